Background: an optimization exercise with open tools, aiming at small area. Do not read the settings as production practice.
Function was checked by simulation only, so behaviour that the tests miss may differ from the original.
Order is by start time. A run may have started before the one above it ended, and the first run may already hold edits.
Not every run is shown, and edits may drop behaviour that the tests do not exercise.
Power is estimated from default activity; no workload was simulated.

## flow/design.v

```verilog
module player(
	output reg beep,
	input Clk,enable,rst
);
	parameter KDIV = 25000;
	parameter TSHIFT = 0;
	wire khz_rise, khz_fall;
	reg [16:0] count,tone;  
	reg clk_khz; 				   
	reg [14:0]kcnt;            
	reg beep_enable;           
	reg [8:0] now;           
	reg [12:0] lengh,beeplengh;   
	parameter 
		all = 9'd339,  
		NOTE_B0  = 17'hc4e33,
		NOTE_C1  = 17'hb8f47,
		NOTE_CS1 = 17'hae62d,
		NOTE_D1  = 17'ha4f5b,
		NOTE_DS1 = 17'h9c801,
		NOTE_E1  = 17'h94ddc,
		NOTE_F1  = 17'h8ab75,
		NOTE_FS1 = 17'h84af6,
		NOTE_G1  = 17'h7c8fc,
		NOTE_GS1 = 17'h75601,
		NOTE_A1  = 17'h6ef91,
		NOTE_AS1 = 17'h693ba,
		NOTE_B1  = 17'h62719,
		NOTE_C2  = 17'h5de67,
		NOTE_CS2 = 17'h5874e,
		NOTE_D2  = 17'h539c1,
		NOTE_DS2 = 17'h4e400,
		NOTE_E2  = 17'h4a6ee,
		NOTE_F2  = 17'h4627c,
		NOTE_FS2 = 17'h41a11,
		NOTE_G2  = 17'h3e47e,
		NOTE_GS2 = 17'h3ab00,
		NOTE_A2  = 17'h377c8,
		NOTE_AS2 = 17'h342ab,
		NOTE_B2  = 17'h319f4,
		NOTE_C3  = 17'h2e977,
		NOTE_CS3 = 17'h2be90,
		NOTE_D3  = 17'h29854,
		NOTE_DS3 = 17'h27200,
		NOTE_E3  = 17'h24fdb,
		NOTE_F3  = 17'h22e09,
		NOTE_FS3 = 17'h20fdf,
		NOTE_G3  = 17'h1f23f,
		NOTE_GS3 = 17'h1d580,
		NOTE_A3  = 17'h1bbe4,
		NOTE_AS3 = 17'h1a320,
		NOTE_B3  = 17'h18b5e,
		NOTE_C4  = 17'h174bb,
		NOTE_CS4 = 17'h1608c,
		NOTE_D4  = 17'h14c2a,
		NOTE_DS4 = 17'h13a01,
		NOTE_E4  = 17'h127ed,
		NOTE_F4  = 17'h117d1,
		NOTE_FS4 = 17'h107ef,
		NOTE_G4  = 17'hf91f,
		NOTE_GS4 = 17'heb50,
		NOTE_A4  = 17'hddf2,
		NOTE_AS4 = 17'hd190,
		NOTE_B4  = 17'hc5af,
		NOTE_C5  = 17'hbab9,
		NOTE_CS5 = 17'hb046,
		NOTE_D5  = 17'ha65d,
		NOTE_DS5 = 17'h9d00,
		NOTE_E5  = 17'h9430,
		NOTE_F5  = 17'h8be8,
		NOTE_FS5 = 17'h83f7,
		NOTE_G5  = 17'h7c8f,
		NOTE_GS5 = 17'h7584,
		NOTE_A5  = 17'h6ef9,
		NOTE_AS5 = 17'h68c8,
		NOTE_B5  = 17'h62d7,
		NOTE_C6  = 17'h5d45,
		NOTE_CS6 = 17'h580e,
		NOTE_D6  = 17'h531c,
		NOTE_DS6 = 17'h4e70,
		NOTE_E6  = 17'h4a09,
		NOTE_F6  = 17'h45e7,
		NOTE_FS6 = 17'h41fb,
		NOTE_G6  = 17'h3e47,
		NOTE_GS6 = 17'h3acb,
		NOTE_A6  = 17'h377c,
		NOTE_AS6 = 17'h345c,
		NOTE_B6  = 17'h316b,
		NOTE_C7  = 17'h2ea8,
		NOTE_CS7 = 17'h2c0c,
		NOTE_D7  = 17'h2992,
		NOTE_DS7 = 17'h273c,
		NOTE_E7  = 17'h2508,
		NOTE_F7  = 17'h22f3,
		NOTE_FS7 = 17'h20fd,
		NOTE_G7  = 17'h1f23,
		NOTE_GS7 = 17'h1d65,
		NOTE_A7  = 17'h1bbe,
		NOTE_AS7 = 17'h1a30,
		NOTE_B7  = 17'h18b7,
		NOTE_C8  = 17'h1754,
		NOTE_CS8 = 17'h1604,
		NOTE_D8  = 17'h14c8,
		NOTE_DS8 = 17'h139e,
		REST     = 17'h0,
		l2  = 13'd960,
		l4  = 13'd480,
		l4d = 13'd720,
		l8  = 13'd240,
		l8d = 13'd360,
		l16 = 13'd120,
		l16d= 13'd180;
	always@(posedge Clk)
		if(rst)begin tone <= NOTE_D5; beeplengh <= l16; end
		else if(khz_fall)
		case(now)
			9'd0:  begin tone <= NOTE_D5  ; beeplengh<= l4d ; end
			9'd1:  begin tone <=  NOTE_E5  ; beeplengh<= l4d ; end 
			9'd2:  begin tone <=  NOTE_A4  ; beeplengh<= l4 ; end  
			9'd3:  begin tone <= NOTE_E5  ; beeplengh<= l4d ; end  
			9'd4:  begin tone <=  NOTE_FS5  ; beeplengh<= l4d ; end
			9'd5:  begin tone <=  NOTE_A5  ; beeplengh<= l16 ; end 
			9'd6:  begin tone <=  NOTE_G5  ; beeplengh<= l16 ; end 
			9'd7:  begin tone <=  NOTE_FS5  ; beeplengh<= l8 ; end
			9'd8:  begin tone <= NOTE_D5  ; beeplengh<= l4d ; end
			9'd9:  begin tone <=  NOTE_E5  ; beeplengh<= l4d ; end
			9'd10:  begin tone <=  NOTE_A4  ; beeplengh<= l2 ; end
			9'd11:  begin tone <= NOTE_A4  ; beeplengh<= l16 ; end
			9'd12:  begin tone <=  NOTE_A4  ; beeplengh<= l16 ; end
			9'd13:  begin tone <=  NOTE_B4  ; beeplengh<= l16 ; end
			9'd14:  begin tone <=  NOTE_D5  ; beeplengh<= l8 ; end
			9'd15:  begin tone <=  NOTE_D5  ; beeplengh<= l16 ; end
			9'd16:  begin tone <= NOTE_D5  ; beeplengh<= l4d ; end
			9'd17:  begin tone <=  NOTE_E5  ; beeplengh<= l4d ; end
			9'd18:  begin tone <=  NOTE_A4  ; beeplengh<= l4 ; end
			9'd19:  begin tone <= NOTE_E5  ; beeplengh<= l4d ; end
			9'd20:  begin tone <=  NOTE_FS5  ; beeplengh<= l4d ; end
			9'd21:  begin tone <=  NOTE_A5  ; beeplengh<= l16 ; end
			9'd22:  begin tone <=  NOTE_G5  ; beeplengh<= l16 ; end
			9'd23:  begin tone <=  NOTE_FS5  ; beeplengh<= l8 ; end
			9'd24:  begin tone <= NOTE_D5  ; beeplengh<= l4d ; end
			9'd25:  begin tone <=  NOTE_E5  ; beeplengh<= l4d ; end
			9'd26:  begin tone <=  NOTE_A4  ; beeplengh<= l2 ; end
			9'd27:  begin tone <= NOTE_A4  ; beeplengh<= l16 ; end
			9'd28:  begin tone <=  NOTE_A4  ; beeplengh<= l16 ; end
			9'd29:  begin tone <=  NOTE_B4  ; beeplengh<= l16 ; end
			9'd30:  begin tone <=  NOTE_D5  ; beeplengh<= l8 ; end
			9'd31:  begin tone <=  NOTE_D5  ; beeplengh<= l16 ; end
			9'd32:  begin tone <= REST  ; beeplengh<= l4 ; end
			9'd33:  begin tone <=  NOTE_B4  ; beeplengh<= l8 ; end
			9'd34:  begin tone <=  NOTE_CS5  ; beeplengh<= l8 ; end
			9'd35:  begin tone <=  NOTE_D5  ; beeplengh<= l8 ; end
			9'd36:  begin tone <=  NOTE_D5  ; beeplengh<= l8 ; end
			9'd37:  begin tone <=  NOTE_E5  ; beeplengh<= l8 ; end
			9'd38:  begin tone <=  NOTE_CS5  ; beeplengh<= l8d ; end
			9'd39:  begin tone <= NOTE_B4  ; beeplengh<= l16 ; end
			9'd40:  begin tone <=  NOTE_A4  ; beeplengh<= l2 ; end
			9'd41:  begin tone <=  REST  ; beeplengh<= l4 ; end
			9'd42:  begin tone <= REST  ; beeplengh<= l8 ; end
			9'd43:  begin tone <=  NOTE_B4  ; beeplengh<= l8 ; end
			9'd44:  begin tone <=  NOTE_B4  ; beeplengh<= l8 ; end
			9'd45:  begin tone <=  NOTE_CS5  ; beeplengh<= l8 ; end
			9'd46:  begin tone <=  NOTE_D5  ; beeplengh<= l8 ; end
			9'd47:  begin tone <=  NOTE_B4  ; beeplengh<= l4 ; end
			9'd48:  begin tone <=  NOTE_A4  ; beeplengh<= l8 ; end
			9'd49:  begin tone <= NOTE_A5  ; beeplengh<= l8 ; end
			9'd50:  begin tone <=  REST  ; beeplengh<= l8 ; end
			9'd51:  begin tone <=  NOTE_A5  ; beeplengh<= l8 ; end
			9'd52:  begin tone <=  NOTE_E5  ; beeplengh<= l4d ; end
			9'd53:  begin tone <=  REST  ; beeplengh<= l4 ; end
			9'd54:  begin tone <= NOTE_B4  ; beeplengh<= l8 ; end
			9'd55:  begin tone <=  NOTE_B4  ; beeplengh<= l8 ; end
			9'd56:  begin tone <=  NOTE_CS5  ; beeplengh<= l8 ; end
			9'd57:  begin tone <=  NOTE_D5  ; beeplengh<= l8 ; end
			9'd58:  begin tone <=  NOTE_B4  ; beeplengh<= l8 ; end
			9'd59:  begin tone <=  NOTE_D5  ; beeplengh<= l8 ; end
			9'd60:  begin tone <=  NOTE_E5  ; beeplengh<= l8 ; end
			9'd61:  begin tone <=  REST  ; beeplengh<= l8 ; end
			9'd62:  begin tone <= REST  ; beeplengh<= l8 ; end
			9'd63:  begin tone <=  NOTE_CS5  ; beeplengh<= l8 ; end
			9'd64:  begin tone <=  NOTE_B4  ; beeplengh<= l8 ; end
			9'd65:  begin tone <=  NOTE_A4  ; beeplengh<= l4d ; end
			9'd66:  begin tone <=  REST  ; beeplengh<= l4 ; end
			9'd67:  begin tone <= REST  ; beeplengh<= l8 ; end
			9'd68:  begin tone <=  NOTE_B4  ; beeplengh<= l8 ; end
			9'd69:  begin tone <=  NOTE_B4  ; beeplengh<= l8 ; end
			9'd70:  begin tone <=  NOTE_CS5  ; beeplengh<= l8 ; end
			9'd71:  begin tone <=  NOTE_D5  ; beeplengh<= l8 ; end
			9'd72:  begin tone <=  NOTE_B4  ; beeplengh<= l8 ; end
			9'd73:  begin tone <=  NOTE_A4  ; beeplengh<= l4 ; end
			9'd74:  begin tone <= NOTE_E5  ; beeplengh<= l8 ; end
			9'd75:  begin tone <=  NOTE_E5  ; beeplengh<= l8 ; end
			9'd76:  begin tone <=  NOTE_E5  ; beeplengh<= l8 ; end
			9'd77:  begin tone <=  NOTE_FS5  ; beeplengh<= l8 ; end
			9'd78:  begin tone <=  NOTE_E5  ; beeplengh<= l4 ; end
			9'd79:  begin tone <=  REST  ; beeplengh<= l4 ; end
			9'd80:  begin tone <= NOTE_D5  ; beeplengh<= l2 ; end
			9'd81:  begin tone <=  NOTE_E5  ; beeplengh<= l8 ; end
			9'd82:  begin tone <=  NOTE_FS5  ; beeplengh<= l8 ; end
			9'd83:  begin tone <=  NOTE_D5  ; beeplengh<= l8 ; end
			9'd84:  begin tone <= NOTE_E5  ; beeplengh<= l8 ; end
			9'd85:  begin tone <=  NOTE_E5  ; beeplengh<= l8 ; end
			9'd86:  begin tone <=  NOTE_E5  ; beeplengh<= l8 ; end
			9'd87:  begin tone <=  NOTE_FS5  ; beeplengh<= l8 ; end
			9'd88:  begin tone <=  NOTE_E5  ; beeplengh<= l4 ; end
			9'd89:  begin tone <=  NOTE_A4  ; beeplengh<= l4 ; end
			9'd90:  begin tone <= REST  ; beeplengh<= l2 ; end
			9'd91:  begin tone <=  NOTE_B4  ; beeplengh<= l8 ; end
			9'd92:  begin tone <=  NOTE_CS5  ; beeplengh<= l8 ; end
			9'd93:  begin tone <=  NOTE_D5  ; beeplengh<= l8 ; end
			9'd94:  begin tone <=  NOTE_B4  ; beeplengh<= l8 ; end
			9'd95:  begin tone <= REST  ; beeplengh<= l8 ; end
			9'd96:  begin tone <=  NOTE_E5  ; beeplengh<= l8 ; end
			9'd97:  begin tone <=  NOTE_FS5  ; beeplengh<= l8 ; end
			9'd98:  begin tone <=  NOTE_E5  ; beeplengh<= l4d ; end
			9'd99:  begin tone <=  NOTE_A4  ; beeplengh<= l16 ; end
			9'd100:  begin tone <=  NOTE_B4  ; beeplengh<= l16 ; end
			9'd101:  begin tone <=  NOTE_D5  ; beeplengh<= l16 ; end
			9'd102:  begin tone <=  NOTE_B4  ; beeplengh<= l16 ; end
			9'd103:  begin tone <= NOTE_FS5  ; beeplengh<= l8d ; end
			9'd104:  begin tone <=  NOTE_FS5  ; beeplengh<= l8d ; end
			9'd105:  begin tone <=  NOTE_E5  ; beeplengh<= l4d ; end
			9'd106:  begin tone <=  NOTE_A4  ; beeplengh<= l16 ; end
			9'd107:  begin tone <=  NOTE_B4  ; beeplengh<= l16 ; end
			9'd108:  begin tone <=  NOTE_D5  ; beeplengh<= l16 ; end
			9'd109:  begin tone <=  NOTE_B4  ; beeplengh<= l16 ; end
			9'd110:  begin tone <= NOTE_E5  ; beeplengh<= l8d ; end
			9'd111:  begin tone <=  NOTE_E5  ; beeplengh<= l8d ; end
			9'd112:  begin tone <=  NOTE_D5  ; beeplengh<= l8d ; end
			9'd113:  begin tone <=  NOTE_CS5  ; beeplengh<= l16 ; end
			9'd114:  begin tone <=  NOTE_B4  ; beeplengh<= l8d ; end
			9'd115:  begin tone <=  NOTE_A4  ; beeplengh<= l16 ; end
			9'd116:  begin tone <=  NOTE_B4  ; beeplengh<= l16 ; end
			9'd117:  begin tone <=  NOTE_D5  ; beeplengh<= l16 ; end
			9'd118:  begin tone <=  NOTE_B4  ; beeplengh<= l16 ; end
			9'd119:  begin tone <= NOTE_D5  ; beeplengh<= l4 ; end
			9'd120:  begin tone <=  NOTE_E5  ; beeplengh<= l8 ; end
			9'd121:  begin tone <=  NOTE_CS5  ; beeplengh<= l8d ; end
			9'd122:  begin tone <=  NOTE_B4  ; beeplengh<= l16 ; end
			9'd123:  begin tone <=  NOTE_A4  ; beeplengh<= l8 ; end
			9'd124:  begin tone <=  NOTE_A4  ; beeplengh<= l8 ; end
			9'd125:  begin tone <=  NOTE_A4  ; beeplengh<= l8 ; end
			9'd126:  begin tone <= NOTE_E5  ; beeplengh<= l4 ; end
			9'd127:  begin tone <=  NOTE_D5  ; beeplengh<= l2 ; end
			9'd128:  begin tone <=  NOTE_A4  ; beeplengh<= l16 ; end
			9'd129:  begin tone <=  NOTE_B4  ; beeplengh<= l16 ; end
			9'd130:  begin tone <=  NOTE_D5  ; beeplengh<= l16 ; end
			9'd131:  begin tone <=  NOTE_B4  ; beeplengh<= l16 ; end
			9'd132:  begin tone <= NOTE_FS5  ; beeplengh<= l8d ; end
			9'd133:  begin tone <=  NOTE_FS5  ; beeplengh<= l8d ; end
			9'd134:  begin tone <=  NOTE_E5  ; beeplengh<= l4d ; end
			9'd135:  begin tone <=  NOTE_A4  ; beeplengh<= l16 ; end
			9'd136:  begin tone <=  NOTE_B4  ; beeplengh<= l16 ; end
			9'd137:  begin tone <=  NOTE_D5  ; beeplengh<= l16 ; end
			9'd138:  begin tone <=  NOTE_B4  ; beeplengh<= l16 ; end
			9'd139:  begin tone <= NOTE_A5  ; beeplengh<= l4 ; end
			9'd140:  begin tone <=  NOTE_CS5  ; beeplengh<= l8 ; end
			9'd141:  begin tone <=  NOTE_D5  ; beeplengh<= l8d ; end
			9'd142:  begin tone <=  NOTE_CS5  ; beeplengh<= l16 ; end
			9'd143:  begin tone <=  NOTE_B4  ; beeplengh<= l8 ; end
			9'd144:  begin tone <=  NOTE_A4  ; beeplengh<= l16 ; end
			9'd145:  begin tone <=  NOTE_B4  ; beeplengh<= l16 ; end
			9'd146:  begin tone <=  NOTE_D5  ; beeplengh<= l16 ; end
			9'd147:  begin tone <=  NOTE_B4  ; beeplengh<= l16 ; end
			9'd148:  begin tone <= NOTE_D5  ; beeplengh<= l4 ; end
			9'd149:  begin tone <=  NOTE_E5  ; beeplengh<= l8 ; end
			9'd150:  begin tone <=  NOTE_CS5  ; beeplengh<= l8d ; end
			9'd151:  begin tone <=  NOTE_B4  ; beeplengh<= l16 ; end
			9'd152:  begin tone <=  NOTE_A4  ; beeplengh<= l4 ; end
			9'd153:  begin tone <=  NOTE_A4  ; beeplengh<= l8 ; end
			9'd154:  begin tone <= NOTE_E5  ; beeplengh<= l4 ; end
			9'd155:  begin tone <=  NOTE_D5  ; beeplengh<= l2 ; end
			9'd156:  begin tone <=  REST  ; beeplengh<= l4 ; end
			9'd157:  begin tone <= REST  ; beeplengh<= l8 ; end
			9'd158:  begin tone <=  NOTE_B4  ; beeplengh<= l8 ; end
			9'd159:  begin tone <=  NOTE_D5  ; beeplengh<= l8 ; end
			9'd160:  begin tone <=  NOTE_B4  ; beeplengh<= l8 ; end
			9'd161:  begin tone <=  NOTE_D5  ; beeplengh<= l8 ; end
			9'd162:  begin tone <=  NOTE_E5  ; beeplengh<= l4 ; end
			9'd163:  begin tone <=  REST  ; beeplengh<= l8 ; end
			9'd164:  begin tone <= REST  ; beeplengh<= l8 ; end
			9'd165:  begin tone <=  NOTE_CS5  ; beeplengh<= l8 ; end
			9'd166:  begin tone <=  NOTE_B4  ; beeplengh<= l8 ; end
			9'd167:  begin tone <=  NOTE_A4  ; beeplengh<= l4d ; end
			9'd168:  begin tone <=  REST  ; beeplengh<= l4 ; end
			9'd169:  begin tone <= REST  ; beeplengh<= l8 ; end
			9'd170:  begin tone <=  NOTE_B4  ; beeplengh<= l8 ; end
			9'd171:  begin tone <=  NOTE_B4  ; beeplengh<= l8 ; end
			9'd172:  begin tone <=  NOTE_CS5  ; beeplengh<= l8 ; end
			9'd173:  begin tone <=  NOTE_D5  ; beeplengh<= l8 ; end
			9'd174:  begin tone <=  NOTE_B4  ; beeplengh<= l8 ; end
			9'd175:  begin tone <=  NOTE_A4  ; beeplengh<= l4 ; end
			9'd176:  begin tone <= REST  ; beeplengh<= l8 ; end
			9'd177:  begin tone <=  NOTE_A5  ; beeplengh<= l8 ; end
			9'd178:  begin tone <=  NOTE_A5  ; beeplengh<= l8 ; end
			9'd179:  begin tone <=  NOTE_E5  ; beeplengh<= l8 ; end
			9'd180:  begin tone <=  NOTE_FS5  ; beeplengh<= l8 ; end
			9'd181:  begin tone <=  NOTE_E5  ; beeplengh<= l8 ; end
			9'd182:  begin tone <=  NOTE_D5  ; beeplengh<= l8 ; end
			9'd183:  begin tone <= REST  ; beeplengh<= l8 ; end
			9'd184:  begin tone <=  NOTE_A4  ; beeplengh<= l8 ; end
			9'd185:  begin tone <=  NOTE_B4  ; beeplengh<= l8 ; end
			9'd186:  begin tone <=  NOTE_CS5  ; beeplengh<= l8 ; end
			9'd187:  begin tone <=  NOTE_D5  ; beeplengh<= l8 ; end
			9'd188:  begin tone <=  NOTE_B4  ; beeplengh<= l8 ; end
			9'd189:  begin tone <= REST  ; beeplengh<= l8 ; end
			9'd190:  begin tone <=  NOTE_CS5  ; beeplengh<= l8 ; end
			9'd191:  begin tone <=  NOTE_B4  ; beeplengh<= l8 ; end
			9'd192:  begin tone <=  NOTE_A4  ; beeplengh<= l4d ; end
			9'd193:  begin tone <=  REST  ; beeplengh<= l4 ; end
			9'd194:  begin tone <= NOTE_B4  ; beeplengh<= l8 ; end
			9'd195:  begin tone <=  NOTE_B4  ; beeplengh<= l8 ; end
			9'd196:  begin tone <=  NOTE_CS5  ; beeplengh<= l8 ; end
			9'd197:  begin tone <=  NOTE_D5  ; beeplengh<= l8 ; end
			9'd198:  begin tone <=  NOTE_B4  ; beeplengh<= l8 ; end
			9'd199:  begin tone <=  NOTE_A4  ; beeplengh<= l4 ; end
			9'd200:  begin tone <=  REST  ; beeplengh<= l8 ; end
			9'd201:  begin tone <= REST  ; beeplengh<= l8 ; end
			9'd202:  begin tone <=  NOTE_E5  ; beeplengh<= l8 ; end
			9'd203:  begin tone <=  NOTE_E5  ; beeplengh<= l8 ; end
			9'd204:  begin tone <=  NOTE_FS5  ; beeplengh<= l4 ; end
			9'd205:  begin tone <=  NOTE_E5  ; beeplengh<= l4d ; end
			9'd206:  begin tone <= NOTE_D5  ; beeplengh<= l2 ; end
			9'd207:  begin tone <=  NOTE_D5  ; beeplengh<= l8 ; end
			9'd208:  begin tone <=  NOTE_E5  ; beeplengh<= l8 ; end
			9'd209:  begin tone <=  NOTE_FS5  ; beeplengh<= l8 ; end
			9'd210:  begin tone <=  NOTE_E5  ; beeplengh<= l4 ; end
			9'd211:  begin tone <= NOTE_E5  ; beeplengh<= l8 ; end
			9'd212:  begin tone <=  NOTE_E5  ; beeplengh<= l8 ; end
			9'd213:  begin tone <=  NOTE_FS5  ; beeplengh<= l8 ; end
			9'd214:  begin tone <=  NOTE_E5  ; beeplengh<= l8 ; end
			9'd215:  begin tone <=  NOTE_A4  ; beeplengh<= l8 ; end
			9'd216:  begin tone <=  NOTE_A4  ; beeplengh<= l4 ; end
			9'd217:  begin tone <= REST  ; beeplengh<= l4d ; end
			9'd218:  begin tone <=  NOTE_A4  ; beeplengh<= l8 ; end
			9'd219:  begin tone <=  NOTE_B4  ; beeplengh<= l8 ; end
			9'd220:  begin tone <=  NOTE_CS5  ; beeplengh<= l8 ; end
			9'd221:  begin tone <=  NOTE_D5  ; beeplengh<= l8 ; end
			9'd222:  begin tone <=  NOTE_B4  ; beeplengh<= l8 ; end
			9'd223:  begin tone <= REST  ; beeplengh<= l8 ; end
			9'd224:  begin tone <=  NOTE_E5  ; beeplengh<= l8 ; end
			9'd225:  begin tone <=  NOTE_FS5  ; beeplengh<= l8 ; end
			9'd226:  begin tone <=  NOTE_E5  ; beeplengh<= l4d ; end
			9'd227:  begin tone <=  NOTE_A4  ; beeplengh<= l16 ; end
			9'd228:  begin tone <=  NOTE_B4  ; beeplengh<= l16 ; end
			9'd229:  begin tone <=  NOTE_D5  ; beeplengh<= l16 ; end
			9'd230:  begin tone <=  NOTE_B4  ; beeplengh<= l16 ; end
			9'd231:  begin tone <= NOTE_FS5  ; beeplengh<= l8d ; end
			9'd232:  begin tone <=  NOTE_FS5  ; beeplengh<= l8d ; end
			9'd233:  begin tone <=  NOTE_E5  ; beeplengh<= l4d ; end
			9'd234:  begin tone <=  NOTE_A4  ; beeplengh<= l16 ; end
			9'd235:  begin tone <=  NOTE_B4  ; beeplengh<= l16 ; end
			9'd236:  begin tone <=  NOTE_D5  ; beeplengh<= l16 ; end
			9'd237:  begin tone <=  NOTE_B4  ; beeplengh<= l16 ; end
			9'd238:  begin tone <= NOTE_E5  ; beeplengh<= l8d ; end
			9'd239:  begin tone <=  NOTE_E5  ; beeplengh<= l8d ; end
			9'd240:  begin tone <=  NOTE_D5  ; beeplengh<= l8d ; end
			9'd241:  begin tone <=  NOTE_CS5  ; beeplengh<= l16 ; end
			9'd242:  begin tone <=  NOTE_B4  ; beeplengh<= l8 ; end
			9'd243:  begin tone <=  NOTE_A4  ; beeplengh<= l16 ; end
			9'd244:  begin tone <=  NOTE_B4  ; beeplengh<= l16 ; end
			9'd245:  begin tone <=  NOTE_D5  ; beeplengh<= l16 ; end
			9'd246:  begin tone <=  NOTE_B4  ; beeplengh<= l16 ; end
			9'd247:  begin tone <= NOTE_D5  ; beeplengh<= l4 ; end
			9'd248:  begin tone <=  NOTE_E5  ; beeplengh<= l8 ; end
			9'd249:  begin tone <=  NOTE_CS5  ; beeplengh<= l8d ; end
			9'd250:  begin tone <=  NOTE_B4  ; beeplengh<= l16 ; end
			9'd251:  begin tone <=  NOTE_A4  ; beeplengh<= l4 ; end
			9'd252:  begin tone <=  NOTE_A4  ; beeplengh<= l8 ; end
			9'd253:  begin tone <= NOTE_E5  ; beeplengh<= l4 ; end
			9'd254:  begin tone <=  NOTE_D5  ; beeplengh<= l2 ; end
			9'd255:  begin tone <=  NOTE_A4  ; beeplengh<= l16 ; end
			9'd256:  begin tone <=  NOTE_B4  ; beeplengh<= l16 ; end
			9'd257:  begin tone <=  NOTE_D5  ; beeplengh<= l16 ; end
			9'd258:  begin tone <=  NOTE_B4  ; beeplengh<= l16 ; end
			9'd259:  begin tone <= NOTE_FS5  ; beeplengh<= l8d ; end
			9'd260:  begin tone <=  NOTE_FS5  ; beeplengh<= l8d ; end
			9'd261:  begin tone <=  NOTE_E5  ; beeplengh<= l4d ; end
			9'd262:  begin tone <=  NOTE_A4  ; beeplengh<= l16 ; end
			9'd263:  begin tone <=  NOTE_B4  ; beeplengh<= l16 ; end
			9'd264:  begin tone <=  NOTE_D5  ; beeplengh<= l16 ; end
			9'd265:  begin tone <=  NOTE_B4  ; beeplengh<= l16 ; end
			9'd266:  begin tone <= NOTE_A5  ; beeplengh<= l4 ; end
			9'd267:  begin tone <=  NOTE_CS5  ; beeplengh<= l8 ; end
			9'd268:  begin tone <=  NOTE_D5  ; beeplengh<= l8d ; end
			9'd269:  begin tone <=  NOTE_CS5  ; beeplengh<= l16 ; end
			9'd270:  begin tone <=  NOTE_B4  ; beeplengh<= l8 ; end
			9'd271:  begin tone <=  NOTE_A4  ; beeplengh<= l16 ; end
			9'd272:  begin tone <=  NOTE_B4  ; beeplengh<= l16 ; end
			9'd273:  begin tone <=  NOTE_D5  ; beeplengh<= l16 ; end
			9'd274:  begin tone <=  NOTE_B4  ; beeplengh<= l16 ; end
			9'd275:  begin tone <= NOTE_D5  ; beeplengh<= l4 ; end
			9'd276:  begin tone <=  NOTE_E5  ; beeplengh<= l8 ; end
			9'd277:  begin tone <=  NOTE_CS5  ; beeplengh<= l8d ; end
			9'd278:  begin tone <=  NOTE_B4  ; beeplengh<= l16 ; end
			9'd279:  begin tone <=  NOTE_A4  ; beeplengh<= l4 ; end
			9'd280:  begin tone <=  NOTE_A4  ; beeplengh<= l8 ; end
			9'd281:  begin tone <= NOTE_E5  ; beeplengh<= l4 ; end
			9'd282:  begin tone <=  NOTE_D5  ; beeplengh<= l2 ; end
			9'd283:  begin tone <=  NOTE_A4  ; beeplengh<= l16 ; end
			9'd284:  begin tone <=  NOTE_B4  ; beeplengh<= l16 ; end
			9'd285:  begin tone <=  NOTE_D5  ; beeplengh<= l16 ; end
			9'd286:  begin tone <=  NOTE_B4  ; beeplengh<= l16 ; end
			9'd287:  begin tone <= NOTE_FS5  ; beeplengh<= l8d ; end
			9'd288:  begin tone <=  NOTE_FS5  ; beeplengh<= l8d ; end
			9'd289:  begin tone <=  NOTE_E5  ; beeplengh<= l4d ; end
			9'd290:  begin tone <=  NOTE_A4  ; beeplengh<= l16 ; end
			9'd291:  begin tone <=  NOTE_B4  ; beeplengh<= l16 ; end
			9'd292:  begin tone <=  NOTE_D5  ; beeplengh<= l16 ; end
			9'd293:  begin tone <=  NOTE_B4  ; beeplengh<= l16 ; end
			9'd294:  begin tone <= NOTE_A5  ; beeplengh<= l4 ; end
			9'd295:  begin tone <=  NOTE_CS5  ; beeplengh<= l8 ; end
			9'd296:  begin tone <=  NOTE_D5  ; beeplengh<= l8d ; end
			9'd297:  begin tone <=  NOTE_CS5  ; beeplengh<= l16 ; end
			9'd298:  begin tone <=  NOTE_B4  ; beeplengh<= l8 ; end
			9'd299:  begin tone <=  NOTE_A4  ; beeplengh<= l16 ; end
			9'd300:  begin tone <=  NOTE_B4  ; beeplengh<= l16 ; end
			9'd301:  begin tone <=  NOTE_D5  ; beeplengh<= l16 ; end
			9'd302:  begin tone <=  NOTE_B4  ; beeplengh<= l16 ; end
			9'd303:  begin tone <= NOTE_D5  ; beeplengh<= l4 ; end
			9'd304:  begin tone <=  NOTE_E5  ; beeplengh<= l8 ; end
			9'd305:  begin tone <=  NOTE_CS5  ; beeplengh<= l8d ; end
			9'd306:  begin tone <=  NOTE_B4  ; beeplengh<= l16 ; end
			9'd307:  begin tone <=  NOTE_A4  ; beeplengh<= l4 ; end
			9'd308:  begin tone <=  NOTE_A4  ; beeplengh<= l8 ; end
			9'd309:  begin tone <= NOTE_E5  ; beeplengh<= l4 ; end
			9'd310:  begin tone <=  NOTE_D5  ; beeplengh<= l2 ; end
			9'd311:  begin tone <=  NOTE_A4  ; beeplengh<= l16 ; end
			9'd312:  begin tone <=  NOTE_B4  ; beeplengh<= l16 ; end
			9'd313:  begin tone <=  NOTE_D5  ; beeplengh<= l16 ; end
			9'd314:  begin tone <=  NOTE_B4  ; beeplengh<= l16 ; end
			9'd315:  begin tone <= NOTE_FS5  ; beeplengh<= l8d ; end
			9'd316:  begin tone <=  NOTE_FS5  ; beeplengh<= l8d ; end
			9'd317:  begin tone <=  NOTE_E5  ; beeplengh<= l4d ; end
			9'd318:  begin tone <=  NOTE_A4  ; beeplengh<= l16 ; end
			9'd319:  begin tone <=  NOTE_B4  ; beeplengh<= l16 ; end
			9'd320:  begin tone <=  NOTE_D5  ; beeplengh<= l16 ; end
			9'd321:  begin tone <=  NOTE_B4  ; beeplengh<= l16 ; end
			9'd322:  begin tone <= NOTE_A5  ; beeplengh<= l4 ; end
			9'd323:  begin tone <=  NOTE_CS5  ; beeplengh<= l8 ; end
			9'd324:  begin tone <=  NOTE_D5  ; beeplengh<= l8d ; end
			9'd325:  begin tone <=  NOTE_CS5  ; beeplengh<= l16 ; end
			9'd326:  begin tone <=  NOTE_B4  ; beeplengh<= l8 ; end
			9'd327:  begin tone <=  NOTE_A4  ; beeplengh<= l16 ; end
			9'd328:  begin tone <=  NOTE_B4  ; beeplengh<= l16 ; end
			9'd329:  begin tone <=  NOTE_D5  ; beeplengh<= l16 ; end
			9'd330:  begin tone <=  NOTE_B4  ; beeplengh<= l16 ; end
			9'd331:  begin tone <= NOTE_D5  ; beeplengh<= l4 ; end
			9'd332:  begin tone <=  NOTE_E5  ; beeplengh<= l8 ; end
			9'd333:  begin tone <=  NOTE_CS5  ; beeplengh<= l8d ; end
			9'd334:  begin tone <=  NOTE_B4  ; beeplengh<= l16 ; end
			9'd335:  begin tone <=  NOTE_A4  ; beeplengh<= l4 ; end
			9'd336:  begin tone <=  NOTE_A4  ; beeplengh<= l8 ; end
			9'd337:  begin tone <= NOTE_E5  ; beeplengh<= l4 ; end
			9'd338:  begin tone <=  NOTE_D5  ; beeplengh<= l2 ; end
			9'd339:  begin tone <=  REST  ; beeplengh<= l4 ; end
		endcase
	always@(posedge Clk)begin
		if(rst || ~enable)begin
			beep_enable <= enable;
			now <= 0;
			lengh <= 0;
			end
		else if(khz_rise)begin
			beep_enable <= 1;
			if(lengh > beeplengh)begin
				lengh <= 0;
				if(now < all)now <= now +1;
				end
			else lengh <= lengh+1;
			end
		end
	always@(posedge Clk)  
			if(rst)begin kcnt <= 0; clk_khz <= 0; end
			else if(kcnt>KDIV)begin
				kcnt <= 0;
				clk_khz <= ~clk_khz;
				end
			else
				kcnt <= kcnt +1;
	always @(posedge Clk)  
		begin
			if(rst)begin count <= 0; beep <= 0; end
			else if(tone == 0)beep <= 0;
			else
				if (beep_enable)
					if(count > (tone >> TSHIFT))begin
						count<=0;
						beep<=~beep;
					end
					else
						count <= count+1;
				else
					beep <= 0;
		end
	assign khz_rise = (kcnt>KDIV) && ~clk_khz;
	assign khz_fall = (kcnt>KDIV) && clk_khz;
endmodule
module player_wrong(
	output reg beep,
	input Clk,enable,rst
);
	parameter KDIV = 25000;
	parameter TSHIFT = 0;
	wire khz_rise, khz_fall;
	reg [16:0] count,tone;  
	reg clk_khz; 				   
	reg [14:0]kcnt;            
	reg beep_enable;           
	reg [1:0] now;           
	reg [12:0] lengh,beeplengh;   
	parameter 
		all = 2'd2,  
		NOTE_B0  = 17'hc4e33,
		NOTE_C1  = 17'hb8f47,
		NOTE_CS1 = 17'hae62d,
		NOTE_D1  = 17'ha4f5b,
		NOTE_DS1 = 17'h9c801,
		NOTE_E1  = 17'h94ddc,
		NOTE_F1  = 17'h8ab75,
		NOTE_FS1 = 17'h84af6,
		NOTE_G1  = 17'h7c8fc,
		NOTE_GS1 = 17'h75601,
		NOTE_A1  = 17'h6ef91,
		NOTE_AS1 = 17'h693ba,
		NOTE_B1  = 17'h62719,
		NOTE_C2  = 17'h5de67,
		NOTE_CS2 = 17'h5874e,
		NOTE_D2  = 17'h539c1,
		NOTE_DS2 = 17'h4e400,
		NOTE_E2  = 17'h4a6ee,
		NOTE_F2  = 17'h4627c,
		NOTE_FS2 = 17'h41a11,
		NOTE_G2  = 17'h3e47e,
		NOTE_GS2 = 17'h3ab00,
		NOTE_A2  = 17'h377c8,
		NOTE_AS2 = 17'h342ab,
		NOTE_B2  = 17'h319f4,
		NOTE_C3  = 17'h2e977,
		NOTE_CS3 = 17'h2be90,
		NOTE_D3  = 17'h29854,
		NOTE_DS3 = 17'h27200,
		NOTE_E3  = 17'h24fdb,
		NOTE_F3  = 17'h22e09,
		NOTE_FS3 = 17'h20fdf,
		NOTE_G3  = 17'h1f23f,
		NOTE_GS3 = 17'h1d580,
		NOTE_A3  = 17'h1bbe4,
		NOTE_AS3 = 17'h1a320,
		NOTE_B3  = 17'h18b5e,
		NOTE_C4  = 17'h174bb,
		NOTE_CS4 = 17'h1608c,
		NOTE_D4  = 17'h14c2a,
		NOTE_DS4 = 17'h13a01,
		NOTE_E4  = 17'h127ed,
		NOTE_F4  = 17'h117d1,
		NOTE_FS4 = 17'h107ef,
		NOTE_G4  = 17'hf91f,
		NOTE_GS4 = 17'heb50,
		NOTE_A4  = 17'hddf2,
		NOTE_AS4 = 17'hd190,
		NOTE_B4  = 17'hc5af,
		NOTE_C5  = 17'hbab9,
		NOTE_CS5 = 17'hb046,
		NOTE_D5  = 17'ha65d,
		NOTE_DS5 = 17'h9d00,
		NOTE_E5  = 17'h9430,
		NOTE_F5  = 17'h8be8,
		NOTE_FS5 = 17'h83f7,
		NOTE_G5  = 17'h7c8f,
		NOTE_GS5 = 17'h7584,
		NOTE_A5  = 17'h6ef9,
		NOTE_AS5 = 17'h68c8,
		NOTE_B5  = 17'h62d7,
		NOTE_C6  = 17'h5d45,
		NOTE_CS6 = 17'h580e,
		NOTE_D6  = 17'h531c,
		NOTE_DS6 = 17'h4e70,
		NOTE_E6  = 17'h4a09,
		NOTE_F6  = 17'h45e7,
		NOTE_FS6 = 17'h41fb,
		NOTE_G6  = 17'h3e47,
		NOTE_GS6 = 17'h3acb,
		NOTE_A6  = 17'h377c,
		NOTE_AS6 = 17'h345c,
		NOTE_B6  = 17'h316b,
		NOTE_C7  = 17'h2ea8,
		NOTE_CS7 = 17'h2c0c,
		NOTE_D7  = 17'h2992,
		NOTE_DS7 = 17'h273c,
		NOTE_E7  = 17'h2508,
		NOTE_F7  = 17'h22f3,
		NOTE_FS7 = 17'h20fd,
		NOTE_G7  = 17'h1f23,
		NOTE_GS7 = 17'h1d65,
		NOTE_A7  = 17'h1bbe,
		NOTE_AS7 = 17'h1a30,
		NOTE_B7  = 17'h18b7,
		NOTE_C8  = 17'h1754,
		NOTE_CS8 = 17'h1604,
		NOTE_D8  = 17'h14c8,
		NOTE_DS8 = 17'h139e,
		REST     = 17'h0,
		l2  = 13'd960,
		l4  = 13'd480,
		l4d = 13'd720,
		l8  = 13'd240,
		l8d = 13'd360,
		l16 = 13'd120,
		l16d= 13'd180;
	always@(posedge Clk)
		if(rst)begin tone <= NOTE_D5; beeplengh <= l16; end
		else if(khz_fall)
		case(now)
			2'd0:  begin tone <= NOTE_E5  ; beeplengh<= l16 ; end
			2'd1:  begin tone <=  NOTE_D5  ; beeplengh<= l16 ; end 
			2'd2:  begin tone <=  REST  ; beeplengh<= l4 ; end  
		endcase
	always@(posedge Clk)begin
		if(rst || ~enable)begin
			beep_enable <= enable;
			now <= 0;
			lengh <= 0;
			end
		else if(khz_rise)begin
			beep_enable <= 1;
			if(lengh > beeplengh)begin
				lengh <= 0;
				if(now < all)now <= now +1;
				end
			else lengh <= lengh+1;
			end
		end
	always@(posedge Clk)  
			if(rst)begin kcnt <= 0; clk_khz <= 0; end
			else if(kcnt>KDIV)begin
				kcnt <= 0;
				clk_khz <= ~clk_khz;
				end
			else
				kcnt <= kcnt +1;
	always @(posedge Clk)  
		begin
			if(rst)begin count <= 0; beep <= 0; end
			else if(tone == 0)beep <= 0;
			else
				if (beep_enable)
					if(count > (tone >> TSHIFT))begin
						count<=0;
						beep<=~beep;
					end
					else
						count <= count+1;
				else
					beep <= 0;
		end
	assign khz_rise = (kcnt>KDIV) && ~clk_khz;
	assign khz_fall = (kcnt>KDIV) && clk_khz;
endmodule
module player_correct(
	output reg beep,
	input Clk,enable,rst
);
	parameter KDIV = 25000;
	parameter TSHIFT = 0;
	wire khz_rise, khz_fall;
	reg [16:0] count,tone;  
	reg clk_khz; 				   
	reg [14:0]kcnt;            
	reg beep_enable;           
	reg [2:0] now;           
	reg [12:0] lengh,beeplengh;   
	parameter 
		all = 3'd7,  
		NOTE_B0  = 17'hc4e33,
		NOTE_C1  = 17'hb8f47,
		NOTE_CS1 = 17'hae62d,
		NOTE_D1  = 17'ha4f5b,
		NOTE_DS1 = 17'h9c801,
		NOTE_E1  = 17'h94ddc,
		NOTE_F1  = 17'h8ab75,
		NOTE_FS1 = 17'h84af6,
		NOTE_G1  = 17'h7c8fc,
		NOTE_GS1 = 17'h75601,
		NOTE_A1  = 17'h6ef91,
		NOTE_AS1 = 17'h693ba,
		NOTE_B1  = 17'h62719,
		NOTE_C2  = 17'h5de67,
		NOTE_CS2 = 17'h5874e,
		NOTE_D2  = 17'h539c1,
		NOTE_DS2 = 17'h4e400,
		NOTE_E2  = 17'h4a6ee,
		NOTE_F2  = 17'h4627c,
		NOTE_FS2 = 17'h41a11,
		NOTE_G2  = 17'h3e47e,
		NOTE_GS2 = 17'h3ab00,
		NOTE_A2  = 17'h377c8,
		NOTE_AS2 = 17'h342ab,
		NOTE_B2  = 17'h319f4,
		NOTE_C3  = 17'h2e977,
		NOTE_CS3 = 17'h2be90,
		NOTE_D3  = 17'h29854,
		NOTE_DS3 = 17'h27200,
		NOTE_E3  = 17'h24fdb,
		NOTE_F3  = 17'h22e09,
		NOTE_FS3 = 17'h20fdf,
		NOTE_G3  = 17'h1f23f,
		NOTE_GS3 = 17'h1d580,
		NOTE_A3  = 17'h1bbe4,
		NOTE_AS3 = 17'h1a320,
		NOTE_B3  = 17'h18b5e,
		NOTE_C4  = 17'h174bb,
		NOTE_CS4 = 17'h1608c,
		NOTE_D4  = 17'h14c2a,
		NOTE_DS4 = 17'h13a01,
		NOTE_E4  = 17'h127ed,
		NOTE_F4  = 17'h117d1,
		NOTE_FS4 = 17'h107ef,
		NOTE_G4  = 17'hf91f,
		NOTE_GS4 = 17'heb50,
		NOTE_A4  = 17'hddf2,
		NOTE_AS4 = 17'hd190,
		NOTE_B4  = 17'hc5af,
		NOTE_C5  = 17'hbab9,
		NOTE_CS5 = 17'hb046,
		NOTE_D5  = 17'ha65d,
		NOTE_DS5 = 17'h9d00,
		NOTE_E5  = 17'h9430,
		NOTE_F5  = 17'h8be8,
		NOTE_FS5 = 17'h83f7,
		NOTE_G5  = 17'h7c8f,
		NOTE_GS5 = 17'h7584,
		NOTE_A5  = 17'h6ef9,
		NOTE_AS5 = 17'h68c8,
		NOTE_B5  = 17'h62d7,
		NOTE_C6  = 17'h5d45,
		NOTE_CS6 = 17'h580e,
		NOTE_D6  = 17'h531c,
		NOTE_DS6 = 17'h4e70,
		NOTE_E6  = 17'h4a09,
		NOTE_F6  = 17'h45e7,
		NOTE_FS6 = 17'h41fb,
		NOTE_G6  = 17'h3e47,
		NOTE_GS6 = 17'h3acb,
		NOTE_A6  = 17'h377c,
		NOTE_AS6 = 17'h345c,
		NOTE_B6  = 17'h316b,
		NOTE_C7  = 17'h2ea8,
		NOTE_CS7 = 17'h2c0c,
		NOTE_D7  = 17'h2992,
		NOTE_DS7 = 17'h273c,
		NOTE_E7  = 17'h2508,
		NOTE_F7  = 17'h22f3,
		NOTE_FS7 = 17'h20fd,
		NOTE_G7  = 17'h1f23,
		NOTE_GS7 = 17'h1d65,
		NOTE_A7  = 17'h1bbe,
		NOTE_AS7 = 17'h1a30,
		NOTE_B7  = 17'h18b7,
		NOTE_C8  = 17'h1754,
		NOTE_CS8 = 17'h1604,
		NOTE_D8  = 17'h14c8,
		NOTE_DS8 = 17'h139e,
		REST     = 17'h0,
		l2  = 13'd960,
		l4  = 13'd480,
		l4d = 13'd720,
		l8  = 13'd240,
		l8d = 13'd360,
		l16 = 13'd120,
		l16d= 13'd180;
	always@(posedge Clk)
		if(rst)begin tone <= NOTE_D5; beeplengh <= l16; end
		else if(khz_fall)
		case(now)
			3'd0:  begin tone <=  NOTE_D4  ; beeplengh<= l16 ; end
			3'd1:  begin tone <=  NOTE_F4  ; beeplengh<= l16 ; end 
			3'd2:  begin tone <=  NOTE_C5  ; beeplengh<= l16 ; end 
			3'd3:  begin tone <=  NOTE_A5  ; beeplengh<= l16 ; end 
			3'd4:  begin tone <=  REST     ; beeplengh<= l8 ; end  
			3'd5:  begin tone <=  NOTE_F5  ; beeplengh<= l16 ; end 
			3'd6:  begin tone <=  NOTE_A5  ; beeplengh<= l4 ; end 
			3'd7:  begin tone <=  REST     ; beeplengh<= l16 ; end 
		endcase
	always@(posedge Clk)begin
		if(rst || ~enable)begin
			beep_enable <= enable;
			now <= 0;
			lengh <= 0;
			end
		else if(khz_rise)begin
			beep_enable <= 1;
			if(lengh > beeplengh)begin
				lengh <= 0;
				if(now < all)now <= now +1;
				end
			else lengh <= lengh+1;
			end
		end
	always@(posedge Clk)  
			if(rst)begin kcnt <= 0; clk_khz <= 0; end
			else if(kcnt>KDIV)begin
				kcnt <= 0;
				clk_khz <= ~clk_khz;
				end
			else
				kcnt <= kcnt +1;
	always @(posedge Clk)  
		begin
			if(rst)begin count <= 0; beep <= 0; end
			else if(tone == 0)beep <= 0;
			else
				if (beep_enable)
					if(count > (tone >> TSHIFT))begin
						count<=0;
						beep<=~beep;
					end
					else
						count <= count+1;
				else
					beep <= 0;
		end
	assign khz_rise = (kcnt>KDIV) && ~clk_khz;
	assign khz_fall = (kcnt>KDIV) && clk_khz;
endmodule
module player_cong(
	output reg beep,
	input Clk,enable,rst
);
	parameter KDIV = 25000;
	parameter TSHIFT = 0;
	wire khz_rise, khz_fall;
	reg [16:0] count,tone;  
	reg clk_khz; 				   
	reg [14:0]kcnt;            
	reg beep_enable;           
	reg [9:0] now;           
	reg [12:0] lengh,beeplengh;   
	parameter 
		all = 10'd387,  
		NOTE_B0  = 17'hc4e33,
		NOTE_C1  = 17'hb8f47,
		NOTE_CS1 = 17'hae62d,
		NOTE_D1  = 17'ha4f5b,
		NOTE_DS1 = 17'h9c801,
		NOTE_E1  = 17'h94ddc,
		NOTE_F1  = 17'h8ab75,
		NOTE_FS1 = 17'h84af6,
		NOTE_G1  = 17'h7c8fc,
		NOTE_GS1 = 17'h75601,
		NOTE_A1  = 17'h6ef91,
		NOTE_AS1 = 17'h693ba,
		NOTE_B1  = 17'h62719,
		NOTE_C2  = 17'h5de67,
		NOTE_CS2 = 17'h5874e,
		NOTE_D2  = 17'h539c1,
		NOTE_DS2 = 17'h4e400,
		NOTE_E2  = 17'h4a6ee,
		NOTE_F2  = 17'h4627c,
		NOTE_FS2 = 17'h41a11,
		NOTE_G2  = 17'h3e47e,
		NOTE_GS2 = 17'h3ab00,
		NOTE_A2  = 17'h377c8,
		NOTE_AS2 = 17'h342ab,
		NOTE_B2  = 17'h319f4,
		NOTE_C3  = 17'h2e977,
		NOTE_CS3 = 17'h2be90,
		NOTE_D3  = 17'h29854,
		NOTE_DS3 = 17'h27200,
		NOTE_E3  = 17'h24fdb,
		NOTE_F3  = 17'h22e09,
		NOTE_FS3 = 17'h20fdf,
		NOTE_G3  = 17'h1f23f,
		NOTE_GS3 = 17'h1d580,
		NOTE_A3  = 17'h1bbe4,
		NOTE_AS3 = 17'h1a320,
		NOTE_B3  = 17'h18b5e,
		NOTE_C4  = 17'h174bb,
		NOTE_CS4 = 17'h1608c,
		NOTE_D4  = 17'h14c2a,
		NOTE_DS4 = 17'h13a01,
		NOTE_E4  = 17'h127ed,
		NOTE_F4  = 17'h117d1,
		NOTE_FS4 = 17'h107ef,
		NOTE_G4  = 17'hf91f,
		NOTE_GS4 = 17'heb50,
		NOTE_A4  = 17'hddf2,
		NOTE_AS4 = 17'hd190,
		NOTE_B4  = 17'hc5af,
		NOTE_C5  = 17'hbab9,
		NOTE_CS5 = 17'hb046,
		NOTE_D5  = 17'ha65d,
		NOTE_DS5 = 17'h9d00,
		NOTE_E5  = 17'h9430,
		NOTE_F5  = 17'h8be8,
		NOTE_FS5 = 17'h83f7,
		NOTE_G5  = 17'h7c8f,
		NOTE_GS5 = 17'h7584,
		NOTE_A5  = 17'h6ef9,
		NOTE_AS5 = 17'h68c8,
		NOTE_B5  = 17'h62d7,
		NOTE_C6  = 17'h5d45,
		NOTE_CS6 = 17'h580e,
		NOTE_D6  = 17'h531c,
		NOTE_DS6 = 17'h4e70,
		NOTE_E6  = 17'h4a09,
		NOTE_F6  = 17'h45e7,
		NOTE_FS6 = 17'h41fb,
		NOTE_G6  = 17'h3e47,
		NOTE_GS6 = 17'h3acb,
		NOTE_A6  = 17'h377c,
		NOTE_AS6 = 17'h345c,
		NOTE_B6  = 17'h316b,
		NOTE_C7  = 17'h2ea8,
		NOTE_CS7 = 17'h2c0c,
		NOTE_D7  = 17'h2992,
		NOTE_DS7 = 17'h273c,
		NOTE_E7  = 17'h2508,
		NOTE_F7  = 17'h22f3,
		NOTE_FS7 = 17'h20fd,
		NOTE_G7  = 17'h1f23,
		NOTE_GS7 = 17'h1d65,
		NOTE_A7  = 17'h1bbe,
		NOTE_AS7 = 17'h1a30,
		NOTE_B7  = 17'h18b7,
		NOTE_C8  = 17'h1754,
		NOTE_CS8 = 17'h1604,
		NOTE_D8  = 17'h14c8,
		NOTE_DS8 = 17'h139e,
		REST     = 17'h0,
		l2  = 13'd960,
		l4  = 13'd480,
		l4d = 13'd720,
		l8  = 13'd240,
		l8d = 13'd360,
		l16 = 13'd120,
		l16d= 13'd180;
	always@(posedge Clk)
		if(rst)begin tone <= NOTE_D5; beeplengh <= l16; end
		else if(khz_fall)
		case(now)
			10'd0:  begin tone <=  NOTE_G3  ; beeplengh<= l16 ; end
			10'd1:  begin tone <=  NOTE_A3  ; beeplengh<= l16 ; end 
			10'd2:  begin tone <=  NOTE_B3  ; beeplengh<= l16 ; end 
			10'd3:  begin tone <=  NOTE_D4  ; beeplengh<= l16 ; end 
			10'd4:  begin tone <=  REST     ; beeplengh<= l8 ; end  
			10'd5:  begin tone <=  NOTE_C4  ; beeplengh<= l16 ; end 
			10'd6:  begin tone <=  NOTE_D4  ; beeplengh<= l4 ; end 
			10'd7:  begin tone <=  REST     ; beeplengh<= l4 ; end 
			10'd8:  begin tone <=  NOTE_B3  ; beeplengh<= l16 ; end
			10'd9:  begin tone <=  NOTE_C4  ; beeplengh<= l16 ; end 
			10'd10:  begin tone <=  NOTE_D4  ; beeplengh<= l16 ; end 
			10'd11:  begin tone <=  NOTE_F4  ; beeplengh<= l16 ; end 
			10'd12:  begin tone <=  REST     ; beeplengh<= l8 ; end  
			10'd13:  begin tone <=  NOTE_E4  ; beeplengh<= l16 ; end 
			10'd14:  begin tone <=  NOTE_F4  ; beeplengh<= l4 ; end 
			10'd15:  begin tone <=  REST     ; beeplengh<= l4 ; end 
			10'd16:  begin tone <=  NOTE_D4  ; beeplengh<= l16 ; end
			10'd17:  begin tone <=  NOTE_E4  ; beeplengh<= l16 ; end 
			10'd18:  begin tone <=  NOTE_F4  ; beeplengh<= l16 ; end 
			10'd19:  begin tone <=  NOTE_A4  ; beeplengh<= l16 ; end 
			10'd20:  begin tone <=  REST     ; beeplengh<= l8 ; end  
			10'd21:  begin tone <=  NOTE_G4  ; beeplengh<= l16 ; end 
			10'd22:  begin tone <=  NOTE_A4  ; beeplengh<= l4 ; end 
			10'd23:  begin tone <=  REST     ; beeplengh<= l4 ; end 
			10'd24:  begin tone <=  NOTE_B5  ; beeplengh<= l16 ; end 
			10'd25:  begin tone <=  REST     ; beeplengh<= 20 ; end 
			10'd26:  begin tone <=  NOTE_B5  ; beeplengh<= l16 ; end 
			10'd27:  begin tone <=  REST     ; beeplengh<= 20 ; end 
			10'd28:  begin tone <=  NOTE_B5  ; beeplengh<= l16 ; end 
			10'd29:  begin tone <=  REST     ; beeplengh<= 20 ; end 
			10'd30:  begin tone <=  NOTE_E6  ; beeplengh<= 2000 ; end 
			10'd31:  begin tone <=  REST     ; beeplengh<= 50 ; end 
			10'd32:		begin tone <=  NOTE_E6  ; beeplengh<= l16 ; end 
			10'd33:		begin tone <=  REST     ; beeplengh<= 20 ; end 
			10'd34:		begin tone <=  NOTE_E6  ; beeplengh<= l16 ; end 
			10'd35:		begin tone <=  REST     ; beeplengh<= l8 ; end 
			10'd36:		begin tone <=  NOTE_E6  ; beeplengh<= l16 ; end 
			10'd37:		begin tone <=  REST     ; beeplengh<= 20 ; end 
			10'd38:		begin tone <=  NOTE_E6  ; beeplengh<= l16 ; end 
			10'd39:		begin tone <=  REST     ; beeplengh<= 20 ; end 
			10'd40:		begin tone <=  NOTE_E6  ; beeplengh<= l16 ; end 
			10'd41:		begin tone <=  REST     ; beeplengh<= 20 ; end 
			10'd42:		begin tone <=  NOTE_E6  ; beeplengh<= l16 ; end 
			10'd43:		begin tone <=  REST     ; beeplengh<= 20 ; end 
			10'd44:		begin tone <=  NOTE_E6  ; beeplengh<= l16 ; end 
			10'd45:		begin tone <=  REST     ; beeplengh<= 20 ; end 
			10'd46:		begin tone <=  NOTE_E6  ; beeplengh<= l16 ; end 
			10'd47:		begin tone <=  REST     ; beeplengh<= 20 ; end 
			10'd48:	   begin tone <= NOTE_D5  ; beeplengh<= l4d ; end
			10'd49:	   begin tone <=  NOTE_E5  ; beeplengh<= l4d ; end 
			10'd50:	   begin tone <=  NOTE_A4  ; beeplengh<= l4 ; end  
			10'd51:	   begin tone <= NOTE_E5  ; beeplengh<= l4d ; end  
			10'd52:	   begin tone <=  NOTE_FS5  ; beeplengh<= l4d ; end
			10'd53:	   begin tone <=  NOTE_A5  ; beeplengh<= l16 ; end 
			10'd54:	   begin tone <=  NOTE_G5  ; beeplengh<= l16 ; end 
			10'd55:	   begin tone <=  NOTE_FS5  ; beeplengh<= l8 ; end
			10'd56:	   begin tone <= NOTE_D5  ; beeplengh<= l4d ; end
			10'd57:	   begin tone <=  NOTE_E5  ; beeplengh<= l4d ; end
			10'd58:		begin tone <=  NOTE_A4  ; beeplengh<= l2 ; end
			10'd59:		begin tone <= NOTE_A4  ; beeplengh<= l16 ; end
			10'd60:		begin tone <=  NOTE_A4  ; beeplengh<= l16 ; end
			10'd61:		begin tone <=  NOTE_B4  ; beeplengh<= l16 ; end
			10'd62:		begin tone <=  NOTE_D5  ; beeplengh<= l8 ; end
			10'd63:		begin tone <=  NOTE_D5  ; beeplengh<= l16 ; end
			10'd64:		begin tone <= NOTE_D5  ; beeplengh<= l4d ; end
			10'd65:		begin tone <=  NOTE_E5  ; beeplengh<= l4d ; end
			10'd66:		begin tone <=  NOTE_A4  ; beeplengh<= l4 ; end
			10'd67:		begin tone <= NOTE_E5  ; beeplengh<= l4d ; end
			10'd68:		begin tone <=  NOTE_FS5  ; beeplengh<= l4d ; end
			10'd69:		begin tone <=  NOTE_A5  ; beeplengh<= l16 ; end
			10'd70:		begin tone <=  NOTE_G5  ; beeplengh<= l16 ; end
			10'd71:		begin tone <=  NOTE_FS5  ; beeplengh<= l8 ; end
			10'd72:		begin tone <= NOTE_D5  ; beeplengh<= l4d ; end
			10'd73:		begin tone <=  NOTE_E5  ; beeplengh<= l4d ; end
			10'd74:		begin tone <=  NOTE_A4  ; beeplengh<= l2 ; end
			10'd75:		begin tone <= NOTE_A4  ; beeplengh<= l16 ; end
			10'd76:		begin tone <=  NOTE_A4  ; beeplengh<= l16 ; end
			10'd77:		begin tone <=  NOTE_B4  ; beeplengh<= l16 ; end
			10'd78:		begin tone <=  NOTE_D5  ; beeplengh<= l8 ; end
			10'd79:		begin tone <=  NOTE_D5  ; beeplengh<= l16 ; end
			10'd80:		begin tone <= REST  ; beeplengh<= l4 ; end
			10'd81:		begin tone <=  NOTE_B4  ; beeplengh<= l8 ; end
			10'd82:		begin tone <=  NOTE_CS5  ; beeplengh<= l8 ; end
			10'd83:		begin tone <=  NOTE_D5  ; beeplengh<= l8 ; end
			10'd84:		begin tone <=  NOTE_D5  ; beeplengh<= l8 ; end
			10'd85:		begin tone <=  NOTE_E5  ; beeplengh<= l8 ; end
			10'd86:		begin tone <=  NOTE_CS5  ; beeplengh<= l8d ; end
			10'd87:		begin tone <= NOTE_B4  ; beeplengh<= l16 ; end
			10'd88:		begin tone <=  NOTE_A4  ; beeplengh<= l2 ; end
			10'd89:		begin tone <=  REST  ; beeplengh<= l4 ; end
			10'd90:		begin tone <= REST  ; beeplengh<= l8 ; end
			10'd91:		begin tone <=  NOTE_B4  ; beeplengh<= l8 ; end
			10'd92:		begin tone <=  NOTE_B4  ; beeplengh<= l8 ; end
			10'd93:		begin tone <=  NOTE_CS5  ; beeplengh<= l8 ; end
			10'd94:		begin tone <=  NOTE_D5  ; beeplengh<= l8 ; end
			10'd95:		begin tone <=  NOTE_B4  ; beeplengh<= l4 ; end
			10'd96:		begin tone <=  NOTE_A4  ; beeplengh<= l8 ; end
			10'd97:		begin tone <= NOTE_A5  ; beeplengh<= l8 ; end
			10'd98:		begin tone <=  REST  ; beeplengh<= l8 ; end
			10'd99:		begin tone <=  NOTE_A5  ; beeplengh<= l8 ; end
			10'd100:		begin tone <=  NOTE_E5  ; beeplengh<= l4d ; end
			10'd101:		begin tone <=  REST  ; beeplengh<= l4 ; end
			10'd102:		begin tone <= NOTE_B4  ; beeplengh<= l8 ; end
			10'd103:		begin tone <=  NOTE_B4  ; beeplengh<= l8 ; end
			10'd104:		begin tone <=  NOTE_CS5  ; beeplengh<= l8 ; end
			10'd105:		begin tone <=  NOTE_D5  ; beeplengh<= l8 ; end
			10'd106:		begin tone <=  NOTE_B4  ; beeplengh<= l8 ; end
			10'd107:		begin tone <=  NOTE_D5  ; beeplengh<= l8 ; end
			10'd108:		begin tone <=  NOTE_E5  ; beeplengh<= l8 ; end
			10'd109:		begin tone <=  REST  ; beeplengh<= l8 ; end
			10'd110:		begin tone <= REST  ; beeplengh<= l8 ; end
			10'd111:		begin tone <=  NOTE_CS5  ; beeplengh<= l8 ; end
			10'd112:		begin tone <=  NOTE_B4  ; beeplengh<= l8 ; end
			10'd113:		begin tone <=  NOTE_A4  ; beeplengh<= l4d ; end
			10'd114:		begin tone <=  REST  ; beeplengh<= l4 ; end
			10'd115:		begin tone <= REST  ; beeplengh<= l8 ; end
			10'd116:		begin tone <=  NOTE_B4  ; beeplengh<= l8 ; end
			10'd117:		begin tone <=  NOTE_B4  ; beeplengh<= l8 ; end
			10'd118:		begin tone <=  NOTE_CS5  ; beeplengh<= l8 ; end
			10'd119:		begin tone <=  NOTE_D5  ; beeplengh<= l8 ; end
			10'd120:		begin tone <=  NOTE_B4  ; beeplengh<= l8 ; end
			10'd121:		begin tone <=  NOTE_A4  ; beeplengh<= l4 ; end
			10'd122:		begin tone <= NOTE_E5  ; beeplengh<= l8 ; end
			10'd123:		begin tone <=  NOTE_E5  ; beeplengh<= l8 ; end
			10'd124:		begin tone <=  NOTE_E5  ; beeplengh<= l8 ; end
			10'd125:		begin tone <=  NOTE_FS5  ; beeplengh<= l8 ; end
			10'd126:		begin tone <=  NOTE_E5  ; beeplengh<= l4 ; end
			10'd127:		begin tone <=  REST  ; beeplengh<= l4 ; end
			10'd128:		begin tone <= NOTE_D5  ; beeplengh<= l2 ; end
			10'd129:		begin tone <=  NOTE_E5  ; beeplengh<= l8 ; end
			10'd130:		begin tone <=  NOTE_FS5  ; beeplengh<= l8 ; end
			10'd131:		begin tone <=  NOTE_D5  ; beeplengh<= l8 ; end
			10'd132:		begin tone <= NOTE_E5  ; beeplengh<= l8 ; end
			10'd133:		begin tone <=  NOTE_E5  ; beeplengh<= l8 ; end
			10'd134:		begin tone <=  NOTE_E5  ; beeplengh<= l8 ; end
			10'd135:		begin tone <=  NOTE_FS5  ; beeplengh<= l8 ; end
			10'd136:		begin tone <=  NOTE_E5  ; beeplengh<= l4 ; end
			10'd137:		begin tone <=  NOTE_A4  ; beeplengh<= l4 ; end
			10'd138:		begin tone <= REST  ; beeplengh<= l2 ; end
			10'd139:		begin tone <=  NOTE_B4  ; beeplengh<= l8 ; end
			10'd140:		begin tone <=  NOTE_CS5  ; beeplengh<= l8 ; end
			10'd141:		begin tone <=  NOTE_D5  ; beeplengh<= l8 ; end
			10'd142:		begin tone <=  NOTE_B4  ; beeplengh<= l8 ; end
			10'd143:		begin tone <= REST  ; beeplengh<= l8 ; end
			10'd144:		begin tone <=  NOTE_E5  ; beeplengh<= l8 ; end
			10'd145:		begin tone <=  NOTE_FS5  ; beeplengh<= l8 ; end
			10'd146:		begin tone <=  NOTE_E5  ; beeplengh<= l4d ; end
			10'd147:		begin tone <=  NOTE_A4  ; beeplengh<= l16 ; end
			10'd148:        begin tone <=  NOTE_B4  ; beeplengh<= l16 ; end
			10'd149:        begin tone <=  NOTE_D5  ; beeplengh<= l16 ; end
			10'd150:        begin tone <=  NOTE_B4  ; beeplengh<= l16 ; end
			10'd151:        begin tone <= NOTE_FS5  ; beeplengh<= l8d ; end
			10'd152:        begin tone <=  NOTE_FS5  ; beeplengh<= l8d ; end
			10'd153:        begin tone <=  NOTE_E5  ; beeplengh<= l4d ; end
			10'd154:        begin tone <=  NOTE_A4  ; beeplengh<= l16 ; end
			10'd155:        begin tone <=  NOTE_B4  ; beeplengh<= l16 ; end
			10'd156:        begin tone <=  NOTE_D5  ; beeplengh<= l16 ; end
			10'd157:        begin tone <=  NOTE_B4  ; beeplengh<= l16 ; end
			10'd158:        begin tone <= NOTE_E5  ; beeplengh<= l8d ; end
			10'd159:        begin tone <=  NOTE_E5  ; beeplengh<= l8d ; end
			10'd160:        begin tone <=  NOTE_D5  ; beeplengh<= l8d ; end
			10'd161:        begin tone <=  NOTE_CS5  ; beeplengh<= l16 ; end
			10'd162:        begin tone <=  NOTE_B4  ; beeplengh<= l8d ; end
			10'd163:        begin tone <=  NOTE_A4  ; beeplengh<= l16 ; end
			10'd164:        begin tone <=  NOTE_B4  ; beeplengh<= l16 ; end
			10'd165:        begin tone <=  NOTE_D5  ; beeplengh<= l16 ; end
			10'd166:        begin tone <=  NOTE_B4  ; beeplengh<= l16 ; end
			10'd167:        begin tone <= NOTE_D5  ; beeplengh<= l4 ; end
			10'd168:        begin tone <=  NOTE_E5  ; beeplengh<= l8 ; end
			10'd169:        begin tone <=  NOTE_CS5  ; beeplengh<= l8d ; end
			10'd170:        begin tone <=  NOTE_B4  ; beeplengh<= l16 ; end
			10'd171:        begin tone <=  NOTE_A4  ; beeplengh<= l8 ; end
			10'd172:        begin tone <=  NOTE_A4  ; beeplengh<= l8 ; end
			10'd173:        begin tone <=  NOTE_A4  ; beeplengh<= l8 ; end
			10'd174:        begin tone <= NOTE_E5  ; beeplengh<= l4 ; end
			10'd175:        begin tone <=  NOTE_D5  ; beeplengh<= l2 ; end
			10'd176:        begin tone <=  NOTE_A4  ; beeplengh<= l16 ; end
			10'd177:        begin tone <=  NOTE_B4  ; beeplengh<= l16 ; end
			10'd178:        begin tone <=  NOTE_D5  ; beeplengh<= l16 ; end
			10'd179:        begin tone <=  NOTE_B4  ; beeplengh<= l16 ; end
			10'd180:        begin tone <= NOTE_FS5  ; beeplengh<= l8d ; end
			10'd181:        begin tone <=  NOTE_FS5  ; beeplengh<= l8d ; end
			10'd182:        begin tone <=  NOTE_E5  ; beeplengh<= l4d ; end
			10'd183:        begin tone <=  NOTE_A4  ; beeplengh<= l16 ; end
			10'd184:        begin tone <=  NOTE_B4  ; beeplengh<= l16 ; end
			10'd185:        begin tone <=  NOTE_D5  ; beeplengh<= l16 ; end
			10'd186:        begin tone <=  NOTE_B4  ; beeplengh<= l16 ; end
			10'd187:        begin tone <= NOTE_A5  ; beeplengh<= l4 ; end
			10'd188:        begin tone <=  NOTE_CS5  ; beeplengh<= l8 ; end
			10'd189:        begin tone <=  NOTE_D5  ; beeplengh<= l8d ; end
			10'd190:        begin tone <=  NOTE_CS5  ; beeplengh<= l16 ; end
			10'd191:        begin tone <=  NOTE_B4  ; beeplengh<= l8 ; end
			10'd192:        begin tone <=  NOTE_A4  ; beeplengh<= l16 ; end
			10'd193:        begin tone <=  NOTE_B4  ; beeplengh<= l16 ; end
			10'd194:        begin tone <=  NOTE_D5  ; beeplengh<= l16 ; end
			10'd195:        begin tone <=  NOTE_B4  ; beeplengh<= l16 ; end
			10'd196:        begin tone <= NOTE_D5  ; beeplengh<= l4 ; end
			10'd197:        begin tone <=  NOTE_E5  ; beeplengh<= l8 ; end
			10'd198:        begin tone <=  NOTE_CS5  ; beeplengh<= l8d ; end
			10'd199:        begin tone <=  NOTE_B4  ; beeplengh<= l16 ; end
			10'd200:        begin tone <=  NOTE_A4  ; beeplengh<= l4 ; end
			10'd201:        begin tone <=  NOTE_A4  ; beeplengh<= l8 ; end
			10'd202:        begin tone <= NOTE_E5  ; beeplengh<= l4 ; end
			10'd203:        begin tone <=  NOTE_D5  ; beeplengh<= l2 ; end
			10'd204:        begin tone <=  REST  ; beeplengh<= l4 ; end
			10'd205:        begin tone <= REST  ; beeplengh<= l8 ; end
			10'd206:        begin tone <=  NOTE_B4  ; beeplengh<= l8 ; end
			10'd207:        begin tone <=  NOTE_D5  ; beeplengh<= l8 ; end
			10'd208:        begin tone <=  NOTE_B4  ; beeplengh<= l8 ; end
			10'd209:        begin tone <=  NOTE_D5  ; beeplengh<= l8 ; end
			10'd210:        begin tone <=  NOTE_E5  ; beeplengh<= l4 ; end
			10'd211:        begin tone <=  REST  ; beeplengh<= l8 ; end
			10'd212:        begin tone <= REST  ; beeplengh<= l8 ; end
			10'd213:        begin tone <=  NOTE_CS5  ; beeplengh<= l8 ; end
			10'd214:        begin tone <=  NOTE_B4  ; beeplengh<= l8 ; end
			10'd215:        begin tone <=  NOTE_A4  ; beeplengh<= l4d ; end
			10'd216:        begin tone <=  REST  ; beeplengh<= l4 ; end
			10'd217:        begin tone <= REST  ; beeplengh<= l8 ; end
			10'd218:        begin tone <=  NOTE_B4  ; beeplengh<= l8 ; end
			10'd219:        begin tone <=  NOTE_B4  ; beeplengh<= l8 ; end
			10'd220:        begin tone <=  NOTE_CS5  ; beeplengh<= l8 ; end
			10'd221:        begin tone <=  NOTE_D5  ; beeplengh<= l8 ; end
			10'd222:        begin tone <=  NOTE_B4  ; beeplengh<= l8 ; end
			10'd223:        begin tone <=  NOTE_A4  ; beeplengh<= l4 ; end
			10'd224:        begin tone <= REST  ; beeplengh<= l8 ; end
			10'd225:        begin tone <=  NOTE_A5  ; beeplengh<= l8 ; end
			10'd226:        begin tone <=  NOTE_A5  ; beeplengh<= l8 ; end
			10'd227:        begin tone <=  NOTE_E5  ; beeplengh<= l8 ; end
			10'd228:        begin tone <=  NOTE_FS5  ; beeplengh<= l8 ; end
			10'd229:        begin tone <=  NOTE_E5  ; beeplengh<= l8 ; end
			10'd230:        begin tone <=  NOTE_D5  ; beeplengh<= l8 ; end
			10'd231:        begin tone <= REST  ; beeplengh<= l8 ; end
			10'd232:        begin tone <=  NOTE_A4  ; beeplengh<= l8 ; end
			10'd233:        begin tone <=  NOTE_B4  ; beeplengh<= l8 ; end
			10'd234:        begin tone <=  NOTE_CS5  ; beeplengh<= l8 ; end
			10'd235:        begin tone <=  NOTE_D5  ; beeplengh<= l8 ; end
			10'd236:        begin tone <=  NOTE_B4  ; beeplengh<= l8 ; end
			10'd237:        begin tone <= REST  ; beeplengh<= l8 ; end
			10'd238:        begin tone <=  NOTE_CS5  ; beeplengh<= l8 ; end
			10'd239:        begin tone <=  NOTE_B4  ; beeplengh<= l8 ; end
			10'd240:        begin tone <=  NOTE_A4  ; beeplengh<= l4d ; end
			10'd241:        begin tone <=  REST  ; beeplengh<= l4 ; end
			10'd242:        begin tone <= NOTE_B4  ; beeplengh<= l8 ; end
			10'd243:        begin tone <=  NOTE_B4  ; beeplengh<= l8 ; end
			10'd244:        begin tone <=  NOTE_CS5  ; beeplengh<= l8 ; end
			10'd245:        begin tone <=  NOTE_D5  ; beeplengh<= l8 ; end
			10'd246:        begin tone <=  NOTE_B4  ; beeplengh<= l8 ; end
			10'd247:        begin tone <=  NOTE_A4  ; beeplengh<= l4 ; end
			10'd248:        begin tone <=  REST  ; beeplengh<= l8 ; end
			10'd249:        begin tone <= REST  ; beeplengh<= l8 ; end
			10'd250:        begin tone <=  NOTE_E5  ; beeplengh<= l8 ; end
			10'd251:        begin tone <=  NOTE_E5  ; beeplengh<= l8 ; end
			10'd252:        begin tone <=  NOTE_FS5  ; beeplengh<= l4 ; end
			10'd253:        begin tone <=  NOTE_E5  ; beeplengh<= l4d ; end
			10'd254:        begin tone <= NOTE_D5  ; beeplengh<= l2 ; end
			10'd255:        begin tone <=  NOTE_D5  ; beeplengh<= l8 ; end
			10'd256:        begin tone <=  NOTE_E5  ; beeplengh<= l8 ; end
			10'd257:        begin tone <=  NOTE_FS5  ; beeplengh<= l8 ; end
			10'd258:        begin tone <=  NOTE_E5  ; beeplengh<= l4 ; end
			10'd259:        begin tone <= NOTE_E5  ; beeplengh<= l8 ; end
			10'd260:        begin tone <=  NOTE_E5  ; beeplengh<= l8 ; end
			10'd261:        begin tone <=  NOTE_FS5  ; beeplengh<= l8 ; end
			10'd262:        begin tone <=  NOTE_E5  ; beeplengh<= l8 ; end
			10'd263:        begin tone <=  NOTE_A4  ; beeplengh<= l8 ; end
			10'd264:        begin tone <=  NOTE_A4  ; beeplengh<= l4 ; end
			10'd265:        begin tone <= REST  ; beeplengh<= l4d ; end
			10'd266:        begin tone <=  NOTE_A4  ; beeplengh<= l8 ; end
			10'd267:        begin tone <=  NOTE_B4  ; beeplengh<= l8 ; end
			10'd268:        begin tone <=  NOTE_CS5  ; beeplengh<= l8 ; end
			10'd269:        begin tone <=  NOTE_D5  ; beeplengh<= l8 ; end
			10'd270:        begin tone <=  NOTE_B4  ; beeplengh<= l8 ; end
			10'd271:        begin tone <= REST  ; beeplengh<= l8 ; end
			10'd272:        begin tone <=  NOTE_E5  ; beeplengh<= l8 ; end
			10'd273:        begin tone <=  NOTE_FS5  ; beeplengh<= l8 ; end
			10'd274:        begin tone <=  NOTE_E5  ; beeplengh<= l4d ; end
			10'd275:        begin tone <=  NOTE_A4  ; beeplengh<= l16 ; end
			10'd276:        begin tone <=  NOTE_B4  ; beeplengh<= l16 ; end
			10'd277:        begin tone <=  NOTE_D5  ; beeplengh<= l16 ; end
			10'd278:        begin tone <=  NOTE_B4  ; beeplengh<= l16 ; end
			10'd279:        begin tone <= NOTE_FS5  ; beeplengh<= l8d ; end
			10'd280:        begin tone <=  NOTE_FS5  ; beeplengh<= l8d ; end
			10'd281:        begin tone <=  NOTE_E5  ; beeplengh<= l4d ; end
			10'd282:        begin tone <=  NOTE_A4  ; beeplengh<= l16 ; end
			10'd283:        begin tone <=  NOTE_B4  ; beeplengh<= l16 ; end
			10'd284:        begin tone <=  NOTE_D5  ; beeplengh<= l16 ; end
			10'd285:        begin tone <=  NOTE_B4  ; beeplengh<= l16 ; end
			10'd286:        begin tone <= NOTE_E5  ; beeplengh<= l8d ; end
			10'd287:        begin tone <=  NOTE_E5  ; beeplengh<= l8d ; end
			10'd288:        begin tone <=  NOTE_D5  ; beeplengh<= l8d ; end
			10'd289:        begin tone <=  NOTE_CS5  ; beeplengh<= l16 ; end
			10'd290:        begin tone <=  NOTE_B4  ; beeplengh<= l8 ; end
			10'd291:        begin tone <=  NOTE_A4  ; beeplengh<= l16 ; end
			10'd292:        begin tone <=  NOTE_B4  ; beeplengh<= l16 ; end
			10'd293:        begin tone <=  NOTE_D5  ; beeplengh<= l16 ; end
			10'd294:        begin tone <=  NOTE_B4  ; beeplengh<= l16 ; end
			10'd295:        begin tone <= NOTE_D5  ; beeplengh<= l4 ; end
			10'd296:        begin tone <=  NOTE_E5  ; beeplengh<= l8 ; end
			10'd297:        begin tone <=  NOTE_CS5  ; beeplengh<= l8d ; end
			10'd298:        begin tone <=  NOTE_B4  ; beeplengh<= l16 ; end
			10'd299:        begin tone <=  NOTE_A4  ; beeplengh<= l4 ; end
			10'd300:        begin tone <=  NOTE_A4  ; beeplengh<= l8 ; end
			10'd301:        begin tone <= NOTE_E5  ; beeplengh<= l4 ; end
			10'd302:        begin tone <=  NOTE_D5  ; beeplengh<= l2 ; end
			10'd303:        begin tone <=  NOTE_A4  ; beeplengh<= l16 ; end
			10'd304:        begin tone <=  NOTE_B4  ; beeplengh<= l16 ; end
			10'd305:        begin tone <=  NOTE_D5  ; beeplengh<= l16 ; end
			10'd306:        begin tone <=  NOTE_B4  ; beeplengh<= l16 ; end
			10'd307:        begin tone <= NOTE_FS5  ; beeplengh<= l8d ; end
			10'd308:        begin tone <=  NOTE_FS5  ; beeplengh<= l8d ; end
			10'd309:        begin tone <=  NOTE_E5  ; beeplengh<= l4d ; end
			10'd310:        begin tone <=  NOTE_A4  ; beeplengh<= l16 ; end
			10'd311:        begin tone <=  NOTE_B4  ; beeplengh<= l16 ; end
			10'd312:        begin tone <=  NOTE_D5  ; beeplengh<= l16 ; end
			10'd313:        begin tone <=  NOTE_B4  ; beeplengh<= l16 ; end
			10'd314:        begin tone <= NOTE_A5  ; beeplengh<= l4 ; end
			10'd315:        begin tone <=  NOTE_CS5  ; beeplengh<= l8 ; end
			10'd316:        begin tone <=  NOTE_D5  ; beeplengh<= l8d ; end
			10'd317:        begin tone <=  NOTE_CS5  ; beeplengh<= l16 ; end
			10'd318:        begin tone <=  NOTE_B4  ; beeplengh<= l8 ; end
			10'd319:        begin tone <=  NOTE_A4  ; beeplengh<= l16 ; end
			10'd320:        begin tone <=  NOTE_B4  ; beeplengh<= l16 ; end
			10'd321:        begin tone <=  NOTE_D5  ; beeplengh<= l16 ; end
			10'd322:        begin tone <=  NOTE_B4  ; beeplengh<= l16 ; end
			10'd323:        begin tone <= NOTE_D5  ; beeplengh<= l4 ; end
			10'd324:        begin tone <=  NOTE_E5  ; beeplengh<= l8 ; end
			10'd325:        begin tone <=  NOTE_CS5  ; beeplengh<= l8d ; end
			10'd326:        begin tone <=  NOTE_B4  ; beeplengh<= l16 ; end
			10'd327:        begin tone <=  NOTE_A4  ; beeplengh<= l4 ; end
			10'd328:        begin tone <=  NOTE_A4  ; beeplengh<= l8 ; end
			10'd329:        begin tone <= NOTE_E5  ; beeplengh<= l4 ; end
			10'd330:        begin tone <=  NOTE_D5  ; beeplengh<= l2 ; end
			10'd331:        begin tone <=  NOTE_A4  ; beeplengh<= l16 ; end
			10'd332:        begin tone <=  NOTE_B4  ; beeplengh<= l16 ; end
			10'd333:        begin tone <=  NOTE_D5  ; beeplengh<= l16 ; end
			10'd334:        begin tone <=  NOTE_B4  ; beeplengh<= l16 ; end
			10'd335:        begin tone <= NOTE_FS5  ; beeplengh<= l8d ; end
			10'd336:        begin tone <=  NOTE_FS5  ; beeplengh<= l8d ; end
			10'd337:        begin tone <=  NOTE_E5  ; beeplengh<= l4d ; end
			10'd338:        begin tone <=  NOTE_A4  ; beeplengh<= l16 ; end
			10'd339:        begin tone <=  NOTE_B4  ; beeplengh<= l16 ; end
			10'd340:        begin tone <=  NOTE_D5  ; beeplengh<= l16 ; end
			10'd341:        begin tone <=  NOTE_B4  ; beeplengh<= l16 ; end
			10'd342:        begin tone <= NOTE_A5  ; beeplengh<= l4 ; end
			10'd343:        begin tone <=  NOTE_CS5  ; beeplengh<= l8 ; end
			10'd344:        begin tone <=  NOTE_D5  ; beeplengh<= l8d ; end
			10'd345:        begin tone <=  NOTE_CS5  ; beeplengh<= l16 ; end
			10'd346:        begin tone <=  NOTE_B4  ; beeplengh<= l8 ; end
			10'd347:        begin tone <=  NOTE_A4  ; beeplengh<= l16 ; end
			10'd348:        begin tone <=  NOTE_B4  ; beeplengh<= l16 ; end
			10'd349:        begin tone <=  NOTE_D5  ; beeplengh<= l16 ; end
			10'd350:        begin tone <=  NOTE_B4  ; beeplengh<= l16 ; end
			10'd351:        begin tone <= NOTE_D5  ; beeplengh<= l4 ; end
			10'd352:        begin tone <=  NOTE_E5  ; beeplengh<= l8 ; end
			10'd353:        begin tone <=  NOTE_CS5  ; beeplengh<= l8d ; end
			10'd354:        begin tone <=  NOTE_B4  ; beeplengh<= l16 ; end
			10'd355:        begin tone <=  NOTE_A4  ; beeplengh<= l4 ; end
			10'd356:        begin tone <=  NOTE_A4  ; beeplengh<= l8 ; end
			10'd357:        begin tone <= NOTE_E5  ; beeplengh<= l4 ; end
			10'd358:        begin tone <=  NOTE_D5  ; beeplengh<= l2 ; end
			10'd359:        begin tone <=  NOTE_A4  ; beeplengh<= l16 ; end
			10'd360:        begin tone <=  NOTE_B4  ; beeplengh<= l16 ; end
			10'd361:        begin tone <=  NOTE_D5  ; beeplengh<= l16 ; end
			10'd362:        begin tone <=  NOTE_B4  ; beeplengh<= l16 ; end
			10'd363:        begin tone <= NOTE_FS5  ; beeplengh<= l8d ; end
			10'd364:        begin tone <=  NOTE_FS5  ; beeplengh<= l8d ; end
			10'd365:        begin tone <=  NOTE_E5  ; beeplengh<= l4d ; end
			10'd366:        begin tone <=  NOTE_A4  ; beeplengh<= l16 ; end
			10'd367:        begin tone <=  NOTE_B4  ; beeplengh<= l16 ; end
			10'd368:        begin tone <=  NOTE_D5  ; beeplengh<= l16 ; end
			10'd369:        begin tone <=  NOTE_B4  ; beeplengh<= l16 ; end
			10'd370:        begin tone <= NOTE_A5  ; beeplengh<= l4 ; end
			10'd371:        begin tone <=  NOTE_CS5  ; beeplengh<= l8 ; end
			10'd372:        begin tone <=  NOTE_D5  ; beeplengh<= l8d ; end
			10'd373:        begin tone <=  NOTE_CS5  ; beeplengh<= l16 ; end
			10'd374:        begin tone <=  NOTE_B4  ; beeplengh<= l8 ; end
			10'd375:        begin tone <=  NOTE_A4  ; beeplengh<= l16 ; end
			10'd376:        begin tone <=  NOTE_B4  ; beeplengh<= l16 ; end
			10'd377:        begin tone <=  NOTE_D5  ; beeplengh<= l16 ; end
			10'd378:        begin tone <=  NOTE_B4  ; beeplengh<= l16 ; end
			10'd379:        begin tone <= NOTE_D5  ; beeplengh<= l4 ; end
			10'd380:        begin tone <=  NOTE_E5  ; beeplengh<= l8 ; end
			10'd381:        begin tone <=  NOTE_CS5  ; beeplengh<= l8d ; end
			10'd382:        begin tone <=  NOTE_B4  ; beeplengh<= l16 ; end
			10'd383:        begin tone <=  NOTE_A4  ; beeplengh<= l4 ; end
			10'd384:        begin tone <=  NOTE_A4  ; beeplengh<= l8 ; end
			10'd385:        begin tone <= NOTE_E5  ; beeplengh<= l4 ; end
			10'd386:        begin tone <=  NOTE_D5  ; beeplengh<= l2 ; end
			10'd387:        begin tone <=  REST  ; beeplengh<= l4 ; end
			endcase
	always@(posedge Clk)begin
		if(rst || ~enable)begin
			beep_enable <= enable;
			now <= 0;
			lengh <= 0;
			end
		else if(khz_rise)begin
			beep_enable <= 1;
			if(lengh > beeplengh)begin
				lengh <= 0;
				if(now < all)now <= now +1;
				end
			else lengh <= lengh+1;
			end
		end
	always@(posedge Clk)  
			if(rst)begin kcnt <= 0; clk_khz <= 0; end
			else if(kcnt>KDIV)begin
				kcnt <= 0;
				clk_khz <= ~clk_khz;
				end
			else
				kcnt <= kcnt +1;
	always @(posedge Clk)  
		begin
			if(rst)begin count <= 0; beep <= 0; end
			else if(tone == 0)beep <= 0;
			else
				if (beep_enable)
					if(count > (tone >> TSHIFT))begin
						count<=0;
						beep<=~beep;
					end
					else
						count <= count+1;
				else
					beep <= 0;
		end
	assign khz_rise = (kcnt>KDIV) && ~clk_khz;
	assign khz_fall = (kcnt>KDIV) && clk_khz;
endmodule
module keep_talk_beeper(
	input  clk,
	input  rst,
	input  en_rick,
	input  en_wrong,
	input  en_correct,
	input  en_cong,
	output beep_rick,
	output beep_wrong,
	output beep_correct,
	output beep_cong
);
	localparam KDIV = 22;
	localparam TSHIFT = 10;
	player         #(.KDIV(KDIV), .TSHIFT(TSHIFT)) C2(beep_rick,    clk, en_rick,    rst);
	player_wrong   #(.KDIV(KDIV), .TSHIFT(TSHIFT)) CB(beep_wrong,   clk, en_wrong,   rst);
	player_correct #(.KDIV(KDIV), .TSHIFT(TSHIFT)) CC(beep_correct, clk, en_correct, rst);
	player_cong    #(.KDIV(KDIV), .TSHIFT(TSHIFT)) CD(beep_cong,    clk, en_cong,    rst);
endmodule
```

## flow/run.sh

```bash
#!/bin/bash
# synth_recipe.tcl (not shown) runs the flow's synth.tcl, then flattens the netlist and writes it again
# the make line also repeats each setting of config.mk as NAME=value (left out here)
make -C /OpenROAD-flow-scripts/flow DESIGN_CONFIG=/design/flow/config.mk WORK_HOME=/design/flow/orfs CLKGATE_MAP_FILE= SYNTH_SCRIPT=/design/flow/synth_recipe.tcl finish
```

## flow/constraint.sdc

```tcl
create_clock -name core_clock -period 10.0 [get_ports {clk}]
set_input_delay 2.0000 -clock core_clock [delete_from_list [all_inputs] [get_ports {clk}]]
set_output_delay 2.0000 -clock core_clock [all_outputs]
set_load 0.01 [all_outputs]
```

## flow/config.mk

```make
export PLATFORM = sky130hd
export DESIGN_NAME = keep_talk_beeper
export DESIGN_NICKNAME = keep_talk_beeper
export VERILOG_FILES = /design/flow/design.v
export SDC_FILE = /design/flow/constraint.sdc
export NUM_CORES = 4
export LEC_CHECK = 0
export CAP_MARGIN = 20
export CORE_MARGIN = 2
export CORE_UTILIZATION = 40
export SLEW_MARGIN = 20
```

==> results.cfg, run 1 <==
[logic_synthesis]
postSynthCellCount = 2535
number_of_enable_type_register_cells_in_the_synthesized_netlist = 4
synth_top_cell_by_area = dfxtp_1
synthesis.area_mm2 = 0.0194
async_flop_share_pct = 0
commonest_register_cell_after_synthesis = dfxtp_1
netlist_top_cells_area = dfxtp_1, nor2_1, ha_1
ys_seq_elements = 289
syn_avg_cell_area_um2 = 7.65
netlist.area_leader.share_pct = 29.4
synth_sequential_area_ratio_pct = 30.0
number_of_distinct_library_cells_after_synthesis = 89
synth_warnings = 132

[sta]
max_slew_margin_pct = 19.4
tns_ns = 0
fin_crit_ns = 4.83
rsz_0062_raised_after_global_routing = false
timing.final.max_slew_violations = 0
finalHoldViolations = 0
skew_ns = 0.0184
min_period_over_period_pct = 48.3
timing.fmax_mhz = 207
worst_slew_pin_slew_ns = 1.21
setup_violation_total_in_the_final_timing_report = 0

[power]
power_density_mw_per_mm2 = 115
vdd_ir_drop_max_uv = 132
p_leak_nw = 7.52

[setup_path]
critical_path_required_ns = 10.41
cp_top_family = simple AND/OR/NAND/NOR gates
worst_ep_arrival_time_ns = 5.24
worst_path_max_delay_cell = buf_4
critical_path.endpoint_type = flop
timing.critical_path.slowest_cell_delay_ns = 0.62
cells_traversed_along_the_worst_timing_path = buf_4, nand3b_1, nor3_1, a311o_1, or3_1, or4b_1, or3_4, nor3_1, a41o_1, buf_4, mux2i_1, nor2_1
crit_path_max_fanout = 74
worstPathBufferInverterCount = 2
crit_path_start_kind = flop
critPathKind = flop to flop

[clock_network]
postCtsResizedCells = 0
cts_max_path_buffers = 3
cts.root.buffer_cell = clkbuf_16
hold_buffers = 0
post-cts-setup-buffer-count = 0
tritoncts_clock_tree = built
ctsHtreeMaxLevel = 1
clk-insertion-delay-late_ns = 0.56
cts_sinks = 289
clock_transition_time_at_the_flip_flop_clock_pins_of_the_worst_setup_and_hold_paths_ns = 0.06
cts_made_buffers = 28

[global_route]
groute.usage.overall_pct = 29.1
number_of_global_route_vias_before_repair = 19100
globalRoute.totalOverflow = 0
antenna_found_initial = 1
grt_max_degree = 75
grt_pass1_wl_mm = 115

[hold_path]
worst_min_delay_path_category = flop to flop

[detailed_routing]
postRouteWirelength_mm = 75.0
drt_pre_antenna_iters = 8
ant_nets = 0
routedWlPerCell_um = 24.1
post_drt_via_cell_ratio = 6.53
initialDrtViolationCount = 3217
drcViolationCount = 0
route.vias.total = 20300

[die]
die_w_um = 224
dieArea_mm2 = 0.0503
design.core.area_mm2 = 0.0478
boundaryPins = 10
fp-row-count = 80
die_height_um = 224
initial_utilization_pct = 40.5

[placement]
routabilityCongestion = 1.06
port_buffers = 9
dp_hpwl_mm = 51.3

[run]
max_cap_viol_count = 0

[cells_and_area]
syn_to_final_growth_pct = 7.77
layout-drive-gt1-share_pct = 6.17
num-nets-final = 2566
num_antenna_cells = 0
final_util_pct = 43.7

[status]
outcome = no timing/DRC/antenna violations
==> cells in the final DEF (no fill, tap or decap), types with 20 or more instances in the layout <==
cell | synthesis | layout
xor2_1 | 53 | 53
a21oi_1 | 113 | 113
inv_1 | 101 | 101
nor2_1 | 347 | 347
o21ai_0 | 68 | 68
o22ai_1 | 40 | 40
nand2b_1 | 48 | 48
nand3b_1 | 27 | 27
a211oi_1 | 37 | 37
ha_1 | 86 | 86
and3_1 | 38 | 38
nand2_1 | 185 | 185
a31oi_1 | 47 | 47
nor4_1 | 54 | 53
nor3_1 | 115 | 115
o32ai_1 | 28 | 28
buf_4 | 11 | 42
mux2i_1 | 24 | 24
conb_1 | 1 | 40
nand3_1 | 97 | 97
and2_1 | 20 | 20
nand4_1 | 51 | 51
dfxtp_1 | 285 | 282
xnor2_1 | 50 | 50
nor2b_1 | 41 | 40
clkbuf_16 | 0 | 29
==> layout make-up <==
| cell class | count | area, µm² |
|---|---|---|
| fill | 4942 | 26900 |
| multi-input combinational | 1998 | 12500 |
| sequential | 289 | 5830 |
| clock buffer | 44 | 852 |
| tap | 615 | 769 |
| timing repair buffer | 52 | 405 |
| inverter | 105 | 394 |
| clock inverter | 8 | 110 |
==> worst reg2reg max path, stage by stage (launching register included) <==
cell and delay (ns):
dfxtp_2 0.34, buf_4 0.62, nand3b_1 0.63, nor3_1 0.09
a311o_1 0.35, or3_1 0.44, or4b_1 0.56, or3_4 0.44
nor3_1 0.33, a41o_1 0.23, buf_4 0.36, mux2i_1 0.26
nor2_1 0.05
==> registers in the layout, summed over array words and instances, names as in the netlist, 4 cells and up <==
signal	flops
CC.kcnt	15
C2.kcnt	15
C2.tone	16
CD.tone	17
CD.now	10
CB.count	17
CD.beeplengh	10
CC.beeplengh	4
C2.beeplengh	6
CB.lengh	13
CC.tone	15
C2.lengh	13
C2.count	17
CD.count	17
CC.lengh	13
CC.count	17
CB.kcnt	15
C2.now	9
CD.kcnt	15
CD.lengh	13
==> power by group <==
group | total [mW] | switching [mW] | internal (mW)
clock network | 1.10 | 0.456 | 0.640
registers | 1.20 | 0.0190 | 1.18
logic | 0.108 | 0.0675 | 0.0406
total | 2.41 | 0.543 | 1.86
==> logic make-up after synthesis <==
logic type / count (synthesis) / share of synthesized area (%)
mux: 24 / 1.24
other cells: 1 / 0.0193
xor+xnor: 103 / 4.65
fa+ha+maj: 86 / 5.55
flops: 289 / 30.0
simple gates: 1191 / 32.3
compound gates: 554 / 19.9
buf+inv: 287 / 6.27
==> cells in the mapped netlist (14+ instances only) <==
library cell	number
nor4_1	54
o32ai_1	28
or4_1	19
or3b_2	14
nand4_1	51
nand3_1	97
nand2b_1	48
a211oi_1	37
nand2_1	185
xor2_1	53
buf_2	59
dfxtp_1	285
o211ai_1	19
mux2i_1	24
a2111oi_0	19
or2_2	17
or3_1	18
o21a_1	19
and2_1	20
a31oi_1	47
nand3b_1	27
xnor2_1	50
clkbuf_1	100
o21ai_0	68
nand4b_1	17
inv_1	101
o22ai_1	40
and3_1	38
nor3_1	115
ha_1	86
a21oi_1	113
nor2b_1	41
nor2_1	347
==> stage by stage <==
stage	hold WS, ns	power (mW)	std cells	setup slack, ns	instance area (µm²)
after CTS	0.457	2.43	3110	5.31	20900
after global placement	0.438	1.33	3057	5.28	19900
final	0.454	2.41	3111	5.17	20900
after floorplan	0.423	1.31	2574	6.19	19500
after global routing	0.485	2.50	3111	4.89	20900
after detailed placement	0.446	1.34	3058	5.33	19900
==> path summary, 6_finish.rpt <==
kind              start         endpoint  slack, ns  cells past startpoint
max reg2reg   CD.now[2]  CD.beeplengh[2]       5.17                     12
min reg2reg  CC.tone[2]       CC.tone[2]       0.45                      2
max           CD.now[2]  CD.beeplengh[2]       5.17                     12
min          CC.tone[2]       CC.tone[2]       0.45                      2
==> per-layer routing <==
metal	routed length, µm	GRT usage, %	vias to the layer above
met5	0	0	-
met4	4630	15.0	0
met3	7400	5.98	347
met2	31900	44.5	1328
met1	31000	38.7	9524
li1	-	-	9122
==> inputs of run 2 (changes only) <==
==> flow/design.v (replaced) <==
module player(
	output reg beep,
	input clk, rst, enable, rise, fall
);
	reg [8:0] now;
	reg [9:0] lengh;
	reg [3:0] tcode;
	reg [5:0] count;
	reg beep_enable;
	reg [3:0] rom_t;
	reg [2:0] rom_l;
	reg [9:0] lim;
	reg [5:0] tval;
	localparam [2379:0] SCORE = 2380'h454d2044255982424889422149350e84911284e3366248894254d2044255982424889422149350e84911284e3366248894254d2044255982424889422149350e84911284e3366248894254d20442559824248894221493366c4911284e336624889427181800208281080222406181830698182054e3230600004420828102012410a000820a04200040c3030e1c00442082810200024821400006880820200022a6902212acc1212444a110a49a8742488942719b312444a12a6902040255982424889422d493366c4911284e33662488942718180020828101511a6060c1820c0c150469818306110820a0408000920850000182020828102011c7001c201441408100012512acc1020a040222404a14294e146105cb43888e1422404a14294e146105cb43888e14;
	localparam [79:0] LIMS = 80'hf02d05a1e01e0f0;
	localparam [95:0] TVALS = 96'h1f6e0b37969c40;
	always @(*) begin
		{rom_t, rom_l} = SCORE[now*7 +: 7];
		lim = LIMS[rom_l*10 +: 10];
		tval = TVALS[tcode*6 +: 6];
	end
	always @(posedge clk)
		if (rst) tcode <= 4'd2;
		else if (fall) tcode <= rom_t;
	always @(posedge clk)
		if (rst || ~enable) begin
			beep_enable <= enable;
			now <= 0;
			lengh <= 0;
		end else if (rise) begin
			beep_enable <= 1'b1;
			if (lengh > lim) begin
				lengh <= 0;
				if (now != 9'd339) now <= now + 1'b1;
			end else
				lengh <= lengh + 1'b1;
		end
	always @(posedge clk)
		if (rst) begin count <= 0; beep <= 1'b0; end
		else if (tcode == 0) beep <= 1'b0;
		else if (beep_enable) begin
			if (count > tval) begin
				count <= 0;
				beep <= ~beep;
			end else
				count <= count + 1'b1;
		end else
			beep <= 1'b0;
endmodule
module player_wrong(
	output reg beep,
	input clk, rst, enable, rise, fall
);
	reg [1:0] now;
	reg [8:0] lengh;
	reg [1:0] tcode;
	reg [5:0] count;
	reg beep_enable;
	reg [1:0] rom_t;
	reg [0:0] rom_l;
	reg [8:0] lim;
	reg [5:0] tval;
	localparam [8:0] SCORE = 9'h62;
	localparam [17:0] LIMS = 18'h3c078;
	localparam [23:0] TVALS = 24'h29940;
	always @(*) begin
		{rom_t, rom_l} = SCORE[now*3 +: 3];
		lim = LIMS[rom_l*9 +: 9];
		tval = TVALS[tcode*6 +: 6];
	end
	always @(posedge clk)
		if (rst) tcode <= 2'd2;
		else if (fall) tcode <= rom_t;
	always @(posedge clk)
		if (rst || ~enable) begin
			beep_enable <= enable;
			now <= 0;
			lengh <= 0;
		end else if (rise) begin
			beep_enable <= 1'b1;
			if (lengh > lim) begin
				lengh <= 0;
				if (now != 2'd2) now <= now + 1'b1;
			end else
				lengh <= lengh + 1'b1;
		end
	always @(posedge clk)
		if (rst) begin count <= 0; beep <= 1'b0; end
		else if (tcode == 0) beep <= 1'b0;
		else if (beep_enable) begin
			if (count > tval) begin
				count <= 0;
				beep <= ~beep;
			end else
				count <= count + 1'b1;
		end else
			beep <= 1'b0;
endmodule
module player_correct(
	output reg beep,
	input clk, rst, enable, rise, fall
);
	reg [2:0] now;
	reg [8:0] lengh;
	reg [2:0] tcode;
	reg [6:0] count;
	reg beep_enable;
	reg [2:0] rom_t;
	reg [1:0] rom_l;
	reg [8:0] lim;
	reg [6:0] tval;
	localparam [39:0] SCORE = 40'h190123214;
	localparam [35:0] LIMS = 36'h781e078;
	localparam [55:0] TVALS = 56'ha69c55c88d80;
	always @(*) begin
		{rom_t, rom_l} = SCORE[now*5 +: 5];
		lim = LIMS[rom_l*9 +: 9];
		tval = TVALS[tcode*7 +: 7];
	end
	always @(posedge clk)
		if (rst) tcode <= 3'd6;
		else if (fall) tcode <= rom_t;
	always @(posedge clk)
		if (rst || ~enable) begin
			beep_enable <= enable;
			now <= 0;
			lengh <= 0;
		end else if (rise) begin
			beep_enable <= 1'b1;
			if (lengh > lim) begin
				lengh <= 0;
				if (now != 3'd7) now <= now + 1'b1;
			end else
				lengh <= lengh + 1'b1;
		end
	always @(posedge clk)
		if (rst) begin count <= 0; beep <= 1'b0; end
		else if (tcode == 0) beep <= 1'b0;
		else if (beep_enable) begin
			if (count > tval) begin
				count <= 0;
				beep <= ~beep;
			end else
				count <= count + 1'b1;
		end else
			beep <= 1'b0;
endmodule
module player_cong(
	output reg beep,
	input clk, rst, enable, rise, fall
);
	reg [8:0] now;
	reg [10:0] lengh;
	reg [4:0] tcode;
	reg [6:0] count;
	reg beep_enable;
	reg [4:0] rom_t;
	reg [3:0] rom_l;
	reg [10:0] lim;
	reg [6:0] tval;
	localparam [3491:0] SCORE = 3492'h1094644021044a63011044421120840a223281c8222108904686331844421120894644021044a63011044421120840a223281c8222108904686331844421120894644021044a63011044421120840a223281c8222108904686331844421120894644021044a63011044421120840a223198cc2221089046863318444211208d0c030000404050081000842200c0c030180c8c030100946862180c00000210404050080400444081400010101402040000806060181c0e00021040405008040000222040a000000c84010100400002128c880420894c6022088842241081444650390444211208d0c663088842241128c8804020044a6301104442112084ca223198cc2221089046863318444211208d0c030000404050080148432300c06030101806025010c8c030180c0841010140201000008881028000003010040405008040043438000e04009080a0100800004450894c602010140200210880224120914682430304e2641a108682410880224120914682430304e2641a1086824032040c81032040c81032040c81002040c8103a200ca1032840ca10110a020020ac5a291012c9a20058a45c2f101249c20048bc62321;
	localparam [175:0] LIMS = 176'h7d0064051e02d02d07803c0f0;
	localparam [223:0] TVALS = 224'h1f373ec57649f8a6299236816374aa5880;
	always @(*) begin
		{rom_t, rom_l} = SCORE[now*9 +: 9];
		lim = LIMS[rom_l*11 +: 11];
		tval = TVALS[tcode*7 +: 7];
	end
	always @(posedge clk)
		if (rst) tcode <= 5'd2;
		else if (fall) tcode <= rom_t;
	always @(posedge clk)
		if (rst || ~enable) begin
			beep_enable <= enable;
			now <= 0;
			lengh <= 0;
		end else if (rise) begin
			beep_enable <= 1'b1;
			if (lengh > lim) begin
				lengh <= 0;
				if (now != 9'd387) now <= now + 1'b1;
			end else
				lengh <= lengh + 1'b1;
		end
	always @(posedge clk)
		if (rst) begin count <= 0; beep <= 1'b0; end
		else if (tcode == 0) beep <= 1'b0;
		else if (beep_enable) begin
			if (count > tval) begin
				count <= 0;
				beep <= ~beep;
			end else
				count <= count + 1'b1;
		end else
			beep <= 1'b0;
endmodule
module keep_talk_beeper(
	input  clk,
	input  rst,
	input  en_rick,
	input  en_wrong,
	input  en_correct,
	input  en_cong,
	output beep_rick,
	output beep_wrong,
	output beep_correct,
	output beep_cong
);
	reg [4:0] kcnt;
	reg clk_khz;
	wire kwrap = (kcnt == 5'd23);
	wire rise = kwrap & ~clk_khz;
	wire fall = kwrap & clk_khz;
	always @(posedge clk)
		if (rst) begin kcnt <= 5'd0; clk_khz <= 1'b0; end
		else if (kwrap) begin kcnt <= 5'd0; clk_khz <= ~clk_khz; end
		else kcnt <= kcnt + 1'b1;
	player         C2(.beep(beep_rick),    .clk(clk), .rst(rst), .enable(en_rick),    .rise(rise), .fall(fall));
	player_wrong   CB(.beep(beep_wrong),   .clk(clk), .rst(rst), .enable(en_wrong),   .rise(rise), .fall(fall));
	player_correct CC(.beep(beep_correct), .clk(clk), .rst(rst), .enable(en_correct), .rise(rise), .fall(fall));
	player_cong    CD(.beep(beep_cong),    .clk(clk), .rst(rst), .enable(en_cong),    .rise(rise), .fall(fall));
endmodule
--- a/flow/config.mk
+++ b/flow/config.mk
@@ -6,4 +6,5 @@
 export NUM_CORES = 4
 export LEC_CHECK = 0
+export ABC_AREA = 1
 export CAP_MARGIN = 20
 export CORE_MARGIN = 2
==> run 2 against run 1 <==
Net effect: core utilization down 0.16 points; cell count is 23% lower; critical endpoint is now CD.now[0]; non-clock buffer count is 31 lower; critical path type unchanged; largest cell class unchanged.
==> results.cfg, run 2 <==
[status]
outcome = no timing/DRC/antenna violations

[logic_synthesis]
synth_top_cell_by_area = dfxtp_1
synth_warnings = 5
commonest_register_cell_after_synthesis = dfxtp_1
postSynthCellCount = 2035
netlist.area_leader.share_pct = 18.1
syn_avg_cell_area_um2 = 6.09
synthesis.area_mm2 = 0.0124
netlist_top_cells_area = dfxtp_1, nand2_1, ha_1
number_of_distinct_library_cells_after_synthesis = 62
async_flop_share_pct = 0
leading_post_synthesis_cells_by_instance_count = nand2_1, nor2_1, inv_1
number_of_enable_type_register_cells_in_the_synthesized_netlist = 4
ys_seq_elements = 116
synth.most_common_cell = nand2_1
synth_sequential_area_ratio_pct = 19.1

[detailed_routing]
postRouteWirelength_mm = 44.8
detail_route.wirelength.met1_mm = 18.7
route.vias.total = 14100
drt_pre_antenna_iters = 6
ant_nets = 0
routedWlPerCell_um = 18.6
post_drt_via_cell_ratio = 5.88
wl_met3_mm = 4.45
initialDrtViolationCount = 1672
routed.top_layer = met4
drcViolationCount = 0
detailroute.wirelength.met2_mm = 19.1

[die]
fp-row-count = 64
die_w_um = 180
boundaryPins = 10
initial_utilization_pct = 40.6
dieArea_mm2 = 0.0324
die_height_um = 180
design.core.area_mm2 = 0.0305

[setup_path]
r2r-end = CD.now[0]
worst_ep_arrival_time_ns = 5.19
crit_top_cell = nand2_1
worst_path_max_delay_cell = inv_2
critPathKind = flop to flop
timing.critical_path.slowest_cell_delay_ns = 0.59
critical_path.endpoint_type = flop
reg2reg_slack_ns = 5.12
crit_path_start_kind = flop
cells_traversed_along_the_worst_timing_path = buf_4, inv_2, nand2_2, inv_2, nand2_1, nand3_1, nand2_1, o21ai_1, inv_1, a21oi_4, nand3_2, nor2_1, nand2_1, ha_1, nand2_1, nand2_1, nor2_1, o21a_1, o21a_1, o21ai_2, nand3_1, nor2_1, nor2_1
crit_path_max_fanout = 39
worstReg2RegStart = CD.now[3]
critical_path_required_ns = 10.31
ff2ff_path_depth = 23

[clock_network]
clock_transition_time_at_the_flip_flop_clock_pins_of_the_worst_setup_and_hold_paths_ns = 0.06
post-cts-setup-buffer-count = 0
postCtsResizedCells = 0
clk-insertion-delay-late_ns = 0.42
cts_made_buffers = 17
cts_max_path_buffers = 2
cts.root.buffer_cell = clkbuf_16
hold_buffers = 0
ctsHtreeMaxLevel = 4
tritoncts_clock_tree = built
cts_sinks = 116

[cells_and_area]
syn_to_final_growth_pct = 7.21
commonest_cells_after_routing_fill_and_taps_aside = nand2_1, nor2_1, inv_1, nand3_1, a21oi_1
largest_reg_flops = 11
fillCellCount = 3215
layout-drive-gt1-share_pct = 5.38
top_regs = CD.lengh x11, C2.lengh x10
largest-register = CD.lengh
num_antenna_cells = 0
num-nets-final = 2130
final_common_cell = nand2_1

[sta]
skew_ns = 0.00511
min_period_over_period_pct = 48.8
finalHoldViolations = 0
max_slew_margin_pct = 20.0
setup_violation_total_in_the_final_timing_report = 0
timing.final.max_slew_violations = 0
fin_crit_ns = 4.88
tns_ns = 0
rsz_0062_raised_after_global_routing = false
worst_slew_pin_slew_ns = 1.20
timing.fmax_mhz = 205

[global_route]
grt_max_degree = 63
groute.usage.overall_pct = 27.0
globalRoute.totalOverflow = 0
grt_pass1_wl_mm = 71.0
antenna_found_initial = 0
number_of_global_route_vias_before_repair = 13200

[hold_path]
min_from = kcnt[0]
min_to = kcnt[0]
min_path_cells = 1
worst_min_delay_path_category = flop to flop

[placement]
routabilityCongestion = 1.04
dp_hpwl_mm = 33.0
port_buffers = 9

[run]
max_cap_viol_count = 0
## run 2: through the flow
stage               util (%)  setup slack [ns]  hold slack (ns)  cells  cell area [µm²]
floorplan                  -              6.46            0.418   2035            12400
global placement        41.4              5.24            0.429   2373            12600
detailed placement      41.4              5.29            0.451   2373            12600
CTS                     43.5              5.26            0.456   2405            13300
global route            43.5              4.64            0.483   2405            13300
finish                  43.5              5.12            0.452   2405            13300
## run 2: final cells by class
type	instances	area, µm²	area share, %
Tap cell	396	495	3.73
Sequential cell	116	2360	17.8
Inverter	205	776	5.84
Clock buffer	19	443	3.34
Timing Repair Buffer	21	180	1.36
Clock inverter	13	205	1.55
Multi-Input combinational cell	1635	8810	66.4
## run 2: worst max path at each step
stage / from / slack, ns / to
4_1_cts: CD.now[3] / 5.26 / CD.now[1]
2_1_floorplan: CD.now[1] / 6.46 / CD.lengh[0]
3_5_place_dp: CD.now[3] / 5.29 / CD.now[0]
5_1_grt: CD.now[3] / 4.64 / CD.now[1]
6_report: CD.now[3] / 5.12 / CD.now[0]
3_3_place_gp: CD.now[3] / 5.24 / CD.now[0]
## run 2: cells by family after synthesis
kind of cell               after synthesis  synth area share, %
AOI/OAI and AO/OA                      392                 18.0
buffers and inverters                  284                 9.76
xor gates and xnor gates                40                 2.83
adders and majority gates              128                 12.9
DFF                                    116                 19.1
and+or+nand+nor                       1075                 37.4
## run 2: critical path, delay by kind of cell, from the launching register on
kind                     cells  cell delay [ns]
AO/OA/AOI/OAI                5             0.96
adder cells (fa/ha/maj)      1             0.29
buffers and inverters        4             1.30
flip-flops                   1             0.52
AND/OR/NAND/NOR             13             1.67
## run 2: routing by layer
layer,vias up,GRT usage (%)
li1,6705,-
met1,6364,35.2
met2,858,41.9
met3,213,5.94
met4,0,14.0
met5,-,0
Power of run 2 is not shown: the default activity estimate is doubtful for this run.
==> inputs of run 3 (changes only) <==
==> flow/design.v (replaced) <==
module score_rom(
	input [8:0] addr,
	output [4:0] t,
	output [3:0] l
);
	localparam [3491:0] SCORE = 3492'h1094644021044a63011044421120840a223281c8222108904686331844421120894644021044a63011044421120840a223281c8222108904686331844421120894644021044a63011044421120840a223281c8222108904686331844421120894644021044a63011044421120840a223198cc2221089046863318444211208d0c030000404050081000842200c0c030180c8c030100946862180c00000210404050080400444081400010101402040000806060181c0e00021040405008040000222040a000000c84010100400002128c880420894c6022088842241081444650390444211208d0c663088842241128c8804020044a6301104442112084ca223198cc2221089046863318444211208d0c030000404050080148432300c06030101806025010c8c030180c0841010140201000008881028000003010040405008040043438000e04009080a0100800004450894c602010140200210880224120914682430204e2641a108682410880224120914682430204e2641a1086824032440c91032440c91032440c91002440c910425c0cc1033040cc10110a420020ac5c2a1012c9c20058a85e2d101289e20050b460311;
	assign {t, l} = SCORE[addr*9 +: 9];
endmodule
module player_cong(
	output reg beep,
	input clk, rst, enable, rise, fall,
	output reg [8:0] now,
	input [4:0] rom_t,
	input [3:0] rom_l
);
	localparam [175:0] LIMS = 176'h32fa0051e02d02d07803c0f0;
	localparam [223:0] TVALS = 224'hfbe6ebb271188b4c91f36816374aa5880;
	reg [10:0] lengh;
	reg [4:0] tcode;
	reg [6:0] count;
	reg beep_enable;
	wire [4:0] cur_t = rom_t;
	wire [3:0] cur_l = rom_l;
	wire [10:0] lim = LIMS[cur_l*11 +: 11];
	wire [6:0] tval = TVALS[tcode*7 +: 7];
	always @(posedge clk)
		if (rst) tcode <= 5'd2;
		else if (fall) tcode <= cur_t;
	always @(posedge clk)
		if (rst || ~enable) begin
			beep_enable <= enable;
			now <= 9'd0;
			lengh <= 0;
		end else if (rise) begin
			beep_enable <= 1'b1;
			if (lengh > lim) begin
				lengh <= 0;
				if (now != 9'd387) now <= now + 1'b1;
			end else
				lengh <= lengh + 1'b1;
		end
	always @(posedge clk)
		if (rst) begin count <= 0; beep <= 1'b0; end
		else if (tcode == 0) beep <= 1'b0;
		else if (beep_enable) begin
			if (count > tval) begin
				count <= 0;
				beep <= ~beep;
			end else
				count <= count + 1'b1;
		end else
			beep <= 1'b0;
endmodule
module player(
	output reg beep,
	input clk, rst, enable, rise, fall,
	output reg [8:0] now,
	input [4:0] rom_t,
	input [3:0] rom_l
);
	localparam [79:0] LIMS = 80'hf02d05a1e01e0f0;
	localparam [95:0] TVALS = 96'h1f6e0b37969c40;
	reg [9:0] lengh;
	reg [3:0] tcode;
	reg [5:0] count;
	reg beep_enable;
	reg [3:0] stage_t;
	reg [2:0] stage_l;
	always @(posedge clk)
		if (rst || ~enable) begin
			stage_t <= 4'd2;
			stage_l <= 3'd4;
		end else if (~(rise | fall)) begin
			stage_t <= rom_t[3:0];
			stage_l <= rom_l[2:0];
		end
	wire [3:0] cur_t = stage_t;
	wire [2:0] cur_l = stage_l;
	wire [9:0] lim = LIMS[cur_l*10 +: 10];
	wire [5:0] tval = TVALS[tcode*6 +: 6];
	always @(posedge clk)
		if (rst) tcode <= 4'd2;
		else if (fall) tcode <= cur_t;
	always @(posedge clk)
		if (rst || ~enable) begin
			beep_enable <= enable;
			now <= 9'd48;
			lengh <= 0;
		end else if (rise) begin
			beep_enable <= 1'b1;
			if (lengh > lim) begin
				lengh <= 0;
				if (now != 9'd387) now <= now + 1'b1;
			end else
				lengh <= lengh + 1'b1;
		end
	always @(posedge clk)
		if (rst) begin count <= 0; beep <= 1'b0; end
		else if (tcode == 0) beep <= 1'b0;
		else if (beep_enable) begin
			if (count > tval) begin
				count <= 0;
				beep <= ~beep;
			end else
				count <= count + 1'b1;
		end else
			beep <= 1'b0;
endmodule
module player_wrong(
	output reg beep,
	input clk, rst, enable, rise, fall
);
	localparam [8:0] SCORE = 9'h62;
	localparam [17:0] LIMS = 18'h3c078;
	localparam [23:0] TVALS = 24'h29940;
	reg [1:0] now;
	reg [8:0] lengh;
	reg [1:0] tcode;
	reg [5:0] count;
	reg beep_enable;
	wire [1:0] rom_t;
	wire [0:0] rom_l;
	assign {rom_t, rom_l} = SCORE[now*3 +: 3];
	wire [8:0] lim = LIMS[rom_l*9 +: 9];
	wire [5:0] tval = TVALS[tcode*6 +: 6];
	always @(posedge clk)
		if (rst) tcode <= 2'd2;
		else if (fall) tcode <= rom_t;
	always @(posedge clk)
		if (rst || ~enable) begin
			beep_enable <= enable;
			now <= 0;
			lengh <= 0;
		end else if (rise) begin
			beep_enable <= 1'b1;
			if (lengh > lim) begin
				lengh <= 0;
				if (now != 2'd2) now <= now + 1'b1;
			end else
				lengh <= lengh + 1'b1;
		end
	always @(posedge clk)
		if (rst) begin count <= 0; beep <= 1'b0; end
		else if (tcode == 0) beep <= 1'b0;
		else if (beep_enable) begin
			if (count > tval) begin
				count <= 0;
				beep <= ~beep;
			end else
				count <= count + 1'b1;
		end else
			beep <= 1'b0;
endmodule
module player_correct(
	output reg beep,
	input clk, rst, enable, rise, fall
);
	localparam [39:0] SCORE = 40'h190124298;
	localparam [35:0] LIMS = 36'h781e078;
	localparam [55:0] TVALS = 56'h14e2ae5288d80;
	reg [2:0] now;
	reg [8:0] lengh;
	reg [2:0] tcode;
	reg [6:0] count;
	reg beep_enable;
	wire [2:0] rom_t;
	wire [1:0] rom_l;
	assign {rom_t, rom_l} = SCORE[now*5 +: 5];
	wire [8:0] lim = LIMS[rom_l*9 +: 9];
	wire [6:0] tval = TVALS[tcode*7 +: 7];
	always @(posedge clk)
		if (rst) tcode <= 3'd3;
		else if (fall) tcode <= rom_t;
	always @(posedge clk)
		if (rst || ~enable) begin
			beep_enable <= enable;
			now <= 0;
			lengh <= 0;
		end else if (rise) begin
			beep_enable <= 1'b1;
			if (lengh > lim) begin
				lengh <= 0;
				if (now != 3'd7) now <= now + 1'b1;
			end else
				lengh <= lengh + 1'b1;
		end
	always @(posedge clk)
		if (rst) begin count <= 0; beep <= 1'b0; end
		else if (tcode == 0) beep <= 1'b0;
		else if (beep_enable) begin
			if (count > tval) begin
				count <= 0;
				beep <= ~beep;
			end else
				count <= count + 1'b1;
		end else
			beep <= 1'b0;
endmodule
module keep_talk_beeper(
	input  clk,
	input  rst,
	input  en_rick,
	input  en_wrong,
	input  en_correct,
	input  en_cong,
	output beep_rick,
	output beep_wrong,
	output beep_correct,
	output beep_cong
);
	reg [4:0] kcnt;
	reg clk_khz;
	wire kwrap = (kcnt == 5'd23);
	wire rise = kwrap & ~clk_khz;
	wire fall = kwrap & clk_khz;
	always @(posedge clk)
		if (rst) begin kcnt <= 5'd0; clk_khz <= 1'b0; end
		else if (kwrap) begin kcnt <= 5'd0; clk_khz <= ~clk_khz; end
		else kcnt <= kcnt + 1'b1;
	wire [8:0] now_rick, now_cong;
	wire [4:0] rom_t;
	wire [3:0] rom_l;
	score_rom      SR(.addr(kwrap ? now_cong : now_rick), .t(rom_t), .l(rom_l));
	player         C2(.beep(beep_rick),    .clk(clk), .rst(rst), .enable(en_rick),    .rise(rise), .fall(fall),
	                  .now(now_rick), .rom_t(rom_t), .rom_l(rom_l));
	player_wrong   CB(.beep(beep_wrong),   .clk(clk), .rst(rst), .enable(en_wrong),   .rise(rise), .fall(fall));
	player_correct CC(.beep(beep_correct), .clk(clk), .rst(rst), .enable(en_correct), .rise(rise), .fall(fall));
	player_cong    CD(.beep(beep_cong),    .clk(clk), .rst(rst), .enable(en_cong),    .rise(rise), .fall(fall),
	                  .now(now_cong), .rom_t(rom_t), .rom_l(rom_l));
endmodule
==> run 3 against run 2 <==
Net effect: hold slack improved by 0.0030 ns; sequential cell count increased by 7; fmax decreased by 15%; non-clock buffer count fell by 3; clock-buffer cell count up 2; cell count fell by 20%; core utilization grew 0.60 points; cell area down 17%.
==> results.cfg, run 3 <==
[sta]
min_period_over_period_pct = 57.7
tns_ns = 0
finalHoldViolations = 0
skew_ns = 0.0185
worst_slew_pin_slew_ns = 0.781
timing.final.max_slew_violations = 0
timing.fmax_mhz = 173
max_slew_margin_pct = 47.8
rsz_0062_raised_after_global_routing = false
setup_violation_total_in_the_final_timing_report = 0
fin_crit_ns = 5.77

[hold_path]
min_path_cells = 1
worst_min_delay_path_category = flop to flop

[clock_network]
hold_buffers = 0
cts_made_buffers = 17
post-cts-setup-buffer-count = 0
tritoncts_clock_tree = built
cts_sinks = 123
cts_max_path_buffers = 2
cts.root.buffer_cell = clkbuf_16
postCtsResizedCells = 0
clk-insertion-delay-late_ns = 0.42
clock_transition_time_at_the_flip_flop_clock_pins_of_the_worst_setup_and_hold_paths_ns = 0.06
ctsHtreeMaxLevel = 4

[setup_path]
critPathKind = flop to flop
crit_cells = 30
crit_path_max_fanout = 37
crit_path_start_kind = flop
worstPathBufferInverterCount = 4
critical_path_required_ns = 10.30
ff2ff_path_depth = 30
cp_top_family = simple AND/OR/NAND/NOR gates
worst_path_max_delay_cell = nor3_1
crit_top_cell = nand2_1
timing.critical_path.slowest_cell_delay_ns = 0.42
worst_ep_arrival_time_ns = 6.07
critical_path.endpoint_type = flop

[run]
max_cap_viol_count = 0

[power]
vdd_ir_drop_max_uv = 78.4
power_density_mw_per_mm2 = 101
p_leak_nw = 5.13
total_power_mw = 1.12

[detailed_routing]
postRouteWirelength_mm = 32.3
routedWlPerCell_um = 16.8
ant_nets = 0
detailroute.wirelength.met2_mm = 13.2
drcViolationCount = 0
drt_pre_antenna_iters = 6
detail_route.wirelength.met1_mm = 14.9
route.vias.total = 10700
post_drt_via_cell_ratio = 5.53
wl_met3_mm = 2.97
initialDrtViolationCount = 1138
routed.top_layer = met4

[die]
initial_utilization_pct = 40.6
fp-row-count = 58
boundaryPins = 10
dieArea_mm2 = 0.0268
design.core.area_mm2 = 0.0251
die_height_um = 164
die_w_um = 164

[placement]
dp_hpwl_mm = 23.8
port_buffers = 9
place_inst = 1893
routabilityCongestion = 1.02

[cells_and_area]
syn_to_final_growth_pct = 8.66
layout-drive-gt1-share_pct = 5.33
num_antenna_cells = 0
stdcell_count = 1925
fillCellCount = 2696
final_util_pct = 44.1
top_regs = CD.lengh x11, C2.lengh x10
commonest_cells_after_routing_fill_and_taps_aside = nand2_1, inv_1, nand3_1, nor2_1, a21oi_1
largest_reg_flops = 11
final_common_cell = nand2_1
num-nets-final = 1694
largest-register = CD.lengh

[logic_synthesis]
leading_post_synthesis_cells_by_instance_count = nand2_1, inv_1, nand3_1
number_of_distinct_library_cells_after_synthesis = 53
synthesis.area_mm2 = 0.0102
ys_seq_elements = 123
commonest_register_cell_after_synthesis = dfxtp_1
postSynthCellCount = 1590
number_of_enable_type_register_cells_in_the_synthesized_netlist = 4
synth_warnings = 5
async_flop_share_pct = 0
netlist_top_cells_area = dfxtp_1, nand2_1, ha_1
syn_avg_cell_area_um2 = 6.41
synth_sequential_area_ratio_pct = 24.5
synth.most_common_cell = nand2_1
netlist.area_leader.share_pct = 23.4
synth_top_cell_by_area = dfxtp_1

[global_route]
grt_max_degree = 53
groute.usage.overall_pct = 24.7
antenna_found_initial = 0
number_of_global_route_vias_before_repair = 9968
globalRoute.totalOverflow = 0
grt_pass1_wl_mm = 52.4

[status]
outcome = no timing/DRC/antenna violations
run 3: worst paths after layout:
path | start | endpoint | slack [ns]
worst max-delay path | kcnt[0] | CD.now[7] | 4.23
worst min-delay path | kcnt[0] | kcnt[0] | 0.45
worst max register to register | kcnt[0] | CD.now[7] | 4.23
worst min register to register | kcnt[0] | kcnt[0] | 0.45
run 3: cell type report:
class / instances / area (µm²) / area share, %
clock buffer: 21 / 480 / 4.34
clock inverter: 11 / 85.1 / 0.768
inverter: 179 / 672 / 6.07
multi-input combinational: 1243 / 6770 / 61.1
sequential: 123 / 2500 / 22.6
tap: 330 / 413 / 3.73
timing repair buffer: 18 / 158 / 1.42
run 3: kinds of logic after synthesis:
group / after synthesis / synth area share, %
and+or+nand+nor: 812 / 34.9
AOI/OAI and AO/OA: 296 / 16.0
buffers and inverters: 224 / 9.07
DFF: 123 / 24.5
adders and majority gates: 106 / 13.0
xor gates and xnor gates: 28 / 2.41
muxes: 1 / 0.0982
run 3: per-stage QoR:
| step | setup slack [ns] | hold WS [ns] | instance area [µm²] |
|---|---|---|---|
| 2_1_floorplan | 5.77 | 0.418 | 10200 |
| 4_1_cts | 4.40 | 0.454 | 11100 |
| 5_1_grt | 3.60 | 0.469 | 11100 |
| 3_3_place_gp | 4.51 | 0.429 | 10500 |
| 6_report | 4.23 | 0.455 | 11100 |
| 3_5_place_dp | 4.44 | 0.442 | 10500 |
run 3: where the power goes:
part / switching (mW) / leakage [nW] / internal (mW)
Clock: 0.242 / 0.272 / 0.345
Sequential: 0.00449 / 1.00 / 0.498
Combinational: 0.0229 / 3.86 / 0.0114
Total: 0.270 / 5.13 / 0.854
run 3: layer usage:
layer | up-vias | GRT usage, %
met5 | - | 0
met4 | 0 | 10.4
met3 | 104 | 5.89
met2 | 493 | 36.4
met1 | 4785 | 34.3
li1 | 5272 | -
run 3: worst reg2reg max path, delay by kind of cell, from the launching register on:
kind,cells,cell delay [ns]
adders and majority gates,3,0.77
and+or+nand+nor,20,3.38
buffers and inverters,4,0.81
AOI/OAI and AO/OA,3,0.34
DFF,1,0.35
==> inputs of run 4 (changes only) <==
==> flow/design.v (replaced) <==
module keep_talk_beeper(clk, rst, en_rick, en_wrong, en_correct, en_cong, beep_rick, beep_wrong, beep_correct, beep_cong);
  input clk;
  wire clk;
  input rst;
  wire rst;
  input en_rick;
  wire en_rick;
  input en_wrong;
  wire en_wrong;
  input en_correct;
  wire en_correct;
  input en_cong;
  wire en_cong;
  output beep_rick;
  reg beep_rick;
  output beep_wrong;
  reg beep_wrong;
  output beep_correct;
  reg beep_correct;
  output beep_cong;
  reg beep_cong;
  reg \C2.beep_enable ;
  reg [5:0] \C2.count ;
  reg [2:0] \C2.cur_l ;
  reg [3:0] \C2.cur_t ;
  wire \C2.fall ;
  reg [9:0] \C2.lengh ;
  reg [8:0] \C2.now ;
  wire \C2.rise ;
  wire [3:0] \C2.rom_l ;
  wire [4:0] \C2.rom_t ;
  reg [3:0] \C2.tcode ;
  reg \CB.beep_enable ;
  reg [5:0] \CB.count ;
  wire [1:0] \CB.cur_t ;
  reg [8:0] \CB.lengh ;
  reg [1:0] \CB.now ;
  reg [1:0] \CB.tcode ;
  reg \CC.beep_enable ;
  reg [6:0] \CC.count ;
  wire [2:0] \CC.cur_t ;
  reg [8:0] \CC.lengh ;
  reg [2:0] \CC.now ;
  reg [2:0] \CC.tcode ;
  reg \CD.beep_enable ;
  reg [6:0] \CD.count ;
  reg [10:0] \CD.lengh ;
  reg [8:0] \CD.now ;
  reg [4:0] \CD.tcode ;
  wire [8:0] \SR.addr ;
  reg clk_khz;
  reg [4:0] kcnt;
  wire n0;
  wire n1;
  wire n10;
  wire n100;
  wire n1000;
  wire n1001;
  wire n1002;
  wire n1003;
  wire n1004;
  wire n1005;
  wire n1006;
  wire n1007;
  wire n1008;
  wire n1009;
  wire n101;
  wire n1010;
  wire n1011;
  wire n1012;
  wire n1013;
  wire n1014;
  wire n1015;
  wire n1016;
  wire n1017;
  wire n1018;
  wire n1019;
  wire n102;
  wire n1020;
  wire n1021;
  wire n1022;
  wire n1023;
  wire n1024;
  wire n1025;
  wire n1026;
  wire n1027;
  wire n1028;
  wire n1029;
  wire n103;
  wire n1030;
  wire n1031;
  wire n1032;
  wire n1033;
  wire n1034;
  wire n1035;
  wire n1036;
  wire n1037;
  wire n1038;
  wire n1039;
  wire n104;
  wire n1040;
  wire n1041;
  wire n1042;
  wire n1043;
  wire n1044;
  wire n1045;
  wire n1046;
  wire n1047;
  wire n1048;
  wire n1049;
  wire n105;
  wire n1050;
  wire n1051;
  wire n1052;
  wire n1053;
  wire n1054;
  wire n1055;
  wire n1056;
  wire n1057;
  wire n1058;
  wire n1059;
  wire n106;
  wire n1060;
  wire n1061;
  wire n1062;
  wire n1063;
  wire n1064;
  wire n1065;
  wire n1066;
  wire n1067;
  wire n1068;
  wire n1069;
  wire n107;
  wire n1070;
  wire n1071;
  wire n1072;
  wire n1073;
  wire n1074;
  wire n1075;
  wire n1076;
  wire n1077;
  wire n1078;
  wire n1079;
  wire n108;
  wire n1080;
  wire n1081;
  wire n1082;
  wire n1083;
  wire n1084;
  wire n1085;
  wire n1086;
  wire n1087;
  wire n1088;
  wire n1089;
  wire n109;
  wire n1090;
  wire n1091;
  wire n1092;
  wire n1093;
  wire n1094;
  wire n1095;
  wire n1096;
  wire n1097;
  wire n1098;
  wire n1099;
  wire n11;
  wire n110;
  wire n1100;
  wire n1101;
  wire n1102;
  wire n1103;
  wire n1104;
  wire n1105;
  wire n1106;
  wire n1107;
  wire n1108;
  wire n1109;
  wire n111;
  wire n1110;
  wire n1111;
  wire n1112;
  wire n1113;
  wire n1114;
  wire n1115;
  wire n1116;
  wire n1117;
  wire n1118;
  wire n1119;
  wire n112;
  wire n1120;
  wire n1121;
  wire n1122;
  wire n1123;
  wire [4:0] n1124;
  wire n1125;
  wire n1126;
  wire n1127;
  wire [4:0] n1128;
  wire n1129;
  wire n113;
  wire n1130;
  wire n1131;
  wire n1132;
  wire n1133;
  wire n1134;
  wire n1135;
  wire n1136;
  wire n114;
  wire n115;
  wire n116;
  wire n117;
  wire n118;
  wire n119;
  wire n12;
  wire n120;
  wire n121;
  wire [1:0] n122;
  wire n123;
  wire n124;
  wire n125;
  wire n126;
  wire n127;
  wire n128;
  wire n129;
  wire n13;
  wire [1:0] n130;
  wire n131;
  wire n132;
  wire n133;
  wire n134;
  wire n135;
  wire n136;
  wire n137;
  wire n138;
  wire n139;
  wire n14;
  wire n140;
  wire n141;
  wire n142;
  wire n143;
  wire n144;
  wire n145;
  wire n146;
  wire n147;
  wire n148;
  wire n149;
  wire [2:0] n15;
  wire n150;
  wire n151;
  wire n152;
  wire n153;
  wire n154;
  wire n155;
  wire n156;
  wire n157;
  wire n158;
  wire n159;
  wire n16;
  wire n160;
  wire n161;
  wire n162;
  wire n163;
  wire n164;
  wire n165;
  wire n166;
  wire n167;
  wire n168;
  wire n169;
  wire n17;
  wire n170;
  wire n171;
  wire n172;
  wire n173;
  wire n174;
  wire n175;
  wire n176;
  wire n177;
  wire n178;
  wire n179;
  wire n18;
  wire n180;
  wire n181;
  wire n182;
  wire n183;
  wire n184;
  wire n185;
  wire n186;
  wire n187;
  wire n188;
  wire n189;
  wire n19;
  wire n190;
  wire n191;
  wire n192;
  wire n193;
  wire n194;
  wire n195;
  wire n196;
  wire n197;
  wire n198;
  wire n199;
  wire n2;
  wire n20;
  wire n200;
  wire [8:0] n201;
  wire n202;
  wire n203;
  wire n204;
  wire n205;
  wire n206;
  wire n207;
  wire n208;
  wire [8:0] n209;
  wire n21;
  wire n210;
  wire n211;
  wire n212;
  wire n213;
  wire n214;
  wire n215;
  wire n216;
  wire n217;
  wire n218;
  wire n219;
  wire n22;
  wire n220;
  wire n221;
  wire n222;
  wire n223;
  wire n224;
  wire n225;
  wire n226;
  wire n227;
  wire n228;
  wire n229;
  wire n23;
  wire n230;
  wire n231;
  wire n232;
  wire n233;
  wire n234;
  wire n235;
  wire n236;
  wire n237;
  wire n238;
  wire n239;
  wire n24;
  wire n240;
  wire n241;
  wire n242;
  wire n243;
  wire n244;
  wire n245;
  wire n246;
  wire n247;
  wire n248;
  wire n249;
  wire n25;
  wire n250;
  wire n251;
  wire n252;
  wire n253;
  wire n254;
  wire n255;
  wire n256;
  wire n257;
  wire n258;
  wire n259;
  wire n26;
  wire n260;
  wire n261;
  wire n262;
  wire n263;
  wire n264;
  wire n265;
  wire n266;
  wire n267;
  wire n268;
  wire n269;
  wire n27;
  wire n270;
  wire n271;
  wire n272;
  wire n273;
  wire n274;
  wire n275;
  wire n276;
  wire n277;
  wire n278;
  wire n279;
  wire n28;
  wire n280;
  wire n281;
  wire n282;
  wire n283;
  wire n284;
  wire n285;
  wire n286;
  wire n287;
  wire n288;
  wire n289;
  wire n29;
  wire n290;
  wire n291;
  wire n292;
  wire n293;
  wire n294;
  wire n295;
  wire n296;
  wire n297;
  wire n298;
  wire n299;
  wire n3;
  wire n30;
  wire n300;
  wire n301;
  wire n302;
  wire n303;
  wire n304;
  wire n305;
  wire n306;
  wire n307;
  wire n308;
  wire n309;
  wire n31;
  wire n310;
  wire n311;
  wire n312;
  wire n313;
  wire n314;
  wire n315;
  wire n316;
  wire n317;
  wire n318;
  wire n319;
  wire n32;
  wire n320;
  wire n321;
  wire n322;
  wire n323;
  wire n324;
  wire n325;
  wire n326;
  wire n327;
  wire n328;
  wire n329;
  wire n33;
  wire n330;
  wire n331;
  wire n332;
  wire n333;
  wire n334;
  wire n335;
  wire n336;
  wire n337;
  wire n338;
  wire n339;
  wire n34;
  wire n340;
  wire n341;
  wire n342;
  wire n343;
  wire n344;
  wire n345;
  wire n346;
  wire n347;
  wire n348;
  wire n349;
  wire n35;
  wire n350;
  wire n351;
  wire n352;
  wire n353;
  wire n354;
  wire n355;
  wire n356;
  wire n357;
  wire n358;
  wire n359;
  wire n36;
  wire n360;
  wire n361;
  wire n362;
  wire n363;
  wire n364;
  wire n365;
  wire n366;
  wire n367;
  wire n368;
  wire n369;
  wire n37;
  wire n370;
  wire n371;
  wire n372;
  wire n373;
  wire n374;
  wire n375;
  wire n376;
  wire n377;
  wire n378;
  wire n379;
  wire n38;
  wire n380;
  wire n381;
  wire n382;
  wire n383;
  wire n384;
  wire n385;
  wire n386;
  wire n387;
  wire n388;
  wire n389;
  wire n39;
  wire n390;
  wire n391;
  wire n392;
  wire n393;
  wire n394;
  wire n395;
  wire n396;
  wire n397;
  wire n398;
  wire n399;
  wire n4;
  wire n40;
  wire n400;
  wire n401;
  wire n402;
  wire n403;
  wire n404;
  wire n405;
  wire n406;
  wire n407;
  wire n408;
  wire n409;
  wire n41;
  wire n410;
  wire n411;
  wire n412;
  wire n413;
  wire n414;
  wire n415;
  wire n416;
  wire n417;
  wire n418;
  wire n419;
  wire n42;
  wire n420;
  wire n421;
  wire n422;
  wire n423;
  wire n424;
  wire n425;
  wire n426;
  wire n427;
  wire n428;
  wire n429;
  wire n43;
  wire n430;
  wire n431;
  wire n432;
  wire n433;
  wire n434;
  wire n435;
  wire n436;
  wire n437;
  wire n438;
  wire n439;
  wire n44;
  wire n440;
  wire n441;
  wire n442;
  wire n443;
  wire n444;
  wire n445;
  wire n446;
  wire n447;
  wire n448;
  wire n449;
  wire n45;
  wire n450;
  wire n451;
  wire n452;
  wire n453;
  wire n454;
  wire n455;
  wire n456;
  wire n457;
  wire n458;
  wire n459;
  wire n46;
  wire n460;
  wire n461;
  wire n462;
  wire n463;
  wire n464;
  wire n465;
  wire n466;
  wire n467;
  wire n468;
  wire n469;
  wire n47;
  wire n470;
  wire n471;
  wire n472;
  wire n473;
  wire n474;
  wire n475;
  wire n476;
  wire n477;
  wire n478;
  wire n479;
  wire n48;
  wire n480;
  wire n481;
  wire n482;
  wire n483;
  wire n484;
  wire n485;
  wire n486;
  wire n487;
  wire n488;
  wire n489;
  wire n49;
  wire n490;
  wire n491;
  wire n492;
  wire n493;
  wire n494;
  wire n495;
  wire n496;
  wire n497;
  wire n498;
  wire n499;
  wire n5;
  wire n50;
  wire n500;
  wire n501;
  wire n502;
  wire n503;
  wire n504;
  wire n505;
  wire n506;
  wire n507;
  wire n508;
  wire n509;
  wire n51;
  wire n510;
  wire n511;
  wire n512;
  wire n513;
  wire n514;
  wire n515;
  wire n516;
  wire n517;
  wire n518;
  wire n519;
  wire n52;
  wire n520;
  wire n521;
  wire n522;
  wire n523;
  wire n524;
  wire n525;
  wire n526;
  wire n527;
  wire n528;
  wire n529;
  wire n53;
  wire n530;
  wire n531;
  wire n532;
  wire n533;
  wire n534;
  wire n535;
  wire n536;
  wire n537;
  wire n538;
  wire n539;
  wire n54;
  wire n540;
  wire n541;
  wire n542;
  wire n543;
  wire n544;
  wire n545;
  wire n546;
  wire n547;
  wire n548;
  wire n549;
  wire n55;
  wire n550;
  wire n551;
  wire n552;
  wire n553;
  wire n554;
  wire n555;
  wire n556;
  wire n557;
  wire n558;
  wire n559;
  wire n56;
  wire n560;
  wire n561;
  wire n562;
  wire n563;
  wire n564;
  wire n565;
  wire n566;
  wire n567;
  wire n568;
  wire n569;
  wire n57;
  wire n570;
  wire n571;
  wire n572;
  wire n573;
  wire n574;
  wire n575;
  wire n576;
  wire n577;
  wire n578;
  wire n579;
  wire n58;
  wire n580;
  wire n581;
  wire n582;
  wire n583;
  wire n584;
  wire n585;
  wire n586;
  wire n587;
  wire n588;
  wire n589;
  wire n59;
  wire n590;
  wire n591;
  wire n592;
  wire n593;
  wire n594;
  wire n595;
  wire n596;
  wire n597;
  wire n598;
  wire n599;
  wire n6;
  wire n60;
  wire n600;
  wire n601;
  wire n602;
  wire n603;
  wire n604;
  wire n605;
  wire n606;
  wire n607;
  wire n608;
  wire n609;
  wire n61;
  wire n610;
  wire n611;
  wire n612;
  wire n613;
  wire n614;
  wire n615;
  wire n616;
  wire n617;
  wire n618;
  wire n619;
  wire n62;
  wire n620;
  wire n621;
  wire n622;
  wire n623;
  wire n624;
  wire n625;
  wire n626;
  wire n627;
  wire n628;
  wire n629;
  wire n63;
  wire n630;
  wire n631;
  wire n632;
  wire n633;
  wire n634;
  wire n635;
  wire n636;
  wire n637;
  wire n638;
  wire n639;
  wire n64;
  wire n640;
  wire n641;
  wire n642;
  wire n643;
  wire n644;
  wire n645;
  wire n646;
  wire n647;
  wire n648;
  wire n649;
  wire n65;
  wire n650;
  wire n651;
  wire n652;
  wire n653;
  wire n654;
  wire n655;
  wire n656;
  wire n657;
  wire n658;
  wire n659;
  wire n66;
  wire n660;
  wire n661;
  wire n662;
  wire n663;
  wire n664;
  wire n665;
  wire n666;
  wire n667;
  wire n668;
  wire n669;
  wire n67;
  wire n670;
  wire n671;
  wire n672;
  wire n673;
  wire n674;
  wire n675;
  wire n676;
  wire n677;
  wire n678;
  wire n679;
  wire n68;
  wire n680;
  wire n681;
  wire n682;
  wire n683;
  wire n684;
  wire n685;
  wire n686;
  wire n687;
  wire n688;
  wire n689;
  wire n69;
  wire n690;
  wire n691;
  wire n692;
  wire n693;
  wire n694;
  wire n695;
  wire n696;
  wire n697;
  wire n698;
  wire n699;
  wire [2:0] n7;
  wire n70;
  wire n700;
  wire n701;
  wire n702;
  wire n703;
  wire n704;
  wire n705;
  wire n706;
  wire n707;
  wire n708;
  wire n709;
  wire n71;
  wire n710;
  wire n711;
  wire n712;
  wire n713;
  wire n714;
  wire n715;
  wire n716;
  wire n717;
  wire n718;
  wire n719;
  wire n72;
  wire n720;
  wire n721;
  wire n722;
  wire n723;
  wire n724;
  wire n725;
  wire n726;
  wire n727;
  wire n728;
  wire n729;
  wire n73;
  wire n730;
  wire n731;
  wire n732;
  wire n733;
  wire n734;
  wire n735;
  wire n736;
  wire n737;
  wire n738;
  wire n739;
  wire n74;
  wire n740;
  wire n741;
  wire n742;
  wire n743;
  wire n744;
  wire n745;
  wire n746;
  wire n747;
  wire n748;
  wire n749;
  wire n75;
  wire n750;
  wire n751;
  wire n752;
  wire n753;
  wire n754;
  wire n755;
  wire n756;
  wire n757;
  wire n758;
  wire n759;
  wire n76;
  wire n760;
  wire n761;
  wire n762;
  wire n763;
  wire n764;
  wire n765;
  wire n766;
  wire n767;
  wire n768;
  wire n769;
  wire n77;
  wire n770;
  wire n771;
  wire n772;
  wire n773;
  wire n774;
  wire n775;
  wire n776;
  wire n777;
  wire n778;
  wire n779;
  wire n78;
  wire n780;
  wire n781;
  wire n782;
  wire n783;
  wire n784;
  wire n785;
  wire n786;
  wire n787;
  wire n788;
  wire n789;
  wire n79;
  wire n790;
  wire n791;
  wire n792;
  wire n793;
  wire n794;
  wire n795;
  wire n796;
  wire n797;
  wire n798;
  wire n799;
  wire n8;
  wire n80;
  wire n800;
  wire n801;
  wire n802;
  wire n803;
  wire n804;
  wire n805;
  wire n806;
  wire n807;
  wire n808;
  wire n809;
  wire n81;
  wire n810;
  wire n811;
  wire n812;
  wire n813;
  wire n814;
  wire n815;
  wire n816;
  wire n817;
  wire n818;
  wire n819;
  wire n82;
  wire n820;
  wire n821;
  wire n822;
  wire n823;
  wire n824;
  wire n825;
  wire n826;
  wire n827;
  wire n828;
  wire n829;
  wire n83;
  wire n830;
  wire n831;
  wire n832;
  wire n833;
  wire n834;
  wire n835;
  wire n836;
  wire n837;
  wire n838;
  wire n839;
  wire n84;
  wire n840;
  wire n841;
  wire n842;
  wire n843;
  wire n844;
  wire n845;
  wire n846;
  wire n847;
  wire n848;
  wire n849;
  wire n85;
  wire n850;
  wire n851;
  wire n852;
  wire n853;
  wire n854;
  wire n855;
  wire n856;
  wire n857;
  wire n858;
  wire n859;
  wire n86;
  wire n860;
  wire n861;
  wire n862;
  wire n863;
  wire n864;
  wire n865;
  wire n866;
  wire n867;
  wire n868;
  wire n869;
  wire n87;
  wire n870;
  wire n871;
  wire n872;
  wire n873;
  wire n874;
  wire n875;
  wire n876;
  wire n877;
  wire n878;
  wire n879;
  wire n88;
  wire n880;
  wire n881;
  wire n882;
  wire n883;
  wire n884;
  wire n885;
  wire n886;
  wire n887;
  wire n888;
  wire n889;
  wire n89;
  wire n890;
  wire n891;
  wire n892;
  wire n893;
  wire n894;
  wire n895;
  wire n896;
  wire n897;
  wire n898;
  wire n899;
  wire n9;
  wire n90;
  wire n900;
  wire n901;
  wire n902;
  wire n903;
  wire n904;
  wire n905;
  wire n906;
  wire n907;
  wire n908;
  wire n909;
  wire n91;
  wire n910;
  wire n911;
  wire n912;
  wire n913;
  wire n914;
  wire n915;
  wire n916;
  wire n917;
  wire n918;
  wire n919;
  wire n92;
  wire n920;
  wire n921;
  wire n922;
  wire n923;
  wire n924;
  wire n925;
  wire n926;
  wire n927;
  wire n928;
  wire n929;
  wire n93;
  wire n930;
  wire n931;
  wire n932;
  wire n933;
  wire n934;
  wire n935;
  wire n936;
  wire n937;
  wire n938;
  wire n939;
  wire n94;
  wire n940;
  wire n941;
  wire n942;
  wire n943;
  wire n944;
  wire n945;
  wire n946;
  wire n947;
  wire n948;
  wire n949;
  wire n95;
  wire n950;
  wire n951;
  wire n952;
  wire n953;
  wire n954;
  wire [8:0] n955;
  wire n956;
  wire n957;
  wire n958;
  wire n959;
  wire n96;
  wire n960;
  wire n961;
  wire n962;
  wire [8:0] n963;
  wire n964;
  wire n965;
  wire n966;
  wire n967;
  wire n968;
  wire n969;
  wire n97;
  wire n970;
  wire n971;
  wire n972;
  wire n973;
  wire n974;
  wire n975;
  wire n976;
  wire n977;
  wire n978;
  wire n979;
  wire n98;
  wire n980;
  wire n981;
  wire n982;
  wire n983;
  wire n984;
  wire n985;
  wire n986;
  wire n987;
  wire n988;
  wire n989;
  wire n99;
  wire n990;
  wire n991;
  wire n992;
  wire n993;
  wire n994;
  wire n995;
  wire n996;
  wire n997;
  wire n998;
  wire n999;
  always @(posedge clk)
    if (rst) \CC.count [3] <= 1'h0;
    else if (n24) \CC.count [3] <= n16;
  always @(posedge clk)
    if (rst) \CC.count [4] <= 1'h0;
    else if (n24) \CC.count [4] <= n14;
  always @(posedge clk)
    if (n21) \CC.now [2] <= 1'h0;
    else if (n25) \CC.now [2] <= n15[2];
  always @(posedge clk)
    if (rst) \CC.count [5] <= 1'h0;
    else if (n24) \CC.count [5] <= n13;
  always @(posedge clk)
    if (rst) \CC.tcode [2] <= 1'h0;
    else if (\C2.fall ) \CC.tcode [2] <= \CC.cur_t [2];
  always @(posedge clk)
    if (n21) \CC.lengh [7] <= 1'h0;
    else if (\C2.rise ) \CC.lengh [7] <= n3;
  always @(posedge clk)
    if (rst) \CC.tcode [0] <= 1'h1;
    else if (\C2.fall ) \CC.tcode [0] <= \CC.cur_t [0];
  always @(posedge clk)
    if (rst) \CC.tcode [1] <= 1'h1;
    else if (\C2.fall ) \CC.tcode [1] <= \CC.cur_t [1];
  always @(posedge clk)
    if (n21) \CC.lengh [0] <= 1'h0;
    else if (\C2.rise ) \CC.lengh [0] <= n11;
  always @(posedge clk)
    if (n21) \CC.lengh [1] <= 1'h0;
    else if (\C2.rise ) \CC.lengh [1] <= n10;
  always @(posedge clk)
    if (n21) \CC.lengh [2] <= 1'h0;
    else if (\C2.rise ) \CC.lengh [2] <= n9;
  always @(posedge clk)
    if (n21) \CC.lengh [3] <= 1'h0;
    else if (\C2.rise ) \CC.lengh [3] <= n8;
  always @(posedge clk)
    if (n21) \CC.lengh [4] <= 1'h0;
    else if (\C2.rise ) \CC.lengh [4] <= n6;
  always @(posedge clk)
    if (n21) \CC.lengh [5] <= 1'h0;
    else if (\C2.rise ) \CC.lengh [5] <= n5;
  always @(posedge clk)
    if (n21) \CC.lengh [6] <= 1'h0;
    else if (\C2.rise ) \CC.lengh [6] <= n4;
  always @(posedge clk)
    if (n21) \CC.now [0] <= 1'h0;
    else if (n25) \CC.now [0] <= n7[0];
  always @(posedge clk)
    if (n21) \CC.now [1] <= 1'h0;
    else if (n25) \CC.now [1] <= n15[1];
  always @(posedge clk)
    if (rst) \CC.count [0] <= 1'h0;
    else if (n24) \CC.count [0] <= n19;
  always @(posedge clk)
    if (rst) \CC.count [1] <= 1'h0;
    else if (n24) \CC.count [1] <= n18;
  assign n28 = \CC.lengh [7] & ~(n1127);
  assign n27 = ~beep_correct;
  assign n26 = n12 & ~(n161);
  assign n161 = n160 & ~(\CC.count [6]);
  assign n160 = ~(n1132 & \CC.count [5]);
  assign n25 = n1127 & ~(n159);
  assign n159 = n56 | ~(\C2.rise );
  assign n23 = rst | ~(n24);
  assign n24 = \CC.beep_enable  & ~(n85);
  assign n85 = n46 & ~(n45);
  assign n22 = n21 | \C2.rise ;
  assign n21 = rst | ~(en_correct);
  assign \CC.cur_t [1] = n72 & ~(n84);
  assign n84 = n53 | \CC.now [1];
  assign n19 = n12 & ~(\CC.count [0]);
  assign n18 = n12 & ~(n83);
  assign n83 = ~(n913 & n916);
  assign n17 = n12 & ~(n82);
  assign n82 = n915 | ~(n48);
  assign n16 = n12 & ~(n81);
  assign n81 = n48 ^ \CC.count [3];
  assign n14 = n12 & ~(n80);
  assign n80 = n47 ^ \CC.count [4];
  assign n13 = n12 & ~(n1131);
  assign n1131 = n1132 ^ n1123;
  assign n1132 = \CC.count [4] & ~(n47);
  assign n12 = n1133 | n1134;
  assign n1133 = n0 & ~(\CC.count [6]);
  assign n1134 = n2 & ~(n1135);
  assign n1135 = n1136 | n1;
  assign n1136 = \CC.count [6] & ~(n0);
  assign n0 = n912 & ~(n46);
  assign n1 = \CC.count [5] & ~(n31);
  assign n2 = n20 | n29;
  assign n20 = n917 & ~(n36);
  assign n29 = n1123 & ~(n30);
  assign n30 = n33 & ~(n31);
  assign n31 = n46 ? \CC.tcode [1] : n32;
  assign n32 = ~n45;
  assign n33 = n34 | n35;
  assign n34 = ~(\CC.tcode [2] ^ \CC.tcode [0]);
  assign n35 = n36 & ~(n917);
  assign n36 = n51 & ~(n37);
  assign n37 = n38 | n43;
  assign n38 = n40 & ~(n39);
  assign n39 = \CC.tcode [2] | ~(\CC.tcode [0]);
  assign n40 = n41 | n50;
  assign n41 = n49 & ~(n42);
  assign n42 = \CC.count [1] & \CC.tcode [1];
  assign n43 = n47 & ~(n44);
  assign n44 = n45 | n46;
  assign n45 = \CC.tcode [0] | \CC.tcode [1];
  assign n46 = ~\CC.tcode [2];
  assign n47 = n48 | n50;
  assign n48 = n916 | n49;
  assign n49 = ~\CC.count [2];
  assign n50 = ~\CC.count [3];
  assign n51 = n162 | ~(n914);
  assign n162 = n302 | n911;
  assign n302 = n303 | \CC.count [3];
  assign n303 = \CC.count [2] & ~(n910);
  assign n910 = ~(\CC.count [1] | \CC.tcode [1]);
  assign n911 = n913 & ~(n912);
  assign n912 = \CC.tcode [0] ^ \CC.tcode [1];
  assign n913 = \CC.count [0] | \CC.count [1];
  assign n914 = n915 | \CC.tcode [2];
  assign n915 = n916 & ~(\CC.count [2]);
  assign n916 = ~(\CC.count [0] & \CC.count [1]);
  assign n917 = ~\CC.count [4];
  assign n1123 = ~\CC.count [5];
  assign n11 = ~(n1125 | n1127);
  assign n1125 = n63 & ~(n76);
  assign n10 = \CC.lengh [0] & ~(n1127);
  assign n9 = \CC.lengh [1] & ~(n1127);
  assign n8 = \CC.lengh [2] & ~(n1127);
  assign n6 = \CC.lengh [3] & ~(n75);
  assign n5 = \CC.lengh [4] & ~(n1127);
  assign n4 = \CC.lengh [5] & ~(n1127);
  assign n3 = \CC.lengh [6] & ~(n1127);
  assign n1127 = n75 & ~(n79);
  assign n79 = n78 & ~(\CC.lengh [3]);
  assign n78 = n77 | ~(n76);
  assign n77 = \CC.lengh [6] | ~(n54);
  assign n76 = \CC.lengh [8] & \CC.lengh [4];
  assign n75 = n74 | n71;
  assign n74 = n61 & ~(n73);
  assign n73 = ~(n64 & n72);
  assign n72 = ~n54;
  assign n71 = n70 & ~(\CC.lengh [2]);
  assign n70 = n69 | ~(n62);
  assign n69 = n64 & ~(n68);
  assign n68 = ~(n67 & n55);
  assign n67 = ~(n66 | n65);
  assign n66 = \CC.lengh [7] | \CC.lengh [5];
  assign n65 = \CC.lengh [1] | ~(\CC.lengh [0]);
  assign n64 = \CC.lengh [6] & ~(n63);
  assign n63 = \CC.lengh [8] | \CC.lengh [4];
  assign n62 = \CC.now [1] | ~(n61);
  assign n61 = ~(n60 | n57);
  assign n60 = n59 | n58;
  assign n59 = ~(\CC.lengh [7] & \CC.lengh [5]);
  assign n58 = \CC.lengh [0] | ~(\CC.lengh [1]);
  assign n57 = \CC.lengh [3] & ~(\CC.lengh [2]);
  assign n15[1] = \CC.now [0] ^ \CC.now [1];
  assign n15[2] = ~(n56 | \CC.cur_t [2]);
  assign n56 = n52 & \CC.now [2];
  assign n7[0] = ~\CC.now [0];
  assign \CC.cur_t [0] = n55 | n53;
  assign n55 = n54 & \CC.now [1];
  assign n54 = \CC.now [2] & ~(\CC.now [0]);
  assign n53 = \CC.now [0] & ~(\CC.now [2]);
  assign \CC.cur_t [2] = ~(n52 | \CC.now [2]);
  assign n52 = \CC.now [0] & \CC.now [1];
  always @(posedge clk)
    if (rst) \CC.count [2] <= 1'h0;
    else if (n24) \CC.count [2] <= n17;
  always @(posedge clk)
    if (n129) \CB.lengh [8] <= 1'h0;
    else if (\C2.rise ) \CB.lengh [8] <= n138;
  always @(posedge clk)
    if (n129) \CB.lengh [4] <= 1'h0;
    else if (\C2.rise ) \CB.lengh [4] <= n116;
  always @(posedge clk)
    if (rst) \CB.count [5] <= 1'h0;
    else if (n133) \CB.count [5] <= n135;
  always @(posedge clk)
    if (n131)
      if (!n129) \CB.beep_enable  <= 1'h1;
      else \CB.beep_enable  <= en_wrong;
  always @(posedge clk)
    if (n129) \CB.lengh [5] <= 1'h0;
    else if (\C2.rise ) \CB.lengh [5] <= \CB.lengh [4];
  always @(posedge clk)
    if (n129) \CB.lengh [6] <= 1'h0;
    else if (\C2.rise ) \CB.lengh [6] <= n114;
  always @(posedge clk)
    if (n129) \CB.now [0] <= 1'h0;
    else if (n134) \CB.now [0] <= n122[0];
  always @(posedge clk)
    if (rst) \CB.count [0] <= 1'h0;
    else if (n133) \CB.count [0] <= n127;
  always @(posedge clk)
    if (rst) \CB.tcode [1] <= 1'h1;
    else if (\C2.fall ) \CB.tcode [1] <= \CB.cur_t [1];
  always @(posedge clk)
    if (rst) \CB.count [1] <= 1'h0;
    else if (n133) \CB.count [1] <= n126;
  always @(posedge clk)
    if (n129) \CB.now [1] <= 1'h0;
    else if (n134) \CB.now [1] <= n130[1];
  always @(posedge clk)
    if (rst) \CB.count [2] <= 1'h0;
    else if (n133) \CB.count [2] <= n125;
  always @(posedge clk)
    if (rst) \CB.count [3] <= 1'h0;
    else if (n133) \CB.count [3] <= n124;
  always @(posedge clk)
    if (rst) \CB.count [4] <= 1'h0;
    else if (n133) \CB.count [4] <= n123;
  always @(posedge clk)
    if (n129) \CB.lengh [7] <= 1'h0;
    else if (\C2.rise ) \CB.lengh [7] <= n113;
  always @(posedge clk)
    if (rst) \CB.tcode [0] <= 1'h0;
    else if (\C2.fall ) \CB.tcode [0] <= \CB.cur_t [0];
  always @(posedge clk)
    if (n129) \CB.lengh [0] <= 1'h0;
    else if (\C2.rise ) \CB.lengh [0] <= n120;
  always @(posedge clk)
    if (n129) \CB.lengh [1] <= 1'h0;
    else if (\C2.rise ) \CB.lengh [1] <= n119;
  always @(posedge clk)
    if (n129) \CB.lengh [2] <= 1'h0;
    else if (\C2.rise ) \CB.lengh [2] <= n118;
  always @(posedge clk)
    if (n129) \CB.lengh [3] <= 1'h0;
    else if (\C2.rise ) \CB.lengh [3] <= n117;
  assign n138 = \CB.lengh [7] & ~(n149);
  assign \CB.cur_t [0] = ~(\CB.now [1] | \CB.now [0]);
  assign n136 = ~beep_wrong;
  assign n135 = n121 & ~(n92);
  assign n92 = n147 & ~(n93);
  assign n93 = n105 & ~(n146);
  assign n134 = n95 & ~(n94);
  assign n94 = ~(n86 & \C2.rise );
  assign n95 = n98 & ~(n96);
  assign n96 = n97 | n89;
  assign n97 = n152 & n86;
  assign n98 = n99 | n86;
  assign n99 = ~(n158 | n91);
  assign n132 = rst | ~(n133);
  assign n133 = \CB.beep_enable  & ~(n100);
  assign n100 = ~(\CB.tcode [0] | \CB.tcode [1]);
  assign n131 = n129 | \C2.rise ;
  assign n129 = rst | ~(en_wrong);
  assign n122[0] = ~\CB.now [0];
  assign n127 = n121 & ~(\CB.count [0]);
  assign n126 = n121 & ~(n101);
  assign n101 = n115 | ~(n107);
  assign n125 = n121 & ~(n102);
  assign n102 = n107 ^ \CB.count [2];
  assign n124 = n121 & ~(n103);
  assign n103 = n106 ^ \CB.count [3];
  assign n123 = n121 & ~(n104);
  assign n104 = n105 ^ n146;
  assign n105 = \CB.count [3] & ~(n106);
  assign n106 = n107 | ~(\CB.count [2]);
  assign n107 = ~(\CB.count [1] & \CB.count [0]);
  assign n121 = n137 & ~(n108);
  assign n108 = n128 & ~(n109);
  assign n109 = n115 & ~(n110);
  assign n110 = n111 | n112;
  assign n111 = \CB.count [2] | \CB.count [3];
  assign n112 = \CB.count [4] | \CB.count [5];
  assign n115 = ~(\CB.count [1] | \CB.count [0]);
  assign n128 = ~(\CB.tcode [0] ^ \CB.tcode [1]);
  assign n137 = n139 | n147;
  assign n139 = n146 & ~(n140);
  assign n140 = n143 & ~(n141);
  assign n141 = n142 & ~(\CB.count [3]);
  assign n142 = \CB.tcode [1] | ~(\CB.count [2]);
  assign n143 = n144 | \CB.count [1];
  assign n144 = \CB.count [3] & ~(n145);
  assign n145 = \CB.tcode [1] & ~(\CB.count [2]);
  assign n146 = ~\CB.count [4];
  assign n147 = ~\CB.count [5];
  assign n120 = ~(n148 | n149);
  assign n148 = \CB.lengh [8] ^ \CB.lengh [4];
  assign n119 = \CB.lengh [0] & ~(n149);
  assign n118 = \CB.lengh [1] & ~(n149);
  assign n117 = \CB.lengh [2] & ~(n149);
  assign n116 = \CB.lengh [3] & ~(n149);
  assign n114 = \CB.lengh [5] & ~(n149);
  assign n113 = \CB.lengh [6] & ~(n149);
  assign n149 = ~(n150 | n89);
  assign n150 = n156 & ~(n151);
  assign n151 = n86 & ~(n152);
  assign n152 = n153 | ~(n154);
  assign n153 = \CB.lengh [0] | ~(\CB.lengh [1]);
  assign n154 = \CB.lengh [7] & ~(n155);
  assign n155 = ~(\CB.lengh [5] & \CB.lengh [2]);
  assign n156 = n157 | n91;
  assign n157 = n158 | n86;
  assign n158 = \CB.lengh [1] | ~(\CB.lengh [0]);
  assign n91 = n90 | \CB.lengh [7];
  assign n90 = \CB.lengh [5] | \CB.lengh [2];
  assign n89 = n88 | n87;
  assign n88 = ~(\CB.lengh [6] & \CB.lengh [3]);
  assign n87 = \CB.lengh [8] | \CB.lengh [4];
  assign n130[1] = \CB.cur_t [1] | ~(n86);
  assign n86 = \CB.now [0] | ~(\CB.now [1]);
  assign \CB.cur_t [1] = \CB.now [0] & ~(\CB.now [1]);
  always @(posedge clk)
    if (n21) \CC.lengh [8] <= 1'h0;
    else if (\C2.rise ) \CC.lengh [8] <= n28;
  always @(posedge clk)
    if (n213) \C2.lengh [9] <= 1'h0;
    else if (\C2.rise ) \C2.lengh [9] <= n229;
  always @(posedge clk)
    if (rst) \C2.count [1] <= 1'h0;
    else if (n210) \C2.count [1] <= n227;
  always @(posedge clk)
    if (rst) \C2.tcode [3] <= 1'h0;
    else if (\C2.fall ) \C2.tcode [3] <= \C2.cur_t [3];
  always @(posedge clk)
    if (n211) beep_rick <= 1'h0;
    else if (!n223) beep_rick <= n206;
  always @(posedge clk)
    if (n213) \C2.cur_t [3] <= 1'h0;
    else if (!n205) \C2.cur_t [3] <= \C2.rom_t [3];
  always @(posedge clk)
    if (rst) \C2.count [2] <= 1'h0;
    else if (n210) \C2.count [2] <= n226;
  always @(posedge clk)
    if (rst) \C2.count [3] <= 1'h0;
    else if (n210) \C2.count [3] <= n225;
  always @(posedge clk)
    if (rst) \C2.count [4] <= 1'h0;
    else if (n210) \C2.count [4] <= n224;
  always @(posedge clk)
    if (rst) \C2.count [5] <= 1'h0;
    else if (n210) \C2.count [5] <= n207;
  always @(posedge clk)
    if (n213) \C2.cur_l [2] <= 1'h1;
    else if (!n205) \C2.cur_l [2] <= \C2.rom_l [2];
  always @(posedge clk)
    if (n213) \C2.lengh [8] <= 1'h0;
    else if (\C2.rise ) \C2.lengh [8] <= n214;
  always @(posedge clk)
    if (n213) \C2.cur_l [0] <= 1'h0;
    else if (!n205) \C2.cur_l [0] <= \C2.rom_l [0];
  always @(posedge clk)
    if (n213) \C2.cur_l [1] <= 1'h0;
    else if (!n205) \C2.cur_l [1] <= \C2.rom_l [1];
  always @(posedge clk)
    if (n213) \C2.cur_t [0] <= 1'h0;
    else if (!n205) \C2.cur_t [0] <= \C2.rom_t [0];
  always @(posedge clk)
    if (n213) \C2.cur_t [1] <= 1'h1;
    else if (!n205) \C2.cur_t [1] <= \C2.rom_t [1];
  always @(posedge clk)
    if (n213) \C2.cur_t [2] <= 1'h0;
    else if (!n205) \C2.cur_t [2] <= \C2.rom_t [2];
  always @(posedge clk)
    if (rst) \C2.tcode [0] <= 1'h0;
    else if (\C2.fall ) \C2.tcode [0] <= \C2.cur_t [0];
  always @(posedge clk)
    if (rst) \C2.tcode [1] <= 1'h1;
    else if (\C2.fall ) \C2.tcode [1] <= \C2.cur_t [1];
  always @(posedge clk)
    if (rst) \C2.tcode [2] <= 1'h0;
    else if (\C2.fall ) \C2.tcode [2] <= \C2.cur_t [2];
  always @(posedge clk)
    if (n213) \C2.lengh [0] <= 1'h0;
    else if (\C2.rise ) \C2.lengh [0] <= n222;
  always @(posedge clk)
    if (n213) \C2.lengh [1] <= 1'h0;
    else if (\C2.rise ) \C2.lengh [1] <= n221;
  always @(posedge clk)
    if (n213) \C2.lengh [2] <= 1'h0;
    else if (\C2.rise ) \C2.lengh [2] <= n220;
  always @(posedge clk)
    if (n213) \C2.lengh [3] <= 1'h0;
    else if (\C2.rise ) \C2.lengh [3] <= n219;
  always @(posedge clk)
    if (n213) \C2.lengh [4] <= 1'h0;
    else if (\C2.rise ) \C2.lengh [4] <= n218;
  always @(posedge clk)
    if (n213) \C2.lengh [5] <= 1'h0;
    else if (\C2.rise ) \C2.lengh [5] <= n217;
  always @(posedge clk)
    if (n213) \C2.lengh [6] <= 1'h0;
    else if (\C2.rise ) \C2.lengh [6] <= n216;
  always @(posedge clk)
    if (n213) \C2.lengh [7] <= 1'h0;
    else if (\C2.rise ) \C2.lengh [7] <= n215;
  always @(posedge clk)
    if (n213) \C2.now [8] <= 1'h0;
    else if (n208) \C2.now [8] <= n209[8];
  always @(posedge clk)
    if (n213) \C2.now [0] <= 1'h0;
    else if (n208) \C2.now [0] <= n201[0];
  always @(posedge clk)
    if (n213) \C2.now [1] <= 1'h0;
    else if (n208) \C2.now [1] <= n209[1];
  always @(posedge clk)
    if (n213) \C2.now [2] <= 1'h0;
    else if (n208) \C2.now [2] <= n209[2];
  always @(posedge clk)
    if (n213) \C2.now [3] <= 1'h0;
    else if (n208) \C2.now [3] <= n209[3];
  always @(posedge clk)
    if (n213) \C2.now [4] <= 1'h1;
    else if (n208) \C2.now [4] <= n209[4];
  always @(posedge clk)
    if (n213) \C2.now [5] <= 1'h1;
    else if (n208) \C2.now [5] <= n209[5];
  always @(posedge clk)
    if (n213) \C2.now [6] <= 1'h0;
    else if (n208) \C2.now [6] <= n209[6];
  always @(posedge clk)
    if (n213) \C2.now [7] <= 1'h0;
    else if (n208) \C2.now [7] <= n209[7];
  always @(posedge clk)
    if (rst) \C2.count [0] <= 1'h0;
    else if (n210) \C2.count [0] <= n228;
  assign n205 = \C2.fall  | \C2.rise ;
  assign n206 = ~beep_rick;
  assign n207 = n223 & ~(n173);
  assign n173 = n174 ^ n254;
  assign n174 = \C2.count [4] & ~(n188);
  assign n208 = n256 & ~(n175);
  assign n175 = ~(n176 & \C2.rise );
  assign n176 = n177 | ~(n181);
  assign n177 = n178 | n260;
  assign n178 = n179 | n180;
  assign n179 = \C2.now [5] | \C2.now [4];
  assign n180 = \C2.now [6] | ~(\C2.now [7]);
  assign n181 = \C2.now [8] & ~(n182);
  assign n182 = \C2.now [3] | \C2.now [2];
  assign n211 = rst | ~(n210);
  assign n210 = \C2.beep_enable  & ~(n183);
  assign n183 = n236 & ~(\C2.tcode [3]);
  assign n212 = n213 | \C2.rise ;
  assign n213 = rst | ~(en_rick);
  assign n229 = \C2.lengh [8] & ~(n256);
  assign n228 = n223 & ~(\C2.count [0]);
  assign n227 = n223 & ~(n184);
  assign n184 = ~(n190 & n249);
  assign n226 = n223 & ~(n185);
  assign n185 = n190 ^ \C2.count [2];
  assign n225 = n223 & ~(n186);
  assign n186 = n189 ^ \C2.count [3];
  assign n224 = n223 & ~(n187);
  assign n187 = n188 ^ \C2.count [4];
  assign n188 = n189 | ~(\C2.count [3]);
  assign n189 = n190 | ~(\C2.count [2]);
  assign n190 = ~(\C2.count [0] & \C2.count [1]);
  assign n223 = n238 & ~(n191);
  assign n191 = n234 & ~(n192);
  assign n192 = n204 & ~(n193);
  assign n193 = n200 & ~(n194);
  assign n194 = n198 & ~(n195);
  assign n195 = n197 & ~(n196);
  assign n196 = n252 | n253;
  assign n197 = \C2.count [3] | \C2.tcode [2];
  assign n198 = ~(n199 & \C2.count [4]);
  assign n199 = \C2.count [3] | ~(\C2.tcode [2]);
  assign n200 = n202 | \C2.count [2];
  assign n202 = n243 & ~(n203);
  assign n203 = ~(\C2.count [1] | \C2.count [3]);
  assign n204 = ~(n230 & n233);
  assign n230 = n231 | ~(n242);
  assign n231 = n232 | n249;
  assign n232 = \C2.count [2] | \C2.count [5];
  assign n233 = n236 | \C2.tcode [3];
  assign n234 = n235 | n237;
  assign n235 = n236 ^ \C2.tcode [3];
  assign n236 = n253 & ~(n244);
  assign n237 = n251 | \C2.count [5];
  assign n238 = n239 | n254;
  assign n239 = n240 & ~(n251);
  assign n240 = n241 | ~(n245);
  assign n241 = n243 ? n253 : n242;
  assign n242 = ~(\C2.count [3] | \C2.count [4]);
  assign n243 = n244 & ~(n252);
  assign n244 = \C2.tcode [0] | \C2.tcode [2];
  assign n245 = n246 | \C2.count [4];
  assign n246 = n250 & ~(n247);
  assign n247 = ~(n248 & n249);
  assign n248 = \C2.count [1] | \C2.tcode [2];
  assign n249 = \C2.count [0] | \C2.count [1];
  assign n250 = \C2.count [2] | ~(\C2.tcode [0]);
  assign n251 = n252 & ~(n253);
  assign n252 = \C2.tcode [0] & \C2.tcode [2];
  assign n253 = ~\C2.tcode [1];
  assign n254 = ~\C2.count [5];
  assign n222 = ~(n255 | n256);
  assign n255 = \C2.lengh [9] ^ \C2.lengh [6];
  assign n221 = \C2.lengh [0] & ~(n172);
  assign n220 = \C2.lengh [1] & ~(n256);
  assign n219 = \C2.lengh [2] & ~(n256);
  assign n218 = \C2.lengh [3] & ~(n256);
  assign n217 = \C2.lengh [4] & ~(n256);
  assign n216 = \C2.lengh [5] & ~(n256);
  assign n215 = \C2.lengh [6] & ~(n256);
  assign n214 = \C2.lengh [7] & ~(n256);
  assign n256 = n172 & ~(n257);
  assign n257 = n258 & ~(\C2.lengh [0]);
  assign n258 = \C2.cur_l [2] ? \C2.lengh [4] : n259;
  assign n259 = ~\C2.lengh [6];
  assign n172 = n285 & ~(n171);
  assign n171 = n170 | n290;
  assign n170 = n169 | n300;
  assign n169 = n168 | n164;
  assign n168 = n166 & ~(n167);
  assign n167 = \C2.lengh [2] | ~(\C2.lengh [1]);
  assign n166 = n165 | n279;
  assign n165 = ~(\C2.lengh [9] | \C2.cur_l [0]);
  assign n164 = \C2.lengh [2] & ~(n163);
  assign n163 = \C2.lengh [3] & ~(n301);
  assign n301 = \C2.lengh [1] & ~(\C2.cur_l [2]);
  assign n300 = n299 | n297;
  assign n299 = n298 & ~(\C2.lengh [5]);
  assign n298 = ~(\C2.lengh [4] | \C2.cur_l [1]);
  assign n297 = n296 | n293;
  assign n296 = n295 | n294;
  assign n295 = \C2.lengh [9] & \C2.lengh [5];
  assign n294 = \C2.lengh [4] & ~(\C2.lengh [1]);
  assign n293 = n291 & ~(n292);
  assign n292 = \C2.lengh [8] & \C2.lengh [1];
  assign n291 = \C2.lengh [9] | \C2.lengh [5];
  assign n290 = \C2.lengh [3] & ~(n289);
  assign n289 = n287 & ~(n288);
  assign n288 = \C2.cur_l [1] & ~(\C2.lengh [8]);
  assign n287 = ~(n286 & \C2.lengh [6]);
  assign n286 = \C2.lengh [7] | ~(\C2.cur_l [0]);
  assign n285 = n284 | n278;
  assign n284 = n281 & ~(n283);
  assign n283 = n282 | n269;
  assign n282 = \C2.cur_l [0] | \C2.cur_l [1];
  assign n281 = n280 | n279;
  assign n280 = \C2.lengh [6] & ~(\C2.lengh [0]);
  assign n279 = ~\C2.lengh [7];
  assign n278 = n268 & ~(n277);
  assign n277 = n270 & ~(n276);
  assign n276 = n272 & ~(n275);
  assign n275 = n274 | \C2.cur_l [2];
  assign n274 = \C2.lengh [0] & ~(n273);
  assign n273 = \C2.lengh [1] & ~(\C2.lengh [4]);
  assign n272 = n271 | \C2.lengh [2];
  assign n271 = ~(\C2.cur_l [0] & \C2.cur_l [1]);
  assign n270 = n269 | \C2.lengh [8];
  assign n269 = \C2.lengh [0] & ~(\C2.lengh [6]);
  assign n268 = n267 | \C2.lengh [3];
  assign n267 = ~(\C2.lengh [7] | \C2.lengh [6]);
  assign n209[1] = \C2.now [1] ^ \C2.now [0];
  assign n209[2] = ~(n260 ^ \C2.now [2]);
  assign n209[3] = ~(n261 ^ \C2.now [3]);
  assign n209[4] = ~(n262 ^ \C2.now [4]);
  assign n209[5] = ~(n263 ^ \C2.now [5]);
  assign n209[6] = n264 ^ \C2.now [6];
  assign n209[7] = n265 ^ \C2.now [7];
  assign n209[8] = n266 ^ \C2.now [8];
  assign n266 = n265 & \C2.now [7];
  assign n265 = n264 & \C2.now [6];
  assign n264 = \C2.now [5] & ~(n263);
  assign n263 = n262 | ~(\C2.now [4]);
  assign n262 = n261 | ~(\C2.now [3]);
  assign n261 = n260 | ~(\C2.now [2]);
  assign n260 = ~(\C2.now [1] & \C2.now [0]);
  assign n201[0] = ~\C2.now [0];
  always @(posedge clk)
    if (rst) \CC.count [6] <= 1'h0;
    else if (n24) \CC.count [6] <= n26;
  assign n751 = n752 | n780;
  assign n752 = n769 & ~(n753);
  assign n753 = n754 | n323;
  assign n754 = n767 & ~(n755);
  assign n755 = n756 | n760;
  assign n756 = n757 | n404;
  assign n757 = n648 & ~(n758);
  assign n758 = n335 & ~(n759);
  assign n759 = n360 | n407;
  assign n760 = n765 & ~(n761);
  assign n761 = n762 | n498;
  assign n762 = n691 & ~(n763);
  assign n763 = n764 | n393;
  assign n764 = n434 & ~(n845);
  assign n765 = n766 | n859;
  assign n766 = n647 | \SR.addr [4];
  assign n767 = n768 | n381;
  assign n768 = n702 | n437;
  assign n769 = n770 | \SR.addr [6];
  assign n770 = n829 & ~(n771);
  assign n771 = n772 | n778;
  assign n772 = n773 | n777;
  assign n773 = n341 & ~(n774);
  assign n774 = n776 & ~(n775);
  assign n775 = n860 | n367;
  assign n776 = n333 | n407;
  assign n777 = n324 & ~(n480);
  assign n778 = n486 & ~(n779);
  assign n779 = n475 & ~(n314);
  assign n780 = n788 & ~(n781);
  assign n781 = n782 | n597;
  assign n782 = n404 & ~(n783);
  assign n783 = n787 & ~(n784);
  assign n784 = n785 | n786;
  assign n785 = ~(n379 | n437);
  assign n786 = n341 & ~(n795);
  assign n787 = n852 | ~(n405);
  assign n788 = n789 | n404;
  assign n789 = n791 & ~(n790);
  assign n790 = n833 & ~(n364);
  assign n791 = n792 | n796;
  assign n792 = n793 | n794;
  assign n793 = n359 & ~(n627);
  assign n794 = n795 & ~(\SR.addr [4]);
  assign n795 = n346 ? n350 : n374;
  assign n796 = \SR.addr [5] & ~(n797);
  assign n797 = \SR.addr [4] & ~(n798);
  assign n798 = n799 & ~(n611);
  assign n799 = n337 & ~(n426);
  assign n800 = n801 | n803;
  assign n801 = n802 | n463;
  assign n802 = n381 & ~(n466);
  assign n803 = n821 & ~(n804);
  assign n804 = n805 | \SR.addr [7];
  assign n805 = n813 & ~(n806);
  assign n806 = n807 | n810;
  assign n807 = n808 | n404;
  assign n808 = n695 & ~(n809);
  assign n809 = n747 | n342;
  assign n810 = n679 & ~(n811);
  assign n811 = n812 | n593;
  assign n812 = n493 ? n346 : n350;
  assign n813 = n818 & ~(n814);
  assign n814 = n817 & ~(n815);
  assign n815 = n816 | n424;
  assign n816 = ~(n359 & n430);
  assign n817 = n493 | n346;
  assign n818 = n819 | n421;
  assign n819 = n820 | n907;
  assign n820 = n543 | n364;
  assign n821 = n822 | n831;
  assign n822 = ~(n823 & n829);
  assign n823 = ~(n824 | n828);
  assign n824 = n825 | \SR.addr [6];
  assign n825 = n827 & ~(n826);
  assign n826 = n396 | n593;
  assign n827 = n499 | n346;
  assign n828 = n341 & ~(n305);
  assign n829 = n830 | n437;
  assign n830 = n380 & ~(n704);
  assign n831 = n834 & ~(n832);
  assign n832 = n833 | n364;
  assign n833 = n345 & ~(n350);
  assign n834 = n354 | n407;
  assign \C2.rom_l [1] = n867 & ~(n835);
  assign n835 = n711 & ~(n836);
  assign n836 = n855 & ~(n837);
  assign n837 = n838 | \SR.addr [7];
  assign n838 = n853 & ~(n839);
  assign n839 = n840 | n849;
  assign n840 = n841 | n846;
  assign n841 = n842 | n404;
  assign n842 = n844 & ~(n843);
  assign n843 = n848 | n342;
  assign n844 = n845 | n374;
  assign n845 = \SR.addr [1] & \SR.addr [3];
  assign n846 = n366 & ~(n847);
  assign n847 = n407 & ~(n848);
  assign n848 = n333 & n329;
  assign n849 = n850 & ~(n852);
  assign n850 = \SR.addr [0] & ~(n851);
  assign n851 = \SR.addr [3] & ~(n610);
  assign n852 = n586 | n593;
  assign n853 = n854 | n437;
  assign n854 = n400 & ~(n488);
  assign n855 = n856 | n865;
  assign n856 = n857 | n861;
  assign n857 = n486 & ~(n858);
  assign n858 = ~(n859 | n860);
  assign n859 = n353 & ~(n356);
  assign n860 = n609 & ~(n373);
  assign n861 = n862 | n905;
  assign n862 = n863 | \SR.addr [6];
  assign n863 = n324 & ~(n864);
  assign n864 = ~(n520 | n334);
  assign n865 = n446 & ~(n866);
  assign n866 = n610 | n609;
  assign n867 = n868 | n887;
  assign n868 = n323 & ~(n869);
  assign n869 = n877 & ~(n870);
  assign n870 = n871 | n874;
  assign n871 = n872 | n532;
  assign n872 = n873 | \SR.addr [8];
  assign n873 = n512 & ~(n563);
  assign n874 = n876 & ~(n875);
  assign n875 = n615 | n658;
  assign n876 = n375 | n393;
  assign n877 = n878 | n498;
  assign n878 = n882 & ~(n879);
  assign n879 = n880 | n881;
  assign n880 = n404 & ~(n536);
  assign n881 = n334 & ~(n393);
  assign n882 = n883 | n404;
  assign n883 = n886 & ~(n884);
  assign n884 = n610 & ~(n885);
  assign n885 = ~(n511 & n376);
  assign n886 = n535 | n904;
  assign n887 = \SR.addr [7] & ~(n888);
  assign n888 = n897 & ~(n889);
  assign n889 = n890 | n892;
  assign n890 = n580 & ~(n891);
  assign n891 = n514 & ~(n327);
  assign n892 = n895 & ~(n893);
  assign n893 = n894 | n658;
  assign n894 = ~(n712 | n450);
  assign n895 = n896 | n488;
  assign n896 = n334 | n393;
  assign n897 = n898 | \SR.addr [6];
  assign n898 = n908 & ~(n899);
  assign n899 = n900 | n905;
  assign n900 = n901 | n902;
  assign n901 = n382 & ~(n593);
  assign n902 = n341 & ~(n903);
  assign n903 = n904 & ~(n611);
  assign n904 = n325 | \SR.addr [3];
  assign n905 = n359 & ~(n906);
  assign n906 = n337 & ~(n907);
  assign n907 = n471 & ~(n374);
  assign n908 = ~(n909 & n305);
  assign n909 = ~(n304 | n703);
  assign n304 = n455 | n364;
  assign n305 = n436 & ~(n450);
  assign \C2.rom_t [0] = n306 | n738;
  assign n306 = n320 & ~(n307);
  assign n307 = n308 | n558;
  assign n308 = n317 & ~(n309);
  assign n309 = n310 | n315;
  assign n310 = n311 | \SR.addr [6];
  assign n311 = n312 & ~(n314);
  assign n312 = ~(n313 | n447);
  assign n313 = n377 | n364;
  assign n314 = n493 & ~(n418);
  assign n315 = n487 & ~(n316);
  assign n316 = ~(n494 & n341);
  assign n317 = n318 | n678;
  assign n318 = n416 & ~(n319);
  assign n319 = n536 & ~(n542);
  assign n320 = n321 | n740;
  assign n321 = n750 | n743;
  assign n750 = n749 | n746;
  assign n749 = n486 & ~(n748);
  assign n748 = n379 & ~(n747);
  assign n747 = \SR.addr [3] & ~(n345);
  assign n746 = n324 & ~(n745);
  assign n745 = n368 & ~(n744);
  assign n744 = ~(n387 & n330);
  assign n743 = n742 | n404;
  assign n742 = n406 & ~(n741);
  assign n741 = n479 | n342;
  assign n740 = n359 & ~(n739);
  assign n739 = n331 & ~(n624);
  assign n738 = n709 & ~(n737);
  assign n737 = n736 | n711;
  assign n736 = n726 & ~(n735);
  assign n735 = n734 | n731;
  assign n734 = n733 | \SR.addr [7];
  assign n733 = n663 & ~(n732);
  assign n732 = \SR.addr [4] & ~(n720);
  assign n731 = n530 & ~(n730);
  assign n730 = n728 & ~(n729);
  assign n729 = n552 | n334;
  assign n728 = n727 | n713;
  assign n727 = n438 & ~(n655);
  assign n726 = n725 | n404;
  assign n725 = n719 & ~(n724);
  assign n724 = n723 | n721;
  assign n723 = n633 & ~(n722);
  assign n722 = n386 | n437;
  assign n721 = n720 & ~(n593);
  assign n720 = n435 | n347;
  assign n719 = n718 | n715;
  assign n718 = n364 & ~(n717);
  assign n717 = n699 & ~(n716);
  assign n716 = n431 | n498;
  assign n715 = n714 & ~(n713);
  assign n714 = n529 | n346;
  assign n713 = n712 | n417;
  assign n712 = n388 | \SR.addr [4];
  assign n711 = \SR.addr [8] & ~(n710);
  assign n710 = n435 & ~(n466);
  assign n709 = ~(n708 & \SR.addr [7]);
  assign n708 = n707 | ~(n689);
  assign n707 = n698 & ~(n706);
  assign n706 = n705 | n701;
  assign n705 = n341 & ~(n704);
  assign n704 = n430 & ~(n703);
  assign n703 = n702 | n388;
  assign n702 = n356 & ~(n329);
  assign n701 = n630 & ~(n700);
  assign n700 = ~(n699 & n359);
  assign n699 = n632 | n367;
  assign n698 = n693 & ~(n697);
  assign n697 = n696 | n404;
  assign n696 = n324 & ~(n695);
  assign n695 = n623 | n694;
  assign n694 = ~n376;
  assign n693 = ~(n692 & n691);
  assign n692 = n486 & ~(n611);
  assign n691 = n690 | n577;
  assign n690 = n347 | n332;
  assign n689 = n688 | n684;
  assign n688 = n687 | n391;
  assign n687 = n686 | \SR.addr [6];
  assign n686 = n341 & ~(n685);
  assign n685 = n348 & ~(n495);
  assign n684 = n683 & ~(n678);
  assign n683 = n682 | ~(n679);
  assign n682 = n681 | n680;
  assign n681 = n360 | \SR.addr [4];
  assign n680 = n407 & ~(n335);
  assign n679 = n613 | n347;
  assign n678 = n677 | \SR.addr [5];
  assign n677 = \SR.addr [4] & ~(n451);
  assign \C2.rom_t [4] = n395 & ~(n676);
  assign n676 = n675 | n603;
  assign n675 = n393 & ~(n674);
  assign n674 = n346 & ~(n328);
  assign \C2.rom_l [0] = n673 | n641;
  assign n673 = n672 | n654;
  assign n672 = n671 | n561;
  assign n671 = n470 & ~(n670);
  assign n670 = n661 & ~(n669);
  assign n669 = n668 | n664;
  assign n668 = n666 & ~(n667);
  assign n667 = n602 | n563;
  assign n666 = n665 | n511;
  assign n665 = n347 | n434;
  assign n664 = n663 & ~(n662);
  assign n663 = n533 & ~(n534);
  assign n662 = \SR.addr [4] & ~(n656);
  assign n661 = n660 | n657;
  assign n660 = n659 | n658;
  assign n659 = ~(n513 | n520);
  assign n658 = ~n541;
  assign n657 = n393 & ~(n656);
  assign n656 = n419 & ~(n655);
  assign n655 = n384 ? n434 : n360;
  assign n654 = n646 & ~(n653);
  assign n653 = n652 | n323;
  assign n652 = n649 & ~(n651);
  assign n651 = n650 | n404;
  assign n650 = n552 & ~(n342);
  assign n649 = n647 | ~(n648);
  assign n648 = n324 & ~(n367);
  assign n647 = \SR.addr [3] & ~(n568);
  assign n646 = n645 | n606;
  assign n645 = n644 | n642;
  assign n644 = n614 & ~(n643);
  assign n643 = n578 | n364;
  assign n642 = n621 | n564;
  assign n641 = n619 & ~(n640);
  assign n640 = n639 | n558;
  assign n639 = n622 & ~(n638);
  assign n638 = n637 | n629;
  assign n637 = n636 | n631;
  assign n636 = n635 | n404;
  assign n635 = n633 & ~(n634);
  assign n634 = n499 | n364;
  assign n633 = ~(n632 & n351);
  assign n632 = n332 | n383;
  assign n631 = n630 & ~(n593);
  assign n630 = ~(n420 | n382);
  assign n629 = n359 & ~(n628);
  assign n628 = n625 & ~(n627);
  assign n627 = n626 | n552;
  assign n626 = n351 & ~(n610);
  assign n625 = n624 | n373;
  assign n624 = n376 & ~(n623);
  assign n623 = n357 & ~(n360);
  assign n622 = n431 | ~(n621);
  assign n621 = n341 & ~(n620);
  assign n620 = n358 & ~(n525);
  assign n619 = n618 | n606;
  assign n618 = \SR.addr [5] & ~(n617);
  assign n617 = n608 & ~(n616);
  assign n616 = n615 & n614;
  assign n615 = n393 & ~(n334);
  assign n614 = n613 & n337;
  assign n613 = ~(n612 | n611);
  assign n612 = \SR.addr [3] & ~(n376);
  assign n611 = n609 & ~(n610);
  assign n610 = n373 | ~(n328);
  assign n609 = \SR.addr [0] & \SR.addr [3];
  assign n608 = n607 | n395;
  assign n607 = n343 & ~(n384);
  assign n606 = n605 | \SR.addr [6];
  assign n605 = n330 & ~(n587);
  assign \C2.rom_l [3] = n602 & ~(n604);
  assign n604 = n603 | n336;
  assign n603 = ~(n470 & n530);
  assign n602 = \SR.addr [4] & ~(n329);
  assign \C2.rom_t [3] = n592 & ~(n601);
  assign n601 = n600 | n596;
  assign n600 = n599 | n597;
  assign n599 = n598 & ~(n594);
  assign n598 = n516 & ~(n498);
  assign n597 = ~n470;
  assign n596 = \SR.addr [6] & ~(n595);
  assign n595 = n594 & ~(n593);
  assign n594 = n373 & ~(n333);
  assign n593 = ~n324;
  assign n592 = n591 | \SR.addr [5];
  assign n591 = n588 & ~(n590);
  assign n590 = n589 & ~(n399);
  assign n589 = ~(n405 & n328);
  assign n588 = n587 | n326;
  assign n587 = n586 | n437;
  assign n586 = n434 & ~(n379);
  assign \C2.rom_l [2] = n585 | n540;
  assign n585 = n584 | n562;
  assign n584 = n322 & ~(n583);
  assign n583 = n567 & ~(n582);
  assign n582 = n581 | n576;
  assign n581 = n580 & ~(n579);
  assign n580 = n341 & ~(n404);
  assign n579 = ~(n578 | n464);
  assign n578 = n454 & n577;
  assign n577 = \SR.addr [2] & \SR.addr [3];
  assign n576 = n575 | n572;
  assign n575 = n512 & ~(n574);
  assign n574 = ~(n573 & n533);
  assign n573 = \SR.addr [0] ? \SR.addr [3] : \SR.addr [4];
  assign n572 = n541 & ~(n571);
  assign n571 = n569 & ~(n570);
  assign n570 = \SR.addr [4] & ~(n337);
  assign n569 = ~(n568 & n542);
  assign n568 = \SR.addr [0] & ~(n430);
  assign n567 = n566 | n563;
  assign n566 = n565 & ~(n564);
  assign n565 = n549 | n393;
  assign n564 = n344 & ~(n501);
  assign n563 = ~n530;
  assign n562 = n561 | n559;
  assign n561 = ~(n560 | n466);
  assign n560 = ~(n334 & \SR.addr [8]);
  assign n559 = n557 & ~(n558);
  assign n558 = \SR.addr [7] | ~(\SR.addr [8]);
  assign n557 = n556 | n546;
  assign n556 = n555 | n548;
  assign n555 = n554 | n551;
  assign n554 = n553 & n533;
  assign n553 = \SR.addr [4] ? n394 : n552;
  assign n552 = n360 & ~(n384);
  assign n551 = n550 & ~(n549);
  assign n550 = n516 & n530;
  assign n549 = n330 & ~(n334);
  assign n548 = n481 & ~(n547);
  assign n547 = n365 | n404;
  assign n546 = n541 & ~(n545);
  assign n545 = n515 & ~(n544);
  assign n544 = n543 & n542;
  assign n543 = n383 & ~(n430);
  assign n542 = \SR.addr [3] & ~(\SR.addr [4]);
  assign n541 = \SR.addr [6] & ~(\SR.addr [5]);
  assign n540 = n470 & ~(n539);
  assign n539 = n527 & ~(n538);
  assign n538 = n537 | n532;
  assign n537 = n533 & ~(n536);
  assign n536 = n535 | n431;
  assign n535 = ~n534;
  assign n534 = \SR.addr [0] & ~(\SR.addr [4]);
  assign n533 = \SR.addr [5] & ~(\SR.addr [6]);
  assign n532 = n529 & ~(n531);
  assign n531 = ~(n511 & n530);
  assign n530 = ~(\SR.addr [5] | \SR.addr [6]);
  assign n529 = ~(n528 | n396);
  assign n528 = n383 & ~(n373);
  assign n527 = n526 | n524;
  assign n526 = n500 | ~(n525);
  assign n525 = n336 & ~(n349);
  assign n524 = n510 & ~(n523);
  assign n523 = n519 & ~(n522);
  assign n522 = n521 | n404;
  assign n521 = n359 & ~(n520);
  assign n520 = n326 & ~(n328);
  assign n519 = ~(n518 & n515);
  assign n518 = \SR.addr [5] & ~(n517);
  assign n517 = n367 & ~(n516);
  assign n516 = \SR.addr [0] | \SR.addr [4];
  assign n515 = n514 | n513;
  assign n514 = n374 | n335;
  assign n513 = n512 | n393;
  assign n512 = n373 & ~(n511);
  assign n511 = \SR.addr [3] & \SR.addr [4];
  assign n510 = ~(n341 & n404);
  assign \C2.rom_t [2] = n415 & ~(n509);
  assign n509 = n508 | n469;
  assign n508 = n470 & ~(n507);
  assign n507 = n492 & ~(n506);
  assign n506 = n503 & ~(n505);
  assign n505 = n504 | \SR.addr [6];
  assign n504 = n341 & ~(n477);
  assign n503 = n502 | n497;
  assign n502 = ~(n501 & n498);
  assign n501 = n500 | n399;
  assign n500 = n499 | n334;
  assign n499 = \SR.addr [0] & ~(n325);
  assign n498 = ~\SR.addr [5];
  assign n497 = n496 & ~(n495);
  assign n496 = \SR.addr [4] & ~(n450);
  assign n495 = n325 & ~(n494);
  assign n494 = n493 | \SR.addr [3];
  assign n493 = n344 | ~(n343);
  assign n492 = n491 | n485;
  assign n491 = n490 | n404;
  assign n490 = n486 & ~(n489);
  assign n489 = ~(n488 | n474);
  assign n488 = n325 & ~(n487);
  assign n487 = n405 | n346;
  assign n486 = ~n364;
  assign n485 = n484 | n478;
  assign n484 = n483 | n482;
  assign n483 = n341 & ~(n473);
  assign n482 = n481 & ~(n437);
  assign n481 = n418 & ~(n480);
  assign n480 = n479 | n426;
  assign n479 = n325 & ~(n329);
  assign n478 = n324 & ~(n477);
  assign n477 = ~(n476 & n473);
  assign n476 = n475 & ~(n474);
  assign n475 = n374 | n348;
  assign n474 = n434 & ~(n418);
  assign n473 = n472 | n353;
  assign n472 = n471 | n332;
  assign n471 = \SR.addr [3] & ~(n347);
  assign n470 = ~(\SR.addr [8] | \SR.addr [7]);
  assign n469 = n462 & ~(n468);
  assign n468 = n467 | n463;
  assign n467 = n464 & ~(n466);
  assign n466 = n465 | ~(n324);
  assign n465 = \SR.addr [6] | ~(\SR.addr [7]);
  assign n464 = n425 & ~(n333);
  assign n463 = ~\SR.addr [8];
  assign n462 = n461 | n444;
  assign n461 = n460 | \SR.addr [7];
  assign n460 = n449 & ~(n459);
  assign n459 = n458 | n453;
  assign n458 = n457 | n363;
  assign n457 = n456 & ~(n365);
  assign n456 = n455 | n434;
  assign n455 = \SR.addr [3] & ~(n454);
  assign n454 = n376 & ~(n377);
  assign n453 = n452 & ~(n451);
  assign n452 = n324 & ~(n431);
  assign n451 = n335 & ~(n450);
  assign n450 = n326 & ~(n373);
  assign n449 = ~(n448 & n446);
  assign n448 = ~(n447 | n382);
  assign n447 = \SR.addr [3] & ~(n387);
  assign n446 = n380 & ~(n445);
  assign n445 = n424 | n342;
  assign n444 = n423 & ~(n443);
  assign n443 = n442 | n429;
  assign n442 = n441 | n433;
  assign n441 = n440 | n404;
  assign n440 = n436 & ~(n439);
  assign n439 = n438 | n437;
  assign n438 = \SR.addr [3] & ~(n352);
  assign n437 = ~n359;
  assign n436 = ~(n435 | n367);
  assign n435 = n434 & ~(n335);
  assign n434 = ~\SR.addr [2];
  assign n433 = n341 & ~(n432);
  assign n432 = n343 & ~(n431);
  assign n431 = n346 & ~(n430);
  assign n430 = \SR.addr [2] | ~(\SR.addr [1]);
  assign n429 = n324 & ~(n428);
  assign n428 = n427 & ~(n424);
  assign n427 = n426 | n348;
  assign n426 = n326 & ~(n425);
  assign n425 = ~(\SR.addr [1] | \SR.addr [2]);
  assign n424 = \SR.addr [2] & ~(n335);
  assign n423 = n422 | n364;
  assign n422 = n416 & ~(n421);
  assign n421 = n420 | n417;
  assign n420 = ~(n419 | n344);
  assign n419 = n418 | n347;
  assign n418 = n350 | \SR.addr [3];
  assign n417 = n325 & ~(n335);
  assign n416 = ~n349;
  assign n415 = n414 | n323;
  assign n414 = n372 & ~(n413);
  assign n413 = n392 & ~(n412);
  assign n412 = n411 | n403;
  assign n411 = n410 | n404;
  assign n410 = n341 & ~(n409);
  assign n409 = n406 & ~(n408);
  assign n408 = n407 & ~(n387);
  assign n407 = ~\SR.addr [1];
  assign n406 = n405 | \SR.addr [3];
  assign n405 = n383 ? \SR.addr [1] : n336;
  assign n404 = ~\SR.addr [6];
  assign n403 = n398 & ~(n402);
  assign n402 = n401 | \SR.addr [5];
  assign n401 = n400 & ~(n399);
  assign n400 = n374 | n333;
  assign n399 = n382 | \SR.addr [4];
  assign n398 = n397 | n395;
  assign n397 = n396 | n327;
  assign n396 = \SR.addr [1] & ~(n343);
  assign n395 = n394 | n393;
  assign n394 = n356 & ~(n335);
  assign n393 = ~\SR.addr [4];
  assign n392 = n375 | ~(n391);
  assign n391 = ~(n390 | n364);
  assign n390 = n389 & ~(n381);
  assign n389 = ~(n388 | n386);
  assign n388 = n346 & ~(n387);
  assign n387 = \SR.addr [0] | ~(\SR.addr [2]);
  assign n386 = n385 | n382;
  assign n385 = n383 & ~(n384);
  assign n384 = ~(\SR.addr [1] & \SR.addr [3]);
  assign n383 = ~\SR.addr [0];
  assign n382 = \SR.addr [3] & ~(n328);
  assign n381 = n376 & ~(n380);
  assign n380 = n379 | \SR.addr [2];
  assign n379 = n378 | n377;
  assign n378 = n360 | \SR.addr [3];
  assign n377 = \SR.addr [0] & \SR.addr [1];
  assign n376 = \SR.addr [0] | \SR.addr [1];
  assign n375 = n357 & ~(n374);
  assign n374 = n328 & ~(n373);
  assign n373 = \SR.addr [1] & \SR.addr [2];
  assign n372 = n371 | n340;
  assign n371 = n370 | n355;
  assign n370 = n369 | n363;
  assign n369 = n368 & n366;
  assign n368 = n333 & ~(n367);
  assign n367 = n346 & ~(n325);
  assign n366 = n336 & ~(n365);
  assign n365 = n364 | n344;
  assign n364 = \SR.addr [4] | ~(\SR.addr [5]);
  assign n363 = n362 | \SR.addr [6];
  assign n362 = n361 & ~(n358);
  assign n361 = n359 & ~(n360);
  assign n360 = \SR.addr [2] & ~(\SR.addr [0]);
  assign n359 = \SR.addr [4] & ~(\SR.addr [5]);
  assign n358 = n357 | n356;
  assign n357 = ~(n333 & n329);
  assign n356 = \SR.addr [2] & ~(\SR.addr [1]);
  assign n355 = n354 & ~(n342);
  assign n354 = n353 | n349;
  assign n353 = n351 & ~(n352);
  assign n352 = \SR.addr [0] & ~(\SR.addr [2]);
  assign n351 = n346 & ~(n350);
  assign n350 = \SR.addr [1] & ~(\SR.addr [0]);
  assign n349 = n345 & ~(n348);
  assign n348 = n347 | n346;
  assign n347 = \SR.addr [0] & ~(\SR.addr [1]);
  assign n346 = ~\SR.addr [3];
  assign n345 = n343 & ~(n344);
  assign n344 = ~(\SR.addr [0] | \SR.addr [2]);
  assign n343 = ~(\SR.addr [0] & \SR.addr [2]);
  assign n342 = ~n341;
  assign n341 = \SR.addr [4] & \SR.addr [5];
  assign n340 = n324 & ~(n339);
  assign n339 = n331 & ~(n338);
  assign n338 = n334 | ~(n337);
  assign n337 = n336 | n335;
  assign n336 = ~(\SR.addr [1] & \SR.addr [2]);
  assign n335 = \SR.addr [3] | ~(\SR.addr [0]);
  assign n334 = n332 & ~(n333);
  assign n333 = \SR.addr [0] | \SR.addr [3];
  assign n332 = \SR.addr [1] & ~(\SR.addr [2]);
  assign n331 = n330 & ~(n327);
  assign n330 = n329 | n328;
  assign n329 = ~(\SR.addr [0] & \SR.addr [3]);
  assign n328 = \SR.addr [1] | \SR.addr [2];
  assign n327 = n326 & ~(n325);
  assign n326 = \SR.addr [3] & ~(\SR.addr [0]);
  assign n325 = \SR.addr [1] | ~(\SR.addr [2]);
  assign n324 = ~(\SR.addr [4] | \SR.addr [5]);
  assign n323 = ~n322;
  assign n322 = \SR.addr [7] & ~(\SR.addr [8]);
  always @(posedge clk)
    if (n22)
      if (!n21) \CC.beep_enable  <= 1'h1;
      else \CC.beep_enable  <= en_correct;
  always @(posedge clk)
    if (n971)
      if (!n935) \CD.beep_enable  <= 1'h1;
      else \CD.beep_enable  <= en_cong;
  always @(posedge clk)
    if (n935) \CD.lengh [5] <= 1'h0;
    else if (\C2.rise ) \CD.lengh [5] <= n976;
  always @(posedge clk)
    if (n935) \CD.lengh [6] <= 1'h0;
    else if (\C2.rise ) \CD.lengh [6] <= n975;
  always @(posedge clk)
    if (n935) \CD.lengh [7] <= 1'h0;
    else if (\C2.rise ) \CD.lengh [7] <= n974;
  always @(posedge clk)
    if (rst) \CD.count [6] <= 1'h0;
    else if (n969) \CD.count [6] <= n967;
  always @(posedge clk)
    if (rst) \CD.tcode [4] <= 1'h0;
    else if (\C2.fall ) \CD.tcode [4] <= \C2.rom_t [4];
  always @(posedge clk)
    if (n935) \CD.lengh [8] <= 1'h0;
    else if (\C2.rise ) \CD.lengh [8] <= n973;
  always @(posedge clk)
    if (n935) \CD.lengh [9] <= 1'h0;
    else if (\C2.rise ) \CD.lengh [9] <= n972;
  always @(posedge clk)
    if (rst) \CD.tcode [2] <= 1'h0;
    else if (\C2.fall ) \CD.tcode [2] <= \C2.rom_t [2];
  always @(posedge clk)
    if (n935) \CD.now [0] <= 1'h0;
    else if (n968) \CD.now [0] <= n955[0];
  always @(posedge clk)
    if (n935) \CD.now [1] <= 1'h0;
    else if (n968) \CD.now [1] <= n963[1];
  always @(posedge clk)
    if (n935) \CD.now [2] <= 1'h0;
    else if (n968) \CD.now [2] <= n963[2];
  always @(posedge clk)
    if (n935) \CD.now [3] <= 1'h0;
    else if (n968) \CD.now [3] <= n963[3];
  always @(posedge clk)
    if (n935) \CD.now [4] <= 1'h0;
    else if (n968) \CD.now [4] <= n963[4];
  always @(posedge clk)
    if (n935) \CD.now [5] <= 1'h0;
    else if (n968) \CD.now [5] <= n963[5];
  always @(posedge clk)
    if (n935) \CD.now [6] <= 1'h0;
    else if (n968) \CD.now [6] <= n963[6];
  always @(posedge clk)
    if (n935) \CD.now [7] <= 1'h0;
    else if (n968) \CD.now [7] <= n963[7];
  always @(posedge clk)
    if (rst) \CD.count [0] <= 1'h0;
    else if (n969) \CD.count [0] <= n988;
  always @(posedge clk)
    if (rst) \CD.count [1] <= 1'h0;
    else if (n969) \CD.count [1] <= n987;
  always @(posedge clk)
    if (rst) \CD.count [2] <= 1'h0;
    else if (n969) \CD.count [2] <= n986;
  always @(posedge clk)
    if (rst) \CD.count [3] <= 1'h0;
    else if (n969) \CD.count [3] <= n985;
  always @(posedge clk)
    if (rst) \CD.count [4] <= 1'h0;
    else if (n969) \CD.count [4] <= n984;
  always @(posedge clk)
    if (rst) \CD.count [5] <= 1'h0;
    else if (n969) \CD.count [5] <= n983;
  always @(posedge clk)
    if (n935) \CD.lengh [10] <= 1'h0;
    else if (\C2.rise ) \CD.lengh [10] <= n1075;
  always @(posedge clk)
    if (rst) \CD.tcode [3] <= 1'h0;
    else if (\C2.fall ) \CD.tcode [3] <= \C2.rom_t [3];
  always @(posedge clk)
    if (rst) \CD.tcode [0] <= 1'h0;
    else if (\C2.fall ) \CD.tcode [0] <= \C2.rom_t [0];
  always @(posedge clk)
    if (rst) \CD.tcode [1] <= 1'h1;
    else if (\C2.fall ) \CD.tcode [1] <= \C2.rom_t [1];
  always @(posedge clk)
    if (n935) \CD.now [8] <= 1'h0;
    else if (n968) \CD.now [8] <= n963[8];
  always @(posedge clk)
    if (n935) \CD.lengh [0] <= 1'h0;
    else if (\C2.rise ) \CD.lengh [0] <= n981;
  always @(posedge clk)
    if (n935) \CD.lengh [1] <= 1'h0;
    else if (\C2.rise ) \CD.lengh [1] <= n980;
  always @(posedge clk)
    if (n935) \CD.lengh [2] <= 1'h0;
    else if (\C2.rise ) \CD.lengh [2] <= n979;
  always @(posedge clk)
    if (n935) \CD.lengh [3] <= 1'h0;
    else if (\C2.rise ) \CD.lengh [3] <= n978;
  always @(posedge clk)
    if (n935) \CD.lengh [4] <= 1'h0;
    else if (\C2.rise ) \CD.lengh [4] <= n977;
  assign n966 = ~beep_cong;
  assign n967 = n982 & ~(n921);
  assign n921 = n922 ^ \CD.count [6];
  assign n922 = ~(n938 & \CD.count [5]);
  assign n968 = n1093 & ~(n923);
  assign n923 = ~(n924 & \C2.rise );
  assign n924 = n925 | ~(n929);
  assign n925 = ~(n926 & n1019);
  assign n926 = ~(n927 | n928);
  assign n927 = \CD.now [3] | \CD.now [2];
  assign n928 = \CD.now [5] | \CD.now [4];
  assign n929 = \CD.now [7] & ~(n930);
  assign n930 = \CD.now [6] | ~(\CD.now [8]);
  assign n970 = rst | ~(n969);
  assign n969 = \CD.beep_enable  & ~(n931);
  assign n931 = n1106 & ~(n1110);
  assign n971 = n935 | \C2.rise ;
  assign n935 = rst | ~(en_cong);
  assign n1075 = \CD.lengh [9] & ~(n1093);
  assign n988 = n982 & ~(\CD.count [0]);
  assign n987 = n982 & ~(n932);
  assign n932 = n954 | n994;
  assign n986 = n982 & ~(n933);
  assign n933 = n954 ^ n1003;
  assign n985 = n982 & ~(n934);
  assign n934 = n940 ^ n965;
  assign n984 = n982 & ~(n936);
  assign n936 = n939 ^ n941;
  assign n983 = n982 & ~(n937);
  assign n937 = ~(n938 ^ \CD.count [5]);
  assign n938 = n939 & ~(n941);
  assign n939 = n940 & ~(n965);
  assign n940 = n954 & ~(n1003);
  assign n941 = ~\CD.count [4];
  assign n982 = n1104 & ~(n942);
  assign n942 = n1105 & ~(n943);
  assign n943 = n1116 & ~(n944);
  assign n944 = n1117 & ~(n945);
  assign n945 = n1007 & ~(n946);
  assign n946 = n1004 & ~(n947);
  assign n947 = n948 | n949;
  assign n948 = n965 & ~(n957);
  assign n949 = n989 & ~(n950);
  assign n950 = n951 | n956;
  assign n951 = n991 & ~(n952);
  assign n952 = n953 | n1003;
  assign n953 = n1017 & ~(n954);
  assign n954 = \CD.count [0] & \CD.count [1];
  assign n956 = n957 & ~(n965);
  assign n957 = n1101 & ~(n958);
  assign n958 = n959 | n964;
  assign n959 = n961 & ~(n960);
  assign n960 = n919 | ~(\CD.tcode [2]);
  assign n961 = n962 | \CD.tcode [3];
  assign n962 = \CD.tcode [0] & ~(\CD.count [2]);
  assign n964 = n1012 & ~(n998);
  assign n965 = ~\CD.count [3];
  assign n989 = n990 | n1015;
  assign n990 = n1003 & ~(n991);
  assign n991 = n1000 & ~(n992);
  assign n992 = n993 | n995;
  assign n993 = n994 | n918;
  assign n994 = ~(\CD.count [0] | \CD.count [1]);
  assign n995 = n999 & ~(n996);
  assign n996 = ~(n997 & n998);
  assign n997 = ~(\CD.count [1] | \CD.tcode [4]);
  assign n998 = \CD.tcode [0] | \CD.tcode [1];
  assign n999 = \CD.tcode [3] | ~(\CD.tcode [2]);
  assign n1000 = n1001 | n1002;
  assign n1001 = n1102 | \CD.tcode [1];
  assign n1002 = \CD.count [0] | ~(\CD.tcode [0]);
  assign n1003 = ~\CD.count [2];
  assign n1004 = n1005 | n1008;
  assign n1005 = \CD.count [4] & ~(n1006);
  assign n1006 = \CD.tcode [2] & ~(\CD.count [3]);
  assign n1007 = ~(n1008 & \CD.count [4]);
  assign n1008 = n1013 & ~(n1009);
  assign n1009 = n1118 ? n1012 : n1010;
  assign n1010 = n1096 & ~(n1011);
  assign n1011 = \CD.tcode [4] & ~(n1108);
  assign n1012 = \CD.tcode [3] & ~(\CD.tcode [4]);
  assign n1013 = n1014 | ~(n1015);
  assign n1014 = n1098 | n1097;
  assign n1015 = n1018 & ~(n1016);
  assign n1016 = n1017 & ~(n919);
  assign n1017 = ~\CD.tcode [0];
  assign n1018 = n920 | n1107;
  assign n920 = n918 | ~(n919);
  assign n919 = \CD.tcode [4] | ~(\CD.tcode [1]);
  assign n918 = n1118 & ~(n1102);
  assign n1118 = ~(\CD.tcode [0] | \CD.tcode [2]);
  assign n1117 = n1115 | \CD.count [5];
  assign n1116 = ~(n1115 & \CD.count [5]);
  assign n1115 = n1114 | ~(n1110);
  assign n1114 = n1113 | n1112;
  assign n1113 = \CD.tcode [3] & ~(\CD.tcode [0]);
  assign n1112 = n1100 & ~(n1111);
  assign n1111 = n1095 & ~(\CD.tcode [4]);
  assign n1110 = n1109 | n1107;
  assign n1109 = n1108 | \CD.tcode [2];
  assign n1108 = \CD.tcode [0] & ~(\CD.tcode [3]);
  assign n1107 = n1106 & ~(n1100);
  assign n1106 = ~\CD.tcode [3];
  assign n1105 = n1103 | \CD.count [6];
  assign n1104 = ~(n1103 & \CD.count [6]);
  assign n1103 = n1096 ? n1101 : n1102;
  assign n1102 = \CD.tcode [4] | ~(\CD.tcode [3]);
  assign n1101 = n1100 | \CD.tcode [3];
  assign n1100 = n1097 ? n1098 : n1099;
  assign n1099 = \CD.tcode [0] | \CD.tcode [2];
  assign n1098 = \CD.tcode [4] ? \CD.tcode [2] : n1095;
  assign n1097 = ~\CD.tcode [1];
  assign n1096 = n1095 & ~(\CD.tcode [1]);
  assign n1095 = ~(\CD.tcode [0] & \CD.tcode [2]);
  assign n981 = ~(n1094 | n1093);
  assign n1094 = \CD.lengh [10] ^ \CD.lengh [8];
  assign n980 = \CD.lengh [0] & ~(n1093);
  assign n979 = \CD.lengh [1] & ~(n1093);
  assign n978 = \CD.lengh [2] & ~(n1093);
  assign n977 = \CD.lengh [3] & ~(n1093);
  assign n976 = \CD.lengh [4] & ~(n1093);
  assign n975 = \CD.lengh [5] & ~(n1093);
  assign n974 = \CD.lengh [6] & ~(n1093);
  assign n973 = \CD.lengh [7] & ~(n1087);
  assign n972 = \CD.lengh [8] & ~(n1093);
  assign n1093 = n1087 & ~(n1092);
  assign n1092 = n1073 & ~(n1091);
  assign n1091 = n1072 & ~(n1090);
  assign n1090 = n1089 | n1088;
  assign n1089 = \CD.lengh [5] & \CD.lengh [4];
  assign n1088 = \CD.lengh [8] & ~(n1065);
  assign n1087 = n1044 & ~(n1086);
  assign n1086 = ~(n1085 & n1051);
  assign n1085 = ~(n1084 | n1068);
  assign n1084 = n1083 | n1079;
  assign n1083 = n1080 & ~(n1082);
  assign n1082 = \CD.lengh [2] & ~(n1081);
  assign n1081 = \CD.lengh [10] & ~(\CD.lengh [8]);
  assign n1080 = n1047 | \CD.lengh [10];
  assign n1079 = n1072 & ~(n1078);
  assign n1078 = n1073 & ~(n1077);
  assign n1077 = n1074 & ~(n1076);
  assign n1076 = ~(\CD.lengh [6] | \C2.rom_l [3]);
  assign n1074 = \CD.lengh [5] | \CD.lengh [4];
  assign n1073 = ~\CD.lengh [7];
  assign n1072 = n1071 | n1070;
  assign n1071 = \C2.rom_l [0] | \C2.rom_l [3];
  assign n1070 = n1069 & ~(\C2.rom_l [1]);
  assign n1069 = \CD.lengh [3] | ~(\C2.rom_l [2]);
  assign n1068 = n1067 | n1060;
  assign n1067 = n1066 | n1063;
  assign n1066 = n1065 & ~(n1064);
  assign n1065 = \C2.rom_l [1] & ~(\C2.rom_l [3]);
  assign n1064 = \CD.lengh [8] & \CD.lengh [6];
  assign n1063 = n1062 & ~(n1035);
  assign n1062 = \CD.lengh [0] & ~(n1061);
  assign n1061 = \CD.lengh [10] & ~(\C2.rom_l [2]);
  assign n1060 = n1059 | n1056;
  assign n1059 = n1057 & ~(n1058);
  assign n1058 = n1041 | ~(\CD.lengh [9]);
  assign n1057 = \C2.rom_l [3] | ~(\CD.lengh [1]);
  assign n1056 = n1052 & ~(n1055);
  assign n1055 = n1054 | n1053;
  assign n1054 = \C2.rom_l [0] | ~(\CD.lengh [2]);
  assign n1053 = \CD.lengh [10] & ~(\CD.lengh [3]);
  assign n1052 = ~(\CD.lengh [6] & \C2.rom_l [3]);
  assign n1051 = n1050 | \CD.lengh [0];
  assign n1050 = n1048 & ~(n1049);
  assign n1049 = \CD.lengh [1] & ~(\CD.lengh [10]);
  assign n1048 = ~(n1047 & n1039);
  assign n1047 = ~(n1046 | n1045);
  assign n1046 = \CD.lengh [9] & \CD.lengh [4];
  assign n1045 = ~(\CD.lengh [6] | \CD.lengh [3]);
  assign n1044 = n1043 | n1028;
  assign n1043 = n1037 & ~(n1042);
  assign n1042 = n1041 | n1040;
  assign n1041 = \CD.lengh [5] & ~(\C2.rom_l [0]);
  assign n1040 = \CD.lengh [2] & ~(n1039);
  assign n1039 = \CD.lengh [1] ? n1038 : \CD.lengh [10];
  assign n1038 = ~\C2.rom_l [0];
  assign n1037 = n1036 | n1033;
  assign n1036 = \C2.rom_l [3] & ~(n1035);
  assign n1035 = n1029 & ~(n1034);
  assign n1034 = \C2.rom_l [1] | \C2.rom_l [0];
  assign n1033 = n1032 & ~(\CD.lengh [4]);
  assign n1032 = n1031 | \CD.lengh [9];
  assign n1031 = n1029 & ~(n1030);
  assign n1030 = ~(\CD.lengh [5] | \CD.lengh [3]);
  assign n1029 = ~\C2.rom_l [2];
  assign n1028 = n1026 & ~(n1027);
  assign n1027 = ~(\CD.lengh [3] & \C2.rom_l [2]);
  assign n1026 = \CD.lengh [9] | \CD.lengh [4];
  assign n955[0] = ~\CD.now [0];
  assign n963[1] = \CD.now [0] ^ \CD.now [1];
  assign n963[2] = n1019 ^ \CD.now [2];
  assign n963[3] = n1020 ^ \CD.now [3];
  assign n963[4] = n1021 ^ \CD.now [4];
  assign n963[5] = n1022 ^ \CD.now [5];
  assign n963[6] = n1023 ^ \CD.now [6];
  assign n963[7] = n1024 ^ \CD.now [7];
  assign n963[8] = n1025 ^ \CD.now [8];
  assign n1025 = n1024 & \CD.now [7];
  assign n1024 = n1023 & \CD.now [6];
  assign n1023 = n1022 & \CD.now [5];
  assign n1022 = n1021 & \CD.now [4];
  assign n1021 = n1020 & \CD.now [3];
  assign n1020 = n1019 & \CD.now [2];
  assign n1019 = \CD.now [0] & \CD.now [1];
  assign n1119 = kcnt[1] & kcnt[0];
  assign n1120 = ~(n1119 & kcnt[2]);
  assign n1121 = kcnt[3] & ~(n1120);
  assign n1122 = n1121 | ~(kcnt[4]);
  assign n1126 = n1122 | n1120;
  assign \SR.addr [7] = n1126 ? \C2.now [7] : \CD.now [7];
  assign \SR.addr [6] = n1126 ? \C2.now [6] : \CD.now [6];
  assign \SR.addr [5] = n1126 ? \C2.now [5] : \CD.now [5];
  assign \SR.addr [4] = n1126 ? \C2.now [4] : \CD.now [4];
  assign \SR.addr [3] = n1126 ? \C2.now [3] : \CD.now [3];
  assign \SR.addr [2] = n1126 ? \C2.now [2] : \CD.now [2];
  assign \SR.addr [1] = n1126 ? \C2.now [1] : \CD.now [1];
  assign \SR.addr [0] = n1126 ? \C2.now [0] : \CD.now [0];
  assign n1124[0] = ~kcnt[0];
  assign n1128[2] = n1119 ^ kcnt[2];
  assign n1128[4] = n1121 ^ kcnt[4];
  assign n1128[3] = ~(n1120 ^ kcnt[3]);
  assign n1128[1] = kcnt[1] ^ kcnt[0];
  assign n1129 = rst | ~(n1126);
  assign \SR.addr [8] = n1126 ? \C2.now [8] : \CD.now [8];
  assign n1130 = ~clk_khz;
  assign \C2.fall  = clk_khz & ~(n1126);
  assign \C2.rise  = n1130 & ~(n1126);
  always @(posedge clk)
    if (n23) beep_correct <= 1'h0;
    else if (!n12) beep_correct <= n27;
  always @(posedge clk)
    if (n132) beep_wrong <= 1'h0;
    else if (!n121) beep_wrong <= n136;
  always @(posedge clk)
    if (n212)
      if (!n213) \C2.beep_enable  <= 1'h1;
      else \C2.beep_enable  <= en_rick;
  always @(posedge clk)
    if (n1129) kcnt[0] <= 1'h0;
    else kcnt[0] <= n1124[0];
  assign \C2.rom_t [1] = n800 & ~(n751);
  always @(posedge clk)
    if (n1129) kcnt[3] <= 1'h0;
    else kcnt[3] <= n1128[3];
  always @(posedge clk)
    if (n1129) kcnt[2] <= 1'h0;
    else kcnt[2] <= n1128[2];
  always @(posedge clk)
    if (n1129) kcnt[4] <= 1'h0;
    else kcnt[4] <= n1128[4];
  always @(posedge clk)
    if (n1129) kcnt[1] <= 1'h0;
    else kcnt[1] <= n1128[1];
  always @(posedge clk)
    if (rst) clk_khz <= 1'h0;
    else if (!n1126) clk_khz <= n1130;
  always @(posedge clk)
    if (n970) beep_cong <= 1'h0;
    else if (!n982) beep_cong <= n966;
  assign n7[2:1] = \CC.now [2:1];
  assign n15[0] = n7[0];
  assign n122[1] = \CB.now [1];
  assign n130[0] = n122[0];
  assign n201[8:1] = \C2.now [8:1];
  assign n209[0] = n201[0];
  assign n955[8:1] = \CD.now [8:1];
  assign n963[0] = n955[0];
  assign n1124[4:1] = kcnt[4:1];
  assign n1128[0] = n1124[0];
endmodule
--- a/flow/config.mk
+++ b/flow/config.mk
@@ -9,4 +9,6 @@
 export CAP_MARGIN = 20
 export CORE_MARGIN = 2
-export CORE_UTILIZATION = 40
+export CORE_UTILIZATION = 60
+export CTS_BUF_LIST = sky130_fd_sc_hd__clkbuf_8
+export CTS_CLUSTER_SIZE = 30
 export SLEW_MARGIN = 20
==> run 4 against run 3 <==
Net effect: still clean; first-iteration DRC count grew 14%; global-route usage is 10 points higher; hold slack worse by 0.028 ns; clock-buffer cell count decreased by 3; critical path depth fell by 1; via count is 8.7% lower; clock power shrank 9.4%; core utilization rose by 22 points; combinational power increased by 18%; critical path type unchanged.
==> results.cfg, run 4 <==
[logic_synthesis]
synth_sequential_area_ratio_pct = 27.9
syn_avg_cell_area_um2 = 6.64
netlist_top_cells_area = dfxtp_1, nand2_1, ha_1
netlist.area_leader.share_pct = 26.5
synth_warnings = 1
synth.most_common_cell = nand2_1
async_flop_share_pct = 0
number_of_distinct_library_cells_after_synthesis = 56
synth_top_cell_by_area = dfxtp_1
ys_seq_elements = 123
synthesis.area_mm2 = 0.00897
leading_post_synthesis_cells_by_instance_count = nand2_1, inv_1, nor2_1
postSynthCellCount = 1352
commonest_register_cell_after_synthesis = dfxtp_1
number_of_enable_type_register_cells_in_the_synthesized_netlist = 4

[die]
boundaryPins = 10
dieArea_mm2 = 0.0160
initial_utilization_pct = 61.5
die_w_um = 126
die_height_um = 126
design.core.area_mm2 = 0.0146
fp-row-count = 44

[setup_path]
worst_ep_arrival_time_ns = 5.92
critPathKind = flop to flop
worst_path_max_delay_cell = nand2_1
critical_path.endpoint_type = flop
crit_path_start_kind = flop
timing.critical_path.slowest_cell_delay_ns = 0.45
crit_path_max_fanout = 31
crit_top_cell = nand2_1
critical_path_required_ns = 10.38

[placement]
place_inst = 1517
routabilityCongestion = 1.12
port_buffers = 9
detailed_place.area_mm2 = 0.00912
pre_cts_slack_ns = 4.68
dp_hpwl_mm = 20.6

[clock_network]
ctsHtreeMaxLevel = 4
cts_max_path_buffers = 2
post-cts-setup-buffer-count = 0
tritoncts_clock_tree = built
cts_made_buffers = 17
clk-insertion-delay-late_ns = 0.45
postCtsResizedCells = 0
cts_sinks = 123
cts.root.buffer_cell = clkbuf_8
hold_buffers = 0
clock_transition_time_at_the_flip_flop_clock_pins_of_the_worst_setup_and_hold_paths_ns = 0.08

[cells_and_area]
layout.cell_area.non_filler_mm2 = 0.00960
layout-drive-gt1-share_pct = 5.64
num-nets-final = 1433
final_common_cell = nand2_1
commonest_cells_after_routing_fill_and_taps_aside = nand2_1, inv_1, nor2_1, dfxtp_1, nand3_1
syn_to_final_growth_pct = 6.94
fillCellCount = 1314
stdcell_count = 1549
num_antenna_cells = 0
largest-register = CD.lengh
final_util_pct = 65.8
top_regs = CD.lengh x11, C2.lengh x10
largest_reg_flops = 11

[sta]
skew_ns = 0.0153
min_period_over_period_pct = 55.4
rsz_0062_raised_after_global_routing = false
tns_ns = 0
timing.final.max_slew_violations = 0
timing.fmax_mhz = 181
worst_slew_pin_slew_ns = 1.14
setup_ws_ns = 4.46
holdWs_ns = 0.426
setup_violation_total_in_the_final_timing_report = 0
max_slew_margin_pct = 23.4
fin_crit_ns = 5.54
finalHoldViolations = 0

[power]
total_power_mw = 1.08
vdd_ir_drop_max_uv = 121
p_leak_nw = 4.50
power_density_mw_per_mm2 = 112

[global_route]
number_of_global_route_vias_before_repair = 8959
globalRoute.totalOverflow = 0
antenna_found_initial = 0
groute.usage.overall_pct = 35.2
grt_max_degree = 32
grt_pass1_wl_mm = 45.4

[detailed_routing]
routedWlPerCell_um = 18.3
drcViolationCount = 0
initialDrtViolationCount = 1303
route.vias.total = 9731
post_drt_via_cell_ratio = 6.28
ant_nets = 0
drt_pre_antenna_iters = 6
postRouteWirelength_mm = 28.3

[status]
outcome = no timing/DRC/antenna violations

[hold_path]
worst_min_delay_path_category = flop to flop

[run]
max_cap_viol_count = 0
[run 4: cell types whose count changed after synthesis, moves of 8 or more]
| cell | before | now |
|---|---|---|
| nand3_1 | 143 | 115 |
| nor3b_1 | 11 | 1 |
| o32ai_1 | 0 | 25 |
| nor2_1 | 132 | 121 |
| o21ai_1 | 12 | 4 |
| ha_1 | 106 | 75 |
| o21ai_0 | 98 | 90 |
| nand2_1 | 429 | 302 |
| xor2_1 | 20 | 4 |
| a21oi_1 | 131 | 89 |
| inv_1 | 168 | 199 |
[run 4: final timing paths]
path / startpoint / endpoint / slack [ns] / cells after the start
worst max-delay path: kcnt[0] / CD.now[7] / 4.46 / 29
worst min-delay path: kcnt[0] / kcnt[0] / 0.43 / 1
worst max register to register: kcnt[0] / CD.now[7] / 4.46 / 29
worst min register to register: kcnt[0] / kcnt[0] / 0.43 / 1
[run 4: worst max-delay path, delay by kind of cell (launching register included)]
kind	cells	cell delay (ns)
AND/OR/NAND/NOR	20	2.97
buffers and inverters	4	0.72
flip-flops	1	0.34
adder cells (fa/ha/maj)	5	1.44
[run 4: logic make-up after synthesis]
family          Yosys count  synth area share (%)
compound gates          288                  19.7
xor+xnor                  5                 0.488
fa+ha+maj                76                  10.6
buf+inv                 243                  11.1
flops                   123                  27.9
simple gates            617                  30.2
[run 4: per-layer routing]
metal | share of wire (%) | GRT usage [%] | up-vias
met5 | 0 | 0 | -
met4 | 5.1 | 17.1 | 0
met3 | 11 | 10.2 | 157
met2 | 42 | 52.8 | 672
met1 | 41 | 46.5 | 4355
li1 | - | - | 4547
[run 4: cell type report]
cell class,instances,area [µm²],share of cell area [%]
clock buffer,18,248,2.58
clock inverter,14,230,2.40
inverter,211,792,8.25
multi-input combinational,986,5470,57.0
sequential,123,2500,26.1
tap,184,230,2.40
timing repair buffer,13,120,1.25
[run 4: power breakdown]
part / internal (mW) / total (mW) / switching [mW]
sequential: 0.498 / 0.504 / 0.00506
combinational: 0.0137 / 0.0404 / 0.0266
clock: 0.310 / 0.533 / 0.223
==> inputs of run 5 (changes only) <==
--- a/flow/config.mk
+++ b/flow/config.mk
@@ -10,5 +10,4 @@
 export CORE_MARGIN = 2
 export CORE_UTILIZATION = 60
-export CTS_BUF_LIST = sky130_fd_sc_hd__clkbuf_8
-export CTS_CLUSTER_SIZE = 30
+export CTS_BUF_LIST = sky130_fd_sc_hd__clkbuf_2 sky130_fd_sc_hd__clkbuf_4 sky130_fd_sc_hd__clkbuf_8
 export SLEW_MARGIN = 20
==> run 5 against run 4 <==
Net effect: clock skew stayed put; via count is the same; critical path type unchanged; clock-buffer cell count unchanged; synthesized cell count did not move; sequential power hardly changed.
==> results.cfg, run 5 <==
[clock_network]
cts_sinks = 123
postCtsResizedCells = 0
post-cts-setup-buffer-count = 0
tritoncts_clock_tree = built
cts_made_buffers = 17
clock_transition_time_at_the_flip_flop_clock_pins_of_the_worst_setup_and_hold_paths_ns = 0.08
cts.root.buffer_cell = clkbuf_8
ctsHtreeMaxLevel = 4
hold_buffers = 0
clk-insertion-delay-late_ns = 0.45
cts_max_path_buffers = 2

[sta]
skew_ns = 0.0153
min_period_over_period_pct = 55.4
finalHoldViolations = 0
fin_crit_ns = 5.54
tns_ns = 0
rsz_0062_raised_after_global_routing = false
timing.fmax_mhz = 181
setup_violation_total_in_the_final_timing_report = 0
timing.final.max_slew_violations = 0
worst_slew_pin_slew_ns = 1.14
max_slew_margin_pct = 23.4

[cells_and_area]
layout.cell_area.non_filler_mm2 = 0.00960
num_antenna_cells = 0
largest-register = CD.lengh
top_regs = CD.lengh x11, C2.lengh x10
commonest_cells_after_routing_fill_and_taps_aside = nand2_1, inv_1, nor2_1, dfxtp_1, nand3_1
layout-drive-gt1-share_pct = 5.64
largest_reg_flops = 11
final_common_cell = nand2_1
fillCellCount = 1314
final_util_pct = 65.8
num-nets-final = 1433
syn_to_final_growth_pct = 6.94

[detailed_routing]
route.vias.total = 9731
drcViolationCount = 0
routedWlPerCell_um = 18.3
post_drt_via_cell_ratio = 6.28
postRouteWirelength_mm = 28.3
ant_nets = 0
initialDrtViolationCount = 1303
drt_pre_antenna_iters = 6

[die]
dieArea_mm2 = 0.0160
fp-row-count = 44
die_w_um = 126
initial_utilization_pct = 61.5
design.core.area_mm2 = 0.0146
die_height_um = 126
boundaryPins = 10

[logic_synthesis]
synthesis.area_mm2 = 0.00897
ys_seq_elements = 123
postSynthCellCount = 1352
commonest_register_cell_after_synthesis = dfxtp_1
netlist_top_cells_area = dfxtp_1, nand2_1, ha_1
number_of_enable_type_register_cells_in_the_synthesized_netlist = 4
syn_avg_cell_area_um2 = 6.64
synth.most_common_cell = nand2_1
number_of_distinct_library_cells_after_synthesis = 56
synth_sequential_area_ratio_pct = 27.9
synth_warnings = 1
leading_post_synthesis_cells_by_instance_count = nand2_1, inv_1, nor2_1
async_flop_share_pct = 0
netlist.area_leader.share_pct = 26.5
synth_top_cell_by_area = dfxtp_1

[power]
p_leak_nw = 4.50
vdd_ir_drop_max_uv = 121
total_power_mw = 1.08
power_density_mw_per_mm2 = 112

[placement]
port_buffers = 9
routabilityCongestion = 1.12
dp_hpwl_mm = 20.6
detailed_place.area_mm2 = 0.00912

[status]
outcome = no timing/DRC/antenna violations

[global_route]
grt_pass1_wl_mm = 45.4
grt_max_degree = 32
groute.usage.overall_pct = 35.2
globalRoute.totalOverflow = 0
antenna_found_initial = 0
number_of_global_route_vias_before_repair = 8959

[hold_path]
worst_min_delay_path_category = flop to flop

[setup_path]
crit_path_max_fanout = 31
critical_path_required_ns = 10.38
critical_path.endpoint_type = flop
worst_path_max_delay_cell = nand2_1
worst_ep_arrival_time_ns = 5.92
timing.critical_path.slowest_cell_delay_ns = 0.45
crit_path_start_kind = flop
critPathKind = flop to flop
crit_top_cell = nand2_1

[run]
max_cap_viol_count = 0
==> run 5: cell counts after synthesis <==
Identical to the previous run, type by type.
==> run 5: area by class of cell <==
class	count	area [µm²]	share of cell area, %
clock buffers	18	248	2.58
inverters	211	792	8.25
flip-flops and latches	123	2500	26.1
well taps	184	230	2.40
clock inverters	14	230	2.40
multi-input cells	986	5470	57.0
repair buffers	13	120	1.25
==> run 5: stage by stage <==
| step | instances | setup slack, ns | hold slack [ns] |
|---|---|---|---|
| 3_3_place_gp | 1517 | 4.86 | 0.408 |
| 5_1_grt | 1549 | 4.06 | 0.445 |
| 6_report | 1549 | 4.46 | 0.426 |
| 2_1_floorplan | 1352 | 6.12 | 0.399 |
| 3_5_place_dp | 1517 | 4.68 | 0.421 |
| 4_1_cts | 1549 | 4.66 | 0.432 |
==> run 5: worst max-delay path: cells and delay by family (launching register included) <==
kind	cells	cell delay, ns
AND/OR/NAND/NOR	20	2.97
adder cells (fa/ha/maj)	5	1.44
flip-flops	1	0.34
buffers and inverters	4	0.72
==> run 5: logic make-up after synthesis <==
group | after synthesis | synth area share, %
DFF | 123 | 27.9
xor gates and xnor gates | 5 | 0.488
buffers and inverters | 243 | 11.1
and+or+nand+nor | 617 | 30.2
adders and majority gates | 76 | 10.6
AOI/OAI and AO/OA | 288 | 19.7
==> run 5: worst paths after layout <==
path	start	to	slack, ns	cells past startpoint
setup reg to reg	kcnt[0]	CD.now[7]	4.46	29
setup / recovery	kcnt[0]	CD.now[7]	4.46	29
hold reg to reg	kcnt[0]	kcnt[0]	0.43	1
hold / removal	kcnt[0]	kcnt[0]	0.43	1
==> run 5: routing by layer <==
metal	track usage, %	wire, µm	vias up
li1	-	-	4547
met1	46.5	11700	4355
met2	52.8	11900	672
met3	10.2	3250	157
met4	17.1	1450	0
met5	0	0	-
==> run 5: where the power goes <==
group	switching [mW]	total, mW	internal [mW]
sequential	0.00506	0.504	0.498
combinational	0.0266	0.0404	0.0137
clock	0.223	0.533	0.310
==> inputs of run 6 (changes only) <==
--- a/flow/config.mk
+++ b/flow/config.mk
@@ -10,4 +10,6 @@
 export CORE_MARGIN = 2
 export CORE_UTILIZATION = 60
-export CTS_BUF_LIST = sky130_fd_sc_hd__clkbuf_2 sky130_fd_sc_hd__clkbuf_4 sky130_fd_sc_hd__clkbuf_8
+export CTS_BUF_LIST = sky130_fd_sc_hd__clkbuf_8
+export CTS_CLUSTER_SIZE = 30
+export GPL_TIMING_DRIVEN = 0
 export SLEW_MARGIN = 20
==> run 6 against run 5 <==
Net effect: non-clock buffer count grew 28; hold slack better by 0.016 ns; sequential share of layout area down 0.26 points; largest cell class unchanged; largest power group is now sequential cells; highest routed layer unchanged.
==> results.cfg, run 6 <==
[cells_and_area]
final_common_cell = nand2_1
num_antenna_cells = 0
top_regs = CD.lengh x11, C2.lengh x10
largest_reg_flops = 11
commonest_cells_after_routing_fill_and_taps_aside = nand2_1, inv_1, nor2_1, dfxtp_1, nand3_1
syn_to_final_growth_pct = 8.00
largest-register = CD.lengh
layout-drive-gt1-share_pct = 6.68
num-nets-final = 1461
fillCellCount = 1216

[die]
boundaryPins = 10
fp-row-count = 44
dieArea_mm2 = 0.0160
design.core.area_mm2 = 0.0146
die_w_um = 126
initial_utilization_pct = 61.5
die_height_um = 126

[placement]
dp_hpwl_mm = 22.5
pre_cts_slack_ns = 5.01
port_buffers = 9
routabilityCongestion = 1.08

[setup_path]
critical_path_required_ns = 10.35
crit_path_start_kind = flop
worst_ep_arrival_time_ns = 5.62
crit_path_max_fanout = 15
timing.critical_path.slowest_cell_delay_ns = 0.35
r2r-end = CD.now[7]
critPathKind = flop to flop
worst_path_max_delay_cell = dfxtp_1
critical_path.endpoint_type = flop
crit_top_cell = nand2_1
worstReg2RegStart = kcnt[0]
reg2reg_slack_ns = 4.73
ff2ff_path_depth = 34
timing.critical_path.from = kcnt[0]

[sta]
timing.final.max_slew_violations = 0
rsz_0062_raised_after_global_routing = false
min_period_over_period_pct = 52.7
setup_ws_ns = 4.73
tns_ns = 0
setup_violation_total_in_the_final_timing_report = 0
worst_slew_pin_slew_ns = 0.831
skew_ns = 0.0133
timing.fmax_mhz = 190
finalHoldViolations = 0
fin_crit_ns = 5.27
max_slew_margin_pct = 44.4

[logic_synthesis]
syn_avg_cell_area_um2 = 6.64
synth-adder-area-share_pct = 10.6
netlist.area_leader.share_pct = 26.5
synth_compound_gate_area_share_pct = 19.7
postSynthCellCount = 1352
synth_top_cell_by_area = dfxtp_1
netlist_top_cells_area = dfxtp_1, nand2_1, ha_1
synth_simple_gate_area_share_pct = 30.2
commonest_register_cell_after_synthesis = dfxtp_1
synth_top_family_by_area = simple AND/OR/NAND/NOR gates
synth_sequential_area_ratio_pct = 27.9
async_flop_share_pct = 0
synth.most_common_cell = nand2_1
synth_warnings = 1
number_of_distinct_library_cells_after_synthesis = 56
synthXorXnorAreaFrac_pct = 0.488
synthMuxAreaShare_pct = 0
synthesis.area_mm2 = 0.00897
number_of_enable_type_register_cells_in_the_synthesized_netlist = 4
ys_seq_elements = 123
leading_post_synthesis_cells_by_instance_count = nand2_1, inv_1, nor2_1

[global_route]
antenna_found_initial = 0
number_of_global_route_vias_before_repair = 9386
grt_max_degree = 17
groute.usage.overall_pct = 38.9
grt_pass1_wl_mm = 49.1
globalRoute.totalOverflow = 0

[clock_network]
clock_transition_time_at_the_flip_flop_clock_pins_of_the_worst_setup_and_hold_paths_ns = 0.08
clk-insertion-delay-late_ns = 0.46
cts_sinks = 123
hold_buffers = 0
postCtsResizedCells = 0
tritoncts_clock_tree = built
cts_made_buffers = 17
ctsHtreeMaxLevel = 4
cts.root.buffer_cell = clkbuf_8
post-cts-setup-buffer-count = 0
cts_max_path_buffers = 2

[hold_path]
worst_min_delay_path_category = flop to flop
min_to = kcnt[0]
min_path_cells = 1
min_from = kcnt[0]

[detailed_routing]
ant_nets = 0
post_drt_via_cell_ratio = 6.32
initialDrtViolationCount = 1350
drt_pre_antenna_iters = 7
postRouteWirelength_mm = 31.3
routedWlPerCell_um = 19.8
drcViolationCount = 0
route.vias.total = 9963

[run]
max_cap_viol_count = 0

[status]
outcome = no timing/DRC/antenna violations

[power]
vdd_ir_drop_max_uv = 123
power_density_mw_per_mm2 = 103
p_leak_nw = 4.56
[run 6: cell counts after synthesis]
Identical to the previous run, type by type.
[run 6: final cells by class]
class | instances | area (µm²) | share of cell area (%)
clock inverters | 15 | 164 | 1.69
repair buffers | 9 | 90.1 | 0.930
flip-flops and latches | 123 | 2500 | 25.8
multi-input cells | 986 | 5470 | 56.5
plain buffers | 32 | 205 | 2.12
clock buffers | 17 | 234 | 2.41
inverters | 211 | 792 | 8.17
well taps | 184 | 230 | 2.38
[run 6: worst max-delay path by stage]
stage,end
final,CD.now[7]
after floorplan,CD.now[2]
after global placement,CD.now[2]
after global routing,CD.now[3]
after CTS,CD.now[7]
after detailed placement,CD.now[0]
[run 6: critical path, delay by kind of cell (launching register included)]
kind	cells	cell delay, ns
adder cells (fa/ha/maj)	5	0.97
AND/OR/NAND/NOR	20	2.28
flip-flops	1	0.35
buffers and inverters	9	1.56
[run 6: power by group]
group | switching (mW) | internal (mW)
registers | 0.00461 | 0.498
logic | 0.0292 | 0.0141
clock network | 0.229 | 0.226
[run 6: through the flow]
step                std cells  area [µm²]  utilization (%)  total power, mW  hold slack (ns)
floorplan                1352        8970                -            0.542            0.399
global placement         1545        9290             63.7            0.554            0.409
detailed placement       1545        9290             63.7            0.555            0.435
CTS                      1577        9690             66.4             1.00            0.446
global route             1577        9690             66.4             1.03            0.475
finish                   1577        9690             66.4             1.00            0.442
[run 6: routing by layer]
layer	vias up	track usage, %	routed length [µm]
met5	-	0	0
met4	0	18.2	1550
met3	147	9.19	3330
met2	630	60.9	13700
met1	4567	50.9	12700
li1	4619	-	-
[run 6: logic make-up (layout without fill, tap and decap cells)]
| kind of cell | Yosys count | count (layout) |
|---|---|---|
| fa+ha+maj | 76 | 76 |
| flops | 123 | 123 |
| compound gates | 288 | 288 |
| simple gates | 617 | 617 |
| xor+xnor | 5 | 5 |
| buf+inv | 243 | 284 |
==> inputs of run 7 (changes only) <==
==> flow/design.v (replaced) <==
module keep_talk_beeper(clk, rst, en_rick, en_wrong, en_correct, en_cong, beep_rick, beep_wrong, beep_correct, beep_cong);
  input clk;
  wire clk;
  input rst;
  wire rst;
  input en_rick;
  wire en_rick;
  input en_wrong;
  wire en_wrong;
  input en_correct;
  wire en_correct;
  input en_cong;
  wire en_cong;
  output beep_rick;
  reg beep_rick;
  output beep_wrong;
  reg beep_wrong;
  output beep_correct;
  reg beep_correct;
  output beep_cong;
  reg beep_cong;
  reg \C2.beep_enable ;
  reg [5:0] \C2.count ;
  reg [2:0] \C2.cur_l ;
  reg [3:0] \C2.cur_t ;
  wire \C2.fall ;
  reg [9:0] \C2.lengh ;
  reg [1:0] \C2.lr ;
  reg [8:0] \C2.now ;
  wire \C2.rise ;
  wire [3:0] \C2.rom_l ;
  wire [4:0] \C2.rom_t ;
  reg [3:0] \C2.tcode ;
  reg \CB.beep_enable ;
  reg [5:0] \CB.count ;
  wire [1:0] \CB.cur_t ;
  reg [8:0] \CB.lengh ;
  reg [1:0] \CB.now ;
  reg [1:0] \CB.tcode ;
  reg \CC.beep_enable ;
  reg [6:0] \CC.count ;
  wire [2:0] \CC.cur_t ;
  reg [8:0] \CC.lengh ;
  reg [2:0] \CC.now ;
  reg [2:0] \CC.tcode ;
  reg \CD.beep_enable ;
  reg [6:0] \CD.count ;
  reg [10:0] \CD.lengh ;
  reg [1:0] \CD.lr ;
  reg [8:0] \CD.now ;
  reg [4:0] \CD.tcode ;
  wire [8:0] \SR.addr ;
  reg clk_khz;
  reg [4:0] kcnt;
  wire n0;
  wire n1;
  wire n10;
  wire n100;
  wire n1000;
  wire n1001;
  wire n1002;
  wire n1003;
  wire n1004;
  wire n1005;
  wire n1006;
  wire n1007;
  wire n1008;
  wire n1009;
  wire n101;
  wire n1010;
  wire n1011;
  wire n1012;
  wire n1013;
  wire n1014;
  wire n1015;
  wire n1016;
  wire n1017;
  wire n1018;
  wire n1019;
  wire n102;
  wire n1020;
  wire n1021;
  wire n1022;
  wire n1023;
  wire n1024;
  wire n1025;
  wire n1026;
  wire n1027;
  wire n1028;
  wire n1029;
  wire n103;
  wire n1030;
  wire n1031;
  wire n1032;
  wire n1033;
  wire n1034;
  wire n1035;
  wire n1036;
  wire n1037;
  wire n1038;
  wire n1039;
  wire n104;
  wire n1040;
  wire n1041;
  wire n1042;
  wire n1043;
  wire n1044;
  wire n1045;
  wire n1046;
  wire n1047;
  wire n1048;
  wire n1049;
  wire n105;
  wire n1050;
  wire n1051;
  wire n1052;
  wire n1053;
  wire n1054;
  wire n1055;
  wire n1056;
  wire n1057;
  wire [4:0] n1058;
  wire n1059;
  wire n106;
  wire n1060;
  wire n1061;
  wire [4:0] n1062;
  wire n1063;
  wire n1064;
  wire n1065;
  wire n1066;
  wire n1067;
  wire n1068;
  wire n1069;
  wire n107;
  wire n1070;
  wire n108;
  wire n109;
  wire n11;
  wire n110;
  wire n111;
  wire n112;
  wire n113;
  wire n114;
  wire n115;
  wire n116;
  wire n117;
  wire n118;
  wire n119;
  wire n12;
  wire n120;
  wire n121;
  wire [1:0] n122;
  wire n123;
  wire n124;
  wire n125;
  wire n126;
  wire n127;
  wire n128;
  wire n129;
  wire n13;
  wire [1:0] n130;
  wire n131;
  wire n132;
  wire n133;
  wire n134;
  wire n135;
  wire n136;
  wire n137;
  wire n138;
  wire n139;
  wire n14;
  wire n140;
  wire n141;
  wire n142;
  wire n143;
  wire n144;
  wire n145;
  wire n146;
  wire n147;
  wire n148;
  wire n149;
  wire [2:0] n15;
  wire n150;
  wire n151;
  wire n152;
  wire n153;
  wire n154;
  wire n155;
  wire n156;
  wire n157;
  wire n158;
  wire n159;
  wire n16;
  wire n160;
  wire n161;
  wire n162;
  wire n163;
  wire n164;
  wire n165;
  wire n166;
  wire n167;
  wire n168;
  wire n169;
  wire n17;
  wire n170;
  wire n171;
  wire n172;
  wire n173;
  wire n174;
  wire n175;
  wire n176;
  wire n177;
  wire n178;
  wire n179;
  wire n18;
  wire n180;
  wire n181;
  wire n182;
  wire n183;
  wire n184;
  wire n185;
  wire n186;
  wire n187;
  wire n188;
  wire n189;
  wire n19;
  wire n190;
  wire n191;
  wire n192;
  wire n193;
  wire n194;
  wire n195;
  wire n196;
  wire n197;
  wire n198;
  wire n199;
  wire n2;
  wire n20;
  wire n200;
  wire n201;
  wire n202;
  wire n203;
  wire n204;
  wire n205;
  wire n206;
  wire n207;
  wire n208;
  wire n209;
  wire n21;
  wire n210;
  wire n211;
  wire n212;
  wire n213;
  wire n214;
  wire n215;
  wire n216;
  wire n217;
  wire n218;
  wire n219;
  wire n22;
  wire n220;
  wire n221;
  wire n222;
  wire n223;
  wire n224;
  wire n225;
  wire n226;
  wire n227;
  wire n228;
  wire n229;
  wire n23;
  wire n230;
  wire n231;
  wire n232;
  wire n233;
  wire n234;
  wire n235;
  wire n236;
  wire n237;
  wire n238;
  wire n239;
  wire n24;
  wire n240;
  wire n241;
  wire n242;
  wire n243;
  wire n244;
  wire n245;
  wire n246;
  wire n247;
  wire n248;
  wire n249;
  wire n25;
  wire n250;
  wire n251;
  wire n252;
  wire n253;
  wire n254;
  wire n255;
  wire n256;
  wire n257;
  wire n258;
  wire n259;
  wire n26;
  wire n260;
  wire n261;
  wire n262;
  wire n263;
  wire n264;
  wire n265;
  wire n266;
  wire n267;
  wire n268;
  wire n269;
  wire n27;
  wire n270;
  wire n271;
  wire n272;
  wire n273;
  wire n274;
  wire n275;
  wire n276;
  wire n277;
  wire n278;
  wire n279;
  wire n28;
  wire n280;
  wire n281;
  wire n282;
  wire n283;
  wire n284;
  wire n285;
  wire n286;
  wire n287;
  wire n288;
  wire n289;
  wire n29;
  wire n290;
  wire n291;
  wire n292;
  wire n293;
  wire n294;
  wire n295;
  wire n296;
  wire n297;
  wire n298;
  wire n299;
  wire n3;
  wire n30;
  wire n300;
  wire n301;
  wire n302;
  wire n303;
  wire n304;
  wire n305;
  wire n306;
  wire n307;
  wire n308;
  wire n309;
  wire n31;
  wire n310;
  wire n311;
  wire n312;
  wire n313;
  wire n314;
  wire n315;
  wire n316;
  wire n317;
  wire n318;
  wire n319;
  wire n32;
  wire n320;
  wire n321;
  wire n322;
  wire n323;
  wire n324;
  wire n325;
  wire n326;
  wire n327;
  wire n328;
  wire n329;
  wire n33;
  wire n330;
  wire n331;
  wire n332;
  wire n333;
  wire n334;
  wire n335;
  wire n336;
  wire n337;
  wire n338;
  wire n339;
  wire n34;
  wire n340;
  wire n341;
  wire n342;
  wire n343;
  wire n344;
  wire n345;
  wire n346;
  wire n347;
  wire n348;
  wire n349;
  wire n35;
  wire n350;
  wire n351;
  wire n352;
  wire n353;
  wire n354;
  wire n355;
  wire n356;
  wire n357;
  wire n358;
  wire n359;
  wire n36;
  wire n360;
  wire n361;
  wire n362;
  wire n363;
  wire n364;
  wire n365;
  wire n366;
  wire n367;
  wire n368;
  wire n369;
  wire n37;
  wire n370;
  wire n371;
  wire n372;
  wire n373;
  wire n374;
  wire n375;
  wire n376;
  wire n377;
  wire n378;
  wire n379;
  wire n38;
  wire n380;
  wire n381;
  wire n382;
  wire n383;
  wire n384;
  wire n385;
  wire n386;
  wire n387;
  wire n388;
  wire n389;
  wire n39;
  wire n390;
  wire n391;
  wire n392;
  wire n393;
  wire n394;
  wire n395;
  wire n396;
  wire n397;
  wire n398;
  wire n399;
  wire n4;
  wire n40;
  wire n400;
  wire n401;
  wire n402;
  wire n403;
  wire n404;
  wire n405;
  wire n406;
  wire n407;
  wire n408;
  wire n409;
  wire n41;
  wire n410;
  wire n411;
  wire n412;
  wire n413;
  wire n414;
  wire n415;
  wire n416;
  wire n417;
  wire n418;
  wire n419;
  wire n42;
  wire n420;
  wire n421;
  wire n422;
  wire n423;
  wire n424;
  wire n425;
  wire n426;
  wire n427;
  wire n428;
  wire n429;
  wire n43;
  wire n430;
  wire n431;
  wire n432;
  wire n433;
  wire n434;
  wire n435;
  wire n436;
  wire n437;
  wire n438;
  wire n439;
  wire n44;
  wire n440;
  wire n441;
  wire n442;
  wire n443;
  wire n444;
  wire n445;
  wire n446;
  wire n447;
  wire n448;
  wire n449;
  wire n45;
  wire n450;
  wire n451;
  wire n452;
  wire n453;
  wire n454;
  wire n455;
  wire n456;
  wire n457;
  wire n458;
  wire n459;
  wire n46;
  wire n460;
  wire n461;
  wire n462;
  wire n463;
  wire n464;
  wire n465;
  wire n466;
  wire n467;
  wire n468;
  wire n469;
  wire n47;
  wire n470;
  wire n471;
  wire n472;
  wire n473;
  wire n474;
  wire n475;
  wire n476;
  wire n477;
  wire n478;
  wire n479;
  wire n48;
  wire n480;
  wire n481;
  wire n482;
  wire n483;
  wire n484;
  wire n485;
  wire n486;
  wire n487;
  wire n488;
  wire n489;
  wire n49;
  wire n490;
  wire n491;
  wire n492;
  wire n493;
  wire n494;
  wire n495;
  wire n496;
  wire n497;
  wire n498;
  wire n499;
  wire n5;
  wire n50;
  wire n500;
  wire n501;
  wire n502;
  wire n503;
  wire n504;
  wire n505;
  wire n506;
  wire n507;
  wire n508;
  wire n509;
  wire n51;
  wire n510;
  wire n511;
  wire n512;
  wire n513;
  wire n514;
  wire n515;
  wire n516;
  wire n517;
  wire n518;
  wire n519;
  wire n52;
  wire n520;
  wire n521;
  wire n522;
  wire n523;
  wire n524;
  wire n525;
  wire n526;
  wire n527;
  wire n528;
  wire n529;
  wire n53;
  wire n530;
  wire n531;
  wire n532;
  wire n533;
  wire n534;
  wire n535;
  wire n536;
  wire n537;
  wire n538;
  wire n539;
  wire n54;
  wire n540;
  wire n541;
  wire n542;
  wire n543;
  wire n544;
  wire n545;
  wire n546;
  wire n547;
  wire n548;
  wire n549;
  wire n55;
  wire n550;
  wire n551;
  wire n552;
  wire n553;
  wire n554;
  wire n555;
  wire n556;
  wire n557;
  wire n558;
  wire n559;
  wire n56;
  wire n560;
  wire n561;
  wire n562;
  wire n563;
  wire n564;
  wire n565;
  wire n566;
  wire n567;
  wire n568;
  wire n569;
  wire n57;
  wire n570;
  wire n571;
  wire n572;
  wire n573;
  wire n574;
  wire n575;
  wire n576;
  wire n577;
  wire n578;
  wire n579;
  wire n58;
  wire n580;
  wire n581;
  wire n582;
  wire n583;
  wire n584;
  wire n585;
  wire n586;
  wire n587;
  wire n588;
  wire n589;
  wire n59;
  wire n590;
  wire n591;
  wire n592;
  wire n593;
  wire n594;
  wire n595;
  wire n596;
  wire n597;
  wire n598;
  wire n599;
  wire n6;
  wire n60;
  wire n600;
  wire n601;
  wire n602;
  wire n603;
  wire n604;
  wire n605;
  wire n606;
  wire n607;
  wire n608;
  wire n609;
  wire n61;
  wire n610;
  wire n611;
  wire n612;
  wire n613;
  wire n614;
  wire n615;
  wire n616;
  wire n617;
  wire n618;
  wire n619;
  wire n62;
  wire n620;
  wire n621;
  wire n622;
  wire n623;
  wire n624;
  wire n625;
  wire n626;
  wire n627;
  wire n628;
  wire n629;
  wire n63;
  wire n630;
  wire n631;
  wire n632;
  wire n633;
  wire n634;
  wire n635;
  wire n636;
  wire n637;
  wire n638;
  wire n639;
  wire n64;
  wire n640;
  wire n641;
  wire n642;
  wire n643;
  wire n644;
  wire n645;
  wire n646;
  wire n647;
  wire n648;
  wire n649;
  wire n65;
  wire n650;
  wire n651;
  wire n652;
  wire n653;
  wire n654;
  wire n655;
  wire n656;
  wire n657;
  wire n658;
  wire n659;
  wire n66;
  wire n660;
  wire n661;
  wire n662;
  wire n663;
  wire n664;
  wire n665;
  wire n666;
  wire n667;
  wire n668;
  wire n669;
  wire n67;
  wire n670;
  wire n671;
  wire n672;
  wire n673;
  wire n674;
  wire n675;
  wire n676;
  wire n677;
  wire n678;
  wire n679;
  wire n68;
  wire n680;
  wire n681;
  wire n682;
  wire n683;
  wire n684;
  wire n685;
  wire n686;
  wire n687;
  wire n688;
  wire n689;
  wire n69;
  wire n690;
  wire n691;
  wire n692;
  wire n693;
  wire n694;
  wire n695;
  wire n696;
  wire n697;
  wire n698;
  wire n699;
  wire [2:0] n7;
  wire n70;
  wire n700;
  wire n701;
  wire n702;
  wire n703;
  wire n704;
  wire n705;
  wire n706;
  wire n707;
  wire n708;
  wire n709;
  wire n71;
  wire n710;
  wire n711;
  wire n712;
  wire n713;
  wire n714;
  wire n715;
  wire n716;
  wire n717;
  wire n718;
  wire n719;
  wire n72;
  wire n720;
  wire n721;
  wire n722;
  wire n723;
  wire n724;
  wire n725;
  wire n726;
  wire n727;
  wire n728;
  wire n729;
  wire n73;
  wire n730;
  wire n731;
  wire n732;
  wire n733;
  wire n734;
  wire n735;
  wire n736;
  wire n737;
  wire n738;
  wire n739;
  wire n74;
  wire n740;
  wire n741;
  wire n742;
  wire n743;
  wire n744;
  wire n745;
  wire n746;
  wire n747;
  wire n748;
  wire n749;
  wire n75;
  wire n750;
  wire n751;
  wire n752;
  wire n753;
  wire n754;
  wire n755;
  wire n756;
  wire n757;
  wire n758;
  wire n759;
  wire n76;
  wire n760;
  wire n761;
  wire n762;
  wire n763;
  wire n764;
  wire n765;
  wire n766;
  wire n767;
  wire n768;
  wire n769;
  wire n77;
  wire n770;
  wire n771;
  wire n772;
  wire n773;
  wire n774;
  wire n775;
  wire n776;
  wire n777;
  wire n778;
  wire n779;
  wire n78;
  wire n780;
  wire n781;
  wire n782;
  wire n783;
  wire n784;
  wire n785;
  wire n786;
  wire n787;
  wire n788;
  wire n789;
  wire n79;
  wire n790;
  wire n791;
  wire n792;
  wire n793;
  wire n794;
  wire n795;
  wire n796;
  wire n797;
  wire n798;
  wire n799;
  wire n8;
  wire n80;
  wire n800;
  wire n801;
  wire n802;
  wire n803;
  wire n804;
  wire n805;
  wire n806;
  wire n807;
  wire n808;
  wire n809;
  wire n81;
  wire n810;
  wire n811;
  wire n812;
  wire n813;
  wire n814;
  wire n815;
  wire n816;
  wire n817;
  wire n818;
  wire n819;
  wire n82;
  wire n820;
  wire n821;
  wire n822;
  wire n823;
  wire n824;
  wire n825;
  wire n826;
  wire n827;
  wire n828;
  wire n829;
  wire n83;
  wire n830;
  wire n831;
  wire n832;
  wire n833;
  wire n834;
  wire n835;
  wire n836;
  wire n837;
  wire n838;
  wire n839;
  wire n84;
  wire n840;
  wire n841;
  wire n842;
  wire n843;
  wire n844;
  wire n845;
  wire n846;
  wire n847;
  wire n848;
  wire n849;
  wire n85;
  wire n850;
  wire n851;
  wire n852;
  wire n853;
  wire n854;
  wire n855;
  wire n856;
  wire n857;
  wire n858;
  wire n859;
  wire n86;
  wire n860;
  wire n861;
  wire n862;
  wire n863;
  wire n864;
  wire n865;
  wire n866;
  wire n867;
  wire n868;
  wire n869;
  wire n87;
  wire n870;
  wire n871;
  wire n872;
  wire n873;
  wire n874;
  wire n875;
  wire n876;
  wire n877;
  wire n878;
  wire n879;
  wire n88;
  wire n880;
  wire n881;
  wire n882;
  wire n883;
  wire n884;
  wire n885;
  wire n886;
  wire n887;
  wire n888;
  wire n889;
  wire n89;
  wire n890;
  wire n891;
  wire n892;
  wire n893;
  wire n894;
  wire n895;
  wire n896;
  wire n897;
  wire n898;
  wire n899;
  wire n9;
  wire n90;
  wire n900;
  wire n901;
  wire n902;
  wire n903;
  wire n904;
  wire n905;
  wire n906;
  wire n907;
  wire n908;
  wire n909;
  wire n91;
  wire n910;
  wire n911;
  wire n912;
  wire n913;
  wire n914;
  wire n915;
  wire n916;
  wire n917;
  wire n918;
  wire n919;
  wire n92;
  wire n920;
  wire n921;
  wire n922;
  wire n923;
  wire n924;
  wire n925;
  wire n926;
  wire n927;
  wire n928;
  wire n929;
  wire n93;
  wire n930;
  wire n931;
  wire n932;
  wire n933;
  wire n934;
  wire n935;
  wire n936;
  wire n937;
  wire n938;
  wire n939;
  wire n94;
  wire n940;
  wire n941;
  wire n942;
  wire n943;
  wire n944;
  wire n945;
  wire n946;
  wire n947;
  wire n948;
  wire n949;
  wire n95;
  wire n950;
  wire n951;
  wire n952;
  wire n953;
  wire n954;
  wire n955;
  wire n956;
  wire n957;
  wire n958;
  wire n959;
  wire n96;
  wire n960;
  wire n961;
  wire n962;
  wire n963;
  wire n964;
  wire n965;
  wire n966;
  wire n967;
  wire n968;
  wire n969;
  wire n97;
  wire n970;
  wire n971;
  wire n972;
  wire n973;
  wire n974;
  wire n975;
  wire n976;
  wire n977;
  wire n978;
  wire n979;
  wire n98;
  wire n980;
  wire n981;
  wire n982;
  wire n983;
  wire n984;
  wire n985;
  wire n986;
  wire n987;
  wire n988;
  wire n989;
  wire n99;
  wire n990;
  wire n991;
  wire n992;
  wire n993;
  wire n994;
  wire n995;
  wire n996;
  wire n997;
  wire n998;
  wire n999;
  always @(posedge clk)
    if (rst) \CC.count [3] <= 1'h0;
    else if (n24) \CC.count [3] <= n16;
  always @(posedge clk)
    if (rst) \CC.count [4] <= 1'h0;
    else if (n24) \CC.count [4] <= n14;
  always @(posedge clk)
    if (n21) \CC.now [2] <= 1'h0;
    else if (n25) \CC.now [2] <= n15[2];
  always @(posedge clk)
    if (rst) \CC.count [5] <= 1'h0;
    else if (n24) \CC.count [5] <= n13;
  always @(posedge clk)
    if (rst) \CC.tcode [2] <= 1'h0;
    else if (\C2.fall ) \CC.tcode [2] <= \CC.cur_t [2];
  always @(posedge clk)
    if (n21) \CC.lengh [7] <= 1'h0;
    else if (\C2.rise ) \CC.lengh [7] <= n3;
  always @(posedge clk)
    if (rst) \CC.tcode [0] <= 1'h1;
    else if (\C2.fall ) \CC.tcode [0] <= \CC.cur_t [0];
  always @(posedge clk)
    if (rst) \CC.tcode [1] <= 1'h1;
    else if (\C2.fall ) \CC.tcode [1] <= \CC.cur_t [1];
  always @(posedge clk)
    if (n21) \CC.lengh [0] <= 1'h0;
    else if (\C2.rise ) \CC.lengh [0] <= n11;
  always @(posedge clk)
    if (n21) \CC.lengh [1] <= 1'h0;
    else if (\C2.rise ) \CC.lengh [1] <= n10;
  always @(posedge clk)
    if (n21) \CC.lengh [2] <= 1'h0;
    else if (\C2.rise ) \CC.lengh [2] <= n9;
  always @(posedge clk)
    if (n21) \CC.lengh [3] <= 1'h0;
    else if (\C2.rise ) \CC.lengh [3] <= n8;
  always @(posedge clk)
    if (n21) \CC.lengh [4] <= 1'h0;
    else if (\C2.rise ) \CC.lengh [4] <= n6;
  always @(posedge clk)
    if (n21) \CC.lengh [5] <= 1'h0;
    else if (\C2.rise ) \CC.lengh [5] <= n5;
  always @(posedge clk)
    if (n21) \CC.lengh [6] <= 1'h0;
    else if (\C2.rise ) \CC.lengh [6] <= n4;
  always @(posedge clk)
    if (n21) \CC.now [0] <= 1'h0;
    else if (n25) \CC.now [0] <= n7[0];
  always @(posedge clk)
    if (n21) \CC.now [1] <= 1'h0;
    else if (n25) \CC.now [1] <= n15[1];
  always @(posedge clk)
    if (rst) \CC.count [0] <= 1'h0;
    else if (n24) \CC.count [0] <= n19;
  always @(posedge clk)
    if (rst) \CC.count [1] <= 1'h0;
    else if (n24) \CC.count [1] <= n18;
  assign n28 = \CC.lengh [7] & ~(n1061);
  assign n27 = ~beep_correct;
  assign n26 = n12 & ~(n161);
  assign n161 = n160 & ~(\CC.count [6]);
  assign n160 = ~(n1066 & \CC.count [5]);
  assign n25 = n1061 & ~(n159);
  assign n159 = n56 | ~(\C2.rise );
  assign n23 = rst | ~(n24);
  assign n24 = \CC.beep_enable  & ~(n85);
  assign n85 = n46 & ~(n45);
  assign n22 = n21 | \C2.rise ;
  assign n21 = rst | ~(en_correct);
  assign \CC.cur_t [1] = n72 & ~(n84);
  assign n84 = n53 | \CC.now [1];
  assign n19 = n12 & ~(\CC.count [0]);
  assign n18 = n12 & ~(n83);
  assign n83 = ~(n815 & n818);
  assign n17 = n12 & ~(n82);
  assign n82 = n817 | ~(n48);
  assign n16 = n12 & ~(n81);
  assign n81 = n48 ^ \CC.count [3];
  assign n14 = n12 & ~(n80);
  assign n80 = n47 ^ \CC.count [4];
  assign n13 = n12 & ~(n1065);
  assign n1065 = n1066 ^ n1057;
  assign n1066 = \CC.count [4] & ~(n47);
  assign n12 = n1067 | n1068;
  assign n1067 = n0 & ~(\CC.count [6]);
  assign n1068 = n2 & ~(n1069);
  assign n1069 = n1070 | n1;
  assign n1070 = \CC.count [6] & ~(n0);
  assign n0 = n814 & ~(n46);
  assign n1 = \CC.count [5] & ~(n31);
  assign n2 = n20 | n29;
  assign n20 = n819 & ~(n36);
  assign n29 = n1057 & ~(n30);
  assign n30 = n33 & ~(n31);
  assign n31 = n46 ? \CC.tcode [1] : n32;
  assign n32 = ~n45;
  assign n33 = n34 | n35;
  assign n34 = ~(\CC.tcode [2] ^ \CC.tcode [0]);
  assign n35 = n36 & ~(n819);
  assign n36 = n51 & ~(n37);
  assign n37 = n38 | n43;
  assign n38 = n40 & ~(n39);
  assign n39 = \CC.tcode [2] | ~(\CC.tcode [0]);
  assign n40 = n41 | n50;
  assign n41 = n49 & ~(n42);
  assign n42 = \CC.count [1] & \CC.tcode [1];
  assign n43 = n47 & ~(n44);
  assign n44 = n45 | n46;
  assign n45 = \CC.tcode [0] | \CC.tcode [1];
  assign n46 = ~\CC.tcode [2];
  assign n47 = n48 | n50;
  assign n48 = n818 | n49;
  assign n49 = ~\CC.count [2];
  assign n50 = ~\CC.count [3];
  assign n51 = n162 | ~(n816);
  assign n162 = n338 | n813;
  assign n338 = n339 | \CC.count [3];
  assign n339 = \CC.count [2] & ~(n812);
  assign n812 = ~(\CC.count [1] | \CC.tcode [1]);
  assign n813 = n815 & ~(n814);
  assign n814 = \CC.tcode [0] ^ \CC.tcode [1];
  assign n815 = \CC.count [0] | \CC.count [1];
  assign n816 = n817 | \CC.tcode [2];
  assign n817 = n818 & ~(\CC.count [2]);
  assign n818 = ~(\CC.count [0] & \CC.count [1]);
  assign n819 = ~\CC.count [4];
  assign n1057 = ~\CC.count [5];
  assign n11 = ~(n1059 | n1061);
  assign n1059 = n63 & ~(n76);
  assign n10 = \CC.lengh [0] & ~(n1061);
  assign n9 = \CC.lengh [1] & ~(n1061);
  assign n8 = \CC.lengh [2] & ~(n1061);
  assign n6 = \CC.lengh [3] & ~(n75);
  assign n5 = \CC.lengh [4] & ~(n1061);
  assign n4 = \CC.lengh [5] & ~(n1061);
  assign n3 = \CC.lengh [6] & ~(n1061);
  assign n1061 = n75 & ~(n79);
  assign n79 = n78 & ~(\CC.lengh [3]);
  assign n78 = n77 | ~(n76);
  assign n77 = \CC.lengh [6] | ~(n54);
  assign n76 = \CC.lengh [8] & \CC.lengh [4];
  assign n75 = n74 | n71;
  assign n74 = n61 & ~(n73);
  assign n73 = ~(n64 & n72);
  assign n72 = ~n54;
  assign n71 = n70 & ~(\CC.lengh [2]);
  assign n70 = n69 | ~(n62);
  assign n69 = n64 & ~(n68);
  assign n68 = ~(n67 & n55);
  assign n67 = ~(n66 | n65);
  assign n66 = \CC.lengh [7] | \CC.lengh [5];
  assign n65 = \CC.lengh [1] | ~(\CC.lengh [0]);
  assign n64 = \CC.lengh [6] & ~(n63);
  assign n63 = \CC.lengh [8] | \CC.lengh [4];
  assign n62 = \CC.now [1] | ~(n61);
  assign n61 = ~(n60 | n57);
  assign n60 = n59 | n58;
  assign n59 = ~(\CC.lengh [7] & \CC.lengh [5]);
  assign n58 = \CC.lengh [0] | ~(\CC.lengh [1]);
  assign n57 = \CC.lengh [3] & ~(\CC.lengh [2]);
  assign n15[1] = \CC.now [0] ^ \CC.now [1];
  assign n15[2] = ~(n56 | \CC.cur_t [2]);
  assign n56 = n52 & \CC.now [2];
  assign n7[0] = ~\CC.now [0];
  assign \CC.cur_t [0] = n55 | n53;
  assign n55 = n54 & \CC.now [1];
  assign n54 = \CC.now [2] & ~(\CC.now [0]);
  assign n53 = \CC.now [0] & ~(\CC.now [2]);
  assign \CC.cur_t [2] = ~(n52 | \CC.now [2]);
  assign n52 = \CC.now [0] & \CC.now [1];
  always @(posedge clk)
    if (rst) \CC.count [2] <= 1'h0;
    else if (n24) \CC.count [2] <= n17;
  always @(posedge clk)
    if (n129) \CB.lengh [8] <= 1'h0;
    else if (\C2.rise ) \CB.lengh [8] <= n138;
  always @(posedge clk)
    if (n129) \CB.lengh [4] <= 1'h0;
    else if (\C2.rise ) \CB.lengh [4] <= n116;
  always @(posedge clk)
    if (rst) \CB.count [5] <= 1'h0;
    else if (n133) \CB.count [5] <= n135;
  always @(posedge clk)
    if (n131)
      if (!n129) \CB.beep_enable  <= 1'h1;
      else \CB.beep_enable  <= en_wrong;
  always @(posedge clk)
    if (n129) \CB.lengh [5] <= 1'h0;
    else if (\C2.rise ) \CB.lengh [5] <= \CB.lengh [4];
  always @(posedge clk)
    if (n129) \CB.lengh [6] <= 1'h0;
    else if (\C2.rise ) \CB.lengh [6] <= n114;
  always @(posedge clk)
    if (n129) \CB.now [0] <= 1'h0;
    else if (n134) \CB.now [0] <= n122[0];
  always @(posedge clk)
    if (rst) \CB.count [0] <= 1'h0;
    else if (n133) \CB.count [0] <= n127;
  always @(posedge clk)
    if (rst) \CB.tcode [1] <= 1'h1;
    else if (\C2.fall ) \CB.tcode [1] <= \CB.cur_t [1];
  always @(posedge clk)
    if (rst) \CB.count [1] <= 1'h0;
    else if (n133) \CB.count [1] <= n126;
  always @(posedge clk)
    if (n129) \CB.now [1] <= 1'h0;
    else if (n134) \CB.now [1] <= n130[1];
  always @(posedge clk)
    if (rst) \CB.count [2] <= 1'h0;
    else if (n133) \CB.count [2] <= n125;
  always @(posedge clk)
    if (rst) \CB.count [3] <= 1'h0;
    else if (n133) \CB.count [3] <= n124;
  always @(posedge clk)
    if (rst) \CB.count [4] <= 1'h0;
    else if (n133) \CB.count [4] <= n123;
  always @(posedge clk)
    if (n129) \CB.lengh [7] <= 1'h0;
    else if (\C2.rise ) \CB.lengh [7] <= n113;
  always @(posedge clk)
    if (rst) \CB.tcode [0] <= 1'h0;
    else if (\C2.fall ) \CB.tcode [0] <= \CB.cur_t [0];
  always @(posedge clk)
    if (n129) \CB.lengh [0] <= 1'h0;
    else if (\C2.rise ) \CB.lengh [0] <= n120;
  always @(posedge clk)
    if (n129) \CB.lengh [1] <= 1'h0;
    else if (\C2.rise ) \CB.lengh [1] <= n119;
  always @(posedge clk)
    if (n129) \CB.lengh [2] <= 1'h0;
    else if (\C2.rise ) \CB.lengh [2] <= n118;
  always @(posedge clk)
    if (n129) \CB.lengh [3] <= 1'h0;
    else if (\C2.rise ) \CB.lengh [3] <= n117;
  assign n138 = \CB.lengh [7] & ~(n149);
  assign \CB.cur_t [0] = ~(\CB.now [1] | \CB.now [0]);
  assign n136 = ~beep_wrong;
  assign n135 = n121 & ~(n92);
  assign n92 = n147 & ~(n93);
  assign n93 = n105 & ~(n146);
  assign n134 = n95 & ~(n94);
  assign n94 = ~(n86 & \C2.rise );
  assign n95 = n98 & ~(n96);
  assign n96 = n97 | n89;
  assign n97 = n152 & n86;
  assign n98 = n99 | n86;
  assign n99 = ~(n158 | n91);
  assign n132 = rst | ~(n133);
  assign n133 = \CB.beep_enable  & ~(n100);
  assign n100 = ~(\CB.tcode [0] | \CB.tcode [1]);
  assign n131 = n129 | \C2.rise ;
  assign n129 = rst | ~(en_wrong);
  assign n122[0] = ~\CB.now [0];
  assign n127 = n121 & ~(\CB.count [0]);
  assign n126 = n121 & ~(n101);
  assign n101 = n115 | ~(n107);
  assign n125 = n121 & ~(n102);
  assign n102 = n107 ^ \CB.count [2];
  assign n124 = n121 & ~(n103);
  assign n103 = n106 ^ \CB.count [3];
  assign n123 = n121 & ~(n104);
  assign n104 = n105 ^ n146;
  assign n105 = \CB.count [3] & ~(n106);
  assign n106 = n107 | ~(\CB.count [2]);
  assign n107 = ~(\CB.count [1] & \CB.count [0]);
  assign n121 = n137 & ~(n108);
  assign n108 = n128 & ~(n109);
  assign n109 = n115 & ~(n110);
  assign n110 = n111 | n112;
  assign n111 = \CB.count [2] | \CB.count [3];
  assign n112 = \CB.count [4] | \CB.count [5];
  assign n115 = ~(\CB.count [1] | \CB.count [0]);
  assign n128 = ~(\CB.tcode [0] ^ \CB.tcode [1]);
  assign n137 = n139 | n147;
  assign n139 = n146 & ~(n140);
  assign n140 = n143 & ~(n141);
  assign n141 = n142 & ~(\CB.count [3]);
  assign n142 = \CB.tcode [1] | ~(\CB.count [2]);
  assign n143 = n144 | \CB.count [1];
  assign n144 = \CB.count [3] & ~(n145);
  assign n145 = \CB.tcode [1] & ~(\CB.count [2]);
  assign n146 = ~\CB.count [4];
  assign n147 = ~\CB.count [5];
  assign n120 = ~(n148 | n149);
  assign n148 = \CB.lengh [8] ^ \CB.lengh [4];
  assign n119 = \CB.lengh [0] & ~(n149);
  assign n118 = \CB.lengh [1] & ~(n149);
  assign n117 = \CB.lengh [2] & ~(n149);
  assign n116 = \CB.lengh [3] & ~(n149);
  assign n114 = \CB.lengh [5] & ~(n149);
  assign n113 = \CB.lengh [6] & ~(n149);
  assign n149 = ~(n150 | n89);
  assign n150 = n156 & ~(n151);
  assign n151 = n86 & ~(n152);
  assign n152 = n153 | ~(n154);
  assign n153 = \CB.lengh [0] | ~(\CB.lengh [1]);
  assign n154 = \CB.lengh [7] & ~(n155);
  assign n155 = ~(\CB.lengh [5] & \CB.lengh [2]);
  assign n156 = n157 | n91;
  assign n157 = n158 | n86;
  assign n158 = \CB.lengh [1] | ~(\CB.lengh [0]);
  assign n91 = n90 | \CB.lengh [7];
  assign n90 = \CB.lengh [5] | \CB.lengh [2];
  assign n89 = n88 | n87;
  assign n88 = ~(\CB.lengh [6] & \CB.lengh [3]);
  assign n87 = \CB.lengh [8] | \CB.lengh [4];
  assign n130[1] = \CB.cur_t [1] | ~(n86);
  assign n86 = \CB.now [0] | ~(\CB.now [1]);
  assign \CB.cur_t [1] = \CB.now [0] & ~(\CB.now [1]);
  always @(posedge clk)
    if (n21) \CC.lengh [8] <= 1'h0;
    else if (\C2.rise ) \CC.lengh [8] <= n28;
  always @(posedge clk)
    if (rst) \C2.count [5] <= 1'h0;
    else if (n232) \C2.count [5] <= n237;
  always @(posedge clk)
    if (rst) \C2.count [2] <= 1'h0;
    else if (n232) \C2.count [2] <= n226;
  always @(posedge clk)
    if (rst) \C2.tcode [3] <= 1'h0;
    else if (\C2.fall ) \C2.tcode [3] <= \C2.cur_t [3];
  always @(posedge clk)
    if (rst) \C2.count [3] <= 1'h0;
    else if (n232) \C2.count [3] <= n225;
  always @(posedge clk)
    if (n233) \C2.cur_t [3] <= 1'h0;
    else if (!n240) \C2.cur_t [3] <= \C2.rom_t [3];
  always @(posedge clk)
    if (rst) \C2.count [4] <= 1'h0;
    else if (n232) \C2.count [4] <= n224;
  always @(posedge clk)
    if (n233) \C2.now [7] <= 1'h0;
    else if (n230) \C2.now [7] <= n205;
  always @(posedge clk)
    if (n236) beep_rick <= 1'h0;
    else if (!n223) beep_rick <= n238;
  always @(posedge clk)
    if (n233) \C2.now [0] <= 1'h0;
    else if (n230) \C2.now [0] <= n212;
  always @(posedge clk)
    if (n233) \C2.cur_l [2] <= 1'h1;
    else if (!n240) \C2.cur_l [2] <= \C2.rom_l [2];
  always @(posedge clk)
    if (n233) \C2.now [1] <= 1'h0;
    else if (n230) \C2.now [1] <= n211;
  always @(posedge clk)
    if (n233) \C2.now [2] <= 1'h0;
    else if (n230) \C2.now [2] <= n210;
  always @(posedge clk)
    if (n233) \C2.now [3] <= 1'h0;
    else if (n230) \C2.now [3] <= n209;
  always @(posedge clk)
    if (n233) \C2.now [4] <= 1'h1;
    else if (n230) \C2.now [4] <= n208;
  always @(posedge clk)
    if (n233) \C2.now [5] <= 1'h1;
    else if (n230) \C2.now [5] <= n207;
  always @(posedge clk)
    if (n233) \C2.lengh [9] <= 1'h0;
    else if (\C2.rise ) \C2.lengh [9] <= n229;
  always @(posedge clk)
    if (n234)
      if (!n233) \C2.beep_enable  <= 1'h1;
      else \C2.beep_enable  <= en_rick;
  always @(posedge clk)
    if (n233) \C2.now [6] <= 1'h0;
    else if (n230) \C2.now [6] <= n206;
  always @(posedge clk)
    if (n233) \C2.lr [0] <= 1'h0;
    else if (n235) \C2.lr [0] <= n222;
  always @(posedge clk)
    if (n233) \C2.lengh [0] <= 1'h0;
    else if (\C2.rise ) \C2.lengh [0] <= n221;
  always @(posedge clk)
    if (n233) \C2.lr [1] <= 1'h0;
    else if (n235) \C2.lr [1] <= n231;
  always @(posedge clk)
    if (n233) \C2.lengh [1] <= 1'h0;
    else if (\C2.rise ) \C2.lengh [1] <= n220;
  always @(posedge clk)
    if (n233) \C2.lengh [2] <= 1'h0;
    else if (\C2.rise ) \C2.lengh [2] <= n219;
  always @(posedge clk)
    if (n233) \C2.lengh [3] <= 1'h0;
    else if (\C2.rise ) \C2.lengh [3] <= n218;
  always @(posedge clk)
    if (n233) \C2.lengh [4] <= 1'h0;
    else if (\C2.rise ) \C2.lengh [4] <= n217;
  always @(posedge clk)
    if (n233) \C2.lengh [5] <= 1'h0;
    else if (\C2.rise ) \C2.lengh [5] <= n216;
  always @(posedge clk)
    if (n233) \C2.lengh [6] <= 1'h0;
    else if (\C2.rise ) \C2.lengh [6] <= n215;
  always @(posedge clk)
    if (n233) \C2.lengh [7] <= 1'h0;
    else if (\C2.rise ) \C2.lengh [7] <= n214;
  always @(posedge clk)
    if (n233) \C2.lengh [8] <= 1'h0;
    else if (\C2.rise ) \C2.lengh [8] <= n213;
  always @(posedge clk)
    if (n233) \C2.cur_l [0] <= 1'h0;
    else if (!n240) \C2.cur_l [0] <= \C2.rom_l [0];
  always @(posedge clk)
    if (n233) \C2.cur_l [1] <= 1'h0;
    else if (!n240) \C2.cur_l [1] <= \C2.rom_l [1];
  always @(posedge clk)
    if (n233) \C2.cur_t [0] <= 1'h1;
    else if (!n240) \C2.cur_t [0] <= \C2.rom_t [0];
  always @(posedge clk)
    if (n233) \C2.cur_t [1] <= 1'h1;
    else if (!n240) \C2.cur_t [1] <= \C2.rom_t [1];
  always @(posedge clk)
    if (n233) \C2.cur_t [2] <= 1'h0;
    else if (!n240) \C2.cur_t [2] <= \C2.rom_t [2];
  always @(posedge clk)
    if (rst) \C2.tcode [0] <= 1'h1;
    else if (\C2.fall ) \C2.tcode [0] <= \C2.cur_t [0];
  always @(posedge clk)
    if (rst) \C2.tcode [1] <= 1'h1;
    else if (\C2.fall ) \C2.tcode [1] <= \C2.cur_t [1];
  always @(posedge clk)
    if (rst) \C2.tcode [2] <= 1'h0;
    else if (\C2.fall ) \C2.tcode [2] <= \C2.cur_t [2];
  always @(posedge clk)
    if (rst) \C2.count [0] <= 1'h0;
    else if (n232) \C2.count [0] <= n228;
  always @(posedge clk)
    if (rst) \C2.count [1] <= 1'h0;
    else if (n232) \C2.count [1] <= n227;
  assign n240 = \C2.fall  | \C2.rise ;
  assign n239 = n204 ^ \C2.now [8];
  assign n204 = n281 & \C2.now [7];
  assign n238 = ~beep_rick;
  assign n237 = n223 & ~(n241);
  assign n241 = n181 & ~(n242);
  assign n242 = n252 & ~(n262);
  assign n236 = rst | ~(n232);
  assign n235 = n246 & ~(n243);
  assign n243 = n292 & ~(n284);
  assign n234 = n233 | \C2.rise ;
  assign n233 = rst | ~(en_rick);
  assign n232 = \C2.beep_enable  & ~(n244);
  assign n244 = n271 & ~(\C2.tcode [3]);
  assign n231 = n284 ? n293 : n285;
  assign n230 = n246 & ~(n245);
  assign n245 = ~(n290 | n275);
  assign n246 = n178 & \C2.rise ;
  assign n229 = \C2.lengh [8] & ~(n175);
  assign n228 = n223 & ~(\C2.count [0]);
  assign n227 = n223 & ~(n247);
  assign n247 = n249 | n189;
  assign n226 = n223 & ~(n248);
  assign n248 = n249 ^ n182;
  assign n249 = \C2.count [0] & \C2.count [1];
  assign n225 = n223 & ~(n250);
  assign n250 = n253 ^ n188;
  assign n224 = n223 & ~(n251);
  assign n251 = n252 ^ n262;
  assign n252 = n253 & ~(n188);
  assign n253 = \C2.count [0] & ~(n195);
  assign n223 = n254 | n263;
  assign n254 = n259 & ~(n255);
  assign n255 = n256 | n257;
  assign n256 = \C2.tcode [3] | ~(n272);
  assign n257 = \C2.count [5] & ~(n258);
  assign n258 = n183 & ~(\C2.tcode [1]);
  assign n259 = n260 | n262;
  assign n260 = n200 & ~(n261);
  assign n261 = \C2.count [3] & \C2.count [5];
  assign n262 = ~\C2.count [4];
  assign n263 = n274 & ~(n264);
  assign n264 = n269 & ~(n265);
  assign n265 = n189 & ~(n266);
  assign n266 = n267 | n268;
  assign n267 = \C2.count [2] | \C2.count [3];
  assign n268 = \C2.count [4] | \C2.count [5];
  assign n269 = n270 | n273;
  assign n270 = n271 ^ \C2.tcode [3];
  assign n271 = ~(n272 | \C2.tcode [1]);
  assign n272 = \C2.tcode [0] | \C2.tcode [2];
  assign n273 = \C2.tcode [1] & ~(n183);
  assign n274 = n203 | n181;
  assign n203 = n200 & ~(n202);
  assign n202 = n201 | \C2.count [4];
  assign n201 = n194 & ~(n193);
  assign n200 = n199 | n187;
  assign n199 = n198 | n192;
  assign n198 = n193 & ~(n197);
  assign n197 = n194 & ~(n196);
  assign n196 = n195 & ~(\C2.tcode [2]);
  assign n195 = ~(\C2.count [1] & \C2.count [2]);
  assign n194 = ~\C2.tcode [0];
  assign n193 = \C2.tcode [1] & ~(\C2.count [3]);
  assign n192 = n190 & ~(n191);
  assign n191 = \C2.tcode [1] | ~(\C2.tcode [2]);
  assign n190 = n189 | n188;
  assign n189 = ~(\C2.count [0] | \C2.count [1]);
  assign n188 = ~\C2.count [3];
  assign n187 = n182 & ~(n186);
  assign n186 = n183 & ~(n185);
  assign n185 = n184 & ~(\C2.count [1]);
  assign n184 = \C2.tcode [0] | ~(\C2.count [0]);
  assign n183 = ~(\C2.tcode [0] & \C2.tcode [2]);
  assign n182 = ~\C2.count [2];
  assign n181 = ~\C2.count [5];
  assign n222 = n180 & ~(\C2.lr [0]);
  assign n180 = n284 | ~(\C2.lr [1]);
  assign n221 = ~(n179 | n178);
  assign n179 = \C2.lengh [9] ^ \C2.lengh [6];
  assign n220 = \C2.lengh [0] & ~(n178);
  assign n219 = \C2.lengh [1] & ~(n178);
  assign n218 = \C2.lengh [2] & ~(n178);
  assign n217 = \C2.lengh [3] & ~(n178);
  assign n216 = \C2.lengh [4] & ~(n178);
  assign n215 = \C2.lengh [5] & ~(n178);
  assign n214 = \C2.lengh [6] & ~(n178);
  assign n213 = \C2.lengh [7] & ~(n178);
  assign n178 = n175 & ~(n177);
  assign n177 = n176 & ~(\C2.lengh [8]);
  assign n176 = n335 | ~(\C2.cur_l [2]);
  assign n175 = n318 & ~(n174);
  assign n174 = n173 | n328;
  assign n173 = n172 | n331;
  assign n172 = n171 | n165;
  assign n171 = n170 | n167;
  assign n170 = n169 | n168;
  assign n169 = \C2.lengh [5] & ~(n302);
  assign n168 = \C2.lengh [7] & \C2.cur_l [2];
  assign n167 = \C2.lengh [8] & ~(n166);
  assign n166 = \C2.lengh [6] | \C2.lengh [1];
  assign n165 = n334 & ~(n164);
  assign n164 = n336 & ~(n163);
  assign n163 = ~(n337 & \C2.lengh [1]);
  assign n337 = \C2.lengh [6] | \C2.lengh [5];
  assign n336 = n335 | \C2.lengh [0];
  assign n335 = ~(\C2.cur_l [0] | \C2.cur_l [1]);
  assign n334 = n333 | n313;
  assign n333 = n320 & ~(n332);
  assign n332 = ~(\C2.lengh [7] | \C2.lengh [1]);
  assign n331 = n329 & ~(n330);
  assign n330 = \C2.lengh [9] | \C2.cur_l [2];
  assign n329 = n307 | ~(n303);
  assign n328 = n319 & ~(n327);
  assign n327 = n323 & ~(n326);
  assign n326 = n324 & ~(n325);
  assign n325 = \C2.lengh [7] | ~(\C2.lengh [6]);
  assign n324 = ~(\C2.lengh [2] & \C2.cur_l [1]);
  assign n323 = n322 | n320;
  assign n322 = \C2.lengh [7] & ~(n321);
  assign n321 = \C2.lengh [6] | \C2.lengh [2];
  assign n320 = ~\C2.lengh [0];
  assign n319 = n308 | \C2.lengh [8];
  assign n318 = n317 | n312;
  assign n317 = n315 & ~(n316);
  assign n316 = n303 | \C2.lengh [3];
  assign n315 = n314 | n313;
  assign n314 = ~(\C2.lengh [9] | \C2.lengh [4]);
  assign n313 = ~\C2.cur_l [1];
  assign n312 = n306 & ~(n311);
  assign n311 = ~(n310 & \C2.lengh [3]);
  assign n310 = n309 | ~(\C2.cur_l [2]);
  assign n309 = n307 & ~(n308);
  assign n308 = \C2.cur_l [1] | ~(\C2.lengh [2]);
  assign n307 = \C2.lengh [4] | ~(\C2.cur_l [0]);
  assign n306 = ~(n305 & \C2.lengh [9]);
  assign n305 = n304 | n303;
  assign n304 = \C2.lengh [4] | \C2.cur_l [0];
  assign n303 = n302 | \C2.lengh [2];
  assign n302 = ~(\C2.lengh [4] | \C2.cur_l [1]);
  assign n212 = ~\C2.now [0];
  assign n211 = \C2.now [1] ^ \C2.now [0];
  assign n210 = n276 & ~(n301);
  assign n301 = n294 & ~(n300);
  assign n300 = \C2.now [2] | ~(n275);
  assign n209 = ~(n276 ^ \C2.now [3]);
  assign n208 = n299 | n286;
  assign n299 = ~(n298 ^ \C2.now [4]);
  assign n298 = n276 | ~(\C2.now [3]);
  assign n207 = n297 | n286;
  assign n297 = n294 & ~(n296);
  assign n296 = n295 ^ n277;
  assign n295 = ~(n278 | n276);
  assign n294 = n293 | n292;
  assign n293 = \C2.lr [1] & ~(\C2.lr [0]);
  assign n292 = n291 | n290;
  assign n291 = \C2.now [0] | ~(\C2.now [1]);
  assign n290 = n289 | n279;
  assign n289 = n288 | n282;
  assign n288 = \C2.now [2] | ~(\C2.now [8]);
  assign n206 = n287 & ~(n286);
  assign n287 = ~(n280 ^ \C2.now [6]);
  assign n286 = n284 & ~(n285);
  assign n285 = \C2.lr [0] & ~(\C2.lr [1]);
  assign n284 = ~(n283 | n280);
  assign n283 = n282 | \C2.now [8];
  assign n282 = \C2.now [7] | \C2.now [6];
  assign n205 = n281 ^ \C2.now [7];
  assign n281 = \C2.now [6] & ~(n280);
  assign n280 = n279 | n276;
  assign n279 = n278 | n277;
  assign n278 = ~(\C2.now [4] & \C2.now [3]);
  assign n277 = ~\C2.now [5];
  assign n276 = n275 | ~(\C2.now [2]);
  assign n275 = ~(\C2.now [1] & \C2.now [0]);
  always @(posedge clk)
    if (rst) \CC.count [6] <= 1'h0;
    else if (n24) \CC.count [6] <= n26;
  assign n730 = n731 | n742;
  assign n731 = n739 & ~(n732);
  assign n732 = n733 | n738;
  assign n733 = n734 | n735;
  assign n734 = n794 & ~(\SR.addr [5]);
  assign n735 = n736 | n517;
  assign n736 = n519 & ~(n737);
  assign n737 = n361 & ~(n464);
  assign n738 = n772 & ~(n633);
  assign n739 = n740 | n741;
  assign n740 = n706 | n458;
  assign n741 = n365 & ~(n527);
  assign n742 = n750 & ~(n743);
  assign n743 = n744 | n563;
  assign n744 = n809 & ~(n745);
  assign n745 = n746 | n748;
  assign n746 = n747 | \SR.addr [6];
  assign n747 = n376 & ~(n401);
  assign n748 = n705 & ~(n749);
  assign n749 = n359 | \SR.addr [5];
  assign n750 = n751 | n755;
  assign n751 = n752 | n555;
  assign n752 = n348 & ~(n753);
  assign n753 = n754 & ~(n385);
  assign n754 = ~(n588 | n441);
  assign n755 = n757 & ~(n756);
  assign n756 = n446 | n380;
  assign n757 = n386 | n620;
  assign n758 = n767 & ~(n759);
  assign n759 = n760 | n583;
  assign n760 = n766 & ~(n761);
  assign n761 = n762 | n764;
  assign n762 = n763 | n555;
  assign n763 = n468 & n398;
  assign n764 = n418 & ~(n765);
  assign n765 = n558 | n361;
  assign n766 = ~(n505 & n423);
  assign n767 = n768 | n773;
  assign n768 = n769 | \SR.addr [6];
  assign n769 = n770 & ~(n793);
  assign n770 = n771 | ~(n617);
  assign n771 = n607 & ~(n772);
  assign n772 = n682 | n434;
  assign n773 = n360 & ~(n774);
  assign n774 = n777 & ~(n775);
  assign n775 = n528 & ~(n776);
  assign n776 = n607 | n458;
  assign n777 = ~(n396 & n381);
  assign \C2.rom_l [2] = n778 | n783;
  assign n778 = n394 & ~(n779);
  assign n779 = n782 & ~(n780);
  assign n780 = n781 | n399;
  assign n781 = n476 & n421;
  assign n782 = n473 | n387;
  assign n783 = n392 & ~(n784);
  assign n784 = n804 & ~(n785);
  assign n785 = n796 & ~(n786);
  assign n786 = n787 | n555;
  assign n787 = n790 & ~(n788);
  assign n788 = n789 | n470;
  assign n789 = n476 & n388;
  assign n790 = n791 | n793;
  assign n791 = ~(n792 & n432);
  assign n792 = n481 | n373;
  assign n793 = n794 | \SR.addr [5];
  assign n794 = ~(n795 | n508);
  assign n795 = n362 & ~(n587);
  assign n796 = n797 | n801;
  assign n797 = n798 | n800;
  assign n798 = n799 | n457;
  assign n799 = n372 & ~(n556);
  assign n800 = n384 & ~(n401);
  assign n801 = n603 & ~(n802);
  assign n802 = n803 | n622;
  assign n803 = n371 | ~(n423);
  assign n804 = n805 | n341;
  assign n805 = n806 | \SR.addr [6];
  assign n806 = n809 & ~(n807);
  assign n807 = n808 | \SR.addr [7];
  assign n808 = n402 & ~(n438);
  assign n809 = n340 & ~(n810);
  assign n810 = n811 & ~(n512);
  assign n811 = n525 & ~(n499);
  assign n340 = n501 | ~(n476);
  assign n341 = n345 & ~(n342);
  assign n342 = n343 | n457;
  assign n343 = n689 & ~(n344);
  assign n344 = n450 | n380;
  assign n345 = n533 | n387;
  assign \C2.rom_l [3] = n670 & ~(n346);
  assign n346 = ~(n525 & n441);
  assign \C2.rom_t [4] = n348 & ~(n347);
  assign n347 = n671 | n644;
  assign n348 = n380 & ~(n349);
  assign n349 = \SR.addr [4] & ~(n503);
  assign \C2.rom_t [1] = n350 | n703;
  assign n350 = n351 | n715;
  assign n351 = n724 & ~(n352);
  assign n352 = n353 | n563;
  assign n353 = n727 & ~(n354);
  assign n354 = n355 | n555;
  assign n355 = n357 & ~(n356);
  assign n356 = n707 | \SR.addr [5];
  assign n357 = n729 | n728;
  assign n729 = n459 | \SR.addr [4];
  assign n728 = n587 & n557;
  assign n727 = n726 | n691;
  assign n726 = n725 | n380;
  assign n725 = n479 & ~(n543);
  assign n724 = n723 | n720;
  assign n723 = n722 | \SR.addr [6];
  assign n722 = n402 & ~(n721);
  assign n721 = n359 & ~(n411);
  assign n720 = n380 & ~(n719);
  assign n719 = n716 & ~(n718);
  assign n718 = n572 & ~(n717);
  assign n717 = n567 | \SR.addr [4];
  assign n716 = n482 | n406;
  assign n715 = n394 & ~(n714);
  assign n714 = n675 & ~(n713);
  assign n713 = n712 | n704;
  assign n712 = n709 & ~(n711);
  assign n711 = n710 | n380;
  assign n710 = n527 & ~(n584);
  assign n709 = n708 | n440;
  assign n708 = n705 & ~(n707);
  assign n707 = n592 & ~(n706);
  assign n706 = n381 & ~(n419);
  assign n705 = ~n479;
  assign n704 = n513 & ~(n677);
  assign n703 = n582 & ~(n702);
  assign n702 = n688 & ~(n701);
  assign n701 = n695 & ~(n700);
  assign n700 = n699 | n555;
  assign n699 = n536 & ~(n698);
  assign n698 = n696 & ~(n697);
  assign n697 = n411 & ~(n458);
  assign n696 = n430 | n401;
  assign n695 = n694 | \SR.addr [5];
  assign n694 = n690 & ~(n693);
  assign n693 = n568 & ~(n692);
  assign n692 = n548 & ~(n691);
  assign n691 = n413 & ~(n508);
  assign n690 = n689 | n434;
  assign n689 = n492 | n373;
  assign n688 = n687 | \SR.addr [6];
  assign n687 = n675 & ~(n686);
  assign n686 = n685 | n678;
  assign n685 = n684 | n679;
  assign n684 = n680 & ~(n683);
  assign n683 = n682 | n458;
  assign n682 = n681 | n620;
  assign n681 = \SR.addr [3] & ~(\SR.addr [0]);
  assign n680 = ~(n557 & n419);
  assign n679 = n396 & ~(n531);
  assign n678 = n594 & ~(n677);
  assign n677 = n676 | \SR.addr [5];
  assign n676 = n622 & n577;
  assign n675 = n674 | n556;
  assign n674 = n621 & ~(n506);
  assign \C2.rom_t [3] = n669 & ~(n673);
  assign n673 = n672 | n671;
  assign n672 = ~(n477 | n449);
  assign n671 = ~n670;
  assign n670 = n555 & ~(n563);
  assign n669 = n668 | n484;
  assign n668 = n644 & n511;
  assign \C2.rom_t [0] = n667 | n629;
  assign n667 = n666 | n657;
  assign n666 = n660 & ~(n665);
  assign n665 = n664 | n661;
  assign n664 = ~(n663 | n458);
  assign n663 = ~(n662 | n441);
  assign n662 = n358 & ~(n607);
  assign n661 = n463 & ~(n635);
  assign n660 = n409 & ~(n659);
  assign n659 = n658 & ~(n646);
  assign n658 = n525 & ~(n526);
  assign n657 = n643 & ~(n656);
  assign n656 = n655 | n583;
  assign n655 = n650 & ~(n654);
  assign n654 = n653 | n609;
  assign n653 = n652 & ~(n651);
  assign n652 = n423 & ~(n410);
  assign n651 = \SR.addr [3] ? n359 : n412;
  assign n650 = n649 | n645;
  assign n649 = n648 | \SR.addr [5];
  assign n648 = n544 & ~(n647);
  assign n647 = n646 | n373;
  assign n646 = n416 & n435;
  assign n645 = n644 & n418;
  assign n644 = n373 & ~(n388);
  assign n643 = n642 | n632;
  assign n642 = n641 | n634;
  assign n641 = n640 | n636;
  assign n640 = n639 | \SR.addr [6];
  assign n639 = n423 & ~(n638);
  assign n638 = n358 & ~(n637);
  assign n637 = n431 & ~(\SR.addr [2]);
  assign n636 = n635 & ~(n556);
  assign n635 = n360 & ~(n607);
  assign n634 = n369 & ~(n633);
  assign n633 = ~n525;
  assign n632 = ~(n631 | n504);
  assign n631 = n630 | n545;
  assign n630 = n543 | n401;
  assign n629 = n616 & ~(n628);
  assign n628 = n627 | n563;
  assign n627 = n619 & ~(n626);
  assign n626 = n625 | n623;
  assign n625 = n624 | \SR.addr [6];
  assign n624 = n423 & ~(\SR.addr [0]);
  assign n623 = n396 & ~(n622);
  assign n622 = n621 & ~(n543);
  assign n621 = ~n620;
  assign n620 = \SR.addr [3] & ~(n359);
  assign n619 = n618 | n495;
  assign n618 = n617 | \SR.addr [5];
  assign n617 = n473 & ~(n376);
  assign n616 = n615 | n604;
  assign n615 = n614 | n605;
  assign n614 = n613 | n609;
  assign n613 = n612 | n611;
  assign n612 = ~(n465 | n458);
  assign n611 = n610 & ~(n416);
  assign n610 = n396 & n374;
  assign n609 = n608 | n555;
  assign n608 = n606 & ~(n607);
  assign n607 = n367 ^ n403;
  assign n606 = n479 & ~(n380);
  assign n605 = n463 & ~(n504);
  assign n604 = n525 & ~(n603);
  assign n603 = n442 & ~(n602);
  assign n602 = n466 | n361;
  assign \C2.rom_t [2] = n601 | n524;
  assign n601 = n600 | n565;
  assign n600 = n581 & ~(n599);
  assign n599 = n598 | n583;
  assign n598 = n591 & ~(n597);
  assign n597 = n596 | \SR.addr [6];
  assign n596 = n510 & ~(n595);
  assign n595 = n594 | \SR.addr [5];
  assign n594 = n592 & ~(n593);
  assign n593 = \SR.addr [3] & ~(n419);
  assign n592 = \SR.addr [4] & ~(n361);
  assign n591 = n590 | n586;
  assign n590 = n589 | n380;
  assign n589 = n446 & ~(n588);
  assign n588 = n497 & ~(n587);
  assign n587 = n359 & ~(n410);
  assign n586 = n573 & ~(n585);
  assign n585 = n584 | n437;
  assign n584 = n421 | \SR.addr [4];
  assign n583 = ~n582;
  assign n582 = \SR.addr [7] & ~(\SR.addr [8]);
  assign n581 = n580 | n576;
  assign n580 = n579 | n578;
  assign n579 = ~(n502 | n401);
  assign n578 = n463 & ~(n577);
  assign n577 = ~(n518 | n512);
  assign n576 = n575 | n571;
  assign n575 = n574 | n555;
  assign n574 = n423 & ~(n573);
  assign n573 = n572 | n420;
  assign n572 = n381 ? \SR.addr [1] : n359;
  assign n571 = n525 & ~(n570);
  assign n570 = n568 & ~(n569);
  assign n569 = n381 & ~(n422);
  assign n568 = ~n567;
  assign n567 = n416 & ~(n566);
  assign n566 = ~n374;
  assign n565 = n542 & ~(n564);
  assign n564 = n563 | n562;
  assign n563 = \SR.addr [7] | \SR.addr [8];
  assign n562 = n550 & ~(n561);
  assign n561 = n560 | n554;
  assign n560 = n559 | n555;
  assign n559 = n544 & ~(n558);
  assign n558 = n557 | n556;
  assign n557 = n464 | n371;
  assign n556 = ~n463;
  assign n555 = ~\SR.addr [6];
  assign n554 = n551 & ~(n553);
  assign n553 = ~(n552 & n413);
  assign n552 = n525 & ~(n376);
  assign n551 = n362 | n374;
  assign n550 = n549 | n546;
  assign n549 = ~(n548 & \SR.addr [5]);
  assign n548 = n547 | ~(n450);
  assign n547 = ~(n404 | n414);
  assign n546 = n378 & ~(n545);
  assign n545 = n363 & ~(n544);
  assign n544 = n543 | n358;
  assign n543 = n363 & ~(n436);
  assign n542 = n541 | n529;
  assign n541 = n540 | n535;
  assign n540 = n539 | \SR.addr [6];
  assign n539 = n463 & ~(n538);
  assign n538 = n536 & ~(n537);
  assign n537 = n383 | n376;
  assign n536 = n404 | n403;
  assign n535 = n532 & ~(n534);
  assign n534 = ~(n533 & \SR.addr [5]);
  assign n533 = \SR.addr [4] & ~(n441);
  assign n532 = ~(n531 & n511);
  assign n531 = ~(n530 | n421);
  assign n530 = n365 & ~(n371);
  assign n529 = n525 & ~(n528);
  assign n528 = n527 & ~(n449);
  assign n527 = n526 | ~(n499);
  assign n526 = n358 & ~(n361);
  assign n525 = \SR.addr [4] & ~(\SR.addr [5]);
  assign n524 = n507 & ~(n523);
  assign n523 = n522 | n516;
  assign n522 = n521 | n517;
  assign n521 = n519 & ~(n520);
  assign n520 = n383 & ~(\SR.addr [0]);
  assign n519 = n396 & ~(n518);
  assign n518 = n371 & ~(n403);
  assign n517 = ~n394;
  assign n516 = n380 & ~(n515);
  assign n515 = n510 & ~(n514);
  assign n514 = n513 & ~(n361);
  assign n513 = \SR.addr [4] & ~(n512);
  assign n512 = \SR.addr [3] & ~(n511);
  assign n511 = n416 | n403;
  assign n510 = n509 | n508;
  assign n509 = n358 ? n361 : n397;
  assign n508 = n372 | \SR.addr [4];
  assign n507 = ~(n506 & n423);
  assign n506 = n505 | n496;
  assign n505 = ~(n504 | n502);
  assign n504 = n439 | n503;
  assign n503 = n414 & ~(n404);
  assign n502 = n501 | n500;
  assign n501 = n374 & ~(n363);
  assign n500 = n497 | ~(n499);
  assign n499 = n498 | n432;
  assign n498 = n397 | n358;
  assign n497 = ~(\SR.addr [0] | \SR.addr [3]);
  assign n496 = ~(n495 | n367);
  assign n495 = n491 & ~(n494);
  assign n494 = n493 | n492;
  assign n493 = n459 | n383;
  assign n492 = n361 & n395;
  assign n491 = n436 | n406;
  assign \C2.rom_l [0] = n490 | n429;
  assign n490 = n462 & ~(n489);
  assign n489 = n488 | \SR.addr [8];
  assign n488 = n472 & ~(n487);
  assign n487 = n478 & ~(n486);
  assign n486 = n485 | \SR.addr [6];
  assign n485 = n480 & ~(n484);
  assign n484 = n483 | \SR.addr [5];
  assign n483 = ~(n482 | n481);
  assign n482 = n367 | n373;
  assign n481 = \SR.addr [3] ? \SR.addr [0] : \SR.addr [2];
  assign n480 = n405 | n479;
  assign n479 = \SR.addr [4] & \SR.addr [3];
  assign n478 = n477 | n475;
  assign n477 = n401 & ~(n476);
  assign n476 = n423 & ~(n381);
  assign n475 = n473 & ~(n474);
  assign n474 = n411 & ~(n417);
  assign n473 = \SR.addr [4] & ~(n459);
  assign n472 = n471 | n393;
  assign n471 = n467 & ~(n470);
  assign n470 = n469 | \SR.addr [7];
  assign n469 = n398 & ~(n468);
  assign n468 = ~(n464 | n395);
  assign n467 = ~(n466 & n463);
  assign n466 = ~(n465 | n464);
  assign n465 = \SR.addr [2] ? \SR.addr [3] : n431;
  assign n464 = ~(\SR.addr [1] | \SR.addr [3]);
  assign n463 = ~(\SR.addr [5] | \SR.addr [4]);
  assign n462 = n461 | n456;
  assign n461 = n460 | n457;
  assign n460 = n459 & ~(n458);
  assign n459 = n395 & ~(n364);
  assign n458 = ~n423;
  assign n457 = ~\SR.addr [7];
  assign n456 = n445 & ~(n455);
  assign n455 = n454 | \SR.addr [6];
  assign n454 = n448 & ~(n453);
  assign n453 = n452 | n380;
  assign n452 = n450 & ~(n451);
  assign n451 = ~(n416 | n411);
  assign n450 = n373 & ~(n449);
  assign n449 = n414 & ~(n375);
  assign n448 = ~(n447 & n446);
  assign n447 = n419 & ~(n362);
  assign n446 = \SR.addr [4] & ~(n383);
  assign n445 = n444 | n390;
  assign n444 = \SR.addr [4] & ~(n443);
  assign n443 = n442 & ~(n430);
  assign n442 = ~(n441 | n440);
  assign n441 = n395 & ~(n435);
  assign n440 = n439 & ~(n432);
  assign n439 = ~(n438 | n434);
  assign n438 = n437 | ~(n435);
  assign n437 = n436 & ~(n411);
  assign n436 = n435 & ~(n397);
  assign n435 = ~(\SR.addr [2] & \SR.addr [0]);
  assign n434 = n430 & ~(n433);
  assign n433 = n403 & ~(n431);
  assign n432 = ~n431;
  assign n431 = \SR.addr [1] | \SR.addr [0];
  assign n430 = n358 & ~(n412);
  assign n429 = n391 & ~(n428);
  assign n428 = ~(n427 & n409);
  assign n427 = ~(n426 | n425);
  assign n426 = n396 & n367;
  assign n425 = n424 & ~(n418);
  assign n424 = n423 & ~(n422);
  assign n423 = \SR.addr [5] & ~(\SR.addr [4]);
  assign n422 = ~(n421 | n420);
  assign n421 = n358 & ~(n419);
  assign n420 = n419 & ~(n358);
  assign n419 = \SR.addr [1] | ~(\SR.addr [2]);
  assign n418 = n413 & ~(n417);
  assign n417 = n416 & ~(n415);
  assign n416 = ~(n404 & n375);
  assign n415 = ~n414;
  assign n414 = \SR.addr [2] & ~(\SR.addr [3]);
  assign n413 = n412 | n411;
  assign n412 = \SR.addr [0] & ~(n359);
  assign n411 = n410 | n358;
  assign n410 = ~(\SR.addr [2] | \SR.addr [1]);
  assign n409 = n394 & ~(n408);
  assign n408 = n407 & ~(n399);
  assign n407 = n406 & n402;
  assign n406 = n405 | \SR.addr [3];
  assign n405 = n404 & ~(n403);
  assign n404 = \SR.addr [1] | ~(\SR.addr [0]);
  assign n403 = ~\SR.addr [2];
  assign n402 = n400 & ~(n401);
  assign n401 = ~n396;
  assign n400 = n375 | \SR.addr [3];
  assign n399 = n398 & n395;
  assign n398 = n397 & n396;
  assign n397 = ~(\SR.addr [2] | \SR.addr [0]);
  assign n396 = \SR.addr [5] & \SR.addr [4];
  assign n395 = \SR.addr [1] & \SR.addr [3];
  assign n394 = n393 & ~(n392);
  assign n393 = ~(\SR.addr [7] | \SR.addr [6]);
  assign n392 = ~\SR.addr [8];
  assign n391 = n390 | n379;
  assign n390 = n387 & ~(n389);
  assign n389 = n388 & ~(\SR.addr [5]);
  assign n388 = n374 & ~(\SR.addr [1]);
  assign n387 = ~(n386 & n380);
  assign n386 = n385 | n376;
  assign n385 = n384 | \SR.addr [4];
  assign n384 = n383 & ~(n381);
  assign n383 = \SR.addr [3] & ~(n382);
  assign n382 = \SR.addr [2] | \SR.addr [1];
  assign n381 = ~\SR.addr [0];
  assign n380 = ~\SR.addr [5];
  assign n379 = n378 & ~(n370);
  assign n378 = ~(n377 | n372);
  assign n377 = n376 | n373;
  assign n376 = n374 & ~(n375);
  assign n375 = \SR.addr [0] | ~(\SR.addr [1]);
  assign n374 = ~(\SR.addr [2] | \SR.addr [3]);
  assign n373 = ~\SR.addr [4];
  assign n372 = n371 & ~(n359);
  assign n371 = \SR.addr [0] & ~(\SR.addr [3]);
  assign n370 = n360 & ~(n369);
  assign n369 = n366 & ~(n368);
  assign n368 = n367 & ~(\SR.addr [2]);
  assign n367 = \SR.addr [1] & \SR.addr [0];
  assign n366 = n365 | ~(n362);
  assign n365 = n364 & ~(n363);
  assign n364 = \SR.addr [0] | ~(\SR.addr [2]);
  assign n363 = ~\SR.addr [1];
  assign n362 = \SR.addr [3] & ~(n361);
  assign n361 = \SR.addr [0] & ~(\SR.addr [2]);
  assign n360 = n358 ? \SR.addr [2] : n359;
  assign n359 = ~(\SR.addr [2] & \SR.addr [1]);
  assign n358 = ~\SR.addr [3];
  always @(posedge clk)
    if (n22)
      if (!n21) \CC.beep_enable  <= 1'h1;
      else \CC.beep_enable  <= en_correct;
  always @(posedge clk)
    if (n896) \CD.lr [1] <= 1'h0;
    else if (n893) \CD.lr [1] <= n894;
  always @(posedge clk)
    if (n896) \CD.now [0] <= 1'h0;
    else if (n895) \CD.now [0] <= n872;
  always @(posedge clk)
    if (n896) \CD.now [1] <= 1'h0;
    else if (n895) \CD.now [1] <= n871;
  always @(posedge clk)
    if (n896) \CD.now [2] <= 1'h0;
    else if (n895) \CD.now [2] <= n870;
  always @(posedge clk)
    if (rst) \CD.count [6] <= 1'h0;
    else if (n899) \CD.count [6] <= n900;
  always @(posedge clk)
    if (rst) \CD.tcode [4] <= 1'h0;
    else if (\C2.fall ) \CD.tcode [4] <= \C2.rom_t [4];
  always @(posedge clk)
    if (n896) \CD.now [3] <= 1'h0;
    else if (n895) \CD.now [3] <= n869;
  always @(posedge clk)
    if (n896) \CD.now [4] <= 1'h0;
    else if (n895) \CD.now [4] <= n868;
  always @(posedge clk)
    if (n896) \CD.now [5] <= 1'h0;
    else if (n895) \CD.now [5] <= n867;
  always @(posedge clk)
    if (n898) beep_cong <= 1'h0;
    else if (!n884) beep_cong <= n901;
  always @(posedge clk)
    if (n896) \CD.now [6] <= 1'h0;
    else if (n895) \CD.now [6] <= n866;
  always @(posedge clk)
    if (n896) \CD.now [8] <= 1'h0;
    else if (n895) \CD.now [8] <= n891;
  always @(posedge clk)
    if (n896) \CD.lengh [10] <= 1'h0;
    else if (\C2.rise ) \CD.lengh [10] <= n892;
  always @(posedge clk)
    if (n896) \CD.now [7] <= 1'h0;
    else if (n895) \CD.now [7] <= n865;
  always @(posedge clk)
    if (rst) \CD.tcode [0] <= 1'h1;
    else if (\C2.fall ) \CD.tcode [0] <= \C2.rom_t [0];
  always @(posedge clk)
    if (rst) \CD.tcode [1] <= 1'h1;
    else if (\C2.fall ) \CD.tcode [1] <= \C2.rom_t [1];
  always @(posedge clk)
    if (n897)
      if (!n896) \CD.beep_enable  <= 1'h1;
      else \CD.beep_enable  <= en_cong;
  always @(posedge clk)
    if (rst) \CD.tcode [2] <= 1'h0;
    else if (\C2.fall ) \CD.tcode [2] <= \C2.rom_t [2];
  always @(posedge clk)
    if (rst) \CD.count [0] <= 1'h0;
    else if (n899) \CD.count [0] <= n890;
  always @(posedge clk)
    if (rst) \CD.count [1] <= 1'h0;
    else if (n899) \CD.count [1] <= n889;
  always @(posedge clk)
    if (rst) \CD.count [2] <= 1'h0;
    else if (n899) \CD.count [2] <= n888;
  always @(posedge clk)
    if (rst) \CD.count [3] <= 1'h0;
    else if (n899) \CD.count [3] <= n887;
  always @(posedge clk)
    if (rst) \CD.count [4] <= 1'h0;
    else if (n899) \CD.count [4] <= n886;
  always @(posedge clk)
    if (rst) \CD.count [5] <= 1'h0;
    else if (n899) \CD.count [5] <= n885;
  always @(posedge clk)
    if (rst) \CD.tcode [3] <= 1'h0;
    else if (\C2.fall ) \CD.tcode [3] <= \C2.rom_t [3];
  always @(posedge clk)
    if (n896) \CD.lengh [0] <= 1'h0;
    else if (\C2.rise ) \CD.lengh [0] <= n882;
  always @(posedge clk)
    if (n896) \CD.lengh [1] <= 1'h0;
    else if (\C2.rise ) \CD.lengh [1] <= n881;
  always @(posedge clk)
    if (n896) \CD.lengh [2] <= 1'h0;
    else if (\C2.rise ) \CD.lengh [2] <= n880;
  always @(posedge clk)
    if (n896) \CD.lengh [3] <= 1'h0;
    else if (\C2.rise ) \CD.lengh [3] <= n879;
  always @(posedge clk)
    if (n896) \CD.lengh [4] <= 1'h0;
    else if (\C2.rise ) \CD.lengh [4] <= n878;
  always @(posedge clk)
    if (n896) \CD.lengh [5] <= 1'h0;
    else if (\C2.rise ) \CD.lengh [5] <= n877;
  always @(posedge clk)
    if (n896) \CD.lengh [6] <= 1'h0;
    else if (\C2.rise ) \CD.lengh [6] <= n876;
  always @(posedge clk)
    if (n896) \CD.lengh [7] <= 1'h0;
    else if (\C2.rise ) \CD.lengh [7] <= n875;
  always @(posedge clk)
    if (n896) \CD.lengh [8] <= 1'h0;
    else if (\C2.rise ) \CD.lengh [8] <= n874;
  always @(posedge clk)
    if (n896) \CD.lengh [9] <= 1'h0;
    else if (\C2.rise ) \CD.lengh [9] <= n873;
  assign n901 = ~beep_cong;
  assign n900 = n884 & ~(n860);
  assign n860 = n861 ^ n1037;
  assign n861 = n909 & ~(n1049);
  assign n898 = rst | ~(n899);
  assign n899 = \CD.beep_enable  & ~(n862);
  assign n862 = n820 & ~(n846);
  assign n897 = n896 | \C2.rise ;
  assign n896 = rst | ~(en_cong);
  assign n895 = n902 & ~(n863);
  assign n863 = n938 & ~(n956);
  assign n894 = n949 ? n945 : n952;
  assign n893 = n902 & ~(n864);
  assign n864 = n949 & ~(n957);
  assign n902 = n1034 & \C2.rise ;
  assign n892 = n1033 & \CD.lengh [9];
  assign n891 = n903 ^ \CD.now [8];
  assign n903 = n943 & \CD.now [7];
  assign n890 = n884 & ~(\CD.count [0]);
  assign n889 = n884 & ~(n904);
  assign n904 = n857 | n851;
  assign n888 = n884 & ~(n905);
  assign n905 = n851 ^ n934;
  assign n887 = n884 & ~(n906);
  assign n906 = n911 ^ n826;
  assign n886 = n884 & ~(n907);
  assign n907 = n910 ^ n912;
  assign n885 = n884 & ~(n908);
  assign n908 = n909 ^ n1049;
  assign n909 = n910 & ~(n912);
  assign n910 = n911 & ~(n826);
  assign n911 = n851 & ~(n934);
  assign n912 = ~\CD.count [4];
  assign n884 = n1047 & ~(n913);
  assign n913 = n1048 & ~(n914);
  assign n914 = n825 & ~(n915);
  assign n915 = n919 & ~(n916);
  assign n916 = n917 | n918;
  assign n917 = n923 & ~(\CD.count [4]);
  assign n918 = n824 & ~(\CD.count [5]);
  assign n919 = n920 | n924;
  assign n920 = n921 | n922;
  assign n921 = \CD.count [3] & ~(n838);
  assign n922 = \CD.count [4] & ~(n923);
  assign n923 = n929 | ~(n834);
  assign n924 = n839 & ~(n925);
  assign n925 = n850 & ~(n926);
  assign n926 = n935 & ~(n927);
  assign n927 = n928 | n933;
  assign n928 = n929 & n844;
  assign n929 = n930 | n932;
  assign n930 = n831 & ~(n931);
  assign n931 = \CD.tcode [4] | ~(\CD.tcode [2]);
  assign n932 = ~(n841 | n1052);
  assign n933 = n934 & ~(n849);
  assign n934 = ~\CD.count [2];
  assign n935 = n936 | n851;
  assign n936 = n852 & ~(n859);
  assign n859 = n858 | n855;
  assign n858 = n857 | n856;
  assign n857 = ~(\CD.count [0] | \CD.count [1]);
  assign n856 = \CD.tcode [4] & ~(n846);
  assign n855 = ~(n854 | \CD.count [1]);
  assign n854 = ~(n827 | n853);
  assign n853 = \CD.tcode [1] & ~(n1039);
  assign n852 = n845 | n1040;
  assign n851 = \CD.count [0] & \CD.count [1];
  assign n850 = ~(n849 & \CD.count [2]);
  assign n849 = n848 | ~(n845);
  assign n848 = n846 & ~(n847);
  assign n847 = ~(n1040 & \CD.tcode [1]);
  assign n846 = n1043 | \CD.tcode [0];
  assign n845 = n844 | n840;
  assign n844 = n843 | n842;
  assign n843 = \CD.tcode [2] & ~(n821);
  assign n842 = n1038 & ~(n841);
  assign n841 = n1039 | \CD.tcode [2];
  assign n840 = n1044 | \CD.tcode [1];
  assign n839 = ~(n838 & n826);
  assign n838 = n837 | ~(n829);
  assign n837 = n836 | n830;
  assign n836 = n834 & ~(n835);
  assign n835 = n821 | n1038;
  assign n834 = n833 | n831;
  assign n833 = n832 | n1043;
  assign n832 = ~(\CD.tcode [0] | \CD.tcode [4]);
  assign n831 = n1052 | n1051;
  assign n830 = n1044 & ~(n1052);
  assign n829 = n828 | n824;
  assign n828 = n827 | n1039;
  assign n827 = n1050 & ~(n1051);
  assign n826 = ~\CD.count [3];
  assign n825 = n824 | n1049;
  assign n824 = ~(n823 | n820);
  assign n823 = n822 & ~(n1041);
  assign n822 = n821 & n1043;
  assign n821 = \CD.tcode [3] | \CD.tcode [4];
  assign n820 = n1050 ? n1051 : n1052;
  assign n1052 = \CD.tcode [0] & \CD.tcode [1];
  assign n1051 = ~(\CD.tcode [0] | \CD.tcode [1]);
  assign n1050 = ~(\CD.tcode [2] | \CD.tcode [4]);
  assign n1049 = ~\CD.count [5];
  assign n1048 = ~(n1046 & n1037);
  assign n1047 = n1046 | n1037;
  assign n1046 = n1045 | n1041;
  assign n1045 = \CD.tcode [1] ? n1042 : n1044;
  assign n1044 = \CD.tcode [4] & ~(n1043);
  assign n1043 = \CD.tcode [3] | \CD.tcode [2];
  assign n1042 = ~n1039;
  assign n1041 = \CD.tcode [2] & ~(n1040);
  assign n1040 = n1039 | n1038;
  assign n1039 = \CD.tcode [4] | ~(\CD.tcode [3]);
  assign n1038 = ~\CD.tcode [0];
  assign n1037 = ~\CD.count [6];
  assign n883 = n1036 & ~(\CD.lr [0]);
  assign n1036 = ~(n949 & \CD.lr [1]);
  assign n882 = ~(n1035 | n1034);
  assign n1035 = \CD.lengh [10] ^ \CD.lengh [8];
  assign n881 = \CD.lengh [0] & ~(n1034);
  assign n880 = \CD.lengh [1] & ~(n1034);
  assign n879 = \CD.lengh [2] & ~(n1034);
  assign n878 = \CD.lengh [3] & ~(n1034);
  assign n877 = \CD.lengh [4] & ~(n1034);
  assign n876 = \CD.lengh [5] & ~(n1034);
  assign n875 = \CD.lengh [6] & ~(n1034);
  assign n874 = \CD.lengh [7] & ~(n1034);
  assign n873 = \CD.lengh [8] & ~(n1034);
  assign n1034 = n968 & ~(n1033);
  assign n1033 = n1032 | n993;
  assign n1032 = n1031 | n1028;
  assign n1031 = n1030 ^ \CD.lengh [0];
  assign n1030 = n980 & ~(n1029);
  assign n1029 = \C2.rom_l [2] | ~(n975);
  assign n1028 = n1027 | n1009;
  assign n1027 = n1026 | n1012;
  assign n1026 = n1025 | n1016;
  assign n1025 = n1023 & ~(n1024);
  assign n1024 = n1021 & ~(\CD.lengh [3]);
  assign n1023 = ~(n1022 & n1017);
  assign n1022 = \CD.lengh [3] & ~(n1021);
  assign n1021 = n1018 & ~(n1020);
  assign n1020 = n971 & ~(n1019);
  assign n1019 = \CD.lengh [2] & ~(\C2.rom_l [0]);
  assign n1018 = ~(n985 & \C2.rom_l [3]);
  assign n1017 = n974 | \CD.lengh [2];
  assign n1016 = n1013 & ~(n1015);
  assign n1015 = n1014 | n984;
  assign n1014 = ~(n988 | n975);
  assign n1013 = ~(n974 & \CD.lengh [8]);
  assign n1012 = n1011 & ~(n979);
  assign n1011 = n1010 | \CD.lengh [10];
  assign n1010 = \CD.lengh [2] & ~(\CD.lengh [3]);
  assign n1009 = n1008 | n1003;
  assign n1008 = n1007 | n1004;
  assign n1007 = n999 & ~(n1006);
  assign n1006 = n973 & ~(n1005);
  assign n1005 = n967 & \CD.lengh [9];
  assign n1004 = \CD.lengh [4] & ~(n978);
  assign n1003 = n1002 | n995;
  assign n1002 = n1001 | n996;
  assign n1001 = n1000 | n998;
  assign n1000 = n973 & ~(n999);
  assign n999 = ~\CD.lengh [7];
  assign n998 = n971 & ~(n997);
  assign n997 = \CD.lengh [10] | \CD.lengh [4];
  assign n996 = \CD.lengh [6] & ~(n994);
  assign n995 = n994 & ~(\CD.lengh [6]);
  assign n994 = n970 ? \C2.rom_l [1] : n985;
  assign n993 = n992 | n982;
  assign n992 = n991 | n983;
  assign n991 = n984 & ~(n990);
  assign n990 = n988 & ~(n989);
  assign n989 = \CD.lengh [8] & ~(n979);
  assign n988 = n987 | n985;
  assign n987 = n986 | n976;
  assign n986 = \CD.lengh [8] | \C2.rom_l [3];
  assign n985 = n969 & ~(\C2.rom_l [0]);
  assign n984 = ~\CD.lengh [5];
  assign n983 = n981 & ~(\CD.lengh [1]);
  assign n982 = \CD.lengh [1] & ~(n981);
  assign n981 = n980 & ~(n966);
  assign n980 = n979 | n969;
  assign n979 = n971 & ~(n978);
  assign n978 = n977 | n974;
  assign n977 = n976 & ~(\C2.rom_l [3]);
  assign n976 = \C2.rom_l [2] & ~(n975);
  assign n975 = \C2.rom_l [1] | ~(\C2.rom_l [0]);
  assign n974 = n965 & ~(n973);
  assign n973 = ~(n971 & n972);
  assign n972 = ~\C2.rom_l [0];
  assign n971 = n970 & ~(n969);
  assign n970 = ~\C2.rom_l [3];
  assign n969 = ~(\C2.rom_l [2] | \C2.rom_l [1]);
  assign n968 = n967 | \CD.lengh [9];
  assign n967 = n966 | \C2.rom_l [3];
  assign n966 = \C2.rom_l [0] & ~(n965);
  assign n965 = \C2.rom_l [2] & \C2.rom_l [1];
  assign n872 = ~\CD.now [0];
  assign n871 = \CD.now [1] ^ \CD.now [0];
  assign n870 = n964 & ~(n939);
  assign n964 = n963 | ~(n958);
  assign n963 = n938 | \CD.now [2];
  assign n869 = n939 ^ \CD.now [3];
  assign n868 = n962 | n950;
  assign n962 = n940 ^ \CD.now [4];
  assign n867 = n961 | n950;
  assign n961 = n958 & ~(n960);
  assign n960 = n959 ^ \CD.now [5];
  assign n959 = ~(n940 & \CD.now [4]);
  assign n958 = n952 | ~(n957);
  assign n957 = n953 & ~(n956);
  assign n956 = n955 | n947;
  assign n955 = n954 | n937;
  assign n954 = \CD.now [2] | ~(\CD.now [8]);
  assign n953 = \CD.now [1] & ~(\CD.now [0]);
  assign n952 = \CD.lr [1] & ~(\CD.lr [0]);
  assign n866 = n944 & ~(n951);
  assign n951 = n950 | n943;
  assign n950 = ~(n949 | n945);
  assign n949 = ~(n948 & n940);
  assign n948 = ~(n947 | \CD.now [8]);
  assign n947 = n946 | n941;
  assign n946 = \CD.now [6] | \CD.now [7];
  assign n945 = \CD.lr [0] & ~(\CD.lr [1]);
  assign n944 = n942 | \CD.now [6];
  assign n865 = n943 ^ \CD.now [7];
  assign n943 = n942 & \CD.now [6];
  assign n942 = n940 & ~(n941);
  assign n941 = ~(\CD.now [5] & \CD.now [4]);
  assign n940 = n939 & ~(n937);
  assign n939 = n938 & \CD.now [2];
  assign n938 = \CD.now [1] & \CD.now [0];
  assign n937 = ~\CD.now [3];
  assign n1053 = kcnt[1] & kcnt[0];
  assign n1054 = ~(n1053 & kcnt[2]);
  assign n1055 = kcnt[3] & ~(n1054);
  assign n1056 = n1055 | ~(kcnt[4]);
  assign n1060 = n1056 | n1054;
  assign \SR.addr [7] = n1060 ? \C2.now [7] : \CD.now [7];
  assign \SR.addr [6] = n1060 ? \C2.now [6] : \CD.now [6];
  assign \SR.addr [5] = n1060 ? \C2.now [5] : \CD.now [5];
  assign \SR.addr [4] = n1060 ? \C2.now [4] : \CD.now [4];
  assign \SR.addr [3] = n1060 ? \C2.now [3] : \CD.now [3];
  assign \SR.addr [2] = n1060 ? \C2.now [2] : \CD.now [2];
  assign \SR.addr [1] = n1060 ? \C2.now [1] : \CD.now [1];
  assign \SR.addr [0] = n1060 ? \C2.now [0] : \CD.now [0];
  assign n1058[0] = ~kcnt[0];
  assign n1062[2] = n1053 ^ kcnt[2];
  assign n1062[4] = n1055 ^ kcnt[4];
  assign n1062[3] = ~(n1054 ^ kcnt[3]);
  assign n1062[1] = kcnt[1] ^ kcnt[0];
  assign n1063 = rst | ~(n1060);
  assign \SR.addr [8] = n1060 ? \C2.now [8] : \CD.now [8];
  assign n1064 = ~clk_khz;
  assign \C2.fall  = clk_khz & ~(n1060);
  assign \C2.rise  = n1064 & ~(n1060);
  always @(posedge clk)
    if (n23) beep_correct <= 1'h0;
    else if (!n12) beep_correct <= n27;
  always @(posedge clk)
    if (n132) beep_wrong <= 1'h0;
    else if (!n121) beep_wrong <= n136;
  always @(posedge clk)
    if (n233) \C2.now [8] <= 1'h0;
    else if (n230) \C2.now [8] <= n239;
  always @(posedge clk)
    if (n1063) kcnt[0] <= 1'h0;
    else kcnt[0] <= n1058[0];
  assign \C2.rom_l [1] = n730 | n758;
  always @(posedge clk)
    if (n1063) kcnt[3] <= 1'h0;
    else kcnt[3] <= n1062[3];
  always @(posedge clk)
    if (n1063) kcnt[2] <= 1'h0;
    else kcnt[2] <= n1062[2];
  always @(posedge clk)
    if (n1063) kcnt[4] <= 1'h0;
    else kcnt[4] <= n1062[4];
  always @(posedge clk)
    if (n1063) kcnt[1] <= 1'h0;
    else kcnt[1] <= n1062[1];
  always @(posedge clk)
    if (rst) clk_khz <= 1'h0;
    else if (!n1060) clk_khz <= n1064;
  always @(posedge clk)
    if (n896) \CD.lr [0] <= 1'h0;
    else if (n893) \CD.lr [0] <= n883;
  assign n7[2:1] = \CC.now [2:1];
  assign n15[0] = n7[0];
  assign n122[1] = \CB.now [1];
  assign n130[0] = n122[0];
  assign n1058[4:1] = kcnt[4:1];
  assign n1062[0] = n1058[0];
endmodule
--- a/flow/config.mk
+++ b/flow/config.mk
@@ -12,4 +12,3 @@
 export CTS_BUF_LIST = sky130_fd_sc_hd__clkbuf_8
 export CTS_CLUSTER_SIZE = 30
-export GPL_TIMING_DRIVEN = 0
 export SLEW_MARGIN = 20
==> run 7 against run 6 <==
Net effect: fmax is 13% lower; total power up 0.29%; hold slack got worse by 0.0012 ns; non-clock buffer count shrank 30; core utilization down 1.4 points; critical endpoint is now CD.now[3]; largest cell class unchanged.
==> results.cfg, run 7 <==
[logic_synthesis]
async_flop_share_pct = 0
commonest_register_cell_after_synthesis = dfxtp_1
synth.most_common_cell = nand2_1
synthesis.area_mm2 = 0.00892
synth_warnings = 1
synth_top_cell_by_area = dfxtp_1
postSynthCellCount = 1345
netlist.area_leader.share_pct = 27.6
syn_avg_cell_area_um2 = 6.63
leading_post_synthesis_cells_by_instance_count = nand2_1, inv_1, nor2_1
netlist_top_cells_area = dfxtp_1, nand2_1, ha_1
ys_seq_elements = 127
number_of_enable_type_register_cells_in_the_synthesized_netlist = 4
number_of_distinct_library_cells_after_synthesis = 56
synth_sequential_area_ratio_pct = 28.9

[die]
dieArea_mm2 = 0.0159
fp-row-count = 44
boundaryPins = 10
design.core.area_mm2 = 0.0145
die_w_um = 126
die_height_um = 126
initial_utilization_pct = 61.4

[setup_path]
timing.critical_path.from = kcnt[0]
crit_cells = 34
cp_top_family = simple AND/OR/NAND/NOR gates
crit_path_max_fanout = 24
capturing_element_of_the_worst_setup_path = CD.now[3]
crit_top_cell = nand2_1
ff2ff_path_depth = 34
critPathKind = flop to flop
critical_path_required_ns = 10.40
worst_ep_arrival_time_ns = 6.49
worst_path_max_delay_cell = inv_1
worstPathBufferInverterCount = 4
r2r-end = CD.now[3]
critical_path.endpoint_type = flop
crit_path_start_kind = flop
timing.critical_path.slowest_cell_delay_ns = 0.46
reg2reg_slack_ns = 3.91
worstReg2RegStart = kcnt[0]

[cells_and_area]
num-nets-final = 1416
largest_reg_flops = 11
layout-drive-gt1-share_pct = 6.27
commonest_cells_after_routing_fill_and_taps_aside = nand2_1, inv_1, nor2_1, dfxtp_1, nand3_1
top_regs = CD.lengh x11, C2.lengh x10
final_common_cell = nand2_1
syn_to_final_growth_pct = 5.96
stdcell_count = 1539
num_antenna_cells = 0
largest-register = CD.lengh
final_util_pct = 65.0

[clock_network]
hold_buffers = 0
clock_transition_time_at_the_flip_flop_clock_pins_of_the_worst_setup_and_hold_paths_ns = 0.08
clk-insertion-delay-late_ns = 0.46
postCtsResizedCells = 0
tritoncts_clock_tree = built
cts_made_buffers = 17
post-cts-setup-buffer-count = 0
cts_sinks = 127
cts.root.buffer_cell = clkbuf_8
cts_max_path_buffers = 2
ctsHtreeMaxLevel = 4

[sta]
timing.fmax_mhz = 164
setup_ws_ns = 3.91
skew_ns = 0.0102
rsz_0062_raised_after_global_routing = false
setup_violation_total_in_the_final_timing_report = 0
max_slew_margin_pct = 34.7
min_period_over_period_pct = 60.9
worst_slew_pin_slew_ns = 0.971
holdWs_ns = 0.441
timing.final.max_slew_violations = 0
fin_crit_ns = 6.09
finalHoldViolations = 0
tns_ns = 0

[global_route]
groute.usage.overall_pct = 32.6
grt_max_degree = 25
antenna_found_initial = 0
grt_pass1_wl_mm = 42.3
globalRoute.totalOverflow = 0
number_of_global_route_vias_before_repair = 8525

[placement]
dp_hpwl_mm = 19.1
routabilityCongestion = 1.03
place_inst = 1507
pre_cts_slack_ns = 4.11
port_buffers = 9

[status]
outcome = no timing/DRC/antenna violations

[detailed_routing]
routedWlPerCell_um = 16.7
initialDrtViolationCount = 902
ant_nets = 0
postRouteWirelength_mm = 25.7
route.vias.total = 9213
drt_pre_antenna_iters = 6
post_drt_via_cell_ratio = 5.99
drcViolationCount = 0

[power]
vdd_ir_drop_max_uv = 131
power_density_mw_per_mm2 = 106
p_leak_nw = 4.37

[hold_path]
min_from = kcnt[0]
worst_min_delay_path_category = flop to flop

[run]
max_cap_viol_count = 0
-- run 7: changes by cell type in the layout (fill, tap and decap cells not counted), moves of 8 or more --
cell	previous run	this run
a211oi_1	6	15
buf_2	8	0
clkbuf_1	9	0
nand2_1	302	255
nor2_1	121	136
o21ai_0	90	101
o21ai_1	4	12
o32ai_1	25	9
-- run 7: where the power goes --
group	leakage, nW	internal (mW)	switching (mW)	total (mW)
Sequential	1.03	0.514	0.00411	0.518
Combinational	3.13	0.0114	0.0253	0.0367
Clock	0.205	0.225	0.224	0.449
-- run 7: cells by family after synthesis --
family / share of synthesized area (%)
adders and majority gates: 9.54
DFF: 28.9
and+or+nand+nor: 29.4
muxes: 0.112
AOI/OAI and AO/OA: 19.8
xor gates and xnor gates: 0.785
buffers and inverters: 11.4
-- run 7: worst min path at each step --
stage	end	slack, ns	cells after the start
6_report	kcnt[0]	0.44	1
5_1_grt	kcnt[0]	0.45	1
4_1_cts	kcnt[0]	0.44	1
3_5_place_dp	kcnt[0]	0.42	1
3_3_place_gp	kcnt[0]	0.41	1
2_1_floorplan	kcnt[0]	0.40	1
-- run 7: stage by stage --
stage	power (mW)	instance area, µm²
2_1_floorplan	0.555	8920
3_3_place_gp	0.565	9060
3_5_place_dp	0.566	9060
4_1_cts	1.01	9450
5_1_grt	1.04	9450
6_report	1.00	9450
-- run 7: final cells by class --
cell class	instances	area, µm²
Multi-Input combinational cell	967	5320
Fill cell	1346	5080
Sequential cell	127	2580
Inverter	218	818
Clock buffer	17	234
Tap cell	184	230
Clock inverter	15	160
Timing Repair Buffer	11	105
-- run 7: per-layer routing --
metal  share of wire [%]  GRT usage (%)
met4                 3.3           12.2
met3                  10           9.86
met2                  42           48.7
met1                  44           44.5
met5                   0              0

==> what the ideal ports hide <==
No port has a modelled driver above. Below, the same layouts with a new extraction and two added sets of constraints.
Step 1 assumes that a clkbuf_16 drives the clock port and a buf_2 every other input.
Step 2 also shifts input and output timing later by t, the mid clock arrival at the registers, as if the neighbouring blocks saw the same clock.
a / b / c = ideal ports / drivers / drivers and shift; a / b = the first two.
run | t (ns) | setup slack, ns | worst setup path at the end | latest minus earliest clock arrival (ns) | worst register clock-pin slew, ns
run 1 | 0.602 | 5.169 / 5.169 / 5.169 | register to register | 0.020 / 0.020 | 0.08 / 0.08
run 2 | 0.463 | 5.124 / 5.124 / 5.124 | register to register | 0.008 / 0.008 | 0.06 / 0.06
run 3 | 0.461 | 4.232 / 4.232 / 4.232 | register to register | 0.019 / 0.019 | 0.06 / 0.06
run 4 | 0.478 | 4.465 / 4.465 / 4.465 | register to register | 0.017 / 0.017 | 0.09 / 0.09
run 5 | 0.478 | 4.465 / 4.465 / 4.465 | register to register | 0.017 / 0.017 | 0.09 / 0.09
run 6 | 0.491 | 4.729 / 4.729 / 4.729 | register to register | 0.017 / 0.017 | 0.09 / 0.09
run 7 | 0.497 | 3.914 / 3.914 / 3.914 | register to register | 0.011 / 0.012 | 0.08 / 0.08
After both steps setup and hold are still met in every run listed.
